Background: an optimization exercise with open tools, aiming at small area, a short achievable clock period and few clock cycles per item. Do not read the settings as production practice. At most, simulation tests tie the RTL to the original design; equivalence was not proved. Runs are listed by start time; runs that overlapped did not see each other's results, and the first one shown may already differ from the original design. Not every run is shown, and edits may drop behaviour that the tests do not exercise. Only the layout flow was run in runs 2 to 4 and 7; the RTL was not checked for function there.

<file path="flow/config.mk">
export PLATFORM = sky130hd
export DESIGN_NAME = systolic_array
export DESIGN_NICKNAME = systolic_array
export VERILOG_FILES = /design/flow/design.v
export SDC_FILE = /design/flow/constraint.sdc
export NUM_CORES = 8
export LEC_CHECK = 0
export CAP_MARGIN = 20
export CORE_MARGIN = 2
export CORE_UTILIZATION = 45
export PLACE_DENSITY = 0.6
export SLEW_MARGIN = 20
</file>
<file path="flow/constraint.sdc">
create_clock -name core_clock -period 8.0 [get_ports {clk}]
set_input_delay 1.6000 -clock core_clock [delete_from_list [all_inputs] [get_ports {clk}]]
set_output_delay 1.6000 -clock core_clock [all_outputs]
set_load 0.01 [all_outputs]
</file>
<file path="flow/design.v">
`timescale 1ns / 1ps
module pe #(
    parameter DATA_WIDTH = 32
) (
    input clk,
    input rst,
    input [DATA_WIDTH-1:0] x_in,
    input [DATA_WIDTH-1:0] w_in,
    output reg [DATA_WIDTH-1:0] x_out,
    output reg [DATA_WIDTH-1:0] w_out,
    output reg [DATA_WIDTH-1:0] y_out
);
    always @(posedge clk) begin : proc_w_out
        if(~rst) begin
            w_out <= 0;
        end else begin
            w_out <= w_in;
        end
    end
    always @(posedge clk) begin : proc_x_out
        if(~rst) begin
            x_out <= 0;
        end else begin
            x_out <= x_in;
        end
    end
    always @(posedge clk) begin : proc_y_out
        if(~rst) begin
            y_out <= 0;
        end else begin
            y_out <= y_out + x_in * w_in;
        end
    end
endmodule
`timescale 1ns / 1ps
module systolic_array#(
    parameter M           = 4,
    parameter N           = 16,
    parameter K           = 4,
    parameter DATA_WIDTH  = 32
) (
    input clk,
    input rst_n,
    input [DATA_WIDTH*M-1:0] X,
    input [DATA_WIDTH*K-1:0] W,
    output reg [DATA_WIDTH*M*K-1:0] Y,
    output reg done
);
    genvar i, j;
    reg [DATA_WIDTH-1:0] X_buffer [0:M-1][0:M-1];
    reg [DATA_WIDTH-1:0] W_buffer [0:K-1][0:K-1];
    reg [DATA_WIDTH-1:0] X_in [0:M-1];
    reg [DATA_WIDTH-1:0] W_in [0:K-1];
    for (i = 0; i < M; i = i + 1) begin
        always @(posedge clk) begin : proc_X_in
            if(~rst_n) begin
                X_in[i] <= 'b0;
            end else begin
                X_in[i] <= X_buffer[i][0];
            end
        end
        for (j = 0; j <= i; j = j + 1) begin
            always @(posedge clk) begin : proc_X_buffer
                if(~rst_n) begin
                    X_buffer[i][j] <= 'b0;
                end else begin
                    if (j == i) begin
                        X_buffer[i][j] <= X[DATA_WIDTH*(i+1)-1:DATA_WIDTH*i];
                    end else begin
                        X_buffer[i][j] <= X_buffer[i][j+1];
                    end
                end
            end
        end
    end
    for (j = 0; j < K; j = j + 1) begin
        always @(posedge clk) begin : proc_W_in
            if(~rst_n) begin
                W_in[j] <= 'b0;
            end else begin
                W_in[j] <= W_buffer[0][j];
            end
        end
        for (i = 0; i <= j; i = i + 1) begin
            always @(posedge clk) begin : proc_W_buffer
                if(~rst_n) begin
                    W_buffer[i][j] <= 'b0;
                end else begin
                    if (i == j) begin
                        W_buffer[i][j] <= W[DATA_WIDTH*(j+1)-1:DATA_WIDTH*j];
                    end else begin
                        W_buffer[i][j] <= W_buffer[i+1][j];
                    end
                end
            end
        end
    end
    wire [DATA_WIDTH-1:0] X_out [0:M-1][0:K-1];
    wire [DATA_WIDTH-1:0] W_out [0:M-1][0:K-1];
    wire [DATA_WIDTH-1:0] Y_out [0:M-1][0:K-1];
    generate
        for (i = 0; i < M; i = i + 1) begin
            for (j = 0; j < K; j = j + 1) begin
                if (i == 0 && j == 0) begin
                    pe pe_00(
                        .clk(clk),
                        .rst(rst_n),
                        .x_in(X_in[0]),
                        .w_in(W_in[0]),
                        .x_out(X_out[0][0]),
                        .w_out(W_out[0][0]),
                        .y_out(Y_out[0][0])
                        );
                end else if (i == 0 && j != 0) begin
                    pe pe_i0(
                        .clk(clk),
                        .rst(rst_n),
                        .x_in(X_out[i][j-1]),
                        .w_in(W_in[j]),
                        .x_out(X_out[i][j]),
                        .w_out(W_out[i][j]),
                        .y_out(Y_out[i][j])
                        );
                end else if (i != 0 && j == 0) begin
                    pe pe_j0(
                        .clk(clk),
                        .rst(rst_n),
                        .x_in(X_in[i]),
                        .w_in(W_out[i-1][j]),
                        .x_out(X_out[i][j]),
                        .w_out(W_out[i][j]),
                        .y_out(Y_out[i][j])
                        );
                end else begin
                    pe pe_ij(
                        .clk(clk),
                        .rst(rst_n),
                        .x_in(X_out[i][j-1]),
                        .w_in(W_out[i-1][j]),
                        .x_out(X_out[i][j]),
                        .w_out(W_out[i][j]),
                        .y_out(Y_out[i][j])
                        );
                end
            end
        end
    endgenerate
    for (i = 0; i < M; i = i + 1) begin
        for (j = 0; j < K; j = j + 1) begin
            always @(posedge clk) begin : proc_Y
                if(~rst_n) begin
                    Y[(i*K+j+1)*DATA_WIDTH-1:(i*K+j)*DATA_WIDTH] <= 'b0;
                end else begin
                    Y[(i*K+j+1)*DATA_WIDTH-1:(i*K+j)*DATA_WIDTH] <= Y_out[i][j];
                end
            end
        end
    end
    reg [31:0] cnt;
    always @(posedge clk) begin : proc_done
        if(~rst_n) begin
            cnt <= 0;
            done <= 1'b0;
        end else begin
            cnt <= cnt + 1;
            if (cnt > N + M + K + 2) begin
                done <= 1'b1;
            end
        end
    end
endmodule
</file>
<file path="flow/run.sh">
#!/bin/bash
# synth_recipe.tcl (not shown) runs the flow's synth.tcl, then flattens the netlist and writes it again
# the make line also repeats each setting of config.mk as NAME=value (left out here)
make -C /OpenROAD-flow-scripts/flow DESIGN_CONFIG=/design/flow/config.mk WORK_HOME=/design/flow/orfs CLKGATE_MAP_FILE= SYNTH_SCRIPT=/design/flow/synth_recipe.tcl finish
</file>
==> reports/results.txt, run 1 <==
The HPWL after detailed placement is 859000 um. The clock insertion delay at the later pin of the skew report came out at 1.05 ns. Dividing the detail-routed via count by the number of cells gives 5.05.

The min-delay analysis places its worst path in the category flop to flop. The detailed-router iteration count before antenna repair was 7; the max-capacitance violation count was 0. In this design, the largest share of critical-path delay is due to adder cells. The die covers 755000 um^2.

Summing all multi-input logic gate instances after layout gives 246000 um^2. The top-area cell type share of the netlist area was 41.7%; the number of remaining DRC errors was 0. The share of the yosys chip area belonging to registers came out at 16.2%. The congestion estimate from routability-driven global placement came to 0.948. The number of hold-repair buffers added at the cts stage is 0.

By startpoint and endpoint, the worst setup path is classified as flop to flop. By area the synthesized netlist is led by sky130_fd_sc_hd__fa_1 (42%), sky130_fd_sc_hd__dfxtp_1 (16%), sky130_fd_sc_hd__and2_1 (12%). The ratio of final minimum period to clock period works out to 97.0%. Counting every instance in the synthesized netlist gives 35700. For this block, the via count after detailed routing is 234000. The tools report the total negative slack as 0 ns. The final critical-path required period is 7.76 ns, and the transition time at the pin with the least slew margin is 1.22 ns. CTS saw 2721 sinks. Data arrives at the worst endpoint at 8.70 ns.

The buffer and inverter count on the worst path was 6; the worst-path maximum fanout was 15. Measured against its own limit, the worst slew margin works out to 18.3%. The total count of hold-check failures in the final report is 0, and the post-placement cell area is 358000 um^2. The clock slew at the register clock pins of the worst setup and hold paths was 0.06 ns.

Setup violations remaining at the end of the flow were counted as 0. The number of global-route vias before repair is 257000, and the average wire per standard cell is 22.8 um. Maximum clock skew at final layout: 0.0676 ns.

Setup repair after global routing left no endpoint under its margin. For this run, the top clock speed supported by timing is 129 MHz. On the critical path, the stage with the largest delay is an instance of sky130_fd_sc_hd__dfxtp_1. In the final design database the tool counted 45200 nets.

Largest net degree at the start of global routing: 283. Leaving out fill and tap cells, the most frequent cells in the layout are sky130_fd_sc_hd__inv_1 (7804), sky130_fd_sc_hd__fa_1 (7008), sky130_fd_sc_hd__and2_1 (6512). The die outline height came out at 869 um. Among all flip-flop cells after synthesis, the most frequent one is sky130_fd_sc_hd__dfxtp_1.

Summing the areas of all compound-gate instances in the mapped netlist gives 2.11% of the synthesized area. The tools report the top-level port count as 771. For the number of distinct library cell variants in the gate-level netlist after synthesis, the log shows 80.

Leaving out fill and tap cells, the most frequent cell in the layout is sky130_fd_sc_hd__inv_1. The synthesized netlist devotes 18.5% of its cell area to simple gates. The post-synthesis xor/xnor area fraction came out at 3.53%. The nature of the critical path endpoint is a flop. The die boundary width is 869 um.

After synthesis, the share of flip-flops with an asynchronous set or reset is 0%. The mapped cell area is 337000 um^2. In this run the remaining antenna-violating nets after routing total 0.

Of all cell types, the one taking the most synthesized area is sky130_fd_sc_hd__fa_1. After synthesis, the largest family of logic cells by area is adder cells. For the maximum count of clock buffers along a single path, the log shows 4. The tools report the area of the core as 745000 um^2. The multiplexer fraction of the synthesized cell area works out to 0.0178%. The final-report max-slew violation count is 0, and the number of input and output port buffers inserted is 770. The post-cts resize count was 0; the starting utilization of the core area was 45.2%. Of the cells placed in the final design, the portion with a size suffix greater than 1 is 4.41%. The initial antenna violation count is 117.

The starting DRC count in detailed routing is 15400. The clock tree synthesis step divided the H-tree into 5 levels. The finished cells cover 370000 um^2.

The TritonCTS buffer count was 338. The number of post-CTS setup repair buffers was 0; the area taken by flip-flops and latches was 54500 um^2. Averaged over all synthesized cells, the footprint is 9.45 um^2.

The data required time at the worst endpoint was 8.94 ns. Number of synthesized flops with an enable pin: 0. TritonCTS built the clock tree. After synthesis the netlist holds a flip-flop and latch count of 2721. The run finished with no timing, DRC or antenna violations. The tools report the element type at the critical path start as a flop.

The routed design has 1060000 um of wire. For this run, the slowest stage of the critical path takes 1.01 ns. In this run the clock root is driven by a sky130_fd_sc_hd__clkbuf_16. Yosys warning count: 10.

After filler insertion, the fill cell instance count of the layout stands at 69700. Synthesis-to-layout area growth: 9.79%. The overall global routing resource usage came out at 28.3%.

The first global-routing pass estimated 1610000 um of wire. The cell repeated most along the worst path is sky130_fd_sc_hd__fa_1. For this run the aggregate overflow at the end of global routing stands at 0. After floorplanning, the core was divided into 317 placement rows.

The adder-cell share of the synthesized area came out at 49.0%.
area by class of cell:
type | instances | area share, %
antenna | 103 | 0.0697
sequential | 2721 | 14.7
timing repair buffer | 1692 | 4.07
clock buffer | 427 | 2.50
tap | 9889 | 3.35
multi-input combinational | 23400 | 66.7
inverter | 7805 | 7.93
clock inverter | 195 | 0.691
cell usage after synthesis, drive strengths merged, types with 86 or more instances:
cell,number
clkbuf,1737
o21ai,219
xor2,371
nand3,86
a21oi,298
a21o,163
and2,6513
nand2,4089
inv,7804
nor2,850
dfxtp,2721
nor3,96
xnor2,988
ha,1986
fa,7008
final timing paths:
kind	from	end	slack, ns	cells after the start
worst max-delay path	W_in[1][7]$_SDFF_PN0_	flop	0.24	25
worst max register to register	W_in[1][7]$_SDFF_PN0_	flop	0.24	25
worst min-delay path	W_buffer[3][6]$_SDFF_PN0_	W_in[3][6]$_SDFF_PN0_	0.40	1
worst min register to register	W_buffer[3][6]$_SDFF_PN0_	W_in[3][6]$_SDFF_PN0_	0.40	1
cell families after synthesis:
group                    count (synthesis)
adder cells (fa/ha/maj)               8994
buffers and inverters                 9555
flip-flops                            2721
AO/OA/AOI/OAI                         1083
multiplexers                             6
XOR/XNOR                              1359
AND/OR/NAND/NOR                      11900
sequential cells by signal, indices dropped and copies added (netlist names):
| register | cells |
|---|---|
| W_buffer | 320 |
| W_in | 128 |
| X_buffer | 320 |
| X_in | 128 |
| Y | 512 |
| cnt | 32 |
| done | 1 |
| genblk3.genblk1.genblk1.genblk1.genblk1.pe_ij.w_out | 192 |
| genblk3.genblk1.genblk1.genblk1.genblk1.pe_ij.x_out | 192 |
| genblk3.genblk1.genblk1.genblk1.genblk1.pe_ij.y_out | 288 |
| genblk3.genblk1.genblk1.genblk1.genblk1.pe_j0.w_out | 64 |
| genblk3.genblk1.genblk1.genblk1.genblk1.pe_j0.x_out | 96 |
| genblk3.genblk1.genblk1.genblk1.genblk1.pe_j0.y_out | 96 |
| genblk3.genblk1.genblk1.genblk1.pe_i0.w_out | 96 |
| genblk3.genblk1.genblk1.genblk1.pe_i0.x_out | 64 |
| genblk3.genblk1.genblk1.genblk1.pe_i0.y_out | 96 |
| genblk3.genblk1.genblk1.pe_00.w_out | 32 |
| genblk3.genblk1.genblk1.pe_00.x_out | 32 |
| genblk3.genblk1.genblk1.pe_00.y_out | 32 |
metal layers:
layer	wire (um)	vias up	track usage (%)
li1	-	103000	-
met1	442000	121000	38.0
met2	491000	7913	46.0
met3	74100	1771	4.97
met4	47700	62	10.7
met5	396	-	0
through the flow:
step	std cells	hold WS [ns]	worst slack (ns)	utilization, %
global placement	45500	0.414	0.307	48.0
detailed placement	45500	0.417	0.275	48.0
CTS	46100	0.403	0.224	49.6
floorplan	35700	0.412	0.828	-
finish	46200	0.402	0.240	49.6
global route	46200	0.419	0.00351	49.6
Testbench counts, summed over its fixed seeds: cycles 7,424, gemms 256.
Power of run 1 is not shown: the default activity estimate is doubtful for this run.
==> run 2: changes to the inputs <==
==> flow/design.v (replaced) <==
module pe (
    input             clk,
    input             clr,
    input      [31:0] x,
    input      [31:0] x3,
    input      [54:0] we,
    output reg [31:0] y
);
  reg  [31:0] as, ac;
  wire [31:0] as_g = as & {32{~clr}};
  wire [31:0] ac_g = ac & {32{~clr}};
  wire [31:0] ns, nc;
  wire n1;
  wire n2;
  wire n3;
  wire n4;
  wire n5;
  wire n6;
  wire n7;
  wire n8;
  wire n9;
  wire n10;
  wire n11;
  wire n12;
  wire n13;
  wire n14;
  wire n15;
  wire n16;
  wire n17;
  wire n18;
  wire n19;
  wire n20;
  wire n21;
  wire n22;
  wire n23;
  wire n24;
  wire n25;
  wire n26;
  wire n27;
  wire n28;
  wire n29;
  wire n30;
  wire n31;
  wire n32;
  wire n33;
  wire n34;
  wire n35;
  wire n36;
  wire n37;
  wire n38;
  wire n39;
  wire n40;
  wire n41;
  wire n42;
  wire n43;
  wire n44;
  wire n45;
  wire n46;
  wire n47;
  wire n48;
  wire n49;
  wire n50;
  wire n51;
  wire n52;
  wire n53;
  wire n54;
  wire n55;
  wire n56;
  wire n57;
  wire n58;
  wire n59;
  wire n60;
  wire n61;
  wire n62;
  wire n63;
  wire n64;
  wire n65;
  wire n66;
  wire n67;
  wire n68;
  wire n69;
  wire n70;
  wire n71;
  wire n72;
  wire n73;
  wire n74;
  wire n75;
  wire n76;
  wire n77;
  wire n78;
  wire n79;
  wire n80;
  wire n81;
  wire n82;
  wire n83;
  wire n84;
  wire n85;
  wire n86;
  wire n87;
  wire n88;
  wire n89;
  wire n90;
  wire n91;
  wire n92;
  wire n93;
  wire n94;
  wire n95;
  wire n96;
  wire n97;
  wire n98;
  wire n99;
  wire n100;
  wire n101;
  wire n102;
  wire n103;
  wire n104;
  wire n105;
  wire n106;
  wire n107;
  wire n108;
  wire n109;
  wire n110;
  wire n111;
  wire n112;
  wire n113;
  wire n114;
  wire n115;
  wire n116;
  wire n117;
  wire n118;
  wire n119;
  wire n120;
  wire n121;
  wire n122;
  wire n123;
  wire n124;
  wire n125;
  wire n126;
  wire n127;
  wire n128;
  wire n129;
  wire n130;
  wire n131;
  wire n132;
  wire n133;
  wire n134;
  wire n135;
  wire n136;
  wire n137;
  wire n138;
  wire n139;
  wire n140;
  wire n141;
  wire n142;
  wire n143;
  wire n144;
  wire n145;
  wire n146;
  wire n147;
  wire n148;
  wire n149;
  wire n150;
  wire n151;
  wire n152;
  wire n153;
  wire n154;
  wire n155;
  wire n156;
  wire n157;
  wire n158;
  wire n159;
  wire n160;
  wire n161;
  wire n162;
  wire n163;
  wire n164;
  wire n165;
  wire n166;
  wire n167;
  wire n168;
  wire n169;
  wire n170;
  wire n171;
  wire n172;
  wire n173;
  wire n174;
  wire n175;
  wire n176;
  wire n177;
  wire n178;
  wire n179;
  wire n180;
  wire n181;
  wire n182;
  wire n183;
  wire n184;
  wire n185;
  wire n186;
  wire n187;
  wire n188;
  wire n189;
  wire n190;
  wire n191;
  wire n192;
  wire n193;
  wire n194;
  wire n195;
  wire n196;
  wire n197;
  wire n198;
  wire n199;
  wire n200;
  wire n201;
  wire n202;
  wire n203;
  wire n204;
  wire n205;
  wire n206;
  wire n207;
  wire n208;
  wire n209;
  wire n210;
  wire n211;
  wire n212;
  wire n213;
  wire n214;
  wire n215;
  wire n216;
  wire n217;
  wire n218;
  wire n219;
  wire n220;
  wire n221;
  wire n222;
  wire n223;
  wire n224;
  wire n225;
  wire n226;
  wire n227;
  wire n228;
  wire n229;
  wire n230;
  wire n231;
  wire n232;
  wire n233;
  wire n234;
  wire n235;
  wire n236;
  wire n237;
  wire n238;
  wire n239;
  wire n240;
  wire n241;
  wire n242;
  wire n243;
  wire n244;
  wire n245;
  wire n246;
  wire n247;
  wire n248;
  wire n249;
  wire n250;
  wire n251;
  wire n252;
  wire n253;
  wire n254;
  wire n255;
  wire n256;
  wire n257;
  wire n258;
  wire n259;
  wire n260;
  wire n261;
  wire n262;
  wire n263;
  wire n264;
  wire n265;
  wire n266;
  wire n267;
  wire n268;
  wire n269;
  wire n270;
  wire n271;
  wire n272;
  wire n273;
  wire n274;
  wire n275;
  wire n276;
  wire n277;
  wire n278;
  wire n279;
  wire n280;
  wire n281;
  wire n282;
  wire n283;
  wire n284;
  wire n285;
  wire n286;
  wire n287;
  wire n288;
  wire n289;
  wire n290;
  wire n291;
  wire n292;
  wire n293;
  wire n294;
  wire n295;
  wire n296;
  wire n297;
  wire n298;
  wire n299;
  wire n300;
  wire n301;
  wire n302;
  wire n303;
  wire n304;
  wire n305;
  wire n306;
  wire n307;
  wire n308;
  wire n309;
  wire n310;
  wire n311;
  wire n312;
  wire n313;
  wire n314;
  wire n315;
  wire n316;
  wire n317;
  wire n318;
  wire n319;
  wire n320;
  wire n321;
  wire n322;
  wire n323;
  wire n324;
  wire n325;
  wire n326;
  wire n327;
  wire n328;
  wire n329;
  wire n330;
  wire n331;
  wire n332;
  wire n333;
  wire n334;
  wire n335;
  wire n336;
  wire n337;
  wire n338;
  wire n339;
  wire n340;
  wire n341;
  wire n342;
  wire n343;
  wire n344;
  wire n345;
  wire n346;
  wire n347;
  wire n348;
  wire n349;
  wire n350;
  wire n351;
  wire n352;
  wire n353;
  wire n354;
  wire n355;
  wire n356;
  wire n357;
  wire n358;
  wire n359;
  wire n360;
  wire n361;
  wire n362;
  wire n363;
  wire n364;
  wire n365;
  wire n366;
  wire n367;
  wire n368;
  wire n369;
  wire n370;
  wire n371;
  wire n372;
  wire n373;
  wire n374;
  wire n375;
  wire n376;
  wire n377;
  wire n378;
  wire n379;
  wire n380;
  wire n381;
  wire n382;
  wire n383;
  wire n384;
  wire n385;
  wire n386;
  wire n387;
  wire n388;
  wire n389;
  wire n390;
  wire n391;
  wire n392;
  wire n393;
  wire n394;
  wire n395;
  wire n396;
  wire n397;
  wire n398;
  wire n399;
  wire n400;
  wire n401;
  wire n402;
  wire n403;
  wire n404;
  wire n405;
  wire n406;
  wire n407;
  wire n408;
  wire n409;
  wire n410;
  wire n411;
  wire n412;
  wire n413;
  wire n414;
  wire n415;
  wire n416;
  wire n417;
  wire n418;
  wire n419;
  wire n420;
  wire n421;
  wire n422;
  wire n423;
  wire n424;
  wire n425;
  wire n426;
  wire n427;
  wire n428;
  wire n429;
  wire n430;
  wire n431;
  wire n432;
  wire n433;
  wire n434;
  wire n435;
  wire n436;
  wire n437;
  wire n438;
  wire n439;
  wire n440;
  wire n441;
  wire n442;
  wire n443;
  wire n444;
  wire n445;
  wire n446;
  wire n447;
  wire n448;
  wire n449;
  wire n450;
  wire n451;
  wire n452;
  wire n453;
  wire n454;
  wire n455;
  wire n456;
  wire n457;
  wire n458;
  wire n459;
  wire n460;
  wire n461;
  wire n462;
  wire n463;
  wire n464;
  wire n465;
  wire n466;
  wire n467;
  wire n468;
  wire n469;
  wire n470;
  wire n471;
  wire n472;
  wire n473;
  wire n474;
  wire n475;
  wire n476;
  wire n477;
  wire n478;
  wire n479;
  wire n480;
  wire n481;
  wire n482;
  wire n483;
  wire n484;
  wire n485;
  wire n486;
  wire n487;
  wire n488;
  wire n489;
  wire n490;
  wire n491;
  wire n492;
  wire n493;
  wire n494;
  wire n495;
  wire n496;
  wire n497;
  wire n498;
  wire n499;
  wire n500;
  wire n501;
  wire n502;
  wire n503;
  wire n504;
  wire n505;
  wire n506;
  wire n507;
  wire n508;
  wire n509;
  wire n510;
  wire n511;
  wire n512;
  wire n513;
  wire n514;
  wire n515;
  wire n516;
  wire n517;
  wire n518;
  wire n519;
  wire n520;
  wire n521;
  wire n522;
  wire n523;
  wire n524;
  wire n525;
  wire n526;
  wire n527;
  wire n528;
  wire n529;
  wire n530;
  wire n531;
  wire n532;
  wire n533;
  wire n534;
  wire n535;
  wire n536;
  wire n537;
  wire n538;
  wire n539;
  wire n540;
  wire n541;
  wire n542;
  wire n543;
  wire n544;
  wire n545;
  wire n546;
  wire n547;
  wire n548;
  wire n549;
  wire n550;
  wire n551;
  wire n552;
  wire n553;
  wire n554;
  wire n555;
  wire n556;
  wire n557;
  wire n558;
  wire n559;
  wire n560;
  wire n561;
  assign n1 = we[4] ^ ((we[0] & x[0]) | (we[2] & x3[0]));
  assign n2 = we[4] ^ ((we[0] & x[1]) | (we[2] & x3[1]) | (we[1] & x[0]));
  assign n3 = we[4] ^ ((we[0] & x[2]) | (we[2] & x3[2]) | (we[1] & x[1]) | (we[3] & x[0]));
  assign n4 = we[4] ^ ((we[0] & x[3]) | (we[2] & x3[3]) | (we[1] & x[2]) | (we[3] & x[1]));
  assign n5 = we[4] ^ ((we[0] & x[4]) | (we[2] & x3[4]) | (we[1] & x[3]) | (we[3] & x[2]));
  assign n6 = we[4] ^ ((we[0] & x[5]) | (we[2] & x3[5]) | (we[1] & x[4]) | (we[3] & x[3]));
  assign n7 = we[4] ^ ((we[0] & x[6]) | (we[2] & x3[6]) | (we[1] & x[5]) | (we[3] & x[4]));
  assign n8 = we[4] ^ ((we[0] & x[7]) | (we[2] & x3[7]) | (we[1] & x[6]) | (we[3] & x[5]));
  assign n9 = we[4] ^ ((we[0] & x[8]) | (we[2] & x3[8]) | (we[1] & x[7]) | (we[3] & x[6]));
  assign n10 = we[4] ^ ((we[0] & x[9]) | (we[2] & x3[9]) | (we[1] & x[8]) | (we[3] & x[7]));
  assign n11 = we[4] ^ ((we[0] & x[10]) | (we[2] & x3[10]) | (we[1] & x[9]) | (we[3] & x[8]));
  assign n12 = we[4] ^ ((we[0] & x[11]) | (we[2] & x3[11]) | (we[1] & x[10]) | (we[3] & x[9]));
  assign n13 = we[4] ^ ((we[0] & x[12]) | (we[2] & x3[12]) | (we[1] & x[11]) | (we[3] & x[10]));
  assign n14 = we[4] ^ ((we[0] & x[13]) | (we[2] & x3[13]) | (we[1] & x[12]) | (we[3] & x[11]));
  assign n15 = we[4] ^ ((we[0] & x[14]) | (we[2] & x3[14]) | (we[1] & x[13]) | (we[3] & x[12]));
  assign n16 = we[4] ^ ((we[0] & x[15]) | (we[2] & x3[15]) | (we[1] & x[14]) | (we[3] & x[13]));
  assign n17 = we[4] ^ ((we[0] & x[16]) | (we[2] & x3[16]) | (we[1] & x[15]) | (we[3] & x[14]));
  assign n18 = we[4] ^ ((we[0] & x[17]) | (we[2] & x3[17]) | (we[1] & x[16]) | (we[3] & x[15]));
  assign n19 = we[4] ^ ((we[0] & x[18]) | (we[2] & x3[18]) | (we[1] & x[17]) | (we[3] & x[16]));
  assign n20 = we[4] ^ ((we[0] & x[19]) | (we[2] & x3[19]) | (we[1] & x[18]) | (we[3] & x[17]));
  assign n21 = we[4] ^ ((we[0] & x[20]) | (we[2] & x3[20]) | (we[1] & x[19]) | (we[3] & x[18]));
  assign n22 = we[4] ^ ((we[0] & x[21]) | (we[2] & x3[21]) | (we[1] & x[20]) | (we[3] & x[19]));
  assign n23 = we[4] ^ ((we[0] & x[22]) | (we[2] & x3[22]) | (we[1] & x[21]) | (we[3] & x[20]));
  assign n24 = we[4] ^ ((we[0] & x[23]) | (we[2] & x3[23]) | (we[1] & x[22]) | (we[3] & x[21]));
  assign n25 = we[4] ^ ((we[0] & x[24]) | (we[2] & x3[24]) | (we[1] & x[23]) | (we[3] & x[22]));
  assign n26 = we[4] ^ ((we[0] & x[25]) | (we[2] & x3[25]) | (we[1] & x[24]) | (we[3] & x[23]));
  assign n27 = we[4] ^ ((we[0] & x[26]) | (we[2] & x3[26]) | (we[1] & x[25]) | (we[3] & x[24]));
  assign n28 = we[4] ^ ((we[0] & x[27]) | (we[2] & x3[27]) | (we[1] & x[26]) | (we[3] & x[25]));
  assign n29 = we[4] ^ ((we[0] & x[28]) | (we[2] & x3[28]) | (we[1] & x[27]) | (we[3] & x[26]));
  assign n30 = we[4] ^ ((we[0] & x[29]) | (we[2] & x3[29]) | (we[1] & x[28]) | (we[3] & x[27]));
  assign n31 = we[4] ^ ((we[0] & x[30]) | (we[2] & x3[30]) | (we[1] & x[29]) | (we[3] & x[28]));
  assign n32 = we[4] ^ ((we[0] & x[31]) | (we[2] & x3[31]) | (we[1] & x[30]) | (we[3] & x[29]));
  assign n33 = we[9] ^ ((we[5] & x[0]) | (we[7] & x3[0]));
  assign n34 = we[9] ^ ((we[5] & x[1]) | (we[7] & x3[1]) | (we[6] & x[0]));
  assign n35 = we[9] ^ ((we[5] & x[2]) | (we[7] & x3[2]) | (we[6] & x[1]) | (we[8] & x[0]));
  assign n36 = we[9] ^ ((we[5] & x[3]) | (we[7] & x3[3]) | (we[6] & x[2]) | (we[8] & x[1]));
  assign n37 = we[9] ^ ((we[5] & x[4]) | (we[7] & x3[4]) | (we[6] & x[3]) | (we[8] & x[2]));
  assign n38 = we[9] ^ ((we[5] & x[5]) | (we[7] & x3[5]) | (we[6] & x[4]) | (we[8] & x[3]));
  assign n39 = we[9] ^ ((we[5] & x[6]) | (we[7] & x3[6]) | (we[6] & x[5]) | (we[8] & x[4]));
  assign n40 = we[9] ^ ((we[5] & x[7]) | (we[7] & x3[7]) | (we[6] & x[6]) | (we[8] & x[5]));
  assign n41 = we[9] ^ ((we[5] & x[8]) | (we[7] & x3[8]) | (we[6] & x[7]) | (we[8] & x[6]));
  assign n42 = we[9] ^ ((we[5] & x[9]) | (we[7] & x3[9]) | (we[6] & x[8]) | (we[8] & x[7]));
  assign n43 = we[9] ^ ((we[5] & x[10]) | (we[7] & x3[10]) | (we[6] & x[9]) | (we[8] & x[8]));
  assign n44 = we[9] ^ ((we[5] & x[11]) | (we[7] & x3[11]) | (we[6] & x[10]) | (we[8] & x[9]));
  assign n45 = we[9] ^ ((we[5] & x[12]) | (we[7] & x3[12]) | (we[6] & x[11]) | (we[8] & x[10]));
  assign n46 = we[9] ^ ((we[5] & x[13]) | (we[7] & x3[13]) | (we[6] & x[12]) | (we[8] & x[11]));
  assign n47 = we[9] ^ ((we[5] & x[14]) | (we[7] & x3[14]) | (we[6] & x[13]) | (we[8] & x[12]));
  assign n48 = we[9] ^ ((we[5] & x[15]) | (we[7] & x3[15]) | (we[6] & x[14]) | (we[8] & x[13]));
  assign n49 = we[9] ^ ((we[5] & x[16]) | (we[7] & x3[16]) | (we[6] & x[15]) | (we[8] & x[14]));
  assign n50 = we[9] ^ ((we[5] & x[17]) | (we[7] & x3[17]) | (we[6] & x[16]) | (we[8] & x[15]));
  assign n51 = we[9] ^ ((we[5] & x[18]) | (we[7] & x3[18]) | (we[6] & x[17]) | (we[8] & x[16]));
  assign n52 = we[9] ^ ((we[5] & x[19]) | (we[7] & x3[19]) | (we[6] & x[18]) | (we[8] & x[17]));
  assign n53 = we[9] ^ ((we[5] & x[20]) | (we[7] & x3[20]) | (we[6] & x[19]) | (we[8] & x[18]));
  assign n54 = we[9] ^ ((we[5] & x[21]) | (we[7] & x3[21]) | (we[6] & x[20]) | (we[8] & x[19]));
  assign n55 = we[9] ^ ((we[5] & x[22]) | (we[7] & x3[22]) | (we[6] & x[21]) | (we[8] & x[20]));
  assign n56 = we[9] ^ ((we[5] & x[23]) | (we[7] & x3[23]) | (we[6] & x[22]) | (we[8] & x[21]));
  assign n57 = we[9] ^ ((we[5] & x[24]) | (we[7] & x3[24]) | (we[6] & x[23]) | (we[8] & x[22]));
  assign n58 = we[9] ^ ((we[5] & x[25]) | (we[7] & x3[25]) | (we[6] & x[24]) | (we[8] & x[23]));
  assign n59 = we[9] ^ ((we[5] & x[26]) | (we[7] & x3[26]) | (we[6] & x[25]) | (we[8] & x[24]));
  assign n60 = we[9] ^ ((we[5] & x[27]) | (we[7] & x3[27]) | (we[6] & x[26]) | (we[8] & x[25]));
  assign n61 = we[9] ^ ((we[5] & x[28]) | (we[7] & x3[28]) | (we[6] & x[27]) | (we[8] & x[26]));
  assign n62 = we[14] ^ ((we[10] & x[0]) | (we[12] & x3[0]));
  assign n63 = we[14] ^ ((we[10] & x[1]) | (we[12] & x3[1]) | (we[11] & x[0]));
  assign n64 = we[14] ^ ((we[10] & x[2]) | (we[12] & x3[2]) | (we[11] & x[1]) | (we[13] & x[0]));
  assign n65 = we[14] ^ ((we[10] & x[3]) | (we[12] & x3[3]) | (we[11] & x[2]) | (we[13] & x[1]));
  assign n66 = we[14] ^ ((we[10] & x[4]) | (we[12] & x3[4]) | (we[11] & x[3]) | (we[13] & x[2]));
  assign n67 = we[14] ^ ((we[10] & x[5]) | (we[12] & x3[5]) | (we[11] & x[4]) | (we[13] & x[3]));
  assign n68 = we[14] ^ ((we[10] & x[6]) | (we[12] & x3[6]) | (we[11] & x[5]) | (we[13] & x[4]));
  assign n69 = we[14] ^ ((we[10] & x[7]) | (we[12] & x3[7]) | (we[11] & x[6]) | (we[13] & x[5]));
  assign n70 = we[14] ^ ((we[10] & x[8]) | (we[12] & x3[8]) | (we[11] & x[7]) | (we[13] & x[6]));
  assign n71 = we[14] ^ ((we[10] & x[9]) | (we[12] & x3[9]) | (we[11] & x[8]) | (we[13] & x[7]));
  assign n72 = we[14] ^ ((we[10] & x[10]) | (we[12] & x3[10]) | (we[11] & x[9]) | (we[13] & x[8]));
  assign n73 = we[14] ^ ((we[10] & x[11]) | (we[12] & x3[11]) | (we[11] & x[10]) | (we[13] & x[9]));
  assign n74 = we[14] ^ ((we[10] & x[12]) | (we[12] & x3[12]) | (we[11] & x[11]) | (we[13] & x[10]));
  assign n75 = we[14] ^ ((we[10] & x[13]) | (we[12] & x3[13]) | (we[11] & x[12]) | (we[13] & x[11]));
  assign n76 = we[14] ^ ((we[10] & x[14]) | (we[12] & x3[14]) | (we[11] & x[13]) | (we[13] & x[12]));
  assign n77 = we[14] ^ ((we[10] & x[15]) | (we[12] & x3[15]) | (we[11] & x[14]) | (we[13] & x[13]));
  assign n78 = we[14] ^ ((we[10] & x[16]) | (we[12] & x3[16]) | (we[11] & x[15]) | (we[13] & x[14]));
  assign n79 = we[14] ^ ((we[10] & x[17]) | (we[12] & x3[17]) | (we[11] & x[16]) | (we[13] & x[15]));
  assign n80 = we[14] ^ ((we[10] & x[18]) | (we[12] & x3[18]) | (we[11] & x[17]) | (we[13] & x[16]));
  assign n81 = we[14] ^ ((we[10] & x[19]) | (we[12] & x3[19]) | (we[11] & x[18]) | (we[13] & x[17]));
  assign n82 = we[14] ^ ((we[10] & x[20]) | (we[12] & x3[20]) | (we[11] & x[19]) | (we[13] & x[18]));
  assign n83 = we[14] ^ ((we[10] & x[21]) | (we[12] & x3[21]) | (we[11] & x[20]) | (we[13] & x[19]));
  assign n84 = we[14] ^ ((we[10] & x[22]) | (we[12] & x3[22]) | (we[11] & x[21]) | (we[13] & x[20]));
  assign n85 = we[14] ^ ((we[10] & x[23]) | (we[12] & x3[23]) | (we[11] & x[22]) | (we[13] & x[21]));
  assign n86 = we[14] ^ ((we[10] & x[24]) | (we[12] & x3[24]) | (we[11] & x[23]) | (we[13] & x[22]));
  assign n87 = we[14] ^ ((we[10] & x[25]) | (we[12] & x3[25]) | (we[11] & x[24]) | (we[13] & x[23]));
  assign n88 = we[19] ^ ((we[15] & x[0]) | (we[17] & x3[0]));
  assign n89 = we[19] ^ ((we[15] & x[1]) | (we[17] & x3[1]) | (we[16] & x[0]));
  assign n90 = we[19] ^ ((we[15] & x[2]) | (we[17] & x3[2]) | (we[16] & x[1]) | (we[18] & x[0]));
  assign n91 = we[19] ^ ((we[15] & x[3]) | (we[17] & x3[3]) | (we[16] & x[2]) | (we[18] & x[1]));
  assign n92 = we[19] ^ ((we[15] & x[4]) | (we[17] & x3[4]) | (we[16] & x[3]) | (we[18] & x[2]));
  assign n93 = we[19] ^ ((we[15] & x[5]) | (we[17] & x3[5]) | (we[16] & x[4]) | (we[18] & x[3]));
  assign n94 = we[19] ^ ((we[15] & x[6]) | (we[17] & x3[6]) | (we[16] & x[5]) | (we[18] & x[4]));
  assign n95 = we[19] ^ ((we[15] & x[7]) | (we[17] & x3[7]) | (we[16] & x[6]) | (we[18] & x[5]));
  assign n96 = we[19] ^ ((we[15] & x[8]) | (we[17] & x3[8]) | (we[16] & x[7]) | (we[18] & x[6]));
  assign n97 = we[19] ^ ((we[15] & x[9]) | (we[17] & x3[9]) | (we[16] & x[8]) | (we[18] & x[7]));
  assign n98 = we[19] ^ ((we[15] & x[10]) | (we[17] & x3[10]) | (we[16] & x[9]) | (we[18] & x[8]));
  assign n99 = we[19] ^ ((we[15] & x[11]) | (we[17] & x3[11]) | (we[16] & x[10]) | (we[18] & x[9]));
  assign n100 = we[19] ^ ((we[15] & x[12]) | (we[17] & x3[12]) | (we[16] & x[11]) | (we[18] & x[10]));
  assign n101 = we[19] ^ ((we[15] & x[13]) | (we[17] & x3[13]) | (we[16] & x[12]) | (we[18] & x[11]));
  assign n102 = we[19] ^ ((we[15] & x[14]) | (we[17] & x3[14]) | (we[16] & x[13]) | (we[18] & x[12]));
  assign n103 = we[19] ^ ((we[15] & x[15]) | (we[17] & x3[15]) | (we[16] & x[14]) | (we[18] & x[13]));
  assign n104 = we[19] ^ ((we[15] & x[16]) | (we[17] & x3[16]) | (we[16] & x[15]) | (we[18] & x[14]));
  assign n105 = we[19] ^ ((we[15] & x[17]) | (we[17] & x3[17]) | (we[16] & x[16]) | (we[18] & x[15]));
  assign n106 = we[19] ^ ((we[15] & x[18]) | (we[17] & x3[18]) | (we[16] & x[17]) | (we[18] & x[16]));
  assign n107 = we[19] ^ ((we[15] & x[19]) | (we[17] & x3[19]) | (we[16] & x[18]) | (we[18] & x[17]));
  assign n108 = we[19] ^ ((we[15] & x[20]) | (we[17] & x3[20]) | (we[16] & x[19]) | (we[18] & x[18]));
  assign n109 = we[19] ^ ((we[15] & x[21]) | (we[17] & x3[21]) | (we[16] & x[20]) | (we[18] & x[19]));
  assign n110 = we[19] ^ ((we[15] & x[22]) | (we[17] & x3[22]) | (we[16] & x[21]) | (we[18] & x[20]));
  assign n111 = we[24] ^ ((we[20] & x[0]) | (we[22] & x3[0]));
  assign n112 = we[24] ^ ((we[20] & x[1]) | (we[22] & x3[1]) | (we[21] & x[0]));
  assign n113 = we[24] ^ ((we[20] & x[2]) | (we[22] & x3[2]) | (we[21] & x[1]) | (we[23] & x[0]));
  assign n114 = we[24] ^ ((we[20] & x[3]) | (we[22] & x3[3]) | (we[21] & x[2]) | (we[23] & x[1]));
  assign n115 = we[24] ^ ((we[20] & x[4]) | (we[22] & x3[4]) | (we[21] & x[3]) | (we[23] & x[2]));
  assign n116 = we[24] ^ ((we[20] & x[5]) | (we[22] & x3[5]) | (we[21] & x[4]) | (we[23] & x[3]));
  assign n117 = we[24] ^ ((we[20] & x[6]) | (we[22] & x3[6]) | (we[21] & x[5]) | (we[23] & x[4]));
  assign n118 = we[24] ^ ((we[20] & x[7]) | (we[22] & x3[7]) | (we[21] & x[6]) | (we[23] & x[5]));
  assign n119 = we[24] ^ ((we[20] & x[8]) | (we[22] & x3[8]) | (we[21] & x[7]) | (we[23] & x[6]));
  assign n120 = we[24] ^ ((we[20] & x[9]) | (we[22] & x3[9]) | (we[21] & x[8]) | (we[23] & x[7]));
  assign n121 = we[24] ^ ((we[20] & x[10]) | (we[22] & x3[10]) | (we[21] & x[9]) | (we[23] & x[8]));
  assign n122 = we[24] ^ ((we[20] & x[11]) | (we[22] & x3[11]) | (we[21] & x[10]) | (we[23] & x[9]));
  assign n123 = we[24] ^ ((we[20] & x[12]) | (we[22] & x3[12]) | (we[21] & x[11]) | (we[23] & x[10]));
  assign n124 = we[24] ^ ((we[20] & x[13]) | (we[22] & x3[13]) | (we[21] & x[12]) | (we[23] & x[11]));
  assign n125 = we[24] ^ ((we[20] & x[14]) | (we[22] & x3[14]) | (we[21] & x[13]) | (we[23] & x[12]));
  assign n126 = we[24] ^ ((we[20] & x[15]) | (we[22] & x3[15]) | (we[21] & x[14]) | (we[23] & x[13]));
  assign n127 = we[24] ^ ((we[20] & x[16]) | (we[22] & x3[16]) | (we[21] & x[15]) | (we[23] & x[14]));
  assign n128 = we[24] ^ ((we[20] & x[17]) | (we[22] & x3[17]) | (we[21] & x[16]) | (we[23] & x[15]));
  assign n129 = we[24] ^ ((we[20] & x[18]) | (we[22] & x3[18]) | (we[21] & x[17]) | (we[23] & x[16]));
  assign n130 = we[24] ^ ((we[20] & x[19]) | (we[22] & x3[19]) | (we[21] & x[18]) | (we[23] & x[17]));
  assign n131 = we[29] ^ ((we[25] & x[0]) | (we[27] & x3[0]));
  assign n132 = we[29] ^ ((we[25] & x[1]) | (we[27] & x3[1]) | (we[26] & x[0]));
  assign n133 = we[29] ^ ((we[25] & x[2]) | (we[27] & x3[2]) | (we[26] & x[1]) | (we[28] & x[0]));
  assign n134 = we[29] ^ ((we[25] & x[3]) | (we[27] & x3[3]) | (we[26] & x[2]) | (we[28] & x[1]));
  assign n135 = we[29] ^ ((we[25] & x[4]) | (we[27] & x3[4]) | (we[26] & x[3]) | (we[28] & x[2]));
  assign n136 = we[29] ^ ((we[25] & x[5]) | (we[27] & x3[5]) | (we[26] & x[4]) | (we[28] & x[3]));
  assign n137 = we[29] ^ ((we[25] & x[6]) | (we[27] & x3[6]) | (we[26] & x[5]) | (we[28] & x[4]));
  assign n138 = we[29] ^ ((we[25] & x[7]) | (we[27] & x3[7]) | (we[26] & x[6]) | (we[28] & x[5]));
  assign n139 = we[29] ^ ((we[25] & x[8]) | (we[27] & x3[8]) | (we[26] & x[7]) | (we[28] & x[6]));
  assign n140 = we[29] ^ ((we[25] & x[9]) | (we[27] & x3[9]) | (we[26] & x[8]) | (we[28] & x[7]));
  assign n141 = we[29] ^ ((we[25] & x[10]) | (we[27] & x3[10]) | (we[26] & x[9]) | (we[28] & x[8]));
  assign n142 = we[29] ^ ((we[25] & x[11]) | (we[27] & x3[11]) | (we[26] & x[10]) | (we[28] & x[9]));
  assign n143 = we[29] ^ ((we[25] & x[12]) | (we[27] & x3[12]) | (we[26] & x[11]) | (we[28] & x[10]));
  assign n144 = we[29] ^ ((we[25] & x[13]) | (we[27] & x3[13]) | (we[26] & x[12]) | (we[28] & x[11]));
  assign n145 = we[29] ^ ((we[25] & x[14]) | (we[27] & x3[14]) | (we[26] & x[13]) | (we[28] & x[12]));
  assign n146 = we[29] ^ ((we[25] & x[15]) | (we[27] & x3[15]) | (we[26] & x[14]) | (we[28] & x[13]));
  assign n147 = we[29] ^ ((we[25] & x[16]) | (we[27] & x3[16]) | (we[26] & x[15]) | (we[28] & x[14]));
  assign n148 = we[34] ^ ((we[30] & x[0]) | (we[32] & x3[0]));
  assign n149 = we[34] ^ ((we[30] & x[1]) | (we[32] & x3[1]) | (we[31] & x[0]));
  assign n150 = we[34] ^ ((we[30] & x[2]) | (we[32] & x3[2]) | (we[31] & x[1]) | (we[33] & x[0]));
  assign n151 = we[34] ^ ((we[30] & x[3]) | (we[32] & x3[3]) | (we[31] & x[2]) | (we[33] & x[1]));
  assign n152 = we[34] ^ ((we[30] & x[4]) | (we[32] & x3[4]) | (we[31] & x[3]) | (we[33] & x[2]));
  assign n153 = we[34] ^ ((we[30] & x[5]) | (we[32] & x3[5]) | (we[31] & x[4]) | (we[33] & x[3]));
  assign n154 = we[34] ^ ((we[30] & x[6]) | (we[32] & x3[6]) | (we[31] & x[5]) | (we[33] & x[4]));
  assign n155 = we[34] ^ ((we[30] & x[7]) | (we[32] & x3[7]) | (we[31] & x[6]) | (we[33] & x[5]));
  assign n156 = we[34] ^ ((we[30] & x[8]) | (we[32] & x3[8]) | (we[31] & x[7]) | (we[33] & x[6]));
  assign n157 = we[34] ^ ((we[30] & x[9]) | (we[32] & x3[9]) | (we[31] & x[8]) | (we[33] & x[7]));
  assign n158 = we[34] ^ ((we[30] & x[10]) | (we[32] & x3[10]) | (we[31] & x[9]) | (we[33] & x[8]));
  assign n159 = we[34] ^ ((we[30] & x[11]) | (we[32] & x3[11]) | (we[31] & x[10]) | (we[33] & x[9]));
  assign n160 = we[34] ^ ((we[30] & x[12]) | (we[32] & x3[12]) | (we[31] & x[11]) | (we[33] & x[10]));
  assign n161 = we[34] ^ ((we[30] & x[13]) | (we[32] & x3[13]) | (we[31] & x[12]) | (we[33] & x[11]));
  assign n162 = we[39] ^ ((we[35] & x[0]) | (we[37] & x3[0]));
  assign n163 = we[39] ^ ((we[35] & x[1]) | (we[37] & x3[1]) | (we[36] & x[0]));
  assign n164 = we[39] ^ ((we[35] & x[2]) | (we[37] & x3[2]) | (we[36] & x[1]) | (we[38] & x[0]));
  assign n165 = we[39] ^ ((we[35] & x[3]) | (we[37] & x3[3]) | (we[36] & x[2]) | (we[38] & x[1]));
  assign n166 = we[39] ^ ((we[35] & x[4]) | (we[37] & x3[4]) | (we[36] & x[3]) | (we[38] & x[2]));
  assign n167 = we[39] ^ ((we[35] & x[5]) | (we[37] & x3[5]) | (we[36] & x[4]) | (we[38] & x[3]));
  assign n168 = we[39] ^ ((we[35] & x[6]) | (we[37] & x3[6]) | (we[36] & x[5]) | (we[38] & x[4]));
  assign n169 = we[39] ^ ((we[35] & x[7]) | (we[37] & x3[7]) | (we[36] & x[6]) | (we[38] & x[5]));
  assign n170 = we[39] ^ ((we[35] & x[8]) | (we[37] & x3[8]) | (we[36] & x[7]) | (we[38] & x[6]));
  assign n171 = we[39] ^ ((we[35] & x[9]) | (we[37] & x3[9]) | (we[36] & x[8]) | (we[38] & x[7]));
  assign n172 = we[39] ^ ((we[35] & x[10]) | (we[37] & x3[10]) | (we[36] & x[9]) | (we[38] & x[8]));
  assign n173 = we[44] ^ ((we[40] & x[0]) | (we[42] & x3[0]));
  assign n174 = we[44] ^ ((we[40] & x[1]) | (we[42] & x3[1]) | (we[41] & x[0]));
  assign n175 = we[44] ^ ((we[40] & x[2]) | (we[42] & x3[2]) | (we[41] & x[1]) | (we[43] & x[0]));
  assign n176 = we[44] ^ ((we[40] & x[3]) | (we[42] & x3[3]) | (we[41] & x[2]) | (we[43] & x[1]));
  assign n177 = we[44] ^ ((we[40] & x[4]) | (we[42] & x3[4]) | (we[41] & x[3]) | (we[43] & x[2]));
  assign n178 = we[44] ^ ((we[40] & x[5]) | (we[42] & x3[5]) | (we[41] & x[4]) | (we[43] & x[3]));
  assign n179 = we[44] ^ ((we[40] & x[6]) | (we[42] & x3[6]) | (we[41] & x[5]) | (we[43] & x[4]));
  assign n180 = we[44] ^ ((we[40] & x[7]) | (we[42] & x3[7]) | (we[41] & x[6]) | (we[43] & x[5]));
  assign n181 = we[49] ^ ((we[45] & x[0]) | (we[47] & x3[0]));
  assign n182 = we[49] ^ ((we[45] & x[1]) | (we[47] & x3[1]) | (we[46] & x[0]));
  assign n183 = we[49] ^ ((we[45] & x[2]) | (we[47] & x3[2]) | (we[46] & x[1]) | (we[48] & x[0]));
  assign n184 = we[49] ^ ((we[45] & x[3]) | (we[47] & x3[3]) | (we[46] & x[2]) | (we[48] & x[1]));
  assign n185 = we[49] ^ ((we[45] & x[4]) | (we[47] & x3[4]) | (we[46] & x[3]) | (we[48] & x[2]));
  assign n186 = (we[50] & x[0]) | (we[52] & x3[0]);
  assign n187 = (we[50] & x[1]) | (we[52] & x3[1]) | (we[51] & x[0]);
  fa u_fa1 (.a(we[4]), .b(ac_g[0]), .c(as_g[0]), .s(n188), .co(n189));
  fa u_fa2 (.a(ac_g[1]), .b(as_g[1]), .c(n189), .s(n190), .co(n191));
  fa u_fa3 (.a(ac_g[2]), .b(as_g[2]), .c(n3), .s(n192), .co(n193));
  fa u_fa4 (.a(we[9]), .b(ac_g[3]), .c(as_g[3]), .s(n194), .co(n195));
  fa u_fa5 (.a(n194), .b(n33), .c(n4), .s(n196), .co(n197));
  fa u_fa6 (.a(ac_g[4]), .b(as_g[4]), .c(n195), .s(n198), .co(n199));
  fa u_fa7 (.a(n34), .b(n5), .c(n197), .s(n200), .co(n201));
  fa u_fa8 (.a(ac_g[5]), .b(as_g[5]), .c(n35), .s(n202), .co(n203));
  fa u_fa9 (.a(n6), .b(n199), .c(n202), .s(n204), .co(n205));
  fa u_fa10 (.a(we[14]), .b(ac_g[6]), .c(as_g[6]), .s(n206), .co(n207));
  fa u_fa11 (.a(n206), .b(n36), .c(n62), .s(n208), .co(n209));
  fa u_fa12 (.a(n7), .b(n203), .c(n208), .s(n210), .co(n211));
  fa u_fa13 (.a(ac_g[7]), .b(as_g[7]), .c(n207), .s(n212), .co(n213));
  fa u_fa14 (.a(n37), .b(n63), .c(n8), .s(n214), .co(n215));
  fa u_fa15 (.a(n209), .b(n212), .c(n214), .s(n216), .co(n217));
  fa u_fa16 (.a(ac_g[8]), .b(as_g[8]), .c(n38), .s(n218), .co(n219));
  fa u_fa17 (.a(n64), .b(n9), .c(n213), .s(n220), .co(n221));
  fa u_fa18 (.a(n215), .b(n218), .c(n220), .s(n222), .co(n223));
  fa u_fa19 (.a(we[19]), .b(ac_g[9]), .c(as_g[9]), .s(n224), .co(n225));
  fa u_fa20 (.a(n10), .b(n224), .c(n39), .s(n226), .co(n227));
  fa u_fa21 (.a(n65), .b(n88), .c(n219), .s(n228), .co(n229));
  fa u_fa22 (.a(n226), .b(n221), .c(n228), .s(n230), .co(n231));
  fa u_fa23 (.a(ac_g[10]), .b(as_g[10]), .c(n225), .s(n232), .co(n233));
  fa u_fa24 (.a(n11), .b(n40), .c(n66), .s(n234), .co(n235));
  fa u_fa25 (.a(n89), .b(n227), .c(n232), .s(n236), .co(n237));
  fa u_fa26 (.a(n234), .b(n229), .c(n236), .s(n238), .co(n239));
  fa u_fa27 (.a(ac_g[11]), .b(as_g[11]), .c(n12), .s(n240), .co(n241));
  fa u_fa28 (.a(n41), .b(n67), .c(n90), .s(n242), .co(n243));
  fa u_fa29 (.a(n233), .b(n235), .c(n240), .s(n244), .co(n245));
  fa u_fa30 (.a(n242), .b(n237), .c(n244), .s(n246), .co(n247));
  fa u_fa31 (.a(we[24]), .b(ac_g[12]), .c(as_g[12]), .s(n248), .co(n249));
  fa u_fa32 (.a(n111), .b(n13), .c(n248), .s(n250), .co(n251));
  fa u_fa33 (.a(n42), .b(n68), .c(n91), .s(n252), .co(n253));
  fa u_fa34 (.a(n241), .b(n243), .c(n250), .s(n254), .co(n255));
  fa u_fa35 (.a(n252), .b(n245), .c(n254), .s(n256), .co(n257));
  fa u_fa36 (.a(ac_g[13]), .b(as_g[13]), .c(n249), .s(n258), .co(n259));
  fa u_fa37 (.a(n112), .b(n14), .c(n43), .s(n260), .co(n261));
  fa u_fa38 (.a(n69), .b(n92), .c(n251), .s(n262), .co(n263));
  fa u_fa39 (.a(n253), .b(n258), .c(n260), .s(n264), .co(n265));
  fa u_fa40 (.a(n255), .b(n262), .c(n264), .s(n266), .co(n267));
  fa u_fa41 (.a(ac_g[14]), .b(as_g[14]), .c(n113), .s(n268), .co(n269));
  fa u_fa42 (.a(n15), .b(n44), .c(n70), .s(n270), .co(n271));
  fa u_fa43 (.a(n93), .b(n259), .c(n261), .s(n272), .co(n273));
  fa u_fa44 (.a(n268), .b(n270), .c(n263), .s(n274), .co(n275));
  fa u_fa45 (.a(n265), .b(n272), .c(n274), .s(n276), .co(n277));
  fa u_fa46 (.a(we[29]), .b(ac_g[15]), .c(as_g[15]), .s(n278), .co(n279));
  fa u_fa47 (.a(n114), .b(n131), .c(n16), .s(n280), .co(n281));
  fa u_fa48 (.a(n278), .b(n45), .c(n71), .s(n282), .co(n283));
  fa u_fa49 (.a(n94), .b(n269), .c(n271), .s(n284), .co(n285));
  fa u_fa50 (.a(n280), .b(n282), .c(n273), .s(n286), .co(n287));
  fa u_fa51 (.a(n284), .b(n275), .c(n286), .s(n288), .co(n289));
  fa u_fa52 (.a(ac_g[16]), .b(as_g[16]), .c(n279), .s(n290), .co(n291));
  fa u_fa53 (.a(n115), .b(n132), .c(n17), .s(n292), .co(n293));
  fa u_fa54 (.a(n46), .b(n72), .c(n95), .s(n294), .co(n295));
  fa u_fa55 (.a(n281), .b(n283), .c(n290), .s(n296), .co(n297));
  fa u_fa56 (.a(n292), .b(n294), .c(n285), .s(n298), .co(n299));
  fa u_fa57 (.a(n296), .b(n287), .c(n298), .s(n300), .co(n301));
  fa u_fa58 (.a(ac_g[17]), .b(as_g[17]), .c(n116), .s(n302), .co(n303));
  fa u_fa59 (.a(n133), .b(n18), .c(n47), .s(n304), .co(n305));
  fa u_fa60 (.a(n73), .b(n96), .c(n291), .s(n306), .co(n307));
  fa u_fa61 (.a(n293), .b(n295), .c(n302), .s(n308), .co(n309));
  fa u_fa62 (.a(n304), .b(n297), .c(n306), .s(n310), .co(n311));
  fa u_fa63 (.a(n308), .b(n299), .c(n310), .s(n312), .co(n313));
  fa u_fa64 (.a(we[34]), .b(ac_g[18]), .c(as_g[18]), .s(n314), .co(n315));
  fa u_fa65 (.a(n117), .b(n134), .c(n148), .s(n316), .co(n317));
  fa u_fa66 (.a(n19), .b(n314), .c(n48), .s(n318), .co(n319));
  fa u_fa67 (.a(n74), .b(n97), .c(n303), .s(n320), .co(n321));
  fa u_fa68 (.a(n305), .b(n316), .c(n318), .s(n322), .co(n323));
  fa u_fa69 (.a(n307), .b(n309), .c(n320), .s(n324), .co(n325));
  fa u_fa70 (.a(n322), .b(n311), .c(n324), .s(n326), .co(n327));
  fa u_fa71 (.a(ac_g[19]), .b(as_g[19]), .c(n315), .s(n328), .co(n329));
  fa u_fa72 (.a(n118), .b(n135), .c(n149), .s(n330), .co(n331));
  fa u_fa73 (.a(n20), .b(n49), .c(n75), .s(n332), .co(n333));
  fa u_fa74 (.a(n98), .b(n317), .c(n319), .s(n334), .co(n335));
  fa u_fa75 (.a(n328), .b(n330), .c(n332), .s(n336), .co(n337));
  fa u_fa76 (.a(n321), .b(n323), .c(n334), .s(n338), .co(n339));
  fa u_fa77 (.a(n336), .b(n325), .c(n338), .s(n340), .co(n341));
  fa u_fa78 (.a(ac_g[20]), .b(as_g[20]), .c(n119), .s(n342), .co(n343));
  fa u_fa79 (.a(n136), .b(n150), .c(n21), .s(n344), .co(n345));
  fa u_fa80 (.a(n50), .b(n76), .c(n99), .s(n346), .co(n347));
  fa u_fa81 (.a(n329), .b(n331), .c(n333), .s(n348), .co(n349));
  fa u_fa82 (.a(n342), .b(n344), .c(n346), .s(n350), .co(n351));
  fa u_fa83 (.a(n335), .b(n337), .c(n348), .s(n352), .co(n353));
  fa u_fa84 (.a(n350), .b(n339), .c(n352), .s(n354), .co(n355));
  fa u_fa85 (.a(we[39]), .b(ac_g[21]), .c(as_g[21]), .s(n356), .co(n357));
  fa u_fa86 (.a(n100), .b(n120), .c(n137), .s(n358), .co(n359));
  fa u_fa87 (.a(n151), .b(n162), .c(n22), .s(n360), .co(n361));
  fa u_fa88 (.a(n356), .b(n51), .c(n77), .s(n362), .co(n363));
  fa u_fa89 (.a(n343), .b(n345), .c(n347), .s(n364), .co(n365));
  fa u_fa90 (.a(n358), .b(n360), .c(n362), .s(n366), .co(n367));
  fa u_fa91 (.a(n349), .b(n351), .c(n364), .s(n368), .co(n369));
  fa u_fa92 (.a(n366), .b(n353), .c(n368), .s(n370), .co(n371));
  fa u_fa93 (.a(ac_g[22]), .b(as_g[22]), .c(n357), .s(n372), .co(n373));
  fa u_fa94 (.a(n101), .b(n121), .c(n138), .s(n374), .co(n375));
  fa u_fa95 (.a(n152), .b(n163), .c(n23), .s(n376), .co(n377));
  fa u_fa96 (.a(n52), .b(n78), .c(n359), .s(n378), .co(n379));
  fa u_fa97 (.a(n361), .b(n363), .c(n372), .s(n380), .co(n381));
  fa u_fa98 (.a(n374), .b(n376), .c(n365), .s(n382), .co(n383));
  fa u_fa99 (.a(n367), .b(n378), .c(n380), .s(n384), .co(n385));
  fa u_fa100 (.a(n369), .b(n382), .c(n384), .s(n386), .co(n387));
  fa u_fa101 (.a(ac_g[23]), .b(as_g[23]), .c(n102), .s(n388), .co(n389));
  fa u_fa102 (.a(n122), .b(n139), .c(n153), .s(n390), .co(n391));
  fa u_fa103 (.a(n164), .b(n24), .c(n53), .s(n392), .co(n393));
  fa u_fa104 (.a(n79), .b(n373), .c(n375), .s(n394), .co(n395));
  fa u_fa105 (.a(n377), .b(n388), .c(n390), .s(n396), .co(n397));
  fa u_fa106 (.a(n392), .b(n379), .c(n381), .s(n398), .co(n399));
  fa u_fa107 (.a(n394), .b(n396), .c(n383), .s(n400), .co(n401));
  fa u_fa108 (.a(n385), .b(n398), .c(n400), .s(n402), .co(n403));
  fa u_fa109 (.a(we[44]), .b(ac_g[24]), .c(as_g[24]), .s(n404), .co(n405));
  fa u_fa110 (.a(n103), .b(n123), .c(n140), .s(n406), .co(n407));
  fa u_fa111 (.a(n154), .b(n165), .c(n173), .s(n408), .co(n409));
  fa u_fa112 (.a(n25), .b(n404), .c(n54), .s(n410), .co(n411));
  fa u_fa113 (.a(n80), .b(n389), .c(n391), .s(n412), .co(n413));
  fa u_fa114 (.a(n393), .b(n406), .c(n408), .s(n414), .co(n415));
  fa u_fa115 (.a(n410), .b(n395), .c(n397), .s(n416), .co(n417));
  fa u_fa116 (.a(n412), .b(n414), .c(n399), .s(n418), .co(n419));
  fa u_fa117 (.a(n416), .b(n401), .c(n418), .s(n420), .co(n421));
  fa u_fa118 (.a(ac_g[25]), .b(as_g[25]), .c(n405), .s(n422), .co(n423));
  fa u_fa119 (.a(n104), .b(n124), .c(n141), .s(n424), .co(n425));
  fa u_fa120 (.a(n155), .b(n166), .c(n174), .s(n426), .co(n427));
  fa u_fa121 (.a(n26), .b(n55), .c(n81), .s(n428), .co(n429));
  fa u_fa122 (.a(n407), .b(n409), .c(n411), .s(n430), .co(n431));
  fa u_fa123 (.a(n422), .b(n424), .c(n426), .s(n432), .co(n433));
  fa u_fa124 (.a(n428), .b(n413), .c(n415), .s(n434), .co(n435));
  fa u_fa125 (.a(n430), .b(n432), .c(n417), .s(n436), .co(n437));
  fa u_fa126 (.a(n434), .b(n419), .c(n436), .s(n438), .co(n439));
  fa u_fa127 (.a(ac_g[26]), .b(as_g[26]), .c(n105), .s(n440), .co(n441));
  fa u_fa128 (.a(n125), .b(n142), .c(n156), .s(n442), .co(n443));
  fa u_fa129 (.a(n167), .b(n175), .c(n27), .s(n444), .co(n445));
  fa u_fa130 (.a(n56), .b(n82), .c(n423), .s(n446), .co(n447));
  fa u_fa131 (.a(n425), .b(n427), .c(n429), .s(n448), .co(n449));
  fa u_fa132 (.a(n440), .b(n442), .c(n444), .s(n450), .co(n451));
  fa u_fa133 (.a(n431), .b(n446), .c(n433), .s(n452), .co(n453));
  fa u_fa134 (.a(n448), .b(n450), .c(n435), .s(n454), .co(n455));
  fa u_fa135 (.a(n452), .b(n437), .c(n454), .s(n456), .co(n457));
  fa u_fa136 (.a(we[49]), .b(ac_g[27]), .c(as_g[27]), .s(n458), .co(n459));
  fa u_fa137 (.a(n106), .b(n126), .c(n143), .s(n460), .co(n461));
  fa u_fa138 (.a(n157), .b(n168), .c(n176), .s(n462), .co(n463));
  fa u_fa139 (.a(n181), .b(n28), .c(n458), .s(n464), .co(n465));
  fa u_fa140 (.a(n57), .b(n83), .c(n441), .s(n466), .co(n467));
  fa u_fa141 (.a(n443), .b(n445), .c(n460), .s(n468), .co(n469));
  fa u_fa142 (.a(n462), .b(n464), .c(n447), .s(n470), .co(n471));
  fa u_fa143 (.a(n449), .b(n451), .c(n466), .s(n472), .co(n473));
  fa u_fa144 (.a(n468), .b(n470), .c(n453), .s(n474), .co(n475));
  fa u_fa145 (.a(n472), .b(n455), .c(n474), .s(n476), .co(n477));
  fa u_fa146 (.a(ac_g[28]), .b(as_g[28]), .c(n459), .s(n478), .co(n479));
  fa u_fa147 (.a(n107), .b(n127), .c(n144), .s(n480), .co(n481));
  fa u_fa148 (.a(n158), .b(n169), .c(n177), .s(n482), .co(n483));
  fa u_fa149 (.a(n182), .b(n29), .c(n58), .s(n484), .co(n485));
  fa u_fa150 (.a(n84), .b(n461), .c(n463), .s(n486), .co(n487));
  fa u_fa151 (.a(n465), .b(n478), .c(n480), .s(n488), .co(n489));
  fa u_fa152 (.a(n482), .b(n484), .c(n467), .s(n490), .co(n491));
  fa u_fa153 (.a(n469), .b(n486), .c(n488), .s(n492), .co(n493));
  fa u_fa154 (.a(n471), .b(n473), .c(n490), .s(n494), .co(n495));
  fa u_fa155 (.a(n492), .b(n475), .c(n494), .s(n496), .co(n497));
  fa u_fa156 (.a(ac_g[29]), .b(as_g[29]), .c(n108), .s(n498), .co(n499));
  fa u_fa157 (.a(n128), .b(n145), .c(n159), .s(n500), .co(n501));
  fa u_fa158 (.a(n170), .b(n178), .c(n183), .s(n502), .co(n503));
  fa u_fa159 (.a(n30), .b(n59), .c(n85), .s(n504), .co(n505));
  fa u_fa160 (.a(n479), .b(n481), .c(n483), .s(n506), .co(n507));
  fa u_fa161 (.a(n485), .b(n498), .c(n500), .s(n508), .co(n509));
  fa u_fa162 (.a(n502), .b(n504), .c(n487), .s(n510), .co(n511));
  fa u_fa163 (.a(n489), .b(n506), .c(n508), .s(n512), .co(n513));
  fa u_fa164 (.a(n491), .b(n510), .c(n493), .s(n514), .co(n515));
  fa u_fa165 (.a(n512), .b(n495), .c(n514), .s(n516), .co(n517));
  fa u_fa166 (.a(ac_g[30]), .b(as_g[30]), .c(n109), .s(n518), .co(n519));
  fa u_fa167 (.a(n129), .b(n146), .c(n160), .s(n520), .co(n521));
  fa u_fa168 (.a(n171), .b(n179), .c(n184), .s(n522), .co(n523));
  fa u_fa169 (.a(n186), .b(n31), .c(n60), .s(n524), .co(n525));
  fa u_fa170 (.a(n86), .b(n499), .c(n501), .s(n526), .co(n527));
  fa u_fa171 (.a(n503), .b(n505), .c(n518), .s(n528), .co(n529));
  fa u_fa172 (.a(n520), .b(n522), .c(n524), .s(n530), .co(n531));
  fa u_fa173 (.a(n507), .b(n509), .c(n526), .s(n532), .co(n533));
  fa u_fa174 (.a(n528), .b(n530), .c(n511), .s(n534), .co(n535));
  fa u_fa175 (.a(n532), .b(n513), .c(n534), .s(n536), .co(n537));
  assign n538 = n515 ^ n536;
  assign n539 = n515 & n536;
  xr2 u_xn540 (.a(ac_g[31]), .b(as_g[31]), .y(n540));
  xr2 u_xn541 (.a(n540), .b(n110), .y(n541));
  xr2 u_xn542 (.a(n130), .b(n147), .y(n542));
  xr2 u_xn543 (.a(n161), .b(n172), .y(n543));
  xr2 u_xn544 (.a(n180), .b(n185), .y(n544));
  xr2 u_xn545 (.a(n187), .b(n32), .y(n545));
  xr2 u_xn546 (.a(n61), .b(n87), .y(n546));
  xr2 u_xn547 (.a(n541), .b(n542), .y(n547));
  xr2 u_xn548 (.a(n543), .b(n544), .y(n548));
  xr2 u_xn549 (.a(n545), .b(n546), .y(n549));
  xr2 u_xn550 (.a(n519), .b(n521), .y(n550));
  xr2 u_xn551 (.a(n523), .b(n525), .y(n551));
  xr2 u_xn552 (.a(n547), .b(n548), .y(n552));
  xr2 u_xn553 (.a(n549), .b(n550), .y(n553));
  xr2 u_xn554 (.a(n551), .b(n552), .y(n554));
  xr2 u_xn555 (.a(n527), .b(n553), .y(n555));
  xr2 u_xn556 (.a(n554), .b(n529), .y(n556));
  xr2 u_xn557 (.a(n531), .b(n555), .y(n557));
  xr2 u_xn558 (.a(n556), .b(n557), .y(n558));
  xr2 u_xn559 (.a(n533), .b(n558), .y(n559));
  xr2 u_xn560 (.a(n535), .b(n559), .y(n560));
  xr2 u_xn561 (.a(n560), .b(n537), .y(n561));
  assign ns = {n539, n517, n497, n477, n457, n439, n421, n403, n387, n371, n355, n341, n327, n313, n301, n289, n277, n267, n257, n247, n239, n231, n223, n217, n211, n205, n201, n198, n193, n191, n2, n1};
  assign nc = {n561, n538, n516, n496, n476, n456, n438, n420, n402, n386, n370, n354, n340, n326, n312, n300, n288, n276, n266, n256, n246, n238, n230, n222, n216, n210, n204, n200, n196, n192, n190, n188};
  always @(posedge clk) begin
    as <= ns;
    ac <= nc;
    y  <= as + ac;
  end
endmodule
module xr2 (
    input  a,
    input  b,
    output y
);
  assign y = a ^ b;
endmodule
module fa (
    input  a,
    input  b,
    input  c,
    output s,
    output co
);
  assign s  = a ^ b ^ c;
  assign co = (a & b) | (c & (a ^ b));
endmodule
module systolic_array #(
    parameter M          = 4,
    parameter N          = 16,
    parameter K          = 4,
    parameter DATA_WIDTH = 32
) (
    input                           clk,
    input                           rst_n,
    input      [DATA_WIDTH*M-1:0]   X,
    input      [DATA_WIDTH*K-1:0]   W,
    output     [DATA_WIDTH*M*K-1:0] Y,
    output reg                      done
);
  genvar i, j, k;
  reg [31:0] xr  [0:3];
  reg [31:0] x3r [0:3];
  reg [54:0] wer [0:3];
  for (i = 0; i < 4; i = i + 1) begin : g_x
    wire [31:0] xi = X[32*i +: 32];
    always @(posedge clk) begin
      xr[i]  <= xi;
      x3r[i] <= xi + {xi[30:0], 1'b0};
    end
  end
  for (j = 0; j < 4; j = j + 1) begin : g_w
    wire [34:0] wx = {2'b00, W[32*j +: 32], 1'b0};
    wire [54:0] enc;
    for (k = 0; k < 11; k = k + 1) begin : g_d
      wire b0 = wx[3*k];
      wire b1 = wx[3*k+1];
      wire b2 = wx[3*k+2];
      wire b3 = wx[3*k+3];
      wire [2:0] p = {1'b0, b2, 1'b0} + {2'b00, b1} + {2'b00, b0};
      wire [2:0] m = b3 ? (3'd4 - p) : p;
      assign enc[5*k+0] = (m == 3'd1);
      assign enc[5*k+1] = (m == 3'd2);
      assign enc[5*k+2] = (m == 3'd3);
      assign enc[5*k+3] = (m == 3'd4);
      assign enc[5*k+4] = b3 & (m != 3'd0);
    end
    always @(posedge clk) wer[j] <= enc;
  end
  reg [4:0] cnt;
  reg       rprev, clr;
  always @(posedge clk) begin
    rprev <= rst_n;
    clr   <= ~rprev;
    if (~rst_n) begin
      cnt  <= 5'd0;
      done <= 1'b0;
    end else begin
      if (cnt != 5'd31) cnt <= cnt + 5'd1;
      if (cnt == 5'd17) done <= 1'b1;
    end
  end
  for (i = 0; i < 4; i = i + 1) begin : g_r
    for (j = 0; j < 4; j = j + 1) begin : g_c
      pe u_pe (
        .clk (clk),
        .clr (clr),
        .x   (xr[i]),
        .x3  (x3r[i]),
        .we  (wer[j]),
        .y   (Y[32*(4*i+j) +: 32])
      );
    end
  end
endmodule
--- a/flow/config.mk
+++ b/flow/config.mk
@@ -10,3 +10,5 @@
 export CORE_UTILIZATION = 45
 export PLACE_DENSITY = 0.6
+export SETUP_SLACK_MARGIN = 5
 export SLEW_MARGIN = 20
+export SYNTH_HIERARCHICAL = 1
==> reports/results.txt, run 2 <==
The flow did not finish. The terminating stage of the flow is global routing (5_1_grt). The tool reported: "[ERROR GRT-0232] Routing congestion too high. Check the congestion heatmap in the GUI". The starting utilization of the core area was 45.1% (-0.074 points); the final RePlAce weighted congestion was 0.972 (+2.5%). The average cell area after synthesis works out to 10.0 um^2 (+6.0%). For the HPWL after detailed placement, the log shows 724000 um (-16%).

The number of input and output port buffers inserted was 770 (unchanged); the TritonCTS buffer count was 273 (-19%). The die outline height was 723 um (-17%). The Yosys warning count was 14 (+4). The run gives 264 (-17%) as the number of cell rows.

The logs give 0 (unchanged) for the number of hold-repair buffers added at the cts stage and 771 (unchanged) for the top-level port count. The mapped cell area is 233000 um^2 (-31%), and the maximum count of clock buffers along a single path is 4 (unchanged). The run gives 23300 (-35%) as the count of mapped cells out of synthesis.

The overall overflow remaining after global route is 1, and the level count of the clock H-tree is 5 (unchanged). In this run the clock root is driven by a sky130_fd_sc_hd__clkbuf_16. The die boundary width works out to 723 um (-17%).

The run gives 59.3% as the overall global routing resource usage. The largest net degree at the start of global routing is 105.
[run 2: how the worst min path moves through the flow]
stage | slack (ns) | cells past startpoint | end
after CTS | 0.43 | 1 | clr$_DFF_P_
after detailed placement | 0.41 | 1 | clr$_DFF_P_
after global placement | 0.41 | 1 | clr$_DFF_P_
after floorplan | 0.34 | 1 | clr$_DFF_P_
[run 2: stage by stage]
| stage | util [%] | std cells | setup slack [ns] | instance area, um^2 |
|---|---|---|---|---|
| after floorplan | - | 23300 | 4.16 | 249000 |
| after detailed placement | 49.1 | 28700 | 2.93 | 254000 |
| after global placement | 49.1 | 28700 | 2.87 | 254000 |
| after CTS | 57.8 | 30800 | 4.18 | 299000 |
[run 2: what timing repair did]
item | CTS
setup endpoints to repair | 1517
pin swaps | 1030
resized for setup | 5562
cloned | 361
endpoints found under the hold margin | 0
buffers inserted | 1200
[run 2: routing by layer]
| layer | track usage [%] | GRT overflow |
|---|---|---|
| met5 | 33.0 | 0 |
| met4 | 55.9 | 0 |
| met3 | 48.6 | 1 |
| met2 | 69.9 | 0 |
| met1 | 60.9 | 0 |
==> run 3: changes to the inputs <==
==> flow/design.v (replaced) <==
module pe (
    input             clk,
    input             rst_n,
    input      [31:0] xm1,   
    input      [31:0] xm3,   
    input      [54:0] we,   
    output reg [31:0] y
);
  reg rprev, clr;
  always @(posedge clk) begin
    rprev <= rst_n;
    clr   <= ~rprev;
  end
  reg  [83:0] acc;
  wire [83:0] acc_g = acc & {84{~clr}};
  wire [83:0] acc_n;
  wire [31:0] r0, r1;
  wire n1, n2, n3, n4, n5, n6, n7, n8, n9, n10, n11, n12, n13, n14, n15, n16, n17, n18, n19, n20, n21, n22, n23, n24, n25, n26, n27, n28, n29, n30, n31, n32, n33, n34, n35, n36, n37, n38, n39, n40, n41, n42, n43, n44, n45, n46, n47, n48, n49, n50, n51, n52, n53, n54, n55, n56, n57, n58, n59, n60, n61, n62, n63, n64, n65, n66, n67, n68, n69, n70, n71, n72, n73, n74, n75, n76, n77, n78, n79, n80, n81, n82, n83, n84, n85, n86, n87, n88, n89, n90, n91, n92, n93, n94, n95, n96, n97, n98, n99, n100, n101, n102, n103, n104, n105, n106, n107, n108, n109, n110, n111, n112, n113, n114, n115, n116, n117, n118, n119, n120, n121, n122, n123, n124, n125, n126, n127, n128, n129, n130, n131, n132, n133, n134, n135, n136, n137, n138, n139, n140, n141, n142, n143, n144, n145, n146, n147, n148, n149, n150, n151, n152, n153, n154, n155, n156, n157, n158, n159, n160, n161, n162, n163, n164, n165, n166, n167, n168, n169, n170, n171, n172, n173, n174, n175, n176, n177, n178, n179, n180, n181, n182, n183, n184, n185, n186, n187, n188, n189, n190, n191, n192, n193, n194, n195, n196, n197, n198, n199, n200, n201, n202, n203, n204, n205, n206, n207, n208, n209, n210, n211, n212, n213, n214, n215, n216, n217, n218, n219, n220, n221, n222, n223, n224, n225, n226, n227, n228, n229, n230, n231, n232, n233, n234, n235, n236, n237, n238, n239, n240, n241, n242, n243, n244, n245, n246, n247, n248, n249, n250, n251, n252, n253, n254, n255, n256, n257, n258, n259, n260, n261, n262, n263, n264, n265, n266, n267, n268, n269, n270, n271, n272, n273, n274, n275, n276, n277, n278, n279, n280, n281, n282, n283, n284, n285, n286, n287, n288, n289, n290, n291, n292, n293, n294, n295, n296, n297, n298, n299, n300, n301, n302, n303, n304, n305, n306, n307, n308, n309, n310, n311, n312, n313, n314, n315, n316, n317, n318, n319, n320, n321, n322, n323, n324, n325, n326, n327, n328, n329, n330, n331, n332, n333, n334, n335, n336, n337, n338, n339, n340, n341, n342, n343, n344, n345, n346, n347, n348, n349, n350, n351, n352, n353, n354, n355, n356, n357, n358, n359, n360, n361, n362, n363, n364, n365, n366, n367, n368, n369, n370, n371, n372, n373, n374, n375, n376, n377, n378, n379, n380, n381, n382, n383, n384, n385, n386, n387, n388, n389, n390, n391, n392, n393, n394, n395, n396, n397, n398, n399, n400, n401, n402, n403, n404, n405, n406, n407, n408, n409, n410, n411, n412, n413, n414, n415, n416, n417, n418, n419, n420, n421, n422, n423, n424, n425, n426, n427, n428, n429, n430, n431, n432, n433, n434, n435, n436, n437, n438, n439, n440, n441, n442, n443, n444, n445, n446, n447, n448, n449, n450, n451, n452, n453, n454, n455, n456, n457, n458, n459, n460, n461, n462, n463, n464, n465, n466, n467, n468, n469, n470, n471, n472, n473, n474, n475, n476, n477, n478, n479, n480, n481, n482, n483, n484, n485, n486, n487, n488, n489, n490, n491, n492, n493, n494, n495, n496, n497, n498, n499, n500, n501, n502, n503, n504, n505, n506, n507, n508, n509, n510, n511, n512, n513, n514, n515, n516, n517, n518, n519, n520, n521, n522, n523, n524, n525, n526, n527, n528, n529, n530, n531, n532, n533, n534, n535, n536, n537, n538, n539, n540, n541, n542, n543, n544, n545, n546, n547, n548, n549, n550, n551, n552, n553, n554, n555, n556, n557, n558, n559, n560, n561, n562, n563, n564, n565, n566, n567, n568, n569, n570, n571, n572, n573, n574, n575, n576, n577, n578, n579, n580, n581, n582, n583, n584, n585, n586, n587, n588, n589, n590, n591, n592, n593, n594, n595, n596, n597, n598, n599, n600, n601, n602, n603, n604;
  assign n1 = we[4] ^ ((we[0] & xm1[0]) | (we[2] & xm3[0]));
  assign n2 = we[4] ^ ((we[0] & xm1[1]) | (we[1] & xm1[0]) | (we[2] & xm3[1]));
  assign n3 = we[4] ^ ((we[0] & xm1[2]) | (we[1] & xm1[1]) | (we[2] & xm3[2]) | (we[3] & xm1[0]));
  assign n4 = we[4] ^ ((we[0] & xm1[3]) | (we[1] & xm1[2]) | (we[2] & xm3[3]) | (we[3] & xm1[1]));
  assign n5 = we[4] ^ ((we[0] & xm1[4]) | (we[1] & xm1[3]) | (we[2] & xm3[4]) | (we[3] & xm1[2]));
  assign n6 = we[4] ^ ((we[0] & xm1[5]) | (we[1] & xm1[4]) | (we[2] & xm3[5]) | (we[3] & xm1[3]));
  assign n7 = we[4] ^ ((we[0] & xm1[6]) | (we[1] & xm1[5]) | (we[2] & xm3[6]) | (we[3] & xm1[4]));
  assign n8 = we[4] ^ ((we[0] & xm1[7]) | (we[1] & xm1[6]) | (we[2] & xm3[7]) | (we[3] & xm1[5]));
  assign n9 = we[4] ^ ((we[0] & xm1[8]) | (we[1] & xm1[7]) | (we[2] & xm3[8]) | (we[3] & xm1[6]));
  assign n10 = we[4] ^ ((we[0] & xm1[9]) | (we[1] & xm1[8]) | (we[2] & xm3[9]) | (we[3] & xm1[7]));
  assign n11 = we[4] ^ ((we[0] & xm1[10]) | (we[1] & xm1[9]) | (we[2] & xm3[10]) | (we[3] & xm1[8]));
  assign n12 = we[4] ^ ((we[0] & xm1[11]) | (we[1] & xm1[10]) | (we[2] & xm3[11]) | (we[3] & xm1[9]));
  assign n13 = we[4] ^ ((we[0] & xm1[12]) | (we[1] & xm1[11]) | (we[2] & xm3[12]) | (we[3] & xm1[10]));
  assign n14 = we[4] ^ ((we[0] & xm1[13]) | (we[1] & xm1[12]) | (we[2] & xm3[13]) | (we[3] & xm1[11]));
  assign n15 = we[4] ^ ((we[0] & xm1[14]) | (we[1] & xm1[13]) | (we[2] & xm3[14]) | (we[3] & xm1[12]));
  assign n16 = we[4] ^ ((we[0] & xm1[15]) | (we[1] & xm1[14]) | (we[2] & xm3[15]) | (we[3] & xm1[13]));
  assign n17 = we[4] ^ ((we[0] & xm1[16]) | (we[1] & xm1[15]) | (we[2] & xm3[16]) | (we[3] & xm1[14]));
  assign n18 = we[4] ^ ((we[0] & xm1[17]) | (we[1] & xm1[16]) | (we[2] & xm3[17]) | (we[3] & xm1[15]));
  assign n19 = we[4] ^ ((we[0] & xm1[18]) | (we[1] & xm1[17]) | (we[2] & xm3[18]) | (we[3] & xm1[16]));
  assign n20 = we[4] ^ ((we[0] & xm1[19]) | (we[1] & xm1[18]) | (we[2] & xm3[19]) | (we[3] & xm1[17]));
  assign n21 = we[4] ^ ((we[0] & xm1[20]) | (we[1] & xm1[19]) | (we[2] & xm3[20]) | (we[3] & xm1[18]));
  assign n22 = we[4] ^ ((we[0] & xm1[21]) | (we[1] & xm1[20]) | (we[2] & xm3[21]) | (we[3] & xm1[19]));
  assign n23 = we[4] ^ ((we[0] & xm1[22]) | (we[1] & xm1[21]) | (we[2] & xm3[22]) | (we[3] & xm1[20]));
  assign n24 = we[4] ^ ((we[0] & xm1[23]) | (we[1] & xm1[22]) | (we[2] & xm3[23]) | (we[3] & xm1[21]));
  assign n25 = we[4] ^ ((we[0] & xm1[24]) | (we[1] & xm1[23]) | (we[2] & xm3[24]) | (we[3] & xm1[22]));
  assign n26 = we[4] ^ ((we[0] & xm1[25]) | (we[1] & xm1[24]) | (we[2] & xm3[25]) | (we[3] & xm1[23]));
  assign n27 = we[4] ^ ((we[0] & xm1[26]) | (we[1] & xm1[25]) | (we[2] & xm3[26]) | (we[3] & xm1[24]));
  assign n28 = we[4] ^ ((we[0] & xm1[27]) | (we[1] & xm1[26]) | (we[2] & xm3[27]) | (we[3] & xm1[25]));
  assign n29 = we[4] ^ ((we[0] & xm1[28]) | (we[1] & xm1[27]) | (we[2] & xm3[28]) | (we[3] & xm1[26]));
  assign n30 = we[4] ^ ((we[0] & xm1[29]) | (we[1] & xm1[28]) | (we[2] & xm3[29]) | (we[3] & xm1[27]));
  assign n31 = we[4] ^ ((we[0] & xm1[30]) | (we[1] & xm1[29]) | (we[2] & xm3[30]) | (we[3] & xm1[28]));
  assign n32 = we[4] ^ ((we[0] & xm1[31]) | (we[1] & xm1[30]) | (we[2] & xm3[31]) | (we[3] & xm1[29]));
  assign n33 = we[9] ^ ((we[5] & xm1[0]) | (we[7] & xm3[0]));
  assign n34 = we[9] ^ ((we[5] & xm1[1]) | (we[6] & xm1[0]) | (we[7] & xm3[1]));
  assign n35 = we[9] ^ ((we[5] & xm1[2]) | (we[6] & xm1[1]) | (we[7] & xm3[2]) | (we[8] & xm1[0]));
  assign n36 = we[9] ^ ((we[5] & xm1[3]) | (we[6] & xm1[2]) | (we[7] & xm3[3]) | (we[8] & xm1[1]));
  assign n37 = we[9] ^ ((we[5] & xm1[4]) | (we[6] & xm1[3]) | (we[7] & xm3[4]) | (we[8] & xm1[2]));
  assign n38 = we[9] ^ ((we[5] & xm1[5]) | (we[6] & xm1[4]) | (we[7] & xm3[5]) | (we[8] & xm1[3]));
  assign n39 = we[9] ^ ((we[5] & xm1[6]) | (we[6] & xm1[5]) | (we[7] & xm3[6]) | (we[8] & xm1[4]));
  assign n40 = we[9] ^ ((we[5] & xm1[7]) | (we[6] & xm1[6]) | (we[7] & xm3[7]) | (we[8] & xm1[5]));
  assign n41 = we[9] ^ ((we[5] & xm1[8]) | (we[6] & xm1[7]) | (we[7] & xm3[8]) | (we[8] & xm1[6]));
  assign n42 = we[9] ^ ((we[5] & xm1[9]) | (we[6] & xm1[8]) | (we[7] & xm3[9]) | (we[8] & xm1[7]));
  assign n43 = we[9] ^ ((we[5] & xm1[10]) | (we[6] & xm1[9]) | (we[7] & xm3[10]) | (we[8] & xm1[8]));
  assign n44 = we[9] ^ ((we[5] & xm1[11]) | (we[6] & xm1[10]) | (we[7] & xm3[11]) | (we[8] & xm1[9]));
  assign n45 = we[9] ^ ((we[5] & xm1[12]) | (we[6] & xm1[11]) | (we[7] & xm3[12]) | (we[8] & xm1[10]));
  assign n46 = we[9] ^ ((we[5] & xm1[13]) | (we[6] & xm1[12]) | (we[7] & xm3[13]) | (we[8] & xm1[11]));
  assign n47 = we[9] ^ ((we[5] & xm1[14]) | (we[6] & xm1[13]) | (we[7] & xm3[14]) | (we[8] & xm1[12]));
  assign n48 = we[9] ^ ((we[5] & xm1[15]) | (we[6] & xm1[14]) | (we[7] & xm3[15]) | (we[8] & xm1[13]));
  assign n49 = we[9] ^ ((we[5] & xm1[16]) | (we[6] & xm1[15]) | (we[7] & xm3[16]) | (we[8] & xm1[14]));
  assign n50 = we[9] ^ ((we[5] & xm1[17]) | (we[6] & xm1[16]) | (we[7] & xm3[17]) | (we[8] & xm1[15]));
  assign n51 = we[9] ^ ((we[5] & xm1[18]) | (we[6] & xm1[17]) | (we[7] & xm3[18]) | (we[8] & xm1[16]));
  assign n52 = we[9] ^ ((we[5] & xm1[19]) | (we[6] & xm1[18]) | (we[7] & xm3[19]) | (we[8] & xm1[17]));
  assign n53 = we[9] ^ ((we[5] & xm1[20]) | (we[6] & xm1[19]) | (we[7] & xm3[20]) | (we[8] & xm1[18]));
  assign n54 = we[9] ^ ((we[5] & xm1[21]) | (we[6] & xm1[20]) | (we[7] & xm3[21]) | (we[8] & xm1[19]));
  assign n55 = we[9] ^ ((we[5] & xm1[22]) | (we[6] & xm1[21]) | (we[7] & xm3[22]) | (we[8] & xm1[20]));
  assign n56 = we[9] ^ ((we[5] & xm1[23]) | (we[6] & xm1[22]) | (we[7] & xm3[23]) | (we[8] & xm1[21]));
  assign n57 = we[9] ^ ((we[5] & xm1[24]) | (we[6] & xm1[23]) | (we[7] & xm3[24]) | (we[8] & xm1[22]));
  assign n58 = we[9] ^ ((we[5] & xm1[25]) | (we[6] & xm1[24]) | (we[7] & xm3[25]) | (we[8] & xm1[23]));
  assign n59 = we[9] ^ ((we[5] & xm1[26]) | (we[6] & xm1[25]) | (we[7] & xm3[26]) | (we[8] & xm1[24]));
  assign n60 = we[9] ^ ((we[5] & xm1[27]) | (we[6] & xm1[26]) | (we[7] & xm3[27]) | (we[8] & xm1[25]));
  assign n61 = we[9] ^ ((we[5] & xm1[28]) | (we[6] & xm1[27]) | (we[7] & xm3[28]) | (we[8] & xm1[26]));
  assign n62 = we[14] ^ ((we[10] & xm1[0]) | (we[12] & xm3[0]));
  assign n63 = we[14] ^ ((we[10] & xm1[1]) | (we[11] & xm1[0]) | (we[12] & xm3[1]));
  assign n64 = we[14] ^ ((we[10] & xm1[2]) | (we[11] & xm1[1]) | (we[12] & xm3[2]) | (we[13] & xm1[0]));
  assign n65 = we[14] ^ ((we[10] & xm1[3]) | (we[11] & xm1[2]) | (we[12] & xm3[3]) | (we[13] & xm1[1]));
  assign n66 = we[14] ^ ((we[10] & xm1[4]) | (we[11] & xm1[3]) | (we[12] & xm3[4]) | (we[13] & xm1[2]));
  assign n67 = we[14] ^ ((we[10] & xm1[5]) | (we[11] & xm1[4]) | (we[12] & xm3[5]) | (we[13] & xm1[3]));
  assign n68 = we[14] ^ ((we[10] & xm1[6]) | (we[11] & xm1[5]) | (we[12] & xm3[6]) | (we[13] & xm1[4]));
  assign n69 = we[14] ^ ((we[10] & xm1[7]) | (we[11] & xm1[6]) | (we[12] & xm3[7]) | (we[13] & xm1[5]));
  assign n70 = we[14] ^ ((we[10] & xm1[8]) | (we[11] & xm1[7]) | (we[12] & xm3[8]) | (we[13] & xm1[6]));
  assign n71 = we[14] ^ ((we[10] & xm1[9]) | (we[11] & xm1[8]) | (we[12] & xm3[9]) | (we[13] & xm1[7]));
  assign n72 = we[14] ^ ((we[10] & xm1[10]) | (we[11] & xm1[9]) | (we[12] & xm3[10]) | (we[13] & xm1[8]));
  assign n73 = we[14] ^ ((we[10] & xm1[11]) | (we[11] & xm1[10]) | (we[12] & xm3[11]) | (we[13] & xm1[9]));
  assign n74 = we[14] ^ ((we[10] & xm1[12]) | (we[11] & xm1[11]) | (we[12] & xm3[12]) | (we[13] & xm1[10]));
  assign n75 = we[14] ^ ((we[10] & xm1[13]) | (we[11] & xm1[12]) | (we[12] & xm3[13]) | (we[13] & xm1[11]));
  assign n76 = we[14] ^ ((we[10] & xm1[14]) | (we[11] & xm1[13]) | (we[12] & xm3[14]) | (we[13] & xm1[12]));
  assign n77 = we[14] ^ ((we[10] & xm1[15]) | (we[11] & xm1[14]) | (we[12] & xm3[15]) | (we[13] & xm1[13]));
  assign n78 = we[14] ^ ((we[10] & xm1[16]) | (we[11] & xm1[15]) | (we[12] & xm3[16]) | (we[13] & xm1[14]));
  assign n79 = we[14] ^ ((we[10] & xm1[17]) | (we[11] & xm1[16]) | (we[12] & xm3[17]) | (we[13] & xm1[15]));
  assign n80 = we[14] ^ ((we[10] & xm1[18]) | (we[11] & xm1[17]) | (we[12] & xm3[18]) | (we[13] & xm1[16]));
  assign n81 = we[14] ^ ((we[10] & xm1[19]) | (we[11] & xm1[18]) | (we[12] & xm3[19]) | (we[13] & xm1[17]));
  assign n82 = we[14] ^ ((we[10] & xm1[20]) | (we[11] & xm1[19]) | (we[12] & xm3[20]) | (we[13] & xm1[18]));
  assign n83 = we[14] ^ ((we[10] & xm1[21]) | (we[11] & xm1[20]) | (we[12] & xm3[21]) | (we[13] & xm1[19]));
  assign n84 = we[14] ^ ((we[10] & xm1[22]) | (we[11] & xm1[21]) | (we[12] & xm3[22]) | (we[13] & xm1[20]));
  assign n85 = we[14] ^ ((we[10] & xm1[23]) | (we[11] & xm1[22]) | (we[12] & xm3[23]) | (we[13] & xm1[21]));
  assign n86 = we[14] ^ ((we[10] & xm1[24]) | (we[11] & xm1[23]) | (we[12] & xm3[24]) | (we[13] & xm1[22]));
  assign n87 = we[14] ^ ((we[10] & xm1[25]) | (we[11] & xm1[24]) | (we[12] & xm3[25]) | (we[13] & xm1[23]));
  assign n88 = we[19] ^ ((we[15] & xm1[0]) | (we[17] & xm3[0]));
  assign n89 = we[19] ^ ((we[15] & xm1[1]) | (we[16] & xm1[0]) | (we[17] & xm3[1]));
  assign n90 = we[19] ^ ((we[15] & xm1[2]) | (we[16] & xm1[1]) | (we[17] & xm3[2]) | (we[18] & xm1[0]));
  assign n91 = we[19] ^ ((we[15] & xm1[3]) | (we[16] & xm1[2]) | (we[17] & xm3[3]) | (we[18] & xm1[1]));
  assign n92 = we[19] ^ ((we[15] & xm1[4]) | (we[16] & xm1[3]) | (we[17] & xm3[4]) | (we[18] & xm1[2]));
  assign n93 = we[19] ^ ((we[15] & xm1[5]) | (we[16] & xm1[4]) | (we[17] & xm3[5]) | (we[18] & xm1[3]));
  assign n94 = we[19] ^ ((we[15] & xm1[6]) | (we[16] & xm1[5]) | (we[17] & xm3[6]) | (we[18] & xm1[4]));
  assign n95 = we[19] ^ ((we[15] & xm1[7]) | (we[16] & xm1[6]) | (we[17] & xm3[7]) | (we[18] & xm1[5]));
  assign n96 = we[19] ^ ((we[15] & xm1[8]) | (we[16] & xm1[7]) | (we[17] & xm3[8]) | (we[18] & xm1[6]));
  assign n97 = we[19] ^ ((we[15] & xm1[9]) | (we[16] & xm1[8]) | (we[17] & xm3[9]) | (we[18] & xm1[7]));
  assign n98 = we[19] ^ ((we[15] & xm1[10]) | (we[16] & xm1[9]) | (we[17] & xm3[10]) | (we[18] & xm1[8]));
  assign n99 = we[19] ^ ((we[15] & xm1[11]) | (we[16] & xm1[10]) | (we[17] & xm3[11]) | (we[18] & xm1[9]));
  assign n100 = we[19] ^ ((we[15] & xm1[12]) | (we[16] & xm1[11]) | (we[17] & xm3[12]) | (we[18] & xm1[10]));
  assign n101 = we[19] ^ ((we[15] & xm1[13]) | (we[16] & xm1[12]) | (we[17] & xm3[13]) | (we[18] & xm1[11]));
  assign n102 = we[19] ^ ((we[15] & xm1[14]) | (we[16] & xm1[13]) | (we[17] & xm3[14]) | (we[18] & xm1[12]));
  assign n103 = we[19] ^ ((we[15] & xm1[15]) | (we[16] & xm1[14]) | (we[17] & xm3[15]) | (we[18] & xm1[13]));
  assign n104 = we[19] ^ ((we[15] & xm1[16]) | (we[16] & xm1[15]) | (we[17] & xm3[16]) | (we[18] & xm1[14]));
  assign n105 = we[19] ^ ((we[15] & xm1[17]) | (we[16] & xm1[16]) | (we[17] & xm3[17]) | (we[18] & xm1[15]));
  assign n106 = we[19] ^ ((we[15] & xm1[18]) | (we[16] & xm1[17]) | (we[17] & xm3[18]) | (we[18] & xm1[16]));
  assign n107 = we[19] ^ ((we[15] & xm1[19]) | (we[16] & xm1[18]) | (we[17] & xm3[19]) | (we[18] & xm1[17]));
  assign n108 = we[19] ^ ((we[15] & xm1[20]) | (we[16] & xm1[19]) | (we[17] & xm3[20]) | (we[18] & xm1[18]));
  assign n109 = we[19] ^ ((we[15] & xm1[21]) | (we[16] & xm1[20]) | (we[17] & xm3[21]) | (we[18] & xm1[19]));
  assign n110 = we[19] ^ ((we[15] & xm1[22]) | (we[16] & xm1[21]) | (we[17] & xm3[22]) | (we[18] & xm1[20]));
  assign n111 = we[24] ^ ((we[20] & xm1[0]) | (we[22] & xm3[0]));
  assign n112 = we[24] ^ ((we[20] & xm1[1]) | (we[21] & xm1[0]) | (we[22] & xm3[1]));
  assign n113 = we[24] ^ ((we[20] & xm1[2]) | (we[21] & xm1[1]) | (we[22] & xm3[2]) | (we[23] & xm1[0]));
  assign n114 = we[24] ^ ((we[20] & xm1[3]) | (we[21] & xm1[2]) | (we[22] & xm3[3]) | (we[23] & xm1[1]));
  assign n115 = we[24] ^ ((we[20] & xm1[4]) | (we[21] & xm1[3]) | (we[22] & xm3[4]) | (we[23] & xm1[2]));
  assign n116 = we[24] ^ ((we[20] & xm1[5]) | (we[21] & xm1[4]) | (we[22] & xm3[5]) | (we[23] & xm1[3]));
  assign n117 = we[24] ^ ((we[20] & xm1[6]) | (we[21] & xm1[5]) | (we[22] & xm3[6]) | (we[23] & xm1[4]));
  assign n118 = we[24] ^ ((we[20] & xm1[7]) | (we[21] & xm1[6]) | (we[22] & xm3[7]) | (we[23] & xm1[5]));
  assign n119 = we[24] ^ ((we[20] & xm1[8]) | (we[21] & xm1[7]) | (we[22] & xm3[8]) | (we[23] & xm1[6]));
  assign n120 = we[24] ^ ((we[20] & xm1[9]) | (we[21] & xm1[8]) | (we[22] & xm3[9]) | (we[23] & xm1[7]));
  assign n121 = we[24] ^ ((we[20] & xm1[10]) | (we[21] & xm1[9]) | (we[22] & xm3[10]) | (we[23] & xm1[8]));
  assign n122 = we[24] ^ ((we[20] & xm1[11]) | (we[21] & xm1[10]) | (we[22] & xm3[11]) | (we[23] & xm1[9]));
  assign n123 = we[24] ^ ((we[20] & xm1[12]) | (we[21] & xm1[11]) | (we[22] & xm3[12]) | (we[23] & xm1[10]));
  assign n124 = we[24] ^ ((we[20] & xm1[13]) | (we[21] & xm1[12]) | (we[22] & xm3[13]) | (we[23] & xm1[11]));
  assign n125 = we[24] ^ ((we[20] & xm1[14]) | (we[21] & xm1[13]) | (we[22] & xm3[14]) | (we[23] & xm1[12]));
  assign n126 = we[24] ^ ((we[20] & xm1[15]) | (we[21] & xm1[14]) | (we[22] & xm3[15]) | (we[23] & xm1[13]));
  assign n127 = we[24] ^ ((we[20] & xm1[16]) | (we[21] & xm1[15]) | (we[22] & xm3[16]) | (we[23] & xm1[14]));
  assign n128 = we[24] ^ ((we[20] & xm1[17]) | (we[21] & xm1[16]) | (we[22] & xm3[17]) | (we[23] & xm1[15]));
  assign n129 = we[24] ^ ((we[20] & xm1[18]) | (we[21] & xm1[17]) | (we[22] & xm3[18]) | (we[23] & xm1[16]));
  assign n130 = we[24] ^ ((we[20] & xm1[19]) | (we[21] & xm1[18]) | (we[22] & xm3[19]) | (we[23] & xm1[17]));
  assign n131 = we[29] ^ ((we[25] & xm1[0]) | (we[27] & xm3[0]));
  assign n132 = we[29] ^ ((we[25] & xm1[1]) | (we[26] & xm1[0]) | (we[27] & xm3[1]));
  assign n133 = we[29] ^ ((we[25] & xm1[2]) | (we[26] & xm1[1]) | (we[27] & xm3[2]) | (we[28] & xm1[0]));
  assign n134 = we[29] ^ ((we[25] & xm1[3]) | (we[26] & xm1[2]) | (we[27] & xm3[3]) | (we[28] & xm1[1]));
  assign n135 = we[29] ^ ((we[25] & xm1[4]) | (we[26] & xm1[3]) | (we[27] & xm3[4]) | (we[28] & xm1[2]));
  assign n136 = we[29] ^ ((we[25] & xm1[5]) | (we[26] & xm1[4]) | (we[27] & xm3[5]) | (we[28] & xm1[3]));
  assign n137 = we[29] ^ ((we[25] & xm1[6]) | (we[26] & xm1[5]) | (we[27] & xm3[6]) | (we[28] & xm1[4]));
  assign n138 = we[29] ^ ((we[25] & xm1[7]) | (we[26] & xm1[6]) | (we[27] & xm3[7]) | (we[28] & xm1[5]));
  assign n139 = we[29] ^ ((we[25] & xm1[8]) | (we[26] & xm1[7]) | (we[27] & xm3[8]) | (we[28] & xm1[6]));
  assign n140 = we[29] ^ ((we[25] & xm1[9]) | (we[26] & xm1[8]) | (we[27] & xm3[9]) | (we[28] & xm1[7]));
  assign n141 = we[29] ^ ((we[25] & xm1[10]) | (we[26] & xm1[9]) | (we[27] & xm3[10]) | (we[28] & xm1[8]));
  assign n142 = we[29] ^ ((we[25] & xm1[11]) | (we[26] & xm1[10]) | (we[27] & xm3[11]) | (we[28] & xm1[9]));
  assign n143 = we[29] ^ ((we[25] & xm1[12]) | (we[26] & xm1[11]) | (we[27] & xm3[12]) | (we[28] & xm1[10]));
  assign n144 = we[29] ^ ((we[25] & xm1[13]) | (we[26] & xm1[12]) | (we[27] & xm3[13]) | (we[28] & xm1[11]));
  assign n145 = we[29] ^ ((we[25] & xm1[14]) | (we[26] & xm1[13]) | (we[27] & xm3[14]) | (we[28] & xm1[12]));
  assign n146 = we[29] ^ ((we[25] & xm1[15]) | (we[26] & xm1[14]) | (we[27] & xm3[15]) | (we[28] & xm1[13]));
  assign n147 = we[29] ^ ((we[25] & xm1[16]) | (we[26] & xm1[15]) | (we[27] & xm3[16]) | (we[28] & xm1[14]));
  assign n148 = we[34] ^ ((we[30] & xm1[0]) | (we[32] & xm3[0]));
  assign n149 = we[34] ^ ((we[30] & xm1[1]) | (we[31] & xm1[0]) | (we[32] & xm3[1]));
  assign n150 = we[34] ^ ((we[30] & xm1[2]) | (we[31] & xm1[1]) | (we[32] & xm3[2]) | (we[33] & xm1[0]));
  assign n151 = we[34] ^ ((we[30] & xm1[3]) | (we[31] & xm1[2]) | (we[32] & xm3[3]) | (we[33] & xm1[1]));
  assign n152 = we[34] ^ ((we[30] & xm1[4]) | (we[31] & xm1[3]) | (we[32] & xm3[4]) | (we[33] & xm1[2]));
  assign n153 = we[34] ^ ((we[30] & xm1[5]) | (we[31] & xm1[4]) | (we[32] & xm3[5]) | (we[33] & xm1[3]));
  assign n154 = we[34] ^ ((we[30] & xm1[6]) | (we[31] & xm1[5]) | (we[32] & xm3[6]) | (we[33] & xm1[4]));
  assign n155 = we[34] ^ ((we[30] & xm1[7]) | (we[31] & xm1[6]) | (we[32] & xm3[7]) | (we[33] & xm1[5]));
  assign n156 = we[34] ^ ((we[30] & xm1[8]) | (we[31] & xm1[7]) | (we[32] & xm3[8]) | (we[33] & xm1[6]));
  assign n157 = we[34] ^ ((we[30] & xm1[9]) | (we[31] & xm1[8]) | (we[32] & xm3[9]) | (we[33] & xm1[7]));
  assign n158 = we[34] ^ ((we[30] & xm1[10]) | (we[31] & xm1[9]) | (we[32] & xm3[10]) | (we[33] & xm1[8]));
  assign n159 = we[34] ^ ((we[30] & xm1[11]) | (we[31] & xm1[10]) | (we[32] & xm3[11]) | (we[33] & xm1[9]));
  assign n160 = we[34] ^ ((we[30] & xm1[12]) | (we[31] & xm1[11]) | (we[32] & xm3[12]) | (we[33] & xm1[10]));
  assign n161 = we[34] ^ ((we[30] & xm1[13]) | (we[31] & xm1[12]) | (we[32] & xm3[13]) | (we[33] & xm1[11]));
  assign n162 = we[39] ^ ((we[35] & xm1[0]) | (we[37] & xm3[0]));
  assign n163 = we[39] ^ ((we[35] & xm1[1]) | (we[36] & xm1[0]) | (we[37] & xm3[1]));
  assign n164 = we[39] ^ ((we[35] & xm1[2]) | (we[36] & xm1[1]) | (we[37] & xm3[2]) | (we[38] & xm1[0]));
  assign n165 = we[39] ^ ((we[35] & xm1[3]) | (we[36] & xm1[2]) | (we[37] & xm3[3]) | (we[38] & xm1[1]));
  assign n166 = we[39] ^ ((we[35] & xm1[4]) | (we[36] & xm1[3]) | (we[37] & xm3[4]) | (we[38] & xm1[2]));
  assign n167 = we[39] ^ ((we[35] & xm1[5]) | (we[36] & xm1[4]) | (we[37] & xm3[5]) | (we[38] & xm1[3]));
  assign n168 = we[39] ^ ((we[35] & xm1[6]) | (we[36] & xm1[5]) | (we[37] & xm3[6]) | (we[38] & xm1[4]));
  assign n169 = we[39] ^ ((we[35] & xm1[7]) | (we[36] & xm1[6]) | (we[37] & xm3[7]) | (we[38] & xm1[5]));
  assign n170 = we[39] ^ ((we[35] & xm1[8]) | (we[36] & xm1[7]) | (we[37] & xm3[8]) | (we[38] & xm1[6]));
  assign n171 = we[39] ^ ((we[35] & xm1[9]) | (we[36] & xm1[8]) | (we[37] & xm3[9]) | (we[38] & xm1[7]));
  assign n172 = we[39] ^ ((we[35] & xm1[10]) | (we[36] & xm1[9]) | (we[37] & xm3[10]) | (we[38] & xm1[8]));
  assign n173 = we[44] ^ ((we[40] & xm1[0]) | (we[42] & xm3[0]));
  assign n174 = we[44] ^ ((we[40] & xm1[1]) | (we[41] & xm1[0]) | (we[42] & xm3[1]));
  assign n175 = we[44] ^ ((we[40] & xm1[2]) | (we[41] & xm1[1]) | (we[42] & xm3[2]) | (we[43] & xm1[0]));
  assign n176 = we[44] ^ ((we[40] & xm1[3]) | (we[41] & xm1[2]) | (we[42] & xm3[3]) | (we[43] & xm1[1]));
  assign n177 = we[44] ^ ((we[40] & xm1[4]) | (we[41] & xm1[3]) | (we[42] & xm3[4]) | (we[43] & xm1[2]));
  assign n178 = we[44] ^ ((we[40] & xm1[5]) | (we[41] & xm1[4]) | (we[42] & xm3[5]) | (we[43] & xm1[3]));
  assign n179 = we[44] ^ ((we[40] & xm1[6]) | (we[41] & xm1[5]) | (we[42] & xm3[6]) | (we[43] & xm1[4]));
  assign n180 = we[44] ^ ((we[40] & xm1[7]) | (we[41] & xm1[6]) | (we[42] & xm3[7]) | (we[43] & xm1[5]));
  assign n181 = we[49] ^ ((we[45] & xm1[0]) | (we[47] & xm3[0]));
  assign n182 = we[49] ^ ((we[45] & xm1[1]) | (we[46] & xm1[0]) | (we[47] & xm3[1]));
  assign n183 = we[49] ^ ((we[45] & xm1[2]) | (we[46] & xm1[1]) | (we[47] & xm3[2]) | (we[48] & xm1[0]));
  assign n184 = we[49] ^ ((we[45] & xm1[3]) | (we[46] & xm1[2]) | (we[47] & xm3[3]) | (we[48] & xm1[1]));
  assign n185 = we[49] ^ ((we[45] & xm1[4]) | (we[46] & xm1[3]) | (we[47] & xm3[4]) | (we[48] & xm1[2]));
  assign n186 = (we[50] & xm1[0]) | (we[52] & xm3[0]);
  assign n187 = (we[50] & xm1[1]) | (we[51] & xm1[0]) | (we[52] & xm3[1]);
  fa u_fa1 (.a(we[4]), .b(acc_g[0]), .c(acc_g[1]), .s(n188), .co(n189));
  fa u_fa2 (.a(acc_g[2]), .b(acc_g[3]), .c(n189), .s(n190), .co(n191));
  fa u_fa3 (.a(acc_g[4]), .b(acc_g[5]), .c(n3), .s(n192), .co(n193));
  fa u_fa4 (.a(we[9]), .b(acc_g[6]), .c(acc_g[7]), .s(n194), .co(n195));
  fa u_fa5 (.a(n33), .b(n4), .c(n194), .s(n196), .co(n197));
  fa u_fa6 (.a(acc_g[8]), .b(acc_g[9]), .c(n195), .s(n198), .co(n199));
  fa u_fa7 (.a(n34), .b(n5), .c(n197), .s(n200), .co(n201));
  fa u_fa8 (.a(acc_g[10]), .b(acc_g[11]), .c(n35), .s(n202), .co(n203));
  fa u_fa9 (.a(n6), .b(n199), .c(n202), .s(n204), .co(n205));
  fa u_fa10 (.a(we[14]), .b(acc_g[12]), .c(acc_g[13]), .s(n206), .co(n207));
  fa u_fa11 (.a(n36), .b(n62), .c(n7), .s(n208), .co(n209));
  fa u_fa12 (.a(n206), .b(n203), .c(n208), .s(n210), .co(n211));
  fa u_fa13 (.a(acc_g[14]), .b(acc_g[15]), .c(n207), .s(n212), .co(n213));
  fa u_fa14 (.a(n37), .b(n63), .c(n8), .s(n214), .co(n215));
  fa u_fa15 (.a(n209), .b(n212), .c(n214), .s(n216), .co(n217));
  fa u_fa16 (.a(acc_g[16]), .b(acc_g[17]), .c(n38), .s(n218), .co(n219));
  fa u_fa17 (.a(n64), .b(n9), .c(n213), .s(n220), .co(n221));
  fa u_fa18 (.a(n215), .b(n218), .c(n220), .s(n222), .co(n223));
  fa u_fa19 (.a(we[19]), .b(acc_g[18]), .c(acc_g[19]), .s(n224), .co(n225));
  fa u_fa20 (.a(n10), .b(n39), .c(n65), .s(n226), .co(n227));
  fa u_fa21 (.a(n88), .b(n224), .c(n219), .s(n228), .co(n229));
  fa u_fa22 (.a(n226), .b(n221), .c(n228), .s(n230), .co(n231));
  fa u_fa23 (.a(acc_g[20]), .b(acc_g[21]), .c(n225), .s(n232), .co(n233));
  fa u_fa24 (.a(n11), .b(n40), .c(n66), .s(n234), .co(n235));
  fa u_fa25 (.a(n89), .b(n227), .c(n232), .s(n236), .co(n237));
  fa u_fa26 (.a(n234), .b(n229), .c(n236), .s(n238), .co(n239));
  fa u_fa27 (.a(acc_g[22]), .b(acc_g[23]), .c(n12), .s(n240), .co(n241));
  fa u_fa28 (.a(n41), .b(n67), .c(n90), .s(n242), .co(n243));
  fa u_fa29 (.a(n233), .b(n235), .c(n240), .s(n244), .co(n245));
  fa u_fa30 (.a(n242), .b(n237), .c(n244), .s(n246), .co(n247));
  fa u_fa31 (.a(we[24]), .b(acc_g[24]), .c(acc_g[25]), .s(n248), .co(n249));
  fa u_fa32 (.a(n111), .b(n13), .c(n42), .s(n250), .co(n251));
  fa u_fa33 (.a(n68), .b(n91), .c(n248), .s(n252), .co(n253));
  fa u_fa34 (.a(n241), .b(n243), .c(n250), .s(n254), .co(n255));
  fa u_fa35 (.a(n252), .b(n245), .c(n254), .s(n256), .co(n257));
  fa u_fa36 (.a(acc_g[26]), .b(acc_g[27]), .c(n249), .s(n258), .co(n259));
  fa u_fa37 (.a(n112), .b(n14), .c(n43), .s(n260), .co(n261));
  fa u_fa38 (.a(n69), .b(n92), .c(n251), .s(n262), .co(n263));
  fa u_fa39 (.a(n253), .b(n258), .c(n260), .s(n264), .co(n265));
  fa u_fa40 (.a(n255), .b(n262), .c(n264), .s(n266), .co(n267));
  fa u_fa41 (.a(acc_g[28]), .b(acc_g[29]), .c(n113), .s(n268), .co(n269));
  fa u_fa42 (.a(n15), .b(n44), .c(n70), .s(n270), .co(n271));
  fa u_fa43 (.a(n93), .b(n259), .c(n261), .s(n272), .co(n273));
  fa u_fa44 (.a(n268), .b(n270), .c(n263), .s(n274), .co(n275));
  fa u_fa45 (.a(n265), .b(n272), .c(n274), .s(n276), .co(n277));
  fa u_fa46 (.a(we[29]), .b(acc_g[30]), .c(acc_g[31]), .s(n278), .co(n279));
  fa u_fa47 (.a(n114), .b(n131), .c(n16), .s(n280), .co(n281));
  fa u_fa48 (.a(n45), .b(n71), .c(n94), .s(n282), .co(n283));
  fa u_fa49 (.a(n278), .b(n269), .c(n271), .s(n284), .co(n285));
  fa u_fa50 (.a(n280), .b(n282), .c(n273), .s(n286), .co(n287));
  fa u_fa51 (.a(n284), .b(n275), .c(n286), .s(n288), .co(n289));
  fa u_fa52 (.a(acc_g[32]), .b(acc_g[33]), .c(n279), .s(n290), .co(n291));
  fa u_fa53 (.a(n115), .b(n132), .c(n17), .s(n292), .co(n293));
  fa u_fa54 (.a(n46), .b(n72), .c(n95), .s(n294), .co(n295));
  fa u_fa55 (.a(n281), .b(n283), .c(n290), .s(n296), .co(n297));
  fa u_fa56 (.a(n292), .b(n294), .c(n285), .s(n298), .co(n299));
  fa u_fa57 (.a(n296), .b(n287), .c(n298), .s(n300), .co(n301));
  fa u_fa58 (.a(acc_g[34]), .b(acc_g[35]), .c(acc_g[36]), .s(n302), .co(n303));
  fa u_fa59 (.a(acc_g[37]), .b(n116), .c(n133), .s(n304), .co(n305));
  fa u_fa60 (.a(n18), .b(n47), .c(n73), .s(n306), .co(n307));
  fa u_fa61 (.a(n96), .b(n302), .c(n291), .s(n308), .co(n309));
  fa u_fa62 (.a(n293), .b(n295), .c(n304), .s(n310), .co(n311));
  fa u_fa63 (.a(n306), .b(n297), .c(n308), .s(n312), .co(n313));
  fa u_fa64 (.a(we[34]), .b(acc_g[38]), .c(acc_g[39]), .s(n314), .co(n315));
  fa u_fa65 (.a(acc_g[40]), .b(n303), .c(n117), .s(n316), .co(n317));
  fa u_fa66 (.a(n134), .b(n148), .c(n19), .s(n318), .co(n319));
  fa u_fa67 (.a(n48), .b(n74), .c(n97), .s(n320), .co(n321));
  fa u_fa68 (.a(n314), .b(n305), .c(n307), .s(n322), .co(n323));
  fa u_fa69 (.a(n316), .b(n318), .c(n320), .s(n324), .co(n325));
  fa u_fa70 (.a(n309), .b(n311), .c(n322), .s(n326), .co(n327));
  fa u_fa71 (.a(acc_g[41]), .b(acc_g[42]), .c(acc_g[43]), .s(n328), .co(n329));
  fa u_fa72 (.a(n315), .b(n118), .c(n135), .s(n330), .co(n331));
  fa u_fa73 (.a(n149), .b(n20), .c(n49), .s(n332), .co(n333));
  fa u_fa74 (.a(n75), .b(n98), .c(n328), .s(n334), .co(n335));
  fa u_fa75 (.a(n317), .b(n319), .c(n321), .s(n336), .co(n337));
  fa u_fa76 (.a(n330), .b(n332), .c(n334), .s(n338), .co(n339));
  fa u_fa77 (.a(n323), .b(n325), .c(n336), .s(n340), .co(n341));
  fa u_fa78 (.a(acc_g[44]), .b(acc_g[45]), .c(acc_g[46]), .s(n342), .co(n343));
  fa u_fa79 (.a(n329), .b(n119), .c(n136), .s(n344), .co(n345));
  fa u_fa80 (.a(n150), .b(n21), .c(n50), .s(n346), .co(n347));
  fa u_fa81 (.a(n76), .b(n99), .c(n342), .s(n348), .co(n349));
  fa u_fa82 (.a(n331), .b(n333), .c(n335), .s(n350), .co(n351));
  fa u_fa83 (.a(n344), .b(n346), .c(n348), .s(n352), .co(n353));
  fa u_fa84 (.a(n337), .b(n339), .c(n350), .s(n354), .co(n355));
  fa u_fa85 (.a(we[39]), .b(acc_g[47]), .c(acc_g[48]), .s(n356), .co(n357));
  fa u_fa86 (.a(acc_g[49]), .b(n343), .c(n100), .s(n358), .co(n359));
  fa u_fa87 (.a(n120), .b(n137), .c(n151), .s(n360), .co(n361));
  fa u_fa88 (.a(n162), .b(n22), .c(n51), .s(n362), .co(n363));
  fa u_fa89 (.a(n77), .b(n356), .c(n345), .s(n364), .co(n365));
  fa u_fa90 (.a(n347), .b(n349), .c(n358), .s(n366), .co(n367));
  fa u_fa91 (.a(n360), .b(n362), .c(n351), .s(n368), .co(n369));
  fa u_fa92 (.a(n364), .b(n353), .c(n366), .s(n370), .co(n371));
  fa u_fa93 (.a(acc_g[50]), .b(acc_g[51]), .c(acc_g[52]), .s(n372), .co(n373));
  fa u_fa94 (.a(n357), .b(n101), .c(n121), .s(n374), .co(n375));
  fa u_fa95 (.a(n138), .b(n152), .c(n163), .s(n376), .co(n377));
  fa u_fa96 (.a(n23), .b(n52), .c(n78), .s(n378), .co(n379));
  fa u_fa97 (.a(n372), .b(n359), .c(n361), .s(n380), .co(n381));
  fa u_fa98 (.a(n363), .b(n374), .c(n376), .s(n382), .co(n383));
  fa u_fa99 (.a(n378), .b(n365), .c(n367), .s(n384), .co(n385));
  fa u_fa100 (.a(n380), .b(n382), .c(n369), .s(n386), .co(n387));
  fa u_fa101 (.a(acc_g[53]), .b(acc_g[54]), .c(acc_g[55]), .s(n388), .co(n389));
  fa u_fa102 (.a(n373), .b(n102), .c(n122), .s(n390), .co(n391));
  fa u_fa103 (.a(n139), .b(n153), .c(n164), .s(n392), .co(n393));
  fa u_fa104 (.a(n24), .b(n53), .c(n79), .s(n394), .co(n395));
  fa u_fa105 (.a(n388), .b(n375), .c(n377), .s(n396), .co(n397));
  fa u_fa106 (.a(n379), .b(n390), .c(n392), .s(n398), .co(n399));
  fa u_fa107 (.a(n394), .b(n381), .c(n383), .s(n400), .co(n401));
  fa u_fa108 (.a(n396), .b(n398), .c(n385), .s(n402), .co(n403));
  fa u_fa109 (.a(we[44]), .b(acc_g[56]), .c(acc_g[57]), .s(n404), .co(n405));
  fa u_fa110 (.a(acc_g[58]), .b(n389), .c(n103), .s(n406), .co(n407));
  fa u_fa111 (.a(n123), .b(n140), .c(n154), .s(n408), .co(n409));
  fa u_fa112 (.a(n165), .b(n173), .c(n25), .s(n410), .co(n411));
  fa u_fa113 (.a(n54), .b(n80), .c(n404), .s(n412), .co(n413));
  fa u_fa114 (.a(n391), .b(n393), .c(n395), .s(n414), .co(n415));
  fa u_fa115 (.a(n406), .b(n408), .c(n410), .s(n416), .co(n417));
  fa u_fa116 (.a(n412), .b(n397), .c(n399), .s(n418), .co(n419));
  fa u_fa117 (.a(n414), .b(n416), .c(n401), .s(n420), .co(n421));
  fa u_fa118 (.a(acc_g[59]), .b(acc_g[60]), .c(acc_g[61]), .s(n422), .co(n423));
  fa u_fa119 (.a(n405), .b(n104), .c(n124), .s(n424), .co(n425));
  fa u_fa120 (.a(n141), .b(n155), .c(n166), .s(n426), .co(n427));
  fa u_fa121 (.a(n174), .b(n26), .c(n55), .s(n428), .co(n429));
  fa u_fa122 (.a(n81), .b(n422), .c(n407), .s(n430), .co(n431));
  fa u_fa123 (.a(n409), .b(n411), .c(n413), .s(n432), .co(n433));
  fa u_fa124 (.a(n424), .b(n426), .c(n428), .s(n434), .co(n435));
  fa u_fa125 (.a(n415), .b(n417), .c(n430), .s(n436), .co(n437));
  fa u_fa126 (.a(n432), .b(n434), .c(n419), .s(n438), .co(n439));
  fa u_fa127 (.a(acc_g[62]), .b(acc_g[63]), .c(acc_g[64]), .s(n440), .co(n441));
  fa u_fa128 (.a(n423), .b(n105), .c(n125), .s(n442), .co(n443));
  fa u_fa129 (.a(n142), .b(n156), .c(n167), .s(n444), .co(n445));
  fa u_fa130 (.a(n175), .b(n27), .c(n56), .s(n446), .co(n447));
  fa u_fa131 (.a(n82), .b(n440), .c(n425), .s(n448), .co(n449));
  fa u_fa132 (.a(n427), .b(n429), .c(n442), .s(n450), .co(n451));
  fa u_fa133 (.a(n444), .b(n446), .c(n431), .s(n452), .co(n453));
  fa u_fa134 (.a(n433), .b(n435), .c(n448), .s(n454), .co(n455));
  fa u_fa135 (.a(n450), .b(n437), .c(n452), .s(n456), .co(n457));
  fa u_fa136 (.a(we[49]), .b(acc_g[65]), .c(acc_g[66]), .s(n458), .co(n459));
  fa u_fa137 (.a(acc_g[67]), .b(n441), .c(n106), .s(n460), .co(n461));
  fa u_fa138 (.a(n126), .b(n143), .c(n157), .s(n462), .co(n463));
  fa u_fa139 (.a(n168), .b(n176), .c(n181), .s(n464), .co(n465));
  fa u_fa140 (.a(n28), .b(n57), .c(n83), .s(n466), .co(n467));
  fa u_fa141 (.a(n458), .b(n443), .c(n445), .s(n468), .co(n469));
  fa u_fa142 (.a(n447), .b(n460), .c(n462), .s(n470), .co(n471));
  fa u_fa143 (.a(n464), .b(n466), .c(n449), .s(n472), .co(n473));
  fa u_fa144 (.a(n451), .b(n468), .c(n470), .s(n474), .co(n475));
  fa u_fa145 (.a(n453), .b(n455), .c(n472), .s(n476), .co(n477));
  fa u_fa146 (.a(acc_g[68]), .b(acc_g[69]), .c(acc_g[70]), .s(n478), .co(n479));
  fa u_fa147 (.a(acc_g[71]), .b(acc_g[72]), .c(n459), .s(n480), .co(n481));
  fa u_fa148 (.a(n107), .b(n127), .c(n144), .s(n482), .co(n483));
  fa u_fa149 (.a(n158), .b(n169), .c(n177), .s(n484), .co(n485));
  fa u_fa150 (.a(n182), .b(n29), .c(n58), .s(n486), .co(n487));
  fa u_fa151 (.a(n84), .b(n478), .c(n461), .s(n488), .co(n489));
  fa u_fa152 (.a(n463), .b(n465), .c(n467), .s(n490), .co(n491));
  fa u_fa153 (.a(n480), .b(n482), .c(n484), .s(n492), .co(n493));
  fa u_fa154 (.a(n486), .b(n469), .c(n471), .s(n494), .co(n495));
  fa u_fa155 (.a(n488), .b(n490), .c(n492), .s(n496), .co(n497));
  fa u_fa156 (.a(acc_g[73]), .b(acc_g[74]), .c(acc_g[75]), .s(n498), .co(n499));
  fa u_fa157 (.a(acc_g[76]), .b(acc_g[77]), .c(n479), .s(n500), .co(n501));
  fa u_fa158 (.a(n108), .b(n128), .c(n145), .s(n502), .co(n503));
  fa u_fa159 (.a(n159), .b(n170), .c(n178), .s(n504), .co(n505));
  fa u_fa160 (.a(n183), .b(n30), .c(n59), .s(n506), .co(n507));
  fa u_fa161 (.a(n85), .b(n498), .c(n481), .s(n508), .co(n509));
  fa u_fa162 (.a(n483), .b(n485), .c(n487), .s(n510), .co(n511));
  fa u_fa163 (.a(n500), .b(n502), .c(n504), .s(n512), .co(n513));
  fa u_fa164 (.a(n506), .b(n489), .c(n491), .s(n514), .co(n515));
  fa u_fa165 (.a(n508), .b(n493), .c(n510), .s(n516), .co(n517));
  fa u_fa166 (.a(n512), .b(n495), .c(n514), .s(n518), .co(n519));
  fa u_fa167 (.a(acc_g[78]), .b(acc_g[79]), .c(acc_g[80]), .s(n520), .co(n521));
  fa u_fa168 (.a(acc_g[81]), .b(n499), .c(n109), .s(n522), .co(n523));
  fa u_fa169 (.a(n129), .b(n146), .c(n160), .s(n524), .co(n525));
  fa u_fa170 (.a(n171), .b(n179), .c(n184), .s(n526), .co(n527));
  fa u_fa171 (.a(n186), .b(n31), .c(n60), .s(n528), .co(n529));
  fa u_fa172 (.a(n86), .b(n520), .c(n501), .s(n530), .co(n531));
  fa u_fa173 (.a(n503), .b(n505), .c(n507), .s(n532), .co(n533));
  fa u_fa174 (.a(n522), .b(n524), .c(n526), .s(n534), .co(n535));
  fa u_fa175 (.a(n528), .b(n509), .c(n511), .s(n536), .co(n537));
  fa u_fa176 (.a(n530), .b(n513), .c(n532), .s(n538), .co(n539));
  fa u_fa177 (.a(n534), .b(n515), .c(n517), .s(n540), .co(n541));
  xr2 u_x1 (.a(acc_g[82]), .b(acc_g[83]), .y(n542));
  xr2 u_x2 (.a(n542), .b(n521), .y(n543));
  xr2 u_x3 (.a(n110), .b(n130), .y(n544));
  xr2 u_x4 (.a(n147), .b(n161), .y(n545));
  xr2 u_x5 (.a(n172), .b(n180), .y(n546));
  xr2 u_x6 (.a(n185), .b(n187), .y(n547));
  xr2 u_x7 (.a(n32), .b(n61), .y(n548));
  xr2 u_x8 (.a(n87), .b(n543), .y(n549));
  xr2 u_x9 (.a(n544), .b(n545), .y(n550));
  xr2 u_x10 (.a(n546), .b(n547), .y(n551));
  xr2 u_x11 (.a(n548), .b(n549), .y(n552));
  xr2 u_x12 (.a(n523), .b(n525), .y(n553));
  xr2 u_x13 (.a(n527), .b(n529), .y(n554));
  xr2 u_x14 (.a(n550), .b(n551), .y(n555));
  xr2 u_x15 (.a(n552), .b(n553), .y(n556));
  xr2 u_x16 (.a(n554), .b(n555), .y(n557));
  xr2 u_x17 (.a(n531), .b(n533), .y(n558));
  xr2 u_x18 (.a(n556), .b(n557), .y(n559));
  xr2 u_x19 (.a(n535), .b(n558), .y(n560));
  xr2 u_x20 (.a(n559), .b(n537), .y(n561));
  xr2 u_x21 (.a(n560), .b(n539), .y(n562));
  xr2 u_x22 (.a(n561), .b(n562), .y(n563));
  assign acc_n = {n563, n541, n540, n519, n538, n536, 1'b0, 1'b0, n518, n516, n497, n477, n496, n494, n475, n473, n476, n457, n474, n456, n439, n454, n438, n421, n436, n420, n403, n418, n402, n387, n400, n386, n384, n371, n370, n368, n355, n354, n341, n352, n340, n327, n338, n326, n313, n324, n301, n312, n299, n310, n300, n289, n288, n277, n276, n267, n266, n257, n256, n247, n246, n239, n238, n231, n230, n223, n222, n217, n216, n211, n210, n205, n204, n201, n200, n198, n196, n193, n192, n191, n190, n2, n188, n1};
  fa u_fa178 (.a(acc[34]), .b(acc[35]), .c(acc[36]), .s(n564), .co(n565));
  fa u_fa179 (.a(acc[38]), .b(acc[39]), .c(acc[40]), .s(n566), .co(n567));
  fa u_fa180 (.a(acc[41]), .b(acc[42]), .c(acc[43]), .s(n568), .co(n569));
  fa u_fa181 (.a(acc[44]), .b(acc[45]), .c(acc[46]), .s(n570), .co(n571));
  fa u_fa182 (.a(acc[47]), .b(acc[48]), .c(acc[49]), .s(n572), .co(n573));
  fa u_fa183 (.a(acc[50]), .b(acc[51]), .c(acc[52]), .s(n574), .co(n575));
  fa u_fa184 (.a(acc[53]), .b(acc[54]), .c(acc[55]), .s(n576), .co(n577));
  fa u_fa185 (.a(acc[56]), .b(acc[57]), .c(acc[58]), .s(n578), .co(n579));
  fa u_fa186 (.a(acc[59]), .b(acc[60]), .c(acc[61]), .s(n580), .co(n581));
  fa u_fa187 (.a(acc[62]), .b(acc[63]), .c(acc[64]), .s(n582), .co(n583));
  fa u_fa188 (.a(acc[65]), .b(acc[66]), .c(acc[67]), .s(n584), .co(n585));
  fa u_fa189 (.a(acc[68]), .b(acc[69]), .c(acc[70]), .s(n586), .co(n587));
  fa u_fa190 (.a(acc[71]), .b(acc[72]), .c(n585), .s(n588), .co(n589));
  fa u_fa191 (.a(acc[73]), .b(acc[74]), .c(acc[75]), .s(n590), .co(n591));
  fa u_fa192 (.a(acc[76]), .b(acc[77]), .c(n587), .s(n592), .co(n593));
  fa u_fa193 (.a(n590), .b(n589), .c(n592), .s(n594), .co(n595));
  fa u_fa194 (.a(acc[78]), .b(acc[79]), .c(acc[80]), .s(n596), .co(n597));
  fa u_fa195 (.a(acc[81]), .b(n591), .c(n596), .s(n598), .co(n599));
  fa u_fa196 (.a(n593), .b(n598), .c(n595), .s(n600), .co(n601));
  xr2 u_x23 (.a(acc[82]), .b(acc[83]), .y(n602));
  xr2 u_x24 (.a(n602), .b(n597), .y(n603));
  xr2 u_x25 (.a(n603), .b(n599), .y(n604));
  assign r0 = {n601, n600, n594, n586, n583, n581, n579, n577, n575, n573, n571, n569, n567, n565, acc[37], acc[32], acc[30], acc[28], acc[26], acc[24], acc[22], acc[20], acc[18], acc[16], acc[14], acc[12], acc[10], acc[8], acc[6], acc[4], acc[2], acc[0]};
  assign r1 = {n604, 1'b0, 1'b0, n588, n584, n582, n580, n578, n576, n574, n572, n570, n568, n566, n564, acc[33], acc[31], acc[29], acc[27], acc[25], acc[23], acc[21], acc[19], acc[17], acc[15], acc[13], acc[11], acc[9], acc[7], acc[5], acc[3], acc[1]};
  always @(posedge clk) begin
    acc <= acc_n;
    y   <= r0 + r1;
  end
endmodule
module fa (
    input  a,
    input  b,
    input  c,
    output s,
    output co
);
  assign s  = a ^ b ^ c;
  assign co = (a & b) | (c & (a ^ b));
endmodule
module ha (
    input  a,
    input  b,
    output s,
    output co
);
  assign s  = a ^ b;
  assign co = a & b;
endmodule
module xr2 (
    input  a,
    input  b,
    output y
);
  assign y = a ^ b;
endmodule
module systolic_array #(
    parameter M          = 4,
    parameter N          = 16,
    parameter K          = 4,
    parameter DATA_WIDTH = 32
) (
    input                           clk,
    input                           rst_n,
    input      [DATA_WIDTH*M-1:0]   X,
    input      [DATA_WIDTH*K-1:0]   W,
    output     [DATA_WIDTH*M*K-1:0] Y,
    output reg                      done
);
  localparam DUP = 1;
  genvar i, j, c;
  wire [31:0] xm1 [0:3][0:DUP-1];
  wire [31:0] xm3 [0:3][0:DUP-1];
  wire [54:0] wer [0:3][0:DUP-1];
  for (c = 0; c < DUP; c = c + 1) begin : g_dup
    for (i = 0; i < 4; i = i + 1) begin : g_x
      xin u_xin (.clk(clk), .x(X[32*i +: 32]), .xm1(xm1[i][c]), .xm3(xm3[i][c]));
    end
    for (j = 0; j < 4; j = j + 1) begin : g_w
      win u_win (.clk(clk), .w(W[32*j +: 32]), .wer(wer[j][c]));
    end
  end
  reg [4:0] cnt;
  always @(posedge clk) begin
    if (~rst_n) begin
      cnt  <= 5'd0;
      done <= 1'b0;
    end else begin
      if (cnt != 5'd31) cnt <= cnt + 5'd1;
      if (cnt == 5'd17) done <= 1'b1;
    end
  end
  for (i = 0; i < 4; i = i + 1) begin : g_r
    for (j = 0; j < 4; j = j + 1) begin : g_c
      pe u_pe (
        .clk   (clk),
        .rst_n (rst_n),
        .xm1 (xm1[i][j*DUP/4]),
        .xm3 (xm3[i][j*DUP/4]),
        .we    (wer[j][i*DUP/4]),
        .y     (Y[32*(4*i+j) +: 32])
      );
    end
  end
endmodule
module xin (
    input             clk,
    input      [31:0] x,
    output reg [31:0] xm1,
    output reg [31:0] xm3
);
  always @(posedge clk) begin
    xm1 <= x;
    xm3 <= x + {x[30:0], 1'b0};
  end
endmodule
module win (
    input             clk,
    input      [31:0] w,
    output reg [54:0] wer
);
  genvar k;
  wire [34:0] wx = {2'd0, w, 1'b0};
  wire [54:0] enc;
  for (k = 0; k < 11; k = k + 1) begin : g_d
    wire [3:0] b = wx[3*k +: 4];
    wire [2:0] p = {2'd0, b[1]} + {1'd0, b[2], 1'd0} + {2'd0, b[0]};
    wire [2:0] mag = b[3] ? (3'd4 - p) : p;
    assign enc[5*k+0] = (mag == 3'd1);
    assign enc[5*k+1] = (mag == 3'd2);
    assign enc[5*k+2] = (mag == 3'd3);
    assign enc[5*k+3] = (mag == 3'd4);
    assign enc[5*k+4] = b[3] & (mag != 3'd0);
  end
  always @(posedge clk) wer <= enc;
endmodule
--- a/flow/config.mk
+++ b/flow/config.mk
@@ -8,7 +8,7 @@
 export CAP_MARGIN = 20
 export CORE_MARGIN = 2
-export CORE_UTILIZATION = 45
-export PLACE_DENSITY = 0.6
-export SETUP_SLACK_MARGIN = 5
+export CORE_UTILIZATION = 38
+export PLACE_DENSITY = 0.55
+export SETUP_SLACK_MARGIN = 4.6
 export SLEW_MARGIN = 20
 export SYNTH_HIERARCHICAL = 1
==> reports/results.txt, run 3 <==
The logs give 771 (unchanged) for the top-level port count and 293 (+11%) for the number of cell rows. The starting utilization of the core area is 38.1% (-7.0 points). The number of input and output port buffers inserted came out at 770 (unchanged).

The first error in the log reads "[ERROR GRT-0232] Routing congestion too high. Check the congestion heatmap in the GUI". Level count of the clock H-tree: 5 (unchanged). The tools report the Yosys warning count as 10 (-4). Overall overflow remaining after global route: 2.

Terminating stage of the flow: global routing (5_1_grt). The average cell area after synthesis works out to 10.4 um^2 (+3.8%). Entering global routing, the biggest net connects 105 pins.

For the maximum count of clock buffers along a single path, the log shows 4 (unchanged). The count of mapped cells out of synthesis is 23400 (+0.41%), and the die outline height is 803 um (+11%). The final RePlAce weighted congestion was 0.955 (-1.7%); the HPWL after detailed placement was 754000 um (+4.1%). The mapped cell area was 243000 um^2 (+4.2%); the die boundary width was 803 um (+11%). The run stopped with a tool error.

The run gives 47.4% as the overall global routing resource usage. Root buffer cell: sky130_fd_sc_hd__clkbuf_16. The TritonCTS buffer count came out at 318 (+16%).
-- run 3: worst max path at each step --
stage,end,cells past startpoint
after floorplan,g_dup[0].g_x[0].u_xin.xm3[31]$_DFF_P_,10
after global placement,g_dup[0].g_x[0].u_xin.xm3[31]$_DFF_P_,11
after detailed placement,g_dup[0].g_x[0].u_xin.xm3[31]$_DFF_P_,11
after CTS,g_r[1].g_c[1].u_pe.y[24]$_DFF_P_,8
-- run 3: routing by layer --
layer | overflow | global-route usage, %
met2 | 0 | 58.1
met1 | 0 | 50.4
met5 | 2 | 18.3
met3 | 0 | 34.7
met4 | 0 | 43.5
-- run 3: timing repair --
item,4_1_cts
buffers inserted,518
pin swaps,77
hold buffers,0
endpoints found under the setup margin,1445
gates resized for setup,1534
cloned,130
-- run 3: per-stage QoR --
step                      hold WS, ns  worst slack (ns)  cell area (um^2)  instances
after detailed placement        0.341              3.17            257000      30400
after CTS                       0.355              4.44            283000      31600
after global placement          0.339              3.10            257000      30400
after floorplan                 0.338              4.44            243000      23400
==> run 4: changes to the inputs <==
--- a/flow/config.mk
+++ b/flow/config.mk
@@ -9,4 +9,6 @@
 export CORE_MARGIN = 2
 export CORE_UTILIZATION = 38
+export CTS_CLUSTER_DIAMETER = 100
+export CTS_CLUSTER_SIZE = 30
 export PLACE_DENSITY = 0.55
 export SETUP_SLACK_MARGIN = 4.6
==> reports/results.txt, run 4 <==
The tools report the count of mapped cells out of synthesis as 23400 (unchanged). The tools report the HPWL after detailed placement as 754000 um (unchanged). Number of cell rows: 293 (unchanged).

The tool reported: "[ERROR GRT-0232] Routing congestion too high. Check the congestion heatmap in the GUI". The average cell area after synthesis is 10.4 um^2 (unchanged). The number of input and output port buffers inserted was 770 (unchanged); the Yosys warning count was 10 (unchanged).

The run stopped with a tool error. The top-level port count was 771 (unchanged); the die outline height was 803 um (unchanged). The mapped cell area is 243000 um^2 (unchanged), and the TritonCTS buffer count is 165 (-48%). For the level count of the clock H-tree, the log shows 4 (-1). The logs give 0.955 (unchanged) for the final RePlAce weighted congestion and 38.1% (unchanged) for the starting utilization of the core area.

The root buffer cell chosen for the clock tree is sky130_fd_sc_hd__clkbuf_16. The die boundary width came out at 803 um (unchanged). Entering global routing, the biggest net connects 101 pins.

The logs give 1 for the overall overflow remaining after global route and 4 (unchanged) for the maximum count of clock buffers along a single path. Terminating stage of the flow: global routing (5_1_grt). The overall global routing resource usage was 46.4%.
run 4: through the flow:
step	setup slack [ns]	hold slack, ns	cells	area [um^2]	util [%]
detailed placement	3.17	0.341	30400	257000	40.4
CTS	4.50	0.321	31500	280000	44.0
floorplan	4.44	0.338	23400	243000	-
global placement	3.10	0.339	30400	257000	40.4
run 4: how the worst max path moves through the flow:
stage,startpoint,to,slack [ns],depth (start not counted)
floorplan,X[0],g_dup[0].g_x[0].u_xin.xm3[31]$_DFF_P_,4.44,10
global placement,X[1],g_dup[0].g_x[0].u_xin.xm3[31]$_DFF_P_,3.10,11
detailed placement,X[1],g_dup[0].g_x[0].u_xin.xm3[31]$_DFF_P_,3.17,11
CTS,g_dup[0].g_w[2].u_win.wer[2]$_DFF_P_,g_r[1].g_c[2].u_pe.acc[33]$_DFF_P_,4.50,9
run 4: repair_timing:
| action | 4_1_cts |
|---|---|
| pin swaps | 120 |
| buffers inserted | 601 |
| endpoints found under the setup margin | 1459 |
| endpoints found under the hold margin | 0 |
| resized for setup | 1700 |
| hold buffers | 0 |
| cloned | 136 |
run 4: routing by layer:
metal  track usage, %  GRT overflow
met5             15.1             0
met4             41.3             0
met3             33.2             0
met2             57.7             1
met1             50.1             0
==> run 5: changes to the inputs <==
--- a/flow/design.v
+++ b/flow/design.v
@@ -472,5 +472,5 @@
     output reg                      done
 );
-  localparam DUP = 1;
+  localparam DUP = 2;
   genvar i, j, c;
   wire [31:0] xm1 [0:3][0:DUP-1];
--- a/flow/config.mk
+++ b/flow/config.mk
@@ -9,6 +9,4 @@
 export CORE_MARGIN = 2
 export CORE_UTILIZATION = 38
-export CTS_CLUSTER_DIAMETER = 100
-export CTS_CLUSTER_SIZE = 30
 export PLACE_DENSITY = 0.55
 export SETUP_SLACK_MARGIN = 4.6
==> reports/results.txt, run 5 <==
The register with the most flip-flops was g_r.g_c.u_pe.acc. The transition time at the pin with the least slew margin is 1.20 ns, and the HPWL after detailed placement is 802000 um (+6.4%). Summed over all failing endpoints, the final setup total negative slack is 0 ns. For the TritonCTS buffer count, the log shows 360 (+120%). The layout net count is 28800. In this run the worst setup path begins at g_r[1].g_c[1].u_pe.acc[2]$_DFF_P_. In this run the register-to-register setup slack is 4.45 ns. The average cell area after synthesis was 10.4 um^2 (+0.21%). The flow ran to the end and the layout has no timing, DRC or antenna violations. Clock latency on the worst-skew pair, taken at its later pin, is 1.11 ns. The die outline height is 834 um (+3.9%). TritonCTS built the clock tree. The number of flip-flops in the largest register is 1312.

In the layout the commonest cells are sky130_fd_sc_hd__xnor2_1 (3503), sky130_fd_sc_hd__fa_1 (3079), sky130_fd_sc_hd__a22o_1 (2656). The tools report the maximum count of clock buffers along a single path as 4 (unchanged). The max-slew headroom at the worst pin is 19.8%, and the mapped cell area is 262000 um^2 (+8.0%). The number of remaining DRC errors was 0.

The die boundary width was 834 um (+3.9%). The nature of the critical path endpoint was a flop. For the number of cell rows, the log shows 305 (+4.1%).

The detailed-router iteration count before antenna repair is 11. The total of fill cells in the finished design was 65400; the detailed-route wire length was 1240000 um. Setup repair after global routing could not meet its margin everywhere. The run gives 32300 as the starting DRC count in detailed routing.

The tools report the reg-to-reg critical path startpoint as g_r[1].g_c[1].u_pe.acc[2]$_DFF_P_. The root buffer cell is sky130_fd_sc_hd__clkbuf_16. The tools report the number of routed nets with antenna violations as 0. The signal on the critical path passes through ha_1 -> a21oi_1 -> nor2_1 -> o31ai_1 -> a21oi_1 -> nand2b_1 -> a31oi_1 -> xnor2_1. The Yosys warning count was 10 (unchanged); the top-level port count was 771 (unchanged). The number of global-route vias before repair is 229000. The launch point of the worst hold path is g_r[0].g_c[3].u_pe.rprev$_DFF_P_.

Compared with the post-synthesis result, the final layout area differs by 14.3%. The share of layout cells above drive strength 1 came out at 11.0%. The mean number of vias per cell came out at 6.72. The worst path needs 3.55 ns of the cycle, external delays included. Counting both buffers and inverters, the worst setup path holds a total of 0. The worst setup path is launched from a flop. The maximum cell stage delay along the critical path was 0.61 ns.

The run gives 0.0793 ns as the maximum clock skew at final layout. The number of input and output port buffers inserted was 770 (unchanged). Leaving out fill and tap cells, the most frequent cell in the layout is sky130_fd_sc_hd__xnor2_1. Hold path endpoint: g_r[0].g_c[3].u_pe.clr$_DFF_P_.

Static timing analysis puts the maximum clock frequency at 282 MHz. The floorplan step defined a core boundary enclosing 688000 um^2. Clock-pin slew was measured on the worst setup and hold paths at 0.07 ns.

The average wire per standard cell was 36.3 um. The overall overflow remaining after global route is 0, and the data required time at the worst endpoint is 8.87 ns. Setup violations remaining at the end of the flow were counted as 0. The number of cells on the worst hold path was 1; the max-capacitance violation count was 0. The worst reg-to-reg path cell count was 8; the total count of hold-check failures in the final report was 0. Overall global routing resource usage: 33.9%.

For the level count of the clock H-tree, the log shows 5 (+1). The routed layout has 230000 vias. For the initial antenna violation count, the log shows 174. Of all nets on the critical path, the largest fanout is 3. The tightest min-delay check is of the flop to flop type. The data arrival time of the worst path came out at 4.42 ns. The worst hold slack came out at 0.343 ns. The first-pass GRT wire length came out at 1720000 um. The largest registers in the layout are g_r.g_c.u_pe.acc x1312, g_r.g_c.u_pe.y x512, g_dup.g_w.u_win.wer x424. Count of mapped cells out of synthesis: 25200 (+7.7%). Classification of the worst setup path: flop to flop. The tools report the number of hold-repair buffers added at the cts stage as 0 (unchanged). The clock drives 2790 sinks. The run gives 38.1% (-0.072 points) as the starting utilization of the core area. The cell repeated most along the worst path was sky130_fd_sc_hd__a21oi_1.

The die covers 696000 um^2. Among all stages on the critical path, the largest delay is contributed by sky130_fd_sc_hd__o31ai_1. Entering global routing, the biggest net connects 83 pins.

The kind of cell with the highest combined delay along the critical path is compound AO/OA/AOI/OAI gates. For the final-report max-slew violation count, the log shows 0. After layout, the worst path uses 44.3% of the clock period. Final RePlAce weighted congestion: 0.958 (+0.32%).

Endpoint of the worst-slack reg-to-reg timing path: g_r[1].g_c[1].u_pe.y[23]$_DFF_P_.
==> run 5: stage by stage <==
step | worst slack [ns] | cells | util, % | area [um^2]
2_1_floorplan | 4.44 | 25200 | - | 262000
3_3_place_gp | 2.93 | 33100 | 40.2 | 277000
3_5_place_dp | 2.88 | 33100 | 40.2 | 277000
4_1_cts | 4.38 | 33900 | 42.7 | 294000
5_1_grt | 4.54 | 34100 | 43.5 | 299000
6_report | 4.45 | 34200 | 43.5 | 300000
==> run 5: metal layers <==
metal	track usage (%)	part of all wire, %	vias to the layer above
met5	0.629	0.077	-
li1	-	-	91500
met4	22.9	8.4	67
met1	42.3	37	115000
met2	48.1	41	17700
met3	13.1	13	5162
==> run 5: how the worst max path moves through the flow <==
stage                                                       end  slack [ns]  depth (start not counted)
after detailed placement  g_dup[0].g_x[2].u_xin.xm3[31]$_DFF_P_        2.88                         11
after floorplan           g_dup[0].g_x[0].u_xin.xm3[31]$_DFF_P_        4.44                         10
after global placement    g_dup[0].g_x[2].u_xin.xm3[31]$_DFF_P_        2.93                         11
after CTS                                                Y[442]        4.38                          1
after global routing         g_r[0].g_c[2].u_pe.acc[67]$_DFF_P_        4.54                          9
final                          g_r[1].g_c[1].u_pe.y[23]$_DFF_P_        4.45                          8
==> run 5: final cells by class <==
type / instances / area [um^2] / share of cell area (%)
repair buffers: 1649 / 18800 / 6.29
clock inverters: 156 / 2150 / 0.716
clock buffers: 505 / 10400 / 3.48
flip-flops and latches: 2790 / 57200 / 19.1
diodes: 164 / 410 / 0.137
multi-input cells: 19500 / 198000 / 66.2
inverters: 217 / 815 / 0.272
well taps: 9210 / 11500 / 3.85
==> run 5: what timing repair did <==
item | 4_1_cts | 5_1_grt
pin swaps | 19 | 80
cloned | 18 | 25
setup buffers | 90 | 111
resized for setup | 1458 | 783
setup endpoints to repair | 1349 | 347
==> run 5: worst register-to-register path: cells and delay by family, from the launching register on <==
kind            cells  cell delay (ns)
compound gates      4             1.79
xor+xnor            1             0.44
fa+ha+maj           1             0.30
flops               1             0.34
simple gates        2             0.49
Testbench counts for the RTL of run 5, summed over its fixed seeds: cycles 4,864, gemms 256.
Power of run 5 is not shown: the default activity estimate is doubtful for this run.
==> run 6: changes to the inputs <==
==> flow/flow/run.sh (new file) <==
#!/bin/bash
set -euo pipefail
bash standard.sh \
  "BUFFER_PORTS_ARGS=-buffer_cell sky130_fd_sc_hd__buf_2" \
  "MATCH_CELL_FOOTPRINT=0" \
  finish > standard.log 2>&1
==> flow/standard.sh (new file) <==
#!/bin/bash
# synth_recipe.tcl (not shown) runs the flow's synth.tcl, then flattens the netlist and writes it again
# the make line also repeats each setting of config.mk as NAME=value (left out here)
make -C /OpenROAD-flow-scripts/flow DESIGN_CONFIG=/design/flow/config.mk WORK_HOME=/design/flow/orfs CLKGATE_MAP_FILE= SYNTH_SCRIPT=/design/flow/synth_recipe.tcl "${@:-finish}"
removed: flow/run.sh
==> reports/results.txt, run 6 <==
The flow ran to the end and the layout has no timing, DRC or antenna violations. The mean number of vias per cell works out to 6.64 (-1.2%). The worst hold path belongs to the class flop to flop.

The clock slew at the register clock pins of the worst setup and hold paths was 0.06 ns (about the same). The initial antenna violation count was 235 (+35%). The wire length on met1 was 458000 um (-1.5%); the data arrival time of the worst path was 4.35 ns (-0.07 ns).

The number of cells on the worst hold path works out to 1 (unchanged). The detailed route wirelength on metal3 came out at 153000 um (-8.8%). The Yosys warning count is 10 (unchanged), and the synthesis-to-layout area growth is 12.3%. For the number of global-route vias before repair, the log shows 225000 (-1.7%). The ratio of final minimum period to clock period was 43.3% (-1.0 points).

The count of mapped cells out of synthesis was 25200 (unchanged). The tools report the detailed-route wire length as 1190000 um (-3.8%). The largest registers in the layout are g_r.g_c.u_pe.acc x1312, g_r.g_c.u_pe.y x512, g_dup.g_w.u_win.wer x424. The share of layout cells above drive strength 1 came out at 13.2% (+2.2 points).

The maximum clock skew at final layout is 0.0811 ns (+0.00184 ns), and the average cell area after synthesis is 10.4 um^2 (unchanged). The overall overflow remaining after global route was 0 (unchanged); the worst reg-to-reg path cell count was 9 (+1). The starting utilization of the core area was 38.1% (unchanged); the max-capacitance violation count was 0 (unchanged). The logs give 771 (unchanged) for the top-level port count and 0 (unchanged) for the final-report max-slew violation count. The worst-path maximum fanout came out at 4 (+1).

The logs give 198000 um^2 (-0.26%) for the combined area of the multi-input logic cells and 0 (unchanged) for the total count of hold-check failures in the final report. Setup repair after global routing could not meet its margin everywhere. The logs give 8.88 ns (about the same) for the data required time at the worst endpoint and 696000 um^2 (unchanged) for the die area.

For the sum of met2 wire segment lengths after detailed routing, the log shows 489000 um (-3.0%). The first-pass GRT wire length is 1670000 um (-3.1%). Maximum count of clock buffers along a single path: 4 (unchanged). The die boundary width was 834 um (unchanged); the mapped cell area was 262000 um^2 (unchanged). The logs give 0 (unchanged) for the number of hold-repair buffers added at the cts stage and 0 (unchanged) for the number of routed nets with antenna violations.

The layout net count was 28700 (-0.33%); the transition time at the pin with the least slew margin was 1.36 ns (+0.159 ns). The run gives 0.962 (+0.44%) as the final RePlAce weighted congestion. For the clock insertion delay at the later pin of the skew report, the log shows 1.11 ns (about the same).

g_r.g_c.u_pe.acc holds more flip-flops than any other register. The area of the core is 688000 um^2 (unchanged). The detailed-router iteration count before antenna repair came out at 14 (+3). For the number of cell rows, the log shows 305 (unchanged). The run gives 32.6% (-1.3 points) as the overall global routing resource usage.

The number of setup violations in the final report came out at 0 (unchanged). For the starting DRC count in detailed routing, the log shows 31100 (-3.7%). The critical path is of the flop to flop type.

The largest net degree at the start of global routing came out at 87 (+4.8%). The number of flip-flops in the largest register came out at 1312 (unchanged). The number of remaining DRC errors came out at 0 (unchanged). The share of the core filled with cells in the final layout was 42.7% (-0.76 points); the HPWL after detailed placement was 780000 um (-2.8%).

The average wire per standard cell is 35.0 um (-3.6%). The nature of the critical path endpoint is a flop. The highest clock frequency the design can meet was 289 MHz (+2.4%). The highest metal layer carrying signal wires in the routed design is met5. The cell sitting at the root of the clock tree is a sky130_fd_sc_hd__clkbuf_16.

Die outline height: 834 um (unchanged). The number of input and output port buffers inserted was 770 (unchanged). Number of vias after detailed routing: 226000 (-1.5%). The final critical-path required period is 3.46 ns (-0.0839 ns), and the total number of clock tree sinks is 2790 (unchanged). Leading cell type in the layout, fill and taps excluded: sky130_fd_sc_hd__xnor2_1. The element type at the critical path start was a flop.

Area taken by flip-flops and latches: 57000 um^2 (-0.23%). The top cell types in the final layout, fill and taps aside, are sky130_fd_sc_hd__xnor2_1 (3494), sky130_fd_sc_hd__fa_1 (3100), sky130_fd_sc_hd__a22o_1 (2656). The logs give 0 ns (unchanged) for the total negative slack and 360 (unchanged) for the TritonCTS buffer count.

The run gives 5 (unchanged) as the level count of the clock H-tree. TritonCTS built the clock tree. The max-slew headroom at the worst pin was 9.20% (-11 points). The total of fill cells in the finished design came out at 65600 (+0.37%).
==> run 6: what timing repair did <==
action,4_1_cts,5_1_grt
pin swaps,16,78
resized for setup,767,679
setup endpoints to repair,750,292
cloned,6,25
setup buffers,71,98
==> run 6: routing by layer <==
layer	vias to the layer above	global-route usage (%)
met4	79	20.6
met3	4804	11.1
li1	91400	-
met1	113000	41.8
met2	16800	46.7
met5	-	0.328
==> run 6: worst max-delay path, cell delays in order, from the launching register on <==
cell and delay (ns):
sky130_fd_sc_hd__dfxtp_1 0.35, sky130_fd_sc_hd__ha_1 0.21, sky130_fd_sc_hd__fa_1 0.42, sky130_fd_sc_hd__a21o_1 0.24, sky130_fd_sc_hd__a221oi_4 0.11, sky130_fd_sc_hd__o21ai_1 0.21, sky130_fd_sc_hd__a311oi_2 0.20, sky130_fd_sc_hd__o41ai_2 0.84
sky130_fd_sc_hd__a21oi_1 0.23, sky130_fd_sc_hd__xnor2_2 0.47
==> run 6: final cells by class <==
cell class	count	area share (%)
diodes	168	0.143
clock buffers	481	3.49
inverters	217	0.277
multi-input cells	19500	67.2
clock inverters	186	0.833
repair buffers	1553	4.78
flip-flops and latches	2790	19.4
well taps	9210	3.92
==> run 6: worst paths after layout <==
kind | end | start | slack [ns]
hold / removal | g_r[2].g_c[1].u_pe.clr$_DFF_P_ | g_r[2].g_c[1].u_pe.rprev$_DFF_P_ | 0.35
setup reg to reg | g_r[1].g_c[1].u_pe.y[26]$_DFF_P_ | g_r[1].g_c[1].u_pe.acc[0]$_DFF_P_ | 4.54
hold reg to reg | g_r[2].g_c[1].u_pe.clr$_DFF_P_ | g_r[2].g_c[1].u_pe.rprev$_DFF_P_ | 0.35
setup / recovery | g_r[1].g_c[1].u_pe.y[26]$_DFF_P_ | g_r[1].g_c[1].u_pe.acc[0]$_DFF_P_ | 4.54
==> run 6: per-stage QoR <==
stage	area, um^2	hold WS (ns)	std cells	setup WS (ns)
after floorplan	262000	0.338	25200	4.44
after global placement	273000	0.338	33100	3.60
after detailed placement	273000	0.341	33100	3.64
after CTS	289000	0.346	33800	4.57
after global routing	294000	0.360	34000	4.53
final	294000	0.354	34100	4.54
Power of run 6 is not shown: the default activity estimate is doubtful for this run.
==> run 7: changes to the inputs <==
==> flow/design.v (replaced) <==
module pe (
    input             clk,
    input             rst_n,
    input      [31:0] xm1,   
    input      [31:0] xm3,   
    input      [54:0] we,    
    output reg [31:0] y
);
  reg rprev, clr;
  always @(posedge clk) begin
    rprev <= rst_n;
    clr   <= ~rprev;
  end
  reg  [100:0] acc;
  wire [100:0] acc_g;
  wire [100:0] acc_n;
  wire [31:0] r0, r1;
  wire n1, n2, n3, n4, n5, n6, n7, n8, n9, n10, n11, n12, n13, n14, n15, n16, n17, n18, n19, n20, n21, n22, n23, n24, n25, n26, n27, n28, n29, n30, n31, n32, n33, n34, n35, n36, n37, n38, n39, n40, n41, n42, n43, n44, n45, n46, n47, n48, n49, n50, n51, n52, n53, n54, n55, n56, n57, n58, n59, n60, n61, n62, n63, n64, n65, n66, n67, n68, n69, n70, n71, n72, n73, n74, n75, n76, n77, n78, n79, n80, n81, n82, n83, n84, n85, n86, n87, n88, n89, n90, n91, n92, n93, n94, n95, n96, n97, n98, n99, n100, n101, n102, n103, n104, n105, n106, n107, n108, n109, n110, n111, n112, n113, n114, n115, n116, n117, n118, n119, n120, n121, n122, n123, n124, n125, n126, n127, n128, n129, n130, n131, n132, n133, n134, n135, n136, n137, n138, n139, n140, n141, n142, n143, n144, n145, n146, n147, n148, n149, n150, n151, n152, n153, n154, n155, n156, n157, n158, n159, n160, n161, n162, n163, n164, n165, n166, n167, n168, n169, n170, n171, n172, n173, n174, n175, n176, n177, n178, n179, n180, n181, n182, n183, n184, n185, n186, n187, n188, n189, n190, n191, n192, n193, n194, n195, n196, n197, n198, n199, n200, n201, n202, n203, n204, n205, n206, n207, n208, n209, n210, n211, n212, n213, n214, n215, n216, n217, n218, n219, n220, n221, n222, n223, n224, n225, n226, n227, n228, n229, n230, n231, n232, n233, n234, n235, n236, n237, n238, n239, n240, n241, n242, n243, n244, n245, n246, n247, n248, n249, n250, n251, n252, n253, n254, n255, n256, n257, n258, n259, n260, n261, n262, n263, n264, n265, n266, n267, n268, n269, n270, n271, n272, n273, n274, n275, n276, n277, n278, n279, n280, n281, n282, n283, n284, n285, n286, n287, n288, n289, n290, n291, n292, n293, n294, n295, n296, n297, n298, n299, n300, n301, n302, n303, n304, n305, n306, n307, n308, n309, n310, n311, n312, n313, n314, n315, n316, n317, n318, n319, n320, n321, n322, n323, n324, n325, n326, n327, n328, n329, n330, n331, n332, n333, n334, n335, n336, n337, n338, n339, n340, n341, n342, n343, n344, n345, n346, n347, n348, n349, n350, n351, n352, n353, n354, n355, n356, n357, n358, n359, n360, n361, n362, n363, n364, n365, n366, n367, n368, n369, n370, n371, n372, n373, n374, n375, n376, n377, n378, n379, n380, n381, n382, n383, n384, n385, n386, n387, n388, n389, n390, n391, n392, n393, n394, n395, n396, n397, n398, n399, n400, n401, n402, n403, n404, n405, n406, n407, n408, n409, n410, n411, n412, n413, n414, n415, n416, n417, n418, n419, n420, n421, n422, n423, n424, n425, n426, n427, n428, n429, n430, n431, n432, n433, n434, n435, n436, n437, n438, n439, n440, n441, n442, n443, n444, n445, n446, n447, n448, n449, n450, n451, n452, n453, n454, n455, n456, n457, n458, n459, n460, n461, n462, n463, n464, n465, n466, n467, n468, n469, n470, n471, n472, n473, n474, n475, n476, n477, n478, n479, n480, n481, n482, n483, n484, n485, n486, n487, n488, n489, n490, n491, n492, n493, n494, n495, n496, n497, n498, n499, n500, n501, n502, n503, n504, n505, n506, n507, n508, n509, n510, n511, n512, n513, n514, n515, n516, n517, n518, n519, n520, n521, n522, n523, n524, n525, n526, n527, n528, n529, n530, n531, n532, n533, n534, n535, n536, n537, n538, n539, n540, n541, n542, n543, n544, n545, n546, n547, n548, n549, n550, n551, n552, n553, n554, n555, n556, n557, n558, n559, n560, n561, n562, n563, n564, n565, n566, n567, n568, n569, n570, n571, n572, n573, n574, n575, n576, n577, n578, n579, n580, n581, n582, n583, n584, n585, n586, n587, n588, n589, n590, n591, n592, n593, n594, n595, n596, n597, n598, n599, n600, n601, n602, n603, n604, n605, n606, n607, n608, n609, n610, n611, n612, n613, n614, n615, n616, n617, n618, n619, n620, n621, n622, n623, n624, n625, n626, n627, n628, n629, n630, n631, n632, n633, n634, n635, n636, n637, n638, n639, n640, n641, n642, n643, n644, n645, n646, n647;
  assign acc_g = acc & {101{~clr}};
  assign n1 = we[4] ^ ((we[0] & xm1[0]) | (we[2] & xm3[0]));
  assign n2 = we[4] ^ ((we[0] & xm1[1]) | (we[1] & xm1[0]) | (we[2] & xm3[1]));
  assign n3 = we[4] ^ ((we[0] & xm1[2]) | (we[1] & xm1[1]) | (we[2] & xm3[2]) | (we[3] & xm1[0]));
  assign n4 = we[4] ^ ((we[0] & xm1[3]) | (we[1] & xm1[2]) | (we[2] & xm3[3]) | (we[3] & xm1[1]));
  assign n5 = we[4] ^ ((we[0] & xm1[4]) | (we[1] & xm1[3]) | (we[2] & xm3[4]) | (we[3] & xm1[2]));
  assign n6 = we[4] ^ ((we[0] & xm1[5]) | (we[1] & xm1[4]) | (we[2] & xm3[5]) | (we[3] & xm1[3]));
  assign n7 = we[4] ^ ((we[0] & xm1[6]) | (we[1] & xm1[5]) | (we[2] & xm3[6]) | (we[3] & xm1[4]));
  assign n8 = we[4] ^ ((we[0] & xm1[7]) | (we[1] & xm1[6]) | (we[2] & xm3[7]) | (we[3] & xm1[5]));
  assign n9 = we[4] ^ ((we[0] & xm1[8]) | (we[1] & xm1[7]) | (we[2] & xm3[8]) | (we[3] & xm1[6]));
  assign n10 = we[4] ^ ((we[0] & xm1[9]) | (we[1] & xm1[8]) | (we[2] & xm3[9]) | (we[3] & xm1[7]));
  assign n11 = we[4] ^ ((we[0] & xm1[10]) | (we[1] & xm1[9]) | (we[2] & xm3[10]) | (we[3] & xm1[8]));
  assign n12 = we[4] ^ ((we[0] & xm1[11]) | (we[1] & xm1[10]) | (we[2] & xm3[11]) | (we[3] & xm1[9]));
  assign n13 = we[4] ^ ((we[0] & xm1[12]) | (we[1] & xm1[11]) | (we[2] & xm3[12]) | (we[3] & xm1[10]));
  assign n14 = we[4] ^ ((we[0] & xm1[13]) | (we[1] & xm1[12]) | (we[2] & xm3[13]) | (we[3] & xm1[11]));
  assign n15 = we[4] ^ ((we[0] & xm1[14]) | (we[1] & xm1[13]) | (we[2] & xm3[14]) | (we[3] & xm1[12]));
  assign n16 = we[4] ^ ((we[0] & xm1[15]) | (we[1] & xm1[14]) | (we[2] & xm3[15]) | (we[3] & xm1[13]));
  assign n17 = we[4] ^ ((we[0] & xm1[16]) | (we[1] & xm1[15]) | (we[2] & xm3[16]) | (we[3] & xm1[14]));
  assign n18 = we[4] ^ ((we[0] & xm1[17]) | (we[1] & xm1[16]) | (we[2] & xm3[17]) | (we[3] & xm1[15]));
  assign n19 = we[4] ^ ((we[0] & xm1[18]) | (we[1] & xm1[17]) | (we[2] & xm3[18]) | (we[3] & xm1[16]));
  assign n20 = we[4] ^ ((we[0] & xm1[19]) | (we[1] & xm1[18]) | (we[2] & xm3[19]) | (we[3] & xm1[17]));
  assign n21 = we[4] ^ ((we[0] & xm1[20]) | (we[1] & xm1[19]) | (we[2] & xm3[20]) | (we[3] & xm1[18]));
  assign n22 = we[4] ^ ((we[0] & xm1[21]) | (we[1] & xm1[20]) | (we[2] & xm3[21]) | (we[3] & xm1[19]));
  assign n23 = we[4] ^ ((we[0] & xm1[22]) | (we[1] & xm1[21]) | (we[2] & xm3[22]) | (we[3] & xm1[20]));
  assign n24 = we[4] ^ ((we[0] & xm1[23]) | (we[1] & xm1[22]) | (we[2] & xm3[23]) | (we[3] & xm1[21]));
  assign n25 = we[4] ^ ((we[0] & xm1[24]) | (we[1] & xm1[23]) | (we[2] & xm3[24]) | (we[3] & xm1[22]));
  assign n26 = we[4] ^ ((we[0] & xm1[25]) | (we[1] & xm1[24]) | (we[2] & xm3[25]) | (we[3] & xm1[23]));
  assign n27 = we[4] ^ ((we[0] & xm1[26]) | (we[1] & xm1[25]) | (we[2] & xm3[26]) | (we[3] & xm1[24]));
  assign n28 = we[4] ^ ((we[0] & xm1[27]) | (we[1] & xm1[26]) | (we[2] & xm3[27]) | (we[3] & xm1[25]));
  assign n29 = we[4] ^ ((we[0] & xm1[28]) | (we[1] & xm1[27]) | (we[2] & xm3[28]) | (we[3] & xm1[26]));
  assign n30 = we[4] ^ ((we[0] & xm1[29]) | (we[1] & xm1[28]) | (we[2] & xm3[29]) | (we[3] & xm1[27]));
  assign n31 = we[4] ^ ((we[0] & xm1[30]) | (we[1] & xm1[29]) | (we[2] & xm3[30]) | (we[3] & xm1[28]));
  assign n32 = we[4] ^ ((we[0] & xm1[31]) | (we[1] & xm1[30]) | (we[2] & xm3[31]) | (we[3] & xm1[29]));
  assign n33 = we[9] ^ ((we[5] & xm1[0]) | (we[7] & xm3[0]));
  assign n34 = we[9] ^ ((we[5] & xm1[1]) | (we[6] & xm1[0]) | (we[7] & xm3[1]));
  assign n35 = we[9] ^ ((we[5] & xm1[2]) | (we[6] & xm1[1]) | (we[7] & xm3[2]) | (we[8] & xm1[0]));
  assign n36 = we[9] ^ ((we[5] & xm1[3]) | (we[6] & xm1[2]) | (we[7] & xm3[3]) | (we[8] & xm1[1]));
  assign n37 = we[9] ^ ((we[5] & xm1[4]) | (we[6] & xm1[3]) | (we[7] & xm3[4]) | (we[8] & xm1[2]));
  assign n38 = we[9] ^ ((we[5] & xm1[5]) | (we[6] & xm1[4]) | (we[7] & xm3[5]) | (we[8] & xm1[3]));
  assign n39 = we[9] ^ ((we[5] & xm1[6]) | (we[6] & xm1[5]) | (we[7] & xm3[6]) | (we[8] & xm1[4]));
  assign n40 = we[9] ^ ((we[5] & xm1[7]) | (we[6] & xm1[6]) | (we[7] & xm3[7]) | (we[8] & xm1[5]));
  assign n41 = we[9] ^ ((we[5] & xm1[8]) | (we[6] & xm1[7]) | (we[7] & xm3[8]) | (we[8] & xm1[6]));
  assign n42 = we[9] ^ ((we[5] & xm1[9]) | (we[6] & xm1[8]) | (we[7] & xm3[9]) | (we[8] & xm1[7]));
  assign n43 = we[9] ^ ((we[5] & xm1[10]) | (we[6] & xm1[9]) | (we[7] & xm3[10]) | (we[8] & xm1[8]));
  assign n44 = we[9] ^ ((we[5] & xm1[11]) | (we[6] & xm1[10]) | (we[7] & xm3[11]) | (we[8] & xm1[9]));
  assign n45 = we[9] ^ ((we[5] & xm1[12]) | (we[6] & xm1[11]) | (we[7] & xm3[12]) | (we[8] & xm1[10]));
  assign n46 = we[9] ^ ((we[5] & xm1[13]) | (we[6] & xm1[12]) | (we[7] & xm3[13]) | (we[8] & xm1[11]));
  assign n47 = we[9] ^ ((we[5] & xm1[14]) | (we[6] & xm1[13]) | (we[7] & xm3[14]) | (we[8] & xm1[12]));
  assign n48 = we[9] ^ ((we[5] & xm1[15]) | (we[6] & xm1[14]) | (we[7] & xm3[15]) | (we[8] & xm1[13]));
  assign n49 = we[9] ^ ((we[5] & xm1[16]) | (we[6] & xm1[15]) | (we[7] & xm3[16]) | (we[8] & xm1[14]));
  assign n50 = we[9] ^ ((we[5] & xm1[17]) | (we[6] & xm1[16]) | (we[7] & xm3[17]) | (we[8] & xm1[15]));
  assign n51 = we[9] ^ ((we[5] & xm1[18]) | (we[6] & xm1[17]) | (we[7] & xm3[18]) | (we[8] & xm1[16]));
  assign n52 = we[9] ^ ((we[5] & xm1[19]) | (we[6] & xm1[18]) | (we[7] & xm3[19]) | (we[8] & xm1[17]));
  assign n53 = we[9] ^ ((we[5] & xm1[20]) | (we[6] & xm1[19]) | (we[7] & xm3[20]) | (we[8] & xm1[18]));
  assign n54 = we[9] ^ ((we[5] & xm1[21]) | (we[6] & xm1[20]) | (we[7] & xm3[21]) | (we[8] & xm1[19]));
  assign n55 = we[9] ^ ((we[5] & xm1[22]) | (we[6] & xm1[21]) | (we[7] & xm3[22]) | (we[8] & xm1[20]));
  assign n56 = we[9] ^ ((we[5] & xm1[23]) | (we[6] & xm1[22]) | (we[7] & xm3[23]) | (we[8] & xm1[21]));
  assign n57 = we[9] ^ ((we[5] & xm1[24]) | (we[6] & xm1[23]) | (we[7] & xm3[24]) | (we[8] & xm1[22]));
  assign n58 = we[9] ^ ((we[5] & xm1[25]) | (we[6] & xm1[24]) | (we[7] & xm3[25]) | (we[8] & xm1[23]));
  assign n59 = we[9] ^ ((we[5] & xm1[26]) | (we[6] & xm1[25]) | (we[7] & xm3[26]) | (we[8] & xm1[24]));
  assign n60 = we[9] ^ ((we[5] & xm1[27]) | (we[6] & xm1[26]) | (we[7] & xm3[27]) | (we[8] & xm1[25]));
  assign n61 = we[9] ^ ((we[5] & xm1[28]) | (we[6] & xm1[27]) | (we[7] & xm3[28]) | (we[8] & xm1[26]));
  assign n62 = we[14] ^ ((we[10] & xm1[0]) | (we[12] & xm3[0]));
  assign n63 = we[14] ^ ((we[10] & xm1[1]) | (we[11] & xm1[0]) | (we[12] & xm3[1]));
  assign n64 = we[14] ^ ((we[10] & xm1[2]) | (we[11] & xm1[1]) | (we[12] & xm3[2]) | (we[13] & xm1[0]));
  assign n65 = we[14] ^ ((we[10] & xm1[3]) | (we[11] & xm1[2]) | (we[12] & xm3[3]) | (we[13] & xm1[1]));
  assign n66 = we[14] ^ ((we[10] & xm1[4]) | (we[11] & xm1[3]) | (we[12] & xm3[4]) | (we[13] & xm1[2]));
  assign n67 = we[14] ^ ((we[10] & xm1[5]) | (we[11] & xm1[4]) | (we[12] & xm3[5]) | (we[13] & xm1[3]));
  assign n68 = we[14] ^ ((we[10] & xm1[6]) | (we[11] & xm1[5]) | (we[12] & xm3[6]) | (we[13] & xm1[4]));
  assign n69 = we[14] ^ ((we[10] & xm1[7]) | (we[11] & xm1[6]) | (we[12] & xm3[7]) | (we[13] & xm1[5]));
  assign n70 = we[14] ^ ((we[10] & xm1[8]) | (we[11] & xm1[7]) | (we[12] & xm3[8]) | (we[13] & xm1[6]));
  assign n71 = we[14] ^ ((we[10] & xm1[9]) | (we[11] & xm1[8]) | (we[12] & xm3[9]) | (we[13] & xm1[7]));
  assign n72 = we[14] ^ ((we[10] & xm1[10]) | (we[11] & xm1[9]) | (we[12] & xm3[10]) | (we[13] & xm1[8]));
  assign n73 = we[14] ^ ((we[10] & xm1[11]) | (we[11] & xm1[10]) | (we[12] & xm3[11]) | (we[13] & xm1[9]));
  assign n74 = we[14] ^ ((we[10] & xm1[12]) | (we[11] & xm1[11]) | (we[12] & xm3[12]) | (we[13] & xm1[10]));
  assign n75 = we[14] ^ ((we[10] & xm1[13]) | (we[11] & xm1[12]) | (we[12] & xm3[13]) | (we[13] & xm1[11]));
  assign n76 = we[14] ^ ((we[10] & xm1[14]) | (we[11] & xm1[13]) | (we[12] & xm3[14]) | (we[13] & xm1[12]));
  assign n77 = we[14] ^ ((we[10] & xm1[15]) | (we[11] & xm1[14]) | (we[12] & xm3[15]) | (we[13] & xm1[13]));
  assign n78 = we[14] ^ ((we[10] & xm1[16]) | (we[11] & xm1[15]) | (we[12] & xm3[16]) | (we[13] & xm1[14]));
  assign n79 = we[14] ^ ((we[10] & xm1[17]) | (we[11] & xm1[16]) | (we[12] & xm3[17]) | (we[13] & xm1[15]));
  assign n80 = we[14] ^ ((we[10] & xm1[18]) | (we[11] & xm1[17]) | (we[12] & xm3[18]) | (we[13] & xm1[16]));
  assign n81 = we[14] ^ ((we[10] & xm1[19]) | (we[11] & xm1[18]) | (we[12] & xm3[19]) | (we[13] & xm1[17]));
  assign n82 = we[14] ^ ((we[10] & xm1[20]) | (we[11] & xm1[19]) | (we[12] & xm3[20]) | (we[13] & xm1[18]));
  assign n83 = we[14] ^ ((we[10] & xm1[21]) | (we[11] & xm1[20]) | (we[12] & xm3[21]) | (we[13] & xm1[19]));
  assign n84 = we[14] ^ ((we[10] & xm1[22]) | (we[11] & xm1[21]) | (we[12] & xm3[22]) | (we[13] & xm1[20]));
  assign n85 = we[14] ^ ((we[10] & xm1[23]) | (we[11] & xm1[22]) | (we[12] & xm3[23]) | (we[13] & xm1[21]));
  assign n86 = we[14] ^ ((we[10] & xm1[24]) | (we[11] & xm1[23]) | (we[12] & xm3[24]) | (we[13] & xm1[22]));
  assign n87 = we[14] ^ ((we[10] & xm1[25]) | (we[11] & xm1[24]) | (we[12] & xm3[25]) | (we[13] & xm1[23]));
  assign n88 = we[19] ^ ((we[15] & xm1[0]) | (we[17] & xm3[0]));
  assign n89 = we[19] ^ ((we[15] & xm1[1]) | (we[16] & xm1[0]) | (we[17] & xm3[1]));
  assign n90 = we[19] ^ ((we[15] & xm1[2]) | (we[16] & xm1[1]) | (we[17] & xm3[2]) | (we[18] & xm1[0]));
  assign n91 = we[19] ^ ((we[15] & xm1[3]) | (we[16] & xm1[2]) | (we[17] & xm3[3]) | (we[18] & xm1[1]));
  assign n92 = we[19] ^ ((we[15] & xm1[4]) | (we[16] & xm1[3]) | (we[17] & xm3[4]) | (we[18] & xm1[2]));
  assign n93 = we[19] ^ ((we[15] & xm1[5]) | (we[16] & xm1[4]) | (we[17] & xm3[5]) | (we[18] & xm1[3]));
  assign n94 = we[19] ^ ((we[15] & xm1[6]) | (we[16] & xm1[5]) | (we[17] & xm3[6]) | (we[18] & xm1[4]));
  assign n95 = we[19] ^ ((we[15] & xm1[7]) | (we[16] & xm1[6]) | (we[17] & xm3[7]) | (we[18] & xm1[5]));
  assign n96 = we[19] ^ ((we[15] & xm1[8]) | (we[16] & xm1[7]) | (we[17] & xm3[8]) | (we[18] & xm1[6]));
  assign n97 = we[19] ^ ((we[15] & xm1[9]) | (we[16] & xm1[8]) | (we[17] & xm3[9]) | (we[18] & xm1[7]));
  assign n98 = we[19] ^ ((we[15] & xm1[10]) | (we[16] & xm1[9]) | (we[17] & xm3[10]) | (we[18] & xm1[8]));
  assign n99 = we[19] ^ ((we[15] & xm1[11]) | (we[16] & xm1[10]) | (we[17] & xm3[11]) | (we[18] & xm1[9]));
  assign n100 = we[19] ^ ((we[15] & xm1[12]) | (we[16] & xm1[11]) | (we[17] & xm3[12]) | (we[18] & xm1[10]));
  assign n101 = we[19] ^ ((we[15] & xm1[13]) | (we[16] & xm1[12]) | (we[17] & xm3[13]) | (we[18] & xm1[11]));
  assign n102 = we[19] ^ ((we[15] & xm1[14]) | (we[16] & xm1[13]) | (we[17] & xm3[14]) | (we[18] & xm1[12]));
  assign n103 = we[19] ^ ((we[15] & xm1[15]) | (we[16] & xm1[14]) | (we[17] & xm3[15]) | (we[18] & xm1[13]));
  assign n104 = we[19] ^ ((we[15] & xm1[16]) | (we[16] & xm1[15]) | (we[17] & xm3[16]) | (we[18] & xm1[14]));
  assign n105 = we[19] ^ ((we[15] & xm1[17]) | (we[16] & xm1[16]) | (we[17] & xm3[17]) | (we[18] & xm1[15]));
  assign n106 = we[19] ^ ((we[15] & xm1[18]) | (we[16] & xm1[17]) | (we[17] & xm3[18]) | (we[18] & xm1[16]));
  assign n107 = we[19] ^ ((we[15] & xm1[19]) | (we[16] & xm1[18]) | (we[17] & xm3[19]) | (we[18] & xm1[17]));
  assign n108 = we[19] ^ ((we[15] & xm1[20]) | (we[16] & xm1[19]) | (we[17] & xm3[20]) | (we[18] & xm1[18]));
  assign n109 = we[19] ^ ((we[15] & xm1[21]) | (we[16] & xm1[20]) | (we[17] & xm3[21]) | (we[18] & xm1[19]));
  assign n110 = we[19] ^ ((we[15] & xm1[22]) | (we[16] & xm1[21]) | (we[17] & xm3[22]) | (we[18] & xm1[20]));
  assign n111 = we[24] ^ ((we[20] & xm1[0]) | (we[22] & xm3[0]));
  assign n112 = we[24] ^ ((we[20] & xm1[1]) | (we[21] & xm1[0]) | (we[22] & xm3[1]));
  assign n113 = we[24] ^ ((we[20] & xm1[2]) | (we[21] & xm1[1]) | (we[22] & xm3[2]) | (we[23] & xm1[0]));
  assign n114 = we[24] ^ ((we[20] & xm1[3]) | (we[21] & xm1[2]) | (we[22] & xm3[3]) | (we[23] & xm1[1]));
  assign n115 = we[24] ^ ((we[20] & xm1[4]) | (we[21] & xm1[3]) | (we[22] & xm3[4]) | (we[23] & xm1[2]));
  assign n116 = we[24] ^ ((we[20] & xm1[5]) | (we[21] & xm1[4]) | (we[22] & xm3[5]) | (we[23] & xm1[3]));
  assign n117 = we[24] ^ ((we[20] & xm1[6]) | (we[21] & xm1[5]) | (we[22] & xm3[6]) | (we[23] & xm1[4]));
  assign n118 = we[24] ^ ((we[20] & xm1[7]) | (we[21] & xm1[6]) | (we[22] & xm3[7]) | (we[23] & xm1[5]));
  assign n119 = we[24] ^ ((we[20] & xm1[8]) | (we[21] & xm1[7]) | (we[22] & xm3[8]) | (we[23] & xm1[6]));
  assign n120 = we[24] ^ ((we[20] & xm1[9]) | (we[21] & xm1[8]) | (we[22] & xm3[9]) | (we[23] & xm1[7]));
  assign n121 = we[24] ^ ((we[20] & xm1[10]) | (we[21] & xm1[9]) | (we[22] & xm3[10]) | (we[23] & xm1[8]));
  assign n122 = we[24] ^ ((we[20] & xm1[11]) | (we[21] & xm1[10]) | (we[22] & xm3[11]) | (we[23] & xm1[9]));
  assign n123 = we[24] ^ ((we[20] & xm1[12]) | (we[21] & xm1[11]) | (we[22] & xm3[12]) | (we[23] & xm1[10]));
  assign n124 = we[24] ^ ((we[20] & xm1[13]) | (we[21] & xm1[12]) | (we[22] & xm3[13]) | (we[23] & xm1[11]));
  assign n125 = we[24] ^ ((we[20] & xm1[14]) | (we[21] & xm1[13]) | (we[22] & xm3[14]) | (we[23] & xm1[12]));
  assign n126 = we[24] ^ ((we[20] & xm1[15]) | (we[21] & xm1[14]) | (we[22] & xm3[15]) | (we[23] & xm1[13]));
  assign n127 = we[24] ^ ((we[20] & xm1[16]) | (we[21] & xm1[15]) | (we[22] & xm3[16]) | (we[23] & xm1[14]));
  assign n128 = we[24] ^ ((we[20] & xm1[17]) | (we[21] & xm1[16]) | (we[22] & xm3[17]) | (we[23] & xm1[15]));
  assign n129 = we[24] ^ ((we[20] & xm1[18]) | (we[21] & xm1[17]) | (we[22] & xm3[18]) | (we[23] & xm1[16]));
  assign n130 = we[24] ^ ((we[20] & xm1[19]) | (we[21] & xm1[18]) | (we[22] & xm3[19]) | (we[23] & xm1[17]));
  assign n131 = we[29] ^ ((we[25] & xm1[0]) | (we[27] & xm3[0]));
  assign n132 = we[29] ^ ((we[25] & xm1[1]) | (we[26] & xm1[0]) | (we[27] & xm3[1]));
  assign n133 = we[29] ^ ((we[25] & xm1[2]) | (we[26] & xm1[1]) | (we[27] & xm3[2]) | (we[28] & xm1[0]));
  assign n134 = we[29] ^ ((we[25] & xm1[3]) | (we[26] & xm1[2]) | (we[27] & xm3[3]) | (we[28] & xm1[1]));
  assign n135 = we[29] ^ ((we[25] & xm1[4]) | (we[26] & xm1[3]) | (we[27] & xm3[4]) | (we[28] & xm1[2]));
  assign n136 = we[29] ^ ((we[25] & xm1[5]) | (we[26] & xm1[4]) | (we[27] & xm3[5]) | (we[28] & xm1[3]));
  assign n137 = we[29] ^ ((we[25] & xm1[6]) | (we[26] & xm1[5]) | (we[27] & xm3[6]) | (we[28] & xm1[4]));
  assign n138 = we[29] ^ ((we[25] & xm1[7]) | (we[26] & xm1[6]) | (we[27] & xm3[7]) | (we[28] & xm1[5]));
  assign n139 = we[29] ^ ((we[25] & xm1[8]) | (we[26] & xm1[7]) | (we[27] & xm3[8]) | (we[28] & xm1[6]));
  assign n140 = we[29] ^ ((we[25] & xm1[9]) | (we[26] & xm1[8]) | (we[27] & xm3[9]) | (we[28] & xm1[7]));
  assign n141 = we[29] ^ ((we[25] & xm1[10]) | (we[26] & xm1[9]) | (we[27] & xm3[10]) | (we[28] & xm1[8]));
  assign n142 = we[29] ^ ((we[25] & xm1[11]) | (we[26] & xm1[10]) | (we[27] & xm3[11]) | (we[28] & xm1[9]));
  assign n143 = we[29] ^ ((we[25] & xm1[12]) | (we[26] & xm1[11]) | (we[27] & xm3[12]) | (we[28] & xm1[10]));
  assign n144 = we[29] ^ ((we[25] & xm1[13]) | (we[26] & xm1[12]) | (we[27] & xm3[13]) | (we[28] & xm1[11]));
  assign n145 = we[29] ^ ((we[25] & xm1[14]) | (we[26] & xm1[13]) | (we[27] & xm3[14]) | (we[28] & xm1[12]));
  assign n146 = we[29] ^ ((we[25] & xm1[15]) | (we[26] & xm1[14]) | (we[27] & xm3[15]) | (we[28] & xm1[13]));
  assign n147 = we[29] ^ ((we[25] & xm1[16]) | (we[26] & xm1[15]) | (we[27] & xm3[16]) | (we[28] & xm1[14]));
  assign n148 = we[34] ^ ((we[30] & xm1[0]) | (we[32] & xm3[0]));
  assign n149 = we[34] ^ ((we[30] & xm1[1]) | (we[31] & xm1[0]) | (we[32] & xm3[1]));
  assign n150 = we[34] ^ ((we[30] & xm1[2]) | (we[31] & xm1[1]) | (we[32] & xm3[2]) | (we[33] & xm1[0]));
  assign n151 = we[34] ^ ((we[30] & xm1[3]) | (we[31] & xm1[2]) | (we[32] & xm3[3]) | (we[33] & xm1[1]));
  assign n152 = we[34] ^ ((we[30] & xm1[4]) | (we[31] & xm1[3]) | (we[32] & xm3[4]) | (we[33] & xm1[2]));
  assign n153 = we[34] ^ ((we[30] & xm1[5]) | (we[31] & xm1[4]) | (we[32] & xm3[5]) | (we[33] & xm1[3]));
  assign n154 = we[34] ^ ((we[30] & xm1[6]) | (we[31] & xm1[5]) | (we[32] & xm3[6]) | (we[33] & xm1[4]));
  assign n155 = we[34] ^ ((we[30] & xm1[7]) | (we[31] & xm1[6]) | (we[32] & xm3[7]) | (we[33] & xm1[5]));
  assign n156 = we[34] ^ ((we[30] & xm1[8]) | (we[31] & xm1[7]) | (we[32] & xm3[8]) | (we[33] & xm1[6]));
  assign n157 = we[34] ^ ((we[30] & xm1[9]) | (we[31] & xm1[8]) | (we[32] & xm3[9]) | (we[33] & xm1[7]));
  assign n158 = we[34] ^ ((we[30] & xm1[10]) | (we[31] & xm1[9]) | (we[32] & xm3[10]) | (we[33] & xm1[8]));
  assign n159 = we[34] ^ ((we[30] & xm1[11]) | (we[31] & xm1[10]) | (we[32] & xm3[11]) | (we[33] & xm1[9]));
  assign n160 = we[34] ^ ((we[30] & xm1[12]) | (we[31] & xm1[11]) | (we[32] & xm3[12]) | (we[33] & xm1[10]));
  assign n161 = we[34] ^ ((we[30] & xm1[13]) | (we[31] & xm1[12]) | (we[32] & xm3[13]) | (we[33] & xm1[11]));
  assign n162 = we[39] ^ ((we[35] & xm1[0]) | (we[37] & xm3[0]));
  assign n163 = we[39] ^ ((we[35] & xm1[1]) | (we[36] & xm1[0]) | (we[37] & xm3[1]));
  assign n164 = we[39] ^ ((we[35] & xm1[2]) | (we[36] & xm1[1]) | (we[37] & xm3[2]) | (we[38] & xm1[0]));
  assign n165 = we[39] ^ ((we[35] & xm1[3]) | (we[36] & xm1[2]) | (we[37] & xm3[3]) | (we[38] & xm1[1]));
  assign n166 = we[39] ^ ((we[35] & xm1[4]) | (we[36] & xm1[3]) | (we[37] & xm3[4]) | (we[38] & xm1[2]));
  assign n167 = we[39] ^ ((we[35] & xm1[5]) | (we[36] & xm1[4]) | (we[37] & xm3[5]) | (we[38] & xm1[3]));
  assign n168 = we[39] ^ ((we[35] & xm1[6]) | (we[36] & xm1[5]) | (we[37] & xm3[6]) | (we[38] & xm1[4]));
  assign n169 = we[39] ^ ((we[35] & xm1[7]) | (we[36] & xm1[6]) | (we[37] & xm3[7]) | (we[38] & xm1[5]));
  assign n170 = we[39] ^ ((we[35] & xm1[8]) | (we[36] & xm1[7]) | (we[37] & xm3[8]) | (we[38] & xm1[6]));
  assign n171 = we[39] ^ ((we[35] & xm1[9]) | (we[36] & xm1[8]) | (we[37] & xm3[9]) | (we[38] & xm1[7]));
  assign n172 = we[39] ^ ((we[35] & xm1[10]) | (we[36] & xm1[9]) | (we[37] & xm3[10]) | (we[38] & xm1[8]));
  assign n173 = we[44] ^ ((we[40] & xm1[0]) | (we[42] & xm3[0]));
  assign n174 = we[44] ^ ((we[40] & xm1[1]) | (we[41] & xm1[0]) | (we[42] & xm3[1]));
  assign n175 = we[44] ^ ((we[40] & xm1[2]) | (we[41] & xm1[1]) | (we[42] & xm3[2]) | (we[43] & xm1[0]));
  assign n176 = we[44] ^ ((we[40] & xm1[3]) | (we[41] & xm1[2]) | (we[42] & xm3[3]) | (we[43] & xm1[1]));
  assign n177 = we[44] ^ ((we[40] & xm1[4]) | (we[41] & xm1[3]) | (we[42] & xm3[4]) | (we[43] & xm1[2]));
  assign n178 = we[44] ^ ((we[40] & xm1[5]) | (we[41] & xm1[4]) | (we[42] & xm3[5]) | (we[43] & xm1[3]));
  assign n179 = we[44] ^ ((we[40] & xm1[6]) | (we[41] & xm1[5]) | (we[42] & xm3[6]) | (we[43] & xm1[4]));
  assign n180 = we[44] ^ ((we[40] & xm1[7]) | (we[41] & xm1[6]) | (we[42] & xm3[7]) | (we[43] & xm1[5]));
  assign n181 = we[49] ^ ((we[45] & xm1[0]) | (we[47] & xm3[0]));
  assign n182 = we[49] ^ ((we[45] & xm1[1]) | (we[46] & xm1[0]) | (we[47] & xm3[1]));
  assign n183 = we[49] ^ ((we[45] & xm1[2]) | (we[46] & xm1[1]) | (we[47] & xm3[2]) | (we[48] & xm1[0]));
  assign n184 = we[49] ^ ((we[45] & xm1[3]) | (we[46] & xm1[2]) | (we[47] & xm3[3]) | (we[48] & xm1[1]));
  assign n185 = we[49] ^ ((we[45] & xm1[4]) | (we[46] & xm1[3]) | (we[47] & xm3[4]) | (we[48] & xm1[2]));
  assign n186 = (we[50] & xm1[0]) | (we[52] & xm3[0]);
  assign n187 = (we[50] & xm1[1]) | (we[51] & xm1[0]) | (we[52] & xm3[1]);
  fa u_f189 (.a(acc_g[0]), .b(acc_g[1]), .c(we[4]), .s(n188), .co(n189));
  fa u_f191 (.a(acc_g[2]), .b(acc_g[3]), .c(n189), .s(n190), .co(n191));
  fa u_f193 (.a(acc_g[4]), .b(acc_g[5]), .c(n3), .s(n192), .co(n193));
  fa u_f195 (.a(acc_g[6]), .b(acc_g[7]), .c(we[9]), .s(n194), .co(n195));
  fa u_f197 (.a(n194), .b(n33), .c(n4), .s(n196), .co(n197));
  fa u_f199 (.a(acc_g[8]), .b(acc_g[9]), .c(n195), .s(n198), .co(n199));
  fa u_f201 (.a(n34), .b(n5), .c(n198), .s(n200), .co(n201));
  fa u_f203 (.a(acc_g[10]), .b(acc_g[11]), .c(n35), .s(n202), .co(n203));
  fa u_f205 (.a(n6), .b(n199), .c(n202), .s(n204), .co(n205));
  fa u_f207 (.a(acc_g[12]), .b(acc_g[13]), .c(we[14]), .s(n206), .co(n207));
  fa u_f209 (.a(n206), .b(n36), .c(n62), .s(n208), .co(n209));
  fa u_f211 (.a(n7), .b(n203), .c(n208), .s(n210), .co(n211));
  fa u_f213 (.a(acc_g[14]), .b(acc_g[15]), .c(n207), .s(n212), .co(n213));
  fa u_f215 (.a(n37), .b(n63), .c(n8), .s(n214), .co(n215));
  fa u_f217 (.a(n212), .b(n209), .c(n214), .s(n216), .co(n217));
  fa u_f219 (.a(acc_g[16]), .b(acc_g[17]), .c(n38), .s(n218), .co(n219));
  fa u_f221 (.a(n64), .b(n9), .c(n213), .s(n220), .co(n221));
  fa u_f223 (.a(n215), .b(n218), .c(n220), .s(n222), .co(n223));
  fa u_f225 (.a(acc_g[18]), .b(acc_g[19]), .c(we[19]), .s(n224), .co(n225));
  fa u_f227 (.a(n224), .b(n10), .c(n39), .s(n226), .co(n227));
  fa u_f229 (.a(n65), .b(n88), .c(n219), .s(n228), .co(n229));
  fa u_f231 (.a(n226), .b(n221), .c(n228), .s(n230), .co(n231));
  fa u_f233 (.a(acc_g[20]), .b(acc_g[21]), .c(n225), .s(n232), .co(n233));
  fa u_f235 (.a(n11), .b(n40), .c(n66), .s(n234), .co(n235));
  fa u_f237 (.a(n89), .b(n232), .c(n227), .s(n236), .co(n237));
  fa u_f239 (.a(n234), .b(n229), .c(n236), .s(n238), .co(n239));
  fa u_f241 (.a(acc_g[22]), .b(acc_g[23]), .c(n12), .s(n240), .co(n241));
  fa u_f243 (.a(n41), .b(n67), .c(n90), .s(n242), .co(n243));
  fa u_f245 (.a(n233), .b(n235), .c(n240), .s(n244), .co(n245));
  fa u_f247 (.a(n242), .b(n237), .c(n244), .s(n246), .co(n247));
  fa u_f249 (.a(acc_g[24]), .b(acc_g[25]), .c(we[24]), .s(n248), .co(n249));
  fa u_f251 (.a(n248), .b(n111), .c(n13), .s(n250), .co(n251));
  fa u_f253 (.a(n42), .b(n68), .c(n91), .s(n252), .co(n253));
  fa u_f255 (.a(n241), .b(n243), .c(n250), .s(n254), .co(n255));
  fa u_f257 (.a(n252), .b(n245), .c(n254), .s(n256), .co(n257));
  fa u_f259 (.a(acc_g[26]), .b(acc_g[27]), .c(n249), .s(n258), .co(n259));
  fa u_f261 (.a(n112), .b(n14), .c(n43), .s(n260), .co(n261));
  fa u_f263 (.a(n69), .b(n92), .c(n258), .s(n262), .co(n263));
  fa u_f265 (.a(n251), .b(n253), .c(n260), .s(n264), .co(n265));
  fa u_f267 (.a(n262), .b(n255), .c(n264), .s(n266), .co(n267));
  fa u_f269 (.a(acc_g[28]), .b(acc_g[29]), .c(acc_g[30]), .s(n268), .co(n269));
  fa u_f271 (.a(acc_g[31]), .b(n268), .c(n113), .s(n270), .co(n271));
  fa u_f273 (.a(n15), .b(n44), .c(n70), .s(n272), .co(n273));
  fa u_f275 (.a(n93), .b(n259), .c(n261), .s(n274), .co(n275));
  fa u_f277 (.a(n270), .b(n272), .c(n263), .s(n276), .co(n277));
  fa u_f279 (.a(acc_g[32]), .b(acc_g[33]), .c(acc_g[34]), .s(n278), .co(n279));
  fa u_f281 (.a(we[29]), .b(n269), .c(n278), .s(n280), .co(n281));
  fa u_f283 (.a(n114), .b(n131), .c(n16), .s(n282), .co(n283));
  fa u_f285 (.a(n45), .b(n71), .c(n94), .s(n284), .co(n285));
  fa u_f287 (.a(n280), .b(n271), .c(n273), .s(n286), .co(n287));
  fa u_f289 (.a(n282), .b(n284), .c(n275), .s(n288), .co(n289));
  fa u_f291 (.a(acc_g[35]), .b(acc_g[36]), .c(acc_g[37]), .s(n290), .co(n291));
  fa u_f293 (.a(n279), .b(n290), .c(n115), .s(n292), .co(n293));
  fa u_f295 (.a(n132), .b(n17), .c(n46), .s(n294), .co(n295));
  fa u_f297 (.a(n72), .b(n95), .c(n281), .s(n296), .co(n297));
  fa u_f299 (.a(n283), .b(n285), .c(n292), .s(n298), .co(n299));
  fa u_f301 (.a(n294), .b(n296), .c(n287), .s(n300), .co(n301));
  fa u_f303 (.a(acc_g[38]), .b(acc_g[39]), .c(acc_g[40]), .s(n302), .co(n303));
  fa u_f305 (.a(n291), .b(n302), .c(n116), .s(n304), .co(n305));
  fa u_f307 (.a(n133), .b(n18), .c(n47), .s(n306), .co(n307));
  fa u_f309 (.a(n73), .b(n96), .c(n293), .s(n308), .co(n309));
  fa u_f311 (.a(n295), .b(n304), .c(n306), .s(n310), .co(n311));
  fa u_f313 (.a(n297), .b(n299), .c(n308), .s(n312), .co(n313));
  fa u_f315 (.a(acc_g[41]), .b(acc_g[42]), .c(acc_g[43]), .s(n314), .co(n315));
  fa u_f317 (.a(we[34]), .b(n303), .c(n314), .s(n316), .co(n317));
  fa u_f319 (.a(n117), .b(n134), .c(n148), .s(n318), .co(n319));
  fa u_f321 (.a(n19), .b(n48), .c(n74), .s(n320), .co(n321));
  fa u_f323 (.a(n97), .b(n316), .c(n305), .s(n322), .co(n323));
  fa u_f325 (.a(n307), .b(n318), .c(n320), .s(n324), .co(n325));
  fa u_f327 (.a(n309), .b(n311), .c(n322), .s(n326), .co(n327));
  fa u_f329 (.a(acc_g[44]), .b(acc_g[45]), .c(acc_g[46]), .s(n328), .co(n329));
  fa u_f331 (.a(n315), .b(n328), .c(n118), .s(n330), .co(n331));
  fa u_f333 (.a(n135), .b(n149), .c(n20), .s(n332), .co(n333));
  fa u_f335 (.a(n49), .b(n75), .c(n98), .s(n334), .co(n335));
  fa u_f337 (.a(n317), .b(n319), .c(n321), .s(n336), .co(n337));
  fa u_f339 (.a(n330), .b(n332), .c(n334), .s(n338), .co(n339));
  fa u_f341 (.a(n323), .b(n325), .c(n336), .s(n340), .co(n341));
  fa u_f343 (.a(acc_g[47]), .b(acc_g[48]), .c(acc_g[49]), .s(n342), .co(n343));
  fa u_f345 (.a(n329), .b(n342), .c(n119), .s(n344), .co(n345));
  fa u_f347 (.a(n136), .b(n150), .c(n21), .s(n346), .co(n347));
  fa u_f349 (.a(n50), .b(n76), .c(n99), .s(n348), .co(n349));
  fa u_f351 (.a(n331), .b(n333), .c(n335), .s(n350), .co(n351));
  fa u_f353 (.a(n344), .b(n346), .c(n348), .s(n352), .co(n353));
  fa u_f355 (.a(n337), .b(n339), .c(n350), .s(n354), .co(n355));
  fa u_f357 (.a(acc_g[50]), .b(acc_g[51]), .c(acc_g[52]), .s(n356), .co(n357));
  fa u_f359 (.a(we[39]), .b(n343), .c(n356), .s(n358), .co(n359));
  fa u_f361 (.a(n100), .b(n120), .c(n137), .s(n360), .co(n361));
  fa u_f363 (.a(n151), .b(n162), .c(n22), .s(n362), .co(n363));
  fa u_f365 (.a(n51), .b(n77), .c(n358), .s(n364), .co(n365));
  fa u_f367 (.a(n345), .b(n347), .c(n349), .s(n366), .co(n367));
  fa u_f369 (.a(n360), .b(n362), .c(n351), .s(n368), .co(n369));
  fa u_f371 (.a(n364), .b(n353), .c(n366), .s(n370), .co(n371));
  fa u_f373 (.a(acc_g[53]), .b(acc_g[54]), .c(acc_g[55]), .s(n372), .co(n373));
  fa u_f375 (.a(acc_g[56]), .b(acc_g[57]), .c(n357), .s(n374), .co(n375));
  fa u_f377 (.a(n372), .b(n101), .c(n121), .s(n376), .co(n377));
  fa u_f379 (.a(n138), .b(n152), .c(n163), .s(n378), .co(n379));
  fa u_f381 (.a(n23), .b(n52), .c(n78), .s(n380), .co(n381));
  fa u_f383 (.a(n359), .b(n374), .c(n361), .s(n382), .co(n383));
  fa u_f385 (.a(n363), .b(n376), .c(n378), .s(n384), .co(n385));
  fa u_f387 (.a(n380), .b(n365), .c(n367), .s(n386), .co(n387));
  fa u_f389 (.a(acc_g[58]), .b(acc_g[59]), .c(acc_g[60]), .s(n388), .co(n389));
  fa u_f391 (.a(acc_g[61]), .b(acc_g[62]), .c(n373), .s(n390), .co(n391));
  fa u_f393 (.a(n388), .b(n102), .c(n122), .s(n392), .co(n393));
  fa u_f395 (.a(n139), .b(n153), .c(n164), .s(n394), .co(n395));
  fa u_f397 (.a(n24), .b(n53), .c(n79), .s(n396), .co(n397));
  fa u_f399 (.a(n375), .b(n390), .c(n377), .s(n398), .co(n399));
  fa u_f401 (.a(n379), .b(n381), .c(n392), .s(n400), .co(n401));
  fa u_f403 (.a(n394), .b(n396), .c(n383), .s(n402), .co(n403));
  fa u_f405 (.a(n385), .b(n398), .c(n400), .s(n404), .co(n405));
  fa u_f407 (.a(acc_g[63]), .b(acc_g[64]), .c(acc_g[65]), .s(n406), .co(n407));
  fa u_f409 (.a(acc_g[66]), .b(acc_g[67]), .c(we[44]), .s(n408), .co(n409));
  fa u_f411 (.a(n389), .b(n406), .c(n408), .s(n410), .co(n411));
  fa u_f413 (.a(n103), .b(n123), .c(n140), .s(n412), .co(n413));
  fa u_f415 (.a(n154), .b(n165), .c(n173), .s(n414), .co(n415));
  fa u_f417 (.a(n25), .b(n54), .c(n80), .s(n416), .co(n417));
  fa u_f419 (.a(n391), .b(n410), .c(n393), .s(n418), .co(n419));
  fa u_f421 (.a(n395), .b(n397), .c(n412), .s(n420), .co(n421));
  fa u_f423 (.a(n414), .b(n416), .c(n399), .s(n422), .co(n423));
  fa u_f425 (.a(n401), .b(n418), .c(n420), .s(n424), .co(n425));
  fa u_f427 (.a(acc_g[68]), .b(acc_g[69]), .c(acc_g[70]), .s(n426), .co(n427));
  fa u_f429 (.a(acc_g[71]), .b(acc_g[72]), .c(n407), .s(n428), .co(n429));
  fa u_f431 (.a(n409), .b(n426), .c(n104), .s(n430), .co(n431));
  fa u_f433 (.a(n124), .b(n141), .c(n155), .s(n432), .co(n433));
  fa u_f435 (.a(n166), .b(n174), .c(n26), .s(n434), .co(n435));
  fa u_f437 (.a(n55), .b(n81), .c(n411), .s(n436), .co(n437));
  fa u_f439 (.a(n428), .b(n413), .c(n415), .s(n438), .co(n439));
  fa u_f441 (.a(n417), .b(n430), .c(n432), .s(n440), .co(n441));
  fa u_f443 (.a(n434), .b(n436), .c(n419), .s(n442), .co(n443));
  fa u_f445 (.a(n421), .b(n438), .c(n440), .s(n444), .co(n445));
  fa u_f447 (.a(acc_g[73]), .b(acc_g[74]), .c(acc_g[75]), .s(n446), .co(n447));
  fa u_f449 (.a(acc_g[76]), .b(acc_g[77]), .c(n427), .s(n448), .co(n449));
  fa u_f451 (.a(n446), .b(n105), .c(n125), .s(n450), .co(n451));
  fa u_f453 (.a(n142), .b(n156), .c(n167), .s(n452), .co(n453));
  fa u_f455 (.a(n175), .b(n27), .c(n56), .s(n454), .co(n455));
  fa u_f457 (.a(n82), .b(n429), .c(n448), .s(n456), .co(n457));
  fa u_f459 (.a(n431), .b(n433), .c(n435), .s(n458), .co(n459));
  fa u_f461 (.a(n450), .b(n452), .c(n454), .s(n460), .co(n461));
  fa u_f463 (.a(n437), .b(n456), .c(n439), .s(n462), .co(n463));
  fa u_f465 (.a(n441), .b(n458), .c(n460), .s(n464), .co(n465));
  fa u_f467 (.a(acc_g[78]), .b(acc_g[79]), .c(acc_g[80]), .s(n466), .co(n467));
  fa u_f469 (.a(acc_g[81]), .b(acc_g[82]), .c(we[49]), .s(n468), .co(n469));
  fa u_f471 (.a(n447), .b(n466), .c(n468), .s(n470), .co(n471));
  fa u_f473 (.a(n106), .b(n126), .c(n143), .s(n472), .co(n473));
  fa u_f475 (.a(n157), .b(n168), .c(n176), .s(n474), .co(n475));
  fa u_f477 (.a(n181), .b(n28), .c(n57), .s(n476), .co(n477));
  fa u_f479 (.a(n83), .b(n449), .c(n470), .s(n478), .co(n479));
  fa u_f481 (.a(n451), .b(n453), .c(n455), .s(n480), .co(n481));
  fa u_f483 (.a(n472), .b(n474), .c(n476), .s(n482), .co(n483));
  fa u_f485 (.a(n457), .b(n459), .c(n478), .s(n484), .co(n485));
  fa u_f487 (.a(n461), .b(n480), .c(n482), .s(n486), .co(n487));
  fa u_f489 (.a(acc_g[83]), .b(acc_g[84]), .c(acc_g[85]), .s(n488), .co(n489));
  fa u_f491 (.a(acc_g[86]), .b(acc_g[87]), .c(n467), .s(n490), .co(n491));
  fa u_f493 (.a(n469), .b(n488), .c(n107), .s(n492), .co(n493));
  fa u_f495 (.a(n127), .b(n144), .c(n158), .s(n494), .co(n495));
  fa u_f497 (.a(n169), .b(n177), .c(n182), .s(n496), .co(n497));
  fa u_f499 (.a(n29), .b(n58), .c(n84), .s(n498), .co(n499));
  fa u_f501 (.a(n471), .b(n490), .c(n473), .s(n500), .co(n501));
  fa u_f503 (.a(n475), .b(n477), .c(n492), .s(n502), .co(n503));
  fa u_f505 (.a(n494), .b(n496), .c(n498), .s(n504), .co(n505));
  fa u_f507 (.a(n479), .b(n481), .c(n483), .s(n506), .co(n507));
  fa u_f509 (.a(n500), .b(n502), .c(n504), .s(n508), .co(n509));
  fa u_f511 (.a(acc_g[88]), .b(acc_g[89]), .c(acc_g[90]), .s(n510), .co(n511));
  fa u_f513 (.a(acc_g[91]), .b(acc_g[92]), .c(n489), .s(n512), .co(n513));
  fa u_f515 (.a(n510), .b(n108), .c(n128), .s(n514), .co(n515));
  fa u_f517 (.a(n145), .b(n159), .c(n170), .s(n516), .co(n517));
  fa u_f519 (.a(n178), .b(n183), .c(n30), .s(n518), .co(n519));
  fa u_f521 (.a(n59), .b(n85), .c(n491), .s(n520), .co(n521));
  fa u_f523 (.a(n512), .b(n493), .c(n495), .s(n522), .co(n523));
  fa u_f525 (.a(n497), .b(n499), .c(n514), .s(n524), .co(n525));
  fa u_f527 (.a(n516), .b(n518), .c(n520), .s(n526), .co(n527));
  fa u_f529 (.a(n501), .b(n503), .c(n505), .s(n528), .co(n529));
  fa u_f531 (.a(n522), .b(n524), .c(n526), .s(n530), .co(n531));
  fa u_f533 (.a(acc_g[93]), .b(acc_g[94]), .c(acc_g[95]), .s(n532), .co(n533));
  fa u_f535 (.a(acc_g[96]), .b(acc_g[97]), .c(n511), .s(n534), .co(n535));
  fa u_f537 (.a(n532), .b(n109), .c(n129), .s(n536), .co(n537));
  fa u_f539 (.a(n146), .b(n160), .c(n171), .s(n538), .co(n539));
  fa u_f541 (.a(n179), .b(n184), .c(n186), .s(n540), .co(n541));
  fa u_f543 (.a(n31), .b(n60), .c(n86), .s(n542), .co(n543));
  fa u_f545 (.a(n513), .b(n534), .c(n515), .s(n544), .co(n545));
  fa u_f547 (.a(n517), .b(n519), .c(n536), .s(n546), .co(n547));
  fa u_f549 (.a(n538), .b(n540), .c(n542), .s(n548), .co(n549));
  fa u_f551 (.a(n521), .b(n523), .c(n525), .s(n550), .co(n551));
  fa u_f553 (.a(n544), .b(n546), .c(n548), .s(n552), .co(n553));
  xr2 u_x554 (.a(acc_g[100]), .b(acc_g[98]), .y(n554));
  xr2 u_x555 (.a(acc_g[99]), .b(n554), .y(n555));
  xr2 u_x556 (.a(n555), .b(n533), .y(n556));
  xr2 u_x557 (.a(n110), .b(n130), .y(n557));
  xr2 u_x558 (.a(n147), .b(n161), .y(n558));
  xr2 u_x559 (.a(n172), .b(n180), .y(n559));
  xr2 u_x560 (.a(n185), .b(n187), .y(n560));
  xr2 u_x561 (.a(n32), .b(n61), .y(n561));
  xr2 u_x562 (.a(n87), .b(n556), .y(n562));
  xr2 u_x563 (.a(n557), .b(n558), .y(n563));
  xr2 u_x564 (.a(n559), .b(n560), .y(n564));
  xr2 u_x565 (.a(n561), .b(n562), .y(n565));
  xr2 u_x566 (.a(n535), .b(n563), .y(n566));
  xr2 u_x567 (.a(n564), .b(n537), .y(n567));
  xr2 u_x568 (.a(n539), .b(n541), .y(n568));
  xr2 u_x569 (.a(n543), .b(n565), .y(n569));
  xr2 u_x570 (.a(n566), .b(n567), .y(n570));
  xr2 u_x571 (.a(n568), .b(n569), .y(n571));
  xr2 u_x572 (.a(n570), .b(n571), .y(n572));
  xr2 u_x573 (.a(n545), .b(n547), .y(n573));
  xr2 u_x574 (.a(n549), .b(n572), .y(n574));
  xr2 u_x575 (.a(n573), .b(n574), .y(n575));
  fa u_f577 (.a(acc[28]), .b(acc[29]), .c(acc[30]), .s(n576), .co(n577));
  fa u_f579 (.a(acc[32]), .b(acc[33]), .c(acc[34]), .s(n578), .co(n579));
  fa u_f581 (.a(acc[35]), .b(acc[36]), .c(acc[37]), .s(n580), .co(n581));
  fa u_f583 (.a(acc[38]), .b(acc[39]), .c(acc[40]), .s(n582), .co(n583));
  fa u_f585 (.a(acc[41]), .b(acc[42]), .c(acc[43]), .s(n584), .co(n585));
  fa u_f587 (.a(acc[44]), .b(acc[45]), .c(acc[46]), .s(n586), .co(n587));
  fa u_f589 (.a(acc[47]), .b(acc[48]), .c(acc[49]), .s(n588), .co(n589));
  fa u_f591 (.a(acc[50]), .b(acc[51]), .c(acc[52]), .s(n590), .co(n591));
  fa u_f593 (.a(acc[53]), .b(acc[54]), .c(acc[55]), .s(n592), .co(n593));
  fa u_f595 (.a(acc[56]), .b(acc[57]), .c(n591), .s(n594), .co(n595));
  fa u_f597 (.a(acc[58]), .b(acc[59]), .c(acc[60]), .s(n596), .co(n597));
  fa u_f599 (.a(acc[61]), .b(acc[62]), .c(n593), .s(n598), .co(n599));
  fa u_f601 (.a(n596), .b(n595), .c(n598), .s(n600), .co(n601));
  fa u_f603 (.a(acc[63]), .b(acc[64]), .c(acc[65]), .s(n602), .co(n603));
  fa u_f605 (.a(acc[66]), .b(acc[67]), .c(n597), .s(n604), .co(n605));
  fa u_f607 (.a(n602), .b(n599), .c(n604), .s(n606), .co(n607));
  fa u_f609 (.a(acc[68]), .b(acc[69]), .c(acc[70]), .s(n608), .co(n609));
  fa u_f611 (.a(acc[71]), .b(acc[72]), .c(n603), .s(n610), .co(n611));
  fa u_f613 (.a(n608), .b(n605), .c(n610), .s(n612), .co(n613));
  fa u_f615 (.a(acc[73]), .b(acc[74]), .c(acc[75]), .s(n614), .co(n615));
  fa u_f617 (.a(acc[76]), .b(acc[77]), .c(n609), .s(n616), .co(n617));
  fa u_f619 (.a(n614), .b(n611), .c(n616), .s(n618), .co(n619));
  fa u_f621 (.a(acc[78]), .b(acc[79]), .c(acc[80]), .s(n620), .co(n621));
  fa u_f623 (.a(acc[81]), .b(acc[82]), .c(n615), .s(n622), .co(n623));
  fa u_f625 (.a(n620), .b(n617), .c(n622), .s(n624), .co(n625));
  fa u_f627 (.a(acc[83]), .b(acc[84]), .c(acc[85]), .s(n626), .co(n627));
  fa u_f629 (.a(acc[86]), .b(acc[87]), .c(n621), .s(n628), .co(n629));
  fa u_f631 (.a(n626), .b(n623), .c(n628), .s(n630), .co(n631));
  fa u_f633 (.a(acc[88]), .b(acc[89]), .c(acc[90]), .s(n632), .co(n633));
  fa u_f635 (.a(acc[91]), .b(acc[92]), .c(n627), .s(n634), .co(n635));
  fa u_f637 (.a(n632), .b(n629), .c(n634), .s(n636), .co(n637));
  fa u_f639 (.a(acc[93]), .b(acc[94]), .c(acc[95]), .s(n638), .co(n639));
  fa u_f641 (.a(acc[96]), .b(acc[97]), .c(n633), .s(n640), .co(n641));
  fa u_f643 (.a(n638), .b(n635), .c(n640), .s(n642), .co(n643));
  xr2 u_x644 (.a(acc[100]), .b(acc[98]), .y(n644));
  xr2 u_x645 (.a(acc[99]), .b(n644), .y(n645));
  xr2 u_x646 (.a(n645), .b(n639), .y(n646));
  xr2 u_x647 (.a(n646), .b(n641), .y(n647));
  assign acc_n = {n575, n553, n551, n531, n552, n550, n529, n527, 1'b0, n530, n528, n509, n507, 1'b0, n508, n506, n487, n485, 1'b0, n486, n465, n484, n463, 1'b0, n464, n445, n462, n443, 1'b0, n444, n425, n442, n423, 1'b0, n424, n405, n422, n403, 1'b0, 1'b0, n404, n402, n387, n386, n371, n369, n384, n382, n370, n368, n355, n354, n341, n352, n340, n327, n338, n326, n313, n324, n312, n301, n310, n300, n289, n298, n288, n277, n286, n267, n276, n274, n265, n266, n257, n256, n247, n246, n239, n238, n231, n230, n223, n222, n217, n216, n211, n210, n205, n204, n201, n200, n197, n196, n193, n192, n191, n190, n2, n188, n1};
  assign r0 = {n643, n637, n631, n625, n619, n613, n607, n601, n600, n592, n589, n587, n585, n583, n581, n579, n577, acc[31], acc[26], acc[24], acc[22], acc[20], acc[18], acc[16], acc[14], acc[12], acc[10], acc[8], acc[6], acc[4], acc[2], acc[0]};
  assign r1 = {n647, n642, n636, n630, n624, n618, n612, n606, 1'b0, n594, n590, n588, n586, n584, n582, n580, n578, n576, acc[27], acc[25], acc[23], acc[21], acc[19], acc[17], acc[15], acc[13], acc[11], acc[9], acc[7], acc[5], acc[3], acc[1]};
  always @(posedge clk) begin
    acc <= acc_n;
    y   <= r0 + r1;
  end
endmodule
module fa (
    input  a,
    input  b,
    input  c,
    output s,
    output co
);
  assign s  = a ^ b ^ c;
  assign co = (a & b) | (c & (a ^ b));
endmodule
module fa1 (
    input  a,
    input  b,
    output s,
    output co
);
  assign s  = ~(a ^ b);
  assign co = a | b;
endmodule
module xr2 (
    input  a,
    input  b,
    output y
);
  assign y = a ^ b;
endmodule
module systolic_array #(
    parameter M          = 4,
    parameter N          = 16,
    parameter K          = 4,
    parameter DATA_WIDTH = 32
) (
    input                           clk,
    input                           rst_n,
    input      [DATA_WIDTH*M-1:0]   X,
    input      [DATA_WIDTH*K-1:0]   W,
    output     [DATA_WIDTH*M*K-1:0] Y,
    output reg                      done
);
  localparam DX1 = 4;
  localparam DX3 = 4;
  localparam DW  = 4;
  genvar i, j, c;
  wire [31:0] xm1 [0:3][0:DX1-1];
  wire [31:0] xm3 [0:3][0:DX3-1];
  wire [54:0] wer [0:3][0:DW-1];
  for (i = 0; i < 4; i = i + 1) begin : g_x
    wire [31:0] x3;
    times3 u_t3 (.x(X[32*i +: 32]), .y(x3));
    for (c = 0; c < DX1; c = c + 1) begin : g_c1
      dq #(.W(32)) u_q (.clk(clk), .d(X[32*i +: 32]), .q(xm1[i][c]));
    end
    for (c = 0; c < DX3; c = c + 1) begin : g_c3
      dq #(.W(32)) u_q (.clk(clk), .d(x3), .q(xm3[i][c]));
    end
  end
  for (j = 0; j < 4; j = j + 1) begin : g_w
    wire [54:0] enc;
    encw u_e (.w(W[32*j +: 32]), .enc(enc));
    for (c = 0; c < DW; c = c + 1) begin : g_cw
      dq #(.W(55)) u_q (.clk(clk), .d(enc), .q(wer[j][c]));
    end
  end
  reg [4:0] cnt;
  always @(posedge clk) begin
    if (~rst_n) begin
      cnt  <= 5'd0;
      done <= 1'b0;
    end else begin
      if (cnt != 5'd31) cnt <= cnt + 5'd1;
      if (cnt == 5'd17) done <= 1'b1;
    end
  end
  for (i = 0; i < 4; i = i + 1) begin : g_r
    for (j = 0; j < 4; j = j + 1) begin : g_c
      pe u_pe (
        .clk   (clk),
        .rst_n (rst_n),
        .xm1   (xm1[i][j*DX1/4]),
        .xm3   (xm3[i][j*DX3/4]),
        .we    (wer[j][i*DW/4]),
        .y     (Y[32*(4*i+j) +: 32])
      );
    end
  end
endmodule
module dq #(
    parameter W = 32
) (
    input              clk,
    input      [W-1:0] d,
    output reg [W-1:0] q
);
  always @(posedge clk) q <= d;
endmodule
module times3 (
    input  [31:0] x,
    output [31:0] y
);
  assign y = x + {x[30:0], 1'b0};
endmodule
module encw (
    input  [31:0] w,
    output [54:0] enc
);
  genvar k;
  wire [34:0] wx = {2'd0, w, 1'b0};
  for (k = 0; k < 11; k = k + 1) begin : g_d
    wire [3:0] b = wx[3*k +: 4];
    wire [2:0] p = {1'b0, b[2], 1'b0} + {2'd0, b[1]} + {2'd0, b[0]};
    wire [2:0] mag = b[3] ? (3'd4 - p) : p;
    assign enc[5*k+0] = (mag == 3'd1);
    assign enc[5*k+1] = (mag == 3'd2);
    assign enc[5*k+2] = (mag == 3'd3);
    assign enc[5*k+3] = (mag == 3'd4);
    assign enc[5*k+4] = b[3] & (mag != 3'd0);
  end
endmodule
==> reports/results.txt, run 7 <==
The flow ran to the end and the layout has no timing, DRC or antenna violations. The Yosys warning count was 10 (unchanged). The run gives 12.6% (+3.4 points) as the max-slew headroom at the worst pin. Combined area of the multi-input logic cells: 199000 um^2 (+0.68%). For the number of global-route vias before repair, the log shows 230000 (+2.0%).

The number of remaining DRC errors was 0 (unchanged). The post-route non-filler standard cell count was 36100 (+5.9%); the post-placement cell count was 34900 (+5.6%). The average wire per standard cell was 36.4 um (+4.0%).

The transition time at the pin with the least slew margin is 1.30 ns (-0.0585 ns), and the average cell area after synthesis is 10.9 um^2 (+4.8%). The run gives 771 (unchanged) as the top-level port count. The buffer and inverter count on the worst path came out at 0 (unchanged).

The overall overflow remaining after global route is 0 (unchanged). For the maximum clock skew at final layout, the log shows 0.104 ns (+0.0230 ns). For the area of the core, the log shows 749000 um^2 (+8.8%). The tools report the max-capacitance violation count as 0 (unchanged). The count of mapped cells out of synthesis is 26200 (+3.9%), and the final critical-path required period is 3.55 ns (+0.0865 ns). The share of layout cells above drive strength 1 works out to 12.6% (-0.60 points). The run gives 282 MHz (-2.4%) as the highest clock frequency the design can meet. The tools report the total of fill cells in the finished design as 71100 (+8.3%).

The worst setup path is launched from a flop. The worst hold path belongs to the class flop to flop. The data required time at the worst endpoint was 8.96 ns (+0.08 ns). Ratio of final minimum period to clock period: 44.4% (+1.1 points). For the final-report max-slew violation count, the log shows 0 (unchanged). The total number of clock tree sinks came out at 3910 (+40%). The HPWL after detailed placement came out at 1000000 um (+29%). The clock slew at the register clock pins of the worst setup and hold paths came out at 0.07 ns (about the same). The starting DRC count in detailed routing came out at 33400 (+7.3%).

The run gives 30000 (+4.6%) as the layout net count. Setup repair after global routing could not meet its margin everywhere. Area taken by flip-flops and latches: 78800 um^2 (+38%). The largest registers in the layout are g_r.g_c.u_pe.acc x1488, g_w.g_cw.u_q.q x848. The register with the most flip-flops was g_r.g_c.u_pe.acc. Clock tree synthesis selected as its root buffer the cell sky130_fd_sc_hd__clkbuf_16.

For the largest net degree at the start of global routing, the log shows 94 (+8.0%). The number of input and output port buffers inserted was 770 (unchanged). The number of flip-flops in the largest register was 1488 (+13%); the maximum cell stage delay along the critical path was 1.12 ns (+0.28 ns). From synthesis to final layout, the design area changed by 11.6%. The tools report the maximum count of clock buffers along a single path as 4 (unchanged).

The library cells used most frequently in the layout, excluding fill and tap cells, are sky130_fd_sc_hd__dfxtp_1 (3630), sky130_fd_sc_hd__fa_1 (3421), sky130_fd_sc_hd__xnor2_1 (3323). Traced cell by cell, the critical path runs through a22o_1 -> a221oi_1 -> xnor2_1 -> fa_1 -> fa_1 -> fa_1. The tools report the share of the core filled with cells in the final layout as 42.5% (-0.25 points). The library cell used most frequently in the layout, excluding fill and tap cells, is sky130_fd_sc_hd__dfxtp_1. The logs give 1320000 um (+10%) for the detailed-route wire length and 1.18 ns (+0.07 ns) for the clock insertion delay at the later pin of the skew report.

The tools report the detailed route wirelength on metal3 as 153000 um (about the same). The slowest stage of the critical path belongs to the cell sky130_fd_sc_hd__dfxtp_1. The most numerous cell type found on the critical path is sky130_fd_sc_hd__fa_1.

The logs give 264 (+12%) for the initial antenna violation count and 1830000 um (+9.2%) for the first-pass GRT wire length. Number of routed nets with antenna violations: 0 (unchanged). TritonCTS built the clock tree.

The level count of the clock H-tree was 5 (unchanged); the number of hold-repair buffers added at the cts stage was 0 (unchanged). The classification of the worst setup path was flop to flop. The starting utilization of the core area was 38.1% (about the same); the number of cell rows was 318 (+4.3%). Die boundary width: 871 um (+4.3%). The worst-path maximum fanout was 8 (+4); the mapped cell area was 285000 um^2 (+8.9%).

The category of cells accounting for the largest share of critical-path delay is adder cells. The sum of met2 wire segment lengths after detailed routing is 544000 um (+11%), and the total count of hold-check failures in the final report is 0 (unchanged). The overall global routing resource usage was 33.5% (+0.93 points); the final RePlAce weighted congestion was 1.03 (+6.8%).

For the total negative slack, the log shows 0 ns (unchanged). The tools report the data arrival time of the worst path as 4.51 ns (+0.16 ns). The run gives 11 (-3) as the detailed-router iteration count before antenna repair. The nature of the critical path endpoint was a flop. The wire length on met1 was 504000 um (+10%). Signal routing reaches up to met5.

Mean number of vias per cell: 6.40 (-3.5%). The TritonCTS buffer count is 459 (+28%), and the die outline height is 871 um (+4.3%). The logs give 231000 (+2.2%) for the number of vias after detailed routing and 758000 um^2 (+8.9%) for the die area. The number of setup violations in the final report was 0 (unchanged).
[run 7: cell types whose count changed in the layout (fill, tap and decap cells not counted), moves of 192 or more]
cell and change:
sky130_fd_sc_hd__dfxtp_1 +1339, sky130_fd_sc_hd__buf_4 +475, sky130_fd_sc_hd__fa_1 +321, sky130_fd_sc_hd__ha_1 -275, sky130_fd_sc_hd__a221oi_2 -243, sky130_fd_sc_hd__a221oi_1 +223, sky130_fd_sc_hd__a21o_1 -205, sky130_fd_sc_hd__conb_1 +192
[run 7: final timing paths]
path	start	end	slack (ns)	cells past startpoint
max reg2reg	g_x[1].g_c3[2].u_q.q[9]$_DFF_P_	g_r[1].g_c[2].u_pe.acc[96]$_DFF_P_	4.45	6
max	g_x[1].g_c3[2].u_q.q[9]$_DFF_P_	g_r[1].g_c[2].u_pe.acc[96]$_DFF_P_	4.45	6
min	g_r[3].g_c[1].u_pe.rprev$_DFF_P_	g_r[3].g_c[1].u_pe.clr$_DFF_P_	0.35	1
min reg2reg	g_r[3].g_c[1].u_pe.rprev$_DFF_P_	g_r[3].g_c[1].u_pe.clr$_DFF_P_	0.35	1
[run 7: what timing repair did]
item / in CTS / in global routing
pin swaps: 36 / 171
gates cloned: 0 / 5
setup buffers: 26 / 87
setup endpoints to repair: 639 / 231
gates resized for setup: 410 / 366
[run 7: metrics by stage]
stage                     hold WS [ns]  worst slack [ns]  cell area [um^2]
after floorplan                  0.338              4.56            286000
after global placement           0.338              3.50            297000
after detailed placement         0.341              3.52            297000
after CTS                        0.354              4.45            315000
after global routing             0.361              4.48            318000
final                            0.354              4.45            318000
[run 7: area by class of cell]
type,instances,area share [%]
sequential,3910,24.7
clock inverter,248,1.09
multi-input combinational,19400,62.5
timing repair buffer,1581,3.28
inverter,205,0.242
tap,9920,3.90
clock buffer,604,4.07
antenna,212,0.167
[run 7: per-layer routing]
metal	GRT usage, %	vias up
met5	0	-
met4	23.6	80
met3	10.7	3804
met2	47.8	15700
met1	42.8	117000
li1	-	94200
Power of run 7 is not shown: the default activity estimate is doubtful for this run.
==> run 8: changes to the inputs <==
==> flow/design.v: back to that of run 5 <==
--- a/flow/config.mk
+++ b/flow/config.mk
@@ -8,6 +8,6 @@
 export CAP_MARGIN = 20
 export CORE_MARGIN = 2
-export CORE_UTILIZATION = 38
-export PLACE_DENSITY = 0.55
+export CORE_UTILIZATION = 46
+export PLACE_DENSITY = 0.62
 export SETUP_SLACK_MARGIN = 4.6
 export SLEW_MARGIN = 20
==> reports/results.txt, run 8 <==
The flow ran to the end and the layout has no timing, DRC or antenna violations. The mapped cell area came out at 262000 um^2 (-8.2%). The synthesis-to-layout area growth was 10.8%. Data arrival time of the worst path: 4.35 ns (-0.16 ns). The initial antenna violation count came out at 227 (-14%). The overall global routing resource usage is 37.7% (+4.2 points). The HPWL after detailed placement is 734000 um (-27%). The element type at the critical path start was a flop. For the starting DRC count in detailed routing, the log shows 33200 (-0.60%).

The ratio of final minimum period to clock period is 43.1% (-1.2 points), and the final RePlAce weighted congestion is 0.994 (-3.3%). For the top-level port count, the log shows 771 (unchanged). Number of hold-repair buffers added at the cts stage: 0 (unchanged). The die outline height is 759 um (-13%). The total number of clock tree sinks is 2790 (-29%), and the Yosys warning count is 10 (unchanged).

For the post-placement cell count, the log shows 31400 (-10%). The tools report the highest clock frequency the design can meet as 290 MHz (+2.8%). In the layout the commonest cells are sky130_fd_sc_hd__xnor2_1 (3503), sky130_fd_sc_hd__fa_1 (3099), sky130_fd_sc_hd__a22o_1 (2656).

The transition time at the pin with the least slew margin works out to 1.18 ns (-0.128 ns). The category of cells accounting for the largest share of critical-path delay is compound AO/OA/AOI/OAI gates. The endpoint identified for the worst register-to-register timing path is g_r[3].g_c[3].u_pe.y[31]$_DFF_P_.

The worst-path maximum fanout was 7 (-1). The number of cell rows was 277 (-13%). Average cell area after synthesis: 10.4 um^2 (-4.6%).

TritonCTS built the clock tree. TritonCTS buffer count: 355 (-23%). The final critical-path required period works out to 3.45 ns (-0.0972 ns).

The worst setup path is captured at a flop. The run gives 1.05 ns (-0.13 ns) as the clock insertion delay at the later pin of the skew report. The total negative slack was 0 ns (unchanged); the number of global-route vias before repair was 226000 (-1.7%). The count of mapped cells out of synthesis is 25200 (-3.8%). The tools report the post-route non-filler standard cell count as 32300 (-11%). The number of input and output port buffers inserted was 770 (unchanged). The share of layout cells above drive strength 1 came out at 12.7% (+0.036 points). The tools report the detailed-router iteration count before antenna repair as 11 (unchanged). The slowest stage of the critical path is the sky130_fd_sc_hd__o31ai_4 cell. The data required time at the worst endpoint was 8.90 ns (-0.06 ns). The run gives 576000 um^2 (-24%) as the die area.

The mean number of vias per cell was 7.07 (+10%). For the register-to-register setup slack, the log shows 4.55 ns (+0.10 ns). The buffer and inverter count on the worst path works out to 1 (+1).

The hold path endpoint was g_r[0].g_c[1].u_pe.clr$_DFF_P_. The launch point of the worst hold path is g_r[0].g_c[1].u_pe.rprev$_DFF_P_. Ranked by flip-flop count, first place goes to g_r.g_c.u_pe.acc. The starting utilization of the core area is 46.1% (+8.0 points), and the die boundary width is 759 um (-13%). The overall overflow remaining after global route came out at 0 (unchanged).

The logs give 568000 um^2 (-24%) for the area of the core and 4 (unchanged) for the maximum count of clock buffers along a single path. The critical path is of the flop to flop type. Maximum cell stage delay along the critical path: 0.65 ns (-0.47 ns). In this run the critical register-to-register path is launched from g_r[3].g_c[3].u_pe.acc[13]$_DFF_P_. The clock slew at the register clock pins of the worst setup and hold paths is 0.06 ns (about the same). In the final layout, the registers with the most flip-flops are g_r.g_c.u_pe.acc x1312, g_r.g_c.u_pe.y x512, g_dup.g_w.u_win.wer x424.

The logs give 5 (unchanged) for the level count of the clock H-tree and 87 (-7.4%) for the largest net degree at the start of global routing. The number of cells on the worst hold path is 1 (unchanged), and the number of setup violations in the final report is 0 (unchanged). The maximum clock skew at final layout came out at 0.0561 ns (-0.0480 ns). The path category of the worst min-delay check is flop to flop.

The tools report the max-slew headroom at the worst pin as 21.1% (+8.5 points). Traced cell by cell, the critical path runs through ha_1 -> a21oi_1 -> inv_1 -> o31ai_4 -> a21oi_1 -> a21oi_1 -> o22ai_1 -> xnor2_2. Setup repair after global routing could not meet its margin everywhere. The run gives 1610000 um (-12%) as the first-pass GRT wire length. The number of remaining DRC errors is 0 (unchanged), and the average wire per standard cell is 35.1 um (-3.5%). The run gives 28700 (-4.6%) as the layout net count.

The final-report max-slew violation count was 0 (unchanged); the number of flip-flops in the largest register was 1312 (-12%). For the number of vias after detailed routing, the log shows 228000 (-1.3%). The run gives 1140000 um (-14%) as the detailed-route wire length. The tree is rooted in a sky130_fd_sc_hd__clkbuf_16. The total count of hold-check failures in the final report came out at 0 (unchanged). For the max-capacitance violation count, the log shows 0 (unchanged).

The worst reg-to-reg path cell count came out at 8 (+2). Cell repeated most along the worst path: sky130_fd_sc_hd__a21oi_1. For the number of routed nets with antenna violations, the log shows 0 (unchanged). The library cell used most frequently in the layout, excluding fill and tap cells, is sky130_fd_sc_hd__xnor2_1.
==> run 8: worst max-delay path by stage <==
stage	start	to	slack [ns]	depth (start not counted)
detailed placement	X[1]	g_dup[0].g_x[0].u_xin.xm3[31]$_DFF_P_	3.68	11
CTS	g_r[0].g_c[2].u_pe.clr$_DFF_P_	g_r[0].g_c[2].u_pe.acc[64]$_DFF_P_	4.56	7
finish	g_r[3].g_c[3].u_pe.acc[13]$_DFF_P_	g_r[3].g_c[3].u_pe.y[31]$_DFF_P_	4.55	8
global placement	X[1]	g_dup[0].g_x[0].u_xin.xm3[31]$_DFF_P_	3.73	11
global route	g_dup[0].g_w[2].u_win.wer[2]$_DFF_P_	g_r[1].g_c[2].u_pe.acc[31]$_DFF_P_	4.52	8
floorplan	X[0]	g_dup[0].g_x[0].u_xin.xm3[31]$_DFF_P_	4.44	10
==> run 8: metal layers <==
layer | vias up | global-route usage (%) | wire length (um)
li1 | 91200 | - | -
met1 | 112000 | 47.3 | 417000
met2 | 18900 | 52.6 | 453000
met3 | 5711 | 16.0 | 169000
met4 | 106 | 24.9 | 96200
met5 | - | 0.117 | 882
==> run 8: repair_timing <==
| item | in CTS | in global routing |
|---|---|---|
| pin swaps | 3 | 54 |
| gates cloned | 5 | 21 |
| endpoints found under the setup margin | 642 | 315 |
| setup buffers | 40 | 72 |
| gates resized for setup | 695 | 693 |
==> run 8: worst register-to-register path, cell delays in order, from the launching register on <==
cell	delay, ns
sky130_fd_sc_hd__dfxtp_1	0.33
sky130_fd_sc_hd__ha_1	0.39
sky130_fd_sc_hd__a21oi_1	0.42
sky130_fd_sc_hd__inv_1	0.15
sky130_fd_sc_hd__o31ai_4	0.65
sky130_fd_sc_hd__a21oi_1	0.37
sky130_fd_sc_hd__a21oi_1	0.37
sky130_fd_sc_hd__o22ai_1	0.19
sky130_fd_sc_hd__xnor2_2	0.45
==> run 8: cell type report <==
class | instances | area [um^2]
clock inverter | 191 | 2390
sequential | 2790 | 57000
timing repair buffer | 1484 | 13100
tap | 7533 | 9430
inverter | 217 | 815
antenna | 149 | 373
multi-input combinational | 19500 | 197000
clock buffer | 461 | 9930
fill | 50900 | 278000
==> run 8: metrics by stage <==
| step | hold slack, ns | area [um^2] | utilization, % | setup slack, ns |
|---|---|---|---|---|
| finish | 0.349 | 290000 | 51.1 | 4.55 |
| global route | 0.365 | 290000 | 51.1 | 4.52 |
| CTS | 0.352 | 286000 | 50.3 | 4.56 |
| detailed placement | 0.341 | 270000 | 47.6 | 3.68 |
| global placement | 0.339 | 270000 | 47.6 | 3.73 |
| floorplan | 0.338 | 262000 | - | 4.44 |
Testbench counts for the RTL of run 8, summed over its fixed seeds: cycles 4,864, gemms 256.
Power of run 8 is not shown: the default activity estimate is doubtful for this run.
==> run 9: changes to the inputs <==
--- a/flow/design.v
+++ b/flow/design.v
@@ -4,5 +4,5 @@
     input      [31:0] xm1,   
     input      [31:0] xm3,   
-    input      [54:0] we,   
+    input      [54:0] we,    
     output reg [31:0] y
 );
@@ -13,8 +13,9 @@
   end
   reg  [83:0] acc;
-  wire [83:0] acc_g = acc & {84{~clr}};
+  wire [83:0] acc_g;
   wire [83:0] acc_n;
   wire [31:0] r0, r1;
   wire n1, n2, n3, n4, n5, n6, n7, n8, n9, n10, n11, n12, n13, n14, n15, n16, n17, n18, n19, n20, n21, n22, n23, n24, n25, n26, n27, n28, n29, n30, n31, n32, n33, n34, n35, n36, n37, n38, n39, n40, n41, n42, n43, n44, n45, n46, n47, n48, n49, n50, n51, n52, n53, n54, n55, n56, n57, n58, n59, n60, n61, n62, n63, n64, n65, n66, n67, n68, n69, n70, n71, n72, n73, n74, n75, n76, n77, n78, n79, n80, n81, n82, n83, n84, n85, n86, n87, n88, n89, n90, n91, n92, n93, n94, n95, n96, n97, n98, n99, n100, n101, n102, n103, n104, n105, n106, n107, n108, n109, n110, n111, n112, n113, n114, n115, n116, n117, n118, n119, n120, n121, n122, n123, n124, n125, n126, n127, n128, n129, n130, n131, n132, n133, n134, n135, n136, n137, n138, n139, n140, n141, n142, n143, n144, n145, n146, n147, n148, n149, n150, n151, n152, n153, n154, n155, n156, n157, n158, n159, n160, n161, n162, n163, n164, n165, n166, n167, n168, n169, n170, n171, n172, n173, n174, n175, n176, n177, n178, n179, n180, n181, n182, n183, n184, n185, n186, n187, n188, n189, n190, n191, n192, n193, n194, n195, n196, n197, n198, n199, n200, n201, n202, n203, n204, n205, n206, n207, n208, n209, n210, n211, n212, n213, n214, n215, n216, n217, n218, n219, n220, n221, n222, n223, n224, n225, n226, n227, n228, n229, n230, n231, n232, n233, n234, n235, n236, n237, n238, n239, n240, n241, n242, n243, n244, n245, n246, n247, n248, n249, n250, n251, n252, n253, n254, n255, n256, n257, n258, n259, n260, n261, n262, n263, n264, n265, n266, n267, n268, n269, n270, n271, n272, n273, n274, n275, n276, n277, n278, n279, n280, n281, n282, n283, n284, n285, n286, n287, n288, n289, n290, n291, n292, n293, n294, n295, n296, n297, n298, n299, n300, n301, n302, n303, n304, n305, n306, n307, n308, n309, n310, n311, n312, n313, n314, n315, n316, n317, n318, n319, n320, n321, n322, n323, n324, n325, n326, n327, n328, n329, n330, n331, n332, n333, n334, n335, n336, n337, n338, n339, n340, n341, n342, n343, n344, n345, n346, n347, n348, n349, n350, n351, n352, n353, n354, n355, n356, n357, n358, n359, n360, n361, n362, n363, n364, n365, n366, n367, n368, n369, n370, n371, n372, n373, n374, n375, n376, n377, n378, n379, n380, n381, n382, n383, n384, n385, n386, n387, n388, n389, n390, n391, n392, n393, n394, n395, n396, n397, n398, n399, n400, n401, n402, n403, n404, n405, n406, n407, n408, n409, n410, n411, n412, n413, n414, n415, n416, n417, n418, n419, n420, n421, n422, n423, n424, n425, n426, n427, n428, n429, n430, n431, n432, n433, n434, n435, n436, n437, n438, n439, n440, n441, n442, n443, n444, n445, n446, n447, n448, n449, n450, n451, n452, n453, n454, n455, n456, n457, n458, n459, n460, n461, n462, n463, n464, n465, n466, n467, n468, n469, n470, n471, n472, n473, n474, n475, n476, n477, n478, n479, n480, n481, n482, n483, n484, n485, n486, n487, n488, n489, n490, n491, n492, n493, n494, n495, n496, n497, n498, n499, n500, n501, n502, n503, n504, n505, n506, n507, n508, n509, n510, n511, n512, n513, n514, n515, n516, n517, n518, n519, n520, n521, n522, n523, n524, n525, n526, n527, n528, n529, n530, n531, n532, n533, n534, n535, n536, n537, n538, n539, n540, n541, n542, n543, n544, n545, n546, n547, n548, n549, n550, n551, n552, n553, n554, n555, n556, n557, n558, n559, n560, n561, n562, n563, n564, n565, n566, n567, n568, n569, n570, n571, n572, n573, n574, n575, n576, n577, n578, n579, n580, n581, n582, n583, n584, n585, n586, n587, n588, n589, n590, n591, n592, n593, n594, n595, n596, n597, n598, n599, n600, n601, n602, n603, n604;
+  assign acc_g = acc & {84{~clr}};
   assign n1 = we[4] ^ ((we[0] & xm1[0]) | (we[2] & xm3[0]));
   assign n2 = we[4] ^ ((we[0] & xm1[1]) | (we[1] & xm1[0]) | (we[2] & xm3[1]));
@@ -204,226 +205,226 @@
   assign n186 = (we[50] & xm1[0]) | (we[52] & xm3[0]);
   assign n187 = (we[50] & xm1[1]) | (we[51] & xm1[0]) | (we[52] & xm3[1]);
-  fa u_fa1 (.a(we[4]), .b(acc_g[0]), .c(acc_g[1]), .s(n188), .co(n189));
-  fa u_fa2 (.a(acc_g[2]), .b(acc_g[3]), .c(n189), .s(n190), .co(n191));
-  fa u_fa3 (.a(acc_g[4]), .b(acc_g[5]), .c(n3), .s(n192), .co(n193));
-  fa u_fa4 (.a(we[9]), .b(acc_g[6]), .c(acc_g[7]), .s(n194), .co(n195));
-  fa u_fa5 (.a(n33), .b(n4), .c(n194), .s(n196), .co(n197));
-  fa u_fa6 (.a(acc_g[8]), .b(acc_g[9]), .c(n195), .s(n198), .co(n199));
-  fa u_fa7 (.a(n34), .b(n5), .c(n197), .s(n200), .co(n201));
-  fa u_fa8 (.a(acc_g[10]), .b(acc_g[11]), .c(n35), .s(n202), .co(n203));
-  fa u_fa9 (.a(n6), .b(n199), .c(n202), .s(n204), .co(n205));
-  fa u_fa10 (.a(we[14]), .b(acc_g[12]), .c(acc_g[13]), .s(n206), .co(n207));
-  fa u_fa11 (.a(n36), .b(n62), .c(n7), .s(n208), .co(n209));
-  fa u_fa12 (.a(n206), .b(n203), .c(n208), .s(n210), .co(n211));
-  fa u_fa13 (.a(acc_g[14]), .b(acc_g[15]), .c(n207), .s(n212), .co(n213));
-  fa u_fa14 (.a(n37), .b(n63), .c(n8), .s(n214), .co(n215));
-  fa u_fa15 (.a(n209), .b(n212), .c(n214), .s(n216), .co(n217));
-  fa u_fa16 (.a(acc_g[16]), .b(acc_g[17]), .c(n38), .s(n218), .co(n219));
-  fa u_fa17 (.a(n64), .b(n9), .c(n213), .s(n220), .co(n221));
-  fa u_fa18 (.a(n215), .b(n218), .c(n220), .s(n222), .co(n223));
-  fa u_fa19 (.a(we[19]), .b(acc_g[18]), .c(acc_g[19]), .s(n224), .co(n225));
-  fa u_fa20 (.a(n10), .b(n39), .c(n65), .s(n226), .co(n227));
-  fa u_fa21 (.a(n88), .b(n224), .c(n219), .s(n228), .co(n229));
-  fa u_fa22 (.a(n226), .b(n221), .c(n228), .s(n230), .co(n231));
-  fa u_fa23 (.a(acc_g[20]), .b(acc_g[21]), .c(n225), .s(n232), .co(n233));
-  fa u_fa24 (.a(n11), .b(n40), .c(n66), .s(n234), .co(n235));
-  fa u_fa25 (.a(n89), .b(n227), .c(n232), .s(n236), .co(n237));
-  fa u_fa26 (.a(n234), .b(n229), .c(n236), .s(n238), .co(n239));
-  fa u_fa27 (.a(acc_g[22]), .b(acc_g[23]), .c(n12), .s(n240), .co(n241));
-  fa u_fa28 (.a(n41), .b(n67), .c(n90), .s(n242), .co(n243));
-  fa u_fa29 (.a(n233), .b(n235), .c(n240), .s(n244), .co(n245));
-  fa u_fa30 (.a(n242), .b(n237), .c(n244), .s(n246), .co(n247));
-  fa u_fa31 (.a(we[24]), .b(acc_g[24]), .c(acc_g[25]), .s(n248), .co(n249));
-  fa u_fa32 (.a(n111), .b(n13), .c(n42), .s(n250), .co(n251));
-  fa u_fa33 (.a(n68), .b(n91), .c(n248), .s(n252), .co(n253));
-  fa u_fa34 (.a(n241), .b(n243), .c(n250), .s(n254), .co(n255));
-  fa u_fa35 (.a(n252), .b(n245), .c(n254), .s(n256), .co(n257));
-  fa u_fa36 (.a(acc_g[26]), .b(acc_g[27]), .c(n249), .s(n258), .co(n259));
-  fa u_fa37 (.a(n112), .b(n14), .c(n43), .s(n260), .co(n261));
-  fa u_fa38 (.a(n69), .b(n92), .c(n251), .s(n262), .co(n263));
-  fa u_fa39 (.a(n253), .b(n258), .c(n260), .s(n264), .co(n265));
-  fa u_fa40 (.a(n255), .b(n262), .c(n264), .s(n266), .co(n267));
-  fa u_fa41 (.a(acc_g[28]), .b(acc_g[29]), .c(n113), .s(n268), .co(n269));
-  fa u_fa42 (.a(n15), .b(n44), .c(n70), .s(n270), .co(n271));
-  fa u_fa43 (.a(n93), .b(n259), .c(n261), .s(n272), .co(n273));
-  fa u_fa44 (.a(n268), .b(n270), .c(n263), .s(n274), .co(n275));
-  fa u_fa45 (.a(n265), .b(n272), .c(n274), .s(n276), .co(n277));
-  fa u_fa46 (.a(we[29]), .b(acc_g[30]), .c(acc_g[31]), .s(n278), .co(n279));
-  fa u_fa47 (.a(n114), .b(n131), .c(n16), .s(n280), .co(n281));
-  fa u_fa48 (.a(n45), .b(n71), .c(n94), .s(n282), .co(n283));
-  fa u_fa49 (.a(n278), .b(n269), .c(n271), .s(n284), .co(n285));
-  fa u_fa50 (.a(n280), .b(n282), .c(n273), .s(n286), .co(n287));
-  fa u_fa51 (.a(n284), .b(n275), .c(n286), .s(n288), .co(n289));
-  fa u_fa52 (.a(acc_g[32]), .b(acc_g[33]), .c(n279), .s(n290), .co(n291));
-  fa u_fa53 (.a(n115), .b(n132), .c(n17), .s(n292), .co(n293));
-  fa u_fa54 (.a(n46), .b(n72), .c(n95), .s(n294), .co(n295));
-  fa u_fa55 (.a(n281), .b(n283), .c(n290), .s(n296), .co(n297));
-  fa u_fa56 (.a(n292), .b(n294), .c(n285), .s(n298), .co(n299));
-  fa u_fa57 (.a(n296), .b(n287), .c(n298), .s(n300), .co(n301));
-  fa u_fa58 (.a(acc_g[34]), .b(acc_g[35]), .c(acc_g[36]), .s(n302), .co(n303));
-  fa u_fa59 (.a(acc_g[37]), .b(n116), .c(n133), .s(n304), .co(n305));
-  fa u_fa60 (.a(n18), .b(n47), .c(n73), .s(n306), .co(n307));
-  fa u_fa61 (.a(n96), .b(n302), .c(n291), .s(n308), .co(n309));
-  fa u_fa62 (.a(n293), .b(n295), .c(n304), .s(n310), .co(n311));
-  fa u_fa63 (.a(n306), .b(n297), .c(n308), .s(n312), .co(n313));
-  fa u_fa64 (.a(we[34]), .b(acc_g[38]), .c(acc_g[39]), .s(n314), .co(n315));
-  fa u_fa65 (.a(acc_g[40]), .b(n303), .c(n117), .s(n316), .co(n317));
-  fa u_fa66 (.a(n134), .b(n148), .c(n19), .s(n318), .co(n319));
-  fa u_fa67 (.a(n48), .b(n74), .c(n97), .s(n320), .co(n321));
-  fa u_fa68 (.a(n314), .b(n305), .c(n307), .s(n322), .co(n323));
-  fa u_fa69 (.a(n316), .b(n318), .c(n320), .s(n324), .co(n325));
-  fa u_fa70 (.a(n309), .b(n311), .c(n322), .s(n326), .co(n327));
-  fa u_fa71 (.a(acc_g[41]), .b(acc_g[42]), .c(acc_g[43]), .s(n328), .co(n329));
-  fa u_fa72 (.a(n315), .b(n118), .c(n135), .s(n330), .co(n331));
-  fa u_fa73 (.a(n149), .b(n20), .c(n49), .s(n332), .co(n333));
-  fa u_fa74 (.a(n75), .b(n98), .c(n328), .s(n334), .co(n335));
-  fa u_fa75 (.a(n317), .b(n319), .c(n321), .s(n336), .co(n337));
-  fa u_fa76 (.a(n330), .b(n332), .c(n334), .s(n338), .co(n339));
-  fa u_fa77 (.a(n323), .b(n325), .c(n336), .s(n340), .co(n341));
-  fa u_fa78 (.a(acc_g[44]), .b(acc_g[45]), .c(acc_g[46]), .s(n342), .co(n343));
-  fa u_fa79 (.a(n329), .b(n119), .c(n136), .s(n344), .co(n345));
-  fa u_fa80 (.a(n150), .b(n21), .c(n50), .s(n346), .co(n347));
-  fa u_fa81 (.a(n76), .b(n99), .c(n342), .s(n348), .co(n349));
-  fa u_fa82 (.a(n331), .b(n333), .c(n335), .s(n350), .co(n351));
-  fa u_fa83 (.a(n344), .b(n346), .c(n348), .s(n352), .co(n353));
-  fa u_fa84 (.a(n337), .b(n339), .c(n350), .s(n354), .co(n355));
-  fa u_fa85 (.a(we[39]), .b(acc_g[47]), .c(acc_g[48]), .s(n356), .co(n357));
-  fa u_fa86 (.a(acc_g[49]), .b(n343), .c(n100), .s(n358), .co(n359));
-  fa u_fa87 (.a(n120), .b(n137), .c(n151), .s(n360), .co(n361));
-  fa u_fa88 (.a(n162), .b(n22), .c(n51), .s(n362), .co(n363));
-  fa u_fa89 (.a(n77), .b(n356), .c(n345), .s(n364), .co(n365));
-  fa u_fa90 (.a(n347), .b(n349), .c(n358), .s(n366), .co(n367));
-  fa u_fa91 (.a(n360), .b(n362), .c(n351), .s(n368), .co(n369));
-  fa u_fa92 (.a(n364), .b(n353), .c(n366), .s(n370), .co(n371));
-  fa u_fa93 (.a(acc_g[50]), .b(acc_g[51]), .c(acc_g[52]), .s(n372), .co(n373));
-  fa u_fa94 (.a(n357), .b(n101), .c(n121), .s(n374), .co(n375));
-  fa u_fa95 (.a(n138), .b(n152), .c(n163), .s(n376), .co(n377));
-  fa u_fa96 (.a(n23), .b(n52), .c(n78), .s(n378), .co(n379));
-  fa u_fa97 (.a(n372), .b(n359), .c(n361), .s(n380), .co(n381));
-  fa u_fa98 (.a(n363), .b(n374), .c(n376), .s(n382), .co(n383));
-  fa u_fa99 (.a(n378), .b(n365), .c(n367), .s(n384), .co(n385));
-  fa u_fa100 (.a(n380), .b(n382), .c(n369), .s(n386), .co(n387));
-  fa u_fa101 (.a(acc_g[53]), .b(acc_g[54]), .c(acc_g[55]), .s(n388), .co(n389));
-  fa u_fa102 (.a(n373), .b(n102), .c(n122), .s(n390), .co(n391));
-  fa u_fa103 (.a(n139), .b(n153), .c(n164), .s(n392), .co(n393));
-  fa u_fa104 (.a(n24), .b(n53), .c(n79), .s(n394), .co(n395));
-  fa u_fa105 (.a(n388), .b(n375), .c(n377), .s(n396), .co(n397));
-  fa u_fa106 (.a(n379), .b(n390), .c(n392), .s(n398), .co(n399));
-  fa u_fa107 (.a(n394), .b(n381), .c(n383), .s(n400), .co(n401));
-  fa u_fa108 (.a(n396), .b(n398), .c(n385), .s(n402), .co(n403));
-  fa u_fa109 (.a(we[44]), .b(acc_g[56]), .c(acc_g[57]), .s(n404), .co(n405));
-  fa u_fa110 (.a(acc_g[58]), .b(n389), .c(n103), .s(n406), .co(n407));
-  fa u_fa111 (.a(n123), .b(n140), .c(n154), .s(n408), .co(n409));
-  fa u_fa112 (.a(n165), .b(n173), .c(n25), .s(n410), .co(n411));
-  fa u_fa113 (.a(n54), .b(n80), .c(n404), .s(n412), .co(n413));
-  fa u_fa114 (.a(n391), .b(n393), .c(n395), .s(n414), .co(n415));
-  fa u_fa115 (.a(n406), .b(n408), .c(n410), .s(n416), .co(n417));
-  fa u_fa116 (.a(n412), .b(n397), .c(n399), .s(n418), .co(n419));
-  fa u_fa117 (.a(n414), .b(n416), .c(n401), .s(n420), .co(n421));
-  fa u_fa118 (.a(acc_g[59]), .b(acc_g[60]), .c(acc_g[61]), .s(n422), .co(n423));
-  fa u_fa119 (.a(n405), .b(n104), .c(n124), .s(n424), .co(n425));
-  fa u_fa120 (.a(n141), .b(n155), .c(n166), .s(n426), .co(n427));
-  fa u_fa121 (.a(n174), .b(n26), .c(n55), .s(n428), .co(n429));
-  fa u_fa122 (.a(n81), .b(n422), .c(n407), .s(n430), .co(n431));
-  fa u_fa123 (.a(n409), .b(n411), .c(n413), .s(n432), .co(n433));
-  fa u_fa124 (.a(n424), .b(n426), .c(n428), .s(n434), .co(n435));
-  fa u_fa125 (.a(n415), .b(n417), .c(n430), .s(n436), .co(n437));
-  fa u_fa126 (.a(n432), .b(n434), .c(n419), .s(n438), .co(n439));
-  fa u_fa127 (.a(acc_g[62]), .b(acc_g[63]), .c(acc_g[64]), .s(n440), .co(n441));
-  fa u_fa128 (.a(n423), .b(n105), .c(n125), .s(n442), .co(n443));
-  fa u_fa129 (.a(n142), .b(n156), .c(n167), .s(n444), .co(n445));
-  fa u_fa130 (.a(n175), .b(n27), .c(n56), .s(n446), .co(n447));
-  fa u_fa131 (.a(n82), .b(n440), .c(n425), .s(n448), .co(n449));
-  fa u_fa132 (.a(n427), .b(n429), .c(n442), .s(n450), .co(n451));
-  fa u_fa133 (.a(n444), .b(n446), .c(n431), .s(n452), .co(n453));
-  fa u_fa134 (.a(n433), .b(n435), .c(n448), .s(n454), .co(n455));
-  fa u_fa135 (.a(n450), .b(n437), .c(n452), .s(n456), .co(n457));
-  fa u_fa136 (.a(we[49]), .b(acc_g[65]), .c(acc_g[66]), .s(n458), .co(n459));
-  fa u_fa137 (.a(acc_g[67]), .b(n441), .c(n106), .s(n460), .co(n461));
-  fa u_fa138 (.a(n126), .b(n143), .c(n157), .s(n462), .co(n463));
-  fa u_fa139 (.a(n168), .b(n176), .c(n181), .s(n464), .co(n465));
-  fa u_fa140 (.a(n28), .b(n57), .c(n83), .s(n466), .co(n467));
-  fa u_fa141 (.a(n458), .b(n443), .c(n445), .s(n468), .co(n469));
-  fa u_fa142 (.a(n447), .b(n460), .c(n462), .s(n470), .co(n471));
-  fa u_fa143 (.a(n464), .b(n466), .c(n449), .s(n472), .co(n473));
-  fa u_fa144 (.a(n451), .b(n468), .c(n470), .s(n474), .co(n475));
-  fa u_fa145 (.a(n453), .b(n455), .c(n472), .s(n476), .co(n477));
-  fa u_fa146 (.a(acc_g[68]), .b(acc_g[69]), .c(acc_g[70]), .s(n478), .co(n479));
-  fa u_fa147 (.a(acc_g[71]), .b(acc_g[72]), .c(n459), .s(n480), .co(n481));
-  fa u_fa148 (.a(n107), .b(n127), .c(n144), .s(n482), .co(n483));
-  fa u_fa149 (.a(n158), .b(n169), .c(n177), .s(n484), .co(n485));
-  fa u_fa150 (.a(n182), .b(n29), .c(n58), .s(n486), .co(n487));
-  fa u_fa151 (.a(n84), .b(n478), .c(n461), .s(n488), .co(n489));
-  fa u_fa152 (.a(n463), .b(n465), .c(n467), .s(n490), .co(n491));
-  fa u_fa153 (.a(n480), .b(n482), .c(n484), .s(n492), .co(n493));
-  fa u_fa154 (.a(n486), .b(n469), .c(n471), .s(n494), .co(n495));
-  fa u_fa155 (.a(n488), .b(n490), .c(n492), .s(n496), .co(n497));
-  fa u_fa156 (.a(acc_g[73]), .b(acc_g[74]), .c(acc_g[75]), .s(n498), .co(n499));
-  fa u_fa157 (.a(acc_g[76]), .b(acc_g[77]), .c(n479), .s(n500), .co(n501));
-  fa u_fa158 (.a(n108), .b(n128), .c(n145), .s(n502), .co(n503));
-  fa u_fa159 (.a(n159), .b(n170), .c(n178), .s(n504), .co(n505));
-  fa u_fa160 (.a(n183), .b(n30), .c(n59), .s(n506), .co(n507));
-  fa u_fa161 (.a(n85), .b(n498), .c(n481), .s(n508), .co(n509));
-  fa u_fa162 (.a(n483), .b(n485), .c(n487), .s(n510), .co(n511));
-  fa u_fa163 (.a(n500), .b(n502), .c(n504), .s(n512), .co(n513));
-  fa u_fa164 (.a(n506), .b(n489), .c(n491), .s(n514), .co(n515));
-  fa u_fa165 (.a(n508), .b(n493), .c(n510), .s(n516), .co(n517));
-  fa u_fa166 (.a(n512), .b(n495), .c(n514), .s(n518), .co(n519));
-  fa u_fa167 (.a(acc_g[78]), .b(acc_g[79]), .c(acc_g[80]), .s(n520), .co(n521));
-  fa u_fa168 (.a(acc_g[81]), .b(n499), .c(n109), .s(n522), .co(n523));
-  fa u_fa169 (.a(n129), .b(n146), .c(n160), .s(n524), .co(n525));
-  fa u_fa170 (.a(n171), .b(n179), .c(n184), .s(n526), .co(n527));
-  fa u_fa171 (.a(n186), .b(n31), .c(n60), .s(n528), .co(n529));
-  fa u_fa172 (.a(n86), .b(n520), .c(n501), .s(n530), .co(n531));
-  fa u_fa173 (.a(n503), .b(n505), .c(n507), .s(n532), .co(n533));
-  fa u_fa174 (.a(n522), .b(n524), .c(n526), .s(n534), .co(n535));
-  fa u_fa175 (.a(n528), .b(n509), .c(n511), .s(n536), .co(n537));
-  fa u_fa176 (.a(n530), .b(n513), .c(n532), .s(n538), .co(n539));
-  fa u_fa177 (.a(n534), .b(n515), .c(n517), .s(n540), .co(n541));
-  xr2 u_x1 (.a(acc_g[82]), .b(acc_g[83]), .y(n542));
-  xr2 u_x2 (.a(n542), .b(n521), .y(n543));
-  xr2 u_x3 (.a(n110), .b(n130), .y(n544));
-  xr2 u_x4 (.a(n147), .b(n161), .y(n545));
-  xr2 u_x5 (.a(n172), .b(n180), .y(n546));
-  xr2 u_x6 (.a(n185), .b(n187), .y(n547));
-  xr2 u_x7 (.a(n32), .b(n61), .y(n548));
-  xr2 u_x8 (.a(n87), .b(n543), .y(n549));
-  xr2 u_x9 (.a(n544), .b(n545), .y(n550));
-  xr2 u_x10 (.a(n546), .b(n547), .y(n551));
-  xr2 u_x11 (.a(n548), .b(n549), .y(n552));
-  xr2 u_x12 (.a(n523), .b(n525), .y(n553));
-  xr2 u_x13 (.a(n527), .b(n529), .y(n554));
-  xr2 u_x14 (.a(n550), .b(n551), .y(n555));
-  xr2 u_x15 (.a(n552), .b(n553), .y(n556));
-  xr2 u_x16 (.a(n554), .b(n555), .y(n557));
-  xr2 u_x17 (.a(n531), .b(n533), .y(n558));
-  xr2 u_x18 (.a(n556), .b(n557), .y(n559));
-  xr2 u_x19 (.a(n535), .b(n558), .y(n560));
-  xr2 u_x20 (.a(n559), .b(n537), .y(n561));
-  xr2 u_x21 (.a(n560), .b(n539), .y(n562));
-  xr2 u_x22 (.a(n561), .b(n562), .y(n563));
+  fa u_f189 (.a(we[4]), .b(acc_g[0]), .c(acc_g[1]), .s(n188), .co(n189));
+  fa u_f191 (.a(acc_g[2]), .b(acc_g[3]), .c(n189), .s(n190), .co(n191));
+  fa u_f193 (.a(acc_g[4]), .b(acc_g[5]), .c(n3), .s(n192), .co(n193));
+  fa u_f195 (.a(we[9]), .b(acc_g[6]), .c(acc_g[7]), .s(n194), .co(n195));
+  fa u_f197 (.a(n33), .b(n4), .c(n194), .s(n196), .co(n197));
+  fa u_f199 (.a(acc_g[8]), .b(acc_g[9]), .c(n195), .s(n198), .co(n199));
+  fa u_f201 (.a(n34), .b(n5), .c(n197), .s(n200), .co(n201));
+  fa u_f203 (.a(acc_g[10]), .b(acc_g[11]), .c(n35), .s(n202), .co(n203));
+  fa u_f205 (.a(n6), .b(n199), .c(n202), .s(n204), .co(n205));
+  fa u_f207 (.a(we[14]), .b(acc_g[12]), .c(acc_g[13]), .s(n206), .co(n207));
+  fa u_f209 (.a(n36), .b(n62), .c(n7), .s(n208), .co(n209));
+  fa u_f211 (.a(n206), .b(n203), .c(n208), .s(n210), .co(n211));
+  fa u_f213 (.a(acc_g[14]), .b(acc_g[15]), .c(n207), .s(n212), .co(n213));
+  fa u_f215 (.a(n37), .b(n63), .c(n8), .s(n214), .co(n215));
+  fa u_f217 (.a(n209), .b(n212), .c(n214), .s(n216), .co(n217));
+  fa u_f219 (.a(acc_g[16]), .b(acc_g[17]), .c(n38), .s(n218), .co(n219));
+  fa u_f221 (.a(n64), .b(n9), .c(n213), .s(n220), .co(n221));
+  fa u_f223 (.a(n215), .b(n218), .c(n220), .s(n222), .co(n223));
+  fa u_f225 (.a(we[19]), .b(acc_g[18]), .c(acc_g[19]), .s(n224), .co(n225));
+  fa u_f227 (.a(n10), .b(n39), .c(n65), .s(n226), .co(n227));
+  fa u_f229 (.a(n88), .b(n224), .c(n219), .s(n228), .co(n229));
+  fa u_f231 (.a(n226), .b(n221), .c(n228), .s(n230), .co(n231));
+  fa u_f233 (.a(acc_g[20]), .b(acc_g[21]), .c(n225), .s(n232), .co(n233));
+  fa u_f235 (.a(n11), .b(n40), .c(n66), .s(n234), .co(n235));
+  fa u_f237 (.a(n89), .b(n227), .c(n232), .s(n236), .co(n237));
+  fa u_f239 (.a(n234), .b(n229), .c(n236), .s(n238), .co(n239));
+  fa u_f241 (.a(acc_g[22]), .b(acc_g[23]), .c(n12), .s(n240), .co(n241));
+  fa u_f243 (.a(n41), .b(n67), .c(n90), .s(n242), .co(n243));
+  fa u_f245 (.a(n233), .b(n235), .c(n240), .s(n244), .co(n245));
+  fa u_f247 (.a(n242), .b(n237), .c(n244), .s(n246), .co(n247));
+  fa u_f249 (.a(we[24]), .b(acc_g[24]), .c(acc_g[25]), .s(n248), .co(n249));
+  fa u_f251 (.a(n111), .b(n13), .c(n42), .s(n250), .co(n251));
+  fa u_f253 (.a(n68), .b(n91), .c(n248), .s(n252), .co(n253));
+  fa u_f255 (.a(n241), .b(n243), .c(n250), .s(n254), .co(n255));
+  fa u_f257 (.a(n252), .b(n245), .c(n254), .s(n256), .co(n257));
+  fa u_f259 (.a(acc_g[26]), .b(acc_g[27]), .c(n249), .s(n258), .co(n259));
+  fa u_f261 (.a(n112), .b(n14), .c(n43), .s(n260), .co(n261));
+  fa u_f263 (.a(n69), .b(n92), .c(n251), .s(n262), .co(n263));
+  fa u_f265 (.a(n253), .b(n258), .c(n260), .s(n264), .co(n265));
+  fa u_f267 (.a(n255), .b(n262), .c(n264), .s(n266), .co(n267));
+  fa u_f269 (.a(acc_g[28]), .b(acc_g[29]), .c(n113), .s(n268), .co(n269));
+  fa u_f271 (.a(n15), .b(n44), .c(n70), .s(n270), .co(n271));
+  fa u_f273 (.a(n93), .b(n259), .c(n261), .s(n272), .co(n273));
+  fa u_f275 (.a(n268), .b(n270), .c(n263), .s(n274), .co(n275));
+  fa u_f277 (.a(n265), .b(n272), .c(n274), .s(n276), .co(n277));
+  fa u_f279 (.a(we[29]), .b(acc_g[30]), .c(acc_g[31]), .s(n278), .co(n279));
+  fa u_f281 (.a(n114), .b(n131), .c(n16), .s(n280), .co(n281));
+  fa u_f283 (.a(n45), .b(n71), .c(n94), .s(n282), .co(n283));
+  fa u_f285 (.a(n278), .b(n269), .c(n271), .s(n284), .co(n285));
+  fa u_f287 (.a(n280), .b(n282), .c(n273), .s(n286), .co(n287));
+  fa u_f289 (.a(n284), .b(n275), .c(n286), .s(n288), .co(n289));
+  fa u_f291 (.a(acc_g[32]), .b(acc_g[33]), .c(n279), .s(n290), .co(n291));
+  fa u_f293 (.a(n115), .b(n132), .c(n17), .s(n292), .co(n293));
+  fa u_f295 (.a(n46), .b(n72), .c(n95), .s(n294), .co(n295));
+  fa u_f297 (.a(n281), .b(n283), .c(n290), .s(n296), .co(n297));
+  fa u_f299 (.a(n292), .b(n294), .c(n285), .s(n298), .co(n299));
+  fa u_f301 (.a(n296), .b(n287), .c(n298), .s(n300), .co(n301));
+  fa u_f303 (.a(acc_g[34]), .b(acc_g[35]), .c(acc_g[36]), .s(n302), .co(n303));
+  fa u_f305 (.a(acc_g[37]), .b(n116), .c(n133), .s(n304), .co(n305));
+  fa u_f307 (.a(n18), .b(n47), .c(n73), .s(n306), .co(n307));
+  fa u_f309 (.a(n96), .b(n302), .c(n291), .s(n308), .co(n309));
+  fa u_f311 (.a(n293), .b(n295), .c(n304), .s(n310), .co(n311));
+  fa u_f313 (.a(n306), .b(n297), .c(n308), .s(n312), .co(n313));
+  fa u_f315 (.a(we[34]), .b(acc_g[38]), .c(acc_g[39]), .s(n314), .co(n315));
+  fa u_f317 (.a(acc_g[40]), .b(n303), .c(n117), .s(n316), .co(n317));
+  fa u_f319 (.a(n134), .b(n148), .c(n19), .s(n318), .co(n319));
+  fa u_f321 (.a(n48), .b(n74), .c(n97), .s(n320), .co(n321));
+  fa u_f323 (.a(n314), .b(n305), .c(n307), .s(n322), .co(n323));
+  fa u_f325 (.a(n316), .b(n318), .c(n320), .s(n324), .co(n325));
+  fa u_f327 (.a(n309), .b(n311), .c(n322), .s(n326), .co(n327));
+  fa u_f329 (.a(acc_g[41]), .b(acc_g[42]), .c(acc_g[43]), .s(n328), .co(n329));
+  fa u_f331 (.a(n315), .b(n118), .c(n135), .s(n330), .co(n331));
+  fa u_f333 (.a(n149), .b(n20), .c(n49), .s(n332), .co(n333));
+  fa u_f335 (.a(n75), .b(n98), .c(n328), .s(n334), .co(n335));
+  fa u_f337 (.a(n317), .b(n319), .c(n321), .s(n336), .co(n337));
+  fa u_f339 (.a(n330), .b(n332), .c(n334), .s(n338), .co(n339));
+  fa u_f341 (.a(n323), .b(n325), .c(n336), .s(n340), .co(n341));
+  fa u_f343 (.a(acc_g[44]), .b(acc_g[45]), .c(acc_g[46]), .s(n342), .co(n343));
+  fa u_f345 (.a(n329), .b(n119), .c(n136), .s(n344), .co(n345));
+  fa u_f347 (.a(n150), .b(n21), .c(n50), .s(n346), .co(n347));
+  fa u_f349 (.a(n76), .b(n99), .c(n342), .s(n348), .co(n349));
+  fa u_f351 (.a(n331), .b(n333), .c(n335), .s(n350), .co(n351));
+  fa u_f353 (.a(n344), .b(n346), .c(n348), .s(n352), .co(n353));
+  fa u_f355 (.a(n337), .b(n339), .c(n350), .s(n354), .co(n355));
+  fa u_f357 (.a(we[39]), .b(acc_g[47]), .c(acc_g[48]), .s(n356), .co(n357));
+  fa u_f359 (.a(acc_g[49]), .b(n343), .c(n100), .s(n358), .co(n359));
+  fa u_f361 (.a(n120), .b(n137), .c(n151), .s(n360), .co(n361));
+  fa u_f363 (.a(n162), .b(n22), .c(n51), .s(n362), .co(n363));
+  fa u_f365 (.a(n77), .b(n356), .c(n345), .s(n364), .co(n365));
+  fa u_f367 (.a(n347), .b(n349), .c(n358), .s(n366), .co(n367));
+  fa u_f369 (.a(n360), .b(n362), .c(n351), .s(n368), .co(n369));
+  fa u_f371 (.a(n364), .b(n353), .c(n366), .s(n370), .co(n371));
+  fa u_f373 (.a(acc_g[50]), .b(acc_g[51]), .c(acc_g[52]), .s(n372), .co(n373));
+  fa u_f375 (.a(n357), .b(n101), .c(n121), .s(n374), .co(n375));
+  fa u_f377 (.a(n138), .b(n152), .c(n163), .s(n376), .co(n377));
+  fa u_f379 (.a(n23), .b(n52), .c(n78), .s(n378), .co(n379));
+  fa u_f381 (.a(n372), .b(n359), .c(n361), .s(n380), .co(n381));
+  fa u_f383 (.a(n363), .b(n374), .c(n376), .s(n382), .co(n383));
+  fa u_f385 (.a(n378), .b(n365), .c(n367), .s(n384), .co(n385));
+  fa u_f387 (.a(n380), .b(n382), .c(n369), .s(n386), .co(n387));
+  fa u_f389 (.a(acc_g[53]), .b(acc_g[54]), .c(acc_g[55]), .s(n388), .co(n389));
+  fa u_f391 (.a(n373), .b(n102), .c(n122), .s(n390), .co(n391));
+  fa u_f393 (.a(n139), .b(n153), .c(n164), .s(n392), .co(n393));
+  fa u_f395 (.a(n24), .b(n53), .c(n79), .s(n394), .co(n395));
+  fa u_f397 (.a(n388), .b(n375), .c(n377), .s(n396), .co(n397));
+  fa u_f399 (.a(n379), .b(n390), .c(n392), .s(n398), .co(n399));
+  fa u_f401 (.a(n394), .b(n381), .c(n383), .s(n400), .co(n401));
+  fa u_f403 (.a(n396), .b(n398), .c(n385), .s(n402), .co(n403));
+  fa u_f405 (.a(we[44]), .b(acc_g[56]), .c(acc_g[57]), .s(n404), .co(n405));
+  fa u_f407 (.a(acc_g[58]), .b(n389), .c(n103), .s(n406), .co(n407));
+  fa u_f409 (.a(n123), .b(n140), .c(n154), .s(n408), .co(n409));
+  fa u_f411 (.a(n165), .b(n173), .c(n25), .s(n410), .co(n411));
+  fa u_f413 (.a(n54), .b(n80), .c(n404), .s(n412), .co(n413));
+  fa u_f415 (.a(n391), .b(n393), .c(n395), .s(n414), .co(n415));
+  fa u_f417 (.a(n406), .b(n408), .c(n410), .s(n416), .co(n417));
+  fa u_f419 (.a(n412), .b(n397), .c(n399), .s(n418), .co(n419));
+  fa u_f421 (.a(n414), .b(n416), .c(n401), .s(n420), .co(n421));
+  fa u_f423 (.a(acc_g[59]), .b(acc_g[60]), .c(acc_g[61]), .s(n422), .co(n423));
+  fa u_f425 (.a(n405), .b(n104), .c(n124), .s(n424), .co(n425));
+  fa u_f427 (.a(n141), .b(n155), .c(n166), .s(n426), .co(n427));
+  fa u_f429 (.a(n174), .b(n26), .c(n55), .s(n428), .co(n429));
+  fa u_f431 (.a(n81), .b(n422), .c(n407), .s(n430), .co(n431));
+  fa u_f433 (.a(n409), .b(n411), .c(n413), .s(n432), .co(n433));
+  fa u_f435 (.a(n424), .b(n426), .c(n428), .s(n434), .co(n435));
+  fa u_f437 (.a(n415), .b(n417), .c(n430), .s(n436), .co(n437));
+  fa u_f439 (.a(n432), .b(n434), .c(n419), .s(n438), .co(n439));
+  fa u_f441 (.a(acc_g[62]), .b(acc_g[63]), .c(acc_g[64]), .s(n440), .co(n441));
+  fa u_f443 (.a(n423), .b(n105), .c(n125), .s(n442), .co(n443));
+  fa u_f445 (.a(n142), .b(n156), .c(n167), .s(n444), .co(n445));
+  fa u_f447 (.a(n175), .b(n27), .c(n56), .s(n446), .co(n447));
+  fa u_f449 (.a(n82), .b(n440), .c(n425), .s(n448), .co(n449));
+  fa u_f451 (.a(n427), .b(n429), .c(n442), .s(n450), .co(n451));
+  fa u_f453 (.a(n444), .b(n446), .c(n431), .s(n452), .co(n453));
+  fa u_f455 (.a(n433), .b(n435), .c(n448), .s(n454), .co(n455));
+  fa u_f457 (.a(n450), .b(n437), .c(n452), .s(n456), .co(n457));
+  fa u_f459 (.a(we[49]), .b(acc_g[65]), .c(acc_g[66]), .s(n458), .co(n459));
+  fa u_f461 (.a(acc_g[67]), .b(n441), .c(n106), .s(n460), .co(n461));
+  fa u_f463 (.a(n126), .b(n143), .c(n157), .s(n462), .co(n463));
+  fa u_f465 (.a(n168), .b(n176), .c(n181), .s(n464), .co(n465));
+  fa u_f467 (.a(n28), .b(n57), .c(n83), .s(n466), .co(n467));
+  fa u_f469 (.a(n458), .b(n443), .c(n445), .s(n468), .co(n469));
+  fa u_f471 (.a(n447), .b(n460), .c(n462), .s(n470), .co(n471));
+  fa u_f473 (.a(n464), .b(n466), .c(n449), .s(n472), .co(n473));
+  fa u_f475 (.a(n451), .b(n468), .c(n470), .s(n474), .co(n475));
+  fa u_f477 (.a(n453), .b(n455), .c(n472), .s(n476), .co(n477));
+  fa u_f479 (.a(acc_g[68]), .b(acc_g[69]), .c(acc_g[70]), .s(n478), .co(n479));
+  fa u_f481 (.a(acc_g[71]), .b(acc_g[72]), .c(n459), .s(n480), .co(n481));
+  fa u_f483 (.a(n107), .b(n127), .c(n144), .s(n482), .co(n483));
+  fa u_f485 (.a(n158), .b(n169), .c(n177), .s(n484), .co(n485));
+  fa u_f487 (.a(n182), .b(n29), .c(n58), .s(n486), .co(n487));
+  fa u_f489 (.a(n84), .b(n478), .c(n461), .s(n488), .co(n489));
+  fa u_f491 (.a(n463), .b(n465), .c(n467), .s(n490), .co(n491));
+  fa u_f493 (.a(n480), .b(n482), .c(n484), .s(n492), .co(n493));
+  fa u_f495 (.a(n486), .b(n469), .c(n471), .s(n494), .co(n495));
+  fa u_f497 (.a(n488), .b(n490), .c(n492), .s(n496), .co(n497));
+  fa u_f499 (.a(acc_g[73]), .b(acc_g[74]), .c(acc_g[75]), .s(n498), .co(n499));
+  fa u_f501 (.a(acc_g[76]), .b(acc_g[77]), .c(n479), .s(n500), .co(n501));
+  fa u_f503 (.a(n108), .b(n128), .c(n145), .s(n502), .co(n503));
+  fa u_f505 (.a(n159), .b(n170), .c(n178), .s(n504), .co(n505));
+  fa u_f507 (.a(n183), .b(n30), .c(n59), .s(n506), .co(n507));
+  fa u_f509 (.a(n85), .b(n498), .c(n481), .s(n508), .co(n509));
+  fa u_f511 (.a(n483), .b(n485), .c(n487), .s(n510), .co(n511));
+  fa u_f513 (.a(n500), .b(n502), .c(n504), .s(n512), .co(n513));
+  fa u_f515 (.a(n506), .b(n489), .c(n491), .s(n514), .co(n515));
+  fa u_f517 (.a(n508), .b(n493), .c(n510), .s(n516), .co(n517));
+  fa u_f519 (.a(n512), .b(n495), .c(n514), .s(n518), .co(n519));
+  fa u_f521 (.a(acc_g[78]), .b(acc_g[79]), .c(acc_g[80]), .s(n520), .co(n521));
+  fa u_f523 (.a(acc_g[81]), .b(n499), .c(n109), .s(n522), .co(n523));
+  fa u_f525 (.a(n129), .b(n146), .c(n160), .s(n524), .co(n525));
+  fa u_f527 (.a(n171), .b(n179), .c(n184), .s(n526), .co(n527));
+  fa u_f529 (.a(n186), .b(n31), .c(n60), .s(n528), .co(n529));
+  fa u_f531 (.a(n86), .b(n520), .c(n501), .s(n530), .co(n531));
+  fa u_f533 (.a(n503), .b(n505), .c(n507), .s(n532), .co(n533));
+  fa u_f535 (.a(n522), .b(n524), .c(n526), .s(n534), .co(n535));
+  fa u_f537 (.a(n528), .b(n509), .c(n511), .s(n536), .co(n537));
+  fa u_f539 (.a(n530), .b(n513), .c(n532), .s(n538), .co(n539));
+  fa u_f541 (.a(n534), .b(n515), .c(n517), .s(n540), .co(n541));
+  xr2 u_x542 (.a(acc_g[82]), .b(acc_g[83]), .y(n542));
+  xr2 u_x543 (.a(n542), .b(n521), .y(n543));
+  xr2 u_x544 (.a(n110), .b(n130), .y(n544));
+  xr2 u_x545 (.a(n147), .b(n161), .y(n545));
+  xr2 u_x546 (.a(n172), .b(n180), .y(n546));
+  xr2 u_x547 (.a(n185), .b(n187), .y(n547));
+  xr2 u_x548 (.a(n32), .b(n61), .y(n548));
+  xr2 u_x549 (.a(n87), .b(n543), .y(n549));
+  xr2 u_x550 (.a(n544), .b(n545), .y(n550));
+  xr2 u_x551 (.a(n546), .b(n547), .y(n551));
+  xr2 u_x552 (.a(n548), .b(n549), .y(n552));
+  xr2 u_x553 (.a(n523), .b(n525), .y(n553));
+  xr2 u_x554 (.a(n527), .b(n529), .y(n554));
+  xr2 u_x555 (.a(n550), .b(n551), .y(n555));
+  xr2 u_x556 (.a(n552), .b(n553), .y(n556));
+  xr2 u_x557 (.a(n554), .b(n555), .y(n557));
+  xr2 u_x558 (.a(n531), .b(n533), .y(n558));
+  xr2 u_x559 (.a(n556), .b(n557), .y(n559));
+  xr2 u_x560 (.a(n535), .b(n558), .y(n560));
+  xr2 u_x561 (.a(n559), .b(n537), .y(n561));
+  xr2 u_x562 (.a(n560), .b(n539), .y(n562));
+  xr2 u_x563 (.a(n561), .b(n562), .y(n563));
+  fa u_f565 (.a(acc[34]), .b(acc[35]), .c(acc[36]), .s(n564), .co(n565));
+  fa u_f567 (.a(acc[38]), .b(acc[39]), .c(acc[40]), .s(n566), .co(n567));
+  fa u_f569 (.a(acc[41]), .b(acc[42]), .c(acc[43]), .s(n568), .co(n569));
+  fa u_f571 (.a(acc[44]), .b(acc[45]), .c(acc[46]), .s(n570), .co(n571));
+  fa u_f573 (.a(acc[47]), .b(acc[48]), .c(acc[49]), .s(n572), .co(n573));
+  fa u_f575 (.a(acc[50]), .b(acc[51]), .c(acc[52]), .s(n574), .co(n575));
+  fa u_f577 (.a(acc[53]), .b(acc[54]), .c(acc[55]), .s(n576), .co(n577));
+  fa u_f579 (.a(acc[56]), .b(acc[57]), .c(acc[58]), .s(n578), .co(n579));
+  fa u_f581 (.a(acc[59]), .b(acc[60]), .c(acc[61]), .s(n580), .co(n581));
+  fa u_f583 (.a(acc[62]), .b(acc[63]), .c(acc[64]), .s(n582), .co(n583));
+  fa u_f585 (.a(acc[65]), .b(acc[66]), .c(acc[67]), .s(n584), .co(n585));
+  fa u_f587 (.a(acc[68]), .b(acc[69]), .c(acc[70]), .s(n586), .co(n587));
+  fa u_f589 (.a(acc[71]), .b(acc[72]), .c(n585), .s(n588), .co(n589));
+  fa u_f591 (.a(acc[73]), .b(acc[74]), .c(acc[75]), .s(n590), .co(n591));
+  fa u_f593 (.a(acc[76]), .b(acc[77]), .c(n587), .s(n592), .co(n593));
+  fa u_f595 (.a(n590), .b(n589), .c(n592), .s(n594), .co(n595));
+  fa u_f597 (.a(acc[78]), .b(acc[79]), .c(acc[80]), .s(n596), .co(n597));
+  fa u_f599 (.a(acc[81]), .b(n591), .c(n596), .s(n598), .co(n599));
+  fa u_f601 (.a(n593), .b(n598), .c(n595), .s(n600), .co(n601));
+  xr2 u_x602 (.a(acc[82]), .b(acc[83]), .y(n602));
+  xr2 u_x603 (.a(n602), .b(n597), .y(n603));
+  xr2 u_x604 (.a(n603), .b(n599), .y(n604));
   assign acc_n = {n563, n541, n540, n519, n538, n536, 1'b0, 1'b0, n518, n516, n497, n477, n496, n494, n475, n473, n476, n457, n474, n456, n439, n454, n438, n421, n436, n420, n403, n418, n402, n387, n400, n386, n384, n371, n370, n368, n355, n354, n341, n352, n340, n327, n338, n326, n313, n324, n301, n312, n299, n310, n300, n289, n288, n277, n276, n267, n266, n257, n256, n247, n246, n239, n238, n231, n230, n223, n222, n217, n216, n211, n210, n205, n204, n201, n200, n198, n196, n193, n192, n191, n190, n2, n188, n1};
-  fa u_fa178 (.a(acc[34]), .b(acc[35]), .c(acc[36]), .s(n564), .co(n565));
-  fa u_fa179 (.a(acc[38]), .b(acc[39]), .c(acc[40]), .s(n566), .co(n567));
-  fa u_fa180 (.a(acc[41]), .b(acc[42]), .c(acc[43]), .s(n568), .co(n569));
-  fa u_fa181 (.a(acc[44]), .b(acc[45]), .c(acc[46]), .s(n570), .co(n571));
-  fa u_fa182 (.a(acc[47]), .b(acc[48]), .c(acc[49]), .s(n572), .co(n573));
-  fa u_fa183 (.a(acc[50]), .b(acc[51]), .c(acc[52]), .s(n574), .co(n575));
-  fa u_fa184 (.a(acc[53]), .b(acc[54]), .c(acc[55]), .s(n576), .co(n577));
-  fa u_fa185 (.a(acc[56]), .b(acc[57]), .c(acc[58]), .s(n578), .co(n579));
-  fa u_fa186 (.a(acc[59]), .b(acc[60]), .c(acc[61]), .s(n580), .co(n581));
-  fa u_fa187 (.a(acc[62]), .b(acc[63]), .c(acc[64]), .s(n582), .co(n583));
-  fa u_fa188 (.a(acc[65]), .b(acc[66]), .c(acc[67]), .s(n584), .co(n585));
-  fa u_fa189 (.a(acc[68]), .b(acc[69]), .c(acc[70]), .s(n586), .co(n587));
-  fa u_fa190 (.a(acc[71]), .b(acc[72]), .c(n585), .s(n588), .co(n589));
-  fa u_fa191 (.a(acc[73]), .b(acc[74]), .c(acc[75]), .s(n590), .co(n591));
-  fa u_fa192 (.a(acc[76]), .b(acc[77]), .c(n587), .s(n592), .co(n593));
-  fa u_fa193 (.a(n590), .b(n589), .c(n592), .s(n594), .co(n595));
-  fa u_fa194 (.a(acc[78]), .b(acc[79]), .c(acc[80]), .s(n596), .co(n597));
-  fa u_fa195 (.a(acc[81]), .b(n591), .c(n596), .s(n598), .co(n599));
-  fa u_fa196 (.a(n593), .b(n598), .c(n595), .s(n600), .co(n601));
-  xr2 u_x23 (.a(acc[82]), .b(acc[83]), .y(n602));
-  xr2 u_x24 (.a(n602), .b(n597), .y(n603));
-  xr2 u_x25 (.a(n603), .b(n599), .y(n604));
   assign r0 = {n601, n600, n594, n586, n583, n581, n579, n577, n575, n573, n571, n569, n567, n565, acc[37], acc[32], acc[30], acc[28], acc[26], acc[24], acc[22], acc[20], acc[18], acc[16], acc[14], acc[12], acc[10], acc[8], acc[6], acc[4], acc[2], acc[0]};
   assign r1 = {n604, 1'b0, 1'b0, n588, n584, n582, n580, n578, n576, n574, n572, n570, n568, n566, n564, acc[33], acc[31], acc[29], acc[27], acc[25], acc[23], acc[21], acc[19], acc[17], acc[15], acc[13], acc[11], acc[9], acc[7], acc[5], acc[3], acc[1]};
@@ -443,5 +444,5 @@
   assign co = (a & b) | (c & (a ^ b));
 endmodule
-module ha (
+module fa1 (
     input  a,
     input  b,
@@ -449,6 +450,6 @@
     output co
 );
-  assign s  = a ^ b;
-  assign co = a & b;
+  assign s  = ~(a ^ b);
+  assign co = a | b;
 endmodule
 module xr2 (
@@ -472,15 +473,26 @@
     output reg                      done
 );
-  localparam DUP = 2;
+  localparam DX1 = 2;
+  localparam DX3 = 2;
+  localparam DW  = 2;
   genvar i, j, c;
-  wire [31:0] xm1 [0:3][0:DUP-1];
-  wire [31:0] xm3 [0:3][0:DUP-1];
-  wire [54:0] wer [0:3][0:DUP-1];
-  for (c = 0; c < DUP; c = c + 1) begin : g_dup
-    for (i = 0; i < 4; i = i + 1) begin : g_x
-      xin u_xin (.clk(clk), .x(X[32*i +: 32]), .xm1(xm1[i][c]), .xm3(xm3[i][c]));
+  wire [31:0] xm1 [0:3][0:DX1-1];
+  wire [31:0] xm3 [0:3][0:DX3-1];
+  wire [54:0] wer [0:3][0:DW-1];
+  for (i = 0; i < 4; i = i + 1) begin : g_x
+    wire [31:0] x3;
+    times3 u_t3 (.x(X[32*i +: 32]), .y(x3));
+    for (c = 0; c < DX1; c = c + 1) begin : g_c1
+      dq #(.W(32)) u_q (.clk(clk), .d(X[32*i +: 32]), .q(xm1[i][c]));
     end
-    for (j = 0; j < 4; j = j + 1) begin : g_w
-      win u_win (.clk(clk), .w(W[32*j +: 32]), .wer(wer[j][c]));
+    for (c = 0; c < DX3; c = c + 1) begin : g_c3
+      dq #(.W(32)) u_q (.clk(clk), .d(x3), .q(xm3[i][c]));
+    end
+  end
+  for (j = 0; j < 4; j = j + 1) begin : g_w
+    wire [54:0] enc;
+    encw u_e (.w(W[32*j +: 32]), .enc(enc));
+    for (c = 0; c < DW; c = c + 1) begin : g_cw
+      dq #(.W(55)) u_q (.clk(clk), .d(enc), .q(wer[j][c]));
     end
   end
@@ -500,7 +512,7 @@
         .clk   (clk),
         .rst_n (rst_n),
-        .xm1 (xm1[i][j*DUP/4]),
-        .xm3 (xm3[i][j*DUP/4]),
-        .we    (wer[j][i*DUP/4]),
+        .xm1   (xm1[i][j*DX1/4]),
+        .xm3   (xm3[i][j*DX3/4]),
+        .we    (wer[j][i*DW/4]),
         .y     (Y[32*(4*i+j) +: 32])
       );
@@ -508,26 +520,28 @@
   end
 endmodule
-module xin (
-    input             clk,
-    input      [31:0] x,
-    output reg [31:0] xm1,
-    output reg [31:0] xm3
+module dq #(
+    parameter W = 32
+) (
+    input              clk,
+    input      [W-1:0] d,
+    output reg [W-1:0] q
 );
-  always @(posedge clk) begin
-    xm1 <= x;
-    xm3 <= x + {x[30:0], 1'b0};
-  end
+  always @(posedge clk) q <= d;
+endmodule
+module times3 (
+    input  [31:0] x,
+    output [31:0] y
+);
+  assign y = x + {x[30:0], 1'b0};
 endmodule
-module win (
-    input             clk,
-    input      [31:0] w,
-    output reg [54:0] wer
+module encw (
+    input  [31:0] w,
+    output [54:0] enc
 );
   genvar k;
   wire [34:0] wx = {2'd0, w, 1'b0};
-  wire [54:0] enc;
   for (k = 0; k < 11; k = k + 1) begin : g_d
     wire [3:0] b = wx[3*k +: 4];
-    wire [2:0] p = {2'd0, b[1]} + {1'd0, b[2], 1'd0} + {2'd0, b[0]};
+    wire [2:0] p = {1'b0, b[2], 1'b0} + {2'd0, b[1]} + {2'd0, b[0]};
     wire [2:0] mag = b[3] ? (3'd4 - p) : p;
     assign enc[5*k+0] = (mag == 3'd1);
@@ -537,4 +551,3 @@
     assign enc[5*k+4] = b[3] & (mag != 3'd0);
   end
-  always @(posedge clk) wer <= enc;
 endmodule
==> flow/flow/run.sh (replaced) <==
#!/bin/bash
set -euo pipefail
bash standard.sh \
  "BUFFER_PORTS_ARGS=-buffer_cell sky130_fd_sc_hd__buf_2" \
  "MATCH_CELL_FOOTPRINT=0" \
  "CTS_ARGS=-sink_clustering_enable -repair_clock_nets -dont_use_dummy_load" \
  finish > standard.log 2>&1
==> reports/results.txt, run 9 <==
The flow ran to the end and the layout has no timing, DRC or antenna violations. The tools report the max-capacitance violation count as 0 (unchanged). Mean number of vias per cell: 7.27 (+2.9%). Worst-path maximum fanout: 7 (unchanged). The total number of clock tree sinks was 2798 (+0.29%). The total negative slack was 0 ns (unchanged). The number of cell rows was 272 (-1.8%).

The path category of the worst min-delay check was flop to flop. The run gives 223000 (-1.2%) as the number of global-route vias before repair. The largest registers in the layout are g_r.g_c.u_pe.acc x1312, g_r.g_c.u_pe.y x512, g_w.g_cw.u_q.q x424. The share of layout cells above drive strength 1 was 12.5% (-0.17 points); the synthesis-to-layout area growth was 9.95%. The tools report the data arrival time of the worst path as 4.37 ns (+0.02 ns).

The logs give 0 (unchanged) for the overall overflow remaining after global route and 0 (unchanged) for the final-report max-slew violation count. The number of vias after detailed routing was 225000 (-1.6%); the post-route non-filler standard cell count was 30900 (-4.4%). Level count of the clock H-tree: 5 (unchanged). The final critical-path required period came out at 3.56 ns (+0.111 ns). The run gives 0 (unchanged) as the number of remaining DRC errors. Number of flip-flops in the largest register: 1312 (unchanged). The detailed-route wire length was 1170000 um (+2.9%). The run gives 24200 (-3.7%) as the count of mapped cells out of synthesis.

The tree is rooted in a sky130_fd_sc_hd__clkbuf_16. The layer flagged by global routing as most heavily used is met2. The area of the core was 549000 um^2 (-3.4%). The TritonCTS buffer count was 342 (-3.7%); the average cell area after synthesis was 10.5 um^2 (+0.53%).

STA classifies the critical path endpoint as a flop. The clock slew at the register clock pins of the worst setup and hold paths was 0.06 ns (about the same). Leading cell type in the layout, fill and taps excluded: sky130_fd_sc_hd__xnor2_1. The first-pass GRT wire length is 1640000 um (+2.0%), and the initial antenna violation count is 192 (-15%). In the layout the commonest cells are sky130_fd_sc_hd__xnor2_1 (3311), sky130_fd_sc_hd__fa_1 (3093), sky130_fd_sc_hd__a22o_1 (2656). The total count of hold-check failures in the final report was 0 (unchanged); the detailed-router iteration count before antenna repair was 14 (+3). Layout net count: 27500 (-4.0%). The Yosys warning count was 10 (unchanged). The overall global routing resource usage came out at 39.9% (+2.2 points).

For the largest net degree at the start of global routing, the log shows 83 (-4.6%). The die boundary width is 746 um (-1.6%), and the met2 global-route usage is 55.6% (+3.0 points). The average wire per standard cell works out to 37.8 um (+7.7%). The run gives 0 (unchanged) as the number of setup violations in the final report. The clock insertion delay at the later pin of the skew report is 1.07 ns (+0.02 ns), and the ratio of final minimum period to clock period is 44.5% (+1.4 points). The maximum clock skew at final layout was 0.109 ns (+0.0531 ns). Global-route met1 utilization: 50.0% (+2.6 points). Setup repair after global routing could not meet its margin everywhere. The tools report the final RePlAce weighted congestion as 0.979 (-1.5%). The run gives 0 (unchanged) as the number of hold-repair buffers added at the cts stage.

The die outline height came out at 746 um (-1.6%). The max-slew headroom at the worst pin is 13.3% (-7.8 points). The data required time at the worst endpoint is 8.81 ns (-0.09 ns), and the HPWL after detailed placement is 745000 um (+1.4%). The tools report the post-placement cell count as 30200 (-3.9%).

The classification of the worst setup path was flop to flop. For the starting DRC count in detailed routing, the log shows 36200 (+9.1%). The top-level port count was 771 (unchanged). The highest clock frequency the design can meet came out at 281 MHz (-3.1%). The maximum count of clock buffers along a single path was 4 (unchanged); the number of routed nets with antenna violations was 0 (unchanged).

The transition time at the pin with the least slew margin was 1.29 ns (+0.116 ns). The number of input and output port buffers inserted is 770 (unchanged), and the mapped cell area is 254000 um^2 (-3.2%). The worst setup path is launched from a flop. The register with the most flip-flops in the final layout is g_r.g_c.u_pe.acc.

TritonCTS built the clock tree. The run gives 46.2% (+0.074 points) as the starting utilization of the core area. The die area was 557000 um^2 (-3.2%); the fraction of met3 tracks used by global routing was 17.5% (+1.5 points).
==> run 9: path summary, 6_finish.rpt <==
check / from / endpoint / slack [ns] / depth (start not counted)
setup / recovery: g_r[3].g_c[0].u_pe.acc[17]$_DFF_P_ / g_r[3].g_c[0].u_pe.y[19]$_DFF_P_ / 4.44 / 8
hold / removal: g_r[2].g_c[0].u_pe.rprev$_DFF_P_ / g_r[2].g_c[0].u_pe.clr$_DFF_P_ / 0.32 / 1
setup reg to reg: g_r[3].g_c[0].u_pe.acc[17]$_DFF_P_ / g_r[3].g_c[0].u_pe.y[19]$_DFF_P_ / 4.44 / 8
hold reg to reg: g_r[2].g_c[0].u_pe.rprev$_DFF_P_ / g_r[2].g_c[0].u_pe.clr$_DFF_P_ / 0.32 / 1
==> run 9: routing by layer <==
| metal | part of all wire, % | vias to the layer above |
|---|---|---|
| met2 | 40 | 20100 |
| li1 | - | 87300 |
| met5 | 0.12 | - |
| met1 | 36 | 111000 |
| met4 | 8.7 | 114 |
| met3 | 16 | 6266 |
==> run 9: layout make-up <==
| cell class | count | area (um^2) |
|---|---|---|
| well taps | 7261 | 9080 |
| inverters | 173 | 649 |
| multi-input cells | 18600 | 189000 |
| diodes | 217 | 543 |
| flip-flops and latches | 2798 | 57200 |
| clock buffers | 342 | 8560 |
| fillers | 49300 | 270000 |
| repair buffers | 1538 | 13800 |
==> run 9: timing repair <==
action,in CTS,in global routing
gates resized for setup,722,839
pin swaps,11,84
endpoints found under the setup margin,639,301
gates cloned,5,29
setup buffers,47,92
==> run 9: worst max-delay path, stage by stage (launching register included) <==
cell,delay (ns)
sky130_fd_sc_hd__dfxtp_1,0.32
sky130_fd_sc_hd__ha_1,0.39
sky130_fd_sc_hd__nand2_1,0.07
sky130_fd_sc_hd__o21ai_0,0.83
sky130_fd_sc_hd__a2111o_1,0.23
sky130_fd_sc_hd__o2111a_1,0.27
sky130_fd_sc_hd__nand2b_4,0.17
sky130_fd_sc_hd__a211oi_2,0.08
sky130_fd_sc_hd__xnor2_1,0.99
==> run 9: per-stage QoR <==
| step | util [%] | setup WS (ns) | hold WS [ns] | instance area, um^2 |
|---|---|---|---|---|
| 2_1_floorplan | - | 4.61 | 0.338 | 254000 |
| 3_3_place_gp | 47.6 | 3.61 | 0.339 | 261000 |
| 3_5_place_dp | 47.6 | 3.70 | 0.341 | 261000 |
| 4_1_cts | 49.7 | 4.56 | 0.328 | 273000 |
| 5_1_grt | 50.8 | 4.44 | 0.340 | 279000 |
| 6_report | 50.8 | 4.44 | 0.321 | 279000 |
Testbench counts for the RTL of run 9, summed over its fixed seeds: cycles 4,864, gemms 256.
Power of run 9 is not shown: the default activity estimate is doubtful for this run.
==> run 10: changes to the inputs <==
--- a/flow/config.mk
+++ b/flow/config.mk
@@ -7,4 +7,5 @@
 export LEC_CHECK = 0
 export CAP_MARGIN = 20
+export CORE_ASPECT_RATIO = 0.4
 export CORE_MARGIN = 2
 export CORE_UTILIZATION = 46
==> reports/results.txt, run 10 <==
The average wire per standard cell works out to 40.0 um (+5.6%). The overall overflow remaining after global route is 0 (unchanged), and the number of cells on the worst hold path is 1 (unchanged). The run gives 57200 um^2 (+0.10%) as the area taken by flip-flops and latches. The largest registers in the layout are g_r.g_c.u_pe.acc x1312, g_r.g_c.u_pe.y x512, g_w.g_cw.u_q.q x424.

The die boundary width came out at 1180 um (+58%). The tools report the final RePlAce weighted congestion as 1.02 (+4.0%). The path with the worst hold slack has its endpoint at g_r[3].g_c[1].u_pe.clr$_DFF_P_.

In this run the most critical hold path is launched from g_r[3].g_c[1].u_pe.rprev$_DFF_P_. Leaving out fill and tap cells, the most frequent cells in the layout are sky130_fd_sc_hd__xnor2_1 (3292), sky130_fd_sc_hd__fa_1 (3073), sky130_fd_sc_hd__a22o_1 (2656). The tools report the max-capacitance violation count as 0 (unchanged). The mapped cell area was 254000 um^2 (unchanged); the final critical-path required period was 3.51 ns (-0.0494 ns). The number of input and output port buffers inserted is 770 (unchanged), and the data arrival time of the worst path is 4.35 ns (-0.02 ns).

For the number of cell rows, the log shows 172 (-37%). For the number of remaining DRC errors, the log shows 0 (unchanged). The endpoint identified for the worst register-to-register timing path is g_r[2].g_c[0].u_pe.acc[67]$_DFF_P_.

The register with the most flip-flops is g_r.g_c.u_pe.acc. For the layout net count, the log shows 27600 (+0.24%). The run gives 0.99 ns (-0.08 ns) as the clock insertion delay at the later pin of the skew report.

The area of the core was 549000 um^2 (about the same); the combined area of the multi-input logic cells was 189000 um^2 (about the same). Synthesis-to-layout area growth: 10.2%. The HPWL after detailed placement is 796000 um (+6.9%), and the starting DRC count in detailed routing is 42700 (+18%). The global-route met1 utilization is 55.0% (+5.1 points), and the detailed-router iteration count before antenna repair is 15 (+1).

The initial antenna violation count was 183 (-4.7%); the max-slew headroom at the worst pin was 18.4% (+5.1 points). The ratio of final minimum period to clock period is 43.9% (-0.62 points), and the number of flip-flops in the largest register is 1312 (unchanged). The number of setup violations in the final report is 0 (unchanged). The tools report the reg-to-reg critical path startpoint as g_x[2].g_c1[0].u_q.q[8]$_DFF_P_. The data required time at the worst endpoint is 8.83 ns (+0.02 ns), and the highest clock frequency the design can meet is 285 MHz (+1.4%). For the total negative slack, the log shows 0 ns (unchanged). Worst reg-to-reg path cell count: 8 (unchanged). The transition time at the pin with the least slew margin is 1.22 ns (-0.0717 ns), and the share of layout cells above drive strength 1 is 13.1% (+0.57 points).

The tools report the count of mapped cells out of synthesis as 24200 (unchanged). The tools report the final-report max-slew violation count as 0 (unchanged). In this run the most used layer during global routing was met1. The logs give 4.49 ns (+0.05 ns) for the register-to-register setup slack and 24.3% (+6.8 points) for the fraction of met3 tracks used by global routing. The maximum clock skew at final layout is 0.0790 ns (-0.0302 ns).

The tools report the top-level port count as 771 (unchanged). For the detailed-route wire length, the log shows 1240000 um (+6.1%). The run gives 46.2% (about the same) as the starting utilization of the core area.

The tools report the met2 global-route usage as 52.2% (-3.4 points). The tools report the total of fill cells in the finished design as 48900 (-0.68%). For the die area, the log shows 558000 um^2 (+0.11%). Setup repair after global routing could not meet its margin everywhere. The worst-path maximum fanout came out at 46 (+39).

For the number of global-route vias before repair, the log shows 224000 (+0.32%). The average cell area after synthesis was 10.5 um^2 (unchanged). The tools report the largest net degree at the start of global routing as 83 (unchanged). Mean number of vias per cell: 7.43 (+2.3%). The number of vias after detailed routing came out at 231000 (+2.7%). In this run the clock root is driven by a sky130_fd_sc_hd__clkbuf_16. The tools report the level count of the clock H-tree as 5 (unchanged). Element type at the critical path start: a flop. The run gives 2798 (unchanged) as the total number of clock tree sinks. The die outline height is 474 um (-37%), and the total count of hold-check failures in the final report is 0 (unchanged). For the TritonCTS buffer count, the log shows 279 (-18%).

The first-pass GRT wire length is 1700000 um (+3.5%). Leading cell type in the layout, fill and taps excluded: sky130_fd_sc_hd__xnor2_1. STA classifies the critical path endpoint as a flop. Number of routed nets with antenna violations: 0 (unchanged). TritonCTS built the clock tree.

The Yosys warning count is 10 (unchanged). The path category of the worst min-delay check is flop to flop. The critical path in this run is classified as flop to flop. The run finished with no timing, DRC or antenna violations. The clock slew at the register clock pins of the worst setup and hold paths was 0.06 ns (about the same); the overall global routing resource usage was 41.8% (+2.0 points). The tools report the maximum count of clock buffers along a single path as 4 (unchanged).
run 10: final cells by class:
type	count	area share (%)
multi-input cells	18600	67.7
flip-flops and latches	2798	20.5
diodes	150	0.134
inverters	173	0.232
well taps	7395	3.31
clock buffers	279	2.50
repair buffers	1666	5.67
run 10: metal layers:
layer  up-vias  share of wire [%]
met5         -               0.30
met4       116                7.7
met3      6150                 18
met2     22400                 36
met1    115000                 38
li1      87400                  -
run 10: per-stage QoR:
stage / instance area (um^2) / hold slack, ns / std cells / setup slack (ns) / util [%]
finish: 279000 / 0.351 / 31000 / 4.49 / 50.9
global route: 279000 / 0.365 / 30900 / 4.49 / 50.9
CTS: 273000 / 0.355 / 30700 / 4.53 / 49.6
detailed placement: 262000 / 0.341 / 30300 / 3.84 / 47.7
global placement: 262000 / 0.338 / 30300 / 3.75 / 47.7
floorplan: 254000 / 0.338 / 24300 / 4.61 / -
run 10: critical path, cell delays in order, from the launching register on:
cell                       delay (ns)
sky130_fd_sc_hd__dfxtp_4         0.39
sky130_fd_sc_hd__buf_12          0.19
sky130_fd_sc_hd__a22o_1          0.33
sky130_fd_sc_hd__a221oi_2        0.23
sky130_fd_sc_hd__xnor2_1         0.13
sky130_fd_sc_hd__fa_1            0.54
sky130_fd_sc_hd__fa_1            0.49
sky130_fd_sc_hd__fa_1            0.45
sky130_fd_sc_hd__fa_1            0.46
run 10: repair_timing:
item	in CTS	in global routing
hold buffers	0	0
setup endpoints to repair	644	290
pin swaps	21	100
resized for setup	836	921
buffers inserted	50	163
endpoints found under the hold margin	0	0
gates cloned	18	42
run 10: worst max path at each step:
stage                                            start  slack, ns                                  to  cells after the start
global route        g_r[3].g_c[1].u_pe.acc[41]$_DFF_P_       4.49    g_r[3].g_c[1].u_pe.y[27]$_DFF_P_                      9
detailed placement                               X[96]       3.84    g_x[3].g_c3[0].u_q.q[31]$_DFF_P_                     10
CTS                     g_r[0].g_c[2].u_pe.clr$_DFF_P_       4.53  g_r[0].g_c[2].u_pe.acc[64]$_DFF_P_                      7
floorplan                                         X[0]       4.61    g_x[0].g_c3[0].u_q.q[23]$_DFF_P_                      9
finish                 g_x[2].g_c1[0].u_q.q[8]$_DFF_P_       4.49  g_r[2].g_c[0].u_pe.acc[67]$_DFF_P_                      8
global placement                                 W[32]       3.75     g_w[1].g_cw[0].u_q.q[0]$_DFF_P_                      4
Power of run 10 is not shown: the default activity estimate is doubtful for this run.
==> run 11: changes to the inputs <==
--- a/flow/config.mk
+++ b/flow/config.mk
@@ -11,5 +11,5 @@
 export CORE_UTILIZATION = 46
 export PLACE_DENSITY = 0.62
-export SETUP_SLACK_MARGIN = 4.6
+export SETUP_SLACK_MARGIN = 4.75
 export SLEW_MARGIN = 20
 export SYNTH_HIERARCHICAL = 1
==> reports/results.txt, run 11 <==
The hold path endpoint was g_r[2].g_c[3].u_pe.clr$_DFF_P_. The number of input and output port buffers inserted came out at 770 (unchanged). TritonCTS built the clock tree.

The run gives 1300000 um (+4.4%) as the detailed-route wire length. The number of vias after detailed routing is 237000 (+2.9%). The post-placement cell area came out at 262000 um^2 (about the same). For the detailed-router iteration count before antenna repair, the log shows 17 (+2). The register with the most flip-flops was g_r.g_c.u_pe.acc. For the max-slew headroom at the worst pin, the log shows 14.3% (-4.0 points).

The TritonCTS buffer count was 284 (+1.8%). The maximum count of clock buffers along a single path came out at 4 (unchanged). The reg-to-reg critical path startpoint is g_x[3].g_c1[0].u_q.q[1]$_DFF_P_. The first-pass GRT wire length came out at 1750000 um (+3.3%). Max-capacitance violation count: 0 (unchanged). The worst setup path is launched from a flop. The HPWL after detailed placement came out at 792000 um (-0.51%).

The combined area of the multi-input logic cells was 194000 um^2 (+2.5%); the number of cells on the worst hold path was 1 (unchanged). The mean number of vias per cell works out to 7.60 (+2.2%). The run gives 4.57 ns (+0.08 ns) as the register-to-register setup slack. The number of routed nets with antenna violations came out at 0 (unchanged). The final RePlAce weighted congestion was 0.992 (-2.5%).

The number of global-route vias before repair was 228000 (+2.2%); the final design instance area without fill was 290000 um^2 (+3.7%). The mapped cell area is 254000 um^2 (unchanged), and the starting DRC count in detailed routing is 47300 (+11%). The worst hold path begins at g_r[2].g_c[3].u_pe.rprev$_DFF_P_. The worst hold slack was 0.330 ns (-0.0211 ns). The final critical-path required period was 3.43 ns (-0.0837 ns). The run finished with no timing, DRC or antenna violations. The tools report the initial antenna violation count as 183 (unchanged). The area of the core was 549000 um^2 (unchanged).

Number of hold-repair buffers added at the cts stage: 0 (unchanged). The cell sitting at the root of the clock tree is a sky130_fd_sc_hd__clkbuf_16. Post-placement cell count: 30300 (+0.020%). The post-route non-filler standard cell count was 31300 (+0.74%).

The setup path with the least slack is of type flop to flop. For the total number of clock tree sinks, the log shows 2798 (unchanged). The clock slew at the register clock pins of the worst setup and hold paths is 0.06 ns (about the same), and the die boundary width is 1180 um (unchanged). The tools report the clock insertion delay at the later pin of the skew report as 0.99 ns (about the same). The count of mapped cells out of synthesis was 24200 (unchanged); the maximum clock skew at final layout was 0.0872 ns (+0.00818 ns). The run gives 4.22 ns (-0.13 ns) as the data arrival time of the worst path. The average wire per standard cell is 41.4 um (+3.6%), and the total negative slack is 0 ns (unchanged).

Largest net degree at the start of global routing: 83 (unchanged). Number of remaining DRC errors: 0 (unchanged). The die outline height is 474 um (unchanged), and the total of fill cells in the finished design is 47800 (-2.3%). The endpoint of the worst-slack reg-to-reg timing path was g_r[3].g_c[1].u_pe.acc[81]$_DFF_P_.

The largest registers in the layout are g_r.g_c.u_pe.acc x1312, g_r.g_c.u_pe.y x512, g_w.g_cw.u_q.q x424. The level count of the clock H-tree is 5 (unchanged), and the ratio of final minimum period to clock period is 42.9% (-1.0 points). In the layout the commonest cells are sky130_fd_sc_hd__xnor2_1 (3253), sky130_fd_sc_hd__fa_1 (2815), sky130_fd_sc_hd__a22o_1 (2652). The top-level port count was 771 (unchanged). The die area is 558000 um^2 (unchanged), and the highest clock frequency the design can meet is 292 MHz (+2.4%). The run gives 0 (unchanged) as the overall overflow remaining after global route.

The run gives 0 (unchanged) as the number of setup violations in the final report. The transition time at the pin with the least slew margin works out to 1.28 ns (+0.0584 ns). Path category of the worst min-delay check: flop to flop. The logs give 10 (unchanged) for the Yosys warning count and 8.79 ns (-0.04 ns) for the data required time at the worst endpoint. The worst-path maximum fanout is 10 (-78%), and the number of cell rows is 172 (unchanged). Setup repair after global routing could not meet its margin everywhere. The tools report the final-report max-slew violation count as 0 (unchanged). The worst reg-to-reg path cell count is 7 (-1), and the synthesis-to-layout area growth is 14.3%.

The total count of hold-check failures in the final report came out at 0 (unchanged). The average cell area after synthesis came out at 10.5 um^2 (unchanged). The leading cell type in the layout, fill and taps excluded is sky130_fd_sc_hd__xnor2_1. The tools report the area taken by flip-flops and latches as 57400 um^2 (+0.24%). The number of flip-flops in the largest register works out to 1312 (unchanged). The overall global routing resource usage came out at 43.4% (+1.6 points).

The share of layout cells above drive strength 1 was 17.8% (+4.7 points). The logs give 46.2% (unchanged) for the starting utilization of the core area and 27800 (+0.88%) for the layout net count. The nature of the critical path endpoint was a flop.
-- run 11: cell count changes in the layout (fill, tap and decap cells not counted), moves of 30 or more --
cell                        before   now
sky130_fd_sc_hd__dfxtp_1      2296  2249
sky130_fd_sc_hd__xnor2_1      3292  3253
sky130_fd_sc_hd__fa_1         3073  2815
sky130_fd_sc_hd__buf_12        149   258
sky130_fd_sc_hd__buf_16         53    87
sky130_fd_sc_hd__dfxtp_4       233   264
sky130_fd_sc_hd__a221oi_2      333   835
sky130_fd_sc_hd__clkbuf_16     335   423
sky130_fd_sc_hd__a221oi_1     2338  1806
sky130_fd_sc_hd__fa_2           83   341
sky130_fd_sc_hd__xnor2_2        39    78
sky130_fd_sc_hd__a221oi_4        5    35
-- run 11: how the worst max path moves through the flow --
| stage | startpoint | endpoint | depth (start not counted) | slack [ns] |
|---|---|---|---|---|
| floorplan | X[0] | g_x[0].g_c3[0].u_q.q[23]$_DFF_P_ | 9 | 4.61 |
| global placement | X[13] | g_x[0].g_c3[0].u_q.q[28]$_DFF_P_ | 8 | 3.83 |
| detailed placement | X[14] | g_x[0].g_c3[0].u_q.q[28]$_DFF_P_ | 8 | 3.77 |
| CTS | g_w[2].g_cw[1].u_q.q[33]$_DFF_P_ | g_r[2].g_c[2].u_pe.acc[64]$_DFF_P_ | 7 | 4.70 |
| global route | g_x[3].g_c1[0].u_q.q[0]$_DFF_P_ | g_r[3].g_c[1].u_pe.acc[83]$_DFF_P_ | 9 | 4.62 |
| finish | g_x[3].g_c1[0].u_q.q[1]$_DFF_P_ | g_r[3].g_c[1].u_pe.acc[81]$_DFF_P_ | 7 | 4.57 |
-- run 11: metrics by stage --
| step | worst slack [ns] | util (%) |
|---|---|---|
| floorplan | 4.61 | - |
| global placement | 3.83 | 47.7 |
| detailed placement | 3.77 | 47.7 |
| CTS | 4.70 | 51.0 |
| global route | 4.62 | 52.8 |
| finish | 4.57 | 52.8 |
-- run 11: repair_timing --
item,CTS,global route
buffers inserted,193,167
endpoints found under the setup margin,917,410
resized for setup,1768,1384
pin swaps,166,355
cloned,89,57
-- run 11: layout make-up --
class / instances / share of cell area [%]
well taps: 7395 / 3.19
multi-input cells: 18600 / 66.9
repair buffers: 1905 / 7.33
inverters: 173 / 0.224
flip-flops and latches: 2798 / 19.8
clock buffers: 284 / 2.45
diodes: 137 / 0.118
-- run 11: critical path: stages, from the launching register on --
cell                       delay [ns]
sky130_fd_sc_hd__dfxtp_4         0.41
sky130_fd_sc_hd__buf_16          0.18
sky130_fd_sc_hd__a222oi_1        0.77
sky130_fd_sc_hd__xnor2_1         0.21
sky130_fd_sc_hd__fa_2            0.39
sky130_fd_sc_hd__fa_1            0.48
sky130_fd_sc_hd__fa_2            0.36
sky130_fd_sc_hd__fa_1            0.42
-- run 11: metal layers --
layer | wire [um] | GRT usage, %
met5 | 6340 | 4.78
met4 | 111000 | 24.5
met1 | 480000 | 56.0
met3 | 244000 | 26.5
met2 | 453000 | 53.9
Power of run 11 is not shown: the default activity estimate is doubtful for this run.
==> run 12: changes to the inputs <==
--- a/flow/config.mk
+++ b/flow/config.mk
@@ -7,9 +7,9 @@
 export LEC_CHECK = 0
 export CAP_MARGIN = 20
-export CORE_ASPECT_RATIO = 0.4
+export CORE_ASPECT_RATIO = 0.25
 export CORE_MARGIN = 2
 export CORE_UTILIZATION = 46
 export PLACE_DENSITY = 0.62
-export SETUP_SLACK_MARGIN = 4.75
+export SETUP_SLACK_MARGIN = 4.6
 export SLEW_MARGIN = 20
 export SYNTH_HIERARCHICAL = 1
==> reports/results.txt, run 12 <==
The transition time at the pin with the least slew margin was 1.32 ns (+0.0449 ns); the number of cell rows was 136 (-21%). Number of global-route vias before repair: 222000 (-3.0%). Number of hold-repair buffers added at the cts stage: 0 (unchanged). The run gives 0 ns (unchanged) as the total negative slack. The post-placement cell area is 262000 um^2 (about the same). The ratio of final minimum period to clock period came out at 44.8% (+1.9 points).

Leaving out fill and tap cells, the most frequent cell in the layout is sky130_fd_sc_hd__xnor2_1. The logs give 1680000 um (-3.8%) for the first-pass GRT wire length and 254000 um^2 (unchanged) for the mapped cell area. The tools report the overall overflow remaining after global route as 0 (unchanged). The run gives 0 (unchanged) as the max-capacitance violation count. The data arrival time of the worst path came out at 4.46 ns (+0.24 ns). The average wire per standard cell was 39.9 um (-3.7%).

The largest net degree at the start of global routing came out at 83 (unchanged). The number of setup violations in the final report came out at 0 (unchanged). In the final layout, the registers with the most flip-flops are g_r.g_c.u_pe.acc x1312, g_r.g_c.u_pe.y x512, g_w.g_cw.u_q.q x424. The Yosys warning count is 10 (unchanged). The final design instance area without fill is 278000 um^2 (-4.0%).

The tools report the total of fill cells in the finished design as 49700 (+3.9%). The die outline height is 375 um (-21%). Worst-path maximum fanout: 4 (-6). The run gives 8.87 ns (+0.08 ns) as the data required time at the worst endpoint. The run finished with no timing, DRC or antenna violations. The critical path starts at g_x[2].g_c3[0].u_q.q[28]$_DFF_P_. The maximum clock skew at final layout was 0.0987 ns (+0.0116 ns); the die boundary width was 1490 um (+26%). The run gives 4.42 ns (-0.15 ns) as the register-to-register setup slack. The tools report the starting DRC count in detailed routing as 40800 (-14%).

The number of flip-flops in the largest register was 1312 (unchanged). The library cells used most frequently in the layout, excluding fill and tap cells, are sky130_fd_sc_hd__xnor2_1 (3313), sky130_fd_sc_hd__fa_1 (3083), sky130_fd_sc_hd__a22o_1 (2656). The share of the core filled with cells in the final layout was 50.7% (-2.1 points); the total count of hold-check failures in the final report was 0 (unchanged). The number of input and output port buffers inserted works out to 770 (unchanged).

The final critical-path required period came out at 3.58 ns (+0.152 ns). The starting utilization of the core area was 46.2% (about the same). Synthesis-to-layout area growth: 9.68%. The element type at the critical path start is a flop. The level count of the clock H-tree was 4 (-1); the initial antenna violation count was 142 (-22%). The tools report the top-level port count as 771 (unchanged). For the die area, the log shows 559000 um^2 (+0.15%).

The termination of the worst setup path is g_r[2].g_c[0].u_pe.acc[81]$_DFF_P_. The reg-to-reg critical path startpoint was g_x[2].g_c3[0].u_q.q[28]$_DFF_P_. The mean number of vias per cell works out to 7.41 (-2.5%). The number of remaining DRC errors came out at 0 (unchanged). The run gives 279 MHz (-4.3%) as the highest clock frequency the design can meet. The tools report the HPWL after detailed placement as 789000 um (-0.32%).

The worst reg-to-reg path cell count works out to 7 (unchanged). In this run the critical register-to-register path is captured at g_r[2].g_c[0].u_pe.acc[81]$_DFF_P_. The path category of the worst min-delay check was flop to flop.

The overall global routing resource usage was 41.8% (-1.6 points). The average cell area after synthesis came out at 10.5 um^2 (unchanged). The root buffer cell chosen for the clock tree is sky130_fd_sc_hd__clkbuf_16. TritonCTS built the clock tree. The clock slew at the register clock pins of the worst setup and hold paths was 0.07 ns (about the same). The tools report the layout net count as 27500 (-1.1%).

The tools report the TritonCTS buffer count as 242 (-15%). By startpoint and endpoint, the worst setup path is classified as flop to flop. STA classifies the critical path endpoint as a flop. For the area of the core, the log shows 549000 um^2 (about the same). For the number of vias after detailed routing, the log shows 230000 (-3.2%). Setup repair after global routing could not meet its margin everywhere.

Total number of clock tree sinks: 2798 (unchanged). The number of routed nets with antenna violations was 0 (unchanged). The tools report the maximum count of clock buffers along a single path as 4 (unchanged). The detailed-route wire length was 1240000 um (-4.4%).

The detailed-router iteration count before antenna repair was 15 (-2); the clock insertion delay at the later pin of the skew report was 1.06 ns (+0.07 ns). The run gives 1.03 (+3.9%) as the final RePlAce weighted congestion. The max-slew headroom at the worst pin is 11.6% (-2.8 points), and the final-report max-slew violation count is 0 (unchanged). The register with the most flip-flops was g_r.g_c.u_pe.acc. The count of mapped cells out of synthesis is 24200 (unchanged), and the share of layout cells above drive strength 1 is 12.5% (-5.3 points).
-- run 12: final cells by class --
class	count	area [um^2]	share of cell area, %
antenna	223	558	0.201
clock buffer	242	6060	2.18
inverter	173	649	0.233
multi-input combinational	18600	189000	67.8
sequential	2798	57200	20.6
tap	7383	9240	3.32
timing repair buffer	1649	15700	5.64
-- run 12: what timing repair did --
action,CTS,global route
cloned,14,35
pin swaps,11,110
buffers inserted,86,119
setup endpoints to repair,746,312
endpoints found under the hold margin,0,0
resized for setup,759,848
-- run 12: how the worst min path moves through the flow --
stage	startpoint	end	slack [ns]	cells after the start
floorplan	g_r[0].g_c[0].u_pe.rprev$_DFF_P_	g_r[0].g_c[0].u_pe.clr$_DFF_P_	0.34	1
detailed placement	g_r[2].g_c[1].u_pe.rprev$_DFF_P_	g_r[2].g_c[1].u_pe.clr$_DFF_P_	0.34	1
global route	g_r[3].g_c[2].u_pe.rprev$_DFF_P_	g_r[3].g_c[2].u_pe.clr$_DFF_P_	0.36	1
finish	g_r[1].g_c[1].u_pe.rprev$_DFF_P_	g_r[1].g_c[1].u_pe.clr$_DFF_P_	0.36	1
global placement	g_r[0].g_c[1].u_pe.rprev$_DFF_P_	g_r[0].g_c[1].u_pe.clr$_DFF_P_	0.34	1
CTS	g_r[3].g_c[3].u_pe.rprev$_DFF_P_	g_r[3].g_c[3].u_pe.clr$_DFF_P_	0.36	1
-- run 12: through the flow --
| step | std cells | hold WS, ns | worst slack, ns |
|---|---|---|---|
| final | 31000 | 0.358 | 4.42 |
| after global routing | 30900 | 0.365 | 4.52 |
| after CTS | 30700 | 0.355 | 4.51 |
| after detailed placement | 30300 | 0.341 | 3.68 |
| after global placement | 30300 | 0.338 | 3.74 |
| after floorplan | 24300 | 0.338 | 4.61 |
-- run 12: per-layer routing --
metal	global-route usage, %	share of wire [%]	vias to the layer above
li1	-	-	87400
met1	53.0	37	115000
met2	53.1	36	21700
met3	26.0	19	6125
met4	21.5	7.0	121
met5	9.53	0.63	-
-- run 12: worst max-delay path, stage by stage (launching register included) --
cell	delay, ns
sky130_fd_sc_hd__dfxtp_1	1.17
sky130_fd_sc_hd__a22o_1	0.26
sky130_fd_sc_hd__a221oi_1	0.06
sky130_fd_sc_hd__xnor2_1	0.19
sky130_fd_sc_hd__fa_1	0.45
sky130_fd_sc_hd__fa_1	0.47
sky130_fd_sc_hd__fa_1	0.39
sky130_fd_sc_hd__fa_1	0.44
Power of run 12 is not shown: the default activity estimate is doubtful for this run.
==> run 13: changes to the inputs <==
--- a/flow/config.mk
+++ b/flow/config.mk
@@ -11,5 +11,5 @@
 export CORE_UTILIZATION = 46
 export PLACE_DENSITY = 0.62
-export SETUP_SLACK_MARGIN = 4.6
+export SETUP_SLACK_MARGIN = 4.75
 export SLEW_MARGIN = 20
 export SYNTH_HIERARCHICAL = 1
==> reports/results.txt, run 13 <==
The run finished, with violations left. The layout checks failed on capacitance limit, slew limit. The tools report the data required time at the worst endpoint as 8.90 ns (+0.03 ns). The worst slack at placement is 3.73 ns (+0.0436 ns), and the number of cell rows is 136 (unchanged).

The total count of hold-check failures in the final report is 0 (unchanged). The library cell used most frequently in the layout, excluding fill and tap cells, is sky130_fd_sc_hd__xnor2_1. The data arrival time of the worst path was 4.35 ns (-0.11 ns); the share of layout cells above drive strength 1 was 18.1% (+5.6 points). The logs give 0 (unchanged) for the number of routed nets with antenna violations and 4.56 ns (+0.14 ns) for the register-to-register setup slack. The overall overflow remaining after global route was 0 (unchanged). The starting utilization of the core area came out at 46.2% (unchanged). The signal on the critical path passes through buf_12 -> buf_16 -> a222oi_1 -> xnor2_1 -> fa_2 -> fa_1 -> fa_2 -> fa_1. Final critical-path required period: 3.44 ns (-0.139 ns). The starting DRC count in detailed routing was 46200 (+13%); the number of flip-flops in the largest register was 1312 (unchanged). The total negative slack was 0 ns (unchanged); the overall global routing resource usage was 43.8% (+2.1 points).

In the layout the commonest cells are sky130_fd_sc_hd__xnor2_1 (3254), sky130_fd_sc_hd__fa_1 (2789), sky130_fd_sc_hd__a22o_1 (2652). The fraction of met3 tracks used by global routing came out at 29.8% (+3.9 points). Number of remaining DRC errors: 0 (unchanged). The worst register-to-register path begins at g_x[1].g_c1[1].u_q.q[1]$_DFF_P_. The layout net count was 27900 (+1.3%).

The most critical setup path has its startpoint at g_x[1].g_c1[1].u_q.q[1]$_DFF_P_. The average wire per standard cell works out to 41.5 um (+4.0%). The largest net degree at the start of global routing was 65 (-22%); the number of global-route vias before repair was 226000 (+2.1%).

The share of the core filled with cells in the final layout is 52.8% (+2.1 points), and the max-capacitance violation count is 1 (+1). The worst setup path is of the flop to flop kind. The die outline height is 375 um (unchanged), and the global-route met1 utilization is 55.0% (+1.9 points). Detailed-route wire length: 1300000 um (+5.2%). The mean number of vias per cell came out at 7.55 (+1.9%).

Register with the most flip-flops: g_r.g_c.u_pe.acc. The logs give 2798 (unchanged) for the total number of clock tree sinks and 10 (unchanged) for the Yosys warning count. The maximum cell stage delay along the critical path came out at 0.55 ns (-0.62 ns). The first-pass GRT wire length was 1750000 um (+4.1%); the maximum clock skew at final layout was 0.109 ns (+0.0103 ns).

The layer flagged by global routing as most heavily used is met1. The run gives 1.02 (-1.2%) as the final RePlAce weighted congestion. The run gives 1.08 ns (+0.02 ns) as the clock insertion delay at the later pin of the skew report. For the die area, the log shows 559000 um^2 (unchanged).

The number of hold-repair buffers added at the cts stage was 0 (unchanged); the number of input and output port buffers inserted was 770 (unchanged). The number of setup violations in the final report was 0 (unchanged); the initial antenna violation count was 174 (+23%). The tools report the area of the core as 549000 um^2 (unchanged). The run gives 24200 (unchanged) as the count of mapped cells out of synthesis. The max-slew headroom at the worst pin came out at -2.89% (-14 points). The launch point of the worst hold path was g_r[3].g_c[1].u_pe.rprev$_DFF_P_. The nature of the critical path endpoint is a flop. The level count of the clock H-tree came out at 4 (unchanged).

The path category of the worst min-delay check is flop to flop. The detailed-router iteration count before antenna repair came out at 22 (+7). The logs give 800000 um (+1.3%) for the HPWL after detailed placement and 237000 (+3.1%) for the number of vias after detailed routing. The largest registers in the layout are g_r.g_c.u_pe.acc x1312, g_r.g_c.u_pe.y x512, g_w.g_cw.u_q.q x424.

The run gives 54.7% (+1.6 points) as the met2 global-route usage. Worst-path maximum fanout: 6 (+2). The top-level port count is 771 (unchanged). The tools report the final-report max-slew violation count as 3 (+3).

The highest clock frequency the design can meet was 290 MHz (+4.0%); the mapped cell area was 254000 um^2 (unchanged). The ratio of final minimum period to clock period came out at 43.0% (-1.7 points). The clock slew at the register clock pins of the worst setup and hold paths was 0.08 ns (about the same). Root buffer cell: sky130_fd_sc_hd__clkbuf_16. The final worst setup slack is 4.56 ns (+0.139 ns).

Setup repair after global routing could not meet its margin everywhere. The die boundary width came out at 1490 um (unchanged). The worst setup path is launched from a flop. Compared with the post-synthesis result, the final layout area differs by 14.3%. The average cell area after synthesis was 10.5 um^2 (unchanged). The slowest stage cell on the critical path is sky130_fd_sc_hd__a222oi_1.

TritonCTS built the clock tree. The transition time at the pin with the least slew margin is 1.53 ns (+0.208 ns), and the maximum count of clock buffers along a single path is 4 (unchanged). TritonCTS buffer count: 241 (-0.41%).
[run 13: cell types whose count changed in the layout (fill, tap and decap cells not counted), sizes merged]
cell    previous run  this run
diode            223       207
clkbuf           304       363
buf             1587      1899
[run 13: metal layers]
metal  part of all wire (%)  wire [um]  up-vias
met3                     20     259000     7094
met1                     36     473000   118000
met2                     36     463000    23500
met4                    7.6      99000      190
met5                   0.69       8950        -
li1                       -          -    88300
[run 13: critical path, delay by kind of cell, from the launching register on]
| kind | cells | cell delay [ns] |
|---|---|---|
| adder cells (fa/ha/maj) | 4 | 1.70 |
| AO/OA/AOI/OAI | 1 | 0.55 |
| flip-flops | 1 | 0.45 |
| buffers and inverters | 2 | 0.34 |
| XOR/XNOR | 1 | 0.21 |
[run 13: timing repair]
action,in CTS,in global routing
setup endpoints to repair,892,416
pin swaps,179,381
gates resized for setup,1732,1330
setup buffers,294,199
cloned,75,47
[run 13: per-stage QoR]
stage	hold slack (ns)	std cells	cell area (um^2)
after floorplan	0.338	24300	254000
final	0.345	31400	290000
after global placement	0.338	30300	262000
after CTS	0.358	30900	280000
after global routing	0.351	31300	290000
after detailed placement	0.341	30300	262000
[run 13: path summary, 6_finish.rpt]
kind                                                      endpoint  cells after the start
worst max-delay path            g_r[1].g_c[2].u_pe.acc[81]$_DFF_P_                      8
worst min-delay path                g_r[3].g_c[1].u_pe.clr$_DFF_P_                      1
worst max register to register  g_r[1].g_c[2].u_pe.acc[81]$_DFF_P_                      8
worst min register to register      g_r[3].g_c[1].u_pe.clr$_DFF_P_                      1
[run 13: layout make-up]
type | count | area [um^2]
fill | 47900 | 259000
inverter | 173 | 649
sequential | 2798 | 57400
timing repair buffer | 2021 | 21900
clock buffer | 241 | 6030
antenna | 207 | 518
multi-input combinational | 18600 | 194000
tap | 7383 | 9240
Power of run 13 is not shown: the default activity estimate is doubtful for this run.
==> run 14: changes to the inputs <==
--- a/flow/design.v
+++ b/flow/design.v
@@ -473,5 +473,5 @@
     output reg                      done
 );
-  localparam DX1 = 2;
+  localparam DX1 = 4;
   localparam DX3 = 2;
   localparam DW  = 2;
--- a/flow/config.mk
+++ b/flow/config.mk
@@ -7,9 +7,9 @@
 export LEC_CHECK = 0
 export CAP_MARGIN = 20
-export CORE_ASPECT_RATIO = 0.25
+export CORE_ASPECT_RATIO = 0.4
 export CORE_MARGIN = 2
 export CORE_UTILIZATION = 46
 export PLACE_DENSITY = 0.62
-export SETUP_SLACK_MARGIN = 4.75
+export SETUP_SLACK_MARGIN = 4.6
 export SLEW_MARGIN = 20
 export SYNTH_HIERARCHICAL = 1
==> reports/results.txt, run 14 <==
The flow ran to the end and the layout has no timing, DRC or antenna violations. For the number of global-route vias before repair, the log shows 221000 (-2.1%). The run gives 1750000 um (-0.10%) as the first-pass GRT wire length. The average wire per standard cell came out at 41.0 um (-1.3%). Starting DRC count in detailed routing: 41200 (-11%). The leading cell type in the layout, fill and taps excluded is sky130_fd_sc_hd__xnor2_1. The tools report the detailed-router iteration count before antenna repair as 12 (-45%).

The detailed-route wire length was 1280000 um (-1.5%); the mean number of vias per cell was 7.28 (-3.5%). The total negative slack is 0 ns (unchanged), and the max-capacitance violation count is 0 (-1). The layout net count is 27700 (-0.57%). For the data required time at the worst endpoint, the log shows 8.87 ns (-0.03 ns). In the layout the commonest cells are sky130_fd_sc_hd__xnor2_1 (3280), sky130_fd_sc_hd__fa_1 (3070), sky130_fd_sc_hd__a22o_1 (2655). The die outline height was 478 um (+27%). The tools report the total number of clock tree sinks as 3054 (+9.1%).

The post-placement cell count was 30700 (+1.3%); the HPWL after detailed placement was 917000 um (+15%). Number of flip-flops in the largest register: 1312 (unchanged). The tools report the post-route non-filler standard cell count as 31300 (-0.28%). The worst-path maximum fanout came out at 4 (-2).

The overall global routing resource usage was 43.1% (-0.76 points); the total count of hold-check failures in the final report was 0 (unchanged). The level count of the clock H-tree was 5 (+1); the overall overflow remaining after global route was 0 (unchanged). The final-report max-slew violation count was 0 (-3). The tools report the top-level port count as 771 (unchanged).

The clock slew at the register clock pins of the worst setup and hold paths was 0.06 ns (-0.02 ns); the ratio of final minimum period to clock period was 44.1% (+1.0 points). The post-placement cell area was 267000 um^2 (+2.1%). The largest net degree at the start of global routing is 83 (+28%), and the number of setup violations in the final report is 0 (unchanged).

The run gives 0 (unchanged) as the number of routed nets with antenna violations. Compared with the post-synthesis result, the final layout area differs by 9.11%. The tools report the highest clock frequency the design can meet as 284 MHz (-2.4%). The maximum count of clock buffers along a single path was 4 (unchanged). g_r.g_c.u_pe.acc holds more flip-flops than any other register. The clock insertion delay at the later pin of the skew report is 1.01 ns (-0.07 ns), and the die boundary width is 1190 um (-20%). The TritonCTS buffer count came out at 298 (+24%).

The critical path is of the flop to flop type. The run gives 259000 um^2 (+2.0%) as the mapped cell area. The die area was 569000 um^2 (+1.9%). The number of remaining DRC errors was 0 (unchanged); the final critical-path required period was 3.53 ns (+0.0839 ns). The logs give 1.07 (+4.9%) for the final RePlAce weighted congestion and 0.0781 ns (-0.0309 ns) for the maximum clock skew at final layout. The average cell area after synthesis came out at 10.6 um^2 (+0.95%). The area of the core was 561000 um^2 (+2.2%). In the final layout, the registers with the most flip-flops are g_r.g_c.u_pe.acc x1312, g_r.g_c.u_pe.y x512, g_x.g_c1.u_q.q x512. The count of mapped cells out of synthesis was 24500 (+1.1%). The transition time at the pin with the least slew margin came out at 1.40 ns (-0.130 ns).

The share of layout cells above drive strength 1 works out to 12.6% (-5.5 points). The run gives 6.42% (+9.3 points) as the max-slew headroom at the worst pin. Setup repair after global routing could not meet its margin everywhere.

The number of input and output port buffers inserted came out at 770 (unchanged). The final design instance area without fill was 282000 um^2 (-2.6%); the starting utilization of the core area was 46.1% (-0.068 points). Initial antenna violation count: 187 (+7.5%). Clock tree synthesis selected as its root buffer the cell sky130_fd_sc_hd__clkbuf_16. The tightest min-delay check is of the flop to flop type. The tools report the element type at the critical path start as a flop. STA classifies the critical path endpoint as a flop. The number of cell rows is 174 (+28%), and the data arrival time of the worst path is 4.39 ns (+0.04 ns). TritonCTS built the clock tree. The number of vias after detailed routing was 228000 (-3.8%); the Yosys warning count was 10 (unchanged).
## run 14: cell types whose count changed in the layout (fill, tap and decap cells not counted), moves of 113 or more
cell,delta
sky130_fd_sc_hd__buf_4,-113
sky130_fd_sc_hd__dfxtp_1,+271
sky130_fd_sc_hd__a221oi_2,-552
sky130_fd_sc_hd__fa_1,+281
sky130_fd_sc_hd__buf_12,-240
sky130_fd_sc_hd__fa_2,-281
sky130_fd_sc_hd__a221oi_1,+562
## run 14: cell type report
class	instances	area, um^2
fillers	50300	279000
diodes	181	453
flip-flops and latches	3054	62300
clock buffers	298	7460
inverters	173	649
well taps	7480	9360
repair buffers	1549	12800
multi-input cells	18600	189000
## run 14: through the flow
step                      util [%]  worst slack [ns]  hold slack, ns
after floorplan                  -              4.61           0.338
after global placement        47.6              3.75           0.339
after detailed placement      47.6              3.74           0.341
after CTS                     49.4              4.56           0.341
after global routing          50.3              4.51           0.346
final                         50.3              4.47           0.343
## run 14: timing repair
item,4_1_cts,5_1_grt
resized for setup,635,801
gates cloned,3,17
hold buffers,0,0
buffers inserted,25,48
pin swaps,16,93
setup endpoints to repair,530,276
## run 14: critical path, cell delays in order, from the launching register on
cell and delay (ns):
sky130_fd_sc_hd__dfxtp_1 0.76, sky130_fd_sc_hd__a22o_1 0.39, sky130_fd_sc_hd__a221oi_1 0.47, sky130_fd_sc_hd__xnor2_1 0.19, sky130_fd_sc_hd__fa_1 0.44, sky130_fd_sc_hd__xor2_1 0.19, sky130_fd_sc_hd__xor2_1 0.31, sky130_fd_sc_hd__xor2_1 0.23
sky130_fd_sc_hd__xor2_1 0.19, sky130_fd_sc_hd__xor2_1 0.20
## run 14: final timing paths
path | startpoint | end | slack [ns] | cells past startpoint
setup / recovery | g_x[0].g_c3[0].u_q.q[30]$_DFF_P_ | g_r[0].g_c[1].u_pe.acc[83]$_DFF_P_ | 4.47 | 9
hold / removal | g_r[3].g_c[0].u_pe.rprev$_DFF_P_ | g_r[3].g_c[0].u_pe.clr$_DFF_P_ | 0.34 | 1
setup reg to reg | g_x[0].g_c3[0].u_q.q[30]$_DFF_P_ | g_r[0].g_c[1].u_pe.acc[83]$_DFF_P_ | 4.47 | 9
hold reg to reg | g_r[3].g_c[0].u_pe.rprev$_DFF_P_ | g_r[3].g_c[0].u_pe.clr$_DFF_P_ | 0.34 | 1
## run 14: metal layers
layer / wire [um] / vias to the layer above / GRT usage [%]
met5: 4880 / - / 3.00
met4: 80600 / 113 / 20.8
met3: 242000 / 4628 / 26.9
met2: 456000 / 20300 / 52.7
met1: 500000 / 115000 / 57.5
li1: - / 88100 / -
Testbench counts for the RTL of run 14, summed over its fixed seeds: cycles 4,864, gemms 256.
Power of run 14 is not shown: the default activity estimate is doubtful for this run.

[what the ideal ports hide]
No port has a modelled driver above. Below, the same layouts with a new extraction and two added sets of constraints.
Step 1, drivers: a clkbuf_16 drives clk and a buf_2 each remaining input, both assumed.
Step 2 also shifts input and output timing later by t, the mid clock arrival at the registers, as if the neighbouring blocks saw the same clock.
Three values: ideal, step 1, step 2; two values: the first two.
run | t (ns) | slack for setup (ns) | hold slack, ns | worst setup path after step 2 | worst slew at a driven data input, ns
run 1 | 1.190 | 0.240 / 0.240 / 0.240 | 0.402 / 0.402 / 0.402 | register to register | 0.14
run 5 | 1.200 | 4.454 / 4.454 / 3.461 | 0.343 / 0.343 / 0.343 | input to register | 0.35
run 6 | 1.198 | 4.537 / 4.526 / 3.577 | 0.354 / 0.354 / 0.354 | input to register | 0.43
run 7 | 1.265 | 4.451 / 4.451 / 3.464 | 0.354 / 0.354 / 0.354 | input to register | 0.33
run 8 | 1.153 | 4.548 / 4.548 / 3.606 | 0.349 / 0.349 / 0.349 | input to register | 0.35
run 9 | 1.132 | 4.437 / 4.437 / 3.631 | 0.321 / 0.321 / 0.321 | input to register | 0.40
run 10 | 1.103 | 4.486 / 4.486 / 3.798 | 0.351 / 0.351 / 0.351 | input to register | 0.27
run 11 | 1.099 | 4.570 / 4.570 / 3.786 | 0.330 / 0.330 / 0.330 | input to register | 0.21
run 12 | 1.171 | 4.418 / 4.418 / 3.533 | 0.358 / 0.358 / 0.358 | input to register | 0.23
run 13 | 1.167 | 4.557 / 4.557 / 3.732 | 0.345 / 0.345 / 0.345 | input to register | 0.27
run 14 | 1.130 | 4.473 / 4.447 / 3.630 | 0.343 / 0.343 / 0.343 | input to register | 0.30
The setup slack of run 5, which loses most, moves by 0.000 ns with the drivers and by -0.993 ns with both steps.
